What follows belongs to an exercise in optimizing a design on an open flow for small area, a short achievable clock period and few clock cycles; a production flow would make more cautious choices.
At most, simulation tests tie the RTL to the original design; equivalence was not proved.
Order is by start time. A run may have started before the one above it ended, and the first run may already hold edits.
Not every run is shown, and edits may drop behaviour that the tests do not exercise.
No functional check of the RTL was part of runs 3 to 6, 13, 17 and 18.
Power is estimated from default activity; no workload was simulated.

File: flow/design.v
module mult32x32_fast_arith (
    input logic clk,              
    input logic reset,            
    input logic [31:0] a,         
    input logic [31:0] b,         
    input logic [1:0] a_sel,      
    input logic b_sel,            
    input logic [2:0] shift_sel,  
    input logic upd_prod,         
    input logic clr_prod,         
    output logic a_msb_is_0,      
    output logic b_msw_is_0,      
    output logic [63:0] product   
);
logic [7:0] a_out;
logic [15:0] b_out;
logic [23:0] mult_to_shifter;
logic [63:0] shifter_to_adder;
logic [63:0] adder;
always_comb begin
    a_msb_is_0 = 1'b0;
    b_msw_is_0 = 1'b0;
    if(a[31:24] == 0) begin
        a_msb_is_0 = 1'b1;
    end 
    if (b[31:16] == 0) begin
        b_msw_is_0 = 1'b1;
    end 
end
always_comb begin
    case (a_sel)
        2'b00: begin
            a_out = a[7:0];
        end 
        2'b01: begin
            a_out = a[15:8];
        end 
        2'b10: begin
            a_out = a[23:16];
        end 
        2'b11: begin
            a_out = a[31:24];
        end 
    endcase
end
always_comb begin
    case (b_sel)
        1'b0: begin
            b_out = b[15:0];
        end 
        1'b1: begin
            b_out = b[31:16];
        end 
    endcase
end
always_comb begin
    mult_to_shifter = a_out*b_out;
    case (shift_sel)
        3'b001: begin
            shifter_to_adder = mult_to_shifter << 8;
        end 
        3'b010: begin
            shifter_to_adder = mult_to_shifter << 16;
        end 
        3'b011: begin
            shifter_to_adder = mult_to_shifter << 24;
        end 
        3'b100: begin
            shifter_to_adder = mult_to_shifter << 32;
        end 
        3'b101: begin
            shifter_to_adder = mult_to_shifter << 40;
        end
        default: begin
            shifter_to_adder = mult_to_shifter;
        end 
    endcase
    adder = product + shifter_to_adder;
end
always_ff @(posedge clk, posedge reset) begin
    if (reset == 1'b1) begin
       product <= 64'b0;
    end
    else begin
        if(clr_prod == 1'b1) begin
            product <= 64'b0;
        end 
        else if(upd_prod == 1'b1) begin
            product <= adder;  
        end
    end
end
endmodule
module mult32x32_fast_fsm (
    input logic clk,               
    input logic reset,             
    input logic start,             
    input logic a_msb_is_0,        
    input logic b_msw_is_0,        
    output logic busy,             
    output logic [1:0] a_sel,      
    output logic b_sel,            
    output logic [2:0] shift_sel,  
    output logic upd_prod,         
    output logic clr_prod          
);
typedef enum {
    idle_st,
    AC,
    AD,
    AE,
    AF,
    BC,
    BD,
    BE,
    BF
  } sm_type;
sm_type current_state;
sm_type next_state;
always_ff @(posedge clk, posedge reset) begin
    if (reset == 1'b1) begin
        current_state <= idle_st;
    end
    else begin
        current_state <= next_state;
    end
end
always_comb begin
    next_state = current_state;
    upd_prod = 1'b0;
    clr_prod = 1'b0;
    a_sel = 2'd0;
    b_sel = 1'b0;
    shift_sel = 3'b000;
    busy = 1'b0;
    case(current_state)
        idle_st: begin
            if(start == 1'b1) begin
                next_state = AC;
                clr_prod = 1'b1;   
            end 
        end   
        AC: begin
            busy = 1'b1;
            upd_prod = 1'b1;
            next_state = AD;
        end
        AD: begin
            a_sel = 2'b01;
            shift_sel = 3'b001;
            busy = 1'b1;
            upd_prod = 1'b1;
            next_state = AE;
        end
        AE: begin
            a_sel = 2'b10;
            shift_sel = 3'b010;
            busy = 1'b1;
            upd_prod = 1'b1;
            if(a_msb_is_0 == 1 && b_msw_is_0 == 0) begin
                next_state = BC;
            end else if(a_msb_is_0 == 1 && b_msw_is_0 == 1) begin
                next_state = idle_st;
            end
            else begin 
            next_state = AF;
            end
        end
        AF: begin
            a_sel = 2'b11;
            shift_sel = 3'b011;
            busy = 1'b1;
            upd_prod = 1'b1;
            if(a_msb_is_0 == 0 && b_msw_is_0 == 1) begin
                next_state = idle_st;
            end
            else begin
                next_state = BC;
            end
        end
        BC: begin
            b_sel = 1'b1;
            shift_sel = 3'b010;
            busy = 1'b1;
            upd_prod = 1'b1;
            next_state = BD;
        end
        BD: begin
            a_sel = 2'b01;
            b_sel = 1'b1;
            shift_sel = 3'b011;
            busy = 1'b1;
            upd_prod = 1'b1;
            next_state = BE;
        end
        BE: begin
            a_sel = 2'b10;
            b_sel = 1'b1;
            shift_sel = 3'b100;
            busy = 1'b1;
            upd_prod = 1'b1;
            if(a_msb_is_0 == 1 && b_msw_is_0 == 0) begin
                next_state = idle_st;
            end
            else begin
                next_state = BF;
            end
        end
        BF: begin
            a_sel = 2'b11;
            b_sel = 1'b1;
            shift_sel = 3'b101;
            busy = 1'b1;
            upd_prod = 1'b1;
            next_state = idle_st;
        end
    endcase
end
endmodule
module mult32x32_fast (
    input logic clk,             
    input logic reset,           
    input logic start,           
    input logic [31:0] a,        
    input logic [31:0] b,        
    output logic busy,           
    output logic [63:0] product  
);
    logic [1:0] a_sel;     
    logic b_sel;          
    logic [2:0] shift_sel;
    logic upd_prod;
    logic clr_prod;
    logic a_msb_is_0;
    logic b_msw_is_0;
mult32x32_fast_fsm fast_fsm_u(
    .clk(clk),
    .reset(reset),
    .start(start),
    .a_msb_is_0(a_msb_is_0),
    .b_msw_is_0(b_msw_is_0), 
    .busy(busy),
    .a_sel(a_sel),
    .b_sel(b_sel),
    .shift_sel(shift_sel),
    .upd_prod(upd_prod),
    .clr_prod(clr_prod)
);
mult32x32_fast_arith fast_arith_u(
    .clk(clk),
    .reset(reset),
    .a(a),
    .b(b),
    .a_sel(a_sel),
    .b_sel(b_sel),
    .shift_sel(shift_sel),
    .upd_prod(upd_prod),
    .clr_prod(clr_prod),
    .a_msb_is_0(a_msb_is_0),
    .b_msw_is_0(b_msw_is_0), 
    .product(product)
);
endmodule
File: flow/config.mk
export PLATFORM = sky130hd
export DESIGN_NAME = mult32x32_fast
export DESIGN_NICKNAME = mult32x32_fast
export VERILOG_FILES = /design/flow/design.v
export SDC_FILE = /design/flow/constraint.sdc
export NUM_CORES = 4
export LEC_CHECK = 0
export CAP_MARGIN = 20
export CORE_MARGIN = 2
export CORE_UTILIZATION = 40
export PLACE_DENSITY = 0.6
export SLEW_MARGIN = 20
File: flow/constraint.sdc
create_clock -name core_clock -period 12.0 [get_ports {clk}]
set_input_delay 2.4000 -clock core_clock [delete_from_list [all_inputs] [get_ports {clk}]]
set_output_delay 2.4000 -clock core_clock [all_outputs]
set_load 0.01 [all_outputs]
File: flow/run.sh
#!/bin/bash
# synth_recipe.tcl (not shown) runs the flow's synth.tcl, then flattens the netlist and writes it again
# the make line also repeats each setting of config.mk as NAME=value (left out here)
make -C /OpenROAD-flow-scripts/flow DESIGN_CONFIG=/design/flow/config.mk WORK_HOME=/design/flow/orfs CLKGATE_MAP_FILE= SYNTH_SCRIPT=/design/flow/synth_recipe.tcl finish
==> impl_metrics.ini, run 1 <==
[status]
status = no timing/DRC/antenna violations

[routing]
vias = 10880
wl_um = 34850
first_pass_iters = 5
first_iter_violations = 738
viasPerCell = 5.633
ant_nets = 0
wl_per_cell_um = 18.05
drc = 0

[synth]
synth-edff-count = 0
synth_ff_type = dfrtp_1
netlist-cell-type-count = 75
postSynthCellCount = 1439
syn-cell-area_um2 = 11260
synth_area_leaders = dfrtp_1, fa_1, ha_1
ys_ff_latch = 68
ys_warn_count = 2
synth.largest_area_cell = dfrtp_1
synth_top_area_share = 0.1511
synth_seq_area_share = 0.1511
synthesis.nets = 1698
async_flop_share = 1.000
synth.avg_cell_area_um2 = 7.826

[die]
die_area_um2 = 29510
coreArea_um2 = 27780
die_height_um = 171.8
fp.dieW_um = 171.8
start_util = 0.4054
num_rows = 61
pin_count = 132

[worst_setup_path]
end_kind = register
cp_slowest_cell = fa_1
cp_common_cell = a21oi_1
critical_path_class = in2reg
cp_max_fo = 11
crit_end = fast_arith_u.product[37]$_DFFE_PP0P_
cp_slowest_stage_delay_ns = 0.54
cp-startpoint = a[22]
worstPathRequired_ns = 12.20
arrival_ns = 11.32
worst-r2r-cell-count = 35
r2r_end = fast_arith_u.product[63]$_DFFE_PP0P_
worstReg2RegStart = fast_fsm_u.current_state[1]$_DFFE_PP0P_
cp-start-kind = input pin
reg2reg_slack_ns = 1.23

[final_layout]
nets = 1808
fin_util = 0.4807
instances_no_fill = 1931
fillers = 2781
final_cell_mix = nor2_1, nand2_1, clkdlybuf4s50_1
drive_gt1_frac = 0.05087
final_common_cell = nor2_1
syn_to_final_growth_pct = 18.59
diodes = 0

[clock_tree]
htreeDepth = 3
numCtsBuffers = 9
cts-resized-gates = 0
root_buffer = clkbuf_16
cts_hold_buf = 0
postCtsSetupRepairBufs = 0
cts_tree = done
clock_latency_ns = 0.35
cts.clk_slew.worst_paths_ns = 0.06
cts.sinks = 68
clock_path_buffers = 2

[global_routing]
grt_usage = 0.2428
antenna_found_initial = 0
grt_max_degree = 69
grt_first_pass_wirelength_um = 56400
grt-ovfl-total = 0
grt_pass1_vias = 10620

[timing]
setup_viol = 0
report.final.slew_viol_count = 0
fin_crit_ns = 11.12
fin_tns_setup_ns = 0
rsz0062_at_grt = no
relSlewSlack = 0.3371
fmax_mhz = 89.92
tightest_slew_ns = 0.9944
period_share = 0.9268
finalClockSkew_ns = 0.009423
finalHoldViolations = 0
worst_slack_ns = 0.8785

[placement]
place_congestion = 0.9241
pre_cts_ws_ns = 0.6106
dp_hpwl_um = 27420
io_buffers = 131
place_inst = 1916

[power]
ir_drop_mv = 0.1854
leakagePower_uw = 0.006255
powerDensity_nw_per_um2 = 265.1

[min_path]
min_path_type = reg2reg

[flow_run]
cap_violations = 0
through the flow:
step	instance area [um^2]	hold WS, ns	power [uW]
global route	13360	0.5462	3879
detailed placement	13050	0.5110	3210
finish	13360	0.5160	3541
floorplan	11260	0.5391	2370
CTS	13360	0.5267	3528
global placement	13050	0.5081	3206
power breakdown:
part / switching [uW] / leakage, uW / internal, uW / total [uW]
logic: 1770 / 0.00530 / 1100 / 2870
clock network: 111 / 0.000148 / 180 / 291
registers: 78.8 / 0.000805 / 302 / 380
total: 1960 / 0.00626 / 1580 / 3540
critical path, delay by kind of cell:
kind	cells	cell delay (ns)
xor+xnor	2	0.71
fa+ha+maj	6	2.74
compound gates	16	3.72
simple gates	4	0.33
mux	2	0.67
buf+inv	4	0.76
logic make-up after synthesis:
group | after synthesis | share of synthesized area
buf+inv | 184 | 0.06144
mux | 36 | 0.03233
compound gates | 408 | 0.2344
xor+xnor | 74 | 0.05755
fa+ha+maj | 192 | 0.2700
flops | 68 | 0.1511
simple gates | 477 | 0.1932
per-layer routing:
layer,global-route usage,wire (um)
met1,0.3409,15990
met2,0.3953,16210
met3,0.03060,1906
met4,0.06248,743
met5,0,0
how the worst min path moves through the flow:
| stage | start | to | slack, ns | cells past startpoint |
|---|---|---|---|---|
| finish | fast_arith_u.product[12]$_DFFE_PP0P_ | fast_arith_u.product[12]$_DFFE_PP0P_ | 0.52 | 2 |
| global route | fast_arith_u.product[24]$_DFFE_PP0P_ | fast_arith_u.product[24]$_DFFE_PP0P_ | 0.55 | 2 |
| CTS | fast_arith_u.product[12]$_DFFE_PP0P_ | fast_arith_u.product[12]$_DFFE_PP0P_ | 0.53 | 2 |
| detailed placement | fast_arith_u.product[51]$_DFFE_PP0P_ | fast_arith_u.product[51]$_DFFE_PP0P_ | 0.51 | 2 |
| global placement | fast_arith_u.product[12]$_DFFE_PP0P_ | fast_arith_u.product[12]$_DFFE_PP0P_ | 0.51 | 2 |
| floorplan | fast_arith_u.product[11]$_DFFE_PP0P_ | fast_arith_u.product[11]$_DFFE_PP0P_ | 0.54 | 2 |
cell type report:
| type | instances | area (um^2) | area share |
|---|---|---|---|
| multi-input cells | 1187 | 8891 | 0.6657 |
| flip-flops and latches | 68 | 1702 | 0.1274 |
| repair buffers | 158 | 1514 | 0.1134 |
| well taps | 378 | 473.0 | 0.03541 |
| inverters | 125 | 469.2 | 0.03513 |
| clock buffers | 10 | 229.0 | 0.01714 |
| clock inverters | 5 | 77.57 | 0.005809 |
cells in the mapped netlist, types with 35 or more instances:
master / count
a21o_1: 40
a21oi_1: 93
clkbuf_1: 50
dfrtp_1: 68
fa_1: 85
ha_1: 107
inv_1: 125
nand2_1: 152
nor2_1: 175
o21ai_0: 120
xnor2_1: 35
xor2_1: 39
registers in the layout, summed over array words and instances, names as in the netlist:
| register | flops |
|---|---|
| fast_arith_u.product | 64 |
| fast_fsm_u.current_state | 4 |
Testbench counts, summed over its fixed seeds: cycles 19,999.
==> run 2, diff against run 1 <==
==> flow/design.v (replaced) <==
module mult32x32_fast_arith (
    input  logic [31:0] a,
    input  logic [15:0] c,
    input  logic        cl,
    input  logic [47:0] r16,
    output logic [63:0] s
);
logic one0;
logic two0;
logic neg0;
logic pp1;
logic pp2;
logic pp3;
logic pp4;
logic pp5;
logic pp6;
logic pp7;
logic pp8;
logic pp9;
logic pp10;
logic pp11;
logic pp12;
logic pp13;
logic pp14;
logic pp15;
logic pp16;
logic pp17;
logic pp18;
logic pp19;
logic pp20;
logic pp21;
logic pp22;
logic pp23;
logic pp24;
logic pp25;
logic pp26;
logic pp27;
logic pp28;
logic pp29;
logic pp30;
logic pp31;
logic pp32;
logic pp33;
logic nn34;
logic one1;
logic two1;
logic neg1;
logic pp35;
logic pp36;
logic pp37;
logic pp38;
logic pp39;
logic pp40;
logic pp41;
logic pp42;
logic pp43;
logic pp44;
logic pp45;
logic pp46;
logic pp47;
logic pp48;
logic pp49;
logic pp50;
logic pp51;
logic pp52;
logic pp53;
logic pp54;
logic pp55;
logic pp56;
logic pp57;
logic pp58;
logic pp59;
logic pp60;
logic pp61;
logic pp62;
logic pp63;
logic pp64;
logic pp65;
logic pp66;
logic pp67;
logic nn68;
logic one2;
logic two2;
logic neg2;
logic pp69;
logic pp70;
logic pp71;
logic pp72;
logic pp73;
logic pp74;
logic pp75;
logic pp76;
logic pp77;
logic pp78;
logic pp79;
logic pp80;
logic pp81;
logic pp82;
logic pp83;
logic pp84;
logic pp85;
logic pp86;
logic pp87;
logic pp88;
logic pp89;
logic pp90;
logic pp91;
logic pp92;
logic pp93;
logic pp94;
logic pp95;
logic pp96;
logic pp97;
logic pp98;
logic pp99;
logic pp100;
logic pp101;
logic nn102;
logic one3;
logic two3;
logic neg3;
logic pp103;
logic pp104;
logic pp105;
logic pp106;
logic pp107;
logic pp108;
logic pp109;
logic pp110;
logic pp111;
logic pp112;
logic pp113;
logic pp114;
logic pp115;
logic pp116;
logic pp117;
logic pp118;
logic pp119;
logic pp120;
logic pp121;
logic pp122;
logic pp123;
logic pp124;
logic pp125;
logic pp126;
logic pp127;
logic pp128;
logic pp129;
logic pp130;
logic pp131;
logic pp132;
logic pp133;
logic pp134;
logic pp135;
logic nn136;
logic one4;
logic two4;
logic neg4;
logic pp137;
logic pp138;
logic pp139;
logic pp140;
logic pp141;
logic pp142;
logic pp143;
logic pp144;
logic pp145;
logic pp146;
logic pp147;
logic pp148;
logic pp149;
logic pp150;
logic pp151;
logic pp152;
logic pp153;
logic pp154;
logic pp155;
logic pp156;
logic pp157;
logic pp158;
logic pp159;
logic pp160;
logic pp161;
logic pp162;
logic pp163;
logic pp164;
logic pp165;
logic pp166;
logic pp167;
logic pp168;
logic pp169;
logic nn170;
logic one5;
logic two5;
logic neg5;
logic pp171;
logic pp172;
logic pp173;
logic pp174;
logic pp175;
logic pp176;
logic pp177;
logic pp178;
logic pp179;
logic pp180;
logic pp181;
logic pp182;
logic pp183;
logic pp184;
logic pp185;
logic pp186;
logic pp187;
logic pp188;
logic pp189;
logic pp190;
logic pp191;
logic pp192;
logic pp193;
logic pp194;
logic pp195;
logic pp196;
logic pp197;
logic pp198;
logic pp199;
logic pp200;
logic pp201;
logic pp202;
logic pp203;
logic nn204;
logic one6;
logic two6;
logic neg6;
logic pp205;
logic pp206;
logic pp207;
logic pp208;
logic pp209;
logic pp210;
logic pp211;
logic pp212;
logic pp213;
logic pp214;
logic pp215;
logic pp216;
logic pp217;
logic pp218;
logic pp219;
logic pp220;
logic pp221;
logic pp222;
logic pp223;
logic pp224;
logic pp225;
logic pp226;
logic pp227;
logic pp228;
logic pp229;
logic pp230;
logic pp231;
logic pp232;
logic pp233;
logic pp234;
logic pp235;
logic pp236;
logic pp237;
logic nn238;
logic one7;
logic two7;
logic neg7;
logic pp239;
logic pp240;
logic pp241;
logic pp242;
logic pp243;
logic pp244;
logic pp245;
logic pp246;
logic pp247;
logic pp248;
logic pp249;
logic pp250;
logic pp251;
logic pp252;
logic pp253;
logic pp254;
logic pp255;
logic pp256;
logic pp257;
logic pp258;
logic pp259;
logic pp260;
logic pp261;
logic pp262;
logic pp263;
logic pp264;
logic pp265;
logic pp266;
logic pp267;
logic pp268;
logic pp269;
logic pp270;
logic pp271;
logic nn272;
logic kx273;
logic kx274;
logic s275;
logic c276;
logic s277;
logic c278;
logic s279;
logic c280;
logic s281;
logic c282;
logic s283;
logic c284;
logic s285;
logic c286;
logic s287;
logic c288;
logic s289;
logic c290;
logic s291;
logic c292;
logic s293;
logic c294;
logic s295;
logic c296;
logic s297;
logic c298;
logic s299;
logic c300;
logic s301;
logic c302;
logic s303;
logic c304;
logic s305;
logic c306;
logic s307;
logic c308;
logic s309;
logic c310;
logic s311;
logic c312;
logic s313;
logic c314;
logic s315;
logic c316;
logic s317;
logic c318;
logic s319;
logic c320;
logic s321;
logic c322;
logic s323;
logic c324;
logic s325;
logic c326;
logic s327;
logic c328;
logic s329;
logic c330;
logic s331;
logic c332;
logic s333;
logic c334;
logic s335;
logic c336;
logic s337;
logic c338;
logic s339;
logic c340;
logic s341;
logic c342;
logic s343;
logic c344;
logic s345;
logic c346;
logic s347;
logic c348;
logic s349;
logic c350;
logic s351;
logic c352;
logic s353;
logic c354;
logic s355;
logic c356;
logic s357;
logic c358;
logic s359;
logic c360;
logic s361;
logic c362;
logic s363;
logic c364;
logic s365;
logic c366;
logic s367;
logic c368;
logic s369;
logic c370;
logic s371;
logic c372;
logic s373;
logic c374;
logic s375;
logic c376;
logic s377;
logic c378;
logic s379;
logic c380;
logic s381;
logic c382;
logic s383;
logic c384;
logic s385;
logic c386;
logic s387;
logic c388;
logic s389;
logic c390;
logic s391;
logic c392;
logic s393;
logic c394;
logic s395;
logic c396;
logic s397;
logic c398;
logic s399;
logic c400;
logic s401;
logic c402;
logic s403;
logic c404;
logic s405;
logic c406;
logic s407;
logic c408;
logic s409;
logic c410;
logic s411;
logic c412;
logic s413;
logic c414;
logic s415;
logic c416;
logic s417;
logic c418;
logic s419;
logic c420;
logic s421;
logic c422;
logic s423;
logic c424;
logic s425;
logic c426;
logic s427;
logic c428;
logic s429;
logic c430;
logic s431;
logic c432;
logic s433;
logic c434;
logic s435;
logic c436;
logic s437;
logic c438;
logic s439;
logic c440;
logic s441;
logic c442;
logic s443;
logic c444;
logic s445;
logic c446;
logic s447;
logic c448;
logic s449;
logic c450;
logic s451;
logic c452;
logic s453;
logic c454;
logic s455;
logic c456;
logic s457;
logic c458;
logic s459;
logic c460;
logic s461;
logic c462;
logic s463;
logic c464;
logic s465;
logic c466;
logic s467;
logic c468;
logic s469;
logic c470;
logic s471;
logic c472;
logic s473;
logic c474;
logic s475;
logic c476;
logic s477;
logic c478;
logic s479;
logic c480;
logic s481;
logic c482;
logic s483;
logic c484;
logic s485;
logic c486;
logic s487;
logic c488;
logic s489;
logic c490;
logic s491;
logic c492;
logic s493;
logic c494;
logic s495;
logic c496;
logic s497;
logic c498;
logic s499;
logic c500;
logic s501;
logic c502;
logic s503;
logic c504;
logic s505;
logic c506;
logic s507;
logic c508;
logic s509;
logic c510;
logic s511;
logic c512;
logic s513;
logic c514;
logic s515;
logic c516;
logic s517;
logic c518;
logic s519;
logic c520;
logic s521;
logic c522;
logic s523;
logic c524;
logic s525;
logic c526;
logic s527;
logic c528;
logic s529;
logic c530;
logic s531;
logic c532;
logic s533;
logic c534;
logic s535;
logic c536;
logic s537;
logic c538;
logic s539;
logic c540;
logic s541;
logic c542;
logic s543;
logic c544;
logic s545;
logic c546;
logic s547;
logic c548;
logic s549;
logic c550;
logic s551;
logic c552;
logic s553;
logic c554;
logic s555;
logic c556;
logic s557;
logic c558;
logic s559;
logic c560;
logic s561;
logic c562;
logic s563;
logic c564;
logic s565;
logic c566;
logic s567;
logic c568;
logic s569;
logic c570;
logic s571;
logic c572;
logic s573;
logic c574;
logic s575;
logic c576;
logic s577;
logic c578;
logic s579;
logic c580;
logic s581;
logic c582;
logic s583;
logic c584;
logic s585;
logic c586;
logic s587;
logic c588;
logic s589;
logic c590;
logic s591;
logic c592;
logic s593;
logic c594;
logic s595;
logic c596;
logic s597;
logic c598;
logic s599;
logic c600;
logic s601;
logic c602;
logic s603;
logic c604;
logic s605;
logic c606;
logic s607;
logic c608;
logic s609;
logic c610;
logic s611;
logic c612;
logic s613;
logic c614;
logic s615;
logic c616;
logic s617;
logic c618;
logic s619;
logic c620;
logic s621;
logic c622;
logic s623;
logic c624;
logic s625;
logic c626;
logic s627;
logic c628;
logic s629;
logic c630;
logic s631;
logic c632;
logic s633;
logic c634;
logic s635;
logic c636;
logic s637;
logic c638;
logic s639;
logic c640;
logic s641;
logic c642;
logic s643;
logic c644;
logic s645;
logic c646;
logic s647;
logic c648;
logic s649;
logic c650;
logic s651;
logic c652;
logic s653;
logic c654;
logic s655;
logic c656;
logic s657;
logic c658;
logic s659;
logic c660;
logic s661;
logic c662;
logic s663;
logic c664;
logic s665;
logic c666;
logic s667;
logic c668;
logic s669;
logic c670;
logic s671;
logic c672;
logic s673;
logic c674;
logic s675;
logic c676;
logic s677;
logic c678;
logic s679;
logic c680;
logic s681;
logic c682;
logic s683;
logic c684;
logic s685;
logic c686;
logic s687;
logic c688;
logic s689;
logic c690;
logic s691;
logic c692;
logic s693;
logic c694;
logic s695;
logic c696;
logic s697;
logic c698;
logic s699;
logic c700;
logic s701;
logic c702;
logic s703;
logic c704;
logic s705;
logic c706;
logic s707;
logic c708;
logic s709;
logic c710;
logic s711;
logic c712;
logic s713;
logic c714;
logic s715;
logic c716;
logic s717;
logic c718;
logic s719;
logic c720;
logic s721;
logic c722;
logic s723;
logic c724;
logic s725;
logic c726;
logic s727;
logic c728;
logic s729;
logic c730;
logic s731;
logic c732;
logic s733;
logic c734;
logic s735;
logic c736;
logic s737;
logic c738;
logic s739;
logic c740;
logic s741;
logic c742;
logic s743;
logic c744;
logic s745;
logic c746;
logic s747;
logic c748;
logic s749;
logic c750;
logic s751;
logic c752;
logic s753;
logic c754;
logic s755;
logic c756;
logic s757;
logic c758;
logic s759;
logic c760;
logic s761;
logic c762;
logic s763;
logic c764;
logic s765;
logic c766;
logic s767;
logic c768;
logic s769;
logic c770;
logic s771;
logic c772;
logic s773;
logic c774;
logic s775;
logic c776;
logic s777;
logic c778;
logic s779;
logic c780;
logic s781;
logic c782;
logic s783;
logic c784;
logic s785;
logic c786;
logic s787;
logic c788;
logic s789;
logic c790;
logic s791;
logic c792;
logic s793;
logic c794;
logic [63:0] r0, r1;
assign one0 = c[0] ^ cl;
assign two0 = (c[1] & ~c[0] & ~cl) | (~c[1] & c[0] & cl);
assign neg0 = c[1];
assign pp1 = ((one0 & a[0])) ^ neg0;
assign pp2 = ((one0 & a[1]) | (two0 & a[0])) ^ neg0;
assign pp3 = ((one0 & a[2]) | (two0 & a[1])) ^ neg0;
assign pp4 = ((one0 & a[3]) | (two0 & a[2])) ^ neg0;
assign pp5 = ((one0 & a[4]) | (two0 & a[3])) ^ neg0;
assign pp6 = ((one0 & a[5]) | (two0 & a[4])) ^ neg0;
assign pp7 = ((one0 & a[6]) | (two0 & a[5])) ^ neg0;
assign pp8 = ((one0 & a[7]) | (two0 & a[6])) ^ neg0;
assign pp9 = ((one0 & a[8]) | (two0 & a[7])) ^ neg0;
assign pp10 = ((one0 & a[9]) | (two0 & a[8])) ^ neg0;
assign pp11 = ((one0 & a[10]) | (two0 & a[9])) ^ neg0;
assign pp12 = ((one0 & a[11]) | (two0 & a[10])) ^ neg0;
assign pp13 = ((one0 & a[12]) | (two0 & a[11])) ^ neg0;
assign pp14 = ((one0 & a[13]) | (two0 & a[12])) ^ neg0;
assign pp15 = ((one0 & a[14]) | (two0 & a[13])) ^ neg0;
assign pp16 = ((one0 & a[15]) | (two0 & a[14])) ^ neg0;
assign pp17 = ((one0 & a[16]) | (two0 & a[15])) ^ neg0;
assign pp18 = ((one0 & a[17]) | (two0 & a[16])) ^ neg0;
assign pp19 = ((one0 & a[18]) | (two0 & a[17])) ^ neg0;
assign pp20 = ((one0 & a[19]) | (two0 & a[18])) ^ neg0;
assign pp21 = ((one0 & a[20]) | (two0 & a[19])) ^ neg0;
assign pp22 = ((one0 & a[21]) | (two0 & a[20])) ^ neg0;
assign pp23 = ((one0 & a[22]) | (two0 & a[21])) ^ neg0;
assign pp24 = ((one0 & a[23]) | (two0 & a[22])) ^ neg0;
assign pp25 = ((one0 & a[24]) | (two0 & a[23])) ^ neg0;
assign pp26 = ((one0 & a[25]) | (two0 & a[24])) ^ neg0;
assign pp27 = ((one0 & a[26]) | (two0 & a[25])) ^ neg0;
assign pp28 = ((one0 & a[27]) | (two0 & a[26])) ^ neg0;
assign pp29 = ((one0 & a[28]) | (two0 & a[27])) ^ neg0;
assign pp30 = ((one0 & a[29]) | (two0 & a[28])) ^ neg0;
assign pp31 = ((one0 & a[30]) | (two0 & a[29])) ^ neg0;
assign pp32 = ((one0 & a[31]) | (two0 & a[30])) ^ neg0;
assign pp33 = ((two0 & a[31])) ^ neg0;
assign nn34 = ~neg0;
assign one1 = c[2] ^ c[1];
assign two1 = (c[3] & ~c[2] & ~c[1]) | (~c[3] & c[2] & c[1]);
assign neg1 = c[3];
assign pp35 = ((one1 & a[0])) ^ neg1;
assign pp36 = ((one1 & a[1]) | (two1 & a[0])) ^ neg1;
assign pp37 = ((one1 & a[2]) | (two1 & a[1])) ^ neg1;
assign pp38 = ((one1 & a[3]) | (two1 & a[2])) ^ neg1;
assign pp39 = ((one1 & a[4]) | (two1 & a[3])) ^ neg1;
assign pp40 = ((one1 & a[5]) | (two1 & a[4])) ^ neg1;
assign pp41 = ((one1 & a[6]) | (two1 & a[5])) ^ neg1;
assign pp42 = ((one1 & a[7]) | (two1 & a[6])) ^ neg1;
assign pp43 = ((one1 & a[8]) | (two1 & a[7])) ^ neg1;
assign pp44 = ((one1 & a[9]) | (two1 & a[8])) ^ neg1;
assign pp45 = ((one1 & a[10]) | (two1 & a[9])) ^ neg1;
assign pp46 = ((one1 & a[11]) | (two1 & a[10])) ^ neg1;
assign pp47 = ((one1 & a[12]) | (two1 & a[11])) ^ neg1;
assign pp48 = ((one1 & a[13]) | (two1 & a[12])) ^ neg1;
assign pp49 = ((one1 & a[14]) | (two1 & a[13])) ^ neg1;
assign pp50 = ((one1 & a[15]) | (two1 & a[14])) ^ neg1;
assign pp51 = ((one1 & a[16]) | (two1 & a[15])) ^ neg1;
assign pp52 = ((one1 & a[17]) | (two1 & a[16])) ^ neg1;
assign pp53 = ((one1 & a[18]) | (two1 & a[17])) ^ neg1;
assign pp54 = ((one1 & a[19]) | (two1 & a[18])) ^ neg1;
assign pp55 = ((one1 & a[20]) | (two1 & a[19])) ^ neg1;
assign pp56 = ((one1 & a[21]) | (two1 & a[20])) ^ neg1;
assign pp57 = ((one1 & a[22]) | (two1 & a[21])) ^ neg1;
assign pp58 = ((one1 & a[23]) | (two1 & a[22])) ^ neg1;
assign pp59 = ((one1 & a[24]) | (two1 & a[23])) ^ neg1;
assign pp60 = ((one1 & a[25]) | (two1 & a[24])) ^ neg1;
assign pp61 = ((one1 & a[26]) | (two1 & a[25])) ^ neg1;
assign pp62 = ((one1 & a[27]) | (two1 & a[26])) ^ neg1;
assign pp63 = ((one1 & a[28]) | (two1 & a[27])) ^ neg1;
assign pp64 = ((one1 & a[29]) | (two1 & a[28])) ^ neg1;
assign pp65 = ((one1 & a[30]) | (two1 & a[29])) ^ neg1;
assign pp66 = ((one1 & a[31]) | (two1 & a[30])) ^ neg1;
assign pp67 = ((two1 & a[31])) ^ neg1;
assign nn68 = ~neg1;
assign one2 = c[4] ^ c[3];
assign two2 = (c[5] & ~c[4] & ~c[3]) | (~c[5] & c[4] & c[3]);
assign neg2 = c[5];
assign pp69 = ((one2 & a[0])) ^ neg2;
assign pp70 = ((one2 & a[1]) | (two2 & a[0])) ^ neg2;
assign pp71 = ((one2 & a[2]) | (two2 & a[1])) ^ neg2;
assign pp72 = ((one2 & a[3]) | (two2 & a[2])) ^ neg2;
assign pp73 = ((one2 & a[4]) | (two2 & a[3])) ^ neg2;
assign pp74 = ((one2 & a[5]) | (two2 & a[4])) ^ neg2;
assign pp75 = ((one2 & a[6]) | (two2 & a[5])) ^ neg2;
assign pp76 = ((one2 & a[7]) | (two2 & a[6])) ^ neg2;
assign pp77 = ((one2 & a[8]) | (two2 & a[7])) ^ neg2;
assign pp78 = ((one2 & a[9]) | (two2 & a[8])) ^ neg2;
assign pp79 = ((one2 & a[10]) | (two2 & a[9])) ^ neg2;
assign pp80 = ((one2 & a[11]) | (two2 & a[10])) ^ neg2;
assign pp81 = ((one2 & a[12]) | (two2 & a[11])) ^ neg2;
assign pp82 = ((one2 & a[13]) | (two2 & a[12])) ^ neg2;
assign pp83 = ((one2 & a[14]) | (two2 & a[13])) ^ neg2;
assign pp84 = ((one2 & a[15]) | (two2 & a[14])) ^ neg2;
assign pp85 = ((one2 & a[16]) | (two2 & a[15])) ^ neg2;
assign pp86 = ((one2 & a[17]) | (two2 & a[16])) ^ neg2;
assign pp87 = ((one2 & a[18]) | (two2 & a[17])) ^ neg2;
assign pp88 = ((one2 & a[19]) | (two2 & a[18])) ^ neg2;
assign pp89 = ((one2 & a[20]) | (two2 & a[19])) ^ neg2;
assign pp90 = ((one2 & a[21]) | (two2 & a[20])) ^ neg2;
assign pp91 = ((one2 & a[22]) | (two2 & a[21])) ^ neg2;
assign pp92 = ((one2 & a[23]) | (two2 & a[22])) ^ neg2;
assign pp93 = ((one2 & a[24]) | (two2 & a[23])) ^ neg2;
assign pp94 = ((one2 & a[25]) | (two2 & a[24])) ^ neg2;
assign pp95 = ((one2 & a[26]) | (two2 & a[25])) ^ neg2;
assign pp96 = ((one2 & a[27]) | (two2 & a[26])) ^ neg2;
assign pp97 = ((one2 & a[28]) | (two2 & a[27])) ^ neg2;
assign pp98 = ((one2 & a[29]) | (two2 & a[28])) ^ neg2;
assign pp99 = ((one2 & a[30]) | (two2 & a[29])) ^ neg2;
assign pp100 = ((one2 & a[31]) | (two2 & a[30])) ^ neg2;
assign pp101 = ((two2 & a[31])) ^ neg2;
assign nn102 = ~neg2;
assign one3 = c[6] ^ c[5];
assign two3 = (c[7] & ~c[6] & ~c[5]) | (~c[7] & c[6] & c[5]);
assign neg3 = c[7];
assign pp103 = ((one3 & a[0])) ^ neg3;
assign pp104 = ((one3 & a[1]) | (two3 & a[0])) ^ neg3;
assign pp105 = ((one3 & a[2]) | (two3 & a[1])) ^ neg3;
assign pp106 = ((one3 & a[3]) | (two3 & a[2])) ^ neg3;
assign pp107 = ((one3 & a[4]) | (two3 & a[3])) ^ neg3;
assign pp108 = ((one3 & a[5]) | (two3 & a[4])) ^ neg3;
assign pp109 = ((one3 & a[6]) | (two3 & a[5])) ^ neg3;
assign pp110 = ((one3 & a[7]) | (two3 & a[6])) ^ neg3;
assign pp111 = ((one3 & a[8]) | (two3 & a[7])) ^ neg3;
assign pp112 = ((one3 & a[9]) | (two3 & a[8])) ^ neg3;
assign pp113 = ((one3 & a[10]) | (two3 & a[9])) ^ neg3;
assign pp114 = ((one3 & a[11]) | (two3 & a[10])) ^ neg3;
assign pp115 = ((one3 & a[12]) | (two3 & a[11])) ^ neg3;
assign pp116 = ((one3 & a[13]) | (two3 & a[12])) ^ neg3;
assign pp117 = ((one3 & a[14]) | (two3 & a[13])) ^ neg3;
assign pp118 = ((one3 & a[15]) | (two3 & a[14])) ^ neg3;
assign pp119 = ((one3 & a[16]) | (two3 & a[15])) ^ neg3;
assign pp120 = ((one3 & a[17]) | (two3 & a[16])) ^ neg3;
assign pp121 = ((one3 & a[18]) | (two3 & a[17])) ^ neg3;
assign pp122 = ((one3 & a[19]) | (two3 & a[18])) ^ neg3;
assign pp123 = ((one3 & a[20]) | (two3 & a[19])) ^ neg3;
assign pp124 = ((one3 & a[21]) | (two3 & a[20])) ^ neg3;
assign pp125 = ((one3 & a[22]) | (two3 & a[21])) ^ neg3;
assign pp126 = ((one3 & a[23]) | (two3 & a[22])) ^ neg3;
assign pp127 = ((one3 & a[24]) | (two3 & a[23])) ^ neg3;
assign pp128 = ((one3 & a[25]) | (two3 & a[24])) ^ neg3;
assign pp129 = ((one3 & a[26]) | (two3 & a[25])) ^ neg3;
assign pp130 = ((one3 & a[27]) | (two3 & a[26])) ^ neg3;
assign pp131 = ((one3 & a[28]) | (two3 & a[27])) ^ neg3;
assign pp132 = ((one3 & a[29]) | (two3 & a[28])) ^ neg3;
assign pp133 = ((one3 & a[30]) | (two3 & a[29])) ^ neg3;
assign pp134 = ((one3 & a[31]) | (two3 & a[30])) ^ neg3;
assign pp135 = ((two3 & a[31])) ^ neg3;
assign nn136 = ~neg3;
assign one4 = c[8] ^ c[7];
assign two4 = (c[9] & ~c[8] & ~c[7]) | (~c[9] & c[8] & c[7]);
assign neg4 = c[9];
assign pp137 = ((one4 & a[0])) ^ neg4;
assign pp138 = ((one4 & a[1]) | (two4 & a[0])) ^ neg4;
assign pp139 = ((one4 & a[2]) | (two4 & a[1])) ^ neg4;
assign pp140 = ((one4 & a[3]) | (two4 & a[2])) ^ neg4;
assign pp141 = ((one4 & a[4]) | (two4 & a[3])) ^ neg4;
assign pp142 = ((one4 & a[5]) | (two4 & a[4])) ^ neg4;
assign pp143 = ((one4 & a[6]) | (two4 & a[5])) ^ neg4;
assign pp144 = ((one4 & a[7]) | (two4 & a[6])) ^ neg4;
assign pp145 = ((one4 & a[8]) | (two4 & a[7])) ^ neg4;
assign pp146 = ((one4 & a[9]) | (two4 & a[8])) ^ neg4;
assign pp147 = ((one4 & a[10]) | (two4 & a[9])) ^ neg4;
assign pp148 = ((one4 & a[11]) | (two4 & a[10])) ^ neg4;
assign pp149 = ((one4 & a[12]) | (two4 & a[11])) ^ neg4;
assign pp150 = ((one4 & a[13]) | (two4 & a[12])) ^ neg4;
assign pp151 = ((one4 & a[14]) | (two4 & a[13])) ^ neg4;
assign pp152 = ((one4 & a[15]) | (two4 & a[14])) ^ neg4;
assign pp153 = ((one4 & a[16]) | (two4 & a[15])) ^ neg4;
assign pp154 = ((one4 & a[17]) | (two4 & a[16])) ^ neg4;
assign pp155 = ((one4 & a[18]) | (two4 & a[17])) ^ neg4;
assign pp156 = ((one4 & a[19]) | (two4 & a[18])) ^ neg4;
assign pp157 = ((one4 & a[20]) | (two4 & a[19])) ^ neg4;
assign pp158 = ((one4 & a[21]) | (two4 & a[20])) ^ neg4;
assign pp159 = ((one4 & a[22]) | (two4 & a[21])) ^ neg4;
assign pp160 = ((one4 & a[23]) | (two4 & a[22])) ^ neg4;
assign pp161 = ((one4 & a[24]) | (two4 & a[23])) ^ neg4;
assign pp162 = ((one4 & a[25]) | (two4 & a[24])) ^ neg4;
assign pp163 = ((one4 & a[26]) | (two4 & a[25])) ^ neg4;
assign pp164 = ((one4 & a[27]) | (two4 & a[26])) ^ neg4;
assign pp165 = ((one4 & a[28]) | (two4 & a[27])) ^ neg4;
assign pp166 = ((one4 & a[29]) | (two4 & a[28])) ^ neg4;
assign pp167 = ((one4 & a[30]) | (two4 & a[29])) ^ neg4;
assign pp168 = ((one4 & a[31]) | (two4 & a[30])) ^ neg4;
assign pp169 = ((two4 & a[31])) ^ neg4;
assign nn170 = ~neg4;
assign one5 = c[10] ^ c[9];
assign two5 = (c[11] & ~c[10] & ~c[9]) | (~c[11] & c[10] & c[9]);
assign neg5 = c[11];
assign pp171 = ((one5 & a[0])) ^ neg5;
assign pp172 = ((one5 & a[1]) | (two5 & a[0])) ^ neg5;
assign pp173 = ((one5 & a[2]) | (two5 & a[1])) ^ neg5;
assign pp174 = ((one5 & a[3]) | (two5 & a[2])) ^ neg5;
assign pp175 = ((one5 & a[4]) | (two5 & a[3])) ^ neg5;
assign pp176 = ((one5 & a[5]) | (two5 & a[4])) ^ neg5;
assign pp177 = ((one5 & a[6]) | (two5 & a[5])) ^ neg5;
assign pp178 = ((one5 & a[7]) | (two5 & a[6])) ^ neg5;
assign pp179 = ((one5 & a[8]) | (two5 & a[7])) ^ neg5;
assign pp180 = ((one5 & a[9]) | (two5 & a[8])) ^ neg5;
assign pp181 = ((one5 & a[10]) | (two5 & a[9])) ^ neg5;
assign pp182 = ((one5 & a[11]) | (two5 & a[10])) ^ neg5;
assign pp183 = ((one5 & a[12]) | (two5 & a[11])) ^ neg5;
assign pp184 = ((one5 & a[13]) | (two5 & a[12])) ^ neg5;
assign pp185 = ((one5 & a[14]) | (two5 & a[13])) ^ neg5;
assign pp186 = ((one5 & a[15]) | (two5 & a[14])) ^ neg5;
assign pp187 = ((one5 & a[16]) | (two5 & a[15])) ^ neg5;
assign pp188 = ((one5 & a[17]) | (two5 & a[16])) ^ neg5;
assign pp189 = ((one5 & a[18]) | (two5 & a[17])) ^ neg5;
assign pp190 = ((one5 & a[19]) | (two5 & a[18])) ^ neg5;
assign pp191 = ((one5 & a[20]) | (two5 & a[19])) ^ neg5;
assign pp192 = ((one5 & a[21]) | (two5 & a[20])) ^ neg5;
assign pp193 = ((one5 & a[22]) | (two5 & a[21])) ^ neg5;
assign pp194 = ((one5 & a[23]) | (two5 & a[22])) ^ neg5;
assign pp195 = ((one5 & a[24]) | (two5 & a[23])) ^ neg5;
assign pp196 = ((one5 & a[25]) | (two5 & a[24])) ^ neg5;
assign pp197 = ((one5 & a[26]) | (two5 & a[25])) ^ neg5;
assign pp198 = ((one5 & a[27]) | (two5 & a[26])) ^ neg5;
assign pp199 = ((one5 & a[28]) | (two5 & a[27])) ^ neg5;
assign pp200 = ((one5 & a[29]) | (two5 & a[28])) ^ neg5;
assign pp201 = ((one5 & a[30]) | (two5 & a[29])) ^ neg5;
assign pp202 = ((one5 & a[31]) | (two5 & a[30])) ^ neg5;
assign pp203 = ((two5 & a[31])) ^ neg5;
assign nn204 = ~neg5;
assign one6 = c[12] ^ c[11];
assign two6 = (c[13] & ~c[12] & ~c[11]) | (~c[13] & c[12] & c[11]);
assign neg6 = c[13];
assign pp205 = ((one6 & a[0])) ^ neg6;
assign pp206 = ((one6 & a[1]) | (two6 & a[0])) ^ neg6;
assign pp207 = ((one6 & a[2]) | (two6 & a[1])) ^ neg6;
assign pp208 = ((one6 & a[3]) | (two6 & a[2])) ^ neg6;
assign pp209 = ((one6 & a[4]) | (two6 & a[3])) ^ neg6;
assign pp210 = ((one6 & a[5]) | (two6 & a[4])) ^ neg6;
assign pp211 = ((one6 & a[6]) | (two6 & a[5])) ^ neg6;
assign pp212 = ((one6 & a[7]) | (two6 & a[6])) ^ neg6;
assign pp213 = ((one6 & a[8]) | (two6 & a[7])) ^ neg6;
assign pp214 = ((one6 & a[9]) | (two6 & a[8])) ^ neg6;
assign pp215 = ((one6 & a[10]) | (two6 & a[9])) ^ neg6;
assign pp216 = ((one6 & a[11]) | (two6 & a[10])) ^ neg6;
assign pp217 = ((one6 & a[12]) | (two6 & a[11])) ^ neg6;
assign pp218 = ((one6 & a[13]) | (two6 & a[12])) ^ neg6;
assign pp219 = ((one6 & a[14]) | (two6 & a[13])) ^ neg6;
assign pp220 = ((one6 & a[15]) | (two6 & a[14])) ^ neg6;
assign pp221 = ((one6 & a[16]) | (two6 & a[15])) ^ neg6;
assign pp222 = ((one6 & a[17]) | (two6 & a[16])) ^ neg6;
assign pp223 = ((one6 & a[18]) | (two6 & a[17])) ^ neg6;
assign pp224 = ((one6 & a[19]) | (two6 & a[18])) ^ neg6;
assign pp225 = ((one6 & a[20]) | (two6 & a[19])) ^ neg6;
assign pp226 = ((one6 & a[21]) | (two6 & a[20])) ^ neg6;
assign pp227 = ((one6 & a[22]) | (two6 & a[21])) ^ neg6;
assign pp228 = ((one6 & a[23]) | (two6 & a[22])) ^ neg6;
assign pp229 = ((one6 & a[24]) | (two6 & a[23])) ^ neg6;
assign pp230 = ((one6 & a[25]) | (two6 & a[24])) ^ neg6;
assign pp231 = ((one6 & a[26]) | (two6 & a[25])) ^ neg6;
assign pp232 = ((one6 & a[27]) | (two6 & a[26])) ^ neg6;
assign pp233 = ((one6 & a[28]) | (two6 & a[27])) ^ neg6;
assign pp234 = ((one6 & a[29]) | (two6 & a[28])) ^ neg6;
assign pp235 = ((one6 & a[30]) | (two6 & a[29])) ^ neg6;
assign pp236 = ((one6 & a[31]) | (two6 & a[30])) ^ neg6;
assign pp237 = ((two6 & a[31])) ^ neg6;
assign nn238 = ~neg6;
assign one7 = c[14] ^ c[13];
assign two7 = (c[15] & ~c[14] & ~c[13]) | (~c[15] & c[14] & c[13]);
assign neg7 = c[15];
assign pp239 = ((one7 & a[0])) ^ neg7;
assign pp240 = ((one7 & a[1]) | (two7 & a[0])) ^ neg7;
assign pp241 = ((one7 & a[2]) | (two7 & a[1])) ^ neg7;
assign pp242 = ((one7 & a[3]) | (two7 & a[2])) ^ neg7;
assign pp243 = ((one7 & a[4]) | (two7 & a[3])) ^ neg7;
assign pp244 = ((one7 & a[5]) | (two7 & a[4])) ^ neg7;
assign pp245 = ((one7 & a[6]) | (two7 & a[5])) ^ neg7;
assign pp246 = ((one7 & a[7]) | (two7 & a[6])) ^ neg7;
assign pp247 = ((one7 & a[8]) | (two7 & a[7])) ^ neg7;
assign pp248 = ((one7 & a[9]) | (two7 & a[8])) ^ neg7;
assign pp249 = ((one7 & a[10]) | (two7 & a[9])) ^ neg7;
assign pp250 = ((one7 & a[11]) | (two7 & a[10])) ^ neg7;
assign pp251 = ((one7 & a[12]) | (two7 & a[11])) ^ neg7;
assign pp252 = ((one7 & a[13]) | (two7 & a[12])) ^ neg7;
assign pp253 = ((one7 & a[14]) | (two7 & a[13])) ^ neg7;
assign pp254 = ((one7 & a[15]) | (two7 & a[14])) ^ neg7;
assign pp255 = ((one7 & a[16]) | (two7 & a[15])) ^ neg7;
assign pp256 = ((one7 & a[17]) | (two7 & a[16])) ^ neg7;
assign pp257 = ((one7 & a[18]) | (two7 & a[17])) ^ neg7;
assign pp258 = ((one7 & a[19]) | (two7 & a[18])) ^ neg7;
assign pp259 = ((one7 & a[20]) | (two7 & a[19])) ^ neg7;
assign pp260 = ((one7 & a[21]) | (two7 & a[20])) ^ neg7;
assign pp261 = ((one7 & a[22]) | (two7 & a[21])) ^ neg7;
assign pp262 = ((one7 & a[23]) | (two7 & a[22])) ^ neg7;
assign pp263 = ((one7 & a[24]) | (two7 & a[23])) ^ neg7;
assign pp264 = ((one7 & a[25]) | (two7 & a[24])) ^ neg7;
assign pp265 = ((one7 & a[26]) | (two7 & a[25])) ^ neg7;
assign pp266 = ((one7 & a[27]) | (two7 & a[26])) ^ neg7;
assign pp267 = ((one7 & a[28]) | (two7 & a[27])) ^ neg7;
assign pp268 = ((one7 & a[29]) | (two7 & a[28])) ^ neg7;
assign pp269 = ((one7 & a[30]) | (two7 & a[29])) ^ neg7;
assign pp270 = ((one7 & a[31]) | (two7 & a[30])) ^ neg7;
assign pp271 = ((two7 & a[31])) ^ neg7;
assign nn272 = ~neg7;
assign kx273 = ~nn34;
assign kx274 = ~nn34;
assign s275 = neg5 ^ pp11;
assign c276 = neg5 & pp11;
assign s277 = pp12 ^ pp44;
assign c278 = pp12 & pp44;
assign s279 = neg6 ^ pp13 ^ pp45;
assign c280 = (neg6 & pp13) | (neg6 & pp45) | (pp13 & pp45);
assign s281 = pp77 ^ pp109;
assign c282 = pp77 & pp109;
assign s283 = pp14 ^ pp46 ^ pp78;
assign c284 = (pp14 & pp46) | (pp14 & pp78) | (pp46 & pp78);
assign s285 = pp110 ^ pp142;
assign c286 = pp110 & pp142;
assign s287 = neg7 ^ pp15 ^ pp47;
assign c288 = (neg7 & pp15) | (neg7 & pp47) | (pp15 & pp47);
assign s289 = pp79 ^ pp111 ^ pp143;
assign c290 = (pp79 & pp111) | (pp79 & pp143) | (pp111 & pp143);
assign s291 = pp175 ^ pp207;
assign c292 = pp175 & pp207;
assign s293 = pp16 ^ pp48 ^ pp80;
assign c294 = (pp16 & pp48) | (pp16 & pp80) | (pp48 & pp80);
assign s295 = pp112 ^ pp144 ^ pp176;
assign c296 = (pp112 & pp144) | (pp112 & pp176) | (pp144 & pp176);
assign s297 = pp208 ^ pp240;
assign c298 = pp208 & pp240;
assign s299 = r16[0] ^ pp17 ^ pp49;
assign c300 = (r16[0] & pp17) | (r16[0] & pp49) | (pp17 & pp49);
assign s301 = pp81 ^ pp113 ^ pp145;
assign c302 = (pp81 & pp113) | (pp81 & pp145) | (pp113 & pp145);
assign s303 = pp177 ^ pp209 ^ pp241;
assign c304 = (pp177 & pp209) | (pp177 & pp241) | (pp209 & pp241);
assign s305 = r16[1] ^ pp18 ^ pp50;
assign c306 = (r16[1] & pp18) | (r16[1] & pp50) | (pp18 & pp50);
assign s307 = pp82 ^ pp114 ^ pp146;
assign c308 = (pp82 & pp114) | (pp82 & pp146) | (pp114 & pp146);
assign s309 = pp178 ^ pp210 ^ pp242;
assign c310 = (pp178 & pp210) | (pp178 & pp242) | (pp210 & pp242);
assign s311 = r16[2] ^ pp19 ^ pp51;
assign c312 = (r16[2] & pp19) | (r16[2] & pp51) | (pp19 & pp51);
assign s313 = pp83 ^ pp115 ^ pp147;
assign c314 = (pp83 & pp115) | (pp83 & pp147) | (pp115 & pp147);
assign s315 = pp179 ^ pp211 ^ pp243;
assign c316 = (pp179 & pp211) | (pp179 & pp243) | (pp211 & pp243);
assign s317 = r16[3] ^ pp20 ^ pp52;
assign c318 = (r16[3] & pp20) | (r16[3] & pp52) | (pp20 & pp52);
assign s319 = pp84 ^ pp116 ^ pp148;
assign c320 = (pp84 & pp116) | (pp84 & pp148) | (pp116 & pp148);
assign s321 = pp180 ^ pp212 ^ pp244;
assign c322 = (pp180 & pp212) | (pp180 & pp244) | (pp212 & pp244);
assign s323 = r16[4] ^ pp21 ^ pp53;
assign c324 = (r16[4] & pp21) | (r16[4] & pp53) | (pp21 & pp53);
assign s325 = pp85 ^ pp117 ^ pp149;
assign c326 = (pp85 & pp117) | (pp85 & pp149) | (pp117 & pp149);
assign s327 = pp181 ^ pp213 ^ pp245;
assign c328 = (pp181 & pp213) | (pp181 & pp245) | (pp213 & pp245);
assign s329 = r16[5] ^ pp22 ^ pp54;
assign c330 = (r16[5] & pp22) | (r16[5] & pp54) | (pp22 & pp54);
assign s331 = pp86 ^ pp118 ^ pp150;
assign c332 = (pp86 & pp118) | (pp86 & pp150) | (pp118 & pp150);
assign s333 = pp182 ^ pp214 ^ pp246;
assign c334 = (pp182 & pp214) | (pp182 & pp246) | (pp214 & pp246);
assign s335 = r16[6] ^ pp23 ^ pp55;
assign c336 = (r16[6] & pp23) | (r16[6] & pp55) | (pp23 & pp55);
assign s337 = pp87 ^ pp119 ^ pp151;
assign c338 = (pp87 & pp119) | (pp87 & pp151) | (pp119 & pp151);
assign s339 = pp183 ^ pp215 ^ pp247;
assign c340 = (pp183 & pp215) | (pp183 & pp247) | (pp215 & pp247);
assign s341 = r16[7] ^ pp24 ^ pp56;
assign c342 = (r16[7] & pp24) | (r16[7] & pp56) | (pp24 & pp56);
assign s343 = pp88 ^ pp120 ^ pp152;
assign c344 = (pp88 & pp120) | (pp88 & pp152) | (pp120 & pp152);
assign s345 = pp184 ^ pp216 ^ pp248;
assign c346 = (pp184 & pp216) | (pp184 & pp248) | (pp216 & pp248);
assign s347 = r16[8] ^ pp25 ^ pp57;
assign c348 = (r16[8] & pp25) | (r16[8] & pp57) | (pp25 & pp57);
assign s349 = pp89 ^ pp121 ^ pp153;
assign c350 = (pp89 & pp121) | (pp89 & pp153) | (pp121 & pp153);
assign s351 = pp185 ^ pp217 ^ pp249;
assign c352 = (pp185 & pp217) | (pp185 & pp249) | (pp217 & pp249);
assign s353 = r16[9] ^ pp26 ^ pp58;
assign c354 = (r16[9] & pp26) | (r16[9] & pp58) | (pp26 & pp58);
assign s355 = pp90 ^ pp122 ^ pp154;
assign c356 = (pp90 & pp122) | (pp90 & pp154) | (pp122 & pp154);
assign s357 = pp186 ^ pp218 ^ pp250;
assign c358 = (pp186 & pp218) | (pp186 & pp250) | (pp218 & pp250);
assign s359 = r16[10] ^ pp27 ^ pp59;
assign c360 = (r16[10] & pp27) | (r16[10] & pp59) | (pp27 & pp59);
assign s361 = pp91 ^ pp123 ^ pp155;
assign c362 = (pp91 & pp123) | (pp91 & pp155) | (pp123 & pp155);
assign s363 = pp187 ^ pp219 ^ pp251;
assign c364 = (pp187 & pp219) | (pp187 & pp251) | (pp219 & pp251);
assign s365 = r16[11] ^ pp28 ^ pp60;
assign c366 = (r16[11] & pp28) | (r16[11] & pp60) | (pp28 & pp60);
assign s367 = pp92 ^ pp124 ^ pp156;
assign c368 = (pp92 & pp124) | (pp92 & pp156) | (pp124 & pp156);
assign s369 = pp188 ^ pp220 ^ pp252;
assign c370 = (pp188 & pp220) | (pp188 & pp252) | (pp220 & pp252);
assign s371 = r16[12] ^ pp29 ^ pp61;
assign c372 = (r16[12] & pp29) | (r16[12] & pp61) | (pp29 & pp61);
assign s373 = pp93 ^ pp125 ^ pp157;
assign c374 = (pp93 & pp125) | (pp93 & pp157) | (pp125 & pp157);
assign s375 = pp189 ^ pp221 ^ pp253;
assign c376 = (pp189 & pp221) | (pp189 & pp253) | (pp221 & pp253);
assign s377 = r16[13] ^ pp30 ^ pp62;
assign c378 = (r16[13] & pp30) | (r16[13] & pp62) | (pp30 & pp62);
assign s379 = pp94 ^ pp126 ^ pp158;
assign c380 = (pp94 & pp126) | (pp94 & pp158) | (pp126 & pp158);
assign s381 = pp190 ^ pp222 ^ pp254;
assign c382 = (pp190 & pp222) | (pp190 & pp254) | (pp222 & pp254);
assign s383 = r16[14] ^ pp31 ^ pp63;
assign c384 = (r16[14] & pp31) | (r16[14] & pp63) | (pp31 & pp63);
assign s385 = pp95 ^ pp127 ^ pp159;
assign c386 = (pp95 & pp127) | (pp95 & pp159) | (pp127 & pp159);
assign s387 = pp191 ^ pp223 ^ pp255;
assign c388 = (pp191 & pp223) | (pp191 & pp255) | (pp223 & pp255);
assign s389 = r16[15] ^ pp32 ^ pp64;
assign c390 = (r16[15] & pp32) | (r16[15] & pp64) | (pp32 & pp64);
assign s391 = pp96 ^ pp128 ^ pp160;
assign c392 = (pp96 & pp128) | (pp96 & pp160) | (pp128 & pp160);
assign s393 = pp192 ^ pp224 ^ pp256;
assign c394 = (pp192 & pp224) | (pp192 & pp256) | (pp224 & pp256);
assign s395 = r16[16] ^ pp33 ^ pp65;
assign c396 = (r16[16] & pp33) | (r16[16] & pp65) | (pp33 & pp65);
assign s397 = pp97 ^ pp129 ^ pp161;
assign c398 = (pp97 & pp129) | (pp97 & pp161) | (pp129 & pp161);
assign s399 = pp193 ^ pp225 ^ pp257;
assign c400 = (pp193 & pp225) | (pp193 & pp257) | (pp225 & pp257);
assign s401 = kx273 ^ r16[17] ^ pp66;
assign c402 = (kx273 & r16[17]) | (kx273 & pp66) | (r16[17] & pp66);
assign s403 = pp98 ^ pp130 ^ pp162;
assign c404 = (pp98 & pp130) | (pp98 & pp162) | (pp130 & pp162);
assign s405 = pp194 ^ pp226 ^ pp258;
assign c406 = (pp194 & pp226) | (pp194 & pp258) | (pp226 & pp258);
assign s407 = kx274 ^ r16[18] ^ pp67;
assign c408 = (kx274 & r16[18]) | (kx274 & pp67) | (r16[18] & pp67);
assign s409 = pp99 ^ pp131 ^ pp163;
assign c410 = (pp99 & pp131) | (pp99 & pp163) | (pp131 & pp163);
assign s411 = pp195 ^ pp227 ^ pp259;
assign c412 = (pp195 & pp227) | (pp195 & pp259) | (pp227 & pp259);
assign s413 = nn68 ^ nn34 ^ r16[19];
assign c414 = (nn68 & nn34) | (nn68 & r16[19]) | (nn34 & r16[19]);
assign s415 = pp100 ^ pp132 ^ pp164;
assign c416 = (pp100 & pp132) | (pp100 & pp164) | (pp132 & pp164);
assign s417 = pp196 ^ pp228 ^ pp260;
assign c418 = (pp196 & pp228) | (pp196 & pp260) | (pp228 & pp260);
assign s419 = 1'b1 ^ r16[20] ^ pp101;
assign c420 = (1'b1 & r16[20]) | (1'b1 & pp101) | (r16[20] & pp101);
assign s421 = pp133 ^ pp165 ^ pp197;
assign c422 = (pp133 & pp165) | (pp133 & pp197) | (pp165 & pp197);
assign s423 = pp229 ^ pp261;
assign c424 = pp229 & pp261;
assign s425 = nn102 ^ r16[21] ^ pp134;
assign c426 = (nn102 & r16[21]) | (nn102 & pp134) | (r16[21] & pp134);
assign s427 = pp166 ^ pp198 ^ pp230;
assign c428 = (pp166 & pp198) | (pp166 & pp230) | (pp198 & pp230);
assign s429 = 1'b1 ^ r16[22] ^ pp135;
assign c430 = (1'b1 & r16[22]) | (1'b1 & pp135) | (r16[22] & pp135);
assign s431 = pp167 ^ pp199;
assign c432 = pp167 & pp199;
assign s433 = nn136 ^ r16[23] ^ pp168;
assign c434 = (nn136 & r16[23]) | (nn136 & pp168) | (r16[23] & pp168);
assign s435 = 1'b1 ^ r16[24];
assign c436 = 1'b1 & r16[24];
assign s437 = neg3 ^ pp7;
assign c438 = neg3 & pp7;
assign s439 = pp8 ^ pp40;
assign c440 = pp8 & pp40;
assign s441 = neg4 ^ pp9 ^ pp41;
assign c442 = (neg4 & pp9) | (neg4 & pp41) | (pp9 & pp41);
assign s443 = pp73 ^ pp105;
assign c444 = pp73 & pp105;
assign s445 = pp10 ^ pp42 ^ pp74;
assign c446 = (pp10 & pp42) | (pp10 & pp74) | (pp42 & pp74);
assign s447 = pp106 ^ pp138;
assign c448 = pp106 & pp138;
assign s449 = pp43 ^ pp75 ^ pp107;
assign c450 = (pp43 & pp75) | (pp43 & pp107) | (pp75 & pp107);
assign s451 = pp139 ^ pp171 ^ s275;
assign c452 = (pp139 & pp171) | (pp139 & s275) | (pp171 & s275);
assign s453 = pp76 ^ pp108 ^ pp140;
assign c454 = (pp76 & pp108) | (pp76 & pp140) | (pp108 & pp140);
assign s455 = pp172 ^ c276 ^ s277;
assign c456 = (pp172 & c276) | (pp172 & s277) | (c276 & s277);
assign s457 = pp141 ^ pp173 ^ pp205;
assign c458 = (pp141 & pp173) | (pp141 & pp205) | (pp173 & pp205);
assign s459 = c278 ^ s281 ^ s279;
assign c460 = (c278 & s281) | (c278 & s279) | (s281 & s279);
assign s461 = pp174 ^ pp206 ^ c282;
assign c462 = (pp174 & pp206) | (pp174 & c282) | (pp206 & c282);
assign s463 = s285 ^ c280 ^ s283;
assign c464 = (s285 & c280) | (s285 & s283) | (c280 & s283);
assign s465 = pp239 ^ c286 ^ s291;
assign c466 = (pp239 & c286) | (pp239 & s291) | (c286 & s291);
assign s467 = c284 ^ s287 ^ s289;
assign c468 = (c284 & s287) | (c284 & s289) | (s287 & s289);
assign s469 = c292 ^ s297 ^ c288;
assign c470 = (c292 & s297) | (c292 & c288) | (s297 & c288);
assign s471 = c290 ^ s293 ^ s295;
assign c472 = (c290 & s293) | (c290 & s295) | (s293 & s295);
assign s473 = c298 ^ c294 ^ c296;
assign c474 = (c298 & c294) | (c298 & c296) | (c294 & c296);
assign s475 = s299 ^ s301 ^ s303;
assign c476 = (s299 & s301) | (s299 & s303) | (s301 & s303);
assign s477 = c300 ^ c302 ^ c304;
assign c478 = (c300 & c302) | (c300 & c304) | (c302 & c304);
assign s479 = s305 ^ s307 ^ s309;
assign c480 = (s305 & s307) | (s305 & s309) | (s307 & s309);
assign s481 = c306 ^ c308 ^ c310;
assign c482 = (c306 & c308) | (c306 & c310) | (c308 & c310);
assign s483 = s311 ^ s313 ^ s315;
assign c484 = (s311 & s313) | (s311 & s315) | (s313 & s315);
assign s485 = c312 ^ c314 ^ c316;
assign c486 = (c312 & c314) | (c312 & c316) | (c314 & c316);
assign s487 = s317 ^ s319 ^ s321;
assign c488 = (s317 & s319) | (s317 & s321) | (s319 & s321);
assign s489 = c318 ^ c320 ^ c322;
assign c490 = (c318 & c320) | (c318 & c322) | (c320 & c322);
assign s491 = s323 ^ s325 ^ s327;
assign c492 = (s323 & s325) | (s323 & s327) | (s325 & s327);
assign s493 = c324 ^ c326 ^ c328;
assign c494 = (c324 & c326) | (c324 & c328) | (c326 & c328);
assign s495 = s329 ^ s331 ^ s333;
assign c496 = (s329 & s331) | (s329 & s333) | (s331 & s333);
assign s497 = c330 ^ c332 ^ c334;
assign c498 = (c330 & c332) | (c330 & c334) | (c332 & c334);
assign s499 = s335 ^ s337 ^ s339;
assign c500 = (s335 & s337) | (s335 & s339) | (s337 & s339);
assign s501 = c336 ^ c338 ^ c340;
assign c502 = (c336 & c338) | (c336 & c340) | (c338 & c340);
assign s503 = s341 ^ s343 ^ s345;
assign c504 = (s341 & s343) | (s341 & s345) | (s343 & s345);
assign s505 = c342 ^ c344 ^ c346;
assign c506 = (c342 & c344) | (c342 & c346) | (c344 & c346);
assign s507 = s347 ^ s349 ^ s351;
assign c508 = (s347 & s349) | (s347 & s351) | (s349 & s351);
assign s509 = c348 ^ c350 ^ c352;
assign c510 = (c348 & c350) | (c348 & c352) | (c350 & c352);
assign s511 = s353 ^ s355 ^ s357;
assign c512 = (s353 & s355) | (s353 & s357) | (s355 & s357);
assign s513 = c354 ^ c356 ^ c358;
assign c514 = (c354 & c356) | (c354 & c358) | (c356 & c358);
assign s515 = s359 ^ s361 ^ s363;
assign c516 = (s359 & s361) | (s359 & s363) | (s361 & s363);
assign s517 = c360 ^ c362 ^ c364;
assign c518 = (c360 & c362) | (c360 & c364) | (c362 & c364);
assign s519 = s365 ^ s367 ^ s369;
assign c520 = (s365 & s367) | (s365 & s369) | (s367 & s369);
assign s521 = c366 ^ c368 ^ c370;
assign c522 = (c366 & c368) | (c366 & c370) | (c368 & c370);
assign s523 = s371 ^ s373 ^ s375;
assign c524 = (s371 & s373) | (s371 & s375) | (s373 & s375);
assign s525 = c372 ^ c374 ^ c376;
assign c526 = (c372 & c374) | (c372 & c376) | (c374 & c376);
assign s527 = s377 ^ s379 ^ s381;
assign c528 = (s377 & s379) | (s377 & s381) | (s379 & s381);
assign s529 = c378 ^ c380 ^ c382;
assign c530 = (c378 & c380) | (c378 & c382) | (c380 & c382);
assign s531 = s383 ^ s385 ^ s387;
assign c532 = (s383 & s385) | (s383 & s387) | (s385 & s387);
assign s533 = c384 ^ c386 ^ c388;
assign c534 = (c384 & c386) | (c384 & c388) | (c386 & c388);
assign s535 = s389 ^ s391 ^ s393;
assign c536 = (s389 & s391) | (s389 & s393) | (s391 & s393);
assign s537 = c390 ^ c392 ^ c394;
assign c538 = (c390 & c392) | (c390 & c394) | (c392 & c394);
assign s539 = s395 ^ s397 ^ s399;
assign c540 = (s395 & s397) | (s395 & s399) | (s397 & s399);
assign s541 = c396 ^ c398 ^ c400;
assign c542 = (c396 & c398) | (c396 & c400) | (c398 & c400);
assign s543 = s401 ^ s403 ^ s405;
assign c544 = (s401 & s403) | (s401 & s405) | (s403 & s405);
assign s545 = c402 ^ c404 ^ c406;
assign c546 = (c402 & c404) | (c402 & c406) | (c404 & c406);
assign s547 = s407 ^ s409 ^ s411;
assign c548 = (s407 & s409) | (s407 & s411) | (s409 & s411);
assign s549 = s413 ^ c408 ^ c410;
assign c550 = (s413 & c408) | (s413 & c410) | (c408 & c410);
assign s551 = c412 ^ s415 ^ s417;
assign c552 = (c412 & s415) | (c412 & s417) | (s415 & s417);
assign s553 = s423 ^ c414 ^ c416;
assign c554 = (s423 & c414) | (s423 & c416) | (c414 & c416);
assign s555 = c418 ^ s419 ^ s421;
assign c556 = (c418 & s419) | (c418 & s421) | (s419 & s421);
assign s557 = pp262 ^ c424 ^ c420;
assign c558 = (pp262 & c424) | (pp262 & c420) | (c424 & c420);
assign s559 = c422 ^ s425 ^ s427;
assign c560 = (c422 & s425) | (c422 & s427) | (s425 & s427);
assign s561 = pp231 ^ pp263 ^ s431;
assign c562 = (pp231 & pp263) | (pp231 & s431) | (pp263 & s431);
assign s563 = c426 ^ c428 ^ s429;
assign c564 = (c426 & c428) | (c426 & s429) | (c428 & s429);
assign s565 = pp200 ^ pp232 ^ pp264;
assign c566 = (pp200 & pp232) | (pp200 & pp264) | (pp232 & pp264);
assign s567 = c432 ^ c430 ^ s433;
assign c568 = (c432 & c430) | (c432 & s433) | (c430 & s433);
assign s569 = pp169 ^ pp201 ^ pp233;
assign c570 = (pp169 & pp201) | (pp169 & pp233) | (pp201 & pp233);
assign s571 = pp265 ^ s435 ^ c434;
assign c572 = (pp265 & s435) | (pp265 & c434) | (s435 & c434);
assign s573 = nn170 ^ r16[25] ^ pp202;
assign c574 = (nn170 & r16[25]) | (nn170 & pp202) | (r16[25] & pp202);
assign s575 = pp234 ^ pp266 ^ c436;
assign c576 = (pp234 & pp266) | (pp234 & c436) | (pp266 & c436);
assign s577 = 1'b1 ^ r16[26] ^ pp203;
assign c578 = (1'b1 & r16[26]) | (1'b1 & pp203) | (r16[26] & pp203);
assign s579 = pp235 ^ pp267;
assign c580 = pp235 & pp267;
assign s581 = nn204 ^ r16[27] ^ pp236;
assign c582 = (nn204 & r16[27]) | (nn204 & pp236) | (r16[27] & pp236);
assign s583 = 1'b1 ^ r16[28];
assign c584 = 1'b1 & r16[28];
assign s585 = neg2 ^ pp5;
assign c586 = neg2 & pp5;
assign s587 = pp6 ^ pp38;
assign c588 = pp6 & pp38;
assign s589 = pp39 ^ pp71 ^ pp103;
assign c590 = (pp39 & pp71) | (pp39 & pp103) | (pp71 & pp103);
assign s591 = pp72 ^ pp104 ^ c438;
assign c592 = (pp72 & pp104) | (pp72 & c438) | (pp104 & c438);
assign s593 = pp137 ^ c440 ^ s443;
assign c594 = (pp137 & c440) | (pp137 & s443) | (c440 & s443);
assign s595 = c444 ^ s447 ^ c442;
assign c596 = (c444 & s447) | (c444 & c442) | (s447 & c442);
assign s597 = c448 ^ c446 ^ s449;
assign c598 = (c448 & c446) | (c448 & s449) | (c446 & s449);
assign s599 = c450 ^ s453 ^ c452;
assign c600 = (c450 & s453) | (c450 & c452) | (s453 & c452);
assign s601 = c454 ^ s457 ^ c456;
assign c602 = (c454 & s457) | (c454 & c456) | (s457 & c456);
assign s603 = c458 ^ s461 ^ c460;
assign c604 = (c458 & s461) | (c458 & c460) | (s461 & c460);
assign s605 = c462 ^ s465 ^ c464;
assign c606 = (c462 & s465) | (c462 & c464) | (s465 & c464);
assign s607 = c466 ^ c468 ^ s469;
assign c608 = (c466 & c468) | (c466 & s469) | (c468 & s469);
assign s609 = c470 ^ c472 ^ s473;
assign c610 = (c470 & c472) | (c470 & s473) | (c472 & s473);
assign s611 = c474 ^ c476 ^ s477;
assign c612 = (c474 & c476) | (c474 & s477) | (c476 & s477);
assign s613 = c478 ^ c480 ^ s481;
assign c614 = (c478 & c480) | (c478 & s481) | (c480 & s481);
assign s615 = c482 ^ c484 ^ s485;
assign c616 = (c482 & c484) | (c482 & s485) | (c484 & s485);
assign s617 = c486 ^ c488 ^ s489;
assign c618 = (c486 & c488) | (c486 & s489) | (c488 & s489);
assign s619 = c490 ^ c492 ^ s493;
assign c620 = (c490 & c492) | (c490 & s493) | (c492 & s493);
assign s621 = c494 ^ c496 ^ s497;
assign c622 = (c494 & c496) | (c494 & s497) | (c496 & s497);
assign s623 = c498 ^ c500 ^ s501;
assign c624 = (c498 & c500) | (c498 & s501) | (c500 & s501);
assign s625 = c502 ^ c504 ^ s505;
assign c626 = (c502 & c504) | (c502 & s505) | (c504 & s505);
assign s627 = c506 ^ c508 ^ s509;
assign c628 = (c506 & c508) | (c506 & s509) | (c508 & s509);
assign s629 = c510 ^ c512 ^ s513;
assign c630 = (c510 & c512) | (c510 & s513) | (c512 & s513);
assign s631 = c514 ^ c516 ^ s517;
assign c632 = (c514 & c516) | (c514 & s517) | (c516 & s517);
assign s633 = c518 ^ c520 ^ s521;
assign c634 = (c518 & c520) | (c518 & s521) | (c520 & s521);
assign s635 = c522 ^ c524 ^ s525;
assign c636 = (c522 & c524) | (c522 & s525) | (c524 & s525);
assign s637 = c526 ^ c528 ^ s529;
assign c638 = (c526 & c528) | (c526 & s529) | (c528 & s529);
assign s639 = c530 ^ c532 ^ s533;
assign c640 = (c530 & c532) | (c530 & s533) | (c532 & s533);
assign s641 = c534 ^ c536 ^ s537;
assign c642 = (c534 & c536) | (c534 & s537) | (c536 & s537);
assign s643 = c538 ^ c540 ^ s541;
assign c644 = (c538 & c540) | (c538 & s541) | (c540 & s541);
assign s645 = c542 ^ c544 ^ s545;
assign c646 = (c542 & c544) | (c542 & s545) | (c544 & s545);
assign s647 = c546 ^ c548 ^ s549;
assign c648 = (c546 & c548) | (c546 & s549) | (c548 & s549);
assign s649 = c550 ^ c552 ^ s553;
assign c650 = (c550 & c552) | (c550 & s553) | (c552 & s553);
assign s651 = c554 ^ c556 ^ s557;
assign c652 = (c554 & c556) | (c554 & s557) | (c556 & s557);
assign s653 = s561 ^ c558 ^ c560;
assign c654 = (s561 & c558) | (s561 & c560) | (c558 & c560);
assign s655 = s565 ^ c562 ^ c564;
assign c656 = (s565 & c562) | (s565 & c564) | (c562 & c564);
assign s657 = c566 ^ s569 ^ c568;
assign c658 = (c566 & s569) | (c566 & c568) | (s569 & c568);
assign s659 = c570 ^ s573 ^ s575;
assign c660 = (c570 & s573) | (c570 & s575) | (s573 & s575);
assign s661 = s579 ^ c574 ^ s577;
assign c662 = (s579 & c574) | (s579 & s577) | (c574 & s577);
assign s663 = pp268 ^ c580 ^ c578;
assign c664 = (pp268 & c580) | (pp268 & c578) | (c580 & c578);
assign s665 = pp237 ^ pp269 ^ s583;
assign c666 = (pp237 & pp269) | (pp237 & s583) | (pp269 & s583);
assign s667 = nn238 ^ r16[29] ^ pp270;
assign c668 = (nn238 & r16[29]) | (nn238 & pp270) | (r16[29] & pp270);
assign s669 = 1'b1 ^ r16[30];
assign c670 = 1'b1 & r16[30];
assign s671 = neg1 ^ pp3;
assign c672 = neg1 & pp3;
assign s673 = pp4 ^ pp36;
assign c674 = pp4 & pp36;
assign s675 = pp37 ^ pp69 ^ s585;
assign c676 = (pp37 & pp69) | (pp37 & s585) | (pp69 & s585);
assign s677 = pp70 ^ c586 ^ s587;
assign c678 = (pp70 & c586) | (pp70 & s587) | (c586 & s587);
assign s679 = c588 ^ s437 ^ s589;
assign c680 = (c588 & s437) | (c588 & s589) | (s437 & s589);
assign s681 = s439 ^ c590 ^ s591;
assign c682 = (s439 & c590) | (s439 & s591) | (c590 & s591);
assign s683 = s441 ^ c592 ^ s593;
assign c684 = (s441 & c592) | (s441 & s593) | (c592 & s593);
assign s685 = s445 ^ c594 ^ s595;
assign c686 = (s445 & c594) | (s445 & s595) | (c594 & s595);
assign s687 = s451 ^ c596 ^ s597;
assign c688 = (s451 & c596) | (s451 & s597) | (c596 & s597);
assign s689 = s455 ^ c598 ^ s599;
assign c690 = (s455 & c598) | (s455 & s599) | (c598 & s599);
assign s691 = s459 ^ c600 ^ s601;
assign c692 = (s459 & c600) | (s459 & s601) | (c600 & s601);
assign s693 = s463 ^ c602 ^ s603;
assign c694 = (s463 & c602) | (s463 & s603) | (c602 & s603);
assign s695 = s467 ^ c604 ^ s605;
assign c696 = (s467 & c604) | (s467 & s605) | (c604 & s605);
assign s697 = s471 ^ c606 ^ s607;
assign c698 = (s471 & c606) | (s471 & s607) | (c606 & s607);
assign s699 = s475 ^ c608 ^ s609;
assign c700 = (s475 & c608) | (s475 & s609) | (c608 & s609);
assign s701 = s479 ^ c610 ^ s611;
assign c702 = (s479 & c610) | (s479 & s611) | (c610 & s611);
assign s703 = s483 ^ c612 ^ s613;
assign c704 = (s483 & c612) | (s483 & s613) | (c612 & s613);
assign s705 = s487 ^ c614 ^ s615;
assign c706 = (s487 & c614) | (s487 & s615) | (c614 & s615);
assign s707 = s491 ^ c616 ^ s617;
assign c708 = (s491 & c616) | (s491 & s617) | (c616 & s617);
assign s709 = s495 ^ c618 ^ s619;
assign c710 = (s495 & c618) | (s495 & s619) | (c618 & s619);
assign s711 = s499 ^ c620 ^ s621;
assign c712 = (s499 & c620) | (s499 & s621) | (c620 & s621);
assign s713 = s503 ^ c622 ^ s623;
assign c714 = (s503 & c622) | (s503 & s623) | (c622 & s623);
assign s715 = s507 ^ c624 ^ s625;
assign c716 = (s507 & c624) | (s507 & s625) | (c624 & s625);
assign s717 = s511 ^ c626 ^ s627;
assign c718 = (s511 & c626) | (s511 & s627) | (c626 & s627);
assign s719 = s515 ^ c628 ^ s629;
assign c720 = (s515 & c628) | (s515 & s629) | (c628 & s629);
assign s721 = s519 ^ c630 ^ s631;
assign c722 = (s519 & c630) | (s519 & s631) | (c630 & s631);
assign s723 = s523 ^ c632 ^ s633;
assign c724 = (s523 & c632) | (s523 & s633) | (c632 & s633);
assign s725 = s527 ^ c634 ^ s635;
assign c726 = (s527 & c634) | (s527 & s635) | (c634 & s635);
assign s727 = s531 ^ c636 ^ s637;
assign c728 = (s531 & c636) | (s531 & s637) | (c636 & s637);
assign s729 = s535 ^ c638 ^ s639;
assign c730 = (s535 & c638) | (s535 & s639) | (c638 & s639);
assign s731 = s539 ^ c640 ^ s641;
assign c732 = (s539 & c640) | (s539 & s641) | (c640 & s641);
assign s733 = s543 ^ c642 ^ s643;
assign c734 = (s543 & c642) | (s543 & s643) | (c642 & s643);
assign s735 = s547 ^ c644 ^ s645;
assign c736 = (s547 & c644) | (s547 & s645) | (c644 & s645);
assign s737 = s551 ^ c646 ^ s647;
assign c738 = (s551 & c646) | (s551 & s647) | (c646 & s647);
assign s739 = s555 ^ c648 ^ s649;
assign c740 = (s555 & c648) | (s555 & s649) | (c648 & s649);
assign s741 = s559 ^ c650 ^ s651;
assign c742 = (s559 & c650) | (s559 & s651) | (c650 & s651);
assign s743 = s563 ^ c652 ^ s653;
assign c744 = (s563 & c652) | (s563 & s653) | (c652 & s653);
assign s745 = s567 ^ c654 ^ s655;
assign c746 = (s567 & c654) | (s567 & s655) | (c654 & s655);
assign s747 = s571 ^ c656 ^ s657;
assign c748 = (s571 & c656) | (s571 & s657) | (c656 & s657);
assign s749 = c572 ^ s659 ^ c658;
assign c750 = (c572 & s659) | (c572 & c658) | (s659 & c658);
assign s751 = c576 ^ s661 ^ c660;
assign c752 = (c576 & s661) | (c576 & c660) | (s661 & c660);
assign s753 = s581 ^ c662 ^ s663;
assign c754 = (s581 & c662) | (s581 & s663) | (c662 & s663);
assign s755 = c582 ^ s665 ^ c664;
assign c756 = (c582 & s665) | (c582 & c664) | (s665 & c664);
assign s757 = c584 ^ s667 ^ c666;
assign c758 = (c584 & s667) | (c584 & c666) | (s667 & c666);
assign s759 = pp271 ^ s669 ^ c668;
assign c760 = (pp271 & s669) | (pp271 & c668) | (s669 & c668);
assign s761 = nn272 ^ r16[31] ^ c670;
assign c762 = (nn272 & r16[31]) | (nn272 & c670) | (r16[31] & c670);
assign s763 = 1'b1 ^ r16[32];
assign c764 = 1'b1 & r16[32];
assign s765 = 1'b1 ^ r16[33];
assign c766 = 1'b1 & r16[33];
assign s767 = 1'b1 ^ r16[34];
assign c768 = 1'b1 & r16[34];
assign s769 = 1'b1 ^ r16[35];
assign c770 = 1'b1 & r16[35];
assign s771 = 1'b1 ^ r16[36];
assign c772 = 1'b1 & r16[36];
assign s773 = 1'b1 ^ r16[37];
assign c774 = 1'b1 & r16[37];
assign s775 = 1'b1 ^ r16[38];
assign c776 = 1'b1 & r16[38];
assign s777 = 1'b1 ^ r16[39];
assign c778 = 1'b1 & r16[39];
assign s779 = 1'b1 ^ r16[40];
assign c780 = 1'b1 & r16[40];
assign s781 = 1'b1 ^ r16[41];
assign c782 = 1'b1 & r16[41];
assign s783 = 1'b1 ^ r16[42];
assign c784 = 1'b1 & r16[42];
assign s785 = 1'b1 ^ r16[43];
assign c786 = 1'b1 & r16[43];
assign s787 = 1'b1 ^ r16[44];
assign c788 = 1'b1 & r16[44];
assign s789 = 1'b1 ^ r16[45];
assign c790 = 1'b1 & r16[45];
assign s791 = 1'b1 ^ r16[46];
assign c792 = 1'b1 & r16[46];
assign s793 = 1'b1 ^ r16[47];
assign c794 = 1'b1 & r16[47];
assign r0 = {c792, c790, c788, c786, c784, c782, c780, c778, c776, c774, c772, c770, c768, c766, c764, c762, c760, c758, c756, c754, c752, c750, c748, c746, c744, c742, c740, c738, c736, c734, c732, c730, c728, c726, c724, c722, c720, c718, c716, c714, c712, c710, c708, c706, c704, c702, c700, c698, c696, c694, c692, c690, c688, c686, c684, c682, c680, c678, c676, c674, c672, s671, pp2, neg0};
assign r1 = {s793, s791, s789, s787, s785, s783, s781, s779, s777, s775, s773, s771, s769, s767, s765, s763, s761, s759, s757, s755, s753, s751, s749, s747, s745, s743, s741, s739, s737, s735, s733, s731, s729, s727, s725, s723, s721, s719, s717, s715, s713, s711, s709, s707, s705, s703, s701, s699, s697, s695, s693, s691, s689, s687, s685, s683, s681, s679, s677, s675, s673, pp35, 1'b0, pp1};
assign s = r0 + r1;
endmodule
module mult32x32_fast_fsm (
    input  logic clk,
    input  logic reset,
    input  logic start,
    input  logic b_msw_is_0,
    output logic busy,
    output logic sel_hi
);
    assign sel_hi = ~busy & ~b_msw_is_0;
    always_ff @(posedge clk, posedge reset) begin
        if (reset)
            busy <= 1'b0;
        else
            busy <= start & sel_hi;
    end
endmodule
module mult32x32_fast (
    input  logic        clk,
    input  logic        reset,
    input  logic        start,
    input  logic [31:0] a,
    input  logic [31:0] b,
    output logic        busy,
    output logic [63:0] product
);
    logic        sel_hi;      
    logic        top;         
    logic [15:0] chunk;
    logic [47:0] r16;
    logic [63:0] s;
    mult32x32_fast_fsm fsm_u (
        .clk(clk), .reset(reset), .start(start), .b_msw_is_0(b[31:16] == 16'd0),
        .busy(busy), .sel_hi(sel_hi)
    );
    assign chunk = sel_hi ? b[31:16] : b[15:0];
    assign top   = ~busy & (sel_hi ? b[31] : b[15]);
    assign r16   = busy ? product[47:0] : {16'd0, a & {32{top}}};
    mult32x32_fast_arith arith_u (.a(a), .c(chunk), .cl(sel_hi & b[15]), .r16(r16), .s(s));
    always_ff @(posedge clk) begin
        if (start | busy)
            product <= s;
    end
endmodule
==> run 2 against run 1 <==
  * Final cell count grew 78%
  * Clock-buffer cell count did not move
  * Utilization fell by 3.1 points
  * Global-route usage up 7.1 points
  * Via count up 92%
  * Clock skew increased by 0.0032 ns
==> impl_metrics.ini, run 2 <==
[status]
status = no timing/DRC/antenna violations

[timing]
fin_tns_setup_ns = 0
finalClockSkew_ns = 0.01266
report.final.slew_viol_count = 0
tightest_slew_ns = 1.134
relSlewSlack = 0.2434
rsz0062_at_grt = no
finalHoldViolations = 0
fin_crit_ns = 10.88
period_share = 0.9067
fmax_mhz = 91.91
setup_viol = 0

[worst_setup_path]
worst-r2r-cell-count = 25
arrival_ns = 10.98
critPathBufInv = 4
cp_slowest_stage_delay_ns = 0.89
critical_path.top_delay_family = compound AO/OA/AOI/OAI gates
cp_slowest_cell = and2_2
end_kind = register
reg2reg_slack_ns = 3.45
cp_common_cell = fa_1
critical_path_class = in2reg
cp_max_fo = 46
worstPathRequired_ns = 12.10
path_depth = 26
cp-start-kind = input pin

[final_layout]
final_common_cell = nand2_1
final_area_um2 = 22070
syn_to_final_growth_pct = 10.56
largest_register = product
top_regs = product: 64 flops, fsm_u.busy: 1 flops
drive_gt1_frac = 0.06158
nets = 3136
final_cell_mix = nand2_1, a21oi_1, inv_1
largest_register_ffs = 64

[synth]
synth.avg_cell_area_um2 = 7.073
synth_top_family_by_area = compound AO/OA/AOI/OAI gates
synth_area_leaders = fa_1, nand2_1, edfxtp_1
yosysMostFrequentCell = nand2_1
synthAdderAreaFrac = 0.2684
synth_compound_area_frac = 0.2788
yosys.area_share.simple = 0.1840
synth.largest_area_cell = fa_1
yosys-mux-area-fraction = 0.009779
synthesis.nets = 3186
synth_ff_type = edfxtp_1
postSynthCellCount = 2822
async_flop_share = 0.01538
ys_warn_count = 2
synthTopCellsByCount = nand2_1, a21oi_1, inv_1
synth_top_area_share = 0.2126
netlist-cell-type-count = 78
yosys.area_share.xor_xnor = 0.05222
synth-edff-count = 64
syn-cell-area_um2 = 19960
ys_ff_latch = 65
synth_seq_area_share = 0.09754

[routing]
first_pass_iters = 6
first_iter_violations = 2421
ant_nets = 0
viasPerCell = 6.082
drc = 0
vias = 20930
wl_per_cell_um = 23.49
wl_um = 80840

[global_routing]
use_met1 = 0.4072
grt_max_degree = 65
antenna_found_initial = 1
grt_usage = 0.3138
grt_pass1_vias = 20030
grt-ovfl-total = 0
grt_first_pass_wirelength_um = 122900
grt.busiest_layer = met2
grt_use_met2 = 0.5060
use_met3 = 0.03846

[clock_tree]
cts_hold_buf = 0
cts.sinks = 65
cts_tree = done
clock_latency_ns = 0.36
htreeDepth = 3
postCtsSetupRepairBufs = 0
root_buffer = clkbuf_16
cts-resized-gates = 0
clock_path_buffers = 2
numCtsBuffers = 9
cts.clk_slew.worst_paths_ns = 0.06

[die]
pin_count = 132
start_util = 0.4069
die_area_um2 = 51700
num_rows = 81
die_height_um = 227.4
coreArea_um2 = 49050
fp.dieW_um = 227.4

[min_path]
min_path_type = reg2reg
hold_path_depth = 4

[placement]
place_congestion = 0.9676
io_buffers = 131
post_dp_cell_area_um2 = 21760
dp_hpwl_um = 61170

[flow_run]
cap_violations = 0
-- run 2: changes by cell type in the layout (fill, tap and decap cells not counted), moves of 22 or more --
cell	delta
xnor2_1	+57
buf_4	+69
inv_1	+151
dfrtp_1	-68
o21ai_0	+48
mux2i_1	-25
edfxtp_1	+64
a221oi_1	+113
a22oi_1	+123
nand2_1	+406
o221ai_1	-24
a21oi_1	+217
fa_1	+127
ha_1	-22
-- run 2: routing by layer --
metal / vias to the layer above / wire [um] / share of wire
li1: 9441 / - / -
met1: 10130 / 32230 / 0.40
met2: 1136 / 36740 / 0.45
met3: 222 / 6482 / 0.080
met4: 2 / 5383 / 0.067
met5: - / 10 / 0.00012
-- run 2: cells by family (layout without fill, tap and decap cells) --
logic type / after synthesis / in the layout
other: 0 / 1
flip-flops: 65 / 65
buffers and inverters: 570 / 525
AND/OR/NAND/NOR: 883 / 883
multiplexers: 16 / 16
AO/OA/AOI/OAI: 867 / 867
XOR/XNOR: 119 / 119
adder cells (fa/ha/maj): 302 / 302
-- run 2: metrics by stage --
step	setup WS [ns]	cells	hold WS [ns]	utilization
floorplan	2.700	2822	0.9044	-
global placement	1.063	3425	1.030	0.4436
detailed placement	0.9277	3425	1.043	0.4436
CTS	1.287	3441	1.054	0.4499
global route	0.7475	3441	1.092	0.4499
finish	1.119	3442	1.047	0.4499
-- run 2: worst paths after layout --
kind | startpoint | end
max in group asynchronous | reset | fsm_u.busy$_DFF_PP0_
setup / recovery | b[17] | product[60]$_DFFE_PP_
setup reg to reg | fsm_u.busy$_DFF_PP0_ | product[60]$_DFFE_PP_
hold reg to reg | product[43]$_DFFE_PP_ | product[60]$_DFFE_PP_
hold / removal | product[43]$_DFFE_PP_ | product[60]$_DFFE_PP_
min in group asynchronous | reset | fsm_u.busy$_DFF_PP0_
-- run 2: tightest hold or removal path, cell delays in order (launching register included) --
cell and delay [ns]:
edfxtp_1 0.42, nand2_1 0.10, inv_1 0.07, ha_1 0.21
xnor2_1 0.14
-- run 2: area by class of cell --
| class | count | area (um^2) |
|---|---|---|
| fill | 5017 | 26980 |
| multi-input combinational | 2187 | 15880 |
| timing repair buffer | 228 | 2052 |
| sequential | 65 | 1948 |
| inverter | 281 | 1055 |
| tap | 664 | 830.8 |
| clock buffer | 10 | 239.0 |
| clock inverter | 6 | 66.31 |
| antenna | 1 | 2.502 |
Testbench counts for the RTL of run 2, summed over its fixed seeds: cycles 4,808.
Power of run 2 is left out: the tool's default activity adds up to more than one toggle a clock period on the data nets, which glitch-free logic cannot reach.
==> run 3, diff against run 2 <==
==> flow/design.v (replaced) <==
module mult32x32_fast_arith (
    input  logic [31:0] a,
    input  logic [15:0] b,
    input  logic [31:0] acc,
    output logic [47:0] s
);
    assign s = a * b + {16'd0, acc};
endmodule
module mult32x32_fast_fsm (
    input  logic clk,
    input  logic reset,
    input  logic start,
    input  logic b_msw_is_0,
    output logic busy,
    output logic go
);
    assign go = start & ~busy;
    always_ff @(posedge clk, posedge reset) begin
        if (reset)
            busy <= 1'b0;
        else
            busy <= go & ~b_msw_is_0;
    end
endmodule
module mult32x32_fast (
    input  logic        clk,
    input  logic        reset,
    input  logic        start,
    input  logic [31:0] a,
    input  logic [31:0] b,
    output logic        busy,
    output logic [63:0] product
);
    logic        go;
    logic [47:0] s;
    mult32x32_fast_fsm fsm_u (
        .clk(clk), .reset(reset), .start(start), .b_msw_is_0(b[31:16] == 16'd0),
        .busy(busy), .go(go)
    );
    mult32x32_fast_arith arith_u (
        .a(a), .b(busy ? b[31:16] : b[15:0]),
        .acc(busy ? product[47:16] : 32'd0), .s(s)
    );
    always_ff @(posedge clk) begin
        if (go)
            product <= {16'd0, s};
        else if (busy)
            product <= {s, product[15:0]};
    end
endmodule
==> run 3 against run 2 <==
  * Area after synthesis is 1.7% higher
  * Sequential share of layout area shrank 0.82 points
  * Die area rose by 1.7%
  * Global-route usage is 9.9 points lower
  * Wire length is 32% lower
  * Clock skew fell by 0.0024 ns
  * Largest cell class unchanged
  * Register-to-register slack better by 0.99 ns
  * Worst hold slack lost 0.60 ns
  * Maximum frequency is 16% higher
  * Via count decreased by 27%
  * Still clean on timing, DRC and antenna
  * First-iteration DRC count decreased by 63%
  * Clock-buffer cell count unchanged
==> impl_metrics.ini, run 3 <==
[status]
status = no timing/DRC/antenna violations

[die]
coreArea_um2 = 50170
pin_count = 132
die_area_um2 = 52590
die_height_um = 229.3
num_rows = 82
start_util = 0.4048
fp.dieW_um = 229.3

[timing]
period_share = 0.7845
fin_crit_ns = 9.413
tightest_slew_ns = 0.9534
fmax_mhz = 106.2
report.final.slew_viol_count = 0
fin_tns_setup_ns = 0
finalHoldViolations = 0
setup_viol = 0
rsz0062_at_grt = no
relSlewSlack = 0.3624
finalClockSkew_ns = 0.01021

[synth]
syn-cell-area_um2 = 20310
synth_ff_type = edfxtp_1
yosys.area_share.xor_xnor = 0.01854
synthAdderAreaFrac = 0.5187
synth_compound_area_frac = 0.06444
synth-edff-count = 48
postSynthCellCount = 2288
synth_top_family_by_area = adder cells
synth_area_leaders = fa_1, inv_1, nand2_1
async_flop_share = 0.01538
ys_ff_latch = 65
synth_seq_area_share = 0.08797
ys_warn_count = 2
yosys.area_share.simple = 0.1676
synth_top_area_share = 0.4436
synthesis.nets = 2927
synth.avg_cell_area_um2 = 8.877
yosys-mux-area-fraction = 0.01251
yosysMostFrequentCell = inv_1
synth.largest_area_cell = fa_1
netlist-cell-type-count = 67
synthTopCellsByCount = inv_1, fa_1, nand2_1

[worst_setup_path]
worst-r2r-cell-count = 21
cp-start-kind = input pin
arrival_ns = 9.48
critical_path_class = in2reg
end_kind = register
cp_max_fo = 24
worstPathRequired_ns = 12.07

[clock_tree]
clock_latency_ns = 0.33
htreeDepth = 3
postCtsSetupRepairBufs = 0
cts_hold_buf = 0
cts.clk_slew.worst_paths_ns = 0.06
root_buffer = clkbuf_16
cts_tree = done
cts-resized-gates = 0
cts.sinks = 65
clock_path_buffers = 2
numCtsBuffers = 9

[min_path]
min_path_type = reg2reg
hold_path_depth = 2

[routing]
wl_per_cell_um = 18.26
wl_um = 54700
first_pass_iters = 6
ant_nets = 0
viasPerCell = 5.067
vias = 15180
first_iter_violations = 901
drc = 0

[final_layout]
largest_register = product
fillers = 4889
drive_gt1_frac = 0.02927
final_common_cell = inv_1
largest_register_ffs = 64
seq_area_um2 = 1788
multi_input_area_um2 = 15880
diodes = 0
syn_to_final_growth_pct = 9.882
top_regs = product: 64 flops, fsm_u.busy: 1 flops
nets = 2957
final_cell_mix = inv_1, fa_1, nand2_1

[global_routing]
grt-ovfl-total = 0
grt_max_degree = 51
grt_first_pass_wirelength_um = 89410
antenna_found_initial = 0
grt_usage = 0.2148
grt_pass1_vias = 16900

[placement]
dp_hpwl_um = 45820
place_congestion = 0.9236
io_buffers = 131

[flow_run]
cap_violations = 0
## run 3: cell types whose count changed in the layout (fill, tap and decap cells not counted), moves of 133 or more
cell / delta
inv_1: +278
and2_1: +217
nor2_1: -152
o21ai_0: -133
a22oi_1: -134
fa_1: +238
nand2_1: -146
a21oi_1: -260
## run 3: cell families (layout without fill, tap and decap cells)
| kind of cell | Yosys count | in the layout |
|---|---|---|
| multiplexers | 23 | 23 |
| buffers and inverters | 675 | 710 |
| adder cells (fa/ha/maj) | 572 | 572 |
| flip-flops | 65 | 65 |
| AND/OR/NAND/NOR | 721 | 721 |
| XOR/XNOR | 43 | 43 |
| AO/OA/AOI/OAI | 189 | 189 |
## run 3: worst paths after layout
| check | start | end | slack (ns) |
|---|---|---|---|
| hold reg to reg | product[63]$_SDFFE_PP0P_ | product[63]$_SDFFE_PP0P_ | 0.45 |
| setup / recovery | b[23] | product[47]$_DFFE_PP_ | 2.59 |
| setup reg to reg | fsm_u.busy$_DFF_PP0_ | product[47]$_DFFE_PP_ | 4.44 |
| max in group asynchronous | reset | fsm_u.busy$_DFF_PP0_ | 9.62 |
| hold / removal | product[63]$_SDFFE_PP0P_ | product[63]$_SDFFE_PP0P_ | 0.45 |
| min in group asynchronous | reset | fsm_u.busy$_DFF_PP0_ | 2.24 |
## run 3: per-stage QoR
stage	instances	util	hold slack (ns)	cell area [um^2]	worst slack [ns]
4_1_cts	2995	0.4448	0.4518	22320	2.636
3_3_place_gp	2979	0.4380	0.4441	21970	2.351
3_5_place_dp	2979	0.4380	0.4441	21970	2.274
5_1_grt	2995	0.4448	0.4899	22320	2.300
2_1_floorplan	2288	-	0.4708	20310	3.587
6_report	2995	0.4448	0.4489	22320	2.587
## run 3: final cells by class
class / instances / area share
sequential: 65 / 0.08012
tap: 672 / 0.03768
timing repair buffer: 141 / 0.06212
inverter: 553 / 0.09301
multi-input combinational: 1548 / 0.7117
clock buffer: 10 / 0.01026
clock inverter: 6 / 0.005158
## run 3: per-layer routing
layer	wire length, um	track usage	up-vias
met1	22380	0.2692	7855
met3	2161	0.01843	96
met4	1557	0.06088	0
met5	0	0	-
met2	28610	0.3946	427
li1	-	-	6799
## run 3: critical path: stages
cell and delay (ns):
clkdlybuf4s50_1 0.48, mux2_2 0.60, buf_4 0.29, nand2_1 0.09
fa_1 0.58, inv_1 0.05, fa_1 0.48, fa_1 0.60
fa_1 0.47, fa_1 0.49, inv_1 0.05, fa_1 0.47
inv_1 0.04, ha_1 0.40, a21o_1 0.24, o21ba_2 0.26
o21ai_0 0.14, a21oi_1 0.21, o221ai_1 0.21, a311o_1 0.45
xnor2_1 0.35, mux2i_1 0.12
Power of run 3 is left out for the same reason.
==> run 4, diff against run 3 <==
==> flow/design.v (replaced) <==
module mult32x32_fast_arith (
    input  logic [31:0] a,
    input  logic [15:0] c,
    input  logic        cl,
    input  logic [47:0] r16,
    output logic [63:0] s
);
logic one0;
logic two0;
logic neg0;
logic pp1;
logic pp2;
logic pp3;
logic pp4;
logic pp5;
logic pp6;
logic pp7;
logic pp8;
logic pp9;
logic pp10;
logic pp11;
logic pp12;
logic pp13;
logic pp14;
logic pp15;
logic pp16;
logic pp17;
logic pp18;
logic pp19;
logic pp20;
logic pp21;
logic pp22;
logic pp23;
logic pp24;
logic pp25;
logic pp26;
logic pp27;
logic pp28;
logic pp29;
logic pp30;
logic pp31;
logic pp32;
logic pp33;
logic nn34;
logic one1;
logic two1;
logic neg1;
logic pp35;
logic pp36;
logic pp37;
logic pp38;
logic pp39;
logic pp40;
logic pp41;
logic pp42;
logic pp43;
logic pp44;
logic pp45;
logic pp46;
logic pp47;
logic pp48;
logic pp49;
logic pp50;
logic pp51;
logic pp52;
logic pp53;
logic pp54;
logic pp55;
logic pp56;
logic pp57;
logic pp58;
logic pp59;
logic pp60;
logic pp61;
logic pp62;
logic pp63;
logic pp64;
logic pp65;
logic pp66;
logic pp67;
logic nn68;
logic one2;
logic two2;
logic neg2;
logic pp69;
logic pp70;
logic pp71;
logic pp72;
logic pp73;
logic pp74;
logic pp75;
logic pp76;
logic pp77;
logic pp78;
logic pp79;
logic pp80;
logic pp81;
logic pp82;
logic pp83;
logic pp84;
logic pp85;
logic pp86;
logic pp87;
logic pp88;
logic pp89;
logic pp90;
logic pp91;
logic pp92;
logic pp93;
logic pp94;
logic pp95;
logic pp96;
logic pp97;
logic pp98;
logic pp99;
logic pp100;
logic pp101;
logic nn102;
logic one3;
logic two3;
logic neg3;
logic pp103;
logic pp104;
logic pp105;
logic pp106;
logic pp107;
logic pp108;
logic pp109;
logic pp110;
logic pp111;
logic pp112;
logic pp113;
logic pp114;
logic pp115;
logic pp116;
logic pp117;
logic pp118;
logic pp119;
logic pp120;
logic pp121;
logic pp122;
logic pp123;
logic pp124;
logic pp125;
logic pp126;
logic pp127;
logic pp128;
logic pp129;
logic pp130;
logic pp131;
logic pp132;
logic pp133;
logic pp134;
logic pp135;
logic nn136;
logic one4;
logic two4;
logic neg4;
logic pp137;
logic pp138;
logic pp139;
logic pp140;
logic pp141;
logic pp142;
logic pp143;
logic pp144;
logic pp145;
logic pp146;
logic pp147;
logic pp148;
logic pp149;
logic pp150;
logic pp151;
logic pp152;
logic pp153;
logic pp154;
logic pp155;
logic pp156;
logic pp157;
logic pp158;
logic pp159;
logic pp160;
logic pp161;
logic pp162;
logic pp163;
logic pp164;
logic pp165;
logic pp166;
logic pp167;
logic pp168;
logic pp169;
logic nn170;
logic one5;
logic two5;
logic neg5;
logic pp171;
logic pp172;
logic pp173;
logic pp174;
logic pp175;
logic pp176;
logic pp177;
logic pp178;
logic pp179;
logic pp180;
logic pp181;
logic pp182;
logic pp183;
logic pp184;
logic pp185;
logic pp186;
logic pp187;
logic pp188;
logic pp189;
logic pp190;
logic pp191;
logic pp192;
logic pp193;
logic pp194;
logic pp195;
logic pp196;
logic pp197;
logic pp198;
logic pp199;
logic pp200;
logic pp201;
logic pp202;
logic pp203;
logic nn204;
logic one6;
logic two6;
logic neg6;
logic pp205;
logic pp206;
logic pp207;
logic pp208;
logic pp209;
logic pp210;
logic pp211;
logic pp212;
logic pp213;
logic pp214;
logic pp215;
logic pp216;
logic pp217;
logic pp218;
logic pp219;
logic pp220;
logic pp221;
logic pp222;
logic pp223;
logic pp224;
logic pp225;
logic pp226;
logic pp227;
logic pp228;
logic pp229;
logic pp230;
logic pp231;
logic pp232;
logic pp233;
logic pp234;
logic pp235;
logic pp236;
logic pp237;
logic nn238;
logic one7;
logic two7;
logic neg7;
logic pp239;
logic pp240;
logic pp241;
logic pp242;
logic pp243;
logic pp244;
logic pp245;
logic pp246;
logic pp247;
logic pp248;
logic pp249;
logic pp250;
logic pp251;
logic pp252;
logic pp253;
logic pp254;
logic pp255;
logic pp256;
logic pp257;
logic pp258;
logic pp259;
logic pp260;
logic pp261;
logic pp262;
logic pp263;
logic pp264;
logic pp265;
logic pp266;
logic pp267;
logic pp268;
logic pp269;
logic pp270;
logic pp271;
logic nn272;
logic kx273;
logic kx274;
logic s275;
logic c276;
logic s277;
logic c278;
logic s279;
logic c280;
logic t281;
logic s282;
logic c283;
logic s284;
logic c285;
logic t286;
logic s287;
logic c288;
logic s289;
logic c290;
logic t291;
logic s292;
logic c293;
logic t294;
logic s295;
logic c296;
logic s297;
logic c298;
logic t299;
logic s300;
logic c301;
logic t302;
logic s303;
logic c304;
logic s305;
logic c306;
logic t307;
logic s308;
logic c309;
logic t310;
logic s311;
logic c312;
logic t313;
logic s314;
logic c315;
logic t316;
logic s317;
logic c318;
logic t319;
logic s320;
logic c321;
logic t322;
logic s323;
logic c324;
logic t325;
logic s326;
logic c327;
logic t328;
logic s329;
logic c330;
logic t331;
logic s332;
logic c333;
logic t334;
logic s335;
logic c336;
logic t337;
logic s338;
logic c339;
logic t340;
logic s341;
logic c342;
logic t343;
logic s344;
logic c345;
logic t346;
logic s347;
logic c348;
logic t349;
logic s350;
logic c351;
logic t352;
logic s353;
logic c354;
logic t355;
logic s356;
logic c357;
logic t358;
logic s359;
logic c360;
logic t361;
logic s362;
logic c363;
logic t364;
logic s365;
logic c366;
logic t367;
logic s368;
logic c369;
logic t370;
logic s371;
logic c372;
logic t373;
logic s374;
logic c375;
logic t376;
logic s377;
logic c378;
logic t379;
logic s380;
logic c381;
logic t382;
logic s383;
logic c384;
logic t385;
logic s386;
logic c387;
logic t388;
logic s389;
logic c390;
logic t391;
logic s392;
logic c393;
logic t394;
logic s395;
logic c396;
logic t397;
logic s398;
logic c399;
logic t400;
logic s401;
logic c402;
logic t403;
logic s404;
logic c405;
logic t406;
logic s407;
logic c408;
logic t409;
logic s410;
logic c411;
logic t412;
logic s413;
logic c414;
logic t415;
logic s416;
logic c417;
logic t418;
logic s419;
logic c420;
logic t421;
logic s422;
logic c423;
logic t424;
logic s425;
logic c426;
logic t427;
logic s428;
logic c429;
logic t430;
logic s431;
logic c432;
logic t433;
logic s434;
logic c435;
logic t436;
logic s437;
logic c438;
logic t439;
logic s440;
logic c441;
logic t442;
logic s443;
logic c444;
logic t445;
logic s446;
logic c447;
logic t448;
logic s449;
logic c450;
logic t451;
logic s452;
logic c453;
logic t454;
logic s455;
logic c456;
logic t457;
logic s458;
logic c459;
logic t460;
logic s461;
logic c462;
logic t463;
logic s464;
logic c465;
logic t466;
logic s467;
logic c468;
logic t469;
logic s470;
logic c471;
logic t472;
logic s473;
logic c474;
logic t475;
logic s476;
logic c477;
logic t478;
logic s479;
logic c480;
logic t481;
logic s482;
logic c483;
logic t484;
logic s485;
logic c486;
logic t487;
logic s488;
logic c489;
logic t490;
logic s491;
logic c492;
logic s493;
logic c494;
logic t495;
logic s496;
logic c497;
logic t498;
logic s499;
logic c500;
logic t501;
logic s502;
logic c503;
logic s504;
logic c505;
logic t506;
logic s507;
logic c508;
logic s509;
logic c510;
logic s511;
logic c512;
logic s513;
logic c514;
logic t515;
logic s516;
logic c517;
logic s518;
logic c519;
logic t520;
logic s521;
logic c522;
logic s523;
logic c524;
logic t525;
logic s526;
logic c527;
logic t528;
logic s529;
logic c530;
logic t531;
logic s532;
logic c533;
logic t534;
logic s535;
logic c536;
logic t537;
logic s538;
logic c539;
logic t540;
logic s541;
logic c542;
logic t543;
logic s544;
logic c545;
logic t546;
logic s547;
logic c548;
logic t549;
logic s550;
logic c551;
logic t552;
logic s553;
logic c554;
logic t555;
logic s556;
logic c557;
logic t558;
logic s559;
logic c560;
logic t561;
logic s562;
logic c563;
logic t564;
logic s565;
logic c566;
logic t567;
logic s568;
logic c569;
logic t570;
logic s571;
logic c572;
logic t573;
logic s574;
logic c575;
logic t576;
logic s577;
logic c578;
logic t579;
logic s580;
logic c581;
logic t582;
logic s583;
logic c584;
logic t585;
logic s586;
logic c587;
logic t588;
logic s589;
logic c590;
logic t591;
logic s592;
logic c593;
logic t594;
logic s595;
logic c596;
logic t597;
logic s598;
logic c599;
logic t600;
logic s601;
logic c602;
logic t603;
logic s604;
logic c605;
logic t606;
logic s607;
logic c608;
logic t609;
logic s610;
logic c611;
logic t612;
logic s613;
logic c614;
logic t615;
logic s616;
logic c617;
logic t618;
logic s619;
logic c620;
logic t621;
logic s622;
logic c623;
logic t624;
logic s625;
logic c626;
logic t627;
logic s628;
logic c629;
logic t630;
logic s631;
logic c632;
logic t633;
logic s634;
logic c635;
logic t636;
logic s637;
logic c638;
logic t639;
logic s640;
logic c641;
logic t642;
logic s643;
logic c644;
logic t645;
logic s646;
logic c647;
logic t648;
logic s649;
logic c650;
logic t651;
logic s652;
logic c653;
logic t654;
logic s655;
logic c656;
logic t657;
logic s658;
logic c659;
logic t660;
logic s661;
logic c662;
logic t663;
logic s664;
logic c665;
logic t666;
logic s667;
logic c668;
logic t669;
logic s670;
logic c671;
logic t672;
logic s673;
logic c674;
logic t675;
logic s676;
logic c677;
logic t678;
logic s679;
logic c680;
logic t681;
logic s682;
logic c683;
logic t684;
logic s685;
logic c686;
logic t687;
logic s688;
logic c689;
logic t690;
logic s691;
logic c692;
logic t693;
logic s694;
logic c695;
logic t696;
logic s697;
logic c698;
logic t699;
logic s700;
logic c701;
logic t702;
logic s703;
logic c704;
logic t705;
logic s706;
logic c707;
logic t708;
logic s709;
logic c710;
logic t711;
logic s712;
logic c713;
logic t714;
logic s715;
logic c716;
logic t717;
logic s718;
logic c719;
logic s720;
logic c721;
logic t722;
logic s723;
logic c724;
logic s725;
logic c726;
logic s727;
logic c728;
logic s729;
logic c730;
logic t731;
logic s732;
logic c733;
logic t734;
logic s735;
logic c736;
logic t737;
logic s738;
logic c739;
logic t740;
logic s741;
logic c742;
logic t743;
logic s744;
logic c745;
logic t746;
logic s747;
logic c748;
logic t749;
logic s750;
logic c751;
logic t752;
logic s753;
logic c754;
logic t755;
logic s756;
logic c757;
logic t758;
logic s759;
logic c760;
logic t761;
logic s762;
logic c763;
logic t764;
logic s765;
logic c766;
logic t767;
logic s768;
logic c769;
logic t770;
logic s771;
logic c772;
logic t773;
logic s774;
logic c775;
logic t776;
logic s777;
logic c778;
logic t779;
logic s780;
logic c781;
logic t782;
logic s783;
logic c784;
logic t785;
logic s786;
logic c787;
logic t788;
logic s789;
logic c790;
logic t791;
logic s792;
logic c793;
logic t794;
logic s795;
logic c796;
logic t797;
logic s798;
logic c799;
logic t800;
logic s801;
logic c802;
logic t803;
logic s804;
logic c805;
logic t806;
logic s807;
logic c808;
logic t809;
logic s810;
logic c811;
logic t812;
logic s813;
logic c814;
logic t815;
logic s816;
logic c817;
logic t818;
logic s819;
logic c820;
logic t821;
logic s822;
logic c823;
logic t824;
logic s825;
logic c826;
logic t827;
logic s828;
logic c829;
logic t830;
logic s831;
logic c832;
logic t833;
logic s834;
logic c835;
logic t836;
logic s837;
logic c838;
logic t839;
logic s840;
logic c841;
logic t842;
logic s843;
logic c844;
logic t845;
logic s846;
logic c847;
logic t848;
logic s849;
logic c850;
logic s851;
logic c852;
logic s853;
logic c854;
logic s855;
logic c856;
logic t857;
logic s858;
logic c859;
logic t860;
logic s861;
logic c862;
logic t863;
logic s864;
logic c865;
logic t866;
logic s867;
logic c868;
logic t869;
logic s870;
logic c871;
logic t872;
logic s873;
logic c874;
logic t875;
logic s876;
logic c877;
logic t878;
logic s879;
logic c880;
logic t881;
logic s882;
logic c883;
logic t884;
logic s885;
logic c886;
logic t887;
logic s888;
logic c889;
logic t890;
logic s891;
logic c892;
logic t893;
logic s894;
logic c895;
logic t896;
logic s897;
logic c898;
logic t899;
logic s900;
logic c901;
logic t902;
logic s903;
logic c904;
logic t905;
logic s906;
logic c907;
logic t908;
logic s909;
logic c910;
logic t911;
logic s912;
logic c913;
logic t914;
logic s915;
logic c916;
logic t917;
logic s918;
logic c919;
logic t920;
logic s921;
logic c922;
logic t923;
logic s924;
logic c925;
logic t926;
logic s927;
logic c928;
logic t929;
logic s930;
logic c931;
logic t932;
logic s933;
logic c934;
logic t935;
logic s936;
logic c937;
logic t938;
logic s939;
logic c940;
logic t941;
logic s942;
logic c943;
logic t944;
logic s945;
logic c946;
logic t947;
logic s948;
logic c949;
logic t950;
logic s951;
logic c952;
logic t953;
logic s954;
logic c955;
logic t956;
logic s957;
logic c958;
logic t959;
logic s960;
logic c961;
logic t962;
logic s963;
logic c964;
logic t965;
logic s966;
logic c967;
logic t968;
logic s969;
logic c970;
logic t971;
logic s972;
logic c973;
logic t974;
logic s975;
logic c976;
logic t977;
logic s978;
logic c979;
logic t980;
logic s981;
logic c982;
logic t983;
logic s984;
logic c985;
logic t986;
logic s987;
logic c988;
logic s989;
logic c990;
logic s991;
logic c992;
logic s993;
logic c994;
logic s995;
logic c996;
logic s997;
logic c998;
logic s999;
logic c1000;
logic s1001;
logic c1002;
logic s1003;
logic c1004;
logic s1005;
logic c1006;
logic s1007;
logic c1008;
logic s1009;
logic c1010;
logic s1011;
logic c1012;
logic s1013;
logic c1014;
logic s1015;
logic c1016;
logic s1017;
logic c1018;
logic [63:0] r0, r1;
assign one0 = c[0] ^ cl;
assign two0 = (c[1] & ~c[0] & ~cl) | (~c[1] & c[0] & cl);
assign neg0 = c[1];
assign pp1 = ((one0 & a[0])) ^ neg0;
assign pp2 = ((one0 & a[1]) | (two0 & a[0])) ^ neg0;
assign pp3 = ((one0 & a[2]) | (two0 & a[1])) ^ neg0;
assign pp4 = ((one0 & a[3]) | (two0 & a[2])) ^ neg0;
assign pp5 = ((one0 & a[4]) | (two0 & a[3])) ^ neg0;
assign pp6 = ((one0 & a[5]) | (two0 & a[4])) ^ neg0;
assign pp7 = ((one0 & a[6]) | (two0 & a[5])) ^ neg0;
assign pp8 = ((one0 & a[7]) | (two0 & a[6])) ^ neg0;
assign pp9 = ((one0 & a[8]) | (two0 & a[7])) ^ neg0;
assign pp10 = ((one0 & a[9]) | (two0 & a[8])) ^ neg0;
assign pp11 = ((one0 & a[10]) | (two0 & a[9])) ^ neg0;
assign pp12 = ((one0 & a[11]) | (two0 & a[10])) ^ neg0;
assign pp13 = ((one0 & a[12]) | (two0 & a[11])) ^ neg0;
assign pp14 = ((one0 & a[13]) | (two0 & a[12])) ^ neg0;
assign pp15 = ((one0 & a[14]) | (two0 & a[13])) ^ neg0;
assign pp16 = ((one0 & a[15]) | (two0 & a[14])) ^ neg0;
assign pp17 = ((one0 & a[16]) | (two0 & a[15])) ^ neg0;
assign pp18 = ((one0 & a[17]) | (two0 & a[16])) ^ neg0;
assign pp19 = ((one0 & a[18]) | (two0 & a[17])) ^ neg0;
assign pp20 = ((one0 & a[19]) | (two0 & a[18])) ^ neg0;
assign pp21 = ((one0 & a[20]) | (two0 & a[19])) ^ neg0;
assign pp22 = ((one0 & a[21]) | (two0 & a[20])) ^ neg0;
assign pp23 = ((one0 & a[22]) | (two0 & a[21])) ^ neg0;
assign pp24 = ((one0 & a[23]) | (two0 & a[22])) ^ neg0;
assign pp25 = ((one0 & a[24]) | (two0 & a[23])) ^ neg0;
assign pp26 = ((one0 & a[25]) | (two0 & a[24])) ^ neg0;
assign pp27 = ((one0 & a[26]) | (two0 & a[25])) ^ neg0;
assign pp28 = ((one0 & a[27]) | (two0 & a[26])) ^ neg0;
assign pp29 = ((one0 & a[28]) | (two0 & a[27])) ^ neg0;
assign pp30 = ((one0 & a[29]) | (two0 & a[28])) ^ neg0;
assign pp31 = ((one0 & a[30]) | (two0 & a[29])) ^ neg0;
assign pp32 = ((one0 & a[31]) | (two0 & a[30])) ^ neg0;
assign pp33 = ((two0 & a[31])) ^ neg0;
assign nn34 = ~neg0;
assign one1 = c[2] ^ c[1];
assign two1 = (c[3] & ~c[2] & ~c[1]) | (~c[3] & c[2] & c[1]);
assign neg1 = c[3];
assign pp35 = ((one1 & a[0])) ^ neg1;
assign pp36 = ((one1 & a[1]) | (two1 & a[0])) ^ neg1;
assign pp37 = ((one1 & a[2]) | (two1 & a[1])) ^ neg1;
assign pp38 = ((one1 & a[3]) | (two1 & a[2])) ^ neg1;
assign pp39 = ((one1 & a[4]) | (two1 & a[3])) ^ neg1;
assign pp40 = ((one1 & a[5]) | (two1 & a[4])) ^ neg1;
assign pp41 = ((one1 & a[6]) | (two1 & a[5])) ^ neg1;
assign pp42 = ((one1 & a[7]) | (two1 & a[6])) ^ neg1;
assign pp43 = ((one1 & a[8]) | (two1 & a[7])) ^ neg1;
assign pp44 = ((one1 & a[9]) | (two1 & a[8])) ^ neg1;
assign pp45 = ((one1 & a[10]) | (two1 & a[9])) ^ neg1;
assign pp46 = ((one1 & a[11]) | (two1 & a[10])) ^ neg1;
assign pp47 = ((one1 & a[12]) | (two1 & a[11])) ^ neg1;
assign pp48 = ((one1 & a[13]) | (two1 & a[12])) ^ neg1;
assign pp49 = ((one1 & a[14]) | (two1 & a[13])) ^ neg1;
assign pp50 = ((one1 & a[15]) | (two1 & a[14])) ^ neg1;
assign pp51 = ((one1 & a[16]) | (two1 & a[15])) ^ neg1;
assign pp52 = ((one1 & a[17]) | (two1 & a[16])) ^ neg1;
assign pp53 = ((one1 & a[18]) | (two1 & a[17])) ^ neg1;
assign pp54 = ((one1 & a[19]) | (two1 & a[18])) ^ neg1;
assign pp55 = ((one1 & a[20]) | (two1 & a[19])) ^ neg1;
assign pp56 = ((one1 & a[21]) | (two1 & a[20])) ^ neg1;
assign pp57 = ((one1 & a[22]) | (two1 & a[21])) ^ neg1;
assign pp58 = ((one1 & a[23]) | (two1 & a[22])) ^ neg1;
assign pp59 = ((one1 & a[24]) | (two1 & a[23])) ^ neg1;
assign pp60 = ((one1 & a[25]) | (two1 & a[24])) ^ neg1;
assign pp61 = ((one1 & a[26]) | (two1 & a[25])) ^ neg1;
assign pp62 = ((one1 & a[27]) | (two1 & a[26])) ^ neg1;
assign pp63 = ((one1 & a[28]) | (two1 & a[27])) ^ neg1;
assign pp64 = ((one1 & a[29]) | (two1 & a[28])) ^ neg1;
assign pp65 = ((one1 & a[30]) | (two1 & a[29])) ^ neg1;
assign pp66 = ((one1 & a[31]) | (two1 & a[30])) ^ neg1;
assign pp67 = ((two1 & a[31])) ^ neg1;
assign nn68 = ~neg1;
assign one2 = c[4] ^ c[3];
assign two2 = (c[5] & ~c[4] & ~c[3]) | (~c[5] & c[4] & c[3]);
assign neg2 = c[5];
assign pp69 = ((one2 & a[0])) ^ neg2;
assign pp70 = ((one2 & a[1]) | (two2 & a[0])) ^ neg2;
assign pp71 = ((one2 & a[2]) | (two2 & a[1])) ^ neg2;
assign pp72 = ((one2 & a[3]) | (two2 & a[2])) ^ neg2;
assign pp73 = ((one2 & a[4]) | (two2 & a[3])) ^ neg2;
assign pp74 = ((one2 & a[5]) | (two2 & a[4])) ^ neg2;
assign pp75 = ((one2 & a[6]) | (two2 & a[5])) ^ neg2;
assign pp76 = ((one2 & a[7]) | (two2 & a[6])) ^ neg2;
assign pp77 = ((one2 & a[8]) | (two2 & a[7])) ^ neg2;
assign pp78 = ((one2 & a[9]) | (two2 & a[8])) ^ neg2;
assign pp79 = ((one2 & a[10]) | (two2 & a[9])) ^ neg2;
assign pp80 = ((one2 & a[11]) | (two2 & a[10])) ^ neg2;
assign pp81 = ((one2 & a[12]) | (two2 & a[11])) ^ neg2;
assign pp82 = ((one2 & a[13]) | (two2 & a[12])) ^ neg2;
assign pp83 = ((one2 & a[14]) | (two2 & a[13])) ^ neg2;
assign pp84 = ((one2 & a[15]) | (two2 & a[14])) ^ neg2;
assign pp85 = ((one2 & a[16]) | (two2 & a[15])) ^ neg2;
assign pp86 = ((one2 & a[17]) | (two2 & a[16])) ^ neg2;
assign pp87 = ((one2 & a[18]) | (two2 & a[17])) ^ neg2;
assign pp88 = ((one2 & a[19]) | (two2 & a[18])) ^ neg2;
assign pp89 = ((one2 & a[20]) | (two2 & a[19])) ^ neg2;
assign pp90 = ((one2 & a[21]) | (two2 & a[20])) ^ neg2;
assign pp91 = ((one2 & a[22]) | (two2 & a[21])) ^ neg2;
assign pp92 = ((one2 & a[23]) | (two2 & a[22])) ^ neg2;
assign pp93 = ((one2 & a[24]) | (two2 & a[23])) ^ neg2;
assign pp94 = ((one2 & a[25]) | (two2 & a[24])) ^ neg2;
assign pp95 = ((one2 & a[26]) | (two2 & a[25])) ^ neg2;
assign pp96 = ((one2 & a[27]) | (two2 & a[26])) ^ neg2;
assign pp97 = ((one2 & a[28]) | (two2 & a[27])) ^ neg2;
assign pp98 = ((one2 & a[29]) | (two2 & a[28])) ^ neg2;
assign pp99 = ((one2 & a[30]) | (two2 & a[29])) ^ neg2;
assign pp100 = ((one2 & a[31]) | (two2 & a[30])) ^ neg2;
assign pp101 = ((two2 & a[31])) ^ neg2;
assign nn102 = ~neg2;
assign one3 = c[6] ^ c[5];
assign two3 = (c[7] & ~c[6] & ~c[5]) | (~c[7] & c[6] & c[5]);
assign neg3 = c[7];
assign pp103 = ((one3 & a[0])) ^ neg3;
assign pp104 = ((one3 & a[1]) | (two3 & a[0])) ^ neg3;
assign pp105 = ((one3 & a[2]) | (two3 & a[1])) ^ neg3;
assign pp106 = ((one3 & a[3]) | (two3 & a[2])) ^ neg3;
assign pp107 = ((one3 & a[4]) | (two3 & a[3])) ^ neg3;
assign pp108 = ((one3 & a[5]) | (two3 & a[4])) ^ neg3;
assign pp109 = ((one3 & a[6]) | (two3 & a[5])) ^ neg3;
assign pp110 = ((one3 & a[7]) | (two3 & a[6])) ^ neg3;
assign pp111 = ((one3 & a[8]) | (two3 & a[7])) ^ neg3;
assign pp112 = ((one3 & a[9]) | (two3 & a[8])) ^ neg3;
assign pp113 = ((one3 & a[10]) | (two3 & a[9])) ^ neg3;
assign pp114 = ((one3 & a[11]) | (two3 & a[10])) ^ neg3;
assign pp115 = ((one3 & a[12]) | (two3 & a[11])) ^ neg3;
assign pp116 = ((one3 & a[13]) | (two3 & a[12])) ^ neg3;
assign pp117 = ((one3 & a[14]) | (two3 & a[13])) ^ neg3;
assign pp118 = ((one3 & a[15]) | (two3 & a[14])) ^ neg3;
assign pp119 = ((one3 & a[16]) | (two3 & a[15])) ^ neg3;
assign pp120 = ((one3 & a[17]) | (two3 & a[16])) ^ neg3;
assign pp121 = ((one3 & a[18]) | (two3 & a[17])) ^ neg3;
assign pp122 = ((one3 & a[19]) | (two3 & a[18])) ^ neg3;
assign pp123 = ((one3 & a[20]) | (two3 & a[19])) ^ neg3;
assign pp124 = ((one3 & a[21]) | (two3 & a[20])) ^ neg3;
assign pp125 = ((one3 & a[22]) | (two3 & a[21])) ^ neg3;
assign pp126 = ((one3 & a[23]) | (two3 & a[22])) ^ neg3;
assign pp127 = ((one3 & a[24]) | (two3 & a[23])) ^ neg3;
assign pp128 = ((one3 & a[25]) | (two3 & a[24])) ^ neg3;
assign pp129 = ((one3 & a[26]) | (two3 & a[25])) ^ neg3;
assign pp130 = ((one3 & a[27]) | (two3 & a[26])) ^ neg3;
assign pp131 = ((one3 & a[28]) | (two3 & a[27])) ^ neg3;
assign pp132 = ((one3 & a[29]) | (two3 & a[28])) ^ neg3;
assign pp133 = ((one3 & a[30]) | (two3 & a[29])) ^ neg3;
assign pp134 = ((one3 & a[31]) | (two3 & a[30])) ^ neg3;
assign pp135 = ((two3 & a[31])) ^ neg3;
assign nn136 = ~neg3;
assign one4 = c[8] ^ c[7];
assign two4 = (c[9] & ~c[8] & ~c[7]) | (~c[9] & c[8] & c[7]);
assign neg4 = c[9];
assign pp137 = ((one4 & a[0])) ^ neg4;
assign pp138 = ((one4 & a[1]) | (two4 & a[0])) ^ neg4;
assign pp139 = ((one4 & a[2]) | (two4 & a[1])) ^ neg4;
assign pp140 = ((one4 & a[3]) | (two4 & a[2])) ^ neg4;
assign pp141 = ((one4 & a[4]) | (two4 & a[3])) ^ neg4;
assign pp142 = ((one4 & a[5]) | (two4 & a[4])) ^ neg4;
assign pp143 = ((one4 & a[6]) | (two4 & a[5])) ^ neg4;
assign pp144 = ((one4 & a[7]) | (two4 & a[6])) ^ neg4;
assign pp145 = ((one4 & a[8]) | (two4 & a[7])) ^ neg4;
assign pp146 = ((one4 & a[9]) | (two4 & a[8])) ^ neg4;
assign pp147 = ((one4 & a[10]) | (two4 & a[9])) ^ neg4;
assign pp148 = ((one4 & a[11]) | (two4 & a[10])) ^ neg4;
assign pp149 = ((one4 & a[12]) | (two4 & a[11])) ^ neg4;
assign pp150 = ((one4 & a[13]) | (two4 & a[12])) ^ neg4;
assign pp151 = ((one4 & a[14]) | (two4 & a[13])) ^ neg4;
assign pp152 = ((one4 & a[15]) | (two4 & a[14])) ^ neg4;
assign pp153 = ((one4 & a[16]) | (two4 & a[15])) ^ neg4;
assign pp154 = ((one4 & a[17]) | (two4 & a[16])) ^ neg4;
assign pp155 = ((one4 & a[18]) | (two4 & a[17])) ^ neg4;
assign pp156 = ((one4 & a[19]) | (two4 & a[18])) ^ neg4;
assign pp157 = ((one4 & a[20]) | (two4 & a[19])) ^ neg4;
assign pp158 = ((one4 & a[21]) | (two4 & a[20])) ^ neg4;
assign pp159 = ((one4 & a[22]) | (two4 & a[21])) ^ neg4;
assign pp160 = ((one4 & a[23]) | (two4 & a[22])) ^ neg4;
assign pp161 = ((one4 & a[24]) | (two4 & a[23])) ^ neg4;
assign pp162 = ((one4 & a[25]) | (two4 & a[24])) ^ neg4;
assign pp163 = ((one4 & a[26]) | (two4 & a[25])) ^ neg4;
assign pp164 = ((one4 & a[27]) | (two4 & a[26])) ^ neg4;
assign pp165 = ((one4 & a[28]) | (two4 & a[27])) ^ neg4;
assign pp166 = ((one4 & a[29]) | (two4 & a[28])) ^ neg4;
assign pp167 = ((one4 & a[30]) | (two4 & a[29])) ^ neg4;
assign pp168 = ((one4 & a[31]) | (two4 & a[30])) ^ neg4;
assign pp169 = ((two4 & a[31])) ^ neg4;
assign nn170 = ~neg4;
assign one5 = c[10] ^ c[9];
assign two5 = (c[11] & ~c[10] & ~c[9]) | (~c[11] & c[10] & c[9]);
assign neg5 = c[11];
assign pp171 = ((one5 & a[0])) ^ neg5;
assign pp172 = ((one5 & a[1]) | (two5 & a[0])) ^ neg5;
assign pp173 = ((one5 & a[2]) | (two5 & a[1])) ^ neg5;
assign pp174 = ((one5 & a[3]) | (two5 & a[2])) ^ neg5;
assign pp175 = ((one5 & a[4]) | (two5 & a[3])) ^ neg5;
assign pp176 = ((one5 & a[5]) | (two5 & a[4])) ^ neg5;
assign pp177 = ((one5 & a[6]) | (two5 & a[5])) ^ neg5;
assign pp178 = ((one5 & a[7]) | (two5 & a[6])) ^ neg5;
assign pp179 = ((one5 & a[8]) | (two5 & a[7])) ^ neg5;
assign pp180 = ((one5 & a[9]) | (two5 & a[8])) ^ neg5;
assign pp181 = ((one5 & a[10]) | (two5 & a[9])) ^ neg5;
assign pp182 = ((one5 & a[11]) | (two5 & a[10])) ^ neg5;
assign pp183 = ((one5 & a[12]) | (two5 & a[11])) ^ neg5;
assign pp184 = ((one5 & a[13]) | (two5 & a[12])) ^ neg5;
assign pp185 = ((one5 & a[14]) | (two5 & a[13])) ^ neg5;
assign pp186 = ((one5 & a[15]) | (two5 & a[14])) ^ neg5;
assign pp187 = ((one5 & a[16]) | (two5 & a[15])) ^ neg5;
assign pp188 = ((one5 & a[17]) | (two5 & a[16])) ^ neg5;
assign pp189 = ((one5 & a[18]) | (two5 & a[17])) ^ neg5;
assign pp190 = ((one5 & a[19]) | (two5 & a[18])) ^ neg5;
assign pp191 = ((one5 & a[20]) | (two5 & a[19])) ^ neg5;
assign pp192 = ((one5 & a[21]) | (two5 & a[20])) ^ neg5;
assign pp193 = ((one5 & a[22]) | (two5 & a[21])) ^ neg5;
assign pp194 = ((one5 & a[23]) | (two5 & a[22])) ^ neg5;
assign pp195 = ((one5 & a[24]) | (two5 & a[23])) ^ neg5;
assign pp196 = ((one5 & a[25]) | (two5 & a[24])) ^ neg5;
assign pp197 = ((one5 & a[26]) | (two5 & a[25])) ^ neg5;
assign pp198 = ((one5 & a[27]) | (two5 & a[26])) ^ neg5;
assign pp199 = ((one5 & a[28]) | (two5 & a[27])) ^ neg5;
assign pp200 = ((one5 & a[29]) | (two5 & a[28])) ^ neg5;
assign pp201 = ((one5 & a[30]) | (two5 & a[29])) ^ neg5;
assign pp202 = ((one5 & a[31]) | (two5 & a[30])) ^ neg5;
assign pp203 = ((two5 & a[31])) ^ neg5;
assign nn204 = ~neg5;
assign one6 = c[12] ^ c[11];
assign two6 = (c[13] & ~c[12] & ~c[11]) | (~c[13] & c[12] & c[11]);
assign neg6 = c[13];
assign pp205 = ((one6 & a[0])) ^ neg6;
assign pp206 = ((one6 & a[1]) | (two6 & a[0])) ^ neg6;
assign pp207 = ((one6 & a[2]) | (two6 & a[1])) ^ neg6;
assign pp208 = ((one6 & a[3]) | (two6 & a[2])) ^ neg6;
assign pp209 = ((one6 & a[4]) | (two6 & a[3])) ^ neg6;
assign pp210 = ((one6 & a[5]) | (two6 & a[4])) ^ neg6;
assign pp211 = ((one6 & a[6]) | (two6 & a[5])) ^ neg6;
assign pp212 = ((one6 & a[7]) | (two6 & a[6])) ^ neg6;
assign pp213 = ((one6 & a[8]) | (two6 & a[7])) ^ neg6;
assign pp214 = ((one6 & a[9]) | (two6 & a[8])) ^ neg6;
assign pp215 = ((one6 & a[10]) | (two6 & a[9])) ^ neg6;
assign pp216 = ((one6 & a[11]) | (two6 & a[10])) ^ neg6;
assign pp217 = ((one6 & a[12]) | (two6 & a[11])) ^ neg6;
assign pp218 = ((one6 & a[13]) | (two6 & a[12])) ^ neg6;
assign pp219 = ((one6 & a[14]) | (two6 & a[13])) ^ neg6;
assign pp220 = ((one6 & a[15]) | (two6 & a[14])) ^ neg6;
assign pp221 = ((one6 & a[16]) | (two6 & a[15])) ^ neg6;
assign pp222 = ((one6 & a[17]) | (two6 & a[16])) ^ neg6;
assign pp223 = ((one6 & a[18]) | (two6 & a[17])) ^ neg6;
assign pp224 = ((one6 & a[19]) | (two6 & a[18])) ^ neg6;
assign pp225 = ((one6 & a[20]) | (two6 & a[19])) ^ neg6;
assign pp226 = ((one6 & a[21]) | (two6 & a[20])) ^ neg6;
assign pp227 = ((one6 & a[22]) | (two6 & a[21])) ^ neg6;
assign pp228 = ((one6 & a[23]) | (two6 & a[22])) ^ neg6;
assign pp229 = ((one6 & a[24]) | (two6 & a[23])) ^ neg6;
assign pp230 = ((one6 & a[25]) | (two6 & a[24])) ^ neg6;
assign pp231 = ((one6 & a[26]) | (two6 & a[25])) ^ neg6;
assign pp232 = ((one6 & a[27]) | (two6 & a[26])) ^ neg6;
assign pp233 = ((one6 & a[28]) | (two6 & a[27])) ^ neg6;
assign pp234 = ((one6 & a[29]) | (two6 & a[28])) ^ neg6;
assign pp235 = ((one6 & a[30]) | (two6 & a[29])) ^ neg6;
assign pp236 = ((one6 & a[31]) | (two6 & a[30])) ^ neg6;
assign pp237 = ((two6 & a[31])) ^ neg6;
assign nn238 = ~neg6;
assign one7 = c[14] ^ c[13];
assign two7 = (c[15] & ~c[14] & ~c[13]) | (~c[15] & c[14] & c[13]);
assign neg7 = c[15];
assign pp239 = ((one7 & a[0])) ^ neg7;
assign pp240 = ((one7 & a[1]) | (two7 & a[0])) ^ neg7;
assign pp241 = ((one7 & a[2]) | (two7 & a[1])) ^ neg7;
assign pp242 = ((one7 & a[3]) | (two7 & a[2])) ^ neg7;
assign pp243 = ((one7 & a[4]) | (two7 & a[3])) ^ neg7;
assign pp244 = ((one7 & a[5]) | (two7 & a[4])) ^ neg7;
assign pp245 = ((one7 & a[6]) | (two7 & a[5])) ^ neg7;
assign pp246 = ((one7 & a[7]) | (two7 & a[6])) ^ neg7;
assign pp247 = ((one7 & a[8]) | (two7 & a[7])) ^ neg7;
assign pp248 = ((one7 & a[9]) | (two7 & a[8])) ^ neg7;
assign pp249 = ((one7 & a[10]) | (two7 & a[9])) ^ neg7;
assign pp250 = ((one7 & a[11]) | (two7 & a[10])) ^ neg7;
assign pp251 = ((one7 & a[12]) | (two7 & a[11])) ^ neg7;
assign pp252 = ((one7 & a[13]) | (two7 & a[12])) ^ neg7;
assign pp253 = ((one7 & a[14]) | (two7 & a[13])) ^ neg7;
assign pp254 = ((one7 & a[15]) | (two7 & a[14])) ^ neg7;
assign pp255 = ((one7 & a[16]) | (two7 & a[15])) ^ neg7;
assign pp256 = ((one7 & a[17]) | (two7 & a[16])) ^ neg7;
assign pp257 = ((one7 & a[18]) | (two7 & a[17])) ^ neg7;
assign pp258 = ((one7 & a[19]) | (two7 & a[18])) ^ neg7;
assign pp259 = ((one7 & a[20]) | (two7 & a[19])) ^ neg7;
assign pp260 = ((one7 & a[21]) | (two7 & a[20])) ^ neg7;
assign pp261 = ((one7 & a[22]) | (two7 & a[21])) ^ neg7;
assign pp262 = ((one7 & a[23]) | (two7 & a[22])) ^ neg7;
assign pp263 = ((one7 & a[24]) | (two7 & a[23])) ^ neg7;
assign pp264 = ((one7 & a[25]) | (two7 & a[24])) ^ neg7;
assign pp265 = ((one7 & a[26]) | (two7 & a[25])) ^ neg7;
assign pp266 = ((one7 & a[27]) | (two7 & a[26])) ^ neg7;
assign pp267 = ((one7 & a[28]) | (two7 & a[27])) ^ neg7;
assign pp268 = ((one7 & a[29]) | (two7 & a[28])) ^ neg7;
assign pp269 = ((one7 & a[30]) | (two7 & a[29])) ^ neg7;
assign pp270 = ((one7 & a[31]) | (two7 & a[30])) ^ neg7;
assign pp271 = ((two7 & a[31])) ^ neg7;
assign nn272 = ~neg7;
assign kx273 = ~nn34;
assign kx274 = ~nn34;
assign s275 = neg5 ^ pp11;
assign c276 = neg5 & pp11;
assign s277 = pp12 ^ pp44;
assign c278 = pp12 & pp44;
assign t281 = neg6 ^ pp13;
assign s279 = t281 ^ pp45;
assign c280 = (neg6 & pp13) | (t281 & pp45);
assign s282 = pp77 ^ pp109;
assign c283 = pp77 & pp109;
assign t286 = pp14 ^ pp46;
assign s284 = t286 ^ pp78;
assign c285 = (pp14 & pp46) | (t286 & pp78);
assign s287 = pp110 ^ pp142;
assign c288 = pp110 & pp142;
assign t291 = neg7 ^ pp15;
assign s289 = t291 ^ pp47;
assign c290 = (neg7 & pp15) | (t291 & pp47);
assign t294 = pp79 ^ pp111;
assign s292 = t294 ^ pp143;
assign c293 = (pp79 & pp111) | (t294 & pp143);
assign s295 = pp175 ^ pp207;
assign c296 = pp175 & pp207;
assign t299 = pp16 ^ pp48;
assign s297 = t299 ^ pp80;
assign c298 = (pp16 & pp48) | (t299 & pp80);
assign t302 = pp112 ^ pp144;
assign s300 = t302 ^ pp176;
assign c301 = (pp112 & pp144) | (t302 & pp176);
assign s303 = pp208 ^ pp240;
assign c304 = pp208 & pp240;
assign t307 = r16[0] ^ pp17;
assign s305 = t307 ^ pp49;
assign c306 = (r16[0] & pp17) | (t307 & pp49);
assign t310 = pp81 ^ pp113;
assign s308 = t310 ^ pp145;
assign c309 = (pp81 & pp113) | (t310 & pp145);
assign t313 = pp177 ^ pp209;
assign s311 = t313 ^ pp241;
assign c312 = (pp177 & pp209) | (t313 & pp241);
assign t316 = r16[1] ^ pp18;
assign s314 = t316 ^ pp50;
assign c315 = (r16[1] & pp18) | (t316 & pp50);
assign t319 = pp82 ^ pp114;
assign s317 = t319 ^ pp146;
assign c318 = (pp82 & pp114) | (t319 & pp146);
assign t322 = pp178 ^ pp210;
assign s320 = t322 ^ pp242;
assign c321 = (pp178 & pp210) | (t322 & pp242);
assign t325 = r16[2] ^ pp19;
assign s323 = t325 ^ pp51;
assign c324 = (r16[2] & pp19) | (t325 & pp51);
assign t328 = pp83 ^ pp115;
assign s326 = t328 ^ pp147;
assign c327 = (pp83 & pp115) | (t328 & pp147);
assign t331 = pp179 ^ pp211;
assign s329 = t331 ^ pp243;
assign c330 = (pp179 & pp211) | (t331 & pp243);
assign t334 = r16[3] ^ pp20;
assign s332 = t334 ^ pp52;
assign c333 = (r16[3] & pp20) | (t334 & pp52);
assign t337 = pp84 ^ pp116;
assign s335 = t337 ^ pp148;
assign c336 = (pp84 & pp116) | (t337 & pp148);
assign t340 = pp180 ^ pp212;
assign s338 = t340 ^ pp244;
assign c339 = (pp180 & pp212) | (t340 & pp244);
assign t343 = r16[4] ^ pp21;
assign s341 = t343 ^ pp53;
assign c342 = (r16[4] & pp21) | (t343 & pp53);
assign t346 = pp85 ^ pp117;
assign s344 = t346 ^ pp149;
assign c345 = (pp85 & pp117) | (t346 & pp149);
assign t349 = pp181 ^ pp213;
assign s347 = t349 ^ pp245;
assign c348 = (pp181 & pp213) | (t349 & pp245);
assign t352 = r16[5] ^ pp22;
assign s350 = t352 ^ pp54;
assign c351 = (r16[5] & pp22) | (t352 & pp54);
assign t355 = pp86 ^ pp118;
assign s353 = t355 ^ pp150;
assign c354 = (pp86 & pp118) | (t355 & pp150);
assign t358 = pp182 ^ pp214;
assign s356 = t358 ^ pp246;
assign c357 = (pp182 & pp214) | (t358 & pp246);
assign t361 = r16[6] ^ pp23;
assign s359 = t361 ^ pp55;
assign c360 = (r16[6] & pp23) | (t361 & pp55);
assign t364 = pp87 ^ pp119;
assign s362 = t364 ^ pp151;
assign c363 = (pp87 & pp119) | (t364 & pp151);
assign t367 = pp183 ^ pp215;
assign s365 = t367 ^ pp247;
assign c366 = (pp183 & pp215) | (t367 & pp247);
assign t370 = r16[7] ^ pp24;
assign s368 = t370 ^ pp56;
assign c369 = (r16[7] & pp24) | (t370 & pp56);
assign t373 = pp88 ^ pp120;
assign s371 = t373 ^ pp152;
assign c372 = (pp88 & pp120) | (t373 & pp152);
assign t376 = pp184 ^ pp216;
assign s374 = t376 ^ pp248;
assign c375 = (pp184 & pp216) | (t376 & pp248);
assign t379 = r16[8] ^ pp25;
assign s377 = t379 ^ pp57;
assign c378 = (r16[8] & pp25) | (t379 & pp57);
assign t382 = pp89 ^ pp121;
assign s380 = t382 ^ pp153;
assign c381 = (pp89 & pp121) | (t382 & pp153);
assign t385 = pp185 ^ pp217;
assign s383 = t385 ^ pp249;
assign c384 = (pp185 & pp217) | (t385 & pp249);
assign t388 = r16[9] ^ pp26;
assign s386 = t388 ^ pp58;
assign c387 = (r16[9] & pp26) | (t388 & pp58);
assign t391 = pp90 ^ pp122;
assign s389 = t391 ^ pp154;
assign c390 = (pp90 & pp122) | (t391 & pp154);
assign t394 = pp186 ^ pp218;
assign s392 = t394 ^ pp250;
assign c393 = (pp186 & pp218) | (t394 & pp250);
assign t397 = r16[10] ^ pp27;
assign s395 = t397 ^ pp59;
assign c396 = (r16[10] & pp27) | (t397 & pp59);
assign t400 = pp91 ^ pp123;
assign s398 = t400 ^ pp155;
assign c399 = (pp91 & pp123) | (t400 & pp155);
assign t403 = pp187 ^ pp219;
assign s401 = t403 ^ pp251;
assign c402 = (pp187 & pp219) | (t403 & pp251);
assign t406 = r16[11] ^ pp28;
assign s404 = t406 ^ pp60;
assign c405 = (r16[11] & pp28) | (t406 & pp60);
assign t409 = pp92 ^ pp124;
assign s407 = t409 ^ pp156;
assign c408 = (pp92 & pp124) | (t409 & pp156);
assign t412 = pp188 ^ pp220;
assign s410 = t412 ^ pp252;
assign c411 = (pp188 & pp220) | (t412 & pp252);
assign t415 = r16[12] ^ pp29;
assign s413 = t415 ^ pp61;
assign c414 = (r16[12] & pp29) | (t415 & pp61);
assign t418 = pp93 ^ pp125;
assign s416 = t418 ^ pp157;
assign c417 = (pp93 & pp125) | (t418 & pp157);
assign t421 = pp189 ^ pp221;
assign s419 = t421 ^ pp253;
assign c420 = (pp189 & pp221) | (t421 & pp253);
assign t424 = r16[13] ^ pp30;
assign s422 = t424 ^ pp62;
assign c423 = (r16[13] & pp30) | (t424 & pp62);
assign t427 = pp94 ^ pp126;
assign s425 = t427 ^ pp158;
assign c426 = (pp94 & pp126) | (t427 & pp158);
assign t430 = pp190 ^ pp222;
assign s428 = t430 ^ pp254;
assign c429 = (pp190 & pp222) | (t430 & pp254);
assign t433 = r16[14] ^ pp31;
assign s431 = t433 ^ pp63;
assign c432 = (r16[14] & pp31) | (t433 & pp63);
assign t436 = pp95 ^ pp127;
assign s434 = t436 ^ pp159;
assign c435 = (pp95 & pp127) | (t436 & pp159);
assign t439 = pp191 ^ pp223;
assign s437 = t439 ^ pp255;
assign c438 = (pp191 & pp223) | (t439 & pp255);
assign t442 = r16[15] ^ pp32;
assign s440 = t442 ^ pp64;
assign c441 = (r16[15] & pp32) | (t442 & pp64);
assign t445 = pp96 ^ pp128;
assign s443 = t445 ^ pp160;
assign c444 = (pp96 & pp128) | (t445 & pp160);
assign t448 = pp192 ^ pp224;
assign s446 = t448 ^ pp256;
assign c447 = (pp192 & pp224) | (t448 & pp256);
assign t451 = r16[16] ^ pp33;
assign s449 = t451 ^ pp65;
assign c450 = (r16[16] & pp33) | (t451 & pp65);
assign t454 = pp97 ^ pp129;
assign s452 = t454 ^ pp161;
assign c453 = (pp97 & pp129) | (t454 & pp161);
assign t457 = pp193 ^ pp225;
assign s455 = t457 ^ pp257;
assign c456 = (pp193 & pp225) | (t457 & pp257);
assign t460 = kx273 ^ r16[17];
assign s458 = t460 ^ pp66;
assign c459 = (kx273 & r16[17]) | (t460 & pp66);
assign t463 = pp98 ^ pp130;
assign s461 = t463 ^ pp162;
assign c462 = (pp98 & pp130) | (t463 & pp162);
assign t466 = pp194 ^ pp226;
assign s464 = t466 ^ pp258;
assign c465 = (pp194 & pp226) | (t466 & pp258);
assign t469 = kx274 ^ r16[18];
assign s467 = t469 ^ pp67;
assign c468 = (kx274 & r16[18]) | (t469 & pp67);
assign t472 = pp99 ^ pp131;
assign s470 = t472 ^ pp163;
assign c471 = (pp99 & pp131) | (t472 & pp163);
assign t475 = pp195 ^ pp227;
assign s473 = t475 ^ pp259;
assign c474 = (pp195 & pp227) | (t475 & pp259);
assign t478 = nn68 ^ nn34;
assign s476 = t478 ^ r16[19];
assign c477 = (nn68 & nn34) | (t478 & r16[19]);
assign t481 = pp100 ^ pp132;
assign s479 = t481 ^ pp164;
assign c480 = (pp100 & pp132) | (t481 & pp164);
assign t484 = pp196 ^ pp228;
assign s482 = t484 ^ pp260;
assign c483 = (pp196 & pp228) | (t484 & pp260);
assign t487 = 1'b1 ^ r16[20];
assign s485 = t487 ^ pp101;
assign c486 = (1'b1 & r16[20]) | (t487 & pp101);
assign t490 = pp133 ^ pp165;
assign s488 = t490 ^ pp197;
assign c489 = (pp133 & pp165) | (t490 & pp197);
assign s491 = pp229 ^ pp261;
assign c492 = pp229 & pp261;
assign t495 = nn102 ^ r16[21];
assign s493 = t495 ^ pp134;
assign c494 = (nn102 & r16[21]) | (t495 & pp134);
assign t498 = pp166 ^ pp198;
assign s496 = t498 ^ pp230;
assign c497 = (pp166 & pp198) | (t498 & pp230);
assign t501 = 1'b1 ^ r16[22];
assign s499 = t501 ^ pp135;
assign c500 = (1'b1 & r16[22]) | (t501 & pp135);
assign s502 = pp167 ^ pp199;
assign c503 = pp167 & pp199;
assign t506 = nn136 ^ r16[23];
assign s504 = t506 ^ pp168;
assign c505 = (nn136 & r16[23]) | (t506 & pp168);
assign s507 = 1'b1 ^ r16[24];
assign c508 = 1'b1 & r16[24];
assign s509 = neg3 ^ pp7;
assign c510 = neg3 & pp7;
assign s511 = pp8 ^ pp40;
assign c512 = pp8 & pp40;
assign t515 = neg4 ^ pp9;
assign s513 = t515 ^ pp41;
assign c514 = (neg4 & pp9) | (t515 & pp41);
assign s516 = pp73 ^ pp105;
assign c517 = pp73 & pp105;
assign t520 = pp10 ^ pp42;
assign s518 = t520 ^ pp74;
assign c519 = (pp10 & pp42) | (t520 & pp74);
assign s521 = pp106 ^ pp138;
assign c522 = pp106 & pp138;
assign t525 = pp43 ^ pp75;
assign s523 = t525 ^ pp107;
assign c524 = (pp43 & pp75) | (t525 & pp107);
assign t528 = pp139 ^ pp171;
assign s526 = t528 ^ s275;
assign c527 = (pp139 & pp171) | (t528 & s275);
assign t531 = pp76 ^ pp108;
assign s529 = t531 ^ pp140;
assign c530 = (pp76 & pp108) | (t531 & pp140);
assign t534 = pp172 ^ c276;
assign s532 = t534 ^ s277;
assign c533 = (pp172 & c276) | (t534 & s277);
assign t537 = pp141 ^ pp173;
assign s535 = t537 ^ pp205;
assign c536 = (pp141 & pp173) | (t537 & pp205);
assign t540 = c278 ^ s282;
assign s538 = t540 ^ s279;
assign c539 = (c278 & s282) | (t540 & s279);
assign t543 = pp174 ^ pp206;
assign s541 = t543 ^ c283;
assign c542 = (pp174 & pp206) | (t543 & c283);
assign t546 = s287 ^ c280;
assign s544 = t546 ^ s284;
assign c545 = (s287 & c280) | (t546 & s284);
assign t549 = pp239 ^ c288;
assign s547 = t549 ^ s295;
assign c548 = (pp239 & c288) | (t549 & s295);
assign t552 = c285 ^ s289;
assign s550 = t552 ^ s292;
assign c551 = (c285 & s289) | (t552 & s292);
assign t555 = c296 ^ s303;
assign s553 = t555 ^ c290;
assign c554 = (c296 & s303) | (t555 & c290);
assign t558 = c293 ^ s297;
assign s556 = t558 ^ s300;
assign c557 = (c293 & s297) | (t558 & s300);
assign t561 = c304 ^ c298;
assign s559 = t561 ^ c301;
assign c560 = (c304 & c298) | (t561 & c301);
assign t564 = s305 ^ s308;
assign s562 = t564 ^ s311;
assign c563 = (s305 & s308) | (t564 & s311);
assign t567 = c306 ^ c309;
assign s565 = t567 ^ c312;
assign c566 = (c306 & c309) | (t567 & c312);
assign t570 = s314 ^ s317;
assign s568 = t570 ^ s320;
assign c569 = (s314 & s317) | (t570 & s320);
assign t573 = c315 ^ c318;
assign s571 = t573 ^ c321;
assign c572 = (c315 & c318) | (t573 & c321);
assign t576 = s323 ^ s326;
assign s574 = t576 ^ s329;
assign c575 = (s323 & s326) | (t576 & s329);
assign t579 = c324 ^ c327;
assign s577 = t579 ^ c330;
assign c578 = (c324 & c327) | (t579 & c330);
assign t582 = s332 ^ s335;
assign s580 = t582 ^ s338;
assign c581 = (s332 & s335) | (t582 & s338);
assign t585 = c333 ^ c336;
assign s583 = t585 ^ c339;
assign c584 = (c333 & c336) | (t585 & c339);
assign t588 = s341 ^ s344;
assign s586 = t588 ^ s347;
assign c587 = (s341 & s344) | (t588 & s347);
assign t591 = c342 ^ c345;
assign s589 = t591 ^ c348;
assign c590 = (c342 & c345) | (t591 & c348);
assign t594 = s350 ^ s353;
assign s592 = t594 ^ s356;
assign c593 = (s350 & s353) | (t594 & s356);
assign t597 = c351 ^ c354;
assign s595 = t597 ^ c357;
assign c596 = (c351 & c354) | (t597 & c357);
assign t600 = s359 ^ s362;
assign s598 = t600 ^ s365;
assign c599 = (s359 & s362) | (t600 & s365);
assign t603 = c360 ^ c363;
assign s601 = t603 ^ c366;
assign c602 = (c360 & c363) | (t603 & c366);
assign t606 = s368 ^ s371;
assign s604 = t606 ^ s374;
assign c605 = (s368 & s371) | (t606 & s374);
assign t609 = c369 ^ c372;
assign s607 = t609 ^ c375;
assign c608 = (c369 & c372) | (t609 & c375);
assign t612 = s377 ^ s380;
assign s610 = t612 ^ s383;
assign c611 = (s377 & s380) | (t612 & s383);
assign t615 = c378 ^ c381;
assign s613 = t615 ^ c384;
assign c614 = (c378 & c381) | (t615 & c384);
assign t618 = s386 ^ s389;
assign s616 = t618 ^ s392;
assign c617 = (s386 & s389) | (t618 & s392);
assign t621 = c387 ^ c390;
assign s619 = t621 ^ c393;
assign c620 = (c387 & c390) | (t621 & c393);
assign t624 = s395 ^ s398;
assign s622 = t624 ^ s401;
assign c623 = (s395 & s398) | (t624 & s401);
assign t627 = c396 ^ c399;
assign s625 = t627 ^ c402;
assign c626 = (c396 & c399) | (t627 & c402);
assign t630 = s404 ^ s407;
assign s628 = t630 ^ s410;
assign c629 = (s404 & s407) | (t630 & s410);
assign t633 = c405 ^ c408;
assign s631 = t633 ^ c411;
assign c632 = (c405 & c408) | (t633 & c411);
assign t636 = s413 ^ s416;
assign s634 = t636 ^ s419;
assign c635 = (s413 & s416) | (t636 & s419);
assign t639 = c414 ^ c417;
assign s637 = t639 ^ c420;
assign c638 = (c414 & c417) | (t639 & c420);
assign t642 = s422 ^ s425;
assign s640 = t642 ^ s428;
assign c641 = (s422 & s425) | (t642 & s428);
assign t645 = c423 ^ c426;
assign s643 = t645 ^ c429;
assign c644 = (c423 & c426) | (t645 & c429);
assign t648 = s431 ^ s434;
assign s646 = t648 ^ s437;
assign c647 = (s431 & s434) | (t648 & s437);
assign t651 = c432 ^ c435;
assign s649 = t651 ^ c438;
assign c650 = (c432 & c435) | (t651 & c438);
assign t654 = s440 ^ s443;
assign s652 = t654 ^ s446;
assign c653 = (s440 & s443) | (t654 & s446);
assign t657 = c441 ^ c444;
assign s655 = t657 ^ c447;
assign c656 = (c441 & c444) | (t657 & c447);
assign t660 = s449 ^ s452;
assign s658 = t660 ^ s455;
assign c659 = (s449 & s452) | (t660 & s455);
assign t663 = c450 ^ c453;
assign s661 = t663 ^ c456;
assign c662 = (c450 & c453) | (t663 & c456);
assign t666 = s458 ^ s461;
assign s664 = t666 ^ s464;
assign c665 = (s458 & s461) | (t666 & s464);
assign t669 = c459 ^ c462;
assign s667 = t669 ^ c465;
assign c668 = (c459 & c462) | (t669 & c465);
assign t672 = s467 ^ s470;
assign s670 = t672 ^ s473;
assign c671 = (s467 & s470) | (t672 & s473);
assign t675 = s476 ^ c468;
assign s673 = t675 ^ c471;
assign c674 = (s476 & c468) | (t675 & c471);
assign t678 = c474 ^ s479;
assign s676 = t678 ^ s482;
assign c677 = (c474 & s479) | (t678 & s482);
assign t681 = s491 ^ c477;
assign s679 = t681 ^ c480;
assign c680 = (s491 & c477) | (t681 & c480);
assign t684 = c483 ^ s485;
assign s682 = t684 ^ s488;
assign c683 = (c483 & s485) | (t684 & s488);
assign t687 = pp262 ^ c492;
assign s685 = t687 ^ c486;
assign c686 = (pp262 & c492) | (t687 & c486);
assign t690 = c489 ^ s493;
assign s688 = t690 ^ s496;
assign c689 = (c489 & s493) | (t690 & s496);
assign t693 = pp231 ^ pp263;
assign s691 = t693 ^ s502;
assign c692 = (pp231 & pp263) | (t693 & s502);
assign t696 = c494 ^ c497;
assign s694 = t696 ^ s499;
assign c695 = (c494 & c497) | (t696 & s499);
assign t699 = pp200 ^ pp232;
assign s697 = t699 ^ pp264;
assign c698 = (pp200 & pp232) | (t699 & pp264);
assign t702 = c503 ^ c500;
assign s700 = t702 ^ s504;
assign c701 = (c503 & c500) | (t702 & s504);
assign t705 = pp169 ^ pp201;
assign s703 = t705 ^ pp233;
assign c704 = (pp169 & pp201) | (t705 & pp233);
assign t708 = pp265 ^ s507;
assign s706 = t708 ^ c505;
assign c707 = (pp265 & s507) | (t708 & c505);
assign t711 = nn170 ^ r16[25];
assign s709 = t711 ^ pp202;
assign c710 = (nn170 & r16[25]) | (t711 & pp202);
assign t714 = pp234 ^ pp266;
assign s712 = t714 ^ c508;
assign c713 = (pp234 & pp266) | (t714 & c508);
assign t717 = 1'b1 ^ r16[26];
assign s715 = t717 ^ pp203;
assign c716 = (1'b1 & r16[26]) | (t717 & pp203);
assign s718 = pp235 ^ pp267;
assign c719 = pp235 & pp267;
assign t722 = nn204 ^ r16[27];
assign s720 = t722 ^ pp236;
assign c721 = (nn204 & r16[27]) | (t722 & pp236);
assign s723 = 1'b1 ^ r16[28];
assign c724 = 1'b1 & r16[28];
assign s725 = neg2 ^ pp5;
assign c726 = neg2 & pp5;
assign s727 = pp6 ^ pp38;
assign c728 = pp6 & pp38;
assign t731 = pp39 ^ pp71;
assign s729 = t731 ^ pp103;
assign c730 = (pp39 & pp71) | (t731 & pp103);
assign t734 = pp72 ^ pp104;
assign s732 = t734 ^ c510;
assign c733 = (pp72 & pp104) | (t734 & c510);
assign t737 = pp137 ^ c512;
assign s735 = t737 ^ s516;
assign c736 = (pp137 & c512) | (t737 & s516);
assign t740 = c517 ^ s521;
assign s738 = t740 ^ c514;
assign c739 = (c517 & s521) | (t740 & c514);
assign t743 = c522 ^ c519;
assign s741 = t743 ^ s523;
assign c742 = (c522 & c519) | (t743 & s523);
assign t746 = c524 ^ s529;
assign s744 = t746 ^ c527;
assign c745 = (c524 & s529) | (t746 & c527);
assign t749 = c530 ^ s535;
assign s747 = t749 ^ c533;
assign c748 = (c530 & s535) | (t749 & c533);
assign t752 = c536 ^ s541;
assign s750 = t752 ^ c539;
assign c751 = (c536 & s541) | (t752 & c539);
assign t755 = c542 ^ s547;
assign s753 = t755 ^ c545;
assign c754 = (c542 & s547) | (t755 & c545);
assign t758 = c548 ^ c551;
assign s756 = t758 ^ s553;
assign c757 = (c548 & c551) | (t758 & s553);
assign t761 = c554 ^ c557;
assign s759 = t761 ^ s559;
assign c760 = (c554 & c557) | (t761 & s559);
assign t764 = c560 ^ c563;
assign s762 = t764 ^ s565;
assign c763 = (c560 & c563) | (t764 & s565);
assign t767 = c566 ^ c569;
assign s765 = t767 ^ s571;
assign c766 = (c566 & c569) | (t767 & s571);
assign t770 = c572 ^ c575;
assign s768 = t770 ^ s577;
assign c769 = (c572 & c575) | (t770 & s577);
assign t773 = c578 ^ c581;
assign s771 = t773 ^ s583;
assign c772 = (c578 & c581) | (t773 & s583);
assign t776 = c584 ^ c587;
assign s774 = t776 ^ s589;
assign c775 = (c584 & c587) | (t776 & s589);
assign t779 = c590 ^ c593;
assign s777 = t779 ^ s595;
assign c778 = (c590 & c593) | (t779 & s595);
assign t782 = c596 ^ c599;
assign s780 = t782 ^ s601;
assign c781 = (c596 & c599) | (t782 & s601);
assign t785 = c602 ^ c605;
assign s783 = t785 ^ s607;
assign c784 = (c602 & c605) | (t785 & s607);
assign t788 = c608 ^ c611;
assign s786 = t788 ^ s613;
assign c787 = (c608 & c611) | (t788 & s613);
assign t791 = c614 ^ c617;
assign s789 = t791 ^ s619;
assign c790 = (c614 & c617) | (t791 & s619);
assign t794 = c620 ^ c623;
assign s792 = t794 ^ s625;
assign c793 = (c620 & c623) | (t794 & s625);
assign t797 = c626 ^ c629;
assign s795 = t797 ^ s631;
assign c796 = (c626 & c629) | (t797 & s631);
assign t800 = c632 ^ c635;
assign s798 = t800 ^ s637;
assign c799 = (c632 & c635) | (t800 & s637);
assign t803 = c638 ^ c641;
assign s801 = t803 ^ s643;
assign c802 = (c638 & c641) | (t803 & s643);
assign t806 = c644 ^ c647;
assign s804 = t806 ^ s649;
assign c805 = (c644 & c647) | (t806 & s649);
assign t809 = c650 ^ c653;
assign s807 = t809 ^ s655;
assign c808 = (c650 & c653) | (t809 & s655);
assign t812 = c656 ^ c659;
assign s810 = t812 ^ s661;
assign c811 = (c656 & c659) | (t812 & s661);
assign t815 = c662 ^ c665;
assign s813 = t815 ^ s667;
assign c814 = (c662 & c665) | (t815 & s667);
assign t818 = c668 ^ c671;
assign s816 = t818 ^ s673;
assign c817 = (c668 & c671) | (t818 & s673);
assign t821 = c674 ^ c677;
assign s819 = t821 ^ s679;
assign c820 = (c674 & c677) | (t821 & s679);
assign t824 = c680 ^ c683;
assign s822 = t824 ^ s685;
assign c823 = (c680 & c683) | (t824 & s685);
assign t827 = s691 ^ c686;
assign s825 = t827 ^ c689;
assign c826 = (s691 & c686) | (t827 & c689);
assign t830 = s697 ^ c692;
assign s828 = t830 ^ c695;
assign c829 = (s697 & c692) | (t830 & c695);
assign t833 = c698 ^ s703;
assign s831 = t833 ^ c701;
assign c832 = (c698 & s703) | (t833 & c701);
assign t836 = c704 ^ s709;
assign s834 = t836 ^ s712;
assign c835 = (c704 & s709) | (t836 & s712);
assign t839 = s718 ^ c710;
assign s837 = t839 ^ s715;
assign c838 = (s718 & c710) | (t839 & s715);
assign t842 = pp268 ^ c719;
assign s840 = t842 ^ c716;
assign c841 = (pp268 & c719) | (t842 & c716);
assign t845 = pp237 ^ pp269;
assign s843 = t845 ^ s723;
assign c844 = (pp237 & pp269) | (t845 & s723);
assign t848 = nn238 ^ r16[29];
assign s846 = t848 ^ pp270;
assign c847 = (nn238 & r16[29]) | (t848 & pp270);
assign s849 = 1'b1 ^ r16[30];
assign c850 = 1'b1 & r16[30];
assign s851 = neg1 ^ pp3;
assign c852 = neg1 & pp3;
assign s853 = pp4 ^ pp36;
assign c854 = pp4 & pp36;
assign t857 = pp37 ^ pp69;
assign s855 = t857 ^ s725;
assign c856 = (pp37 & pp69) | (t857 & s725);
assign t860 = pp70 ^ c726;
assign s858 = t860 ^ s727;
assign c859 = (pp70 & c726) | (t860 & s727);
assign t863 = c728 ^ s509;
assign s861 = t863 ^ s729;
assign c862 = (c728 & s509) | (t863 & s729);
assign t866 = s511 ^ c730;
assign s864 = t866 ^ s732;
assign c865 = (s511 & c730) | (t866 & s732);
assign t869 = s513 ^ c733;
assign s867 = t869 ^ s735;
assign c868 = (s513 & c733) | (t869 & s735);
assign t872 = s518 ^ c736;
assign s870 = t872 ^ s738;
assign c871 = (s518 & c736) | (t872 & s738);
assign t875 = s526 ^ c739;
assign s873 = t875 ^ s741;
assign c874 = (s526 & c739) | (t875 & s741);
assign t878 = s532 ^ c742;
assign s876 = t878 ^ s744;
assign c877 = (s532 & c742) | (t878 & s744);
assign t881 = s538 ^ c745;
assign s879 = t881 ^ s747;
assign c880 = (s538 & c745) | (t881 & s747);
assign t884 = s544 ^ c748;
assign s882 = t884 ^ s750;
assign c883 = (s544 & c748) | (t884 & s750);
assign t887 = s550 ^ c751;
assign s885 = t887 ^ s753;
assign c886 = (s550 & c751) | (t887 & s753);
assign t890 = s556 ^ c754;
assign s888 = t890 ^ s756;
assign c889 = (s556 & c754) | (t890 & s756);
assign t893 = s562 ^ c757;
assign s891 = t893 ^ s759;
assign c892 = (s562 & c757) | (t893 & s759);
assign t896 = s568 ^ c760;
assign s894 = t896 ^ s762;
assign c895 = (s568 & c760) | (t896 & s762);
assign t899 = s574 ^ c763;
assign s897 = t899 ^ s765;
assign c898 = (s574 & c763) | (t899 & s765);
assign t902 = s580 ^ c766;
assign s900 = t902 ^ s768;
assign c901 = (s580 & c766) | (t902 & s768);
assign t905 = s586 ^ c769;
assign s903 = t905 ^ s771;
assign c904 = (s586 & c769) | (t905 & s771);
assign t908 = s592 ^ c772;
assign s906 = t908 ^ s774;
assign c907 = (s592 & c772) | (t908 & s774);
assign t911 = s598 ^ c775;
assign s909 = t911 ^ s777;
assign c910 = (s598 & c775) | (t911 & s777);
assign t914 = s604 ^ c778;
assign s912 = t914 ^ s780;
assign c913 = (s604 & c778) | (t914 & s780);
assign t917 = s610 ^ c781;
assign s915 = t917 ^ s783;
assign c916 = (s610 & c781) | (t917 & s783);
assign t920 = s616 ^ c784;
assign s918 = t920 ^ s786;
assign c919 = (s616 & c784) | (t920 & s786);
assign t923 = s622 ^ c787;
assign s921 = t923 ^ s789;
assign c922 = (s622 & c787) | (t923 & s789);
assign t926 = s628 ^ c790;
assign s924 = t926 ^ s792;
assign c925 = (s628 & c790) | (t926 & s792);
assign t929 = s634 ^ c793;
assign s927 = t929 ^ s795;
assign c928 = (s634 & c793) | (t929 & s795);
assign t932 = s640 ^ c796;
assign s930 = t932 ^ s798;
assign c931 = (s640 & c796) | (t932 & s798);
assign t935 = s646 ^ c799;
assign s933 = t935 ^ s801;
assign c934 = (s646 & c799) | (t935 & s801);
assign t938 = s652 ^ c802;
assign s936 = t938 ^ s804;
assign c937 = (s652 & c802) | (t938 & s804);
assign t941 = s658 ^ c805;
assign s939 = t941 ^ s807;
assign c940 = (s658 & c805) | (t941 & s807);
assign t944 = s664 ^ c808;
assign s942 = t944 ^ s810;
assign c943 = (s664 & c808) | (t944 & s810);
assign t947 = s670 ^ c811;
assign s945 = t947 ^ s813;
assign c946 = (s670 & c811) | (t947 & s813);
assign t950 = s676 ^ c814;
assign s948 = t950 ^ s816;
assign c949 = (s676 & c814) | (t950 & s816);
assign t953 = s682 ^ c817;
assign s951 = t953 ^ s819;
assign c952 = (s682 & c817) | (t953 & s819);
assign t956 = s688 ^ c820;
assign s954 = t956 ^ s822;
assign c955 = (s688 & c820) | (t956 & s822);
assign t959 = s694 ^ c823;
assign s957 = t959 ^ s825;
assign c958 = (s694 & c823) | (t959 & s825);
assign t962 = s700 ^ c826;
assign s960 = t962 ^ s828;
assign c961 = (s700 & c826) | (t962 & s828);
assign t965 = s706 ^ c829;
assign s963 = t965 ^ s831;
assign c964 = (s706 & c829) | (t965 & s831);
assign t968 = c707 ^ s834;
assign s966 = t968 ^ c832;
assign c967 = (c707 & s834) | (t968 & c832);
assign t971 = c713 ^ s837;
assign s969 = t971 ^ c835;
assign c970 = (c713 & s837) | (t971 & c835);
assign t974 = s720 ^ c838;
assign s972 = t974 ^ s840;
assign c973 = (s720 & c838) | (t974 & s840);
assign t977 = c721 ^ s843;
assign s975 = t977 ^ c841;
assign c976 = (c721 & s843) | (t977 & c841);
assign t980 = c724 ^ s846;
assign s978 = t980 ^ c844;
assign c979 = (c724 & s846) | (t980 & c844);
assign t983 = pp271 ^ s849;
assign s981 = t983 ^ c847;
assign c982 = (pp271 & s849) | (t983 & c847);
assign t986 = nn272 ^ r16[31];
assign s984 = t986 ^ c850;
assign c985 = (nn272 & r16[31]) | (t986 & c850);
assign s987 = 1'b1 ^ r16[32];
assign c988 = 1'b1 & r16[32];
assign s989 = 1'b1 ^ r16[33];
assign c990 = 1'b1 & r16[33];
assign s991 = 1'b1 ^ r16[34];
assign c992 = 1'b1 & r16[34];
assign s993 = 1'b1 ^ r16[35];
assign c994 = 1'b1 & r16[35];
assign s995 = 1'b1 ^ r16[36];
assign c996 = 1'b1 & r16[36];
assign s997 = 1'b1 ^ r16[37];
assign c998 = 1'b1 & r16[37];
assign s999 = 1'b1 ^ r16[38];
assign c1000 = 1'b1 & r16[38];
assign s1001 = 1'b1 ^ r16[39];
assign c1002 = 1'b1 & r16[39];
assign s1003 = 1'b1 ^ r16[40];
assign c1004 = 1'b1 & r16[40];
assign s1005 = 1'b1 ^ r16[41];
assign c1006 = 1'b1 & r16[41];
assign s1007 = 1'b1 ^ r16[42];
assign c1008 = 1'b1 & r16[42];
assign s1009 = 1'b1 ^ r16[43];
assign c1010 = 1'b1 & r16[43];
assign s1011 = 1'b1 ^ r16[44];
assign c1012 = 1'b1 & r16[44];
assign s1013 = 1'b1 ^ r16[45];
assign c1014 = 1'b1 & r16[45];
assign s1015 = 1'b1 ^ r16[46];
assign c1016 = 1'b1 & r16[46];
assign s1017 = 1'b1 ^ r16[47];
assign c1018 = 1'b1 & r16[47];
assign r0 = {c1016, c1014, c1012, c1010, c1008, c1006, c1004, c1002, c1000, c998, c996, c994, c992, c990, c988, c985, c982, c979, c976, c973, c970, c967, c964, c961, c958, c955, c952, c949, c946, c943, c940, c937, c934, c931, c928, c925, c922, c919, c916, c913, c910, c907, c904, c901, c898, c895, c892, c889, c886, c883, c880, c877, c874, c871, c868, c865, c862, c859, c856, c854, c852, s851, pp2, neg0};
assign r1 = {s1017, s1015, s1013, s1011, s1009, s1007, s1005, s1003, s1001, s999, s997, s995, s993, s991, s989, s987, s984, s981, s978, s975, s972, s969, s966, s963, s960, s957, s954, s951, s948, s945, s942, s939, s936, s933, s930, s927, s924, s921, s918, s915, s912, s909, s906, s903, s900, s897, s894, s891, s888, s885, s882, s879, s876, s873, s870, s867, s864, s861, s858, s855, s853, pp35, 1'b0, pp1};
assign s = r0 + r1;
endmodule
module mult32x32_fast_fsm (
    input  logic clk,
    input  logic reset,
    input  logic start,
    input  logic b_msw_is_0,
    output logic busy,
    output logic sel_hi
);
    assign sel_hi = ~busy & ~b_msw_is_0;
    always_ff @(posedge clk, posedge reset) begin
        if (reset)
            busy <= 1'b0;
        else
            busy <= start & sel_hi;
    end
endmodule
module mult32x32_fast (
    input  logic        clk,
    input  logic        reset,
    input  logic        start,
    input  logic [31:0] a,
    input  logic [31:0] b,
    output logic        busy,
    output logic [63:0] product
);
    logic        sel_hi;      
    logic        top;         
    logic [15:0] chunk;
    logic [47:0] r16;
    logic [63:0] s;
    mult32x32_fast_fsm fsm_u (
        .clk(clk), .reset(reset), .start(start), .b_msw_is_0(b[31:16] == 16'd0),
        .busy(busy), .sel_hi(sel_hi)
    );
    assign chunk = sel_hi ? b[31:16] : b[15:0];
    assign top   = ~busy & (sel_hi ? b[31] : b[15]);
    assign r16   = busy ? product[47:0] : {16'd0, a & {32{top}}};
    mult32x32_fast_arith arith_u (.a(a), .c(chunk), .cl(sel_hi & b[15]), .r16(r16), .s(s));
    always_ff @(posedge clk) begin
        if (start | busy)
            product <= s;
    end
endmodule
--- a/flow/config.mk
+++ b/flow/config.mk
@@ -6,4 +6,5 @@
 export NUM_CORES = 4
 export LEC_CHECK = 0
+export ABC_AREA = 1
 export CAP_MARGIN = 20
 export CORE_MARGIN = 2
==> run 4 against run 3 <==
  * Synthesized cell count is 5.8% lower
  * Area after synthesis shrank 14%
  * Highest routed layer is now met5
  * Die area is 14% lower
  * Final cell count fell by 6.3%
  * Clock-buffer cell count is 2 higher
  * Wire length rose by 24%
  * First-iteration DRC count up 87%
  * Setup slack worse by 0.84 ns
  * Non-clock buffer count up 22
==> impl_metrics.ini, run 4 <==
[synth]
synth.largest_area_cell = fa_1
yosysMostFrequentCell = inv_1
postSynthCellCount = 2155
synthTopCellsByCount = inv_1, xor2_1, nand2_1
synthesis.nets = 2526
synth_top_area_share = 0.2529
netlist-cell-type-count = 50
async_flop_share = 0.01538
syn-cell-area_um2 = 17410
synth_area_leaders = fa_1, xor2_1, edfxtp_1
synth.avg_cell_area_um2 = 8.080
ys_ff_latch = 65
synth-edff-count = 64
ys_warn_count = 2
synth_seq_area_share = 0.1118
synth_ff_type = edfxtp_1

[placement]
io_buffers = 131
dp_hpwl_um = 51290
place_congestion = 0.9757

[timing]
setup_viol = 0
period_share = 0.8548
finalClockSkew_ns = 0.01089
fin_tns_setup_ns = 0
tightest_slew_ns = 0.9769
relSlewSlack = 0.3487
fin_crit_ns = 10.26
rsz0062_at_grt = no
finalHoldViolations = 0
report.final.slew_viol_count = 0
fmax_mhz = 97.49

[worst_setup_path]
crit_end = product[56]$_DFFE_PP_
cp-start-kind = input pin
critical_path_class = in2reg
end_kind = register
arrival_ns = 10.37
cp-startpoint = b[23]
worst-r2r-cell-count = 30
reg2reg_slack_ns = 3.25
cp_slowest_stage_delay_ns = 0.58
cp_max_fo = 31
critical_path.top_delay_family = adder cells
cp_slowest_cell = buf_4
worstReg2RegStart = fsm_u.busy$_DFF_PP0_
path_depth = 33
worstPathRequired_ns = 12.11
r2r_end = product[56]$_DFFE_PP_
critPathBufInv = 7

[final_layout]
nets = 2586
largest_register_ffs = 64
syn_to_final_growth_pct = 12.21
final_cell_mix = inv_1, xor2_1, nand2_1
largest_register = product
final_common_cell = inv_1
drive_gt1_frac = 0.06532
top_regs = product: 64 flops, fsm_u.busy: 1 flops

[global_routing]
grt_usage = 0.3082
grt-ovfl-total = 0
grt_first_pass_wirelength_um = 104000
grt_max_degree = 65
antenna_found_initial = 4
grt_pass1_vias = 17080

[clock_tree]
cts_tree = done
htreeDepth = 3
cts_hold_buf = 0
numCtsBuffers = 9
cts.sinks = 65
cts-resized-gates = 0
postCtsSetupRepairBufs = 0
root_buffer = clkbuf_16
clock_path_buffers = 2
clock_latency_ns = 0.35
cts.clk_slew.worst_paths_ns = 0.06

[routing]
ant_nets = 0
first_pass_iters = 6
vias = 16520
drc = 0
first_iter_violations = 1689
wl_per_cell_um = 24.16
wl_um = 67790
viasPerCell = 5.887

[die]
start_util = 0.4051
num_rows = 76
coreArea_um2 = 42980
die_area_um2 = 45210
pin_count = 132
fp.dieW_um = 212.6
die_height_um = 212.6

[status]
status = no timing/DRC/antenna violations

[min_path]
min_path_type = reg2reg

[flow_run]
cap_violations = 0
[run 4: cell count changes in the layout (fill, tap and decap cells not counted), moves of 30 or more]
cell / before / now
ha_1: 122 / 84
nand2_1: 412 / 267
o22ai_2: 0 / 61
fa_1: 450 / 220
o22ai_1: 1 / 188
a21oi_1: 50 / 93
o21ai_0: 35 / 91
xor2_1: 16 / 294
clkinv_1: 0 / 30
nor2_1: 33 / 140
inv_1: 553 / 324
and2_1: 228 / 1
nand3_1: 6 / 40
[run 4: worst reg2reg max path, delay by kind of cell (launching register included)]
family	cells	cell delay (ns)
AO/OA/AOI/OAI	7	1.32
adder cells (fa/ha/maj)	5	2.40
flip-flops	1	0.34
buffers and inverters	8	2.23
AND/OR/NAND/NOR	9	2.05
XOR/XNOR	1	0.18
[run 4: stage by stage]
| step | setup WS, ns | utilization | std cells | hold slack [ns] | area [um^2] |
|---|---|---|---|---|---|
| floorplan | 3.911 | - | 2155 | 0.7673 | 17410 |
| global placement | 1.626 | 0.4472 | 2789 | 0.7769 | 19220 |
| detailed placement | 1.632 | 0.4472 | 2789 | 0.7839 | 19220 |
| CTS | 2.010 | 0.4545 | 2805 | 0.7986 | 19540 |
| global route | 1.344 | 0.4545 | 2805 | 0.8757 | 19540 |
| finish | 1.743 | 0.4546 | 2806 | 0.8023 | 19540 |
[run 4: area by class of cell]
cell class / count / area, um^2
diodes: 1 / 2.502
repair buffers: 163 / 1551
flip-flops and latches: 65 / 1948
clock buffers: 12 / 236.5
clock inverters: 4 / 77.57
well taps: 585 / 732.0
inverters: 362 / 1361
multi-input cells: 1614 / 13630
fillers: 4331 / 23440
[run 4: worst min path at each step]
stage / startpoint / slack, ns / endpoint / cells past startpoint
after global routing: product[47]$_DFFE_PP_ / 0.88 / product[63]$_DFFE_PP_ / 4
after CTS: product[47]$_DFFE_PP_ / 0.80 / product[63]$_DFFE_PP_ / 5
after floorplan: fsm_u.busy$_DFF_PP0_ / 0.77 / product[63]$_DFFE_PP_ / 4
after global placement: product[47]$_DFFE_PP_ / 0.78 / product[63]$_DFFE_PP_ / 5
after detailed placement: product[47]$_DFFE_PP_ / 0.78 / product[63]$_DFFE_PP_ / 4
final: product[47]$_DFFE_PP_ / 0.80 / product[63]$_DFFE_PP_ / 5
[run 4: cells by family after synthesis]
group                      Yosys count  share of synthesized area
adders and majority gates          304                     0.3133
buffers and inverters              476                     0.1100
and+or+nand+nor                    506                     0.1193
AOI/OAI and AO/OA                  497                     0.1911
xor gates and xnor gates           307                     0.1544
DFF                                 65                     0.1118
[run 4: metal layers]
metal  wire, um  GRT usage  vias to the layer above
met1      26710     0.3966                     8102
met5         27          0                        -
met4       3932     0.1637                        4
li1           -          -                     7175
met3       7019    0.07386                      231
met2      30100     0.4797                     1006
Power of run 4 is left out for the same reason.
==> run 5, diff against run 4 <==
--- a/flow/config.mk
+++ b/flow/config.mk
@@ -11,3 +11,4 @@
 export CORE_UTILIZATION = 40
 export PLACE_DENSITY = 0.6
+export SETUP_SLACK_MARGIN = 3
 export SLEW_MARGIN = 20
==> run 5 against run 4 <==
  * Wire length increased by 5.6%
  * Area after synthesis unchanged
  * Register-to-register slack improved by 1.3 ns
  * First-iteration DRC count increased by 11%
==> impl_metrics.ini, run 5 <==
[clock_tree]
cts_hold_buf = 0
clock_path_buffers = 2
numCtsBuffers = 9
root_buffer = clkbuf_16
cts_tree = done
cts.sinks = 65
clock_latency_ns = 0.35
htreeDepth = 3
cts.clk_slew.worst_paths_ns = 0.06

[worst_setup_path]
cp_slowest_stage_delay_ns = 0.56
cp_slowest_cell = fa_1
cp_common_cell = nand2_1
cp-startpoint = b[29]
cp-start-kind = input pin
arrival_ns = 9.01
critPathBufInv = 7
cp_max_fo = 24
worstPathRequired_ns = 12.11
end_kind = register
critical_path_class = in2reg
worstReg2RegStart = fsm_u.busy$_DFF_PP0_
critical_path.top_delay_family = adder cells

[global_routing]
grt_first_pass_wirelength_um = 106200
grt_max_degree = 65
grt_usage = 0.3150
grt_pass1_vias = 17410
antenna_found_initial = 3
grt-ovfl-total = 0

[status]
status = no timing/DRC/antenna violations

[synth]
synth_seq_area_share = 0.1118
synth_ff_type = edfxtp_1
ys_ff_latch = 65
ys_warn_count = 2
synth_area_leaders = fa_1, xor2_1, edfxtp_1
netlist-cell-type-count = 50
synth.largest_area_cell = fa_1
synthAdderAreaFrac = 0.3133
synth.avg_cell_area_um2 = 8.080
yosys.area_share.xor_xnor = 0.1544
synth_top_family_by_area = adder cells
syn-cell-area_um2 = 17410
synthesis.nets = 2526
yosysMostFrequentCell = inv_1
async_flop_share = 0.01538
synth-edff-count = 64
synth_top_area_share = 0.2529
yosys.area_share.simple = 0.1193
postSynthCellCount = 2155
synth_compound_area_frac = 0.1911
yosys-mux-area-fraction = 0
synthTopCellsByCount = inv_1, xor2_1, nand2_1

[placement]
place_congestion = 0.9757
dp_hpwl_um = 51290
io_buffers = 131

[final_layout]
final_cell_mix = inv_1, xor2_1, nand2_1
syn_to_final_growth_pct = 22.23
largest_register = product
top_regs = product: 64 flops, fsm_u.busy: 1 flops
nets = 2654
largest_register_ffs = 64
drive_gt1_frac = 0.1525
final_common_cell = inv_1

[timing]
finalHoldViolations = 0
tightest_slew_ns = 0.9811
fin_crit_ns = 8.900
fmax_mhz = 112.4
rsz0062_at_grt = yes
finalClockSkew_ns = 0.01093
period_share = 0.7416
report.final.slew_viol_count = 0
setup_viol = 0
fin_tns_setup_ns = 0
relSlewSlack = 0.3419

[flow_run]
cap_violations = 0

[routing]
first_iter_violations = 1874
vias = 17110
drc = 0
viasPerCell = 5.941
first_pass_iters = 9
wl_per_cell_um = 24.85
ant_nets = 0
wl_um = 71570

[die]
die_height_um = 212.6
pin_count = 132
num_rows = 76
start_util = 0.4051
fp.dieW_um = 212.6
die_area_um2 = 45210
coreArea_um2 = 42980

[min_path]
min_path_type = reg2reg
min_from = product[47]$_DFFE_PP_
[run 5: routing by layer]
layer,track usage,vias up,wire (um)
li1,-,7325,-
met1,0.4042,8408,27630
met2,0.4891,1093,31620
met3,0.07725,282,7768
met4,0.1700,2,4531
met5,0,-,13
[run 5: timing repair]
| action | CTS | global route |
|---|---|---|
| endpoints found under the setup margin | 49 | 36 |
| pin swaps | 19 | 89 |
| cloned | 3 | 4 |
| setup buffers | 33 | 28 |
| gates resized for setup | 79 | 198 |
[run 5: layout make-up]
class,count,area [um^2]
Multi-Input combinational cell,1616,14490
Antenna cell,7,17.52
Clock inverter,4,77.57
Sequential cell,65,1948
Clock buffer,12,236.5
Inverter,362,1391
Tap cell,585,732.0
Fill cell,4152,21700
Timing Repair Buffer,229,2385
[run 5: cell families after synthesis]
family	Yosys count
AND/OR/NAND/NOR	506
XOR/XNOR	307
flip-flops	65
adder cells (fa/ha/maj)	304
buffers and inverters	476
AO/OA/AOI/OAI	497
[run 5: path summary, 6_finish.rpt]
check,endpoint,cells past startpoint,slack [ns]
hold reg to reg,product[63]$_DFFE_PP_,5,0.80
min in group asynchronous,fsm_u.busy$_DFF_PP0_,2,2.17
setup reg to reg,product[56]$_DFFE_PP_,32,4.57
setup / recovery,product[56]$_DFFE_PP_,37,3.10
max in group asynchronous,fsm_u.busy$_DFF_PP0_,2,9.73
hold / removal,product[63]$_DFFE_PP_,5,0.80
[run 5: through the flow]
step                cells  setup slack, ns  hold slack, ns    util  area [um^2]
global placement     2789            1.626          0.7769  0.4472        19220
CTS                  2841            3.013          0.7986  0.4688        20150
floorplan            2155            3.911          0.7673       -        17410
detailed placement   2789            1.632          0.7839  0.4472        19220
global route         2873            2.835          0.8757  0.4947        21260
finish               2880            3.100          0.7974  0.4951        21280
[run 5: worst min-delay path, delay by kind of cell, from the launching register on]
kind	cells	cell delay, ns
simple gates	5	0.27
flops	1	0.37
Power of run 5 is left out for the same reason.
==> run 6, diff against run 5 <==
--- a/flow/config.mk
+++ b/flow/config.mk
@@ -11,4 +11,4 @@
 export CORE_UTILIZATION = 40
 export PLACE_DENSITY = 0.6
-export SETUP_SLACK_MARGIN = 3
+export SETUP_SLACK_MARGIN = 5
 export SLEW_MARGIN = 20
==> run 6 against run 5 <==
  * Utilization rose by 8.7 points
  * Clock-buffer cell count fell by 2
  * Still clean on timing, DRC and antenna
  * Cell area rose by 18%
  * Global-route usage rose by 3.6 points
  * Largest cell class unchanged
  * Highest routed layer is now met4
  * Non-clock buffer count rose by 150
  * Synthesized cell count did not move
==> impl_metrics.ini, run 6 <==
[status]
status = no timing/DRC/antenna violations

[die]
die_area_um2 = 45210
die_height_um = 212.6
pin_count = 132
coreArea_um2 = 42980
fp.dieW_um = 212.6
num_rows = 76
start_util = 0.4051

[clock_tree]
clock_latency_ns = 0.38
root_buffer = clkbuf_16
cts.sinks = 65
cts_tree = done
clock_path_buffers = 2
htreeDepth = 3
numCtsBuffers = 9
cts.clk_slew.worst_paths_ns = 0.06

[final_layout]
top_regs = product: 64 flops, fsm_u.busy: 1 flops
nets = 2813
syn_to_final_growth_pct = 43.72
drive_gt1_frac = 0.3600
final_cell_mix = inv_1, xor2_1, nand2_1
diodes = 0
largest_register = product
final_common_cell = inv_1
largest_register_ffs = 64

[routing]
ant_nets = 0
wl_um = 80180
first_pass_iters = 5
drc = 0
wl_per_cell_um = 26.44
first_iter_violations = 2178
viasPerCell = 5.927
vias = 17970

[worst_setup_path]
critical_path_class = in2reg
cp_slowest_cell = fa_1
end_kind = register
worstPathRequired_ns = 12.10
cp_max_fo = 6
cp_common_cell = nor2_4
cp-start-kind = input pin
reg2reg_slack_ns = 4.46
worst-r2r-cell-count = 31
arrival_ns = 8.55
cp_slowest_stage_delay_ns = 0.55

[timing]
fin_crit_ns = 8.446
rsz0062_at_grt = yes
tightest_slew_ns = 1.062
relSlewSlack = 0.2918
report.final.slew_viol_count = 0
worst_slack_ns = 3.554
holdWs_ns = 0.8043
finalClockSkew_ns = 0.01984
fin_tns_setup_ns = 0
finalHoldViolations = 0
setup_viol = 0
period_share = 0.7038
fmax_mhz = 118.4

[synth]
synth_compound_area_frac = 0.1911
syn-cell-area_um2 = 17410
synthAdderAreaFrac = 0.3133
ys_ff_latch = 65
synthTopCellsByCount = inv_1, xor2_1, nand2_1
synthesis.nets = 2526
postSynthCellCount = 2155
yosys.area_share.xor_xnor = 0.1544
yosys-mux-area-fraction = 0
yosysMostFrequentCell = inv_1
yosys.area_share.simple = 0.1193
netlist-cell-type-count = 50
synth_top_area_share = 0.2529
synth_seq_area_share = 0.1118
synth_area_leaders = fa_1, xor2_1, edfxtp_1
synth-edff-count = 64
synth.avg_cell_area_um2 = 8.080
synth_ff_type = edfxtp_1
ys_warn_count = 2
synth.largest_area_cell = fa_1
synth_top_family_by_area = adder cells
async_flop_share = 0.01538

[global_routing]
grt_usage = 0.3511
use_met3 = 0.09129
grt-ovfl-total = 0
grt_first_pass_wirelength_um = 116600
grt_max_degree = 65
grt_pass1_vias = 18740
use_met1 = 0.4642
antenna_found_initial = 1
grt.busiest_layer = met2
grt_use_met2 = 0.5223

[placement]
dp_hpwl_um = 53000
place_congestion = 0.9790
pre_cts_ws_ns = 1.336
io_buffers = 131

[flow_run]
cap_violations = 0

[min_path]
min_path_type = reg2reg
hold_path_depth = 4
==> run 6: cell types whose count changed in the layout (fill, tap and decap cells not counted), sizes merged, moves of 3 or more <==
cell	before	now
clkdlybuf4s50	127	114
nor2	151	154
diode	7	0
buf	94	259
inv	328	332
clkbuf	16	12
clkinv	36	33
nand2	276	280
bufbuf	0	3
dlymetal6s2s	4	1
==> run 6: per-layer routing <==
metal	part of all wire	vias to the layer above
li1	-	7617
met1	0.39	8865
met2	0.43	1160
met3	0.12	328
met4	0.062	0
met5	0	-
==> run 6: path summary, 6_finish.rpt <==
kind,start,end
min,product[47]$_DFFE_PP_,product[63]$_DFFE_PP_
max,b[27],product[58]$_DFFE_PP_
min reg2reg,product[47]$_DFFE_PP_,product[63]$_DFFE_PP_
max reg2reg,fsm_u.busy$_DFF_PP0_,product[58]$_DFFE_PP_
min in group asynchronous,reset,fsm_u.busy$_DFF_PP0_
max in group asynchronous,reset,fsm_u.busy$_DFF_PP0_
==> run 6: timing repair <==
action	in CTS	in global routing
setup endpoints to repair	60	57
resized for setup	550	190
pin swaps	225	136
cloned	17	3
hold buffers	0	0
buffers inserted	173	39
==> run 6: critical path: cells and delay by family <==
| family | cells | cell delay, ns |
|---|---|---|
| fa+ha+maj | 5 | 2.20 |
| simple gates | 12 | 1.50 |
| compound gates | 7 | 1.06 |
| buf+inv | 8 | 0.93 |
| xor+xnor | 2 | 0.41 |
==> run 6: final cells by class <==
class | instances | area, um^2
multi-input combinational | 1624 | 16670
timing repair inverter | 1 | 8.758
sequential | 65 | 1948
inverter | 362 | 1408
clock inverter | 6 | 106.4
fill | 3688 | 17960
timing repair buffer | 379 | 3925
tap | 585 | 732.0
clock buffer | 10 | 229.0
==> run 6: logic make-up (layout without fill, tap and decap cells) <==
family | count (synthesis) | after routing
AND/OR/NAND/NOR | 506 | 515
AO/OA/AOI/OAI | 497 | 498
buffers and inverters | 476 | 758
XOR/XNOR | 307 | 307
adder cells (fa/ha/maj) | 304 | 304
flip-flops | 65 | 65
==> run 6: per-stage QoR <==
stage	cells	cell area, um^2	utilization
global placement	2784	19910	0.4631
finish	3032	25020	0.5822
global route	3032	25020	0.5822
detailed placement	2784	19910	0.4631
CTS	2990	23810	0.5540
floorplan	2155	18160	-
Power of run 6 is left out for the same reason.
==> run 7, diff against run 6 <==
--- a/flow/design.v
+++ b/flow/design.v
@@ -1,6 +1,6 @@
 module mult32x32_fast_arith (
     input  logic [31:0] a,
-    input  logic [15:0] c,
-    input  logic        cl,
+    input  logic [31:0] b,
+    input  logic        sel,
     input  logic [47:0] r16,
     output logic [63:0] s
@@ -9,4 +9,8 @@
 logic two0;
 logic neg0;
+logic onel0;
+logic twol0;
+logic oneh0;
+logic twoh0;
 logic pp1;
 logic pp2;
@@ -46,4 +50,8 @@
 logic two1;
 logic neg1;
+logic onel1;
+logic twol1;
+logic oneh1;
+logic twoh1;
 logic pp35;
 logic pp36;
@@ -83,4 +91,8 @@
 logic two2;
 logic neg2;
+logic onel2;
+logic twol2;
+logic oneh2;
+logic twoh2;
 logic pp69;
 logic pp70;
@@ -120,4 +132,8 @@
 logic two3;
 logic neg3;
+logic onel3;
+logic twol3;
+logic oneh3;
+logic twoh3;
 logic pp103;
 logic pp104;
@@ -157,4 +173,8 @@
 logic two4;
 logic neg4;
+logic onel4;
+logic twol4;
+logic oneh4;
+logic twoh4;
 logic pp137;
 logic pp138;
@@ -194,4 +214,8 @@
 logic two5;
 logic neg5;
+logic onel5;
+logic twol5;
+logic oneh5;
+logic twoh5;
 logic pp171;
 logic pp172;
@@ -231,4 +255,8 @@
 logic two6;
 logic neg6;
+logic onel6;
+logic twol6;
+logic oneh6;
+logic twoh6;
 logic pp205;
 logic pp206;
@@ -268,4 +296,8 @@
 logic two7;
 logic neg7;
+logic onel7;
+logic twol7;
+logic oneh7;
+logic twoh7;
 logic pp239;
 logic pp240;
@@ -1049,7 +1081,11 @@
 logic c1018;
 logic [63:0] r0, r1;
-assign one0 = c[0] ^ cl;
-assign two0 = (c[1] & ~c[0] & ~cl) | (~c[1] & c[0] & cl);
-assign neg0 = c[1];
+assign onel0 = b[0] ^ 1'b0;
+assign twol0 = (b[1] & ~b[0] & ~1'b0) | (~b[1] & b[0] & 1'b0);
+assign oneh0 = b[16] ^ b[15];
+assign twoh0 = (b[17] & ~b[16] & ~b[15]) | (~b[17] & b[16] & b[15]);
+assign one0 = sel ? oneh0 : onel0;
+assign two0 = sel ? twoh0 : twol0;
+assign neg0 = sel ? b[17] : b[1];
 assign pp1 = ((one0 & a[0])) ^ neg0;
 assign pp2 = ((one0 & a[1]) | (two0 & a[0])) ^ neg0;
@@ -1086,7 +1122,11 @@
 assign pp33 = ((two0 & a[31])) ^ neg0;
 assign nn34 = ~neg0;
-assign one1 = c[2] ^ c[1];
-assign two1 = (c[3] & ~c[2] & ~c[1]) | (~c[3] & c[2] & c[1]);
-assign neg1 = c[3];
+assign onel1 = b[2] ^ b[1];
+assign twol1 = (b[3] & ~b[2] & ~b[1]) | (~b[3] & b[2] & b[1]);
+assign oneh1 = b[18] ^ b[17];
+assign twoh1 = (b[19] & ~b[18] & ~b[17]) | (~b[19] & b[18] & b[17]);
+assign one1 = sel ? oneh1 : onel1;
+assign two1 = sel ? twoh1 : twol1;
+assign neg1 = sel ? b[19] : b[3];
 assign pp35 = ((one1 & a[0])) ^ neg1;
 assign pp36 = ((one1 & a[1]) | (two1 & a[0])) ^ neg1;
@@ -1123,7 +1163,11 @@
 assign pp67 = ((two1 & a[31])) ^ neg1;
 assign nn68 = ~neg1;
-assign one2 = c[4] ^ c[3];
-assign two2 = (c[5] & ~c[4] & ~c[3]) | (~c[5] & c[4] & c[3]);
-assign neg2 = c[5];
+assign onel2 = b[4] ^ b[3];
+assign twol2 = (b[5] & ~b[4] & ~b[3]) | (~b[5] & b[4] & b[3]);
+assign oneh2 = b[20] ^ b[19];
+assign twoh2 = (b[21] & ~b[20] & ~b[19]) | (~b[21] & b[20] & b[19]);
+assign one2 = sel ? oneh2 : onel2;
+assign two2 = sel ? twoh2 : twol2;
+assign neg2 = sel ? b[21] : b[5];
 assign pp69 = ((one2 & a[0])) ^ neg2;
 assign pp70 = ((one2 & a[1]) | (two2 & a[0])) ^ neg2;
@@ -1160,7 +1204,11 @@
 assign pp101 = ((two2 & a[31])) ^ neg2;
 assign nn102 = ~neg2;
-assign one3 = c[6] ^ c[5];
-assign two3 = (c[7] & ~c[6] & ~c[5]) | (~c[7] & c[6] & c[5]);
-assign neg3 = c[7];
+assign onel3 = b[6] ^ b[5];
+assign twol3 = (b[7] & ~b[6] & ~b[5]) | (~b[7] & b[6] & b[5]);
+assign oneh3 = b[22] ^ b[21];
+assign twoh3 = (b[23] & ~b[22] & ~b[21]) | (~b[23] & b[22] & b[21]);
+assign one3 = sel ? oneh3 : onel3;
+assign two3 = sel ? twoh3 : twol3;
+assign neg3 = sel ? b[23] : b[7];
 assign pp103 = ((one3 & a[0])) ^ neg3;
 assign pp104 = ((one3 & a[1]) | (two3 & a[0])) ^ neg3;
@@ -1197,7 +1245,11 @@
 assign pp135 = ((two3 & a[31])) ^ neg3;
 assign nn136 = ~neg3;
-assign one4 = c[8] ^ c[7];
-assign two4 = (c[9] & ~c[8] & ~c[7]) | (~c[9] & c[8] & c[7]);
-assign neg4 = c[9];
+assign onel4 = b[8] ^ b[7];
+assign twol4 = (b[9] & ~b[8] & ~b[7]) | (~b[9] & b[8] & b[7]);
+assign oneh4 = b[24] ^ b[23];
+assign twoh4 = (b[25] & ~b[24] & ~b[23]) | (~b[25] & b[24] & b[23]);
+assign one4 = sel ? oneh4 : onel4;
+assign two4 = sel ? twoh4 : twol4;
+assign neg4 = sel ? b[25] : b[9];
 assign pp137 = ((one4 & a[0])) ^ neg4;
 assign pp138 = ((one4 & a[1]) | (two4 & a[0])) ^ neg4;
@@ -1234,7 +1286,11 @@
 assign pp169 = ((two4 & a[31])) ^ neg4;
 assign nn170 = ~neg4;
-assign one5 = c[10] ^ c[9];
-assign two5 = (c[11] & ~c[10] & ~c[9]) | (~c[11] & c[10] & c[9]);
-assign neg5 = c[11];
+assign onel5 = b[10] ^ b[9];
+assign twol5 = (b[11] & ~b[10] & ~b[9]) | (~b[11] & b[10] & b[9]);
+assign oneh5 = b[26] ^ b[25];
+assign twoh5 = (b[27] & ~b[26] & ~b[25]) | (~b[27] & b[26] & b[25]);
+assign one5 = sel ? oneh5 : onel5;
+assign two5 = sel ? twoh5 : twol5;
+assign neg5 = sel ? b[27] : b[11];
 assign pp171 = ((one5 & a[0])) ^ neg5;
 assign pp172 = ((one5 & a[1]) | (two5 & a[0])) ^ neg5;
@@ -1271,7 +1327,11 @@
 assign pp203 = ((two5 & a[31])) ^ neg5;
 assign nn204 = ~neg5;
-assign one6 = c[12] ^ c[11];
-assign two6 = (c[13] & ~c[12] & ~c[11]) | (~c[13] & c[12] & c[11]);
-assign neg6 = c[13];
+assign onel6 = b[12] ^ b[11];
+assign twol6 = (b[13] & ~b[12] & ~b[11]) | (~b[13] & b[12] & b[11]);
+assign oneh6 = b[28] ^ b[27];
+assign twoh6 = (b[29] & ~b[28] & ~b[27]) | (~b[29] & b[28] & b[27]);
+assign one6 = sel ? oneh6 : onel6;
+assign two6 = sel ? twoh6 : twol6;
+assign neg6 = sel ? b[29] : b[13];
 assign pp205 = ((one6 & a[0])) ^ neg6;
 assign pp206 = ((one6 & a[1]) | (two6 & a[0])) ^ neg6;
@@ -1308,7 +1368,11 @@
 assign pp237 = ((two6 & a[31])) ^ neg6;
 assign nn238 = ~neg6;
-assign one7 = c[14] ^ c[13];
-assign two7 = (c[15] & ~c[14] & ~c[13]) | (~c[15] & c[14] & c[13]);
-assign neg7 = c[15];
+assign onel7 = b[14] ^ b[13];
+assign twol7 = (b[15] & ~b[14] & ~b[13]) | (~b[15] & b[14] & b[13]);
+assign oneh7 = b[30] ^ b[29];
+assign twoh7 = (b[31] & ~b[30] & ~b[29]) | (~b[31] & b[30] & b[29]);
+assign one7 = sel ? oneh7 : onel7;
+assign two7 = sel ? twoh7 : twol7;
+assign neg7 = sel ? b[31] : b[15];
 assign pp239 = ((one7 & a[0])) ^ neg7;
 assign pp240 = ((one7 & a[1]) | (two7 & a[0])) ^ neg7;
@@ -2122,5 +2186,4 @@
     logic        sel_hi;      
     logic        top;         
-    logic [15:0] chunk;
     logic [47:0] r16;
     logic [63:0] s;
@@ -2129,8 +2192,7 @@
         .busy(busy), .sel_hi(sel_hi)
     );
-    assign chunk = sel_hi ? b[31:16] : b[15:0];
     assign top   = ~busy & (sel_hi ? b[31] : b[15]);
     assign r16   = busy ? product[47:0] : {16'd0, a & {32{top}}};
-    mult32x32_fast_arith arith_u (.a(a), .c(chunk), .cl(sel_hi & b[15]), .r16(r16), .s(s));
+    mult32x32_fast_arith arith_u (.a(a), .b(b), .sel(sel_hi), .r16(r16), .s(s));
     always_ff @(posedge clk) begin
         if (start | busy)
--- a/flow/config.mk
+++ b/flow/config.mk
@@ -11,4 +11,4 @@
 export CORE_UTILIZATION = 40
 export PLACE_DENSITY = 0.6
-export SETUP_SLACK_MARGIN = 5
+export SETUP_SLACK_MARGIN = 2
 export SLEW_MARGIN = 20
==> run 7 against run 6 <==
  * Worst hold slack got worse by 0.037 ns
  * Via count fell by 7.7%
  * Clock-buffer cell count fell by 1
  * Maximum frequency fell by 12%
  * Highest routed layer unchanged
  * First-iteration DRC count fell by 11%
  * Critical path depth fell by 6
==> impl_metrics.ini, run 7 <==
[status]
status = no timing/DRC/antenna violations

[die]
num_rows = 76
pin_count = 132
die_area_um2 = 45690
start_util = 0.4068
die_height_um = 213.8
coreArea_um2 = 43270
fp.dieW_um = 213.8

[clock_tree]
root_buffer = clkbuf_16
cts_hold_buf = 0
htreeDepth = 3
cts-resized-gates = 0
numCtsBuffers = 9
postCtsSetupRepairBufs = 0
clock_latency_ns = 0.38
cts.sinks = 65
clock_path_buffers = 2
cts.clk_slew.worst_paths_ns = 0.06
cts_tree = done

[final_layout]
largest_register_ffs = 64
fin_util = 0.4527
drive_gt1_frac = 0.05396
syn_to_final_growth_pct = 11.28
final_cell_mix = inv_1, xor2_1, nand2_1
nets = 2589
final_common_cell = inv_1
top_regs = product: 64 flops, fsm_u.busy: 1 flops
largest_register = product

[routing]
vias = 16590
drc = 0
first_iter_violations = 1947
wl_per_cell_um = 24.08
ant_nets = 0
wl_um = 67680
first_pass_iters = 9
viasPerCell = 5.901

[synth]
ys_ff_latch = 65
synth_ff_type = edfxtp_1
async_flop_share = 0.01538
syn-cell-area_um2 = 17600
postSynthCellCount = 2171
netlist-cell-type-count = 55
synthesis.nets = 2541
synth_top_area_share = 0.2514
ys_warn_count = 2
yosysMostFrequentCell = inv_1
synth_area_leaders = fa_1, xor2_1, edfxtp_1
synth-edff-count = 64
synth_seq_area_share = 0.1106
synthTopCellsByCount = inv_1, xor2_1, nand2_1
synth.largest_area_cell = fa_1
synth.avg_cell_area_um2 = 8.107

[global_routing]
grt-ovfl-total = 0
grt_first_pass_wirelength_um = 102900
grt_pass1_vias = 16990
antenna_found_initial = 2
grt_max_degree = 65
grt_usage = 0.3024

[timing]
relSlewSlack = 0.2959
tightest_slew_ns = 1.056
period_share = 0.8042
fin_tns_setup_ns = 0
setup_viol = 0
fin_crit_ns = 9.650
finalClockSkew_ns = 0.01577
finalHoldViolations = 0
rsz0062_at_grt = no
fmax_mhz = 103.6
holdWs_ns = 0.7672
report.final.slew_viol_count = 0

[worst_setup_path]
end_kind = register
cp-start-kind = input pin
cp_max_fo = 32
critical_path_class = in2reg
cp_slowest_stage_delay_ns = 0.67
worstPathRequired_ns = 12.13
cp_slowest_cell = a31oi_4
arrival_ns = 9.78

[flow_run]
cap_violations = 0

[placement]
dp_hpwl_um = 51510
place_congestion = 0.9905
io_buffers = 131

[min_path]
min_path_type = reg2reg
-- run 7: worst paths after layout --
path	depth (start not counted)	startpoint	to	slack, ns
worst max-delay path	28	b[23]	product[63]$_DFFE_PP_	2.35
worst min-delay path	4	product[47]$_DFFE_PP_	product[63]$_DFFE_PP_	0.77
worst max register to register	25	fsm_u.busy$_DFF_PP0_	product[63]$_DFFE_PP_	4.53
worst min register to register	4	product[47]$_DFFE_PP_	product[63]$_DFFE_PP_	0.77
max in group asynchronous	2	reset	fsm_u.busy$_DFF_PP0_	9.75
min in group asynchronous	2	reset	fsm_u.busy$_DFF_PP0_	2.16
-- run 7: critical path: cells and delay by family --
kind | cells | cell delay [ns]
fa+ha+maj | 5 | 2.10
simple gates | 9 | 1.15
xor+xnor | 1 | 0.20
buf+inv | 6 | 1.32
compound gates | 7 | 2.59
-- run 7: cell families after synthesis --
family	after synthesis	share of synthesized area
compound gates	518	0.1912
simple gates	513	0.1228
buf+inv	459	0.1096
xor+xnor	312	0.1553
fa+ha+maj	303	0.3097
flops	65	0.1106
mux	1	0.0007818
-- run 7: layout make-up --
cell class / instances / area, um^2
inverters: 346 / 1304
clock inverters: 7 / 116.4
repair buffers: 150 / 1481
multi-input cells: 1647 / 13770
diodes: 2 / 5.005
flip-flops and latches: 65 / 1948
clock buffers: 9 / 225.2
fillers: 4271 / 23680
well taps: 585 / 732.0
-- run 7: metal layers --
metal / global-route usage / share of wire / up-vias
li1: - / - / 7243
met1: 0.4192 / 0.43 / 8151
met2: 0.4502 / 0.43 / 1017
met3: 0.08685 / 0.11 / 177
met4: 0.1051 / 0.034 / 0
met5: 0 / 0 / -
-- run 7: through the flow --
step                      setup WS, ns  cell area (um^2)  std cells
after floorplan                  4.209             17600       2171
after global placement           2.274             19200       2791
final                            2.350             19590       2811
after CTS                        2.584             19540       2807
after detailed placement         2.201             19200       2791
after global routing             2.076             19580       2809
Testbench counts for the RTL of run 7, summed over its fixed seeds: cycles 4,808.
Power of run 7 is left out for the same reason.
==> run 8, diff against run 7 <==
--- a/flow/config.mk
+++ b/flow/config.mk
@@ -11,4 +11,4 @@
 export CORE_UTILIZATION = 40
 export PLACE_DENSITY = 0.6
-export SETUP_SLACK_MARGIN = 2
+export SETUP_SLACK_MARGIN = 3
 export SLEW_MARGIN = 20
==> run 8 against run 7 <==
  * Register-to-register slack improved by 0.72 ns
  * Clock skew about the same
  * Utilization increased by 1.1 points
  * Largest cell class unchanged
  * Still clean
  * Non-clock buffer count increased by 25
  * Via count increased by 1.6%
  * Cell area increased by 2.5%
  * Critical endpoint is now product[56]$_DFFE_PP_
  * Die area unchanged
  * Sequential share of layout area decreased by 0.24 points
  * Final cell count increased by 1.0%
  * Sequential cell count unchanged
==> impl_metrics.ini, run 8 <==
[synth]
synth.largest_area_cell = fa_1
yosysMostFrequentCell = inv_1
synth_area_leaders = fa_1, xor2_1, edfxtp_1
synthesis.nets = 2541
ys_ff_latch = 65
postSynthCellCount = 2171
async_flop_share = 0.01538
synth_ff_type = edfxtp_1
synthTopCellsByCount = inv_1, xor2_1, nand2_1
synth.avg_cell_area_um2 = 8.107
synth_seq_area_share = 0.1106
netlist-cell-type-count = 55
synth-edff-count = 64
ys_warn_count = 2
synth_top_area_share = 0.2514
syn-cell-area_um2 = 17600

[clock_tree]
cts_tree = done
cts.sinks = 65
root_buffer = clkbuf_16
cts.clk_slew.worst_paths_ns = 0.06
clock_latency_ns = 0.38
clock_path_buffers = 2
cts_hold_buf = 0
numCtsBuffers = 9
htreeDepth = 3

[timing]
setup_viol = 0
relSlewSlack = 0.3405
report.final.slew_viol_count = 0
fmax_mhz = 114.3
tightest_slew_ns = 0.9893
period_share = 0.7289
finalClockSkew_ns = 0.01574
rsz0062_at_grt = yes
worst_slack_ns = 3.253
finalHoldViolations = 0
fin_tns_setup_ns = 0
fin_crit_ns = 8.747

[die]
pin_count = 132
die_height_um = 213.8
start_util = 0.4068
coreArea_um2 = 43270
num_rows = 76
die_area_um2 = 45690
fp.dieW_um = 213.8

[worst_setup_path]
worst-r2r-cell-count = 21
r2r_end = product[56]$_DFFE_PP_
end_kind = register
cp-startpoint = b[21]
reg2reg_slack_ns = 5.25
worstPathRequired_ns = 12.12
cp_max_fo = 30
critical_path_class = in2reg
cp-start-kind = input pin
worstReg2RegStart = fsm_u.busy$_DFF_PP0_
arrival_ns = 8.86

[final_layout]
syn_to_final_growth_pct = 14.03
largest_register = product
final_common_cell = inv_1
top_regs = product: 64 flops, fsm_u.busy: 1 flops
final_cell_mix = inv_1, xor2_1, nand2_1
fillers = 4221
nets = 2618
largest_register_ffs = 64
drive_gt1_frac = 0.07057

[placement]
pre_cts_ws_ns = 2.201
place_congestion = 0.9905
dp_hpwl_um = 51510
io_buffers = 131

[flow_run]
cap_violations = 0

[min_path]
hold_path_depth = 4
hold_end = product[63]$_DFFE_PP_
min_path_type = reg2reg
min_from = product[47]$_DFFE_PP_

[global_routing]
grt-ovfl-total = 0
grt_max_degree = 65
grt_pass1_vias = 17180
antenna_found_initial = 1
grt_first_pass_wirelength_um = 104700
grt_usage = 0.3083

[routing]
first_pass_iters = 6
vias = 16850
drc = 0
viasPerCell = 5.935
wl_per_cell_um = 24.52
wl_um = 69610
ant_nets = 0
first_iter_violations = 2133

[status]
status = no timing/DRC/antenna violations
-- run 8: cell counts after synthesis --
No cell type changed its count.
-- run 8: cells by family (layout without fill, tap and decap cells) --
| logic type | after synthesis | count (layout) | synth area share |
|---|---|---|---|
| AO/OA/AOI/OAI | 518 | 520 | 0.1912 |
| XOR/XNOR | 312 | 312 | 0.1553 |
| adder cells (fa/ha/maj) | 303 | 303 | 0.3097 |
| buffers and inverters | 459 | 537 | 0.1096 |
| flip-flops | 65 | 65 | 0.1106 |
| multiplexers | 1 | 1 | 0.0007818 |
| other | 0 | 1 | 0 |
| AND/OR/NAND/NOR | 513 | 515 | 0.1228 |
-- run 8: what timing repair did --
action | 4_1_cts | 5_1_grt
resized for setup | 12 | 52
gates cloned | 2 | 2
pin swaps | 2 | 8
buffers inserted | 9 | 18
endpoints found under the setup margin | 21 | 33
endpoints found under the hold margin | 0 | 0
-- run 8: how the worst max path moves through the flow --
stage / to / slack [ns] / depth (start not counted)
after floorplan: product[56]$_DFFE_PP_ / 4.21 / 28
after global placement: product[56]$_DFFE_PP_ / 2.27 / 27
after CTS: product[56]$_DFFE_PP_ / 2.93 / 27
after detailed placement: product[56]$_DFFE_PP_ / 2.20 / 27
final: product[56]$_DFFE_PP_ / 3.25 / 25
after global routing: product[58]$_DFFE_PP_ / 2.98 / 30
-- run 8: per-layer routing --
layer  up-vias  wire length (um)  GRT usage
met5         -                 0          0
met4         0              2665     0.1106
met3       192              8427    0.08919
met2      1124             29630     0.4619
met1      8214             28890     0.4233
li1       7320                 -          -
-- run 8: cell type report --
type / count / area [um^2] / area share
multi-input cells: 1651 / 13940 / 0.6948
clock inverters: 7 / 116.4 / 0.005798
diodes: 1 / 2.502 / 0.0001247
clock buffers: 9 / 225.2 / 0.01122
inverters: 346 / 1331 / 0.06633
well taps: 585 / 732.0 / 0.03647
flip-flops and latches: 65 / 1948 / 0.09707
repair buffers: 175 / 1770 / 0.08822
-- run 8: through the flow --
stage          hold WS, ns  std cells  cell area (um^2)  utilization
3_5_place_dp        0.7540       2791             19200       0.4437
2_1_floorplan       0.7639       2171             17600            -
3_3_place_gp        0.7560       2791             19200       0.4437
6_report            0.7682       2839             20070       0.4639
4_1_cts             0.7703       2818             19700       0.4553
5_1_grt             0.8348       2838             20070       0.4638
-- run 8: worst max-delay path, cell delays in order --
cell	delay (ns)
clkdlybuf4s50_1	0.57
nor2_1	0.10
nand2_1	0.09
nor2_2	0.05
nand2_4	0.11
nand2_4	0.22
o21ai_2	0.54
inv_6	0.30
xor2_1	0.26
fa_1	0.51
fa_1	0.52
fa_1	0.50
fa_1	0.55
inv_1	0.07
ha_1	0.40
nand2_1	0.12
nor2_1	0.21
inv_1	0.11
nor4_2	0.34
nand4_1	0.13
nand3_1	0.16
nand3_1	0.10
o211ai_1	0.15
a21oi_1	0.15
xnor2_1	0.15
Power of run 8 is left out for the same reason.
==> run 9, diff against run 8 <==
==> flow/flow/run.sh (new file) <==
#!/bin/bash
# Layout: the standard flow (standard.sh, its synthesis unchanged), with two changes:
# the ports are buffered with buf_4 cells instead of the delay buffers buffer_ports picks
# by default, and the resizer may swap a cell for one of another footprint.
# make's full output goes to standard_flow.log here; ORFS's per-step logs to orfs/logs/.
set -euo pipefail
bash standard.sh \
  "BUFFER_PORTS_ARGS=-buffer_cell sky130_fd_sc_hd__buf_4" \
  MATCH_CELL_FOOTPRINT=0 \
  finish > standard_flow.log 2>&1
==> flow/standard.sh (new file) <==
#!/bin/bash
# synth_recipe.tcl (not shown) runs the flow's synth.tcl, then flattens the netlist and writes it again
# the make line also repeats each setting of config.mk as NAME=value (left out here)
make -C /OpenROAD-flow-scripts/flow DESIGN_CONFIG=/design/flow/config.mk WORK_HOME=/design/flow/orfs CLKGATE_MAP_FILE= SYNTH_SCRIPT=/design/flow/synth_recipe.tcl "${@:-finish}"
removed: flow/run.sh
==> run 9 against run 8 <==
  * Register-to-register slack worse by 0.34 ns
  * Final cell count down 0.42%
  * Sequential cell count unchanged
  * Die area unchanged
  * Via count down 0.97%
  * Clock skew up 0.012 ns
  * Worst hold slack better by 0.032 ns
  * Highest routed layer is now met5
  * Sequential share of layout area up 0.32 points
  * Critical path depth down 1
  * Clock-buffer cell count unchanged
  * Largest cell class unchanged
  * Synthesized cell count unchanged
==> impl_metrics.ini, run 9 <==
[die]
coreArea_um2 = 43270
fp.dieW_um = 213.8
start_util = 0.4068
pin_count = 132
die_area_um2 = 45690
num_rows = 76
die_height_um = 213.8

[placement]
post_dp_cell_area_um2 = 18900
place_congestion = 0.9999
dp_hpwl_um = 51570
io_buffers = 131

[synth]
ys_ff_latch = 65
ys_warn_count = 2
syn-cell-area_um2 = 17600
synth.avg_cell_area_um2 = 8.107
synth.largest_area_cell = fa_1
synth_top_area_share = 0.2514
synth_ff_type = edfxtp_1
postSynthCellCount = 2171
async_flop_share = 0.01538
synth-edff-count = 64
synth_seq_area_share = 0.1106
yosysMostFrequentCell = inv_1
synth_area_leaders = fa_1, xor2_1, edfxtp_1
synthTopCellsByCount = inv_1, xor2_1, nand2_1
synthesis.nets = 2541
netlist-cell-type-count = 55

[clock_tree]
clock_path_buffers = 2
cts_tree = done
cts_hold_buf = 0
root_buffer = clkbuf_16
htreeDepth = 3
numCtsBuffers = 9
cts.sinks = 65
cts.clk_slew.worst_paths_ns = 0.06
clock_latency_ns = 0.39

[routing]
ant_nets = 0
drc = 0
wl_um = 68430
vias = 16690
first_pass_iters = 9
wl_per_cell_um = 24.20
first_iter_violations = 2138
viasPerCell = 5.903

[timing]
relSlewSlack = 0.2900
finalHoldViolations = 0
fmax_mhz = 113.7
tightest_slew_ns = 1.064
finalClockSkew_ns = 0.02807
period_share = 0.7331
fin_crit_ns = 8.797
fin_tns_setup_ns = 0
setup_viol = 0
rsz0062_at_grt = no
report.final.slew_viol_count = 0

[global_routing]
antenna_found_initial = 1
grt-ovfl-total = 0
grt_pass1_vias = 16720
grt_first_pass_wirelength_um = 102200
grt_max_degree = 65
grt_usage = 0.3021

[worst_setup_path]
end_kind = register
cp-start-kind = input pin
arrival_ns = 8.88
worstPathRequired_ns = 12.09
critical_path_class = in2reg
cp_slowest_stage_delay_ns = 0.75
reg2reg_slack_ns = 4.91
cp_max_fo = 32
crit_chain = buf_4 > nor2_1 > nand2_1 > nor2_2 > nand2_4 > nand2_8 > inv_4 > a31oi_2 > o22ai_1 > xor2_1 > ha_1 > inv_1 > fa_1 > fa_1 > inv_1 > fa_1 > ha_1 > a21oi_1 > o21ai_0 > a21oi_1 > o21ai_4 > nand2_1 > nand2_2 > xor2_1
cp_common_cell = fa_1
cp_slowest_cell = a31oi_2

[final_layout]
final_area_um2 = 19420
diodes = 0
drive_gt1_frac = 0.1240
largest_register_ffs = 64
largest_register = product
final_common_cell = inv_1
top_regs = product: 64 flops, fsm_u.busy: 1 flops
syn_to_final_growth_pct = 10.37
final_cell_mix = inv_1, xor2_1, nand2_1
nets = 2607

[flow_run]
cap_violations = 0

[status]
status = no timing/DRC/antenna violations

[min_path]
min_path_type = reg2reg
[run 9: final cells by class]
type	instances	area, um^2
Inverter	346	1313
Tap cell	585	732.0
Clock buffer	9	225.2
Clock inverter	7	101.3
Fill cell	4382	23840
Timing Repair Buffer	166	1279
Sequential cell	65	1948
Multi-Input combinational cell	1649	13830
[run 9: stage by stage]
stage | cells | worst slack, ns | hold WS, ns | utilization
after floorplan | 2171 | 4.209 | 0.7639 | -
after global placement | 2795 | 2.615 | 0.7676 | 0.4368
after detailed placement | 2795 | 2.580 | 0.7848 | 0.4368
after CTS | 2811 | 3.008 | 0.7980 | 0.4444
after global routing | 2827 | 3.006 | 0.8542 | 0.4490
final | 2827 | 3.203 | 0.7998 | 0.4490
[run 9: final timing paths]
path	startpoint	to	depth (start not counted)
min reg2reg	product[47]$_DFFE_PP_	product[63]$_DFFE_PP_	5
max	b[25]	product[21]$_DFFE_PP_	24
max in group asynchronous	reset	fsm_u.busy$_DFF_PP0_	2
min	product[47]$_DFFE_PP_	product[63]$_DFFE_PP_	5
min in group asynchronous	reset	fsm_u.busy$_DFF_PP0_	2
max reg2reg	fsm_u.busy$_DFF_PP0_	product[21]$_DFFE_PP_	21
[run 9: layer usage]
| layer | routed length, um | share of wire | vias up | global-route usage |
|---|---|---|---|---|
| met2 | 28750 | 0.42 | 1117 | 0.4476 |
| met1 | 28840 | 0.42 | 8087 | 0.4310 |
| li1 | - | - | 7285 | - |
| met4 | 2342 | 0.034 | 4 | 0.09818 |
| met5 | 121 | 0.0018 | - | 0.01724 |
| met3 | 8366 | 0.12 | 194 | 0.07162 |
[run 9: repair_timing]
action                                  CTS  global route
buffers inserted                          0            13
pin swaps                                 1             5
endpoints found under the setup margin    2            21
resized for setup                         1            15
cloned                                    0             2
[run 9: logic make-up (layout without fill, tap and decap cells)]
group / after synthesis / count (layout) / synth area share
flip-flops: 65 / 65 / 0.1106
AO/OA/AOI/OAI: 518 / 519 / 0.1912
adder cells (fa/ha/maj): 303 / 303 / 0.3097
XOR/XNOR: 312 / 312 / 0.1553
multiplexers: 1 / 1 / 0.0007818
AND/OR/NAND/NOR: 513 / 514 / 0.1228
buffers and inverters: 459 / 528 / 0.1096
[run 9: critical path: cells and delay by family]
family / cells / cell delay, ns
AOI/OAI and AO/OA: 6 / 2.27
xor gates and xnor gates: 2 / 0.73
and+or+nand+nor: 7 / 0.99
adders and majority gates: 5 / 2.04
buffers and inverters: 4 / 0.44
Power of run 9 is left out for the same reason.
==> run 10, diff against run 9 <==
--- a/flow/config.mk
+++ b/flow/config.mk
@@ -9,6 +9,6 @@
 export CAP_MARGIN = 20
 export CORE_MARGIN = 2
-export CORE_UTILIZATION = 40
-export PLACE_DENSITY = 0.6
+export CORE_UTILIZATION = 60
+export PLACE_DENSITY = 0.75
 export SETUP_SLACK_MARGIN = 3
 export SLEW_MARGIN = 20
==> run 10 against run 9 <==
  * Highest routed layer unchanged
  * Synthesized cell count unchanged
  * Cell area down 1.4%
  * Critical path depth up 1
  * Sequential share of layout area up 0.14 points
  * Die area down 33%
  * Final cell count down 7.3%
  * Clock-buffer cell count unchanged
==> impl_metrics.ini, run 10 <==
[status]
status = no timing/DRC/antenna violations

[routing]
viasPerCell = 6.535
wl_per_cell_um = 25.04
drc = 0
vias = 17130
first_pass_iters = 8
ant_nets = 0
wl_um = 65640
first_iter_violations = 2572

[clock_tree]
root_buffer = clkbuf_16
htreeDepth = 3
cts.clk_slew.worst_paths_ns = 0.07
clock_latency_ns = 0.36
clock_path_buffers = 2
cts.sinks = 65
numCtsBuffers = 9
cts_tree = done

[worst_setup_path]
cp-startpoint = b[25]
worstReg2RegStart = fsm_u.busy$_DFF_PP0_
critical_path.top_delay_family = adder cells
worstPathRequired_ns = 12.15
critPathBufInv = 4
worst-r2r-cell-count = 20
cp-start-kind = input pin
critical_path_class = in2reg
cp_common_cell = fa_1
r2r_end = product[48]$_DFFE_PP_
cp_slowest_cell = fa_1
reg2reg_slack_ns = 4.58
cp_slowest_stage_delay_ns = 0.62
cp_max_fo = 30
arrival_ns = 8.96
end_kind = register

[synth]
synthAdderAreaFrac = 0.3097
synth_top_area_share = 0.2514
yosys.area_share.simple = 0.1228
yosys-mux-area-fraction = 0.0007820
synth_top_family_by_area = adder cells
yosysMostFrequentCell = inv_1
synthTopCellsByCount = inv_1, xor2_1, nand2_1
ys_warn_count = 2
synth_ff_type = edfxtp_1
synth_seq_area_share = 0.1106
async_flop_share = 0.01538
ys_ff_latch = 65
synth_compound_area_frac = 0.1912
synth.largest_area_cell = fa_1
synth_area_leaders = fa_1, xor2_1, edfxtp_1
netlist-cell-type-count = 55
syn-cell-area_um2 = 17600
postSynthCellCount = 2171
synth.avg_cell_area_um2 = 8.107
synthesis.nets = 2541
synth-edff-count = 64
yosys.area_share.xor_xnor = 0.1553

[timing]
setup_viol = 0
finalHoldViolations = 0
rsz0062_at_grt = yes
relSlewSlack = 0.3358
fmax_mhz = 113.6
holdWs_ns = 0.8961
tightest_slew_ns = 0.9948
fin_crit_ns = 8.805
fin_tns_setup_ns = 0
period_share = 0.7338
report.final.slew_viol_count = 0
finalClockSkew_ns = 0.01087

[final_layout]
largest_register_ffs = 64
final_common_cell = inv_1
syn_to_final_growth_pct = 8.837
final_area_um2 = 19150
top_regs = product: 64 flops, fsm_u.busy: 1 flops
largest_register = product
final_cell_mix = inv_1, xor2_1, nand2_1
nets = 2600
drive_gt1_frac = 0.1217
fillers = 2460

[min_path]
min_path_type = reg2reg
min_from = product[47]$_DFFE_PP_
hold_path_depth = 5
hold_end = product[63]$_DFFE_PP_

[placement]
place_congestion = 1.022
post_dp_cell_area_um2 = 18630
dp_hpwl_um = 48580
io_buffers = 131

[global_routing]
grt_usage = 0.4291
grt_pass1_vias = 16970
grt_max_degree = 65
antenna_found_initial = 3
grt_first_pass_wirelength_um = 99610
grt-ovfl-total = 0

[die]
coreArea_um2 = 28780
die_area_um2 = 30720
start_util = 0.6115
fp.dieW_um = 175.3
die_height_um = 175.3
pin_count = 132
num_rows = 62

[flow_run]
cap_violations = 0
[run 10: logic make-up after synthesis]
| group | count (synthesis) |
|---|---|
| buffers and inverters | 459 |
| AO/OA/AOI/OAI | 518 |
| AND/OR/NAND/NOR | 513 |
| XOR/XNOR | 312 |
| multiplexers | 1 |
| flip-flops | 65 |
| adder cells (fa/ha/maj) | 303 |
[run 10: how the worst max path moves through the flow]
stage                                 end  slack, ns  depth (start not counted)
global placement    product[63]$_DFFE_PP_       2.30                         27
CTS                 product[48]$_DFFE_PP_       3.04                         25
finish              product[48]$_DFFE_PP_       3.19                         25
global route        product[48]$_DFFE_PP_       2.98                         27
floorplan           product[56]$_DFFE_PP_       4.21                         28
detailed placement  product[63]$_DFFE_PP_       2.20                         27
[run 10: per-layer routing]
metal  wire length [um]  track usage  vias to the layer above
met1              25140       0.5934                     8226
met4               3240       0.1663                        2
li1                   -            -                     7272
met2              27140       0.6186                     1354
met5                 13            0                        -
met3              10100       0.1496                      273
[run 10: final cells by class]
type,count,area [um^2],share of cell area
inverter,346,1315,0.06865
multi-input combinational,1650,13860,0.7234
tap,384,480.5,0.02508
clock inverter,7,93.84,0.004899
timing repair buffer,158,1230,0.06421
sequential,65,1948,0.1017
antenna,2,5.005,0.0002613
clock buffer,9,225.2,0.01176
[run 10: repair_timing]
action,4_1_cts,5_1_grt
resized for setup,5,24
endpoints found under the setup margin,5,17
gates cloned,1,2
pin swaps,2,2
hold buffers,0,0
setup buffers,3,4
[run 10: per-stage QoR]
stage	std cells	worst slack, ns	utilization
detailed placement	2593	2.203	0.6475
CTS	2613	3.037	0.6608
global placement	2593	2.297	0.6475
global route	2619	2.982	0.6654
finish	2621	3.195	0.6656
floorplan	2171	4.209	-
[run 10: worst register-to-register path: cells and delay by family (launching register included)]
family / cells / cell delay, ns
adder cells (fa/ha/maj): 5 / 2.64
AND/OR/NAND/NOR: 7 / 1.41
buffers and inverters: 4 / 1.02
AO/OA/AOI/OAI: 2 / 0.81
flip-flops: 1 / 0.68
XOR/XNOR: 2 / 0.65
Power of run 10 is left out for the same reason.
==> run 11, diff against run 10 <==
--- a/flow/config.mk
+++ b/flow/config.mk
@@ -9,6 +9,6 @@
 export CAP_MARGIN = 20
 export CORE_MARGIN = 2
-export CORE_UTILIZATION = 60
-export PLACE_DENSITY = 0.75
-export SETUP_SLACK_MARGIN = 3
+export CORE_UTILIZATION = 40
+export PLACE_DENSITY = 0.6
+export SETUP_SLACK_MARGIN = 4
 export SLEW_MARGIN = 20
==> run 11 against run 10 <==
  * Still clean
  * Register-to-register slack gained 0.65 ns
  * Cell area grew 9.1%
  * Wire length grew 8.4%
  * Sequential cell count is the same
  * Largest cell class unchanged
  * Highest routed layer unchanged
==> impl_metrics.ini, run 11 <==
[status]
status = no timing/DRC/antenna violations

[timing]
report.final.slew_viol_count = 0
rsz0062_at_grt = yes
period_share = 0.6778
fin_tns_setup_ns = 0
fmax_mhz = 123.0
fin_crit_ns = 8.133
finalHoldViolations = 0
finalClockSkew_ns = 0.03051
relSlewSlack = 0.3258
tightest_slew_ns = 1.011
setup_viol = 0

[synth]
synth.avg_cell_area_um2 = 8.107
yosysMostFrequentCell = inv_1
synth_seq_area_share = 0.1106
synth.largest_area_cell = fa_1
ys_ff_latch = 65
postSynthCellCount = 2171
synth_area_leaders = fa_1, xor2_1, edfxtp_1
synthTopCellsByCount = inv_1, xor2_1, nand2_1
synth_top_area_share = 0.2514
syn-cell-area_um2 = 17600
synthesis.nets = 2541
ys_warn_count = 2
synth-edff-count = 64
synth_ff_type = edfxtp_1
async_flop_share = 0.01538
netlist-cell-type-count = 55

[worst_setup_path]
worstPathRequired_ns = 12.09
cp_slowest_cell = fa_1
r2r_end = product[17]$_DFFE_PP_
worst-r2r-cell-count = 22
critical_path.top_delay_family = adder cells
path_depth = 26
critPathBufInv = 5
reg2reg_slack_ns = 5.23
worstReg2RegStart = fsm_u.busy$_DFF_PP0_
cp-startpoint = b[25]
arrival_ns = 8.23
critical_path_class = in2reg
cp_max_fo = 16
crit_end = product[17]$_DFFE_PP_
end_kind = register
cp-start-kind = input pin
cp_slowest_stage_delay_ns = 0.49

[die]
die_area_um2 = 45690
num_rows = 76
pin_count = 132
coreArea_um2 = 43270
fp.dieW_um = 213.8
start_util = 0.4068
die_height_um = 213.8

[clock_tree]
numCtsBuffers = 9
cts.clk_slew.worst_paths_ns = 0.07
clock_latency_ns = 0.40
root_buffer = clkbuf_16
cts_hold_buf = 0
htreeDepth = 3
clock_path_buffers = 2
cts.sinks = 65
cts_tree = done

[global_routing]
grt-ovfl-total = 0
antenna_found_initial = 0
grt_max_degree = 65
grt_pass1_vias = 17120
grt_usage = 0.3119
grt_first_pass_wirelength_um = 105300

[final_layout]
final_common_cell = inv_1
drive_gt1_frac = 0.2021
nets = 2656
largest_register = product
final_cell_mix = inv_1, xor2_1, nand2_1
largest_register_ffs = 64
syn_to_final_growth_pct = 18.78
top_regs = product: 64 flops, fsm_u.busy: 1 flops

[routing]
first_pass_iters = 6
wl_per_cell_um = 24.73
wl_um = 71160
ant_nets = 0
drc = 0
viasPerCell = 5.930
vias = 17060
first_iter_violations = 2377

[placement]
io_buffers = 131
dp_hpwl_um = 51570
place_congestion = 0.9999

[min_path]
min_path_type = reg2reg

[flow_run]
cap_violations = 0
[run 11: cell counts after synthesis]
Identical to the previous run, type by type.
[run 11: worst min-delay path by stage]
stage | startpoint | end | slack, ns | cells past startpoint
after floorplan | product[47]$_DFFE_PP_ | product[63]$_DFFE_PP_ | 0.76 | 4
after global placement | product[47]$_DFFE_PP_ | product[63]$_DFFE_PP_ | 0.77 | 4
after global routing | product[47]$_DFFE_PP_ | product[63]$_DFFE_PP_ | 0.85 | 4
after CTS | product[47]$_DFFE_PP_ | product[63]$_DFFE_PP_ | 0.80 | 5
after detailed placement | product[47]$_DFFE_PP_ | product[63]$_DFFE_PP_ | 0.78 | 4
final | product[47]$_DFFE_PP_ | product[63]$_DFFE_PP_ | 0.80 | 5
[run 11: what timing repair did]
item                       4_1_cts  5_1_grt
resized for setup              110      181
buffers inserted                18       39
pin swaps                       14       37
setup endpoints to repair       46       43
cloned                           6        2
hold endpoints to repair         0        0
[run 11: cell families after synthesis]
logic type	Yosys count	share of synthesized area
adder cells (fa/ha/maj)	303	0.3097
multiplexers	1	0.0007818
AO/OA/AOI/OAI	518	0.1912
flip-flops	65	0.1106
XOR/XNOR	312	0.1553
buffers and inverters	459	0.1096
AND/OR/NAND/NOR	513	0.1228
[run 11: through the flow]
stage / setup slack [ns] / std cells / util / hold slack [ns] / cell area [um^2]
after floorplan: 4.209 / 2171 / - / 0.7639 / 17600
after global placement: 2.615 / 2795 / 0.4368 / 0.7676 / 18900
after detailed placement: 2.580 / 2795 / 0.4368 / 0.7848 / 18900
after CTS: 3.927 / 2835 / 0.4584 / 0.7980 / 19830
after global routing: 3.826 / 2876 / 0.4831 / 0.8542 / 20900
final: 3.867 / 2877 / 0.4832 / 0.8041 / 20910
[run 11: tightest hold or removal path, cell delays in order, from the launching register on]
cell and delay [ns]:
edfxtp_1 0.38, nand2_1 0.06, nand2_1 0.05, nor2_1 0.05, nand2_1 0.06, nand2_1 0.04
[run 11: area by class of cell]
class / count / area (um^2)
flip-flops and latches: 65 / 1948
well taps: 585 / 732.0
repair buffers: 210 / 1787
repair inverters: 1 / 8.758
inverters: 346 / 1345
fillers: 4229 / 22360
clock buffers: 9 / 225.2
diodes: 1 / 2.502
multi-input cells: 1653 / 14760
clock inverters: 7 / 101.3
[run 11: metal layers]
metal	vias up	share of wire	GRT usage
met5	-	0.0016	0.01724
li1	7396	-	-
met4	2	0.039	0.1111
met2	1177	0.42	0.4618
met1	8269	0.42	0.4347
met3	217	0.12	0.08494
Power of run 11 is left out for the same reason.
==> run 12, diff against run 11 <==
==> flow/flow/run.sh (replaced) <==
#!/bin/bash
# Layout: the standard flow (standard.sh, its synthesis unchanged), with two changes:
# the ports are buffered with buf_2 cells instead of the delay buffers buffer_ports picks
# by default, and the resizer may swap a cell for one of another footprint.
# make's full output goes to standard_flow.log here; ORFS's per-step logs to orfs/logs/.
set -euo pipefail
bash standard.sh \
  "BUFFER_PORTS_ARGS=-buffer_cell sky130_fd_sc_hd__buf_2" \
  MATCH_CELL_FOOTPRINT=0 \
  finish > standard_flow.log 2>&1
--- a/flow/config.mk
+++ b/flow/config.mk
@@ -11,4 +11,4 @@
 export CORE_UTILIZATION = 40
 export PLACE_DENSITY = 0.6
-export SETUP_SLACK_MARGIN = 4
+export SETUP_SLACK_MARGIN = 3
 export SLEW_MARGIN = 20
==> run 12 against run 11 <==
  * Still clean
  * Synthesized cell count unchanged
  * Sequential share of layout area increased by 0.79 points
  * Sequential cell count unchanged
  * Worst hold slack got worse by 0.041 ns
  * Non-clock buffer count decreased by 41
  * Clock-buffer cell count increased by 1
  * Clock skew decreased by 0.022 ns
  * Die area unchanged
  * Global-route usage increased by 0.21 points
  * Setup slack got worse by 0.58 ns
  * Final cell count decreased by 1.5%
  * Register-to-register slack got worse by 0.66 ns
  * Critical path type unchanged
  * Largest cell class unchanged
  * Highest routed layer unchanged
==> impl_metrics.ini, run 12 <==
[routing]
first_pass_iters = 6
ant_nets = 0
first_iter_violations = 2042
viasPerCell = 5.932
wl_per_cell_um = 24.83
wl_um = 70350
vias = 16800
drc = 0

[timing]
finalClockSkew_ns = 0.009003
holdWs_ns = 0.7626
fin_crit_ns = 8.715
period_share = 0.7262
rsz0062_at_grt = yes
setup_viol = 0
report.final.slew_viol_count = 0
tightest_slew_ns = 1.050
relSlewSlack = 0.3003
finalHoldViolations = 0
fmax_mhz = 114.7
fin_tns_setup_ns = 0

[final_layout]
top_regs = product: 64 flops, fsm_u.busy: 1 flops
nets = 2613
final_cell_mix = inv_1, xor2_1, nand2_1
seq_area_um2 = 1948
syn_to_final_growth_pct = 9.477
final_common_cell = inv_1
drive_gt1_frac = 0.1241
multi_input_area_um2 = 13920
instances_no_fill = 2833
largest_register = product
largest_register_ffs = 64
fin_util = 0.4453
fillers = 4359
diodes = 0

[clock_tree]
cts_tree = done
cts.sinks = 65
cts_hold_buf = 0
htreeDepth = 3
numCtsBuffers = 9
root_buffer = clkbuf_16
clock_latency_ns = 0.37
cts.clk_slew.worst_paths_ns = 0.06
clock_path_buffers = 2

[synth]
ys_ff_latch = 65
synth-edff-count = 64
netlist-cell-type-count = 55
async_flop_share = 0.01538
synth_ff_type = edfxtp_1
synth.largest_area_cell = fa_1
synthTopCellsByCount = inv_1, xor2_1, nand2_1
syn-cell-area_um2 = 17600
synth_top_area_share = 0.2514
ys_warn_count = 2
synth_seq_area_share = 0.1106
synthesis.nets = 2541
synth.avg_cell_area_um2 = 8.107
yosysMostFrequentCell = inv_1
postSynthCellCount = 2171
synth_area_leaders = fa_1, xor2_1, edfxtp_1

[worst_setup_path]
crit_end = product[56]$_DFFE_PP_
cp_max_fo = 37
cp-start-kind = input pin
reg2reg_slack_ns = 4.57
worstPathRequired_ns = 12.12
arrival_ns = 8.83
worstReg2RegStart = fsm_u.busy$_DFF_PP0_
critical_path_class = in2reg
cp-startpoint = b[25]
worst-r2r-cell-count = 24
r2r_end = product[56]$_DFFE_PP_
end_kind = register

[die]
die_height_um = 213.8
fp.dieW_um = 213.8
num_rows = 76
start_util = 0.4068
pin_count = 132
coreArea_um2 = 43270
die_area_um2 = 45690

[global_routing]
grt_pass1_vias = 17220
antenna_found_initial = 3
grt_max_degree = 65
grt_usage = 0.3140
grt-ovfl-total = 0
grt_first_pass_wirelength_um = 106600

[placement]
io_buffers = 131
place_congestion = 0.9894
place_inst = 2793
dp_hpwl_um = 51530

[min_path]
min_path_type = reg2reg

[flow_run]
cap_violations = 0

[status]
status = no timing/DRC/antenna violations
## run 12: cell counts after synthesis
No cell type changed its count.
## run 12: critical path, cell delays in order
cell      delay, ns
buf_2          0.12
nor2_1         0.23
nand2_1        0.11
nor2_2         0.13
nand2_4        0.09
nand2_8        0.23
mux2i_4        0.30
buf_12         0.31
or2_4          0.36
o21ai_0        0.26
inv_1          0.16
fa_1           0.44
fa_1           0.41
fa_1           0.50
fa_1           0.58
inv_1          0.06
ha_1           0.39
nand2_1        0.12
nor2_1         0.22
inv_1          0.11
nor4_2         0.37
nand4_1        0.13
nand3_1        0.17
nand3_1        0.10
o211ai_1       0.17
a21oi_1        0.15
xnor2_1        0.16
## run 12: timing repair
action                     in CTS  in global routing
hold endpoints to repair        0                  0
setup buffers                   1                 18
pin swaps                       5                  7
resized for setup               6                 19
setup endpoints to repair      16                 22
gates cloned                    5                  0
## run 12: kinds of logic after synthesis
kind of cell	share of synthesized area
simple gates	0.1228
mux	0.0007818
xor+xnor	0.1553
flops	0.1106
compound gates	0.1912
buf+inv	0.1096
fa+ha+maj	0.3097
## run 12: worst min path at each step
stage                     startpoint               endpoint  slack, ns  depth (start not counted)
2_1_floorplan  product[47]$_DFFE_PP_  product[63]$_DFFE_PP_       0.76                          4
3_3_place_gp   product[47]$_DFFE_PP_  product[63]$_DFFE_PP_       0.75                          4
3_5_place_dp   product[47]$_DFFE_PP_  product[63]$_DFFE_PP_       0.76                          4
4_1_cts        product[47]$_DFFE_PP_  product[63]$_DFFE_PP_       0.76                          4
5_1_grt        product[47]$_DFFE_PP_  product[63]$_DFFE_PP_       0.87                          4
6_report       product[47]$_DFFE_PP_  product[63]$_DFFE_PP_       0.76                          4
## run 12: layer usage
metal	wire length [um]	part of all wire	vias to the layer above	global-route usage
li1	-	-	7302	-
met1	28960	0.41	8173	0.4188
met2	30140	0.43	1140	0.4732
met3	8647	0.12	187	0.09988
met4	2589	0.037	2	0.1226
met5	13	0.00018	-	0
## run 12: area by class of cell
type,instances,area share
inverter,346,0.06793
clock buffer,10,0.01188
sequential,65,0.1011
multi-input combinational,1652,0.7224
timing repair buffer,169,0.05442
clock inverter,6,0.004286
tap,585,0.03799
## run 12: metrics by stage
step / worst slack, ns / area (um^2)
finish: 3.285 / 19270
global route: 2.932 / 19270
CTS: 3.020 / 18950
detailed placement: 2.167 / 18560
global placement: 2.318 / 18560
floorplan: 4.209 / 17600
Power of run 12 is left out for the same reason.
==> run 13, diff against run 12 <==
==> flow/design.v (replaced) <==
module mult32x32_fast_arith (
    input  logic [31:0] a,
    input  logic [15:0] c,
    input  logic        cl,
    input  logic [63:0] x,
    output logic [63:0] s
);
logic one0;
logic two0;
logic neg0;
logic pp1;
logic pp2;
logic pp3;
logic pp4;
logic pp5;
logic pp6;
logic pp7;
logic pp8;
logic pp9;
logic pp10;
logic pp11;
logic pp12;
logic pp13;
logic pp14;
logic pp15;
logic pp16;
logic pp17;
logic pp18;
logic pp19;
logic pp20;
logic pp21;
logic pp22;
logic pp23;
logic pp24;
logic pp25;
logic pp26;
logic pp27;
logic pp28;
logic pp29;
logic pp30;
logic pp31;
logic pp32;
logic pp33;
logic nn34;
logic one1;
logic two1;
logic neg1;
logic pp35;
logic pp36;
logic pp37;
logic pp38;
logic pp39;
logic pp40;
logic pp41;
logic pp42;
logic pp43;
logic pp44;
logic pp45;
logic pp46;
logic pp47;
logic pp48;
logic pp49;
logic pp50;
logic pp51;
logic pp52;
logic pp53;
logic pp54;
logic pp55;
logic pp56;
logic pp57;
logic pp58;
logic pp59;
logic pp60;
logic pp61;
logic pp62;
logic pp63;
logic pp64;
logic pp65;
logic pp66;
logic pp67;
logic nn68;
logic one2;
logic two2;
logic neg2;
logic pp69;
logic pp70;
logic pp71;
logic pp72;
logic pp73;
logic pp74;
logic pp75;
logic pp76;
logic pp77;
logic pp78;
logic pp79;
logic pp80;
logic pp81;
logic pp82;
logic pp83;
logic pp84;
logic pp85;
logic pp86;
logic pp87;
logic pp88;
logic pp89;
logic pp90;
logic pp91;
logic pp92;
logic pp93;
logic pp94;
logic pp95;
logic pp96;
logic pp97;
logic pp98;
logic pp99;
logic pp100;
logic pp101;
logic nn102;
logic one3;
logic two3;
logic neg3;
logic pp103;
logic pp104;
logic pp105;
logic pp106;
logic pp107;
logic pp108;
logic pp109;
logic pp110;
logic pp111;
logic pp112;
logic pp113;
logic pp114;
logic pp115;
logic pp116;
logic pp117;
logic pp118;
logic pp119;
logic pp120;
logic pp121;
logic pp122;
logic pp123;
logic pp124;
logic pp125;
logic pp126;
logic pp127;
logic pp128;
logic pp129;
logic pp130;
logic pp131;
logic pp132;
logic pp133;
logic pp134;
logic pp135;
logic nn136;
logic one4;
logic two4;
logic neg4;
logic pp137;
logic pp138;
logic pp139;
logic pp140;
logic pp141;
logic pp142;
logic pp143;
logic pp144;
logic pp145;
logic pp146;
logic pp147;
logic pp148;
logic pp149;
logic pp150;
logic pp151;
logic pp152;
logic pp153;
logic pp154;
logic pp155;
logic pp156;
logic pp157;
logic pp158;
logic pp159;
logic pp160;
logic pp161;
logic pp162;
logic pp163;
logic pp164;
logic pp165;
logic pp166;
logic pp167;
logic pp168;
logic pp169;
logic nn170;
logic one5;
logic two5;
logic neg5;
logic pp171;
logic pp172;
logic pp173;
logic pp174;
logic pp175;
logic pp176;
logic pp177;
logic pp178;
logic pp179;
logic pp180;
logic pp181;
logic pp182;
logic pp183;
logic pp184;
logic pp185;
logic pp186;
logic pp187;
logic pp188;
logic pp189;
logic pp190;
logic pp191;
logic pp192;
logic pp193;
logic pp194;
logic pp195;
logic pp196;
logic pp197;
logic pp198;
logic pp199;
logic pp200;
logic pp201;
logic pp202;
logic pp203;
logic nn204;
logic one6;
logic two6;
logic neg6;
logic pp205;
logic pp206;
logic pp207;
logic pp208;
logic pp209;
logic pp210;
logic pp211;
logic pp212;
logic pp213;
logic pp214;
logic pp215;
logic pp216;
logic pp217;
logic pp218;
logic pp219;
logic pp220;
logic pp221;
logic pp222;
logic pp223;
logic pp224;
logic pp225;
logic pp226;
logic pp227;
logic pp228;
logic pp229;
logic pp230;
logic pp231;
logic pp232;
logic pp233;
logic pp234;
logic pp235;
logic pp236;
logic pp237;
logic nn238;
logic one7;
logic two7;
logic neg7;
logic pp239;
logic pp240;
logic pp241;
logic pp242;
logic pp243;
logic pp244;
logic pp245;
logic pp246;
logic pp247;
logic pp248;
logic pp249;
logic pp250;
logic pp251;
logic pp252;
logic pp253;
logic pp254;
logic pp255;
logic pp256;
logic pp257;
logic pp258;
logic pp259;
logic pp260;
logic pp261;
logic pp262;
logic pp263;
logic pp264;
logic pp265;
logic pp266;
logic pp267;
logic pp268;
logic pp269;
logic pp270;
logic pp271;
logic nn272;
logic kx273;
logic kx274;
logic s275;
logic c276;
logic s277;
logic c278;
logic s279;
logic c280;
logic t281;
logic s282;
logic c283;
logic s284;
logic c285;
logic t286;
logic s287;
logic c288;
logic s289;
logic c290;
logic t291;
logic s292;
logic c293;
logic t294;
logic s295;
logic c296;
logic s297;
logic c298;
logic t299;
logic s300;
logic c301;
logic t302;
logic s303;
logic c304;
logic s305;
logic c306;
logic t307;
logic s308;
logic c309;
logic t310;
logic s311;
logic c312;
logic t313;
logic s314;
logic c315;
logic t316;
logic s317;
logic c318;
logic t319;
logic s320;
logic c321;
logic t322;
logic s323;
logic c324;
logic t325;
logic s326;
logic c327;
logic t328;
logic s329;
logic c330;
logic t331;
logic s332;
logic c333;
logic t334;
logic s335;
logic c336;
logic t337;
logic s338;
logic c339;
logic t340;
logic s341;
logic c342;
logic t343;
logic s344;
logic c345;
logic t346;
logic s347;
logic c348;
logic t349;
logic s350;
logic c351;
logic t352;
logic s353;
logic c354;
logic t355;
logic s356;
logic c357;
logic t358;
logic s359;
logic c360;
logic t361;
logic s362;
logic c363;
logic t364;
logic s365;
logic c366;
logic t367;
logic s368;
logic c369;
logic t370;
logic s371;
logic c372;
logic t373;
logic s374;
logic c375;
logic t376;
logic s377;
logic c378;
logic t379;
logic s380;
logic c381;
logic t382;
logic s383;
logic c384;
logic t385;
logic s386;
logic c387;
logic t388;
logic s389;
logic c390;
logic t391;
logic s392;
logic c393;
logic t394;
logic s395;
logic c396;
logic t397;
logic s398;
logic c399;
logic t400;
logic s401;
logic c402;
logic t403;
logic s404;
logic c405;
logic t406;
logic s407;
logic c408;
logic t409;
logic s410;
logic c411;
logic t412;
logic s413;
logic c414;
logic t415;
logic s416;
logic c417;
logic t418;
logic s419;
logic c420;
logic t421;
logic s422;
logic c423;
logic t424;
logic s425;
logic c426;
logic t427;
logic s428;
logic c429;
logic t430;
logic s431;
logic c432;
logic t433;
logic s434;
logic c435;
logic t436;
logic s437;
logic c438;
logic t439;
logic s440;
logic c441;
logic t442;
logic s443;
logic c444;
logic t445;
logic s446;
logic c447;
logic t448;
logic s449;
logic c450;
logic t451;
logic s452;
logic c453;
logic t454;
logic s455;
logic c456;
logic t457;
logic s458;
logic c459;
logic t460;
logic s461;
logic c462;
logic t463;
logic s464;
logic c465;
logic t466;
logic s467;
logic c468;
logic t469;
logic s470;
logic c471;
logic t472;
logic s473;
logic c474;
logic t475;
logic s476;
logic c477;
logic t478;
logic s479;
logic c480;
logic t481;
logic s482;
logic c483;
logic t484;
logic s485;
logic c486;
logic t487;
logic s488;
logic c489;
logic t490;
logic s491;
logic c492;
logic t493;
logic s494;
logic c495;
logic t496;
logic s497;
logic c498;
logic t499;
logic s500;
logic c501;
logic t502;
logic s503;
logic c504;
logic t505;
logic s506;
logic c507;
logic t508;
logic s509;
logic c510;
logic s511;
logic c512;
logic t513;
logic s514;
logic c515;
logic t516;
logic s517;
logic c518;
logic t519;
logic s520;
logic c521;
logic s522;
logic c523;
logic t524;
logic s525;
logic c526;
logic s527;
logic c528;
logic s529;
logic c530;
logic s531;
logic c532;
logic t533;
logic s534;
logic c535;
logic s536;
logic c537;
logic t538;
logic s539;
logic c540;
logic s541;
logic c542;
logic t543;
logic s544;
logic c545;
logic t546;
logic s547;
logic c548;
logic t549;
logic s550;
logic c551;
logic t552;
logic s553;
logic c554;
logic t555;
logic s556;
logic c557;
logic t558;
logic s559;
logic c560;
logic t561;
logic s562;
logic c563;
logic t564;
logic s565;
logic c566;
logic t567;
logic s568;
logic c569;
logic t570;
logic s571;
logic c572;
logic t573;
logic s574;
logic c575;
logic t576;
logic s577;
logic c578;
logic t579;
logic s580;
logic c581;
logic t582;
logic s583;
logic c584;
logic t585;
logic s586;
logic c587;
logic t588;
logic s589;
logic c590;
logic t591;
logic s592;
logic c593;
logic t594;
logic s595;
logic c596;
logic t597;
logic s598;
logic c599;
logic t600;
logic s601;
logic c602;
logic t603;
logic s604;
logic c605;
logic t606;
logic s607;
logic c608;
logic t609;
logic s610;
logic c611;
logic t612;
logic s613;
logic c614;
logic t615;
logic s616;
logic c617;
logic t618;
logic s619;
logic c620;
logic t621;
logic s622;
logic c623;
logic t624;
logic s625;
logic c626;
logic t627;
logic s628;
logic c629;
logic t630;
logic s631;
logic c632;
logic t633;
logic s634;
logic c635;
logic t636;
logic s637;
logic c638;
logic t639;
logic s640;
logic c641;
logic t642;
logic s643;
logic c644;
logic t645;
logic s646;
logic c647;
logic t648;
logic s649;
logic c650;
logic t651;
logic s652;
logic c653;
logic t654;
logic s655;
logic c656;
logic t657;
logic s658;
logic c659;
logic t660;
logic s661;
logic c662;
logic t663;
logic s664;
logic c665;
logic t666;
logic s667;
logic c668;
logic t669;
logic s670;
logic c671;
logic t672;
logic s673;
logic c674;
logic t675;
logic s676;
logic c677;
logic t678;
logic s679;
logic c680;
logic t681;
logic s682;
logic c683;
logic t684;
logic s685;
logic c686;
logic t687;
logic s688;
logic c689;
logic t690;
logic s691;
logic c692;
logic t693;
logic s694;
logic c695;
logic t696;
logic s697;
logic c698;
logic t699;
logic s700;
logic c701;
logic t702;
logic s703;
logic c704;
logic t705;
logic s706;
logic c707;
logic t708;
logic s709;
logic c710;
logic t711;
logic s712;
logic c713;
logic t714;
logic s715;
logic c716;
logic t717;
logic s718;
logic c719;
logic t720;
logic s721;
logic c722;
logic t723;
logic s724;
logic c725;
logic t726;
logic s727;
logic c728;
logic t729;
logic s730;
logic c731;
logic t732;
logic s733;
logic c734;
logic t735;
logic s736;
logic c737;
logic t738;
logic s739;
logic c740;
logic t741;
logic s742;
logic c743;
logic t744;
logic s745;
logic c746;
logic t747;
logic s748;
logic c749;
logic s750;
logic c751;
logic t752;
logic s753;
logic c754;
logic s755;
logic c756;
logic s757;
logic c758;
logic s759;
logic c760;
logic t761;
logic s762;
logic c763;
logic t764;
logic s765;
logic c766;
logic t767;
logic s768;
logic c769;
logic t770;
logic s771;
logic c772;
logic t773;
logic s774;
logic c775;
logic t776;
logic s777;
logic c778;
logic t779;
logic s780;
logic c781;
logic t782;
logic s783;
logic c784;
logic t785;
logic s786;
logic c787;
logic t788;
logic s789;
logic c790;
logic t791;
logic s792;
logic c793;
logic t794;
logic s795;
logic c796;
logic t797;
logic s798;
logic c799;
logic t800;
logic s801;
logic c802;
logic t803;
logic s804;
logic c805;
logic t806;
logic s807;
logic c808;
logic t809;
logic s810;
logic c811;
logic t812;
logic s813;
logic c814;
logic t815;
logic s816;
logic c817;
logic t818;
logic s819;
logic c820;
logic t821;
logic s822;
logic c823;
logic t824;
logic s825;
logic c826;
logic t827;
logic s828;
logic c829;
logic t830;
logic s831;
logic c832;
logic t833;
logic s834;
logic c835;
logic t836;
logic s837;
logic c838;
logic t839;
logic s840;
logic c841;
logic t842;
logic s843;
logic c844;
logic t845;
logic s846;
logic c847;
logic t848;
logic s849;
logic c850;
logic t851;
logic s852;
logic c853;
logic t854;
logic s855;
logic c856;
logic t857;
logic s858;
logic c859;
logic t860;
logic s861;
logic c862;
logic t863;
logic s864;
logic c865;
logic t866;
logic s867;
logic c868;
logic t869;
logic s870;
logic c871;
logic t872;
logic s873;
logic c874;
logic t875;
logic s876;
logic c877;
logic t878;
logic s879;
logic c880;
logic t881;
logic s882;
logic c883;
logic t884;
logic s885;
logic c886;
logic s887;
logic c888;
logic s889;
logic c890;
logic s891;
logic c892;
logic t893;
logic s894;
logic c895;
logic t896;
logic s897;
logic c898;
logic t899;
logic s900;
logic c901;
logic t902;
logic s903;
logic c904;
logic t905;
logic s906;
logic c907;
logic t908;
logic s909;
logic c910;
logic t911;
logic s912;
logic c913;
logic t914;
logic s915;
logic c916;
logic t917;
logic s918;
logic c919;
logic t920;
logic s921;
logic c922;
logic t923;
logic s924;
logic c925;
logic t926;
logic s927;
logic c928;
logic t929;
logic s930;
logic c931;
logic t932;
logic s933;
logic c934;
logic t935;
logic s936;
logic c937;
logic t938;
logic s939;
logic c940;
logic t941;
logic s942;
logic c943;
logic t944;
logic s945;
logic c946;
logic t947;
logic s948;
logic c949;
logic t950;
logic s951;
logic c952;
logic t953;
logic s954;
logic c955;
logic t956;
logic s957;
logic c958;
logic t959;
logic s960;
logic c961;
logic t962;
logic s963;
logic c964;
logic t965;
logic s966;
logic c967;
logic t968;
logic s969;
logic c970;
logic t971;
logic s972;
logic c973;
logic t974;
logic s975;
logic c976;
logic t977;
logic s978;
logic c979;
logic t980;
logic s981;
logic c982;
logic t983;
logic s984;
logic c985;
logic t986;
logic s987;
logic c988;
logic t989;
logic s990;
logic c991;
logic t992;
logic s993;
logic c994;
logic t995;
logic s996;
logic c997;
logic t998;
logic s999;
logic c1000;
logic t1001;
logic s1002;
logic c1003;
logic t1004;
logic s1005;
logic c1006;
logic t1007;
logic s1008;
logic c1009;
logic t1010;
logic s1011;
logic c1012;
logic t1013;
logic s1014;
logic c1015;
logic t1016;
logic s1017;
logic c1018;
logic t1019;
logic s1020;
logic c1021;
logic t1022;
logic s1023;
logic c1024;
logic t1025;
logic s1026;
logic c1027;
logic t1028;
logic s1029;
logic c1030;
logic s1031;
logic c1032;
logic s1033;
logic c1034;
logic s1035;
logic c1036;
logic s1037;
logic c1038;
logic s1039;
logic c1040;
logic s1041;
logic c1042;
logic s1043;
logic c1044;
logic s1045;
logic c1046;
logic s1047;
logic c1048;
logic s1049;
logic c1050;
logic s1051;
logic c1052;
logic s1053;
logic c1054;
logic s1055;
logic c1056;
logic s1057;
logic c1058;
logic s1059;
logic c1060;
logic [63:0] r0, r1;
assign one0 = c[0] ^ cl;
assign two0 = (c[1] & ~c[0] & ~cl) | (~c[1] & c[0] & cl);
assign neg0 = c[1];
assign pp1 = ((one0 & a[0])) ^ neg0;
assign pp2 = ((one0 & a[1]) | (two0 & a[0])) ^ neg0;
assign pp3 = ((one0 & a[2]) | (two0 & a[1])) ^ neg0;
assign pp4 = ((one0 & a[3]) | (two0 & a[2])) ^ neg0;
assign pp5 = ((one0 & a[4]) | (two0 & a[3])) ^ neg0;
assign pp6 = ((one0 & a[5]) | (two0 & a[4])) ^ neg0;
assign pp7 = ((one0 & a[6]) | (two0 & a[5])) ^ neg0;
assign pp8 = ((one0 & a[7]) | (two0 & a[6])) ^ neg0;
assign pp9 = ((one0 & a[8]) | (two0 & a[7])) ^ neg0;
assign pp10 = ((one0 & a[9]) | (two0 & a[8])) ^ neg0;
assign pp11 = ((one0 & a[10]) | (two0 & a[9])) ^ neg0;
assign pp12 = ((one0 & a[11]) | (two0 & a[10])) ^ neg0;
assign pp13 = ((one0 & a[12]) | (two0 & a[11])) ^ neg0;
assign pp14 = ((one0 & a[13]) | (two0 & a[12])) ^ neg0;
assign pp15 = ((one0 & a[14]) | (two0 & a[13])) ^ neg0;
assign pp16 = ((one0 & a[15]) | (two0 & a[14])) ^ neg0;
assign pp17 = ((one0 & a[16]) | (two0 & a[15])) ^ neg0;
assign pp18 = ((one0 & a[17]) | (two0 & a[16])) ^ neg0;
assign pp19 = ((one0 & a[18]) | (two0 & a[17])) ^ neg0;
assign pp20 = ((one0 & a[19]) | (two0 & a[18])) ^ neg0;
assign pp21 = ((one0 & a[20]) | (two0 & a[19])) ^ neg0;
assign pp22 = ((one0 & a[21]) | (two0 & a[20])) ^ neg0;
assign pp23 = ((one0 & a[22]) | (two0 & a[21])) ^ neg0;
assign pp24 = ((one0 & a[23]) | (two0 & a[22])) ^ neg0;
assign pp25 = ((one0 & a[24]) | (two0 & a[23])) ^ neg0;
assign pp26 = ((one0 & a[25]) | (two0 & a[24])) ^ neg0;
assign pp27 = ((one0 & a[26]) | (two0 & a[25])) ^ neg0;
assign pp28 = ((one0 & a[27]) | (two0 & a[26])) ^ neg0;
assign pp29 = ((one0 & a[28]) | (two0 & a[27])) ^ neg0;
assign pp30 = ((one0 & a[29]) | (two0 & a[28])) ^ neg0;
assign pp31 = ((one0 & a[30]) | (two0 & a[29])) ^ neg0;
assign pp32 = ((one0 & a[31]) | (two0 & a[30])) ^ neg0;
assign pp33 = ((two0 & a[31])) ^ neg0;
assign nn34 = ~neg0;
assign one1 = c[2] ^ c[1];
assign two1 = (c[3] & ~c[2] & ~c[1]) | (~c[3] & c[2] & c[1]);
assign neg1 = c[3];
assign pp35 = ((one1 & a[0])) ^ neg1;
assign pp36 = ((one1 & a[1]) | (two1 & a[0])) ^ neg1;
assign pp37 = ((one1 & a[2]) | (two1 & a[1])) ^ neg1;
assign pp38 = ((one1 & a[3]) | (two1 & a[2])) ^ neg1;
assign pp39 = ((one1 & a[4]) | (two1 & a[3])) ^ neg1;
assign pp40 = ((one1 & a[5]) | (two1 & a[4])) ^ neg1;
assign pp41 = ((one1 & a[6]) | (two1 & a[5])) ^ neg1;
assign pp42 = ((one1 & a[7]) | (two1 & a[6])) ^ neg1;
assign pp43 = ((one1 & a[8]) | (two1 & a[7])) ^ neg1;
assign pp44 = ((one1 & a[9]) | (two1 & a[8])) ^ neg1;
assign pp45 = ((one1 & a[10]) | (two1 & a[9])) ^ neg1;
assign pp46 = ((one1 & a[11]) | (two1 & a[10])) ^ neg1;
assign pp47 = ((one1 & a[12]) | (two1 & a[11])) ^ neg1;
assign pp48 = ((one1 & a[13]) | (two1 & a[12])) ^ neg1;
assign pp49 = ((one1 & a[14]) | (two1 & a[13])) ^ neg1;
assign pp50 = ((one1 & a[15]) | (two1 & a[14])) ^ neg1;
assign pp51 = ((one1 & a[16]) | (two1 & a[15])) ^ neg1;
assign pp52 = ((one1 & a[17]) | (two1 & a[16])) ^ neg1;
assign pp53 = ((one1 & a[18]) | (two1 & a[17])) ^ neg1;
assign pp54 = ((one1 & a[19]) | (two1 & a[18])) ^ neg1;
assign pp55 = ((one1 & a[20]) | (two1 & a[19])) ^ neg1;
assign pp56 = ((one1 & a[21]) | (two1 & a[20])) ^ neg1;
assign pp57 = ((one1 & a[22]) | (two1 & a[21])) ^ neg1;
assign pp58 = ((one1 & a[23]) | (two1 & a[22])) ^ neg1;
assign pp59 = ((one1 & a[24]) | (two1 & a[23])) ^ neg1;
assign pp60 = ((one1 & a[25]) | (two1 & a[24])) ^ neg1;
assign pp61 = ((one1 & a[26]) | (two1 & a[25])) ^ neg1;
assign pp62 = ((one1 & a[27]) | (two1 & a[26])) ^ neg1;
assign pp63 = ((one1 & a[28]) | (two1 & a[27])) ^ neg1;
assign pp64 = ((one1 & a[29]) | (two1 & a[28])) ^ neg1;
assign pp65 = ((one1 & a[30]) | (two1 & a[29])) ^ neg1;
assign pp66 = ((one1 & a[31]) | (two1 & a[30])) ^ neg1;
assign pp67 = ((two1 & a[31])) ^ neg1;
assign nn68 = ~neg1;
assign one2 = c[4] ^ c[3];
assign two2 = (c[5] & ~c[4] & ~c[3]) | (~c[5] & c[4] & c[3]);
assign neg2 = c[5];
assign pp69 = ((one2 & a[0])) ^ neg2;
assign pp70 = ((one2 & a[1]) | (two2 & a[0])) ^ neg2;
assign pp71 = ((one2 & a[2]) | (two2 & a[1])) ^ neg2;
assign pp72 = ((one2 & a[3]) | (two2 & a[2])) ^ neg2;
assign pp73 = ((one2 & a[4]) | (two2 & a[3])) ^ neg2;
assign pp74 = ((one2 & a[5]) | (two2 & a[4])) ^ neg2;
assign pp75 = ((one2 & a[6]) | (two2 & a[5])) ^ neg2;
assign pp76 = ((one2 & a[7]) | (two2 & a[6])) ^ neg2;
assign pp77 = ((one2 & a[8]) | (two2 & a[7])) ^ neg2;
assign pp78 = ((one2 & a[9]) | (two2 & a[8])) ^ neg2;
assign pp79 = ((one2 & a[10]) | (two2 & a[9])) ^ neg2;
assign pp80 = ((one2 & a[11]) | (two2 & a[10])) ^ neg2;
assign pp81 = ((one2 & a[12]) | (two2 & a[11])) ^ neg2;
assign pp82 = ((one2 & a[13]) | (two2 & a[12])) ^ neg2;
assign pp83 = ((one2 & a[14]) | (two2 & a[13])) ^ neg2;
assign pp84 = ((one2 & a[15]) | (two2 & a[14])) ^ neg2;
assign pp85 = ((one2 & a[16]) | (two2 & a[15])) ^ neg2;
assign pp86 = ((one2 & a[17]) | (two2 & a[16])) ^ neg2;
assign pp87 = ((one2 & a[18]) | (two2 & a[17])) ^ neg2;
assign pp88 = ((one2 & a[19]) | (two2 & a[18])) ^ neg2;
assign pp89 = ((one2 & a[20]) | (two2 & a[19])) ^ neg2;
assign pp90 = ((one2 & a[21]) | (two2 & a[20])) ^ neg2;
assign pp91 = ((one2 & a[22]) | (two2 & a[21])) ^ neg2;
assign pp92 = ((one2 & a[23]) | (two2 & a[22])) ^ neg2;
assign pp93 = ((one2 & a[24]) | (two2 & a[23])) ^ neg2;
assign pp94 = ((one2 & a[25]) | (two2 & a[24])) ^ neg2;
assign pp95 = ((one2 & a[26]) | (two2 & a[25])) ^ neg2;
assign pp96 = ((one2 & a[27]) | (two2 & a[26])) ^ neg2;
assign pp97 = ((one2 & a[28]) | (two2 & a[27])) ^ neg2;
assign pp98 = ((one2 & a[29]) | (two2 & a[28])) ^ neg2;
assign pp99 = ((one2 & a[30]) | (two2 & a[29])) ^ neg2;
assign pp100 = ((one2 & a[31]) | (two2 & a[30])) ^ neg2;
assign pp101 = ((two2 & a[31])) ^ neg2;
assign nn102 = ~neg2;
assign one3 = c[6] ^ c[5];
assign two3 = (c[7] & ~c[6] & ~c[5]) | (~c[7] & c[6] & c[5]);
assign neg3 = c[7];
assign pp103 = ((one3 & a[0])) ^ neg3;
assign pp104 = ((one3 & a[1]) | (two3 & a[0])) ^ neg3;
assign pp105 = ((one3 & a[2]) | (two3 & a[1])) ^ neg3;
assign pp106 = ((one3 & a[3]) | (two3 & a[2])) ^ neg3;
assign pp107 = ((one3 & a[4]) | (two3 & a[3])) ^ neg3;
assign pp108 = ((one3 & a[5]) | (two3 & a[4])) ^ neg3;
assign pp109 = ((one3 & a[6]) | (two3 & a[5])) ^ neg3;
assign pp110 = ((one3 & a[7]) | (two3 & a[6])) ^ neg3;
assign pp111 = ((one3 & a[8]) | (two3 & a[7])) ^ neg3;
assign pp112 = ((one3 & a[9]) | (two3 & a[8])) ^ neg3;
assign pp113 = ((one3 & a[10]) | (two3 & a[9])) ^ neg3;
assign pp114 = ((one3 & a[11]) | (two3 & a[10])) ^ neg3;
assign pp115 = ((one3 & a[12]) | (two3 & a[11])) ^ neg3;
assign pp116 = ((one3 & a[13]) | (two3 & a[12])) ^ neg3;
assign pp117 = ((one3 & a[14]) | (two3 & a[13])) ^ neg3;
assign pp118 = ((one3 & a[15]) | (two3 & a[14])) ^ neg3;
assign pp119 = ((one3 & a[16]) | (two3 & a[15])) ^ neg3;
assign pp120 = ((one3 & a[17]) | (two3 & a[16])) ^ neg3;
assign pp121 = ((one3 & a[18]) | (two3 & a[17])) ^ neg3;
assign pp122 = ((one3 & a[19]) | (two3 & a[18])) ^ neg3;
assign pp123 = ((one3 & a[20]) | (two3 & a[19])) ^ neg3;
assign pp124 = ((one3 & a[21]) | (two3 & a[20])) ^ neg3;
assign pp125 = ((one3 & a[22]) | (two3 & a[21])) ^ neg3;
assign pp126 = ((one3 & a[23]) | (two3 & a[22])) ^ neg3;
assign pp127 = ((one3 & a[24]) | (two3 & a[23])) ^ neg3;
assign pp128 = ((one3 & a[25]) | (two3 & a[24])) ^ neg3;
assign pp129 = ((one3 & a[26]) | (two3 & a[25])) ^ neg3;
assign pp130 = ((one3 & a[27]) | (two3 & a[26])) ^ neg3;
assign pp131 = ((one3 & a[28]) | (two3 & a[27])) ^ neg3;
assign pp132 = ((one3 & a[29]) | (two3 & a[28])) ^ neg3;
assign pp133 = ((one3 & a[30]) | (two3 & a[29])) ^ neg3;
assign pp134 = ((one3 & a[31]) | (two3 & a[30])) ^ neg3;
assign pp135 = ((two3 & a[31])) ^ neg3;
assign nn136 = ~neg3;
assign one4 = c[8] ^ c[7];
assign two4 = (c[9] & ~c[8] & ~c[7]) | (~c[9] & c[8] & c[7]);
assign neg4 = c[9];
assign pp137 = ((one4 & a[0])) ^ neg4;
assign pp138 = ((one4 & a[1]) | (two4 & a[0])) ^ neg4;
assign pp139 = ((one4 & a[2]) | (two4 & a[1])) ^ neg4;
assign pp140 = ((one4 & a[3]) | (two4 & a[2])) ^ neg4;
assign pp141 = ((one4 & a[4]) | (two4 & a[3])) ^ neg4;
assign pp142 = ((one4 & a[5]) | (two4 & a[4])) ^ neg4;
assign pp143 = ((one4 & a[6]) | (two4 & a[5])) ^ neg4;
assign pp144 = ((one4 & a[7]) | (two4 & a[6])) ^ neg4;
assign pp145 = ((one4 & a[8]) | (two4 & a[7])) ^ neg4;
assign pp146 = ((one4 & a[9]) | (two4 & a[8])) ^ neg4;
assign pp147 = ((one4 & a[10]) | (two4 & a[9])) ^ neg4;
assign pp148 = ((one4 & a[11]) | (two4 & a[10])) ^ neg4;
assign pp149 = ((one4 & a[12]) | (two4 & a[11])) ^ neg4;
assign pp150 = ((one4 & a[13]) | (two4 & a[12])) ^ neg4;
assign pp151 = ((one4 & a[14]) | (two4 & a[13])) ^ neg4;
assign pp152 = ((one4 & a[15]) | (two4 & a[14])) ^ neg4;
assign pp153 = ((one4 & a[16]) | (two4 & a[15])) ^ neg4;
assign pp154 = ((one4 & a[17]) | (two4 & a[16])) ^ neg4;
assign pp155 = ((one4 & a[18]) | (two4 & a[17])) ^ neg4;
assign pp156 = ((one4 & a[19]) | (two4 & a[18])) ^ neg4;
assign pp157 = ((one4 & a[20]) | (two4 & a[19])) ^ neg4;
assign pp158 = ((one4 & a[21]) | (two4 & a[20])) ^ neg4;
assign pp159 = ((one4 & a[22]) | (two4 & a[21])) ^ neg4;
assign pp160 = ((one4 & a[23]) | (two4 & a[22])) ^ neg4;
assign pp161 = ((one4 & a[24]) | (two4 & a[23])) ^ neg4;
assign pp162 = ((one4 & a[25]) | (two4 & a[24])) ^ neg4;
assign pp163 = ((one4 & a[26]) | (two4 & a[25])) ^ neg4;
assign pp164 = ((one4 & a[27]) | (two4 & a[26])) ^ neg4;
assign pp165 = ((one4 & a[28]) | (two4 & a[27])) ^ neg4;
assign pp166 = ((one4 & a[29]) | (two4 & a[28])) ^ neg4;
assign pp167 = ((one4 & a[30]) | (two4 & a[29])) ^ neg4;
assign pp168 = ((one4 & a[31]) | (two4 & a[30])) ^ neg4;
assign pp169 = ((two4 & a[31])) ^ neg4;
assign nn170 = ~neg4;
assign one5 = c[10] ^ c[9];
assign two5 = (c[11] & ~c[10] & ~c[9]) | (~c[11] & c[10] & c[9]);
assign neg5 = c[11];
assign pp171 = ((one5 & a[0])) ^ neg5;
assign pp172 = ((one5 & a[1]) | (two5 & a[0])) ^ neg5;
assign pp173 = ((one5 & a[2]) | (two5 & a[1])) ^ neg5;
assign pp174 = ((one5 & a[3]) | (two5 & a[2])) ^ neg5;
assign pp175 = ((one5 & a[4]) | (two5 & a[3])) ^ neg5;
assign pp176 = ((one5 & a[5]) | (two5 & a[4])) ^ neg5;
assign pp177 = ((one5 & a[6]) | (two5 & a[5])) ^ neg5;
assign pp178 = ((one5 & a[7]) | (two5 & a[6])) ^ neg5;
assign pp179 = ((one5 & a[8]) | (two5 & a[7])) ^ neg5;
assign pp180 = ((one5 & a[9]) | (two5 & a[8])) ^ neg5;
assign pp181 = ((one5 & a[10]) | (two5 & a[9])) ^ neg5;
assign pp182 = ((one5 & a[11]) | (two5 & a[10])) ^ neg5;
assign pp183 = ((one5 & a[12]) | (two5 & a[11])) ^ neg5;
assign pp184 = ((one5 & a[13]) | (two5 & a[12])) ^ neg5;
assign pp185 = ((one5 & a[14]) | (two5 & a[13])) ^ neg5;
assign pp186 = ((one5 & a[15]) | (two5 & a[14])) ^ neg5;
assign pp187 = ((one5 & a[16]) | (two5 & a[15])) ^ neg5;
assign pp188 = ((one5 & a[17]) | (two5 & a[16])) ^ neg5;
assign pp189 = ((one5 & a[18]) | (two5 & a[17])) ^ neg5;
assign pp190 = ((one5 & a[19]) | (two5 & a[18])) ^ neg5;
assign pp191 = ((one5 & a[20]) | (two5 & a[19])) ^ neg5;
assign pp192 = ((one5 & a[21]) | (two5 & a[20])) ^ neg5;
assign pp193 = ((one5 & a[22]) | (two5 & a[21])) ^ neg5;
assign pp194 = ((one5 & a[23]) | (two5 & a[22])) ^ neg5;
assign pp195 = ((one5 & a[24]) | (two5 & a[23])) ^ neg5;
assign pp196 = ((one5 & a[25]) | (two5 & a[24])) ^ neg5;
assign pp197 = ((one5 & a[26]) | (two5 & a[25])) ^ neg5;
assign pp198 = ((one5 & a[27]) | (two5 & a[26])) ^ neg5;
assign pp199 = ((one5 & a[28]) | (two5 & a[27])) ^ neg5;
assign pp200 = ((one5 & a[29]) | (two5 & a[28])) ^ neg5;
assign pp201 = ((one5 & a[30]) | (two5 & a[29])) ^ neg5;
assign pp202 = ((one5 & a[31]) | (two5 & a[30])) ^ neg5;
assign pp203 = ((two5 & a[31])) ^ neg5;
assign nn204 = ~neg5;
assign one6 = c[12] ^ c[11];
assign two6 = (c[13] & ~c[12] & ~c[11]) | (~c[13] & c[12] & c[11]);
assign neg6 = c[13];
assign pp205 = ((one6 & a[0])) ^ neg6;
assign pp206 = ((one6 & a[1]) | (two6 & a[0])) ^ neg6;
assign pp207 = ((one6 & a[2]) | (two6 & a[1])) ^ neg6;
assign pp208 = ((one6 & a[3]) | (two6 & a[2])) ^ neg6;
assign pp209 = ((one6 & a[4]) | (two6 & a[3])) ^ neg6;
assign pp210 = ((one6 & a[5]) | (two6 & a[4])) ^ neg6;
assign pp211 = ((one6 & a[6]) | (two6 & a[5])) ^ neg6;
assign pp212 = ((one6 & a[7]) | (two6 & a[6])) ^ neg6;
assign pp213 = ((one6 & a[8]) | (two6 & a[7])) ^ neg6;
assign pp214 = ((one6 & a[9]) | (two6 & a[8])) ^ neg6;
assign pp215 = ((one6 & a[10]) | (two6 & a[9])) ^ neg6;
assign pp216 = ((one6 & a[11]) | (two6 & a[10])) ^ neg6;
assign pp217 = ((one6 & a[12]) | (two6 & a[11])) ^ neg6;
assign pp218 = ((one6 & a[13]) | (two6 & a[12])) ^ neg6;
assign pp219 = ((one6 & a[14]) | (two6 & a[13])) ^ neg6;
assign pp220 = ((one6 & a[15]) | (two6 & a[14])) ^ neg6;
assign pp221 = ((one6 & a[16]) | (two6 & a[15])) ^ neg6;
assign pp222 = ((one6 & a[17]) | (two6 & a[16])) ^ neg6;
assign pp223 = ((one6 & a[18]) | (two6 & a[17])) ^ neg6;
assign pp224 = ((one6 & a[19]) | (two6 & a[18])) ^ neg6;
assign pp225 = ((one6 & a[20]) | (two6 & a[19])) ^ neg6;
assign pp226 = ((one6 & a[21]) | (two6 & a[20])) ^ neg6;
assign pp227 = ((one6 & a[22]) | (two6 & a[21])) ^ neg6;
assign pp228 = ((one6 & a[23]) | (two6 & a[22])) ^ neg6;
assign pp229 = ((one6 & a[24]) | (two6 & a[23])) ^ neg6;
assign pp230 = ((one6 & a[25]) | (two6 & a[24])) ^ neg6;
assign pp231 = ((one6 & a[26]) | (two6 & a[25])) ^ neg6;
assign pp232 = ((one6 & a[27]) | (two6 & a[26])) ^ neg6;
assign pp233 = ((one6 & a[28]) | (two6 & a[27])) ^ neg6;
assign pp234 = ((one6 & a[29]) | (two6 & a[28])) ^ neg6;
assign pp235 = ((one6 & a[30]) | (two6 & a[29])) ^ neg6;
assign pp236 = ((one6 & a[31]) | (two6 & a[30])) ^ neg6;
assign pp237 = ((two6 & a[31])) ^ neg6;
assign nn238 = ~neg6;
assign one7 = c[14] ^ c[13];
assign two7 = (c[15] & ~c[14] & ~c[13]) | (~c[15] & c[14] & c[13]);
assign neg7 = c[15];
assign pp239 = ((one7 & a[0])) ^ neg7;
assign pp240 = ((one7 & a[1]) | (two7 & a[0])) ^ neg7;
assign pp241 = ((one7 & a[2]) | (two7 & a[1])) ^ neg7;
assign pp242 = ((one7 & a[3]) | (two7 & a[2])) ^ neg7;
assign pp243 = ((one7 & a[4]) | (two7 & a[3])) ^ neg7;
assign pp244 = ((one7 & a[5]) | (two7 & a[4])) ^ neg7;
assign pp245 = ((one7 & a[6]) | (two7 & a[5])) ^ neg7;
assign pp246 = ((one7 & a[7]) | (two7 & a[6])) ^ neg7;
assign pp247 = ((one7 & a[8]) | (two7 & a[7])) ^ neg7;
assign pp248 = ((one7 & a[9]) | (two7 & a[8])) ^ neg7;
assign pp249 = ((one7 & a[10]) | (two7 & a[9])) ^ neg7;
assign pp250 = ((one7 & a[11]) | (two7 & a[10])) ^ neg7;
assign pp251 = ((one7 & a[12]) | (two7 & a[11])) ^ neg7;
assign pp252 = ((one7 & a[13]) | (two7 & a[12])) ^ neg7;
assign pp253 = ((one7 & a[14]) | (two7 & a[13])) ^ neg7;
assign pp254 = ((one7 & a[15]) | (two7 & a[14])) ^ neg7;
assign pp255 = ((one7 & a[16]) | (two7 & a[15])) ^ neg7;
assign pp256 = ((one7 & a[17]) | (two7 & a[16])) ^ neg7;
assign pp257 = ((one7 & a[18]) | (two7 & a[17])) ^ neg7;
assign pp258 = ((one7 & a[19]) | (two7 & a[18])) ^ neg7;
assign pp259 = ((one7 & a[20]) | (two7 & a[19])) ^ neg7;
assign pp260 = ((one7 & a[21]) | (two7 & a[20])) ^ neg7;
assign pp261 = ((one7 & a[22]) | (two7 & a[21])) ^ neg7;
assign pp262 = ((one7 & a[23]) | (two7 & a[22])) ^ neg7;
assign pp263 = ((one7 & a[24]) | (two7 & a[23])) ^ neg7;
assign pp264 = ((one7 & a[25]) | (two7 & a[24])) ^ neg7;
assign pp265 = ((one7 & a[26]) | (two7 & a[25])) ^ neg7;
assign pp266 = ((one7 & a[27]) | (two7 & a[26])) ^ neg7;
assign pp267 = ((one7 & a[28]) | (two7 & a[27])) ^ neg7;
assign pp268 = ((one7 & a[29]) | (two7 & a[28])) ^ neg7;
assign pp269 = ((one7 & a[30]) | (two7 & a[29])) ^ neg7;
assign pp270 = ((one7 & a[31]) | (two7 & a[30])) ^ neg7;
assign pp271 = ((two7 & a[31])) ^ neg7;
assign nn272 = ~neg7;
assign kx273 = ~nn34;
assign kx274 = ~nn34;
assign s275 = neg4 ^ x[8];
assign c276 = neg4 & x[8];
assign s277 = x[9] ^ pp10;
assign c278 = x[9] & pp10;
assign t281 = neg5 ^ x[10];
assign s279 = t281 ^ pp11;
assign c280 = (neg5 & x[10]) | (t281 & pp11);
assign s282 = pp43 ^ pp75;
assign c283 = pp43 & pp75;
assign t286 = x[11] ^ pp12;
assign s284 = t286 ^ pp44;
assign c285 = (x[11] & pp12) | (t286 & pp44);
assign s287 = pp76 ^ pp108;
assign c288 = pp76 & pp108;
assign t291 = neg6 ^ x[12];
assign s289 = t291 ^ pp13;
assign c290 = (neg6 & x[12]) | (t291 & pp13);
assign t294 = pp45 ^ pp77;
assign s292 = t294 ^ pp109;
assign c293 = (pp45 & pp77) | (t294 & pp109);
assign s295 = pp141 ^ pp173;
assign c296 = pp141 & pp173;
assign t299 = x[13] ^ pp14;
assign s297 = t299 ^ pp46;
assign c298 = (x[13] & pp14) | (t299 & pp46);
assign t302 = pp78 ^ pp110;
assign s300 = t302 ^ pp142;
assign c301 = (pp78 & pp110) | (t302 & pp142);
assign s303 = pp174 ^ pp206;
assign c304 = pp174 & pp206;
assign t307 = x[14] ^ pp15;
assign s305 = t307 ^ pp47;
assign c306 = (x[14] & pp15) | (t307 & pp47);
assign t310 = pp79 ^ pp111;
assign s308 = t310 ^ pp143;
assign c309 = (pp79 & pp111) | (t310 & pp143);
assign t313 = pp175 ^ pp207;
assign s311 = t313 ^ pp239;
assign c312 = (pp175 & pp207) | (t313 & pp239);
assign t316 = x[15] ^ pp16;
assign s314 = t316 ^ pp48;
assign c315 = (x[15] & pp16) | (t316 & pp48);
assign t319 = pp80 ^ pp112;
assign s317 = t319 ^ pp144;
assign c318 = (pp80 & pp112) | (t319 & pp144);
assign t322 = pp176 ^ pp208;
assign s320 = t322 ^ pp240;
assign c321 = (pp176 & pp208) | (t322 & pp240);
assign t325 = x[16] ^ pp17;
assign s323 = t325 ^ pp49;
assign c324 = (x[16] & pp17) | (t325 & pp49);
assign t328 = pp81 ^ pp113;
assign s326 = t328 ^ pp145;
assign c327 = (pp81 & pp113) | (t328 & pp145);
assign t331 = pp177 ^ pp209;
assign s329 = t331 ^ pp241;
assign c330 = (pp177 & pp209) | (t331 & pp241);
assign t334 = x[17] ^ pp18;
assign s332 = t334 ^ pp50;
assign c333 = (x[17] & pp18) | (t334 & pp50);
assign t337 = pp82 ^ pp114;
assign s335 = t337 ^ pp146;
assign c336 = (pp82 & pp114) | (t337 & pp146);
assign t340 = pp178 ^ pp210;
assign s338 = t340 ^ pp242;
assign c339 = (pp178 & pp210) | (t340 & pp242);
assign t343 = x[18] ^ pp19;
assign s341 = t343 ^ pp51;
assign c342 = (x[18] & pp19) | (t343 & pp51);
assign t346 = pp83 ^ pp115;
assign s344 = t346 ^ pp147;
assign c345 = (pp83 & pp115) | (t346 & pp147);
assign t349 = pp179 ^ pp211;
assign s347 = t349 ^ pp243;
assign c348 = (pp179 & pp211) | (t349 & pp243);
assign t352 = x[19] ^ pp20;
assign s350 = t352 ^ pp52;
assign c351 = (x[19] & pp20) | (t352 & pp52);
assign t355 = pp84 ^ pp116;
assign s353 = t355 ^ pp148;
assign c354 = (pp84 & pp116) | (t355 & pp148);
assign t358 = pp180 ^ pp212;
assign s356 = t358 ^ pp244;
assign c357 = (pp180 & pp212) | (t358 & pp244);
assign t361 = x[20] ^ pp21;
assign s359 = t361 ^ pp53;
assign c360 = (x[20] & pp21) | (t361 & pp53);
assign t364 = pp85 ^ pp117;
assign s362 = t364 ^ pp149;
assign c363 = (pp85 & pp117) | (t364 & pp149);
assign t367 = pp181 ^ pp213;
assign s365 = t367 ^ pp245;
assign c366 = (pp181 & pp213) | (t367 & pp245);
assign t370 = x[21] ^ pp22;
assign s368 = t370 ^ pp54;
assign c369 = (x[21] & pp22) | (t370 & pp54);
assign t373 = pp86 ^ pp118;
assign s371 = t373 ^ pp150;
assign c372 = (pp86 & pp118) | (t373 & pp150);
assign t376 = pp182 ^ pp214;
assign s374 = t376 ^ pp246;
assign c375 = (pp182 & pp214) | (t376 & pp246);
assign t379 = x[22] ^ pp23;
assign s377 = t379 ^ pp55;
assign c378 = (x[22] & pp23) | (t379 & pp55);
assign t382 = pp87 ^ pp119;
assign s380 = t382 ^ pp151;
assign c381 = (pp87 & pp119) | (t382 & pp151);
assign t385 = pp183 ^ pp215;
assign s383 = t385 ^ pp247;
assign c384 = (pp183 & pp215) | (t385 & pp247);
assign t388 = x[23] ^ pp24;
assign s386 = t388 ^ pp56;
assign c387 = (x[23] & pp24) | (t388 & pp56);
assign t391 = pp88 ^ pp120;
assign s389 = t391 ^ pp152;
assign c390 = (pp88 & pp120) | (t391 & pp152);
assign t394 = pp184 ^ pp216;
assign s392 = t394 ^ pp248;
assign c393 = (pp184 & pp216) | (t394 & pp248);
assign t397 = x[24] ^ pp25;
assign s395 = t397 ^ pp57;
assign c396 = (x[24] & pp25) | (t397 & pp57);
assign t400 = pp89 ^ pp121;
assign s398 = t400 ^ pp153;
assign c399 = (pp89 & pp121) | (t400 & pp153);
assign t403 = pp185 ^ pp217;
assign s401 = t403 ^ pp249;
assign c402 = (pp185 & pp217) | (t403 & pp249);
assign t406 = x[25] ^ pp26;
assign s404 = t406 ^ pp58;
assign c405 = (x[25] & pp26) | (t406 & pp58);
assign t409 = pp90 ^ pp122;
assign s407 = t409 ^ pp154;
assign c408 = (pp90 & pp122) | (t409 & pp154);
assign t412 = pp186 ^ pp218;
assign s410 = t412 ^ pp250;
assign c411 = (pp186 & pp218) | (t412 & pp250);
assign t415 = x[26] ^ pp27;
assign s413 = t415 ^ pp59;
assign c414 = (x[26] & pp27) | (t415 & pp59);
assign t418 = pp91 ^ pp123;
assign s416 = t418 ^ pp155;
assign c417 = (pp91 & pp123) | (t418 & pp155);
assign t421 = pp187 ^ pp219;
assign s419 = t421 ^ pp251;
assign c420 = (pp187 & pp219) | (t421 & pp251);
assign t424 = x[27] ^ pp28;
assign s422 = t424 ^ pp60;
assign c423 = (x[27] & pp28) | (t424 & pp60);
assign t427 = pp92 ^ pp124;
assign s425 = t427 ^ pp156;
assign c426 = (pp92 & pp124) | (t427 & pp156);
assign t430 = pp188 ^ pp220;
assign s428 = t430 ^ pp252;
assign c429 = (pp188 & pp220) | (t430 & pp252);
assign t433 = x[28] ^ pp29;
assign s431 = t433 ^ pp61;
assign c432 = (x[28] & pp29) | (t433 & pp61);
assign t436 = pp93 ^ pp125;
assign s434 = t436 ^ pp157;
assign c435 = (pp93 & pp125) | (t436 & pp157);
assign t439 = pp189 ^ pp221;
assign s437 = t439 ^ pp253;
assign c438 = (pp189 & pp221) | (t439 & pp253);
assign t442 = x[29] ^ pp30;
assign s440 = t442 ^ pp62;
assign c441 = (x[29] & pp30) | (t442 & pp62);
assign t445 = pp94 ^ pp126;
assign s443 = t445 ^ pp158;
assign c444 = (pp94 & pp126) | (t445 & pp158);
assign t448 = pp190 ^ pp222;
assign s446 = t448 ^ pp254;
assign c447 = (pp190 & pp222) | (t448 & pp254);
assign t451 = x[30] ^ pp31;
assign s449 = t451 ^ pp63;
assign c450 = (x[30] & pp31) | (t451 & pp63);
assign t454 = pp95 ^ pp127;
assign s452 = t454 ^ pp159;
assign c453 = (pp95 & pp127) | (t454 & pp159);
assign t457 = pp191 ^ pp223;
assign s455 = t457 ^ pp255;
assign c456 = (pp191 & pp223) | (t457 & pp255);
assign t460 = x[31] ^ pp32;
assign s458 = t460 ^ pp64;
assign c459 = (x[31] & pp32) | (t460 & pp64);
assign t463 = pp96 ^ pp128;
assign s461 = t463 ^ pp160;
assign c462 = (pp96 & pp128) | (t463 & pp160);
assign t466 = pp192 ^ pp224;
assign s464 = t466 ^ pp256;
assign c465 = (pp192 & pp224) | (t466 & pp256);
assign t469 = x[32] ^ pp33;
assign s467 = t469 ^ pp65;
assign c468 = (x[32] & pp33) | (t469 & pp65);
assign t472 = pp97 ^ pp129;
assign s470 = t472 ^ pp161;
assign c471 = (pp97 & pp129) | (t472 & pp161);
assign t475 = pp193 ^ pp225;
assign s473 = t475 ^ pp257;
assign c474 = (pp193 & pp225) | (t475 & pp257);
assign t478 = kx273 ^ x[33];
assign s476 = t478 ^ pp66;
assign c477 = (kx273 & x[33]) | (t478 & pp66);
assign t481 = pp98 ^ pp130;
assign s479 = t481 ^ pp162;
assign c480 = (pp98 & pp130) | (t481 & pp162);
assign t484 = pp194 ^ pp226;
assign s482 = t484 ^ pp258;
assign c483 = (pp194 & pp226) | (t484 & pp258);
assign t487 = kx274 ^ x[34];
assign s485 = t487 ^ pp67;
assign c486 = (kx274 & x[34]) | (t487 & pp67);
assign t490 = pp99 ^ pp131;
assign s488 = t490 ^ pp163;
assign c489 = (pp99 & pp131) | (t490 & pp163);
assign t493 = pp195 ^ pp227;
assign s491 = t493 ^ pp259;
assign c492 = (pp195 & pp227) | (t493 & pp259);
assign t496 = nn68 ^ nn34;
assign s494 = t496 ^ x[35];
assign c495 = (nn68 & nn34) | (t496 & x[35]);
assign t499 = pp100 ^ pp132;
assign s497 = t499 ^ pp164;
assign c498 = (pp100 & pp132) | (t499 & pp164);
assign t502 = pp196 ^ pp228;
assign s500 = t502 ^ pp260;
assign c501 = (pp196 & pp228) | (t502 & pp260);
assign t505 = 1'b1 ^ x[36];
assign s503 = t505 ^ pp101;
assign c504 = (1'b1 & x[36]) | (t505 & pp101);
assign t508 = pp133 ^ pp165;
assign s506 = t508 ^ pp197;
assign c507 = (pp133 & pp165) | (t508 & pp197);
assign s509 = pp229 ^ pp261;
assign c510 = pp229 & pp261;
assign t513 = nn102 ^ x[37];
assign s511 = t513 ^ pp134;
assign c512 = (nn102 & x[37]) | (t513 & pp134);
assign t516 = pp166 ^ pp198;
assign s514 = t516 ^ pp230;
assign c515 = (pp166 & pp198) | (t516 & pp230);
assign t519 = 1'b1 ^ x[38];
assign s517 = t519 ^ pp135;
assign c518 = (1'b1 & x[38]) | (t519 & pp135);
assign s520 = pp167 ^ pp199;
assign c521 = pp167 & pp199;
assign t524 = nn136 ^ x[39];
assign s522 = t524 ^ pp168;
assign c523 = (nn136 & x[39]) | (t524 & pp168);
assign s525 = 1'b1 ^ x[40];
assign c526 = 1'b1 & x[40];
assign s527 = neg2 ^ x[4];
assign c528 = neg2 & x[4];
assign s529 = x[5] ^ pp6;
assign c530 = x[5] & pp6;
assign t533 = neg3 ^ x[6];
assign s531 = t533 ^ pp7;
assign c532 = (neg3 & x[6]) | (t533 & pp7);
assign s534 = pp39 ^ pp71;
assign c535 = pp39 & pp71;
assign t538 = x[7] ^ pp8;
assign s536 = t538 ^ pp40;
assign c537 = (x[7] & pp8) | (t538 & pp40);
assign s539 = pp72 ^ pp104;
assign c540 = pp72 & pp104;
assign t543 = pp9 ^ pp41;
assign s541 = t543 ^ pp73;
assign c542 = (pp9 & pp41) | (t543 & pp73);
assign t546 = pp105 ^ pp137;
assign s544 = t546 ^ s275;
assign c545 = (pp105 & pp137) | (t546 & s275);
assign t549 = pp42 ^ pp74;
assign s547 = t549 ^ pp106;
assign c548 = (pp42 & pp74) | (t549 & pp106);
assign t552 = pp138 ^ c276;
assign s550 = t552 ^ s277;
assign c551 = (pp138 & c276) | (t552 & s277);
assign t555 = pp107 ^ pp139;
assign s553 = t555 ^ pp171;
assign c554 = (pp107 & pp139) | (t555 & pp171);
assign t558 = c278 ^ s282;
assign s556 = t558 ^ s279;
assign c557 = (c278 & s282) | (t558 & s279);
assign t561 = pp140 ^ pp172;
assign s559 = t561 ^ c283;
assign c560 = (pp140 & pp172) | (t561 & c283);
assign t564 = s287 ^ c280;
assign s562 = t564 ^ s284;
assign c563 = (s287 & c280) | (t564 & s284);
assign t567 = pp205 ^ c288;
assign s565 = t567 ^ s295;
assign c566 = (pp205 & c288) | (t567 & s295);
assign t570 = c285 ^ s289;
assign s568 = t570 ^ s292;
assign c569 = (c285 & s289) | (t570 & s292);
assign t573 = c296 ^ s303;
assign s571 = t573 ^ c290;
assign c572 = (c296 & s303) | (t573 & c290);
assign t576 = c293 ^ s297;
assign s574 = t576 ^ s300;
assign c575 = (c293 & s297) | (t576 & s300);
assign t579 = c304 ^ c298;
assign s577 = t579 ^ c301;
assign c578 = (c304 & c298) | (t579 & c301);
assign t582 = s305 ^ s308;
assign s580 = t582 ^ s311;
assign c581 = (s305 & s308) | (t582 & s311);
assign t585 = c306 ^ c309;
assign s583 = t585 ^ c312;
assign c584 = (c306 & c309) | (t585 & c312);
assign t588 = s314 ^ s317;
assign s586 = t588 ^ s320;
assign c587 = (s314 & s317) | (t588 & s320);
assign t591 = c315 ^ c318;
assign s589 = t591 ^ c321;
assign c590 = (c315 & c318) | (t591 & c321);
assign t594 = s323 ^ s326;
assign s592 = t594 ^ s329;
assign c593 = (s323 & s326) | (t594 & s329);
assign t597 = c324 ^ c327;
assign s595 = t597 ^ c330;
assign c596 = (c324 & c327) | (t597 & c330);
assign t600 = s332 ^ s335;
assign s598 = t600 ^ s338;
assign c599 = (s332 & s335) | (t600 & s338);
assign t603 = c333 ^ c336;
assign s601 = t603 ^ c339;
assign c602 = (c333 & c336) | (t603 & c339);
assign t606 = s341 ^ s344;
assign s604 = t606 ^ s347;
assign c605 = (s341 & s344) | (t606 & s347);
assign t609 = c342 ^ c345;
assign s607 = t609 ^ c348;
assign c608 = (c342 & c345) | (t609 & c348);
assign t612 = s350 ^ s353;
assign s610 = t612 ^ s356;
assign c611 = (s350 & s353) | (t612 & s356);
assign t615 = c351 ^ c354;
assign s613 = t615 ^ c357;
assign c614 = (c351 & c354) | (t615 & c357);
assign t618 = s359 ^ s362;
assign s616 = t618 ^ s365;
assign c617 = (s359 & s362) | (t618 & s365);
assign t621 = c360 ^ c363;
assign s619 = t621 ^ c366;
assign c620 = (c360 & c363) | (t621 & c366);
assign t624 = s368 ^ s371;
assign s622 = t624 ^ s374;
assign c623 = (s368 & s371) | (t624 & s374);
assign t627 = c369 ^ c372;
assign s625 = t627 ^ c375;
assign c626 = (c369 & c372) | (t627 & c375);
assign t630 = s377 ^ s380;
assign s628 = t630 ^ s383;
assign c629 = (s377 & s380) | (t630 & s383);
assign t633 = c378 ^ c381;
assign s631 = t633 ^ c384;
assign c632 = (c378 & c381) | (t633 & c384);
assign t636 = s386 ^ s389;
assign s634 = t636 ^ s392;
assign c635 = (s386 & s389) | (t636 & s392);
assign t639 = c387 ^ c390;
assign s637 = t639 ^ c393;
assign c638 = (c387 & c390) | (t639 & c393);
assign t642 = s395 ^ s398;
assign s640 = t642 ^ s401;
assign c641 = (s395 & s398) | (t642 & s401);
assign t645 = c396 ^ c399;
assign s643 = t645 ^ c402;
assign c644 = (c396 & c399) | (t645 & c402);
assign t648 = s404 ^ s407;
assign s646 = t648 ^ s410;
assign c647 = (s404 & s407) | (t648 & s410);
assign t651 = c405 ^ c408;
assign s649 = t651 ^ c411;
assign c650 = (c405 & c408) | (t651 & c411);
assign t654 = s413 ^ s416;
assign s652 = t654 ^ s419;
assign c653 = (s413 & s416) | (t654 & s419);
assign t657 = c414 ^ c417;
assign s655 = t657 ^ c420;
assign c656 = (c414 & c417) | (t657 & c420);
assign t660 = s422 ^ s425;
assign s658 = t660 ^ s428;
assign c659 = (s422 & s425) | (t660 & s428);
assign t663 = c423 ^ c426;
assign s661 = t663 ^ c429;
assign c662 = (c423 & c426) | (t663 & c429);
assign t666 = s431 ^ s434;
assign s664 = t666 ^ s437;
assign c665 = (s431 & s434) | (t666 & s437);
assign t669 = c432 ^ c435;
assign s667 = t669 ^ c438;
assign c668 = (c432 & c435) | (t669 & c438);
assign t672 = s440 ^ s443;
assign s670 = t672 ^ s446;
assign c671 = (s440 & s443) | (t672 & s446);
assign t675 = c441 ^ c444;
assign s673 = t675 ^ c447;
assign c674 = (c441 & c444) | (t675 & c447);
assign t678 = s449 ^ s452;
assign s676 = t678 ^ s455;
assign c677 = (s449 & s452) | (t678 & s455);
assign t681 = c450 ^ c453;
assign s679 = t681 ^ c456;
assign c680 = (c450 & c453) | (t681 & c456);
assign t684 = s458 ^ s461;
assign s682 = t684 ^ s464;
assign c683 = (s458 & s461) | (t684 & s464);
assign t687 = c459 ^ c462;
assign s685 = t687 ^ c465;
assign c686 = (c459 & c462) | (t687 & c465);
assign t690 = s467 ^ s470;
assign s688 = t690 ^ s473;
assign c689 = (s467 & s470) | (t690 & s473);
assign t693 = c468 ^ c471;
assign s691 = t693 ^ c474;
assign c692 = (c468 & c471) | (t693 & c474);
assign t696 = s476 ^ s479;
assign s694 = t696 ^ s482;
assign c695 = (s476 & s479) | (t696 & s482);
assign t699 = c477 ^ c480;
assign s697 = t699 ^ c483;
assign c698 = (c477 & c480) | (t699 & c483);
assign t702 = s485 ^ s488;
assign s700 = t702 ^ s491;
assign c701 = (s485 & s488) | (t702 & s491);
assign t705 = s494 ^ c486;
assign s703 = t705 ^ c489;
assign c704 = (s494 & c486) | (t705 & c489);
assign t708 = c492 ^ s497;
assign s706 = t708 ^ s500;
assign c707 = (c492 & s497) | (t708 & s500);
assign t711 = s509 ^ c495;
assign s709 = t711 ^ c498;
assign c710 = (s509 & c495) | (t711 & c498);
assign t714 = c501 ^ s503;
assign s712 = t714 ^ s506;
assign c713 = (c501 & s503) | (t714 & s506);
assign t717 = pp262 ^ c510;
assign s715 = t717 ^ c504;
assign c716 = (pp262 & c510) | (t717 & c504);
assign t720 = c507 ^ s511;
assign s718 = t720 ^ s514;
assign c719 = (c507 & s511) | (t720 & s514);
assign t723 = pp231 ^ pp263;
assign s721 = t723 ^ s520;
assign c722 = (pp231 & pp263) | (t723 & s520);
assign t726 = c512 ^ c515;
assign s724 = t726 ^ s517;
assign c725 = (c512 & c515) | (t726 & s517);
assign t729 = pp200 ^ pp232;
assign s727 = t729 ^ pp264;
assign c728 = (pp200 & pp232) | (t729 & pp264);
assign t732 = c521 ^ c518;
assign s730 = t732 ^ s522;
assign c731 = (c521 & c518) | (t732 & s522);
assign t735 = pp169 ^ pp201;
assign s733 = t735 ^ pp233;
assign c734 = (pp169 & pp201) | (t735 & pp233);
assign t738 = pp265 ^ s525;
assign s736 = t738 ^ c523;
assign c737 = (pp265 & s525) | (t738 & c523);
assign t741 = nn170 ^ x[41];
assign s739 = t741 ^ pp202;
assign c740 = (nn170 & x[41]) | (t741 & pp202);
assign t744 = pp234 ^ pp266;
assign s742 = t744 ^ c526;
assign c743 = (pp234 & pp266) | (t744 & c526);
assign t747 = 1'b1 ^ x[42];
assign s745 = t747 ^ pp203;
assign c746 = (1'b1 & x[42]) | (t747 & pp203);
assign s748 = pp235 ^ pp267;
assign c749 = pp235 & pp267;
assign t752 = nn204 ^ x[43];
assign s750 = t752 ^ pp236;
assign c751 = (nn204 & x[43]) | (t752 & pp236);
assign s753 = 1'b1 ^ x[44];
assign c754 = 1'b1 & x[44];
assign s755 = neg1 ^ x[2];
assign c756 = neg1 & x[2];
assign s757 = x[3] ^ pp4;
assign c758 = x[3] & pp4;
assign t761 = pp5 ^ pp37;
assign s759 = t761 ^ pp69;
assign c760 = (pp5 & pp37) | (t761 & pp69);
assign t764 = pp38 ^ pp70;
assign s762 = t764 ^ c528;
assign c763 = (pp38 & pp70) | (t764 & c528);
assign t767 = pp103 ^ c530;
assign s765 = t767 ^ s534;
assign c766 = (pp103 & c530) | (t767 & s534);
assign t770 = c535 ^ s539;
assign s768 = t770 ^ c532;
assign c769 = (c535 & s539) | (t770 & c532);
assign t773 = c540 ^ c537;
assign s771 = t773 ^ s541;
assign c772 = (c540 & c537) | (t773 & s541);
assign t776 = c542 ^ s547;
assign s774 = t776 ^ c545;
assign c775 = (c542 & s547) | (t776 & c545);
assign t779 = c548 ^ s553;
assign s777 = t779 ^ c551;
assign c778 = (c548 & s553) | (t779 & c551);
assign t782 = c554 ^ s559;
assign s780 = t782 ^ c557;
assign c781 = (c554 & s559) | (t782 & c557);
assign t785 = c560 ^ s565;
assign s783 = t785 ^ c563;
assign c784 = (c560 & s565) | (t785 & c563);
assign t788 = c566 ^ c569;
assign s786 = t788 ^ s571;
assign c787 = (c566 & c569) | (t788 & s571);
assign t791 = c572 ^ c575;
assign s789 = t791 ^ s577;
assign c790 = (c572 & c575) | (t791 & s577);
assign t794 = c578 ^ c581;
assign s792 = t794 ^ s583;
assign c793 = (c578 & c581) | (t794 & s583);
assign t797 = c584 ^ c587;
assign s795 = t797 ^ s589;
assign c796 = (c584 & c587) | (t797 & s589);
assign t800 = c590 ^ c593;
assign s798 = t800 ^ s595;
assign c799 = (c590 & c593) | (t800 & s595);
assign t803 = c596 ^ c599;
assign s801 = t803 ^ s601;
assign c802 = (c596 & c599) | (t803 & s601);
assign t806 = c602 ^ c605;
assign s804 = t806 ^ s607;
assign c805 = (c602 & c605) | (t806 & s607);
assign t809 = c608 ^ c611;
assign s807 = t809 ^ s613;
assign c808 = (c608 & c611) | (t809 & s613);
assign t812 = c614 ^ c617;
assign s810 = t812 ^ s619;
assign c811 = (c614 & c617) | (t812 & s619);
assign t815 = c620 ^ c623;
assign s813 = t815 ^ s625;
assign c814 = (c620 & c623) | (t815 & s625);
assign t818 = c626 ^ c629;
assign s816 = t818 ^ s631;
assign c817 = (c626 & c629) | (t818 & s631);
assign t821 = c632 ^ c635;
assign s819 = t821 ^ s637;
assign c820 = (c632 & c635) | (t821 & s637);
assign t824 = c638 ^ c641;
assign s822 = t824 ^ s643;
assign c823 = (c638 & c641) | (t824 & s643);
assign t827 = c644 ^ c647;
assign s825 = t827 ^ s649;
assign c826 = (c644 & c647) | (t827 & s649);
assign t830 = c650 ^ c653;
assign s828 = t830 ^ s655;
assign c829 = (c650 & c653) | (t830 & s655);
assign t833 = c656 ^ c659;
assign s831 = t833 ^ s661;
assign c832 = (c656 & c659) | (t833 & s661);
assign t836 = c662 ^ c665;
assign s834 = t836 ^ s667;
assign c835 = (c662 & c665) | (t836 & s667);
assign t839 = c668 ^ c671;
assign s837 = t839 ^ s673;
assign c838 = (c668 & c671) | (t839 & s673);
assign t842 = c674 ^ c677;
assign s840 = t842 ^ s679;
assign c841 = (c674 & c677) | (t842 & s679);
assign t845 = c680 ^ c683;
assign s843 = t845 ^ s685;
assign c844 = (c680 & c683) | (t845 & s685);
assign t848 = c686 ^ c689;
assign s846 = t848 ^ s691;
assign c847 = (c686 & c689) | (t848 & s691);
assign t851 = c692 ^ c695;
assign s849 = t851 ^ s697;
assign c850 = (c692 & c695) | (t851 & s697);
assign t854 = c698 ^ c701;
assign s852 = t854 ^ s703;
assign c853 = (c698 & c701) | (t854 & s703);
assign t857 = c704 ^ c707;
assign s855 = t857 ^ s709;
assign c856 = (c704 & c707) | (t857 & s709);
assign t860 = c710 ^ c713;
assign s858 = t860 ^ s715;
assign c859 = (c710 & c713) | (t860 & s715);
assign t863 = s721 ^ c716;
assign s861 = t863 ^ c719;
assign c862 = (s721 & c716) | (t863 & c719);
assign t866 = s727 ^ c722;
assign s864 = t866 ^ c725;
assign c865 = (s727 & c722) | (t866 & c725);
assign t869 = c728 ^ s733;
assign s867 = t869 ^ c731;
assign c868 = (c728 & s733) | (t869 & c731);
assign t872 = c734 ^ s739;
assign s870 = t872 ^ s742;
assign c871 = (c734 & s739) | (t872 & s742);
assign t875 = s748 ^ c740;
assign s873 = t875 ^ s745;
assign c874 = (s748 & c740) | (t875 & s745);
assign t878 = pp268 ^ c749;
assign s876 = t878 ^ c746;
assign c877 = (pp268 & c749) | (t878 & c746);
assign t881 = pp237 ^ pp269;
assign s879 = t881 ^ s753;
assign c880 = (pp237 & pp269) | (t881 & s753);
assign t884 = nn238 ^ x[45];
assign s882 = t884 ^ pp270;
assign c883 = (nn238 & x[45]) | (t884 & pp270);
assign s885 = 1'b1 ^ x[46];
assign c886 = 1'b1 & x[46];
assign s887 = neg0 ^ x[0];
assign c888 = neg0 & x[0];
assign s889 = x[1] ^ pp2;
assign c890 = x[1] & pp2;
assign t893 = pp3 ^ pp35;
assign s891 = t893 ^ s755;
assign c892 = (pp3 & pp35) | (t893 & s755);
assign t896 = pp36 ^ c756;
assign s894 = t896 ^ s757;
assign c895 = (pp36 & c756) | (t896 & s757);
assign t899 = s527 ^ c758;
assign s897 = t899 ^ s759;
assign c898 = (s527 & c758) | (t899 & s759);
assign t902 = s529 ^ c760;
assign s900 = t902 ^ s762;
assign c901 = (s529 & c760) | (t902 & s762);
assign t905 = s531 ^ c763;
assign s903 = t905 ^ s765;
assign c904 = (s531 & c763) | (t905 & s765);
assign t908 = s536 ^ c766;
assign s906 = t908 ^ s768;
assign c907 = (s536 & c766) | (t908 & s768);
assign t911 = s544 ^ c769;
assign s909 = t911 ^ s771;
assign c910 = (s544 & c769) | (t911 & s771);
assign t914 = s550 ^ c772;
assign s912 = t914 ^ s774;
assign c913 = (s550 & c772) | (t914 & s774);
assign t917 = s556 ^ c775;
assign s915 = t917 ^ s777;
assign c916 = (s556 & c775) | (t917 & s777);
assign t920 = s562 ^ c778;
assign s918 = t920 ^ s780;
assign c919 = (s562 & c778) | (t920 & s780);
assign t923 = s568 ^ c781;
assign s921 = t923 ^ s783;
assign c922 = (s568 & c781) | (t923 & s783);
assign t926 = s574 ^ c784;
assign s924 = t926 ^ s786;
assign c925 = (s574 & c784) | (t926 & s786);
assign t929 = s580 ^ c787;
assign s927 = t929 ^ s789;
assign c928 = (s580 & c787) | (t929 & s789);
assign t932 = s586 ^ c790;
assign s930 = t932 ^ s792;
assign c931 = (s586 & c790) | (t932 & s792);
assign t935 = s592 ^ c793;
assign s933 = t935 ^ s795;
assign c934 = (s592 & c793) | (t935 & s795);
assign t938 = s598 ^ c796;
assign s936 = t938 ^ s798;
assign c937 = (s598 & c796) | (t938 & s798);
assign t941 = s604 ^ c799;
assign s939 = t941 ^ s801;
assign c940 = (s604 & c799) | (t941 & s801);
assign t944 = s610 ^ c802;
assign s942 = t944 ^ s804;
assign c943 = (s610 & c802) | (t944 & s804);
assign t947 = s616 ^ c805;
assign s945 = t947 ^ s807;
assign c946 = (s616 & c805) | (t947 & s807);
assign t950 = s622 ^ c808;
assign s948 = t950 ^ s810;
assign c949 = (s622 & c808) | (t950 & s810);
assign t953 = s628 ^ c811;
assign s951 = t953 ^ s813;
assign c952 = (s628 & c811) | (t953 & s813);
assign t956 = s634 ^ c814;
assign s954 = t956 ^ s816;
assign c955 = (s634 & c814) | (t956 & s816);
assign t959 = s640 ^ c817;
assign s957 = t959 ^ s819;
assign c958 = (s640 & c817) | (t959 & s819);
assign t962 = s646 ^ c820;
assign s960 = t962 ^ s822;
assign c961 = (s646 & c820) | (t962 & s822);
assign t965 = s652 ^ c823;
assign s963 = t965 ^ s825;
assign c964 = (s652 & c823) | (t965 & s825);
assign t968 = s658 ^ c826;
assign s966 = t968 ^ s828;
assign c967 = (s658 & c826) | (t968 & s828);
assign t971 = s664 ^ c829;
assign s969 = t971 ^ s831;
assign c970 = (s664 & c829) | (t971 & s831);
assign t974 = s670 ^ c832;
assign s972 = t974 ^ s834;
assign c973 = (s670 & c832) | (t974 & s834);
assign t977 = s676 ^ c835;
assign s975 = t977 ^ s837;
assign c976 = (s676 & c835) | (t977 & s837);
assign t980 = s682 ^ c838;
assign s978 = t980 ^ s840;
assign c979 = (s682 & c838) | (t980 & s840);
assign t983 = s688 ^ c841;
assign s981 = t983 ^ s843;
assign c982 = (s688 & c841) | (t983 & s843);
assign t986 = s694 ^ c844;
assign s984 = t986 ^ s846;
assign c985 = (s694 & c844) | (t986 & s846);
assign t989 = s700 ^ c847;
assign s987 = t989 ^ s849;
assign c988 = (s700 & c847) | (t989 & s849);
assign t992 = s706 ^ c850;
assign s990 = t992 ^ s852;
assign c991 = (s706 & c850) | (t992 & s852);
assign t995 = s712 ^ c853;
assign s993 = t995 ^ s855;
assign c994 = (s712 & c853) | (t995 & s855);
assign t998 = s718 ^ c856;
assign s996 = t998 ^ s858;
assign c997 = (s718 & c856) | (t998 & s858);
assign t1001 = s724 ^ c859;
assign s999 = t1001 ^ s861;
assign c1000 = (s724 & c859) | (t1001 & s861);
assign t1004 = s730 ^ c862;
assign s1002 = t1004 ^ s864;
assign c1003 = (s730 & c862) | (t1004 & s864);
assign t1007 = s736 ^ c865;
assign s1005 = t1007 ^ s867;
assign c1006 = (s736 & c865) | (t1007 & s867);
assign t1010 = c737 ^ s870;
assign s1008 = t1010 ^ c868;
assign c1009 = (c737 & s870) | (t1010 & c868);
assign t1013 = c743 ^ s873;
assign s1011 = t1013 ^ c871;
assign c1012 = (c743 & s873) | (t1013 & c871);
assign t1016 = s750 ^ c874;
assign s1014 = t1016 ^ s876;
assign c1015 = (s750 & c874) | (t1016 & s876);
assign t1019 = c751 ^ s879;
assign s1017 = t1019 ^ c877;
assign c1018 = (c751 & s879) | (t1019 & c877);
assign t1022 = c754 ^ s882;
assign s1020 = t1022 ^ c880;
assign c1021 = (c754 & s882) | (t1022 & c880);
assign t1025 = pp271 ^ s885;
assign s1023 = t1025 ^ c883;
assign c1024 = (pp271 & s885) | (t1025 & c883);
assign t1028 = nn272 ^ x[47];
assign s1026 = t1028 ^ c886;
assign c1027 = (nn272 & x[47]) | (t1028 & c886);
assign s1029 = 1'b1 ^ x[48];
assign c1030 = 1'b1 & x[48];
assign s1031 = 1'b1 ^ x[49];
assign c1032 = 1'b1 & x[49];
assign s1033 = 1'b1 ^ x[50];
assign c1034 = 1'b1 & x[50];
assign s1035 = 1'b1 ^ x[51];
assign c1036 = 1'b1 & x[51];
assign s1037 = 1'b1 ^ x[52];
assign c1038 = 1'b1 & x[52];
assign s1039 = 1'b1 ^ x[53];
assign c1040 = 1'b1 & x[53];
assign s1041 = 1'b1 ^ x[54];
assign c1042 = 1'b1 & x[54];
assign s1043 = 1'b1 ^ x[55];
assign c1044 = 1'b1 & x[55];
assign s1045 = 1'b1 ^ x[56];
assign c1046 = 1'b1 & x[56];
assign s1047 = 1'b1 ^ x[57];
assign c1048 = 1'b1 & x[57];
assign s1049 = 1'b1 ^ x[58];
assign c1050 = 1'b1 & x[58];
assign s1051 = 1'b1 ^ x[59];
assign c1052 = 1'b1 & x[59];
assign s1053 = 1'b1 ^ x[60];
assign c1054 = 1'b1 & x[60];
assign s1055 = 1'b1 ^ x[61];
assign c1056 = 1'b1 & x[61];
assign s1057 = 1'b1 ^ x[62];
assign c1058 = 1'b1 & x[62];
assign s1059 = 1'b1 ^ x[63];
assign c1060 = 1'b1 & x[63];
assign r0 = {c1058, c1056, c1054, c1052, c1050, c1048, c1046, c1044, c1042, c1040, c1038, c1036, c1034, c1032, c1030, c1027, c1024, c1021, c1018, c1015, c1012, c1009, c1006, c1003, c1000, c997, c994, c991, c988, c985, c982, c979, c976, c973, c970, c967, c964, c961, c958, c955, c952, c949, c946, c943, c940, c937, c934, c931, c928, c925, c922, c919, c916, c913, c910, c907, c904, c901, c898, c895, c892, c890, c888, s887};
assign r1 = {s1059, s1057, s1055, s1053, s1051, s1049, s1047, s1045, s1043, s1041, s1039, s1037, s1035, s1033, s1031, s1029, s1026, s1023, s1020, s1017, s1014, s1011, s1008, s1005, s1002, s999, s996, s993, s990, s987, s984, s981, s978, s975, s972, s969, s966, s963, s960, s957, s954, s951, s948, s945, s942, s939, s936, s933, s930, s927, s924, s921, s918, s915, s912, s909, s906, s903, s900, s897, s894, s891, s889, pp1};
assign s = r0 + r1;
endmodule
module mult32x32_fast_fsm (
    input  logic clk,
    input  logic reset,
    input  logic start,
    input  logic b_msw_is_0,
    output logic busy,
    output logic sel_hi
);
    assign sel_hi = ~busy & ~b_msw_is_0;
    always_ff @(posedge clk, posedge reset) begin
        if (reset)
            busy <= 1'b0;
        else
            busy <= start & sel_hi;
    end
endmodule
module mult32x32_fast (
    input  logic        clk,
    input  logic        reset,
    input  logic        start,
    input  logic [31:0] a,
    input  logic [31:0] b,
    output logic        busy,
    output logic [63:0] product
);
    logic        sel_hi;      
    logic        t16, t32;    
    logic [63:0] x;           
    logic [63:0] s;
    mult32x32_fast_fsm fsm_u (
        .clk(clk), .reset(reset), .start(start), .b_msw_is_0(b[31:16] == 16'd0),
        .busy(busy), .sel_hi(sel_hi)
    );
    assign t16 = ~busy & ~sel_hi & b[15];
    assign t32 = sel_hi & b[31];
    always_comb begin
        if (busy) begin
            x = {16'd0, product[63:16]};
        end else begin
            x = {({32{t32}} & a), 32'd0} | {16'd0, ({32{t16}} & a), 16'd0};
            x[30] = x[30] | t32;
            x[14] = b[15];
        end
    end
    mult32x32_fast_arith arith_u (
        .a(a), .c(busy ? b[31:16] : b[15:0]), .cl(busy & b[15]), .x(x), .s(s)
    );
    always_ff @(posedge clk) begin
        if (start & ~busy)
            product <= s;
        else if (busy)
            product[63:16] <= s[47:0];
    end
endmodule
==> run 13 against run 12 <==
  * Maximum frequency down 2.6%
  * Clock-buffer cell count down 1
  * Final cell count up 25%
  * Die area up 14%
  * Wire length up 25%
  * Cell area up 13%
  * Sequential share of layout area down 1.2 points
  * Non-clock buffer count up 7
  * Synthesized cell count up 29%
  * Sequential cell count unchanged
  * First-iteration DRC count up 24%
  * Worst hold slack better by 0.084 ns
  * Critical endpoint is now product[40]$_DFFE_PP_
  * Largest cell class unchanged
==> impl_metrics.ini, run 13 <==
[min_path]
min_path_type = reg2reg

[worst_setup_path]
cp_max_fo = 34
worstPathRequired_ns = 12.24
critical_path_class = in2reg
reg2reg_slack_ns = 3.54
arrival_ns = 9.19
end_kind = register
cp-start-kind = input pin

[timing]
fin_tns_setup_ns = 0
finalHoldViolations = 0
holdWs_ns = 0.8465
period_share = 0.7457
fin_crit_ns = 8.948
tightest_slew_ns = 1.203
relSlewSlack = 0.1929
rsz0062_at_grt = no
fmax_mhz = 111.8
report.final.slew_viol_count = 0
setup_viol = 0
finalClockSkew_ns = 0.01718
worst_slack_ns = 3.052

[placement]
io_buffers = 131
dp_hpwl_um = 68190
place_congestion = 0.9810
pre_cts_ws_ns = 2.455

[die]
die_height_um = 228.2
num_rows = 82
coreArea_um2 = 49860
fp.dieW_um = 228.2
start_util = 0.4032
die_area_um2 = 52070
pin_count = 132

[clock_tree]
htreeDepth = 3
numCtsBuffers = 9
cts_tree = done
clock_latency_ns = 0.38
clock_path_buffers = 2
cts.clk_slew.worst_paths_ns = 0.07
cts.sinks = 65
root_buffer = clkbuf_16

[synth]
synth_top_area_share = 0.2350
synth_top_family_by_area = adder cells
synthTopCellsByCount = nand2_1, inv_1, xor2_1
synth.largest_area_cell = fa_1
synth_ff_type = edfxtp_1
synth_seq_area_share = 0.09683
synth.avg_cell_area_um2 = 7.196
synthAdderAreaFrac = 0.2866
yosysMostFrequentCell = nand2_1
postSynthCellCount = 2794
async_flop_share = 0.01538
netlist-cell-type-count = 39
synthesis.nets = 3180
ys_warn_count = 2
synth_area_leaders = fa_1, nand2_1, xor2_1
yosys.area_share.xor_xnor = 0.1246
ys_ff_latch = 65
syn-cell-area_um2 = 20110
synth_compound_area_frac = 0.1454
yosys.area_share.simple = 0.2128
synth-edff-count = 64
yosys-mux-area-fraction = 0

[flow_run]
cap_violations = 0

[global_routing]
antenna_found_initial = 4
grt_max_degree = 65
grt_pass1_vias = 19800
grt_first_pass_wirelength_um = 128700
grt-ovfl-total = 0
grt_usage = 0.3310

[routing]
ant_nets = 0
viasPerCell = 5.664
first_pass_iters = 8
wl_per_cell_um = 24.97
first_iter_violations = 2532
wl_um = 88210
drc = 0
vias = 20010

[final_layout]
top_regs = product: 64 flops, fsm_u.busy: 1 flops
drive_gt1_frac = 0.1147
largest_register_ffs = 64
largest_register = product
fillers = 5272
final_cell_mix = nand2_1, inv_1, xor2_1
nets = 3240
final_common_cell = nand2_1
syn_to_final_growth_pct = 8.675

[status]
status = no timing/DRC/antenna violations
[run 13: cell count changes in the layout (fill, tap and decap cells not counted), moves of 15 or more]
| cell | delta |
|---|---|
| a21oi_1 | -41 |
| a22oi_1 | +16 |
| fa_1 | +15 |
| inv_1 | +196 |
| nand2_1 | +458 |
| nand3_1 | +80 |
| o21ai_0 | -43 |
| o22ai_1 | -73 |
| o22ai_2 | +74 |
[run 13: metal layers]
layer  track usage  routed length [um]  share of wire
met1        0.4519               36070           0.41
met2        0.5001               37860           0.43
met3       0.08525               10210           0.12
met4        0.1309                4038          0.046
met5             0                  30        0.00034
[run 13: kinds of logic (layout without fill, tap and decap cells)]
logic type	count (synthesis)	after routing
xor+xnor	286	286
other cells	0	1
simple gates	1063	1065
flops	65	65
buf+inv	677	738
fa+ha+maj	319	319
compound gates	384	386
[run 13: final cells by class]
cell class	count	area (um^2)	share of cell area
multi-input combinational	2056	15640	0.7159
inverter	546	2049	0.09380
sequential	65	1951	0.08927
timing repair buffer	176	1060	0.04850
tap	672	840.8	0.03848
clock buffer	9	225.2	0.01031
clock inverter	7	78.83	0.003608
antenna	1	2.502	0.0001145
[run 13: timing repair]
action	CTS	global route
setup buffers	1	18
cloned	0	4
pin swaps	1	4
setup endpoints to repair	24	38
gates resized for setup	2	6
hold buffers	0	0
[run 13: worst paths after layout]
check	start	cells past startpoint	endpoint
setup reg to reg	fsm_u.busy$_DFF_PP0_	23	product[40]$_DFFE_PP_
min in group asynchronous	reset	2	fsm_u.busy$_DFF_PP0_
max in group asynchronous	reset	2	fsm_u.busy$_DFF_PP0_
hold reg to reg	product[16]$_DFFE_PP_	4	product[0]$_DFFE_PP_
setup / recovery	b[29]	24	product[40]$_DFFE_PP_
hold / removal	product[16]$_DFFE_PP_	4	product[0]$_DFFE_PP_
[run 13: critical path, cell delays in order]
cell and delay, ns:
buf_2 0.09, inv_1 0.06, nand2_1 0.08, o21ai_4 0.08, buf_4 0.57, nor2_1 0.31
a21oi_2 0.92, o22ai_1 0.18, xor2_1 0.21, fa_1 0.42, fa_1 0.45, fa_1 0.56
fa_1 0.52, inv_1 0.07, ha_1 0.36, nand2_1 0.17, inv_1 0.06, nand2_1 0.08
nand2_1 0.07, a21oi_1 0.28, nand3_1 0.35, xor2_1 0.63, nand2_1 0.12, nand2_1 0.10
[run 13: metrics by stage]
stage	instance area [um^2]	utilization	std cells
2_1_floorplan	20110	-	2794
3_3_place_gp	21260	0.4264	3491
3_5_place_dp	21280	0.4268	3492
4_1_cts	21600	0.4333	3509
5_1_grt	21850	0.4381	3531
6_report	21850	0.4382	3532
Power of run 13 is left out for the same reason.
==> run 14, diff against run 13 <==
==> flow/design.v: back to that of run 7 <==
--- a/flow/config.mk
+++ b/flow/config.mk
@@ -11,4 +11,4 @@
 export CORE_UTILIZATION = 40
 export PLACE_DENSITY = 0.6
-export SETUP_SLACK_MARGIN = 3
+export SETUP_SLACK_MARGIN = 4
 export SLEW_MARGIN = 20
==> run 14 against run 13 <==
  * Still clean
  * Final cell count decreased by 18%
  * Sequential cell count unchanged
  * Global-route usage decreased by 1.2 points
  * Synthesized cell count decreased by 22%
  * Die area decreased by 12%
  * Register-to-register slack improved by 1.6 ns
  * Area after synthesis decreased by 12%
  * Critical path depth increased by 5
  * Utilization increased by 5.6 points
  * First-iteration DRC count decreased by 19%
  * Setup slack improved by 1.0 ns
  * Cell area decreased by 2.2%
  * Largest cell class unchanged
==> impl_metrics.ini, run 14 <==
[timing]
setup_viol = 0
report.final.slew_viol_count = 0
period_share = 0.6585
tightest_slew_ns = 1.000
finalHoldViolations = 0
fin_tns_setup_ns = 0
rsz0062_at_grt = yes
worst_slack_ns = 4.098
fmax_mhz = 126.6
fin_crit_ns = 7.902
finalClockSkew_ns = 0.008005
relSlewSlack = 0.3290

[synth]
synth.largest_area_cell = fa_1
synth_seq_area_share = 0.1106
async_flop_share = 0.01538
synthTopCellsByCount = inv_1, xor2_1, nand2_1
postSynthCellCount = 2171
syn-cell-area_um2 = 17600
ys_warn_count = 2
synth-edff-count = 64
synth_top_area_share = 0.2514
synth_area_leaders = fa_1, xor2_1, edfxtp_1
synthesis.nets = 2541
ys_ff_latch = 65
synth.avg_cell_area_um2 = 8.107
synth_ff_type = edfxtp_1
netlist-cell-type-count = 55
yosysMostFrequentCell = inv_1

[worst_setup_path]
critical_path.top_delay_family = adder cells
cp_slowest_stage_delay_ns = 0.56
cp-startpoint = b[27]
cp_slowest_cell = fa_2
reg2reg_slack_ns = 5.11
r2r_end = product[52]$_DFFE_PP_
crit_end = product[52]$_DFFE_PP_
worstPathRequired_ns = 12.12
cp-start-kind = input pin
critical_path_class = in2reg
worstReg2RegStart = fsm_u.busy$_DFF_PP0_
path_depth = 29
end_kind = register
cp_max_fo = 18
arrival_ns = 8.02
critPathBufInv = 7
worst-r2r-cell-count = 26

[clock_tree]
cts_tree = done
cts.sinks = 65
root_buffer = clkbuf_16
numCtsBuffers = 9
clock_latency_ns = 0.38
htreeDepth = 3
cts.clk_slew.worst_paths_ns = 0.06
clock_path_buffers = 2

[final_layout]
nets = 2682
syn_to_final_growth_pct = 21.48
largest_register_ffs = 64
final_common_cell = inv_1
instances_no_fill = 2905
final_cell_mix = inv_1, xor2_1, nand2_1
largest_register = product
top_regs = product: 64 flops, fsm_u.busy: 1 flops
fillers = 4096
drive_gt1_frac = 0.2352

[placement]
place_congestion = 0.9894
dp_hpwl_um = 51530
place_inst = 2793
io_buffers = 131
pre_cts_ws_ns = 2.167

[routing]
vias = 17470
first_iter_violations = 2048
wl_per_cell_um = 25.52
first_pass_iters = 8
viasPerCell = 6.014
ant_nets = 0
wl_um = 74150
drc = 0

[global_routing]
use_met3 = 0.1043
grt_first_pass_wirelength_um = 108400
grt-ovfl-total = 0
grt_max_degree = 65
grt.busiest_layer = met2
grt_use_met2 = 0.4787
antenna_found_initial = 5
use_met1 = 0.4216
grt_pass1_vias = 17560
grt_usage = 0.3189

[die]
die_height_um = 213.8
die_area_um2 = 45690
fp.dieW_um = 213.8
pin_count = 132
start_util = 0.4068
coreArea_um2 = 43270
num_rows = 76

[flow_run]
cap_violations = 0

[min_path]
min_path_type = reg2reg

[status]
status = no timing/DRC/antenna violations
-- run 14: worst register-to-register path: stages, from the launching register on --
cell      delay, ns
dfrtp_2        0.34
buf_4          0.60
inv_1          0.57
nand2_8        0.30
inv_16         0.11
nor3_4         0.23
buf_6          0.16
a31oi_4        0.04
buf_4          0.19
o22ai_1        0.22
xor2_1         0.28
fa_1           0.51
fa_2           0.42
fa_2           0.56
fa_1           0.44
inv_1          0.13
ha_4           0.23
nand2_2        0.10
inv_1          0.05
a21boi_2       0.16
o21ai_1        0.10
a31oi_1        0.21
nand3_2        0.13
nand2_1        0.08
o211ai_1       0.16
buf_4          0.20
xor2_1         0.13
-- run 14: timing repair --
item,4_1_cts,5_1_grt
setup buffers,43,35
gates resized for setup,127,250
endpoints found under the hold margin,0,0
hold buffers,0,0
endpoints found under the setup margin,49,41
pin swaps,23,85
gates cloned,8,7
-- run 14: cell type report --
cell class	count	area [um^2]	area share
antenna	3	7.507	0.0003511
clock buffer	10	229.0	0.01071
clock inverter	6	82.58	0.003863
inverter	346	1369	0.06403
multi-input combinational	1654	15110	0.7070
sequential	65	1948	0.09112
tap	585	732.0	0.03424
timing repair buffer	236	1897	0.08872
-- run 14: cell families after synthesis --
group / Yosys count / synth area share
compound gates: 518 / 0.1912
xor+xnor: 312 / 0.1553
fa+ha+maj: 303 / 0.3097
buf+inv: 459 / 0.1096
flops: 65 / 0.1106
mux: 1 / 0.0007818
simple gates: 513 / 0.1228
-- run 14: per-layer routing --
metal / wire length, um / vias to the layer above
li1: - / 7449
met1: 29040 / 8455
met2: 31260 / 1277
met3: 9885 / 286
met4: 3798 / 4
met5: 163 / -
-- run 14: how the worst min path moves through the flow --
stage,start,end,slack (ns),cells past startpoint
floorplan,product[47]$_DFFE_PP_,product[63]$_DFFE_PP_,0.76,4
global placement,product[47]$_DFFE_PP_,product[63]$_DFFE_PP_,0.75,4
detailed placement,product[47]$_DFFE_PP_,product[63]$_DFFE_PP_,0.76,4
CTS,product[47]$_DFFE_PP_,product[63]$_DFFE_PP_,0.76,4
global route,product[47]$_DFFE_PP_,product[63]$_DFFE_PP_,0.87,4
finish,product[47]$_DFFE_PP_,product[63]$_DFFE_PP_,0.76,4
-- run 14: metrics by stage --
step	utilization	hold WS (ns)	area (um^2)
floorplan	-	0.7639	17600
global placement	0.4289	0.7500	18560
detailed placement	0.4289	0.7556	18560
CTS	0.4593	0.7634	19870
global route	0.4940	0.8718	21370
finish	0.4941	0.7639	21380
Testbench counts for the RTL of run 14, summed over its fixed seeds: cycles 4,808.
Power of run 14 is left out for the same reason.
==> run 15, diff against run 14 <==
--- a/flow/config.mk
+++ b/flow/config.mk
@@ -11,4 +11,4 @@
 export CORE_UTILIZATION = 40
 export PLACE_DENSITY = 0.6
-export SETUP_SLACK_MARGIN = 4
+export SETUP_SLACK_MARGIN = 3.5
 export SLEW_MARGIN = 20
==> run 15 against run 14 <==
  * Still clean on timing, DRC and antenna
  * Global-route usage down 0.27 points
  * Critical path depth down 1
  * Die area unchanged
  * Critical path type unchanged
  * Largest cell class unchanged
==> impl_metrics.ini, run 15 <==
[status]
status = no timing/DRC/antenna violations

[routing]
wl_met2_um = 29990
met1_length_um = 28520
top_layer_used = met4
viasPerCell = 5.970
first_iter_violations = 2063
ant_nets = 0
wl_per_cell_um = 24.93
drc = 0
wl_um = 71100
first_pass_iters = 5
vias = 17030
met3_length_um = 9309

[synth]
yosys-mux-area-fraction = 0.0007820
netlist-cell-type-count = 55
synth.largest_area_cell = fa_1
yosysMostFrequentCell = inv_1
synth_compound_area_frac = 0.1912
synth_area_leaders = fa_1, xor2_1, edfxtp_1
ys_ff_latch = 65
synth_top_area_share = 0.2514
ys_warn_count = 2
synthesis.nets = 2541
async_flop_share = 0.01538
yosys.area_share.xor_xnor = 0.1553
synth_seq_area_share = 0.1106
postSynthCellCount = 2171
synth.avg_cell_area_um2 = 8.107
synth-edff-count = 64
synthTopCellsByCount = inv_1, xor2_1, nand2_1
synth_ff_type = edfxtp_1
yosys.area_share.simple = 0.1228
synthAdderAreaFrac = 0.3097
syn-cell-area_um2 = 17600
synth_top_family_by_area = adder cells

[die]
coreArea_um2 = 43270
fp.dieW_um = 213.8
die_area_um2 = 45690
pin_count = 132
start_util = 0.4068
die_height_um = 213.8
num_rows = 76

[global_routing]
grt_usage = 0.3161
grt_max_degree = 65
grt_first_pass_wirelength_um = 107500
grt-ovfl-total = 0
grt_pass1_vias = 17340
antenna_found_initial = 1

[worst_setup_path]
arrival_ns = 8.41
reg2reg_slack_ns = 4.83
critical_path_class = in2reg
cp-start-kind = input pin
worstReg2RegStart = fsm_u.busy$_DFF_PP0_
worst-r2r-cell-count = 25
end_kind = register
worstPathRequired_ns = 12.12
r2r_end = product[58]$_DFFE_PP_
cp_max_fo = 18

[timing]
report.final.slew_viol_count = 0
finalHoldViolations = 0
fin_tns_setup_ns = 0
period_share = 0.6909
finalClockSkew_ns = 0.009120
relSlewSlack = 0.3447
fmax_mhz = 120.6
rsz0062_at_grt = yes
tightest_slew_ns = 0.9830
fin_crit_ns = 8.291
setup_viol = 0

[min_path]
min_path_type = reg2reg
min_from = product[47]$_DFFE_PP_
hold_end = product[63]$_DFFE_PP_
hold_path_depth = 4

[final_layout]
syn_to_final_growth_pct = 11.59
nets = 2632
final_cell_mix = inv_1, xor2_1, nand2_1
diodes = 0
fillers = 4341
largest_register = product
drive_gt1_frac = 0.1425
final_common_cell = inv_1
multi_input_area_um2 = 14090
seq_area_um2 = 1948
largest_register_ffs = 64
top_regs = product: 64 flops, fsm_u.busy: 1 flops

[placement]
dp_hpwl_um = 51530
io_buffers = 131
place_congestion = 0.9894

[clock_tree]
clock_path_buffers = 2
root_buffer = clkbuf_16
cts.clk_slew.worst_paths_ns = 0.06
clock_latency_ns = 0.37
htreeDepth = 3
numCtsBuffers = 9
cts.sinks = 65
cts_hold_buf = 0
cts_tree = done

[flow_run]
cap_violations = 0
[run 15: cell types whose count changed in the layout (fill, tap and decap cells not counted), sizes merged]
| cell | delta |
|---|---|
| clkbuf | -6 |
| bufinv | -1 |
| diode | -3 |
| buf | -44 |
| inv | +1 |
[run 15: worst max-delay path, cell delays in order]
cell      delay, ns
buf_2          0.13
nor2_1         0.18
nand2_1        0.10
nor2_2         0.13
nand2_4        0.14
nand2_8        0.15
inv_8          0.14
a31oi_4        0.48
buf_4          0.23
o22ai_1        0.08
xor2_1         0.20
fa_1           0.59
fa_1           0.46
fa_1           0.49
fa_1           0.49
inv_1          0.04
ha_1           0.39
nand2_1        0.14
nor2_2         0.20
inv_1          0.11
nor3_1         0.29
nand3_1        0.12
nand3_1        0.18
nand3_1        0.10
o211ai_1       0.15
nand2_1        0.10
nand2_1        0.11
xor2_1         0.08
[run 15: area by class of cell]
type | instances | area share
Clock buffer | 10 | 0.01166
Clock inverter | 6 | 0.004205
Inverter | 346 | 0.06728
Multi-Input combinational cell | 1654 | 0.7174
Sequential cell | 65 | 0.09920
Tap cell | 585 | 0.03727
Timing Repair Buffer | 186 | 0.06295
[run 15: cell families after synthesis]
family / Yosys count
AOI/OAI and AO/OA: 518
xor gates and xnor gates: 312
adders and majority gates: 303
buffers and inverters: 459
DFF: 65
muxes: 1
and+or+nand+nor: 513
[run 15: how the worst max path moves through the flow]
stage                             to  startpoint  slack (ns)  depth (start not counted)
4_1_cts        product[56]$_DFFE_PP_       b[25]        3.54                         27
5_1_grt        product[56]$_DFFE_PP_       b[17]        3.47                         28
3_5_place_dp   product[56]$_DFFE_PP_       b[25]        2.17                         27
2_1_floorplan  product[56]$_DFFE_PP_       b[23]        4.21                         28
6_report       product[58]$_DFFE_PP_       b[21]        3.71                         28
3_3_place_gp   product[56]$_DFFE_PP_       b[25]        2.32                         27
[run 15: through the flow]
stage	utilization	hold slack, ns	instances	setup slack [ns]	instance area (um^2)
final	0.4539	0.7629	2852	3.709	19640
after global routing	0.4539	0.8716	2852	3.473	19640
after CTS	0.4466	0.7634	2838	3.538	19320
after detailed placement	0.4289	0.7556	2793	2.167	18560
after global placement	0.4289	0.7500	2793	2.318	18560
after floorplan	-	0.7639	2171	4.209	17600
[run 15: layer usage]
metal / up-vias / GRT usage
met4: 0 / 0.1231
met2: 1127 / 0.4735
li1: 7348 / -
met5: - / 0
met1: 8312 / 0.4210
met3: 240 / 0.1059
[run 15: what timing repair did]
action / 4_1_cts / 5_1_grt
resized for setup: 32 / 57
pin swaps: 9 / 2
gates cloned: 6 / 2
setup endpoints to repair: 42 / 28
setup buffers: 23 / 12
Power of run 15 is left out for the same reason.
==> run 16, diff against run 15 <==
--- a/flow/config.mk
+++ b/flow/config.mk
@@ -10,4 +10,5 @@
 export CORE_MARGIN = 2
 export CORE_UTILIZATION = 40
+export CTS_BUF_LIST = sky130_fd_sc_hd__clkbuf_4 sky130_fd_sc_hd__clkbuf_8
 export PLACE_DENSITY = 0.6
 export SETUP_SLACK_MARGIN = 3.5
==> run 16 against run 15 <==
  * Worst hold slack about the same
  * Via count increased by 0.16%
  * First-iteration DRC count decreased by 4.3%
  * Area after synthesis unchanged
  * Maximum frequency decreased by 0.34%
  * Clock-buffer cell count unchanged
  * Critical path type unchanged
  * Critical endpoint is now product[56]$_DFFE_PP_
==> impl_metrics.ini, run 16 <==
[die]
die_height_um = 213.8
start_util = 0.4068
die_area_um2 = 45690
fp.dieW_um = 213.8
pin_count = 132
coreArea_um2 = 43270
num_rows = 76

[timing]
rsz0062_at_grt = yes
report.final.slew_viol_count = 0
finalHoldViolations = 0
worst_slack_ns = 3.680
fin_tns_setup_ns = 0
fin_crit_ns = 8.320
setup_viol = 0
finalClockSkew_ns = 0.01342
fmax_mhz = 120.2
period_share = 0.6933
holdWs_ns = 0.7632
relSlewSlack = 0.3561
tightest_slew_ns = 0.9658

[synth]
ys_ff_latch = 65
ys_warn_count = 2
yosys.area_share.xor_xnor = 0.1553
synth-edff-count = 64
yosys.area_share.simple = 0.1228
synthTopCellsByCount = inv_1, xor2_1, nand2_1
syn-cell-area_um2 = 17600
synth.largest_area_cell = fa_1
synth_top_area_share = 0.2514
synth_top_family_by_area = adder cells
synth.avg_cell_area_um2 = 8.107
postSynthCellCount = 2171
synth_ff_type = edfxtp_1
synth_area_leaders = fa_1, xor2_1, edfxtp_1
yosysMostFrequentCell = inv_1
netlist-cell-type-count = 55
synthAdderAreaFrac = 0.3097
synth_compound_area_frac = 0.1912
yosys-mux-area-fraction = 0.0007820
synthesis.nets = 2541
synth_seq_area_share = 0.1106
async_flop_share = 0.01538

[flow_run]
cap_violations = 0

[clock_tree]
clock_latency_ns = 0.41
cts_tree = done
htreeDepth = 3
clock_path_buffers = 2
numCtsBuffers = 9
cts_hold_buf = 0
root_buffer = clkbuf_8
cts.clk_slew.worst_paths_ns = 0.08
cts.sinks = 65

[global_routing]
grt_max_degree = 65
antenna_found_initial = 3
grt_first_pass_wirelength_um = 107400
grt-ovfl-total = 0
grt_usage = 0.3154
grt_pass1_vias = 17380

[routing]
first_pass_iters = 6
first_iter_violations = 1974
viasPerCell = 5.978
wl_um = 71040
ant_nets = 0
drc = 0
wl_per_cell_um = 24.90
vias = 17060

[final_layout]
largest_register = product
drive_gt1_frac = 0.1385
fillers = 4347
final_cell_mix = inv_1, xor2_1, nand2_1
instances_no_fill = 2853
top_regs = product: 64 flops, fsm_u.busy: 1 flops
final_common_cell = inv_1
syn_to_final_growth_pct = 10.72
largest_register_ffs = 64
nets = 2632

[worst_setup_path]
end_kind = register
worstPathRequired_ns = 12.15
cp-start-kind = input pin
cp_max_fo = 32
cp_slowest_stage_delay_ns = 0.56
reg2reg_slack_ns = 4.86
arrival_ns = 8.47
cp_common_cell = fa_1
critical_path_class = in2reg
critical_path.top_delay_family = adder cells
cp_slowest_cell = fa_1
critPathBufInv = 4

[placement]
pre_cts_ws_ns = 2.167
io_buffers = 131
place_inst = 2793
place_congestion = 0.9894
dp_hpwl_um = 51530

[min_path]
min_path_type = reg2reg

[status]
status = no timing/DRC/antenna violations
==> run 16: cell counts after synthesis <==
Identical to the previous run, type by type.
==> run 16: layout make-up <==
type	instances	area [um^2]	area share
diodes	1	2.502	0.0001284
clock buffers	10	131.4	0.006742
clock inverters	6	82.58	0.004238
inverters	346	1321	0.06781
multi-input cells	1654	14040	0.7203
flip-flops and latches	65	1948	0.09997
well taps	585	732.0	0.03756
repair buffers	186	1232	0.06325
==> run 16: cell families after synthesis <==
kind of cell	count (synthesis)
compound gates	518
xor+xnor	312
fa+ha+maj	303
buf+inv	459
flops	65
mux	1
simple gates	513
==> run 16: tightest hold or removal path, delay by kind of cell (launching register included) <==
kind	cells	cell delay (ns)
flops	1	0.37
simple gates	4	0.31
==> run 16: repair_timing <==
action                     in CTS  in global routing
gates cloned                    6                  2
setup buffers                  23                 12
pin swaps                       9                  1
setup endpoints to repair      39                 26
gates resized for setup        30                 40
==> run 16: through the flow <==
step / utilization / instance area (um^2)
finish: 0.4504 / 19490
CTS: 0.4439 / 19210
global placement: 0.4289 / 18560
global route: 0.4503 / 19480
floorplan: - / 17600
detailed placement: 0.4289 / 18560
==> run 16: path summary, 6_finish.rpt <==
check,from,to,cells after the start
max in group asynchronous,reset,fsm_u.busy$_DFF_PP0_,2
max,b[21],product[56]$_DFFE_PP_,27
min,product[47]$_DFFE_PP_,product[63]$_DFFE_PP_,4
min reg2reg,product[47]$_DFFE_PP_,product[63]$_DFFE_PP_,4
min in group asynchronous,reset,fsm_u.busy$_DFF_PP0_,2
max reg2reg,fsm_u.busy$_DFF_PP0_,product[56]$_DFFE_PP_,24
==> run 16: metal layers <==
layer / track usage / share of wire
met3: 0.1119 / 0.14
met1: 0.4153 / 0.40
met5: 0 / 0.00015
met2: 0.4736 / 0.42
met4: 0.1226 / 0.045
Power of run 16 is left out for the same reason.
==> run 17, diff against run 16 <==
--- a/flow/design.v
+++ b/flow/design.v
@@ -4,5 +4,6 @@
     input  logic        sel,
     input  logic [47:0] r16,
-    output logic [63:0] s
+    output logic [63:0] r0,
+    output logic [63:0] r1
 );
 logic one0;
@@ -1080,5 +1081,4 @@
 logic s1017;
 logic c1018;
-logic [63:0] r0, r1;
 assign onel0 = b[0] ^ 1'b0;
 assign twol0 = (b[1] & ~b[0] & ~1'b0) | (~b[1] & b[0] & 1'b0);
@@ -2157,5 +2157,555 @@
 assign r0 = {c1016, c1014, c1012, c1010, c1008, c1006, c1004, c1002, c1000, c998, c996, c994, c992, c990, c988, c985, c982, c979, c976, c973, c970, c967, c964, c961, c958, c955, c952, c949, c946, c943, c940, c937, c934, c931, c928, c925, c922, c919, c916, c913, c910, c907, c904, c901, c898, c895, c892, c889, c886, c883, c880, c877, c874, c871, c868, c865, c862, c859, c856, c854, c852, s851, pp2, neg0};
 assign r1 = {s1017, s1015, s1013, s1011, s1009, s1007, s1005, s1003, s1001, s999, s997, s995, s993, s991, s989, s987, s984, s981, s978, s975, s972, s969, s966, s963, s960, s957, s954, s951, s948, s945, s942, s939, s936, s933, s930, s927, s924, s921, s918, s915, s912, s909, s906, s903, s900, s897, s894, s891, s888, s885, s882, s879, s876, s873, s870, s867, s864, s861, s858, s855, s853, pp35, 1'b0, pp1};
-assign s = r0 + r1;
+endmodule
+module mult32x32_fast_add (
+    input  logic [63:0] u,
+    input  logic [63:0] v,
+    output logic [63:0] y
+);
+logic [63:0] p, g;
+logic G1_1;
+logic G3_2;
+logic P3_2;
+logic G5_3;
+logic P5_3;
+logic G7_4;
+logic P7_4;
+logic G9_5;
+logic P9_5;
+logic G11_6;
+logic P11_6;
+logic G13_7;
+logic P13_7;
+logic G15_8;
+logic P15_8;
+logic G17_9;
+logic P17_9;
+logic G19_10;
+logic P19_10;
+logic G21_11;
+logic P21_11;
+logic G23_12;
+logic P23_12;
+logic G25_13;
+logic P25_13;
+logic G27_14;
+logic P27_14;
+logic G29_15;
+logic P29_15;
+logic G31_16;
+logic P31_16;
+logic G33_17;
+logic P33_17;
+logic G35_18;
+logic P35_18;
+logic G37_19;
+logic P37_19;
+logic G39_20;
+logic P39_20;
+logic G41_21;
+logic P41_21;
+logic G43_22;
+logic P43_22;
+logic G45_23;
+logic P45_23;
+logic G47_24;
+logic P47_24;
+logic G49_25;
+logic P49_25;
+logic G51_26;
+logic P51_26;
+logic G53_27;
+logic P53_27;
+logic G55_28;
+logic P55_28;
+logic G57_29;
+logic P57_29;
+logic G59_30;
+logic P59_30;
+logic G61_31;
+logic P61_31;
+logic G63_32;
+logic P63_32;
+logic G3_33;
+logic P3_33;
+logic G7_34;
+logic P7_34;
+logic G11_35;
+logic P11_35;
+logic G15_36;
+logic P15_36;
+logic G19_37;
+logic P19_37;
+logic G23_38;
+logic P23_38;
+logic G27_39;
+logic P27_39;
+logic G31_40;
+logic P31_40;
+logic G35_41;
+logic P35_41;
+logic G39_42;
+logic P39_42;
+logic G43_43;
+logic P43_43;
+logic G47_44;
+logic P47_44;
+logic G51_45;
+logic P51_45;
+logic G55_46;
+logic P55_46;
+logic G59_47;
+logic P59_47;
+logic G63_48;
+logic P63_48;
+logic G7_49;
+logic P7_49;
+logic G15_50;
+logic P15_50;
+logic G23_51;
+logic P23_51;
+logic G31_52;
+logic P31_52;
+logic G39_53;
+logic P39_53;
+logic G47_54;
+logic P47_54;
+logic G55_55;
+logic P55_55;
+logic G63_56;
+logic P63_56;
+logic G15_57;
+logic P15_57;
+logic G31_58;
+logic P31_58;
+logic G47_59;
+logic P47_59;
+logic G63_60;
+logic P63_60;
+logic G31_61;
+logic P31_61;
+logic G63_62;
+logic P63_62;
+logic G63_63;
+logic P63_63;
+logic G47_64;
+logic P47_64;
+logic G23_65;
+logic P23_65;
+logic G39_66;
+logic P39_66;
+logic G55_67;
+logic P55_67;
+logic G11_68;
+logic P11_68;
+logic G19_69;
+logic P19_69;
+logic G27_70;
+logic P27_70;
+logic G35_71;
+logic P35_71;
+logic G43_72;
+logic P43_72;
+logic G51_73;
+logic P51_73;
+logic G59_74;
+logic P59_74;
+logic G5_75;
+logic P5_75;
+logic G9_76;
+logic P9_76;
+logic G13_77;
+logic P13_77;
+logic G17_78;
+logic P17_78;
+logic G21_79;
+logic P21_79;
+logic G25_80;
+logic P25_80;
+logic G29_81;
+logic P29_81;
+logic G33_82;
+logic P33_82;
+logic G37_83;
+logic P37_83;
+logic G41_84;
+logic P41_84;
+logic G45_85;
+logic P45_85;
+logic G49_86;
+logic P49_86;
+logic G53_87;
+logic P53_87;
+logic G57_88;
+logic P57_88;
+logic G61_89;
+logic P61_89;
+logic G2_90;
+logic P2_90;
+logic G4_91;
+logic P4_91;
+logic G6_92;
+logic P6_92;
+logic G8_93;
+logic P8_93;
+logic G10_94;
+logic P10_94;
+logic G12_95;
+logic P12_95;
+logic G14_96;
+logic P14_96;
+logic G16_97;
+logic P16_97;
+logic G18_98;
+logic P18_98;
+logic G20_99;
+logic P20_99;
+logic G22_100;
+logic P22_100;
+logic G24_101;
+logic P24_101;
+logic G26_102;
+logic P26_102;
+logic G28_103;
+logic P28_103;
+logic G30_104;
+logic P30_104;
+logic G32_105;
+logic P32_105;
+logic G34_106;
+logic P34_106;
+logic G36_107;
+logic P36_107;
+logic G38_108;
+logic P38_108;
+logic G40_109;
+logic P40_109;
+logic G42_110;
+logic P42_110;
+logic G44_111;
+logic P44_111;
+logic G46_112;
+logic P46_112;
+logic G48_113;
+logic P48_113;
+logic G50_114;
+logic P50_114;
+logic G52_115;
+logic P52_115;
+logic G54_116;
+logic P54_116;
+logic G56_117;
+logic P56_117;
+logic G58_118;
+logic P58_118;
+logic G60_119;
+logic P60_119;
+logic G62_120;
+logic P62_120;
+assign p = u ^ v;
+assign g = u & v;
+assign G1_1 = g[1] | (p[1] & g[0]);
+assign G3_2 = g[3] | (p[3] & g[2]);
+assign P3_2 = p[3] & p[2];
+assign G5_3 = g[5] | (p[5] & g[4]);
+assign P5_3 = p[5] & p[4];
+assign G7_4 = g[7] | (p[7] & g[6]);
+assign P7_4 = p[7] & p[6];
+assign G9_5 = g[9] | (p[9] & g[8]);
+assign P9_5 = p[9] & p[8];
+assign G11_6 = g[11] | (p[11] & g[10]);
+assign P11_6 = p[11] & p[10];
+assign G13_7 = g[13] | (p[13] & g[12]);
+assign P13_7 = p[13] & p[12];
+assign G15_8 = g[15] | (p[15] & g[14]);
+assign P15_8 = p[15] & p[14];
+assign G17_9 = g[17] | (p[17] & g[16]);
+assign P17_9 = p[17] & p[16];
+assign G19_10 = g[19] | (p[19] & g[18]);
+assign P19_10 = p[19] & p[18];
+assign G21_11 = g[21] | (p[21] & g[20]);
+assign P21_11 = p[21] & p[20];
+assign G23_12 = g[23] | (p[23] & g[22]);
+assign P23_12 = p[23] & p[22];
+assign G25_13 = g[25] | (p[25] & g[24]);
+assign P25_13 = p[25] & p[24];
+assign G27_14 = g[27] | (p[27] & g[26]);
+assign P27_14 = p[27] & p[26];
+assign G29_15 = g[29] | (p[29] & g[28]);
+assign P29_15 = p[29] & p[28];
+assign G31_16 = g[31] | (p[31] & g[30]);
+assign P31_16 = p[31] & p[30];
+assign G33_17 = g[33] | (p[33] & g[32]);
+assign P33_17 = p[33] & p[32];
+assign G35_18 = g[35] | (p[35] & g[34]);
+assign P35_18 = p[35] & p[34];
+assign G37_19 = g[37] | (p[37] & g[36]);
+assign P37_19 = p[37] & p[36];
+assign G39_20 = g[39] | (p[39] & g[38]);
+assign P39_20 = p[39] & p[38];
+assign G41_21 = g[41] | (p[41] & g[40]);
+assign P41_21 = p[41] & p[40];
+assign G43_22 = g[43] | (p[43] & g[42]);
+assign P43_22 = p[43] & p[42];
+assign G45_23 = g[45] | (p[45] & g[44]);
+assign P45_23 = p[45] & p[44];
+assign G47_24 = g[47] | (p[47] & g[46]);
+assign P47_24 = p[47] & p[46];
+assign G49_25 = g[49] | (p[49] & g[48]);
+assign P49_25 = p[49] & p[48];
+assign G51_26 = g[51] | (p[51] & g[50]);
+assign P51_26 = p[51] & p[50];
+assign G53_27 = g[53] | (p[53] & g[52]);
+assign P53_27 = p[53] & p[52];
+assign G55_28 = g[55] | (p[55] & g[54]);
+assign P55_28 = p[55] & p[54];
+assign G57_29 = g[57] | (p[57] & g[56]);
+assign P57_29 = p[57] & p[56];
+assign G59_30 = g[59] | (p[59] & g[58]);
+assign P59_30 = p[59] & p[58];
+assign G61_31 = g[61] | (p[61] & g[60]);
+assign P61_31 = p[61] & p[60];
+assign G63_32 = g[63] | (p[63] & g[62]);
+assign P63_32 = p[63] & p[62];
+assign G3_33 = G3_2 | (P3_2 & G1_1);
+assign P3_33 = P3_2 & p[1];
+assign G7_34 = G7_4 | (P7_4 & G5_3);
+assign P7_34 = P7_4 & P5_3;
+assign G11_35 = G11_6 | (P11_6 & G9_5);
+assign P11_35 = P11_6 & P9_5;
+assign G15_36 = G15_8 | (P15_8 & G13_7);
+assign P15_36 = P15_8 & P13_7;
+assign G19_37 = G19_10 | (P19_10 & G17_9);
+assign P19_37 = P19_10 & P17_9;
+assign G23_38 = G23_12 | (P23_12 & G21_11);
+assign P23_38 = P23_12 & P21_11;
+assign G27_39 = G27_14 | (P27_14 & G25_13);
+assign P27_39 = P27_14 & P25_13;
+assign G31_40 = G31_16 | (P31_16 & G29_15);
+assign P31_40 = P31_16 & P29_15;
+assign G35_41 = G35_18 | (P35_18 & G33_17);
+assign P35_41 = P35_18 & P33_17;
+assign G39_42 = G39_20 | (P39_20 & G37_19);
+assign P39_42 = P39_20 & P37_19;
+assign G43_43 = G43_22 | (P43_22 & G41_21);
+assign P43_43 = P43_22 & P41_21;
+assign G47_44 = G47_24 | (P47_24 & G45_23);
+assign P47_44 = P47_24 & P45_23;
+assign G51_45 = G51_26 | (P51_26 & G49_25);
+assign P51_45 = P51_26 & P49_25;
+assign G55_46 = G55_28 | (P55_28 & G53_27);
+assign P55_46 = P55_28 & P53_27;
+assign G59_47 = G59_30 | (P59_30 & G57_29);
+assign P59_47 = P59_30 & P57_29;
+assign G63_48 = G63_32 | (P63_32 & G61_31);
+assign P63_48 = P63_32 & P61_31;
+assign G7_49 = G7_34 | (P7_34 & G3_33);
+assign P7_49 = P7_34 & P3_33;
+assign G15_50 = G15_36 | (P15_36 & G11_35);
+assign P15_50 = P15_36 & P11_35;
+assign G23_51 = G23_38 | (P23_38 & G19_37);
+assign P23_51 = P23_38 & P19_37;
+assign G31_52 = G31_40 | (P31_40 & G27_39);
+assign P31_52 = P31_40 & P27_39;
+assign G39_53 = G39_42 | (P39_42 & G35_41);
+assign P39_53 = P39_42 & P35_41;
+assign G47_54 = G47_44 | (P47_44 & G43_43);
+assign P47_54 = P47_44 & P43_43;
+assign G55_55 = G55_46 | (P55_46 & G51_45);
+assign P55_55 = P55_46 & P51_45;
+assign G63_56 = G63_48 | (P63_48 & G59_47);
+assign P63_56 = P63_48 & P59_47;
+assign G15_57 = G15_50 | (P15_50 & G7_49);
+assign P15_57 = P15_50 & P7_49;
+assign G31_58 = G31_52 | (P31_52 & G23_51);
+assign P31_58 = P31_52 & P23_51;
+assign G47_59 = G47_54 | (P47_54 & G39_53);
+assign P47_59 = P47_54 & P39_53;
+assign G63_60 = G63_56 | (P63_56 & G55_55);
+assign P63_60 = P63_56 & P55_55;
+assign G31_61 = G31_58 | (P31_58 & G15_57);
+assign P31_61 = P31_58 & P15_57;
+assign G63_62 = G63_60 | (P63_60 & G47_59);
+assign P63_62 = P63_60 & P47_59;
+assign G63_63 = G63_62 | (P63_62 & G31_61);
+assign P63_63 = P63_62 & P31_61;
+assign G47_64 = G47_59 | (P47_59 & G31_61);
+assign P47_64 = P47_59 & P31_61;
+assign G23_65 = G23_51 | (P23_51 & G15_57);
+assign P23_65 = P23_51 & P15_57;
+assign G39_66 = G39_53 | (P39_53 & G31_61);
+assign P39_66 = P39_53 & P31_61;
+assign G55_67 = G55_55 | (P55_55 & G47_64);
+assign P55_67 = P55_55 & P47_64;
+assign G11_68 = G11_35 | (P11_35 & G7_49);
+assign P11_68 = P11_35 & P7_49;
+assign G19_69 = G19_37 | (P19_37 & G15_57);
+assign P19_69 = P19_37 & P15_57;
+assign G27_70 = G27_39 | (P27_39 & G23_65);
+assign P27_70 = P27_39 & P23_65;
+assign G35_71 = G35_41 | (P35_41 & G31_61);
+assign P35_71 = P35_41 & P31_61;
+assign G43_72 = G43_43 | (P43_43 & G39_66);
+assign P43_72 = P43_43 & P39_66;
+assign G51_73 = G51_45 | (P51_45 & G47_64);
+assign P51_73 = P51_45 & P47_64;
+assign G59_74 = G59_47 | (P59_47 & G55_67);
+assign P59_74 = P59_47 & P55_67;
+assign G5_75 = G5_3 | (P5_3 & G3_33);
+assign P5_75 = P5_3 & P3_33;
+assign G9_76 = G9_5 | (P9_5 & G7_49);
+assign P9_76 = P9_5 & P7_49;
+assign G13_77 = G13_7 | (P13_7 & G11_68);
+assign P13_77 = P13_7 & P11_68;
+assign G17_78 = G17_9 | (P17_9 & G15_57);
+assign P17_78 = P17_9 & P15_57;
+assign G21_79 = G21_11 | (P21_11 & G19_69);
+assign P21_79 = P21_11 & P19_69;
+assign G25_80 = G25_13 | (P25_13 & G23_65);
+assign P25_80 = P25_13 & P23_65;
+assign G29_81 = G29_15 | (P29_15 & G27_70);
+assign P29_81 = P29_15 & P27_70;
+assign G33_82 = G33_17 | (P33_17 & G31_61);
+assign P33_82 = P33_17 & P31_61;
+assign G37_83 = G37_19 | (P37_19 & G35_71);
+assign P37_83 = P37_19 & P35_71;
+assign G41_84 = G41_21 | (P41_21 & G39_66);
+assign P41_84 = P41_21 & P39_66;
+assign G45_85 = G45_23 | (P45_23 & G43_72);
+assign P45_85 = P45_23 & P43_72;
+assign G49_86 = G49_25 | (P49_25 & G47_64);
+assign P49_86 = P49_25 & P47_64;
+assign G53_87 = G53_27 | (P53_27 & G51_73);
+assign P53_87 = P53_27 & P51_73;
+assign G57_88 = G57_29 | (P57_29 & G55_67);
+assign P57_88 = P57_29 & P55_67;
+assign G61_89 = G61_31 | (P61_31 & G59_74);
+assign P61_89 = P61_31 & P59_74;
+assign G2_90 = g[2] | (p[2] & G1_1);
+assign P2_90 = p[2] & p[1];
+assign G4_91 = g[4] | (p[4] & G3_33);
+assign P4_91 = p[4] & P3_33;
+assign G6_92 = g[6] | (p[6] & G5_75);
+assign P6_92 = p[6] & P5_75;
+assign G8_93 = g[8] | (p[8] & G7_49);
+assign P8_93 = p[8] & P7_49;
+assign G10_94 = g[10] | (p[10] & G9_76);
+assign P10_94 = p[10] & P9_76;
+assign G12_95 = g[12] | (p[12] & G11_68);
+assign P12_95 = p[12] & P11_68;
+assign G14_96 = g[14] | (p[14] & G13_77);
+assign P14_96 = p[14] & P13_77;
+assign G16_97 = g[16] | (p[16] & G15_57);
+assign P16_97 = p[16] & P15_57;
+assign G18_98 = g[18] | (p[18] & G17_78);
+assign P18_98 = p[18] & P17_78;
+assign G20_99 = g[20] | (p[20] & G19_69);
+assign P20_99 = p[20] & P19_69;
+assign G22_100 = g[22] | (p[22] & G21_79);
+assign P22_100 = p[22] & P21_79;
+assign G24_101 = g[24] | (p[24] & G23_65);
+assign P24_101 = p[24] & P23_65;
+assign G26_102 = g[26] | (p[26] & G25_80);
+assign P26_102 = p[26] & P25_80;
+assign G28_103 = g[28] | (p[28] & G27_70);
+assign P28_103 = p[28] & P27_70;
+assign G30_104 = g[30] | (p[30] & G29_81);
+assign P30_104 = p[30] & P29_81;
+assign G32_105 = g[32] | (p[32] & G31_61);
+assign P32_105 = p[32] & P31_61;
+assign G34_106 = g[34] | (p[34] & G33_82);
+assign P34_106 = p[34] & P33_82;
+assign G36_107 = g[36] | (p[36] & G35_71);
+assign P36_107 = p[36] & P35_71;
+assign G38_108 = g[38] | (p[38] & G37_83);
+assign P38_108 = p[38] & P37_83;
+assign G40_109 = g[40] | (p[40] & G39_66);
+assign P40_109 = p[40] & P39_66;
+assign G42_110 = g[42] | (p[42] & G41_84);
+assign P42_110 = p[42] & P41_84;
+assign G44_111 = g[44] | (p[44] & G43_72);
+assign P44_111 = p[44] & P43_72;
+assign G46_112 = g[46] | (p[46] & G45_85);
+assign P46_112 = p[46] & P45_85;
+assign G48_113 = g[48] | (p[48] & G47_64);
+assign P48_113 = p[48] & P47_64;
+assign G50_114 = g[50] | (p[50] & G49_86);
+assign P50_114 = p[50] & P49_86;
+assign G52_115 = g[52] | (p[52] & G51_73);
+assign P52_115 = p[52] & P51_73;
+assign G54_116 = g[54] | (p[54] & G53_87);
+assign P54_116 = p[54] & P53_87;
+assign G56_117 = g[56] | (p[56] & G55_67);
+assign P56_117 = p[56] & P55_67;
+assign G58_118 = g[58] | (p[58] & G57_88);
+assign P58_118 = p[58] & P57_88;
+assign G60_119 = g[60] | (p[60] & G59_74);
+assign P60_119 = p[60] & P59_74;
+assign G62_120 = g[62] | (p[62] & G61_89);
+assign P62_120 = p[62] & P61_89;
+assign y[0] = p[0];
+assign y[1] = p[1] ^ g[0];
+assign y[2] = p[2] ^ G1_1;
+assign y[3] = p[3] ^ G2_90;
+assign y[4] = p[4] ^ G3_33;
+assign y[5] = p[5] ^ G4_91;
+assign y[6] = p[6] ^ G5_75;
+assign y[7] = p[7] ^ G6_92;
+assign y[8] = p[8] ^ G7_49;
+assign y[9] = p[9] ^ G8_93;
+assign y[10] = p[10] ^ G9_76;
+assign y[11] = p[11] ^ G10_94;
+assign y[12] = p[12] ^ G11_68;
+assign y[13] = p[13] ^ G12_95;
+assign y[14] = p[14] ^ G13_77;
+assign y[15] = p[15] ^ G14_96;
+assign y[16] = p[16] ^ G15_57;
+assign y[17] = p[17] ^ G16_97;
+assign y[18] = p[18] ^ G17_78;
+assign y[19] = p[19] ^ G18_98;
+assign y[20] = p[20] ^ G19_69;
+assign y[21] = p[21] ^ G20_99;
+assign y[22] = p[22] ^ G21_79;
+assign y[23] = p[23] ^ G22_100;
+assign y[24] = p[24] ^ G23_65;
+assign y[25] = p[25] ^ G24_101;
+assign y[26] = p[26] ^ G25_80;
+assign y[27] = p[27] ^ G26_102;
+assign y[28] = p[28] ^ G27_70;
+assign y[29] = p[29] ^ G28_103;
+assign y[30] = p[30] ^ G29_81;
+assign y[31] = p[31] ^ G30_104;
+assign y[32] = p[32] ^ G31_61;
+assign y[33] = p[33] ^ G32_105;
+assign y[34] = p[34] ^ G33_82;
+assign y[35] = p[35] ^ G34_106;
+assign y[36] = p[36] ^ G35_71;
+assign y[37] = p[37] ^ G36_107;
+assign y[38] = p[38] ^ G37_83;
+assign y[39] = p[39] ^ G38_108;
+assign y[40] = p[40] ^ G39_66;
+assign y[41] = p[41] ^ G40_109;
+assign y[42] = p[42] ^ G41_84;
+assign y[43] = p[43] ^ G42_110;
+assign y[44] = p[44] ^ G43_72;
+assign y[45] = p[45] ^ G44_111;
+assign y[46] = p[46] ^ G45_85;
+assign y[47] = p[47] ^ G46_112;
+assign y[48] = p[48] ^ G47_64;
+assign y[49] = p[49] ^ G48_113;
+assign y[50] = p[50] ^ G49_86;
+assign y[51] = p[51] ^ G50_114;
+assign y[52] = p[52] ^ G51_73;
+assign y[53] = p[53] ^ G52_115;
+assign y[54] = p[54] ^ G53_87;
+assign y[55] = p[55] ^ G54_116;
+assign y[56] = p[56] ^ G55_67;
+assign y[57] = p[57] ^ G56_117;
+assign y[58] = p[58] ^ G57_88;
+assign y[59] = p[59] ^ G58_118;
+assign y[60] = p[60] ^ G59_74;
+assign y[61] = p[61] ^ G60_119;
+assign y[62] = p[62] ^ G61_89;
+assign y[63] = p[63] ^ G62_120;
 endmodule
 module mult32x32_fast_fsm (
@@ -2187,5 +2737,6 @@
     logic        top;         
     logic [47:0] r16;
-    logic [63:0] s;
+    logic [63:0] r0, r1;               
+    logic [63:0] sum_q, carry_q;       
     mult32x32_fast_fsm fsm_u (
         .clk(clk), .reset(reset), .start(start), .b_msw_is_0(b[31:16] == 16'd0),
@@ -2194,8 +2745,11 @@
     assign top   = ~busy & (sel_hi ? b[31] : b[15]);
     assign r16   = busy ? product[47:0] : {16'd0, a & {32{top}}};
-    mult32x32_fast_arith arith_u (.a(a), .b(b), .sel(sel_hi), .r16(r16), .s(s));
+    mult32x32_fast_arith arith_u (.a(a), .b(b), .sel(sel_hi), .r16(r16), .r0(r0), .r1(r1));
     always_ff @(posedge clk) begin
-        if (start | busy)
-            product <= s;
+        if (start | busy) begin
+            sum_q   <= r0;
+            carry_q <= r1;
+        end
     end
+    mult32x32_fast_add add_u (.u(sum_q), .v(carry_q), .y(product));
 endmodule
--- a/flow/config.mk
+++ b/flow/config.mk
@@ -10,6 +10,5 @@
 export CORE_MARGIN = 2
 export CORE_UTILIZATION = 40
-export CTS_BUF_LIST = sky130_fd_sc_hd__clkbuf_4 sky130_fd_sc_hd__clkbuf_8
 export PLACE_DENSITY = 0.6
-export SETUP_SLACK_MARGIN = 3.5
+export SETUP_SLACK_MARGIN = 5
 export SLEW_MARGIN = 20
==> run 17 against run 16 <==
  * Maximum frequency grew 23%
  * Worst hold slack better by 0.027 ns
  * Utilization decreased by 1.4 points
  * Clock-buffer cell count increased by 7
  * Final cell count is 26% higher
  * Highest routed layer is now met4
  * Still clean on timing, DRC and antenna
  * Synthesized cell count increased by 35%
  * Wire length increased by 3.8%
  * Area after synthesis rose by 16%
  * Critical endpoint is now carry_q[21]$_DFFE_PP_
  * Largest cell class unchanged
  * Global-route usage fell by 3.2 points
  * Via count increased by 18%
  * Register-to-register slack better by 1.7 ns
  * Non-clock buffer count decreased by 23
==> impl_metrics.ini, run 17 <==
[synth]
synth-edff-count = 127
synth_ff_type = edfxtp_1
netlist-cell-type-count = 35
postSynthCellCount = 2925
synth.largest_area_cell = fa_1
synth_area_leaders = fa_1, nand2_1, edfxtp_1
synthesis.nets = 3326
synth_seq_area_share = 0.1873
synthTopCellsByCount = nand2_1, nand3_1, inv_1
async_flop_share = 0.007813
synth_top_area_share = 0.2462
yosysMostFrequentCell = nand2_1
synth.avg_cell_area_um2 = 7.005
syn-cell-area_um2 = 20490
ys_warn_count = 2
ys_ff_latch = 128

[timing]
fin_tns_setup_ns = 0
fin_crit_ns = 6.763
setup_viol = 0
fmax_mhz = 147.9
tightest_slew_ns = 1.055
finalClockSkew_ns = 0.01753
finalHoldViolations = 0
holdWs_ns = 0.7901
rsz0062_at_grt = no
report.final.slew_viol_count = 0
relSlewSlack = 0.2943
worst_slack_ns = 5.237
period_share = 0.5636

[final_layout]
instances_no_fill = 3598
top_regs = sum_q: 64 flops, carry_q: 63 flops, fsm_u.busy: 1 flops
largest_register = sum_q
final_common_cell = nand2_1
syn_to_final_growth_pct = 7.267
nets = 3312
drive_gt1_frac = 0.07866
final_cell_mix = nand2_1, nand3_1, inv_1
largest_register_ffs = 64
fin_util = 0.4363

[global_routing]
grt_usage = 0.2838
grt_first_pass_wirelength_um = 114300
grt_max_degree = 71
grt_pass1_vias = 20220
antenna_found_initial = 2
grt-ovfl-total = 0

[worst_setup_path]
critical_path_class = in2reg
arrival_ns = 7.01
worstPathRequired_ns = 12.25
end_kind = register
cp_max_fo = 35
cp_common_cell = fa_1
cp-start-kind = input pin
cp_slowest_stage_delay_ns = 0.59
crit_chain = buf_2 > inv_1 > nand2_1 > nor4_2 > nand3_1 > nand2_8 > nand2_1 > o21ai_2 > buf_6 > nor2_1 > buf_4 > clkinvlp_4 > o22ai_1 > fa_1 > inv_1 > fa_1 > fa_1 > fa_1 > inv_1
cp_slowest_cell = fa_1

[power]
switchingPower_uw = 3473
power_frac_clock = 0.080
powerDensity_nw_per_um2 = 304.9
p_seq_frac = 0.164
intPower_uw = 3228
p_sw_frac = 0.5183
leakagePower_uw = 0.01178
ir_drop_mv = 0.2486
pwr-share-comb = 0.756

[routing]
wl_per_cell_um = 20.50
ant_nets = 0
first_pass_iters = 7
vias = 20080
drc = 0
wl_um = 73760
first_iter_violations = 1999
viasPerCell = 5.581

[die]
pin_count = 132
fp.dieW_um = 230.3
die_area_um2 = 53050
num_rows = 82
die_height_um = 230.3
start_util = 0.4067
coreArea_um2 = 50380

[clock_tree]
clock_path_buffers = 2
cts.sinks = 128
clock_latency_ns = 0.50
root_buffer = clkbuf_16
htreeDepth = 4
cts_tree = done
cts.clk_slew.worst_paths_ns = 0.07
numCtsBuffers = 17

[placement]
place_inst = 3561
place_congestion = 0.8885
dp_hpwl_um = 50220
io_buffers = 131
pre_cts_ws_ns = 4.392

[flow_run]
cap_violations = 0

[min_path]
min_path_type = reg2reg

[status]
status = no timing/DRC/antenna violations
## run 17: changes by cell type in the layout (fill, tap and decap cells not counted), sizes merged, moves of 65 or more
cell,previous run,this run
a21oi,91,26
nand2,295,1183
nand3,34,513
nor2,153,61
o22ai,247,8
xor2,295,34
## run 17: cells by family (layout without fill, tap and decap cells)
group                      after synthesis  in the layout  synth area share
DFF                                    128            128            0.1873
other                                    0              2                 0
adders and majority gates              334            334            0.2963
buffers and inverters                  544            543            0.1088
xor gates and xnor gates                48             48           0.02052
muxes                                    1              1         0.0005495
and+or+nand+nor                       1769           1769            0.3574
AOI/OAI and AO/OA                      101            101           0.02913
## run 17: power by group through the flow
stage,clock network [uW],registers [uW],logic (uW)
3_3_place_gp,0,1100,5010
3_5_place_dp,0,1110,5090
5_1_grt,564,1120,5740
2_1_floorplan,0,1070,3300
4_1_cts,552,1100,5110
6_report,538,1100,5060
## run 17: worst paths after layout
kind	start	end	slack (ns)	depth (start not counted)
worst max-delay path	b[29]	carry_q[21]$_DFFE_PP_	5.24	19
max in group asynchronous	reset	fsm_u.busy$_DFF_PP0_	10.19	2
min in group asynchronous	reset	fsm_u.busy$_DFF_PP0_	1.72	2
worst min-delay path	sum_q[47]$_DFFE_PP_	carry_q[63]$_DFFE_PP_	0.79	3
worst min register to register	sum_q[47]$_DFFE_PP_	carry_q[63]$_DFFE_PP_	0.79	3
worst max register to register	carry_q[0]$_DFFE_PP_	carry_q[35]$_DFFE_PP_	6.58	18
## run 17: layout make-up
class / count / area (um^2)
Fill cell: 5120 / 28400
Multi-Input combinational cell: 2253 / 14470
Sequential cell: 128 / 3839
Inverter: 348 / 1336
Timing Repair Buffer: 163 / 899.6
Tap cell: 672 / 840.8
Clock buffer: 17 / 425.4
Clock inverter: 15 / 162.7
Antenna cell: 2 / 5.005
## run 17: per-layer routing
layer  part of all wire  global-route usage  vias up
met4              0.062              0.1724        0
met1               0.38              0.3338     9525
met2               0.47              0.4755     1119
met3              0.090             0.05952      274
li1                   -                   -     9162
met5                  0                   0        -
## run 17: repair_timing
action / CTS / global route
setup endpoints to repair: 8 / 33
pin swaps: 0 / 0
resized for setup: 1 / 18
endpoints found under the hold margin: 0 / 0
setup buffers: 0 / 3
hold buffers: 0 / 0
## run 17: per-stage QoR
stage | area [um^2] | power (uW)
2_1_floorplan | 20490 | 4369
3_3_place_gp | 21310 | 6113
3_5_place_dp | 21310 | 6197
4_1_cts | 21900 | 6766
5_1_grt | 21970 | 7429
6_report | 21980 | 6701
## run 17: critical path, delay by kind of cell
kind            cells  cell delay, ns
fa+ha+maj           4            2.03
buf+inv             7            1.17
compound gates      2            0.27
simple gates        6            1.07
==> run 18: too many edits to list; what changed since run 17 <==
flow/design.v: 2755 -> 2789 lines; modules unchanged: 2
  mult32x32_fast_arith: edited, 2159 -> 2179 lines, shown in part
  mult32x32_fast: edited, 29 -> 43 lines
==> module mult32x32_fast_arith, changes in run 18, first 118 of 2030 lines <==
@@ -1,7 +1,7 @@
 module mult32x32_fast_arith (
     input  logic [31:0] a,
-    input  logic [31:0] b,
-    input  logic        sel,
-    input  logic [47:0] r16,
+    input  logic [15:0] c,
+    input  logic        cl,
+    input  logic [63:0] x,
     output logic [63:0] r0,
     output logic [63:0] r1
@@ -10,8 +10,4 @@
 logic two0;
 logic neg0;
-logic onel0;
-logic twol0;
-logic oneh0;
-logic twoh0;
 logic pp1;
 logic pp2;
@@ -51,8 +47,4 @@
 logic two1;
 logic neg1;
-logic onel1;
-logic twol1;
-logic oneh1;
-logic twoh1;
 logic pp35;
 logic pp36;
@@ -92,8 +84,4 @@
 logic two2;
 logic neg2;
-logic onel2;
-logic twol2;
-logic oneh2;
-logic twoh2;
 logic pp69;
 logic pp70;
@@ -133,8 +121,4 @@
 logic two3;
 logic neg3;
-logic onel3;
-logic twol3;
-logic oneh3;
-logic twoh3;
 logic pp103;
 logic pp104;
@@ -174,8 +158,4 @@
 logic two4;
 logic neg4;
-logic onel4;
-logic twol4;
-logic oneh4;
-logic twoh4;
 logic pp137;
 logic pp138;
@@ -215,8 +195,4 @@
 logic two5;
 logic neg5;
-logic onel5;
-logic twol5;
-logic oneh5;
-logic twoh5;
 logic pp171;
 logic pp172;
@@ -256,8 +232,4 @@
 logic two6;
 logic neg6;
-logic onel6;
-logic twol6;
-logic oneh6;
-logic twoh6;
 logic pp205;
 logic pp206;
@@ -297,8 +269,4 @@
 logic two7;
 logic neg7;
-logic onel7;
-logic twol7;
-logic oneh7;
-logic twoh7;
 logic pp239;
 logic pp240;
@@ -555,52 +523,52 @@
 logic s491;
 logic c492;
-logic s493;
-logic c494;
-logic t495;
-logic s496;
-logic c497;
-logic t498;
-logic s499;
-logic c500;
-logic t501;
-logic s502;
-logic c503;
-logic s504;
-logic c505;
-logic t506;
-logic s507;
-logic c508;
+logic t493;
+logic s494;
+logic c495;
+logic t496;
+logic s497;
+logic c498;
+logic t499;
+logic s500;
+logic c501;
+logic t502;
+logic s503;
+logic c504;
+logic t505;
+logic s506;
+logic c507;
+logic t508;
==> module mult32x32_fast as of run 18 <==
module mult32x32_fast (
    input  logic        clk,
    input  logic        reset,
    input  logic        start,
    input  logic [31:0] a,
    input  logic [31:0] b,
    output logic        busy,
    output logic [63:0] product
);
    logic        sel_hi;      
    logic        t16, t32;    
    logic [63:0] x;           
    logic [63:0] r0, r1;      
    logic [63:0] sum_q, carry_q;
    mult32x32_fast_fsm fsm_u (
        .clk(clk), .reset(reset), .start(start), .b_msw_is_0(b[31:16] == 16'd0),
        .busy(busy), .sel_hi(sel_hi)
    );
    assign t16 = ~busy & ~sel_hi & b[15];
    assign t32 = sel_hi & b[31];
    always_comb begin
        if (busy) begin
            x = {16'd0, product[63:16]};
        end else begin
            x = {({32{t32}} & a), 32'd0} | {16'd0, ({32{t16}} & a), 16'd0};
            x[30] = x[30] | t32;
            x[14] = b[15];
        end
    end
    mult32x32_fast_arith arith_u (
        .a(a), .c(busy ? b[31:16] : b[15:0]), .cl(busy & b[15]), .x(x), .r0(r0), .r1(r1)
    );
    always_ff @(posedge clk) begin
        if (start & ~busy) begin
            sum_q   <= r0;
            carry_q <= r1;
        end else if (busy) begin
            sum_q   <= {r0[47:0], product[15:0]};
            carry_q <= {r1[47:0], 16'd0};
        end
    end
    mult32x32_fast_add add_u (.u(sum_q), .v(carry_q), .y(product));
endmodule
==> run 18 against run 17 <==
  * Highest routed layer unchanged
  * Maximum frequency down 3.4%
  * Largest cell class unchanged
  * Critical path depth down 5
  * Worst hold slack worse by 0.13 ns
  * Synthesized cell count is 33% lower
==> impl_metrics.ini, run 18 <==
[flow_run]
cap_violations = 0

[synth]
synth.avg_cell_area_um2 = 9.661
synth_area_leaders = fa_1, edfxtp_1, xor2_1
yosys.area_share.simple = 0.06631
yosysMostFrequentCell = fa_1
syn-cell-area_um2 = 18910
synth_ff_type = edfxtp_1
synth_seq_area_share = 0.2046
synthTopCellsByCount = fa_1, xor2_1, o22ai_1
postSynthCellCount = 1957
synth-edff-count = 128
ys_warn_count = 2
netlist-cell-type-count = 42
synth_top_family_by_area = adder cells
yosys-mux-area-fraction = 0.02442
synth_top_area_share = 0.2827
synthAdderAreaFrac = 0.3363
ys_ff_latch = 129
synth.largest_area_cell = fa_1
synth_compound_area_frac = 0.1539
synthesis.nets = 2372
yosys.area_share.xor_xnor = 0.1316
async_flop_share = 0.007752

[clock_tree]
cts_hold_buf = 0
clock_path_buffers = 2
cts_tree = done
numCtsBuffers = 17
htreeDepth = 4
cts.sinks = 129
clock_latency_ns = 0.50
root_buffer = clkbuf_16
cts.clk_slew.worst_paths_ns = 0.06

[routing]
vias = 16110
wl_um = 75870
first_iter_violations = 1838
wl_per_cell_um = 28.99
viasPerCell = 6.156
ant_nets = 0
drc = 0
first_pass_iters = 5

[timing]
relSlewSlack = 0.2000
fin_tns_setup_ns = 0
finalClockSkew_ns = 0.01660
worst_slack_ns = 5.001
tightest_slew_ns = 1.199
period_share = 0.5833
report.final.slew_viol_count = 0
setup_viol = 0
fin_crit_ns = 6.999
finalHoldViolations = 0
fmax_mhz = 142.9
rsz0062_at_grt = yes

[final_layout]
final_cell_mix = fa_1, xor2_1, o22ai_1
syn_to_final_growth_pct = 9.258
nets = 2409
final_common_cell = fa_1
top_regs = carry_q: 64 flops, sum_q: 64 flops, fsm_u.busy: 1 flops
drive_gt1_frac = 0.1295
fillers = 4470
final_area_um2 = 20660

[global_routing]
use_met1 = 0.3670
grt_use_met2 = 0.4752
grt-ovfl-total = 0
grt_max_degree = 73
antenna_found_initial = 2
grt_usage = 0.3051
grt_first_pass_wirelength_um = 109900
use_met3 = 0.09282
grt.busiest_layer = met2
grt_pass1_vias = 16590

[placement]
place_congestion = 0.9580
dp_hpwl_um = 52280
io_buffers = 131
post_dp_cell_area_um2 = 19980
pre_cts_ws_ns = 4.224

[die]
num_rows = 79
coreArea_um2 = 46560
start_util = 0.4061
die_area_um2 = 49020
pin_count = 132
die_height_um = 221.4
fp.dieW_um = 221.4

[worst_setup_path]
r2r_end = carry_q[34]$_DFFE_PP_
critical_path_class = in2reg
cp_max_fo = 35
arrival_ns = 7.20
cp-start-kind = input pin
worstPathRequired_ns = 12.20
cp-startpoint = b[23]
end_kind = register
reg2reg_slack_ns = 5.58
worstReg2RegStart = fsm_u.busy$_DFF_PP0_
worst-r2r-cell-count = 13
crit_end = carry_q[34]$_DFFE_PP_

[status]
status = no timing/DRC/antenna violations

[min_path]
min_path_type = reg2reg
## run 18: changes by cell type after synthesis, sizes merged, moves of 29 or more
cell    change
xor2      +228
a21oi      +35
nand3     -499
buf        -55
o22ai     +240
nand2     -991
mux2i      +45
o21ai      +39
inv       -129
clkinv     +29
## run 18: worst min-delay path by stage
stage,start,endpoint,slack (ns),cells past startpoint
final,sum_q[0]$_DFFE_PP_,sum_q[0]$_DFFE_PP_,0.66,3
after global routing,sum_q[0]$_DFFE_PP_,sum_q[0]$_DFFE_PP_,0.72,3
after CTS,sum_q[0]$_DFFE_PP_,sum_q[0]$_DFFE_PP_,0.67,3
after detailed placement,sum_q[0]$_DFFE_PP_,sum_q[0]$_DFFE_PP_,0.65,3
after global placement,sum_q[0]$_DFFE_PP_,sum_q[0]$_DFFE_PP_,0.65,3
after floorplan,sum_q[0]$_DFFE_PP_,sum_q[0]$_DFFE_PP_,0.69,3
## run 18: metrics by stage
| stage | util | std cells | hold slack [ns] |
|---|---|---|---|
| after floorplan | - | 1957 | 0.6856 |
| after global placement | 0.4293 | 2578 | 0.6463 |
| after detailed placement | 0.4293 | 2578 | 0.6534 |
| after CTS | 0.4423 | 2610 | 0.6694 |
| after global routing | 0.4435 | 2614 | 0.7161 |
| final | 0.4437 | 2617 | 0.6627 |
## run 18: area by class of cell
class | count | area [um^2] | share of cell area
clock buffer | 18 | 429.2 | 0.02078
sequential | 129 | 3870 | 0.1873
tap | 607 | 759.5 | 0.03677
multi-input combinational | 1443 | 13640 | 0.6603
antenna | 3 | 7.507 | 0.0003634
timing repair buffer | 155 | 850.8 | 0.04119
clock inverter | 14 | 166.4 | 0.008056
inverter | 248 | 933.4 | 0.04518
## run 18: timing repair
item                       CTS  global route
setup buffers                0             0
resized for setup            2            10
pin swaps                    0             4
cloned                       0             4
setup endpoints to repair   34            47
## run 18: critical path, cell delays in order
cell	delay, ns
buf_2	0.09
inv_1	0.12
nand2_1	0.11
o21ai_4	0.09
buf_6	0.47
nor2_1	0.30
nor2_2	0.96
o22ai_1	0.18
xor2_1	0.22
fa_1	0.48
fa_1	0.58
fa_1	0.44
fa_1	0.63
mux2i_1	0.11
## run 18: layer usage
layer | vias up | share of wire
met5 | - | 0
met4 | 0 | 0.076
met3 | 338 | 0.11
met2 | 1158 | 0.44
met1 | 7952 | 0.37
li1 | 6662 | -
## run 18: logic make-up after synthesis
| family | Yosys count |
|---|---|
| AO/OA/AOI/OAI | 448 |
| XOR/XNOR | 284 |
| adder cells (fa/ha/maj) | 348 |
| buffers and inverters | 389 |
| flip-flops | 129 |
| multiplexers | 46 |
| AND/OR/NAND/NOR | 313 |
Power of run 18 is not shown: default switching activity piles up to over one toggle a cycle in this logic, so the estimate is an artifact.

## what the ideal ports hide
Ports are ideal in the flow. The routed layouts listed here were re-timed in OpenROAD. Step 1 (the two cells are an assumption about what drives the block):
set clk [get_ports {clk}]
set_driving_cell -lib_cell sky130_fd_sc_hd__clkbuf_16 $clk
set_driving_cell -lib_cell sky130_fd_sc_hd__buf_2 [delete_from_list [all_inputs] $clk]
Step 2 also shifts input and output timing later by t, the mid clock arrival at the registers, as if the neighbouring blocks saw the same clock. Three values: ideal, step 1, step 2; two values: the first two.
run | t, ns | setup WS [ns] | slew at the worst register clock pin (ns)
run 1 | 0.396 | 0.878 / 0.905 / 0.510 | 0.06 / 0.06
run 2 | 0.401 | 1.119 / 1.143 / 0.742 | 0.07 / 0.07
run 3 | 0.365 | 2.587 / 2.601 / 2.236 | 0.06 / 0.06
run 4 | 0.394 | 1.743 / 1.768 / 1.374 | 0.06 / 0.06
run 5 | 0.401 | 3.100 / 3.126 / 2.726 | 0.06 / 0.06
run 6 | 0.419 | 3.554 / 3.564 / 3.145 | 0.08 / 0.08
run 7 | 0.419 | 2.350 / 2.378 / 1.959 | 0.07 / 0.07
run 8 | 0.420 | 3.253 / 3.282 / 2.862 | 0.07 / 0.07
run 9 | 0.432 | 3.203 / 3.227 / 2.795 | 0.09 / 0.09
run 10 | 0.406 | 3.195 / 3.225 / 2.818 | 0.07 / 0.07
run 11 | 0.433 | 3.867 / 3.885 / 3.451 | 0.09 / 0.09
run 12 | 0.418 | 3.285 / 3.317 / 2.899 | 0.07 / 0.07
run 13 | 0.414 | 3.052 / 3.073 / 2.659 | 0.07 / 0.07
run 14 | 0.424 | 4.098 / 4.131 / 3.707 | 0.07 / 0.07
run 15 | 0.419 | 3.709 / 3.740 / 3.320 | 0.07 / 0.07
run 16 | 0.448 | 3.680 / 3.707 / 3.260 | 0.09 / 0.09
run 17 | 0.550 | 5.237 / 5.278 / 4.728 | 0.08 / 0.08
run 18 | 0.550 | 5.001 / 5.039 / 4.490 | 0.07 / 0.07
After both steps setup and hold are still met in every run listed. The setup slack of run 18, which loses most, moves by +0.038 ns with the drivers and by -0.511 ns with both steps.
